Source: an optimization exercise on an open RTL-to-GDS flow (aim: small area). Production flows keep margins and buffers that such runs may drop.
RTL that was checked went through simulation tests only; none was proved equivalent to the original.
Runs are listed by start time; runs that overlapped did not see each other's results, and the first one shown may already differ from the original design.
The series may have gaps, and a smaller design here may also do less where the tests do not look.
The RTL of runs 2, 5 to 8, 11 to 14, 16 to 20, 22, 23, 26, 27, 30, 31 and 33 was laid out without a check of its function.
In runs 24 to 36 the design's own scripts or RTL, not TritonCTS, make the clock network.
No driver is modelled on the clock port, so clock power and skew are understated where the tree is cut down; a real chip needs a root buffer or a tree.
Power figures rest on the tool's default switching activity, not on a simulated workload.

==> flow/design.v <==
`timescale 1ns / 1ps
module alu32_top(
    input  wire        clk,
    input  wire [31:0] a,
    input  wire [31:0] b,
    input  wire [2:0]  op_code,
    output reg  [32:0] result,
    output reg         zero_flag,
    output reg         control_flag
    );
    reg  [31:0] a_q, b_q;
    reg  [2:0]  op_q;
    wire [32:0] alu_result;
    wire        alu_zero, alu_control;
    always @(posedge clk) begin
        a_q  <= a;
        b_q  <= b;
        op_q <= op_code;
        result       <= alu_result;
        zero_flag    <= alu_zero;
        control_flag <= alu_control;
    end
    ALU_8_Bit #(.WIDTH(32)) u_alu (
        .A(a_q),
        .B(b_q),
        .op_code(op_q),
        .result(alu_result),
        .zero_flag(alu_zero),
        .control_flag(alu_control)
    );
endmodule

`timescale 1ns / 1ps
module ALU_8_Bit #(parameter WIDTH = 8) (
    A,
    B,
    op_code,
    result,
    zero_flag,
    control_flag
    );
    input [WIDTH-1:0] A, B;
    input [2:0] op_code;
    output reg  zero_flag,  
                control_flag;  
    output reg [WIDTH:0] result;
    parameter [2:0] Add = 3'b000,
                    Sub = 3'b001,
                    Greater = 3'b010,
                    Equal = 3'b011,
                    Less = 3'b100,
                    And = 3'b101,
                    Or = 3'b110,
                    Xor = 3'b111;
    always @ (A or B or op_code)
    begin 
    case (op_code)
    Add: 
        begin
        result = A + B;
        control_flag = result[WIDTH];
        zero_flag = (result == 16'b0);
        end
    Sub:
        begin
        result = A-B;
        control_flag = result[WIDTH];
        zero_flag = (result == 16'b0);
        end
    Greater:
        begin
        result = (A>B);
        zero_flag = (result == 16'b0);
        control_flag = 1'b0;
        end
    Equal:
        begin
        result = (A==B);
        zero_flag = (result == 16'b0); 
        control_flag = 1'b0;
        end
    Less:
        begin
        result = (A<B);
        zero_flag = (result == 16'b0);
        control_flag = 1'b0;
        end
    And:
        begin
        result = (A & B);
        zero_flag = (result == 16'b0);
        control_flag = 1'b0;
        end
    Or:
        begin
        result = (A | B);
        zero_flag = (result == 16'b0);
        control_flag = 1'b0;
        end
    Xor:
        begin
        result = A ^ B;
        zero_flag = (result == 16'b0);
        control_flag = 1'b0;
        end
    default:
        begin
        result = 16'b0;
        control_flag = 1'b0;
        zero_flag = 1'b0;
        end
    endcase 
    end
endmodule
==> flow/run.sh <==
#!/bin/bash
# synth_recipe.tcl (not shown) runs the flow's synth.tcl, then flattens the netlist and writes it again
# the make line also repeats each setting of config.mk as NAME=value (left out here)
make -C /OpenROAD-flow-scripts/flow DESIGN_CONFIG=/design/flow/config.mk WORK_HOME=/design/flow/orfs CLKGATE_MAP_FILE= SYNTH_SCRIPT=/design/flow/synth_recipe.tcl finish
==> flow/config.mk <==
export PLATFORM = sky130hd
export DESIGN_NAME = alu32_top
export DESIGN_NICKNAME = alu32_top
export VERILOG_FILES = /design/flow/design.v
export SDC_FILE = /design/flow/constraint.sdc
export NUM_CORES = 4
export LEC_CHECK = 0
export CAP_MARGIN = 20
export CORE_MARGIN = 2
export CORE_UTILIZATION = 40
export SLEW_MARGIN = 20
==> flow/constraint.sdc <==
create_clock -name core_clock -period 5.0 [get_ports {clk}]
set_input_delay 1.0000 -clock core_clock [delete_from_list [all_inputs] [get_ports {clk}]]
set_output_delay 1.0000 -clock core_clock [all_outputs]
set_load 0.01 [all_outputs]
==> results list, run 1 <==
* Worst hold path type: reg2reg
* EDFF count, synth: 0
- The library cells used most frequently in the layout, excluding fill and tap cells, are sky130_fd_sc_hd__clkdlybuf4s50_1, sky130_fd_sc_hd__dfxtp_1, sky130_fd_sc_hd__ha_1.
- Crit path top cell by count: sky130_fd_sc_hd__nand2_1
* Fraction of final layout cells with drive strength greater than 1: 5.15%
- The slowest stage of the critical path is the sky130_fd_sc_hd__o311ai_0 cell.
- Leading cell type in the layout, fill and taps excluded: sky130_fd_sc_hd__clkdlybuf4s50_1
* Vias: 8795
- Result of the run: no timing/DRC/antenna violations
- Critical path data required time: 5.32 ns
- Top flip-flop cell by instance count after synthesis: sky130_fd_sc_hd__dfxtp_1
- Final non-filler cell total: 1441
* Number of gates resized after cts: 0
- The max-slew violation count is 0.
- In this run the cell area of the synthesized design comes to 0.00855 mm².
- Diode insertion count for antenna repair: 0
* Setup-failing EPs final: 0
- The number of nets handed over by synthesis was 1261.
- Across the run, the number of max-cap violations was 0.
* Overall power consumption: 2.71 mW
- Number of distinct standard cells referenced by the synthesized netlist: 81
- The H-tree was split into 3 levels.
- Final WL: 31600 µm
- Remaining antenna violation count after routing: 0
- Min cycle time layout: 3.97 ns
- Ratio of routed vias to standard cells: 6.10
* Count of standard-cell rows: 53
- Area of the die: 0.0226 mm²
- DR iter-0 viols: 1142
- DRT Pass-1 Iters: 7
- # nets final: 1328
- Number of cells after detailed placement: 1426
* Cell count after synthesis: 1095
- Areal power density over the cells: 269 mW/mm²
- Of all nets on the critical path, the largest fanout is 15.
- Initial Utilization: 40.7%
* Synthesized flop and latch total: 102
- During placement, the flow inserted port buffers numbering 102.
* Worst vdd ir: 0.126 mV
- The clock reaches the later pin of the worst-skew pair after 0.37 ns.
- Maximum number of pins on one net before global-route repair: 47
- Dividing the detail-routed wire length by the instance count gives 21.9 µm.
- Of the synthesized area, sequential elements account for 23.9%.
- The number of antenna violations at the first check in global routing came to 0.
- Critical path capture point type: flip-flop
- Number of buffers inserted during clock tree synthesis: 9
* Via count of the first global-routing pass: 7928
- After clock tree synthesis, the flow added hold-fix buffers numbering 0.
- Buffers added to address setup during post-CTS repair amount to 0.
* Category of the critical setup timing path: reg2reg
* Leakage power figure: 4.28 nW
- On the worst path, the slowest cell contributes a delay of 0.61 ns.
- GRT Overall Usage: 28.0%
* Worst-path cell chain: inv_1 -> ha_1 -> nor2_1 -> a221oi_2 -> nand2_1 -> a21o_1 -> or2_1 -> o311ai_0 -> nand3b_1 -> nor4_1 -> a31oi_1 -> nand2_1
* Worst-case clock buffer depth: 2
- The floorplan step defined a core boundary enclosing 0.0210 mm².
* I/O pins: 103
- Post-synthesis area per instance: 7.81 µm²
- At the pin with the least slew margin, the transition time is 0.807 ns.
* Root buffer cell: sky130_fd_sc_hd__clkbuf_16
- After clock tree synthesis, the clock-pin slew on the worst setup and hold paths is 0.08 ns.
- TritonCTS built the clock tree.
- RSZ-0062 raised after global routing: no
- Final weighted congestion in routability-driven placement: 0.979
* Number of sinks driven by the clock tree: 102
- Final clock skew: 0.0110 ns
- Post-synthesis async set-or-reset flop share: 0%
- Synthesis-to-finish area growth: 17.8%
* Peak clock frequency supported by timing: 252 MHz
* Number of remaining DRC errors: 0
- Die X: 150 µm
* Period utilization: 79.4%
- Final Hold Viols: 0
- Sum of negative setup slack: 0 ns
- DIE HEIGHT: 150 µm
* Wire length of the first global-routing pass: 47900 µm
- Summed over all layers, the global routing overflow is 0.
- Data on the critical path arrives at its endpoint at 4.29 ns.
- Crit path launch type: flip-flop
* Max_slew headroom: 45.7%
- After legalization and detailed placement, the total HPWL measured 24000 µm.
- Warning count from the yosys run: 2
## registers in the layout (all words and copies together), names as in the netlist
name,flops
op_q,3
result,33
a_q,32
control_flag,1
zero_flag,1
b_q,32
## worst max-delay path: cells and delay by family, from the launching register on
family,cells,cell delay [ns]
DFF,1,0.37
and+or+nand+nor,6,1.51
AOI/OAI and AO/OA,4,1.43
buffers and inverters,1,0.06
adders and majority gates,1,0.56
## per-layer routing
metal  global-route usage (%)  up-vias  wire, µm
met1                     40.5     4171     14500
met2                     42.4      497     13600
li1                         -     4075         -
met5                        0        -         0
met3                     5.09       52      2870
met4                     7.55        0       675
## final timing paths
path / startpoint / endpoint / slack (ns) / depth (start not counted)
setup / recovery: a_q[3]$_DFF_P_ / zero_flag$_DFF_P_ / 1.03 / 12
hold / removal: b_q[7]$_DFF_P_ / result[7]$_DFF_P_ / 0.79 / 5
setup reg to reg: a_q[3]$_DFF_P_ / zero_flag$_DFF_P_ / 1.03 / 12
hold reg to reg: b_q[7]$_DFF_P_ / result[7]$_DFF_P_ / 0.79 / 5
## final cells by class
type	count	area, µm²
Fill cell	2095	11000
Multi-Input combinational cell	833	5880
Sequential cell	102	2040
Timing Repair Buffer	117	1130
Inverter	99	372
Tap cell	275	344
Clock buffer	11	243
Clock inverter	4	56.3
## cell usage after synthesis, types with 7 or more instances
| cell type | count | area share, % |
|---|---|---|
| sky130_fd_sc_hd__o22ai_1 | 37 | 2.7 |
| sky130_fd_sc_hd__a31oi_1 | 10 | 0.73 |
| sky130_fd_sc_hd__buf_2 | 15 | 0.88 |
| sky130_fd_sc_hd__a211oi_1 | 11 | 0.97 |
| sky130_fd_sc_hd__o31ai_1 | 14 | 1.2 |
| sky130_fd_sc_hd__clkbuf_1 | 36 | 1.6 |
| sky130_fd_sc_hd__o21bai_1 | 10 | 0.88 |
| sky130_fd_sc_hd__nand4_1 | 23 | 1.7 |
| sky130_fd_sc_hd__nand2_1 | 79 | 3.5 |
| sky130_fd_sc_hd__inv_1 | 93 | 4.1 |
| sky130_fd_sc_hd__dfxtp_1 | 102 | 24 |
| sky130_fd_sc_hd__or2_2 | 9 | 0.66 |
| sky130_fd_sc_hd__buf_1 | 7 | 0.31 |
| sky130_fd_sc_hd__nor2b_1 | 12 | 0.88 |
| sky130_fd_sc_hd__a21o_1 | 12 | 1.1 |
| sky130_fd_sc_hd__xnor2_1 | 40 | 4.1 |
| sky130_fd_sc_hd__a21oi_1 | 80 | 4.7 |
| sky130_fd_sc_hd__nor2_1 | 76 | 3.3 |
| sky130_fd_sc_hd__o211ai_1 | 15 | 1.3 |
| sky130_fd_sc_hd__nor3_1 | 33 | 1.9 |
| sky130_fd_sc_hd__o21ai_0 | 60 | 3.5 |
| sky130_fd_sc_hd__mux2i_1 | 46 | 5.4 |
| sky130_fd_sc_hd__or3_1 | 8 | 0.59 |
| sky130_fd_sc_hd__nand3_1 | 16 | 0.94 |
| sky130_fd_sc_hd__nand2b_1 | 8 | 0.59 |
| sky130_fd_sc_hd__ha_1 | 96 | 14 |
| sky130_fd_sc_hd__a22o_1 | 9 | 0.92 |
| sky130_fd_sc_hd__nor4_1 | 20 | 1.5 |
## logic make-up after synthesis
kind of cell    synth area share [%]
flops                           23.9
simple gates                    18.5
xor+xnor                        4.71
buf+inv                         7.37
fa+ha+maj                       14.5
mux                             5.78
compound gates                  25.3
## report_power, final
| part | leakage [nW] | internal, mW | switching (mW) | total, mW |
|---|---|---|---|---|
| combinational | 3.28 | 0.425 | 0.642 | 1.07 |
| clock | 0.146 | 0.404 | 0.337 | 0.741 |
| sequential | 0.858 | 0.877 | 0.0284 | 0.905 |
## per-stage QoR
stage | util [%] | area (µm²) | hold slack (ns) | setup slack (ns)
floorplan | - | 8550 | 0.702 | 1.96
global placement | 46.5 | 9770 | 0.766 | 1.12
detailed placement | 46.5 | 9770 | 0.777 | 1.18
CTS | 47.9 | 10100 | 0.789 | 1.16
global route | 47.9 | 10100 | 0.837 | 0.814
finish | 47.9 | 10100 | 0.786 | 1.03
==> run 2, diff against run 1 <==
==> flow/design.v (replaced) <==
`timescale 1ns / 1ps
module alu32_top(
    input  wire        clk,
    input  wire [31:0] a,
    input  wire [31:0] b,
    input  wire [2:0]  op_code,
    output reg  [32:0] result,
    output reg         zero_flag,
    output reg         control_flag
    );
    reg  [31:0] a_q, b_q;
    reg  [2:0]  op_q;
    wire [32:0] alu_result;
    wire        alu_zero, alu_control;
    always @(posedge clk) begin
        a_q  <= a;
        b_q  <= b;
        op_q <= op_code;
        result       <= alu_result;
        zero_flag    <= alu_zero;
        control_flag <= alu_control;
    end
    ALU_8_Bit #(.WIDTH(32)) u_alu (
        .A(a_q),
        .B(b_q),
        .op_code(op_q),
        .result(alu_result),
        .zero_flag(alu_zero),
        .control_flag(alu_control)
    );
endmodule

module ALU_8_Bit #(parameter WIDTH = 8) (A, B, op_code, result, zero_flag, control_flag);
    input  [WIDTH-1:0] A, B;
    input  [2:0] op_code;
    output reg zero_flag, control_flag;
    output reg [WIDTH:0] result;
    wire sub = (op_code != 3'b000);
    wire [WIDTH-1:0] bx = B ^ {WIDTH{sub}};
    wire [WIDTH-1:0] p = A ^ bx;
    wire [WIDTH:0] c;
    assign c[0] = sub;
    genvar i;
    generate for (i = 0; i < WIDTH; i = i + 1) begin : g_c
        assign c[i+1] = p[i] ? c[i] : A[i];
    end endgenerate
    wire [WIDTH-1:0] s = p ^ c[WIDTH-1:0];
    wire z = ~|s;
    wire co = c[WIDTH];
    always @* begin
        case (op_code)
        3'b000: begin result = {co, s};  control_flag = co; end
        3'b001: begin result = {~co, s}; control_flag = ~co; end
        3'b010: begin result = {{WIDTH{1'b0}}, co & ~z}; control_flag = 1'b0; end
        3'b011: begin result = {{WIDTH{1'b0}}, z};  control_flag = 1'b0; end
        3'b100: begin result = {{WIDTH{1'b0}}, ~co}; control_flag = 1'b0; end
        3'b101: begin result = {1'b0, A & B}; control_flag = 1'b0; end
        3'b110: begin result = {1'b0, A | B}; control_flag = 1'b0; end
        default: begin result = {1'b0, p}; control_flag = 1'b0; end
        endcase
        zero_flag = ~|result;
    end
endmodule
--- a/flow/config.mk
+++ b/flow/config.mk
@@ -5,6 +5,7 @@
 export SDC_FILE = /design/flow/constraint.sdc
 export NUM_CORES = 4
 export LEC_CHECK = 0
+export ABC_AREA = 1
 export CAP_MARGIN = 20
 export CORE_MARGIN = 2
 export CORE_UTILIZATION = 40
==> results list, run 2 <==
- Number of antenna violations at the first check in global routing: 0 (unchanged)
- Final Max Slew Viols: 0 (unchanged)
- The standard-cell row count was 40 (-25%).
* Top cells by count, synth: sky130_fd_sc_hd__nand2_1, sky130_fd_sc_hd__dfxtp_1, sky130_fd_sc_hd__inv_1
- The maximum clock frequency is 214 MHz (-15%).
- Worst hold path type: reg2reg
- The data required time at the worst endpoint came to 5.25 ns (-0.07 ns).
- Register clock-pin slew on the reported worst setup and hold paths: 0.07 ns (about the same)
- The share of the synthesized area in the top cell type is 41.4% (+17 points).
- Clock tree synthesis selected as its root buffer the cell sky130_fd_sc_hd__clkbuf_16.
* Post-synthesis area per instance: 7.83 µm² (+0.32%)
- The power per standard cell area is 335 mW/mm² (+24%).
* Most frequent cells in the layout: sky130_fd_sc_hd__nand2_1, sky130_fd_sc_hd__clkdlybuf4s50_1, sky130_fd_sc_hd__dfxtp_1
- Final WL: 12900 µm (-59%)
- The library cell used most frequently in the layout, excluding fill and tap cells, is sky130_fd_sc_hd__nand2_1.
- CP max stage delay: 0.37 ns (-0.24 ns)
- The worst setup path is of the reg2reg kind.
- Max capacitance violation total: 0 (unchanged)
- The pre-CTS worst setup slack came to 0.00282 ns (-1.18 ns).
- Detail Placement HPWL: 9320 µm (-61%)
- Synthesized flop and latch total: 102 (unchanged)
* Insertion delay of the later-clocked pin in the worst-skew pair: 0.36 ns (about the same)
- The iteration count of the initial detailed-routing pass came to 5 (-2).
- Launch point of the worst hold path: b_q[10]$_DFF_P_
- The violation count after the first detailed-route iteration was 231 (-80%).
- The first-pass GRT wire length was 19700 µm (-59%).
- The routed via count divided by cell count came to 4.96 (-19%).
* Fraction of final layout cells with drive strength greater than 1: 14.5% (+9.3 points)
- The count of buffers from port buffering was 102 (unchanged).
* Most instantiated library cell after synthesis: sky130_fd_sc_hd__nand2_1
- CTS Hold Buffers Added: 0 (unchanged)
- Number of distinct standard cells referenced by the synthesized netlist: 40 (-51%)
- Maximum number of pins on one net before global-route repair: 26 (-45%)
* Slack of the worst reg-to-reg path: 0.33 ns (-0.70 ns)
- Cell area after synthesis: 0.00494 mm² (-42%)
* Vias: 4492 (-49%)
- Hold EP: result[10]$_DFF_P_
- The number of buffers added by the clock tree synthesis step is 9 (unchanged).
* WHS Path Cells: 2 (-3)
* Remaining antenna violation count after routing: 0 (unchanged)
- Period utilization: 93.4% (+14 points)
- Seq/Total Area, Yosys: 41.4% (+17 points)
- Reg-to-reg critical path startpoint: op_q[1]$_DFF_P_
* Die X: 115 µm (-23%)
* EDFF count, synth: 0 (unchanged)
- Worst vdd ir: 0.242 mV (+93%)
* GRT Overall Usage: 19.2% (-8.8 points)
- Worst R2R Path Depth: 47 (+35)
* Crit path top cell by count: sky130_fd_sc_hd__nand3_2
- The clock period minus final worst setup slack is 4.67 ns (+0.697 ns).
- Clock tree from TritonCTS: yes
- Post-synthesis async set-or-reset flop share: 0% (unchanged)
- The endpoint identified for the worst register-to-register timing path is result[0]$_DFF_P_.
* Final weighted congestion in routability-driven placement: 0.847 (-13%)
- The total inserted antenna cells came to 0 (unchanged).
- Area of the die: 0.0132 mm² (-41%)
- The count of buffer and inverter cells on the critical path came to 2 (+1).
* Final cell utilization of the core: 56.6% (+8.7 points)
* Number of remaining DRC errors: 0 (unchanged)
* Synth area leader: sky130_fd_sc_hd__dfxtp_1
* Number of sinks driven by the clock tree: 102 (unchanged)
- The setup-violating endpoint count in the final report is 0 (unchanged).
* Data arrival time of the critical path: 4.91 ns (+0.62 ns)
- The worst setup path is captured at a flip-flop.
- The via count of the first global-routing pass is 4231 (-47%).
* Final Hold Viols: 0 (unchanged)
- The slew at the pin with the worst max-slew slack was 0.652 ns (-0.156 ns).
- The buffer levels on the longest clock path was 2 (unchanged).
- Sorting the synthesized cells by area gives the leading types as sky130_fd_sc_hd__dfxtp_1, sky130_fd_sc_hd__nand2_1, sky130_fd_sc_hd__xnor2_1.
- The total congestion overflow is 0 (unchanged).
- Cell count after synthesis: 630 (-42%)
* Crit path launch type: flip-flop
- Leakage power figure: 3.05 nW (-29%)
- The register with the most flip-flops in the final layout is result.
- # nets final: 825 (-38%)
- Among all flip-flop cells after synthesis, the most frequent one is sky130_fd_sc_hd__dfxtp_1.
- The boundary pin count was 103 (unchanged).
- The effective utilization at floorplan is 41.1% (+0.41 points).
* DIE HEIGHT: 115 µm (-23%)
* Net Count, Synth: 700 (-44%)
- Core outline area: 0.0120 mm² (-43%)
* Warning count from the yosys run: 2 (unchanged)
* Maximum level of the CTS H-tree: 3 (unchanged)
- Final clock skew: 0.0111 ns (+0.000164 ns)
- The largest individual stage delay along the critical path comes from the cell sky130_fd_sc_hd__dfxtp_4.
- Max_slew headroom: 56.4% (+11 points)
- The area growth from synthesis to layout is 37.7%.
- The flow ran to the end and the layout has no timing, DRC or antenna violations.
- Registers with the most flip-flops: result x33, a_q x32, b_q x32
- Biggest fanout along the worst timing path: 5 (-10)
- The average routed wire per standard cell was 14.2 µm (-35%).
- Largest register FFs: 33 (unchanged)
- Family with the most delay on the worst path: simple AND/OR/NAND/NOR gates
- Least setup slack across all paths after layout: 0.332 ns (-0.697 ns)
- The final standard cell area without fillers is 0.00680 mm² (-33%).
- Area post-placement: 0.00617 mm² (-37%)
## run 2: logic make-up after synthesis
logic type / synth area share (%)
and+or+nand+nor: 29.1
xor gates and xnor gates: 12.0
DFF: 41.4
buffers and inverters: 7.45
adders and majority gates: 0.507
AOI/OAI and AO/OA: 9.56
## run 2: layout make-up
cell class / instances / area, µm²
fillers: 1119 / 5220
multi-input cells: 432 / 2730
flip-flops and latches: 102 / 2050
repair buffers: 126 / 1210
inverters: 84 / 318
clock buffers: 11 / 253
well taps: 147 / 184
clock inverters: 4 / 53.8
## run 2: how the worst max path moves through the flow
stage	startpoint	endpoint	cells past startpoint	slack (ns)
2_1_floorplan	op_q[0]$_DFF_P_	result[0]$_DFF_P_	44	0.98
3_3_place_gp	op_q[0]$_DFF_P_	zero_flag$_DFF_P_	33	0.16
3_5_place_dp	op_q[0]$_DFF_P_	zero_flag$_DFF_P_	34	0.003
4_1_cts	op_q[0]$_DFF_P_	zero_flag$_DFF_P_	36	0.05
5_1_grt	op_q[1]$_DFF_P_	zero_flag$_DFF_P_	44	-0.03
6_report	op_q[1]$_DFF_P_	result[0]$_DFF_P_	47	0.33
## run 2: metal layers
layer	vias up	track usage (%)	part of all wire [%]
met5	-	0	0
met4	0	8.11	2.1
met3	18	4.48	4.5
met2	125	32.3	48
met1	2054	23.5	45
li1	2295	-	-
## run 2: stage by stage
stage                     hold WS, ns  TNS, ns  std cells  power [mW]
after floorplan                 0.533        0        630        1.29
after global placement          0.590        0        876        1.51
after detailed placement        0.591        0        876        1.52
after CTS                       0.603        0        891        2.23
after global routing            0.645  -0.0543        906        2.39
final                           0.593        0        906        2.27
## run 2: what timing repair did
action	in CTS	in global routing
buffers inserted	0	14
resized for setup	3	41
pin swaps	0	15
gates cloned	0	1
setup endpoints to repair	1	6
## run 2: worst reg2reg max path: cells and delay by family (launching register included)
kind / cells / cell delay (ns)
flops: 1 / 0.37
buf+inv: 2 / 0.17
simple gates: 45 / 4.03
## run 2: power breakdown
part / leakage [nW] / total [mW] / internal [mW] / switching (mW)
Clock: 0.144 / 0.706 / 0.414 / 0.293
Sequential: 0.858 / 0.926 / 0.886 / 0.0409
Combinational: 2.05 / 0.641 / 0.299 / 0.342
Total: 3.05 / 2.27 / 1.60 / 0.676
==> run 3, diff against run 2 <==
==> flow/design.v (replaced) <==
`timescale 1ns / 1ps
module alu32_top(
    input  wire        clk,
    input  wire [31:0] a,
    input  wire [31:0] b,
    input  wire [2:0]  op_code,
    output reg  [32:0] result,
    output reg         zero_flag,
    output reg         control_flag
    );
    reg  [31:0] a_q, b_q;
    reg  [2:0]  op_q;
    wire [32:0] alu_result;
    wire        alu_zero, alu_control;
    always @(posedge clk) begin
        a_q  <= a;
        b_q  <= b;
        op_q <= op_code;
        result       <= alu_result;
        zero_flag    <= alu_zero;
        control_flag <= alu_control;
    end
    ALU_8_Bit #(.WIDTH(32)) u_alu (
        .A(a_q),
        .B(b_q),
        .op_code(op_q),
        .result(alu_result),
        .zero_flag(alu_zero),
        .control_flag(alu_control)
    );
endmodule

`timescale 1ns / 1ps
module ALU_8_Bit #(parameter WIDTH = 8) (A, B, op_code, result, zero_flag, control_flag);
    input  [WIDTH-1:0] A, B;
    input  [2:0] op_code;
    output zero_flag, control_flag;
    output [WIDTH:0] result;
    wire inv, nar, kp, kg, op_add, op_sub, op_gt, op_eq, op_lt;
    alu_decode u_dec (.op(op_code), .inv(inv), .nar(nar), .kp(kp), .kg(kg), .op_add(op_add),
        .op_sub(op_sub), .op_gt(op_gt), .op_eq(op_eq), .op_lt(op_lt));
    wire [31:0] bx, p, g, ns, nl, r;
    wire [32:0] cc;    
    alu_xor2 u_bx0 (.a(B[0]), .b(inv), .y(bx[0]));
    alu_ha u_ha0 (.a(A[0]), .b(bx[0]), .s(p[0]), .c(g[0]));
    alu_xor2 u_bx1 (.a(B[1]), .b(inv), .y(bx[1]));
    alu_ha u_ha1 (.a(A[1]), .b(bx[1]), .s(p[1]), .c(g[1]));
    alu_xor2 u_bx2 (.a(B[2]), .b(inv), .y(bx[2]));
    alu_ha u_ha2 (.a(A[2]), .b(bx[2]), .s(p[2]), .c(g[2]));
    alu_xor2 u_bx3 (.a(B[3]), .b(inv), .y(bx[3]));
    alu_ha u_ha3 (.a(A[3]), .b(bx[3]), .s(p[3]), .c(g[3]));
    alu_xor2 u_bx4 (.a(B[4]), .b(inv), .y(bx[4]));
    alu_ha u_ha4 (.a(A[4]), .b(bx[4]), .s(p[4]), .c(g[4]));
    alu_xor2 u_bx5 (.a(B[5]), .b(inv), .y(bx[5]));
    alu_ha u_ha5 (.a(A[5]), .b(bx[5]), .s(p[5]), .c(g[5]));
    alu_xor2 u_bx6 (.a(B[6]), .b(inv), .y(bx[6]));
    alu_ha u_ha6 (.a(A[6]), .b(bx[6]), .s(p[6]), .c(g[6]));
    alu_xor2 u_bx7 (.a(B[7]), .b(inv), .y(bx[7]));
    alu_ha u_ha7 (.a(A[7]), .b(bx[7]), .s(p[7]), .c(g[7]));
    alu_xor2 u_bx8 (.a(B[8]), .b(inv), .y(bx[8]));
    alu_ha u_ha8 (.a(A[8]), .b(bx[8]), .s(p[8]), .c(g[8]));
    alu_xor2 u_bx9 (.a(B[9]), .b(inv), .y(bx[9]));
    alu_ha u_ha9 (.a(A[9]), .b(bx[9]), .s(p[9]), .c(g[9]));
    alu_xor2 u_bx10 (.a(B[10]), .b(inv), .y(bx[10]));
    alu_ha u_ha10 (.a(A[10]), .b(bx[10]), .s(p[10]), .c(g[10]));
    alu_xor2 u_bx11 (.a(B[11]), .b(inv), .y(bx[11]));
    alu_ha u_ha11 (.a(A[11]), .b(bx[11]), .s(p[11]), .c(g[11]));
    alu_xor2 u_bx12 (.a(B[12]), .b(inv), .y(bx[12]));
    alu_ha u_ha12 (.a(A[12]), .b(bx[12]), .s(p[12]), .c(g[12]));
    alu_xor2 u_bx13 (.a(B[13]), .b(inv), .y(bx[13]));
    alu_ha u_ha13 (.a(A[13]), .b(bx[13]), .s(p[13]), .c(g[13]));
    alu_xor2 u_bx14 (.a(B[14]), .b(inv), .y(bx[14]));
    alu_ha u_ha14 (.a(A[14]), .b(bx[14]), .s(p[14]), .c(g[14]));
    alu_xor2 u_bx15 (.a(B[15]), .b(inv), .y(bx[15]));
    alu_ha u_ha15 (.a(A[15]), .b(bx[15]), .s(p[15]), .c(g[15]));
    alu_xor2 u_bx16 (.a(B[16]), .b(inv), .y(bx[16]));
    alu_ha u_ha16 (.a(A[16]), .b(bx[16]), .s(p[16]), .c(g[16]));
    alu_xor2 u_bx17 (.a(B[17]), .b(inv), .y(bx[17]));
    alu_ha u_ha17 (.a(A[17]), .b(bx[17]), .s(p[17]), .c(g[17]));
    alu_xor2 u_bx18 (.a(B[18]), .b(inv), .y(bx[18]));
    alu_ha u_ha18 (.a(A[18]), .b(bx[18]), .s(p[18]), .c(g[18]));
    alu_xor2 u_bx19 (.a(B[19]), .b(inv), .y(bx[19]));
    alu_ha u_ha19 (.a(A[19]), .b(bx[19]), .s(p[19]), .c(g[19]));
    alu_xor2 u_bx20 (.a(B[20]), .b(inv), .y(bx[20]));
    alu_ha u_ha20 (.a(A[20]), .b(bx[20]), .s(p[20]), .c(g[20]));
    alu_xor2 u_bx21 (.a(B[21]), .b(inv), .y(bx[21]));
    alu_ha u_ha21 (.a(A[21]), .b(bx[21]), .s(p[21]), .c(g[21]));
    alu_xor2 u_bx22 (.a(B[22]), .b(inv), .y(bx[22]));
    alu_ha u_ha22 (.a(A[22]), .b(bx[22]), .s(p[22]), .c(g[22]));
    alu_xor2 u_bx23 (.a(B[23]), .b(inv), .y(bx[23]));
    alu_ha u_ha23 (.a(A[23]), .b(bx[23]), .s(p[23]), .c(g[23]));
    alu_xor2 u_bx24 (.a(B[24]), .b(inv), .y(bx[24]));
    alu_ha u_ha24 (.a(A[24]), .b(bx[24]), .s(p[24]), .c(g[24]));
    alu_xor2 u_bx25 (.a(B[25]), .b(inv), .y(bx[25]));
    alu_ha u_ha25 (.a(A[25]), .b(bx[25]), .s(p[25]), .c(g[25]));
    alu_xor2 u_bx26 (.a(B[26]), .b(inv), .y(bx[26]));
    alu_ha u_ha26 (.a(A[26]), .b(bx[26]), .s(p[26]), .c(g[26]));
    alu_xor2 u_bx27 (.a(B[27]), .b(inv), .y(bx[27]));
    alu_ha u_ha27 (.a(A[27]), .b(bx[27]), .s(p[27]), .c(g[27]));
    alu_xor2 u_bx28 (.a(B[28]), .b(inv), .y(bx[28]));
    alu_ha u_ha28 (.a(A[28]), .b(bx[28]), .s(p[28]), .c(g[28]));
    alu_xor2 u_bx29 (.a(B[29]), .b(inv), .y(bx[29]));
    alu_ha u_ha29 (.a(A[29]), .b(bx[29]), .s(p[29]), .c(g[29]));
    alu_xor2 u_bx30 (.a(B[30]), .b(inv), .y(bx[30]));
    alu_ha u_ha30 (.a(A[30]), .b(bx[30]), .s(p[30]), .c(g[30]));
    alu_xor2 u_bx31 (.a(B[31]), .b(inv), .y(bx[31]));
    alu_ha u_ha31 (.a(A[31]), .b(bx[31]), .s(p[31]), .c(g[31]));
    assign cc[0] = inv;
    alu_a21oi u_c0 (.a1(p[0]), .a2(cc[0]), .b1(g[0]), .y(cc[1]));
    wire k1;
    alu_nor2 u_k1 (.a(p[1]), .b(g[1]), .y(k1));
    alu_a21oi u_c1 (.a1(p[1]), .a2(cc[1]), .b1(k1), .y(cc[2]));
    alu_a21oi u_c2 (.a1(p[2]), .a2(cc[2]), .b1(g[2]), .y(cc[3]));
    wire k3;
    alu_nor2 u_k3 (.a(p[3]), .b(g[3]), .y(k3));
    alu_a21oi u_c3 (.a1(p[3]), .a2(cc[3]), .b1(k3), .y(cc[4]));
    alu_a21oi u_c4 (.a1(p[4]), .a2(cc[4]), .b1(g[4]), .y(cc[5]));
    wire k5;
    alu_nor2 u_k5 (.a(p[5]), .b(g[5]), .y(k5));
    alu_a21oi u_c5 (.a1(p[5]), .a2(cc[5]), .b1(k5), .y(cc[6]));
    alu_a21oi u_c6 (.a1(p[6]), .a2(cc[6]), .b1(g[6]), .y(cc[7]));
    wire k7;
    alu_nor2 u_k7 (.a(p[7]), .b(g[7]), .y(k7));
    alu_a21oi u_c7 (.a1(p[7]), .a2(cc[7]), .b1(k7), .y(cc[8]));
    wire P8, G8;
    alu_gp #(.N(4)) u_gp8 (.p(p[11:8]), .g(g[11:8]), .P(P8), .G(G8));
    alu_a21oi u_c8 (.a1(p[8]), .a2(cc[8]), .b1(g[8]), .y(cc[9]));
    wire k9;
    alu_nor2 u_k9 (.a(p[9]), .b(g[9]), .y(k9));
    alu_a21oi u_c9 (.a1(p[9]), .a2(cc[9]), .b1(k9), .y(cc[10]));
    alu_a21oi u_c10 (.a1(p[10]), .a2(cc[10]), .b1(g[10]), .y(cc[11]));
    alu_a21oi u_bc8 (.a1(P8), .a2(cc[8]), .b1(G8), .y(cc[12]));
    wire P12, G12;
    alu_gp #(.N(4)) u_gp12 (.p(p[15:12]), .g(g[15:12]), .P(P12), .G(G12));
    wire k12;
    alu_nor2 u_k12 (.a(p[12]), .b(g[12]), .y(k12));
    alu_a21oi u_c12 (.a1(p[12]), .a2(cc[12]), .b1(k12), .y(cc[13]));
    alu_a21oi u_c13 (.a1(p[13]), .a2(cc[13]), .b1(g[13]), .y(cc[14]));
    wire k14;
    alu_nor2 u_k14 (.a(p[14]), .b(g[14]), .y(k14));
    alu_a21oi u_c14 (.a1(p[14]), .a2(cc[14]), .b1(k14), .y(cc[15]));
    wire K12;
    alu_nor2 u_K12 (.a(P12), .b(G12), .y(K12));
    alu_a21oi u_bc12 (.a1(P12), .a2(cc[12]), .b1(K12), .y(cc[16]));
    wire P16, G16;
    alu_gp #(.N(4)) u_gp16 (.p(p[19:16]), .g(g[19:16]), .P(P16), .G(G16));
    alu_a21oi u_c16 (.a1(p[16]), .a2(cc[16]), .b1(g[16]), .y(cc[17]));
    wire k17;
    alu_nor2 u_k17 (.a(p[17]), .b(g[17]), .y(k17));
    alu_a21oi u_c17 (.a1(p[17]), .a2(cc[17]), .b1(k17), .y(cc[18]));
    alu_a21oi u_c18 (.a1(p[18]), .a2(cc[18]), .b1(g[18]), .y(cc[19]));
    alu_a21oi u_bc16 (.a1(P16), .a2(cc[16]), .b1(G16), .y(cc[20]));
    wire P20, G20;
    alu_gp #(.N(4)) u_gp20 (.p(p[23:20]), .g(g[23:20]), .P(P20), .G(G20));
    wire k20;
    alu_nor2 u_k20 (.a(p[20]), .b(g[20]), .y(k20));
    alu_a21oi u_c20 (.a1(p[20]), .a2(cc[20]), .b1(k20), .y(cc[21]));
    alu_a21oi u_c21 (.a1(p[21]), .a2(cc[21]), .b1(g[21]), .y(cc[22]));
    wire k22;
    alu_nor2 u_k22 (.a(p[22]), .b(g[22]), .y(k22));
    alu_a21oi u_c22 (.a1(p[22]), .a2(cc[22]), .b1(k22), .y(cc[23]));
    wire K20;
    alu_nor2 u_K20 (.a(P20), .b(G20), .y(K20));
    alu_a21oi u_bc20 (.a1(P20), .a2(cc[20]), .b1(K20), .y(cc[24]));
    wire P24, G24;
    alu_gp #(.N(4)) u_gp24 (.p(p[27:24]), .g(g[27:24]), .P(P24), .G(G24));
    alu_a21oi u_c24 (.a1(p[24]), .a2(cc[24]), .b1(g[24]), .y(cc[25]));
    wire k25;
    alu_nor2 u_k25 (.a(p[25]), .b(g[25]), .y(k25));
    alu_a21oi u_c25 (.a1(p[25]), .a2(cc[25]), .b1(k25), .y(cc[26]));
    alu_a21oi u_c26 (.a1(p[26]), .a2(cc[26]), .b1(g[26]), .y(cc[27]));
    alu_a21oi u_bc24 (.a1(P24), .a2(cc[24]), .b1(G24), .y(cc[28]));
    wire P28, G28;
    alu_gp #(.N(4)) u_gp28 (.p(p[31:28]), .g(g[31:28]), .P(P28), .G(G28));
    wire k28;
    alu_nor2 u_k28 (.a(p[28]), .b(g[28]), .y(k28));
    alu_a21oi u_c28 (.a1(p[28]), .a2(cc[28]), .b1(k28), .y(cc[29]));
    alu_a21oi u_c29 (.a1(p[29]), .a2(cc[29]), .b1(g[29]), .y(cc[30]));
    wire k30;
    alu_nor2 u_k30 (.a(p[30]), .b(g[30]), .y(k30));
    alu_a21oi u_c30 (.a1(p[30]), .a2(cc[30]), .b1(k30), .y(cc[31]));
    wire K28;
    alu_nor2 u_K28 (.a(P28), .b(G28), .y(K28));
    alu_a21oi u_bc28 (.a1(P28), .a2(cc[28]), .b1(K28), .y(cc[32]));
    alu_xnor2 u_s0 (.a(p[0]), .b(cc[0]), .y(ns[0]));
    alu_xor2 u_s1 (.a(p[1]), .b(cc[1]), .y(ns[1]));
    alu_xnor2 u_s2 (.a(p[2]), .b(cc[2]), .y(ns[2]));
    alu_xor2 u_s3 (.a(p[3]), .b(cc[3]), .y(ns[3]));
    alu_xnor2 u_s4 (.a(p[4]), .b(cc[4]), .y(ns[4]));
    alu_xor2 u_s5 (.a(p[5]), .b(cc[5]), .y(ns[5]));
    alu_xnor2 u_s6 (.a(p[6]), .b(cc[6]), .y(ns[6]));
    alu_xor2 u_s7 (.a(p[7]), .b(cc[7]), .y(ns[7]));
    alu_xnor2 u_s8 (.a(p[8]), .b(cc[8]), .y(ns[8]));
    alu_xor2 u_s9 (.a(p[9]), .b(cc[9]), .y(ns[9]));
    alu_xnor2 u_s10 (.a(p[10]), .b(cc[10]), .y(ns[10]));
    alu_xor2 u_s11 (.a(p[11]), .b(cc[11]), .y(ns[11]));
    alu_xor2 u_s12 (.a(p[12]), .b(cc[12]), .y(ns[12]));
    alu_xnor2 u_s13 (.a(p[13]), .b(cc[13]), .y(ns[13]));
    alu_xor2 u_s14 (.a(p[14]), .b(cc[14]), .y(ns[14]));
    alu_xnor2 u_s15 (.a(p[15]), .b(cc[15]), .y(ns[15]));
    alu_xnor2 u_s16 (.a(p[16]), .b(cc[16]), .y(ns[16]));
    alu_xor2 u_s17 (.a(p[17]), .b(cc[17]), .y(ns[17]));
    alu_xnor2 u_s18 (.a(p[18]), .b(cc[18]), .y(ns[18]));
    alu_xor2 u_s19 (.a(p[19]), .b(cc[19]), .y(ns[19]));
    alu_xor2 u_s20 (.a(p[20]), .b(cc[20]), .y(ns[20]));
    alu_xnor2 u_s21 (.a(p[21]), .b(cc[21]), .y(ns[21]));
    alu_xor2 u_s22 (.a(p[22]), .b(cc[22]), .y(ns[22]));
    alu_xnor2 u_s23 (.a(p[23]), .b(cc[23]), .y(ns[23]));
    alu_xnor2 u_s24 (.a(p[24]), .b(cc[24]), .y(ns[24]));
    alu_xor2 u_s25 (.a(p[25]), .b(cc[25]), .y(ns[25]));
    alu_xnor2 u_s26 (.a(p[26]), .b(cc[26]), .y(ns[26]));
    alu_xor2 u_s27 (.a(p[27]), .b(cc[27]), .y(ns[27]));
    alu_xor2 u_s28 (.a(p[28]), .b(cc[28]), .y(ns[28]));
    alu_xnor2 u_s29 (.a(p[29]), .b(cc[29]), .y(ns[29]));
    alu_xor2 u_s30 (.a(p[30]), .b(cc[30]), .y(ns[30]));
    alu_xnor2 u_s31 (.a(p[31]), .b(cc[31]), .y(ns[31]));
    wire co = cc[32];
    wire eq;
    alu_and_tree #(.N(14)) u_eq (.a({P8, P12, P16, P20, P24, P28, p[0], p[1], p[2], p[3], p[4], p[5], p[6], p[7]}), .y(eq));
    wire hi, cmpbit;
    alu_flags u_fl (.co(co), .eq(eq), .op_add(op_add), .op_sub(op_sub), .op_gt(op_gt),
        .op_eq(op_eq), .op_lt(op_lt), .hi(hi), .cmpbit(cmpbit));
    wire ncmp;
    alu_inv u_ncmp (.a(cmpbit), .y(ncmp));
    alu_a22oi u_l0 (.a1(p[0]), .a2(kp), .b1(g[0]), .b2(kg), .y(nl[0]));
    alu_a22oi u_l1 (.a1(p[1]), .a2(kp), .b1(g[1]), .b2(kg), .y(nl[1]));
    alu_a22oi u_l2 (.a1(p[2]), .a2(kp), .b1(g[2]), .b2(kg), .y(nl[2]));
    alu_a22oi u_l3 (.a1(p[3]), .a2(kp), .b1(g[3]), .b2(kg), .y(nl[3]));
    alu_a22oi u_l4 (.a1(p[4]), .a2(kp), .b1(g[4]), .b2(kg), .y(nl[4]));
    alu_a22oi u_l5 (.a1(p[5]), .a2(kp), .b1(g[5]), .b2(kg), .y(nl[5]));
    alu_a22oi u_l6 (.a1(p[6]), .a2(kp), .b1(g[6]), .b2(kg), .y(nl[6]));
    alu_a22oi u_l7 (.a1(p[7]), .a2(kp), .b1(g[7]), .b2(kg), .y(nl[7]));
    alu_a22oi u_l8 (.a1(p[8]), .a2(kp), .b1(g[8]), .b2(kg), .y(nl[8]));
    alu_a22oi u_l9 (.a1(p[9]), .a2(kp), .b1(g[9]), .b2(kg), .y(nl[9]));
    alu_a22oi u_l10 (.a1(p[10]), .a2(kp), .b1(g[10]), .b2(kg), .y(nl[10]));
    alu_a22oi u_l11 (.a1(p[11]), .a2(kp), .b1(g[11]), .b2(kg), .y(nl[11]));
    alu_a22oi u_l12 (.a1(p[12]), .a2(kp), .b1(g[12]), .b2(kg), .y(nl[12]));
    alu_a22oi u_l13 (.a1(p[13]), .a2(kp), .b1(g[13]), .b2(kg), .y(nl[13]));
    alu_a22oi u_l14 (.a1(p[14]), .a2(kp), .b1(g[14]), .b2(kg), .y(nl[14]));
    alu_a22oi u_l15 (.a1(p[15]), .a2(kp), .b1(g[15]), .b2(kg), .y(nl[15]));
    alu_a22oi u_l16 (.a1(p[16]), .a2(kp), .b1(g[16]), .b2(kg), .y(nl[16]));
    alu_a22oi u_l17 (.a1(p[17]), .a2(kp), .b1(g[17]), .b2(kg), .y(nl[17]));
    alu_a22oi u_l18 (.a1(p[18]), .a2(kp), .b1(g[18]), .b2(kg), .y(nl[18]));
    alu_a22oi u_l19 (.a1(p[19]), .a2(kp), .b1(g[19]), .b2(kg), .y(nl[19]));
    alu_a22oi u_l20 (.a1(p[20]), .a2(kp), .b1(g[20]), .b2(kg), .y(nl[20]));
    alu_a22oi u_l21 (.a1(p[21]), .a2(kp), .b1(g[21]), .b2(kg), .y(nl[21]));
    alu_a22oi u_l22 (.a1(p[22]), .a2(kp), .b1(g[22]), .b2(kg), .y(nl[22]));
    alu_a22oi u_l23 (.a1(p[23]), .a2(kp), .b1(g[23]), .b2(kg), .y(nl[23]));
    alu_a22oi u_l24 (.a1(p[24]), .a2(kp), .b1(g[24]), .b2(kg), .y(nl[24]));
    alu_a22oi u_l25 (.a1(p[25]), .a2(kp), .b1(g[25]), .b2(kg), .y(nl[25]));
    alu_a22oi u_l26 (.a1(p[26]), .a2(kp), .b1(g[26]), .b2(kg), .y(nl[26]));
    alu_a22oi u_l27 (.a1(p[27]), .a2(kp), .b1(g[27]), .b2(kg), .y(nl[27]));
    alu_a22oi u_l28 (.a1(p[28]), .a2(kp), .b1(g[28]), .b2(kg), .y(nl[28]));
    alu_a22oi u_l29 (.a1(p[29]), .a2(kp), .b1(g[29]), .b2(kg), .y(nl[29]));
    alu_a22oi u_l30 (.a1(p[30]), .a2(kp), .b1(g[30]), .b2(kg), .y(nl[30]));
    alu_a22oi u_l31 (.a1(p[31]), .a2(kp), .b1(g[31]), .b2(kg), .y(nl[31]));
    alu_o211ai u_r0 (.a1(ns[0]), .a2(nar), .b1(nl[0]), .c1(ncmp), .y(r[0]));
    alu_o21ai u_r1 (.a1(ns[1]), .a2(nar), .b1(nl[1]), .y(r[1]));
    alu_o21ai u_r2 (.a1(ns[2]), .a2(nar), .b1(nl[2]), .y(r[2]));
    alu_o21ai u_r3 (.a1(ns[3]), .a2(nar), .b1(nl[3]), .y(r[3]));
    alu_o21ai u_r4 (.a1(ns[4]), .a2(nar), .b1(nl[4]), .y(r[4]));
    alu_o21ai u_r5 (.a1(ns[5]), .a2(nar), .b1(nl[5]), .y(r[5]));
    alu_o21ai u_r6 (.a1(ns[6]), .a2(nar), .b1(nl[6]), .y(r[6]));
    alu_o21ai u_r7 (.a1(ns[7]), .a2(nar), .b1(nl[7]), .y(r[7]));
    alu_o21ai u_r8 (.a1(ns[8]), .a2(nar), .b1(nl[8]), .y(r[8]));
    alu_o21ai u_r9 (.a1(ns[9]), .a2(nar), .b1(nl[9]), .y(r[9]));
    alu_o21ai u_r10 (.a1(ns[10]), .a2(nar), .b1(nl[10]), .y(r[10]));
    alu_o21ai u_r11 (.a1(ns[11]), .a2(nar), .b1(nl[11]), .y(r[11]));
    alu_o21ai u_r12 (.a1(ns[12]), .a2(nar), .b1(nl[12]), .y(r[12]));
    alu_o21ai u_r13 (.a1(ns[13]), .a2(nar), .b1(nl[13]), .y(r[13]));
    alu_o21ai u_r14 (.a1(ns[14]), .a2(nar), .b1(nl[14]), .y(r[14]));
    alu_o21ai u_r15 (.a1(ns[15]), .a2(nar), .b1(nl[15]), .y(r[15]));
    alu_o21ai u_r16 (.a1(ns[16]), .a2(nar), .b1(nl[16]), .y(r[16]));
    alu_o21ai u_r17 (.a1(ns[17]), .a2(nar), .b1(nl[17]), .y(r[17]));
    alu_o21ai u_r18 (.a1(ns[18]), .a2(nar), .b1(nl[18]), .y(r[18]));
    alu_o21ai u_r19 (.a1(ns[19]), .a2(nar), .b1(nl[19]), .y(r[19]));
    alu_o21ai u_r20 (.a1(ns[20]), .a2(nar), .b1(nl[20]), .y(r[20]));
    alu_o21ai u_r21 (.a1(ns[21]), .a2(nar), .b1(nl[21]), .y(r[21]));
    alu_o21ai u_r22 (.a1(ns[22]), .a2(nar), .b1(nl[22]), .y(r[22]));
    alu_o21ai u_r23 (.a1(ns[23]), .a2(nar), .b1(nl[23]), .y(r[23]));
    alu_o21ai u_r24 (.a1(ns[24]), .a2(nar), .b1(nl[24]), .y(r[24]));
    alu_o21ai u_r25 (.a1(ns[25]), .a2(nar), .b1(nl[25]), .y(r[25]));
    alu_o21ai u_r26 (.a1(ns[26]), .a2(nar), .b1(nl[26]), .y(r[26]));
    alu_o21ai u_r27 (.a1(ns[27]), .a2(nar), .b1(nl[27]), .y(r[27]));
    alu_o21ai u_r28 (.a1(ns[28]), .a2(nar), .b1(nl[28]), .y(r[28]));
    alu_o21ai u_r29 (.a1(ns[29]), .a2(nar), .b1(nl[29]), .y(r[29]));
    alu_o21ai u_r30 (.a1(ns[30]), .a2(nar), .b1(nl[30]), .y(r[30]));
    alu_o21ai u_r31 (.a1(ns[31]), .a2(nar), .b1(nl[31]), .y(r[31]));
    assign result = {hi, r};
    assign control_flag = hi;
    wire zlo;
    alu_or #(.N(24)) u_zlo (.a(r[23:0]), .y(zlo));
    alu_nor #(.N(10)) u_z (.a({hi, r[31:24], zlo}), .y(zero_flag));
endmodule
module alu_xor2 (input a, input b, output y);
    assign y = a ^ b;
endmodule
module alu_xnor2 (input a, input b, output y);
    assign y = ~(a ^ b);
endmodule
module alu_ha (input a, input b, output s, output c);
    assign s = a ^ b;
    assign c = a & b;
endmodule
module alu_nor2 (input a, input b, output y);
    assign y = ~(a | b);
endmodule
module alu_a21oi (input a1, input a2, input b1, output y);
    assign y = ~((a1 & a2) | b1);
endmodule
module alu_a22oi (input a1, input a2, input b1, input b2, output y);
    assign y = ~((a1 & a2) | (b1 & b2));
endmodule
module alu_o21ai (input a1, input a2, input b1, output y);
    assign y = ~((a1 | a2) & b1);
endmodule
module alu_o211ai (input a1, input a2, input b1, input c1, output y);
    assign y = ~((a1 | a2) & b1 & c1);
endmodule
module alu_inv (input a, output y);
    assign y = ~a;
endmodule
module alu_gp #(parameter N = 4) (input [N-1:0] p, input [N-1:0] g, output P, output G);
    integer k;
    reg gg;
    always @* begin
        gg = g[0];
        for (k = 1; k < N; k = k + 1) gg = g[k] | (p[k] & gg);
    end
    assign G = gg;
    assign P = &p;
endmodule
module alu_and_tree #(parameter N = 8) (input [N-1:0] a, output y);
    assign y = &a;
endmodule
module alu_or #(parameter N = 8) (input [N-1:0] a, output y);
    assign y = |a;
endmodule
module alu_nor #(parameter N = 8) (input [N-1:0] a, output y);
    assign y = ~|a;
endmodule
module alu_decode (input [2:0] op, output inv, output nar, output kp, output kg,
                   output op_add, output op_sub, output op_gt, output op_eq, output op_lt);
    assign op_add = (op == 3'b000);
    assign op_sub = (op == 3'b001);
    assign op_gt  = (op == 3'b010);
    assign op_eq  = (op == 3'b011);
    assign op_lt  = (op == 3'b100);
    assign inv = op_sub | op_gt | op_eq | op_lt;
    assign nar = ~(op_add | op_sub);
    assign kp  = (op == 3'b110) | (op == 3'b111);
    assign kg  = (op == 3'b101) | (op == 3'b110);
endmodule
module alu_flags (input co, input eq, input op_add, input op_sub, input op_gt, input op_eq,
                  input op_lt, output hi, output cmpbit);
    assign hi = (op_add & co) | (op_sub & ~co);
    assign cmpbit = (op_gt & co & ~eq) | (op_eq & eq) | (op_lt & ~co);
endmodule
==> flow/flow/run.sh (new file) <==
#!/bin/bash
# Standard ORFS layout, with the port buffers made from the smallest buffer cell and
# power recovery (downsizing of non-critical cells) after global routing.
set -euo pipefail
bash standard.sh BUFFER_PORTS_ARGS="-buffer_cell sky130_fd_sc_hd__buf_1" RECOVER_POWER=100 finish > make_finish.log 2>&1
==> flow/standard.sh (new file) <==
#!/bin/bash
# synth_recipe.tcl (not shown) runs the flow's synth.tcl, then flattens the netlist and writes it again
# the make line also repeats each setting of config.mk as NAME=value (left out here)
make -C /OpenROAD-flow-scripts/flow DESIGN_CONFIG=/design/flow/config.mk WORK_HOME=/design/flow/orfs CLKGATE_MAP_FILE= SYNTH_SCRIPT=/design/flow/synth_recipe.tcl "${@:-finish}"
--- a/flow/config.mk
+++ b/flow/config.mk
@@ -5,8 +5,9 @@
 export SDC_FILE = /design/flow/constraint.sdc
 export NUM_CORES = 4
 export LEC_CHECK = 0
-export ABC_AREA = 1
 export CAP_MARGIN = 20
 export CORE_MARGIN = 2
 export CORE_UTILIZATION = 40
 export SLEW_MARGIN = 20
+export SYNTH_HIERARCHICAL = 1
+export SYNTH_MINIMUM_KEEP_SIZE = 0
removed: flow/run.sh
==> results list, run 3 <==
- Vias: 3199 (-29%)
- Data arrival time of the critical path: 5.00 ns (+0.09 ns)
- The count of buffers from port buffering came to 102 (unchanged).
- The number of buffers added by the clock tree synthesis step was 9 (unchanged).
- Crit path launch type: flip-flop
- Number of antenna violations at the first check in global routing: 0 (unchanged)
- The Yosys warning count is 8 (+6).
* Proportion of netlist area held by the largest area contributor: 47.3% (+6.0 points)
* CTS Hold Buffers Added: 0 (unchanged)
* Max capacitance violation total: 0 (unchanged)
- The worst setup path is captured at a flip-flop.
- The most numerous cell type found on the critical path is sky130_fd_sc_hd__a21oi_2.
- The number of instances on the worst hold path was 3 (+1).
* Top cells by count, synth: sky130_fd_sc_hd__dfxtp_1, sky130_fd_sc_hd__xor2_1, sky130_fd_sc_hd__o21ai_1
- The peak ir drop on the vdd network was 0.197 mV (-18%).
- Final Instance Area: 0.00524 mm² (-23%)
* Leakage power figure: 1.96 nW (-36%)
* Seq/Total Area, Yosys: 47.3% (+6.0 points)
- Critical path data required time: 5.29 ns (+0.04 ns)
- The fraction of the cycle the final worst path needs is 94.1% (+0.75 points).
- The number of distinct library cell variants in the gate-level netlist after synthesis was 27 (-33%).
- The buffer levels on the longest clock path is 2 (unchanged).
- The boundary pin count was 103 (unchanged).
* Worst R2R Path Depth: 25 (-47%)
- Net Count, Synth: 475 (-32%)
* Cell area after synthesis: 0.00431 mm² (-13%)
* Peak clock frequency supported by timing: 213 MHz (-0.80%)
- Worst slew pin tran: 1.01 ns (+0.355 ns)
* Detail Placement HPWL: 7280 µm (-22%)
* Final Max Slew Viols: 0 (unchanged)
- The async set-or-reset flop fraction in the synthesized netlist is 0% (unchanged).
- The final sum of negative setup slack is 0 ns (unchanged).
* Root buffer cell: sky130_fd_sc_hd__clkbuf_8
* Die X: 108 µm (-6.3%)
- result holds more flip-flops than any other register.
- The worst register-to-register path ends at zero_flag$_DFF_P_.
- Crit path max-delay cell type: sky130_fd_sc_hd__or4_1
- Synth area leader: sky130_fd_sc_hd__dfxtp_1
- The power per standard cell area was 395 mW/mm² (+18%).
* DIE HEIGHT: 108 µm (-6.3%)
* Final cell utilization of the core: 50.3% (-6.3 points)
- The number of cells in the finished layout apart from fillers came to 646 (-29%).
* GRT Overall Usage: 17.8% (-1.4 points)
- The effective utilization at floorplan is 41.4% (+0.31 points).
* Most instantiated library cell after synthesis: sky130_fd_sc_hd__dfxtp_1
- The cell count after synthesis came to 375 (-40%).
- Registers with the most flip-flops: result x33, a_q x32, b_q x32
* Diode insertion count for antenna repair: 0 (unchanged)
* Residual overflow from global routing: 0 (unchanged)
* Insertion delay of the later-clocked pin in the worst-skew pair: 0.38 ns (+0.02 ns)
- Count of standard-cell rows: 37 (-7.5%)
- Remaining antenna violation count after routing: 0 (unchanged)
- The total number of H-tree levels was 3 (unchanged).
* Final Hold Viols: 0 (unchanged)
- The total core area is 0.0104 mm² (-13%).
- The weighted congestion at the end of routability-driven global placement came to 0.886 (+4.6%).
- Synthesized flop and latch total: 102 (unchanged)
- Area of the multi-input gates: 0.00232 mm² (-15%)
- The run finished with no timing, DRC or antenna violations.
* Via count of the first global-routing pass: 3136 (-26%)
- Min cycle time layout: 4.71 ns (+0.0376 ns)
* Category of the critical setup timing path: reg2reg
* Synthesis-to-finish area growth: 21.4%
- Ranked by total cell area, the synthesized netlist is headed by sky130_fd_sc_hd__dfxtp_1, sky130_fd_sc_hd__xor2_1, sky130_fd_sc_hd__a22oi_2.
- The remaining max-slew budget at the tightest pin was 32.9% (-24 points).
* Number of sinks driven by the clock tree: 102 (unchanged)
* Worst hold path type: reg2reg
- In this run the critical register-to-register path is launched from op_q[2]$_DFF_P_.
- Area of the die: 0.0116 mm² (-12%)
- The startpoint identified for the worst hold timing path is a_q[31]$_DFF_P_.
- # fillers: 996 (-11%)
- The routed via count divided by cell count is 4.95 (-0.12%).
- CP max stage delay: 0.42 ns (+0.05 ns)
- Number of remaining DRC errors: 0 (unchanged)
- The final routed wirelength across all metal layers is 9880 µm (-23%).
- Largest register FFs: 33 (unchanged)
- Setup-failing EPs final: 0 (unchanged)
- TritonCTS built the clock tree.
* Final clock skew: 0.0109 ns (-0.000191 ns)
* DR iter-0 viols: 124 (-46%)
- The register clock-pin slew on the reported worst setup and hold paths was 0.09 ns (+0.02 ns).
- Slack of the worst reg-to-reg path: 0.29 ns (-0.04 ns)
* # nets final: 606 (-27%)
- Most frequent cells in the layout: sky130_fd_sc_hd__buf_1, sky130_fd_sc_hd__dfxtp_1, sky130_fd_sc_hd__xor2_1
* Fraction of final layout cells with drive strength greater than 1: 21.2% (+6.7 points)
* Top flip-flop cell by instance count after synthesis: sky130_fd_sc_hd__dfxtp_1
- Number of cells after detailed placement: 624 (-29%)
- The worst hold path terminates at result[31]$_DFF_P_.
* Wire length of the first global-routing pass: 15600 µm (-21%)
- Area post-placement: 0.00496 mm² (-20%)
- The pin count of the biggest net entering global routing was 33 (+27%).
- Leading cell type in the layout, fill and taps excluded: sky130_fd_sc_hd__buf_1
- The largest fanout of any net on the critical path was 7 (+2).
* Average wire per standard cell: 15.3 µm (+7.6%)
- EDFF count, synth: 0 (unchanged)
* DRT Pass-1 Iters: 4 (-1)
- The mean cell area of the mapped netlist was 11.5 µm² (+47%).
* Flip-flop and latch area: 0.00204 mm² (-0.18%)
[run 3: worst max-delay path by stage]
| stage | depth (start not counted) | to | from | slack [ns] |
|---|---|---|---|---|
| after global placement | 24 | zero_flag$_DFF_P_ | op_q[2]$_DFF_P_ | 0.13 |
| after floorplan | 27 | zero_flag$_DFF_P_ | op_q[0]$_DFF_P_ | -0.28 |
| after global routing | 28 | zero_flag$_DFF_P_ | op_q[2]$_DFF_P_ | -0.04 |
| after CTS | 28 | zero_flag$_DFF_P_ | op_q[2]$_DFF_P_ | 0.03 |
| final | 25 | zero_flag$_DFF_P_ | op_q[2]$_DFF_P_ | 0.29 |
| after detailed placement | 24 | zero_flag$_DFF_P_ | op_q[2]$_DFF_P_ | -0.05 |
[run 3: kinds of logic after synthesis]
| logic type | synth area share [%] |
|---|---|
| simple gates | 7.54 |
| flops | 47.3 |
| buf+inv | 0.348 |
| mux | 0.348 |
| xor+xnor | 13.2 |
| fa+ha+maj | 9.28 |
| compound gates | 21.9 |
[run 3: routing by layer]
layer	global-route usage, %	vias up	part of all wire (%)
met3	5.33	18	5.1
met5	0	-	0
met1	22.7	1464	46
met2	28.4	94	47
met4	6.32	0	1.8
li1	-	1623	-
[run 3: critical path: cells and delay by family, from the launching register on]
kind                     cells  cell delay [ns]
flip-flops                   1             0.34
AO/OA/AOI/OAI               15             2.08
XOR/XNOR                     2             0.31
AND/OR/NAND/NOR              6             1.44
buffers and inverters        1             0.15
adder cells (fa/ha/maj)      1             0.28
[run 3: repair_timing]
action,4_1_cts,5_1_grt
setup buffers,0,7
pin swaps,0,10
endpoints found under the setup margin,1,1
resized for setup,2,6
[run 3: cell type report]
type	instances	area share, %
Clock buffer	14	3.11
Multi-Input combinational cell	270	44.3
Clock inverter	1	0.0956
Timing Repair Buffer	121	10.0
Tap cell	136	3.25
Inverter	2	0.143
Sequential cell	102	39.1
[run 3: stage by stage]
step / total power [mW] / hold slack (ns) / setup WS, ns
floorplan: 1.41 / 0.618 / -0.276
global placement: 1.58 / 0.663 / 0.127
detailed placement: 1.59 / 0.677 / -0.0542
CTS: 2.06 / 0.686 / 0.0322
global route: 2.20 / 0.678 / -0.0370
finish: 2.07 / 0.686 / 0.295
[run 3: Yosys stat by module, one instance, submodules excluded, a selection]
module      area (µm²)  flip-flops and latches  cells inside  times used
alu_a22oi         12.5                       0             1          32
alu_o21ai         5.00                       0             1          31
alu_nor2          3.75                       0             1          16
alu_xnor2         8.76                       0             1          16
alu_decode        73.8                       0            12           1
alu_a21oi         8.76                       0             1          32
alu32_top         2040                     102           102           1
alu_inv           3.75                       0             1           1
alu_o211ai        12.5                       0             1           1
alu_ha            12.5                       0             1          32
[run 3: where the power goes]
group | internal [mW] | switching [mW]
Sequential | 0.897 | 0.0296
Combinational | 0.287 | 0.394
Clock | 0.206 | 0.257
==> run 4, diff against run 3 <==
--- a/flow/design.v
+++ b/flow/design.v
@@ -288,9 +288,27 @@
     alu_o21ai u_r31 (.a1(ns[31]), .a2(nar), .b1(nl[31]), .y(r[31]));
     assign result = {hi, r};
     assign control_flag = hi;
-    wire zlo;
-    alu_or #(.N(24)) u_zlo (.a(r[23:0]), .y(zlo));
-    alu_nor #(.N(10)) u_z (.a({hi, r[31:24], zlo}), .y(zero_flag));
+    wire ze;
+    alu_nor #(.N(20)) u_zlo (.a(r[19:0]), .y(ze));
+    wire zp0;
+    alu_nor2 u_zp0 (.a(r[20]), .b(r[21]), .y(zp0));
+    wire zp1;
+    alu_nor2 u_zp1 (.a(r[22]), .b(r[23]), .y(zp1));
+    wire zp2;
+    alu_nor2 u_zp2 (.a(r[24]), .b(r[25]), .y(zp2));
+    wire zp3;
+    alu_nor2 u_zp3 (.a(r[26]), .b(r[27]), .y(zp3));
+    wire zp4;
+    alu_nor2 u_zp4 (.a(r[28]), .b(r[29]), .y(zp4));
+    wire zp5;
+    alu_nor2 u_zp5 (.a(r[30]), .b(r[31]), .y(zp5));
+    wire zp6;
+    alu_inv u_zp6 (.a(hi), .y(zp6));
+    wire zn0;
+    alu_nand #(.N(4)) u_zn0 (.a({ze, zp0, zp1, zp2}), .y(zn0));
+    wire zn1;
+    alu_nand #(.N(4)) u_zn1 (.a({zp3, zp4, zp5, zp6}), .y(zn1));
+    alu_nor #(.N(2)) u_z (.a({zn0, zn1}), .y(zero_flag));
 endmodule
 module alu_xor2 (input a, input b, output y);
     assign y = a ^ b;
@@ -339,6 +357,9 @@
 module alu_nor #(parameter N = 8) (input [N-1:0] a, output y);
     assign y = ~|a;
 endmodule
+module alu_nand #(parameter N = 4) (input [N-1:0] a, output y);
+    assign y = ~&a;
+endmodule
 module alu_decode (input [2:0] op, output inv, output nar, output kp, output kg,
                    output op_add, output op_sub, output op_gt, output op_eq, output op_lt);
     assign op_add = (op == 3'b000);
==> flow/flow/run.sh (replaced) <==
#!/bin/bash
# Standard ORFS layout with three changes: the port buffers use the smallest buffer cell,
# every combinational cell is put at its smallest drive strength after floorplanning (the
# repair steps then size up only what timing needs), and power recovery downsizes
# non-critical cells after global routing.
set -euo pipefail
W=$(pwd)
bash standard.sh BUFFER_PORTS_ARGS="-buffer_cell sky130_fd_sc_hd__buf_1" \
  POST_FLOORPLAN_TCL="$W/flow/downsize.tcl" RECOVER_POWER=100 finish > make_finish.log 2>&1
==> flow/flow/downsize.tcl (new file) <==
# POST_FLOORPLAN hook: put every combinational cell at the smallest drive strength of its
# family; the later repair steps size up what timing needs.
set n 0
foreach inst [[ord::get_db_block] getInsts] {
  set m [$inst getMaster]
  set name [$m getName]
  if {![regexp {^(sky130_fd_sc_hd__[a-z0-9]+)_([0-9]+)$} $name -> base sz]} { continue }
  if {[string match {*df*} $base] || [string match {*clk*} $base] || [string match {*tap*} $base]
      || [string match {*conb*} $base] || [string match {*dl*} $base]} { continue }
  set best ""
  set best_a 1e9
  foreach lc [get_lib_cells ${base}_*] {
    set ln [get_name $lc]
    if {![regexp "^${base}_\[0-9\]+\$" $ln]} { continue }
    if {[get_property $lc dont_use]} { continue }
    set a [get_property $lc area]
    if {$a < $best_a} { set best_a $a; set best $ln }
  }
  if {$best ne "" && $best ne $name} {
    $inst swapMaster [[ord::get_db] findMaster $best]
    incr n
  }
}
puts "downsize: replaced $n cells"
==> results list, run 4 <==
- Diode insertion count for antenna repair: 0 (unchanged)
- Among all stages on the critical path, the largest delay is contributed by sky130_fd_sc_hd__dfxtp_1.
* Flip-flop and latch area: 0.00204 mm² (-0.12%)
* Buffers added on ports: 102 (unchanged)
- The peak ir drop on the vdd network is 0.176 mV (-11%).
- Detail Placement HPWL: 6550 µm (-9.9%)
- The largest fanout of any net on the critical path came to 7 (unchanged).
* Final weighted congestion in routability-driven placement: 0.843 (-4.9%)
* Final Instance Area: 0.00491 mm² (-6.2%)
* # nets final: 602 (-0.66%)
- Root buffer cell: sky130_fd_sc_hd__clkbuf_8
- The tightest min-delay check is of the reg2reg type.
- Number of antenna violations at the first check in global routing: 0 (unchanged)
- The global routing usage summed across all routing layers is 16.1% (-1.7 points).
* Ratio of routed vias to standard cells: 4.94 (-0.16%)
- Largest register FFs: 33 (unchanged)
- Proportion of netlist area held by the largest area contributor: 47.3% (-0.082 points)
- Adder-cell area share of the yosys netlist: 9.27% (-0.016 points)
* Register containing the most flip-flops in the final layout: result
- Critical path capture point type: flip-flop
* Register clock-pin slew on the reported worst setup and hold paths: 0.09 ns (about the same)
- The number of clock sinks is 102 (unchanged).
* Areal power density over the cells: 407 mW/mm² (+3.0%)
* Fraction of final layout cells with drive strength greater than 1: 8.09% (-13 points)
* Number of distinct standard cells referenced by the synthesized netlist: 26 (-3.7%)
- Final cell utilization of the core: 47.1% (-3.1 points)
- Critical path data required time: 5.32 ns (+0.03 ns)
* Insertion delay of the later-clocked pin in the worst-skew pair: 0.37 ns (about the same)
- The count of antenna-violating nets left after detailed routing was 0 (unchanged).
* Top cells by count, synth: sky130_fd_sc_hd__dfxtp_1, sky130_fd_sc_hd__xor2_1, sky130_fd_sc_hd__o21ai_1
* Cell count after synthesis: 382 (+1.9%)
- Count of standard-cell rows: 37 (unchanged)
- The pin count of the biggest net entering global routing was 34 (+3.0%).
- The post-synthesis compound-gate area fraction came to 21.9% (-0.038 points).
* Final Hold Viols: 0 (unchanged)
- Data arrival time of the critical path: 4.87 ns (-0.13 ns)
- The largest total area in the synthesized netlist belongs to sky130_fd_sc_hd__dfxtp_1.
* Leakage power figure: 1.90 nW (-2.9%)
* Worst slew pin tran: 0.703 ns (-0.304 ns)
* WHS Path Cells: 3 (unchanged)
- The violation count after the first detailed-route iteration came to 124 (unchanged).
- The sequential share of the synthesized area came to 47.3% (-0.082 points).
* Number of remaining DRC errors: 0 (unchanged)
- Reg2Reg Capture Point: zero_flag$_DFF_P_
* Worst R2R Path Depth: 28 (+12%)
* Period utilization: 91.0% (-3.1 points)
- Maximum level of the CTS H-tree: 3 (unchanged)
- Share of cell area taken by muxes after synthesis: 0.348% (-0.00060 points)
* Area of the multi-input gates: 0.00204 mm² (-12%)
* Max_slew headroom: 53.1% (+20 points)
- Peak clock frequency supported by timing: 220 MHz (+3.4%)
* Synthesis-to-finish area growth: 13.6%
* Crit path top cell by count: sky130_fd_sc_hd__a21oi_2
- Setup-failing EPs final: 0 (unchanged)
- Post-synthesis area per instance: 11.3 µm² (-1.7%)
- The synthesized-area fraction occupied by and/or/nand/nor cells came to 7.62% (+0.074 points).
* Average wire per standard cell: 14.0 µm (-8.3%)
* Final Max Slew Viols: 0 (unchanged)
- The critical path starts at op_q[2]$_DFF_P_.
- Max capacitance violation total: 0 (unchanged)
- Highest Signal Layer: met4
* Min cycle time layout: 4.55 ns (-0.154 ns)
- Number of buffers inserted during clock tree synthesis: 9 (unchanged)
- Met1 layer wirelength in the final routing: 4080 µm (-11%)
- Synthesized flop and latch total: 102 (unchanged)
- The flow ran to the end and the layout has no timing, DRC or antenna violations.
- TritonCTS built the clock tree.
- The number of enable-type register cells in the synthesized netlist is 0 (unchanged).
- The maximum clock skew at final layout came to 0.00693 ns (-0.00400 ns).
- # fillers: 1022 (+2.6%)
- The worst register-to-register path begins at op_q[2]$_DFF_P_.
- In the final layout, the registers with the most flip-flops are result x33, a_q x32, b_q x32.
- The worst hold path terminates at result[31]$_DFF_P_.
- After synthesis, the largest family of logic cells by area is compound AO/OA/AOI/OAI gates.
- The boundary pin count came to 103 (unchanged).
- Initial Utilization: 41.5% (+0.072 points)
* Wire length of the first global-routing pass: 14300 µm (-8.3%)
- Final WL: 9020 µm (-8.7%)
- Sorting the synthesized cells by area gives the leading types as sky130_fd_sc_hd__dfxtp_1, sky130_fd_sc_hd__xor2_1, sky130_fd_sc_hd__a22oi_2.
- Met2 wire len: 4120 µm (-11%)
* Most frequent cells in the layout: sky130_fd_sc_hd__dfxtp_1, sky130_fd_sc_hd__buf_1, sky130_fd_sc_hd__xor2_1
* DRT Pass-1 Iters: 6 (+2)
- Vias: 3179 (-0.63%)
* Core outline area: 0.0104 mm² (unchanged)
- Launch point of the worst hold path: a_q[31]$_DFF_P_
- Area post-placement: 0.00463 mm² (-6.6%)
* Area of the die: 0.0116 mm² (+0.17%)
- Worst-case clock buffer depth: 2 (unchanged)
* Top flip-flop cell by instance count after synthesis: sky130_fd_sc_hd__dfxtp_1
- Met3 wire len: 562 µm (+11%)
* DIE HEIGHT: 108 µm (about the same)
* Cell area after synthesis: 0.00432 mm² (+0.17%)
- Crit path launch type: flip-flop
* Most instantiated library cell after synthesis: sky130_fd_sc_hd__dfxtp_1
- Worst hold slack: 0.687 ns (+0.00134 ns)
* Warning count from the yosys run: 8 (unchanged)
- Post-synthesis async set-or-reset flop share: 0% (unchanged)
- Category of the critical setup timing path: reg2reg
- CP max stage delay: 0.38 ns (-0.04 ns)
* Residual overflow from global routing: 0 (unchanged)
* XOR/XNOR share of the synthesized area: 13.2% (-0.023 points)
* Via count of the first global-routing pass: 3068 (-2.2%)
* Net Count, Synth: 482 (+1.5%)
- The width of the die came to 108 µm (about the same).
- Slack of the worst reg-to-reg path: 0.45 ns (+0.15 ns)
run 4: worst max-delay path, delay by kind of cell (launching register included):
family | cells | cell delay [ns]
compound gates | 16 | 2.40
simple gates | 8 | 0.98
flops | 1 | 0.38
fa+ha+maj | 1 | 0.36
buf+inv | 2 | 0.21
xor+xnor | 1 | 0.17
run 4: logic make-up (layout without fill, tap and decap cells):
kind of cell | after synthesis | after routing
flops | 102 | 102
compound gates | 115 | 115
xor+xnor | 65 | 65
mux | 1 | 1
simple gates | 63 | 63
fa+ha+maj | 32 | 32
buf+inv | 4 | 129
run 4: worst max path at each step:
stage | endpoint
finish | zero_flag$_DFF_P_
global route | zero_flag$_DFF_P_
CTS | zero_flag$_DFF_P_
detailed placement | zero_flag$_DFF_P_
global placement | zero_flag$_DFF_P_
floorplan | zero_flag$_DFF_P_
run 4: layer usage:
layer | global-route usage [%] | up-vias
met1 | 19.5 | 1448
met3 | 4.12 | 18
li1 | - | 1613
met4 | 8.52 | 0
met2 | 26.1 | 100
met5 | 0 | -
run 4: repair_timing:
action	4_1_cts	5_1_grt
endpoints found under the setup margin	1	3
hold buffers	0	0
resized for setup	5	12
gates cloned	0	0
pin swaps	0	1
setup buffers	0	1
run 4: cell type report:
class	instances	area share (%)
flip-flops and latches	102	41.6
repair buffers	110	9.10
clock inverters	4	0.918
well taps	136	3.47
clock buffers	12	3.16
inverters	3	0.229
multi-input cells	276	41.5
run 4: power breakdown:
| group | switching [mW] | total (mW) | leakage [nW] | internal, mW |
|---|---|---|---|---|
| logic | 0.327 | 0.557 | 0.937 | 0.230 |
| registers | 0.0283 | 0.925 | 0.857 | 0.896 |
| clock network | 0.262 | 0.519 | 0.106 | 0.256 |
run 4: modules after synthesis (local to each module, per instance), excerpt:
module,flip-flops and latches,cells,area [µm²],times used
alu32_top,102,102,2040,1
alu_a21oi,0,1,8.76,32
alu_a22oi,0,1,12.5,32
alu_decode,0,12,73.8,1
alu_flags,0,5,37.5,1
alu_o211ai,0,1,12.5,1
alu_xnor2,0,1,8.76,16
run 4: stage by stage:
stage	total power [mW]	setup WS, ns	setup TNS [ns]	cells
detailed placement	1.47	-0.298	-0.298	626
floorplan	1.41	0.199	0	382
global placement	1.47	-0.0369	-0.0369	626
global route	2.12	-0.0285	-0.0285	643
CTS	2.00	0.0190	0	642
finish	2.00	0.448	0	643
==> run 5, diff against run 4 <==
--- a/flow/design.v
+++ b/flow/design.v
@@ -122,66 +122,62 @@
     wire k7;
     alu_nor2 u_k7 (.a(p[7]), .b(g[7]), .y(k7));
     alu_a21oi u_c7 (.a1(p[7]), .a2(cc[7]), .b1(k7), .y(cc[8]));
-    wire P8, G8;
-    alu_gp #(.N(4)) u_gp8 (.p(p[11:8]), .g(g[11:8]), .P(P8), .G(G8));
     alu_a21oi u_c8 (.a1(p[8]), .a2(cc[8]), .b1(g[8]), .y(cc[9]));
     wire k9;
     alu_nor2 u_k9 (.a(p[9]), .b(g[9]), .y(k9));
     alu_a21oi u_c9 (.a1(p[9]), .a2(cc[9]), .b1(k9), .y(cc[10]));
     alu_a21oi u_c10 (.a1(p[10]), .a2(cc[10]), .b1(g[10]), .y(cc[11]));
-    alu_a21oi u_bc8 (.a1(P8), .a2(cc[8]), .b1(G8), .y(cc[12]));
+    wire k11;
+    alu_nor2 u_k11 (.a(p[11]), .b(g[11]), .y(k11));
+    alu_a21oi u_c11 (.a1(p[11]), .a2(cc[11]), .b1(k11), .y(cc[12]));
     wire P12, G12;
     alu_gp #(.N(4)) u_gp12 (.p(p[15:12]), .g(g[15:12]), .P(P12), .G(G12));
-    wire k12;
-    alu_nor2 u_k12 (.a(p[12]), .b(g[12]), .y(k12));
-    alu_a21oi u_c12 (.a1(p[12]), .a2(cc[12]), .b1(k12), .y(cc[13]));
-    alu_a21oi u_c13 (.a1(p[13]), .a2(cc[13]), .b1(g[13]), .y(cc[14]));
-    wire k14;
-    alu_nor2 u_k14 (.a(p[14]), .b(g[14]), .y(k14));
-    alu_a21oi u_c14 (.a1(p[14]), .a2(cc[14]), .b1(k14), .y(cc[15]));
-    wire K12;
-    alu_nor2 u_K12 (.a(P12), .b(G12), .y(K12));
-    alu_a21oi u_bc12 (.a1(P12), .a2(cc[12]), .b1(K12), .y(cc[16]));
+    alu_a21oi u_c12 (.a1(p[12]), .a2(cc[12]), .b1(g[12]), .y(cc[13]));
+    wire k13;
+    alu_nor2 u_k13 (.a(p[13]), .b(g[13]), .y(k13));
+    alu_a21oi u_c13 (.a1(p[13]), .a2(cc[13]), .b1(k13), .y(cc[14]));
+    alu_a21oi u_c14 (.a1(p[14]), .a2(cc[14]), .b1(g[14]), .y(cc[15]));
+    alu_a21oi u_bc12 (.a1(P12), .a2(cc[12]), .b1(G12), .y(cc[16]));
     wire P16, G16;
     alu_gp #(.N(4)) u_gp16 (.p(p[19:16]), .g(g[19:16]), .P(P16), .G(G16));
-    alu_a21oi u_c16 (.a1(p[16]), .a2(cc[16]), .b1(g[16]), .y(cc[17]));
-    wire k17;
-    alu_nor2 u_k17 (.a(p[17]), .b(g[17]), .y(k17));
-    alu_a21oi u_c17 (.a1(p[17]), .a2(cc[17]), .b1(k17), .y(cc[18]));
-    alu_a21oi u_c18 (.a1(p[18]), .a2(cc[18]), .b1(g[18]), .y(cc[19]));
-    alu_a21oi u_bc16 (.a1(P16), .a2(cc[16]), .b1(G16), .y(cc[20]));
+    wire k16;
+    alu_nor2 u_k16 (.a(p[16]), .b(g[16]), .y(k16));
+    alu_a21oi u_c16 (.a1(p[16]), .a2(cc[16]), .b1(k16), .y(cc[17]));
+    alu_a21oi u_c17 (.a1(p[17]), .a2(cc[17]), .b1(g[17]), .y(cc[18]));
+    wire k18;
+    alu_nor2 u_k18 (.a(p[18]), .b(g[18]), .y(k18));
+    alu_a21oi u_c18 (.a1(p[18]), .a2(cc[18]), .b1(k18), .y(cc[19]));
+    wire K16;
+    alu_nor2 u_K16 (.a(P16), .b(G16), .y(K16));
+    alu_a21oi u_bc16 (.a1(P16), .a2(cc[16]), .b1(K16), .y(cc[20]));
     wire P20, G20;
     alu_gp #(.N(4)) u_gp20 (.p(p[23:20]), .g(g[23:20]), .P(P20), .G(G20));
-    wire k20;
-    alu_nor2 u_k20 (.a(p[20]), .b(g[20]), .y(k20));
-    alu_a21oi u_c20 (.a1(p[20]), .a2(cc[20]), .b1(k20), .y(cc[21]));
-    alu_a21oi u_c21 (.a1(p[21]), .a2(cc[21]), .b1(g[21]), .y(cc[22]));
-    wire k22;
-    alu_nor2 u_k22 (.a(p[22]), .b(g[22]), .y(k22));
-    alu_a21oi u_c22 (.a1(p[22]), .a2(cc[22]), .b1(k22), .y(cc[23]));
-    wire K20;
-    alu_nor2 u_K20 (.a(P20), .b(G20), .y(K20));
-    alu_a21oi u_bc20 (.a1(P20), .a2(cc[20]), .b1(K20), .y(cc[24]));
+    alu_a21oi u_c20 (.a1(p[20]), .a2(cc[20]), .b1(g[20]), .y(cc[21]));
+    wire k21;
+    alu_nor2 u_k21 (.a(p[21]), .b(g[21]), .y(k21));
+    alu_a21oi u_c21 (.a1(p[21]), .a2(cc[21]), .b1(k21), .y(cc[22]));
+    alu_a21oi u_c22 (.a1(p[22]), .a2(cc[22]), .b1(g[22]), .y(cc[23]));
+    alu_a21oi u_bc20 (.a1(P20), .a2(cc[20]), .b1(G20), .y(cc[24]));
     wire P24, G24;
     alu_gp #(.N(4)) u_gp24 (.p(p[27:24]), .g(g[27:24]), .P(P24), .G(G24));
-    alu_a21oi u_c24 (.a1(p[24]), .a2(cc[24]), .b1(g[24]), .y(cc[25]));
-    wire k25;
-    alu_nor2 u_k25 (.a(p[25]), .b(g[25]), .y(k25));
-    alu_a21oi u_c25 (.a1(p[25]), .a2(cc[25]), .b1(k25), .y(cc[26]));
-    alu_a21oi u_c26 (.a1(p[26]), .a2(cc[26]), .b1(g[26]), .y(cc[27]));
-    alu_a21oi u_bc24 (.a1(P24), .a2(cc[24]), .b1(G24), .y(cc[28]));
+    wire k24;
+    alu_nor2 u_k24 (.a(p[24]), .b(g[24]), .y(k24));
+    alu_a21oi u_c24 (.a1(p[24]), .a2(cc[24]), .b1(k24), .y(cc[25]));
+    alu_a21oi u_c25 (.a1(p[25]), .a2(cc[25]), .b1(g[25]), .y(cc[26]));
+    wire k26;
+    alu_nor2 u_k26 (.a(p[26]), .b(g[26]), .y(k26));
+    alu_a21oi u_c26 (.a1(p[26]), .a2(cc[26]), .b1(k26), .y(cc[27]));
+    wire K24;
+    alu_nor2 u_K24 (.a(P24), .b(G24), .y(K24));
+    alu_a21oi u_bc24 (.a1(P24), .a2(cc[24]), .b1(K24), .y(cc[28]));
     wire P28, G28;
     alu_gp #(.N(4)) u_gp28 (.p(p[31:28]), .g(g[31:28]), .P(P28), .G(G28));
-    wire k28;
-    alu_nor2 u_k28 (.a(p[28]), .b(g[28]), .y(k28));
-    alu_a21oi u_c28 (.a1(p[28]), .a2(cc[28]), .b1(k28), .y(cc[29]));
-    alu_a21oi u_c29 (.a1(p[29]), .a2(cc[29]), .b1(g[29]), .y(cc[30]));
-    wire k30;
-    alu_nor2 u_k30 (.a(p[30]), .b(g[30]), .y(k30));
-    alu_a21oi u_c30 (.a1(p[30]), .a2(cc[30]), .b1(k30), .y(cc[31]));
-    wire K28;
-    alu_nor2 u_K28 (.a(P28), .b(G28), .y(K28));
-    alu_a21oi u_bc28 (.a1(P28), .a2(cc[28]), .b1(K28), .y(cc[32]));
+    alu_a21oi u_c28 (.a1(p[28]), .a2(cc[28]), .b1(g[28]), .y(cc[29]));
+    wire k29;
+    alu_nor2 u_k29 (.a(p[29]), .b(g[29]), .y(k29));
+    alu_a21oi u_c29 (.a1(p[29]), .a2(cc[29]), .b1(k29), .y(cc[30]));
+    alu_a21oi u_c30 (.a1(p[30]), .a2(cc[30]), .b1(g[30]), .y(cc[31]));
+    alu_a21oi u_bc28 (.a1(P28), .a2(cc[28]), .b1(G28), .y(cc[32]));
     alu_xnor2 u_s0 (.a(p[0]), .b(cc[0]), .y(ns[0]));
     alu_xor2 u_s1 (.a(p[1]), .b(cc[1]), .y(ns[1]));
     alu_xnor2 u_s2 (.a(p[2]), .b(cc[2]), .y(ns[2]));
@@ -194,34 +190,32 @@
     alu_xor2 u_s9 (.a(p[9]), .b(cc[9]), .y(ns[9]));
     alu_xnor2 u_s10 (.a(p[10]), .b(cc[10]), .y(ns[10]));
     alu_xor2 u_s11 (.a(p[11]), .b(cc[11]), .y(ns[11]));
-    alu_xor2 u_s12 (.a(p[12]), .b(cc[12]), .y(ns[12]));
-    alu_xnor2 u_s13 (.a(p[13]), .b(cc[13]), .y(ns[13]));
-    alu_xor2 u_s14 (.a(p[14]), .b(cc[14]), .y(ns[14]));
-    alu_xnor2 u_s15 (.a(p[15]), .b(cc[15]), .y(ns[15]));
-    alu_xnor2 u_s16 (.a(p[16]), .b(cc[16]), .y(ns[16]));
-    alu_xor2 u_s17 (.a(p[17]), .b(cc[17]), .y(ns[17]));
-    alu_xnor2 u_s18 (.a(p[18]), .b(cc[18]), .y(ns[18]));
-    alu_xor2 u_s19 (.a(p[19]), .b(cc[19]), .y(ns[19]));
-    alu_xor2 u_s20 (.a(p[20]), .b(cc[20]), .y(ns[20]));
-    alu_xnor2 u_s21 (.a(p[21]), .b(cc[21]), .y(ns[21]));
-    alu_xor2 u_s22 (.a(p[22]), .b(cc[22]), .y(ns[22]));
-    alu_xnor2 u_s23 (.a(p[23]), .b(cc[23]), .y(ns[23]));
-    alu_xnor2 u_s24 (.a(p[24]), .b(cc[24]), .y(ns[24]));
-    alu_xor2 u_s25 (.a(p[25]), .b(cc[25]), .y(ns[25]));
-    alu_xnor2 u_s26 (.a(p[26]), .b(cc[26]), .y(ns[26]));
-    alu_xor2 u_s27 (.a(p[27]), .b(cc[27]), .y(ns[27]));
-    alu_xor2 u_s28 (.a(p[28]), .b(cc[28]), .y(ns[28]));
-    alu_xnor2 u_s29 (.a(p[29]), .b(cc[29]), .y(ns[29]));
-    alu_xor2 u_s30 (.a(p[30]), .b(cc[30]), .y(ns[30]));
-    alu_xnor2 u_s31 (.a(p[31]), .b(cc[31]), .y(ns[31]));
-    wire co = cc[32];
+    alu_xnor2 u_s12 (.a(p[12]), .b(cc[12]), .y(ns[12]));
+    alu_xor2 u_s13 (.a(p[13]), .b(cc[13]), .y(ns[13]));
+    alu_xnor2 u_s14 (.a(p[14]), .b(cc[14]), .y(ns[14]));
+    alu_xor2 u_s15 (.a(p[15]), .b(cc[15]), .y(ns[15]));
+    alu_xor2 u_s16 (.a(p[16]), .b(cc[16]), .y(ns[16]));
+    alu_xnor2 u_s17 (.a(p[17]), .b(cc[17]), .y(ns[17]));
+    alu_xor2 u_s18 (.a(p[18]), .b(cc[18]), .y(ns[18]));
+    alu_xnor2 u_s19 (.a(p[19]), .b(cc[19]), .y(ns[19]));
+    alu_xnor2 u_s20 (.a(p[20]), .b(cc[20]), .y(ns[20]));
+    alu_xor2 u_s21 (.a(p[21]), .b(cc[21]), .y(ns[21]));
+    alu_xnor2 u_s22 (.a(p[22]), .b(cc[22]), .y(ns[22]));
+    alu_xor2 u_s23 (.a(p[23]), .b(cc[23]), .y(ns[23]));
+    alu_xor2 u_s24 (.a(p[24]), .b(cc[24]), .y(ns[24]));
+    alu_xnor2 u_s25 (.a(p[25]), .b(cc[25]), .y(ns[25]));
+    alu_xor2 u_s26 (.a(p[26]), .b(cc[26]), .y(ns[26]));
+    alu_xnor2 u_s27 (.a(p[27]), .b(cc[27]), .y(ns[27]));
+    alu_xnor2 u_s28 (.a(p[28]), .b(cc[28]), .y(ns[28]));
+    alu_xor2 u_s29 (.a(p[29]), .b(cc[29]), .y(ns[29]));
+    alu_xnor2 u_s30 (.a(p[30]), .b(cc[30]), .y(ns[30]));
+    alu_xor2 u_s31 (.a(p[31]), .b(cc[31]), .y(ns[31]));
+    wire co = ~cc[32];
     wire eq;
-    alu_and_tree #(.N(14)) u_eq (.a({P8, P12, P16, P20, P24, P28, p[0], p[1], p[2], p[3], p[4], p[5], p[6], p[7]}), .y(eq));
-    wire hi, cmpbit;
+    alu_and_tree #(.N(17)) u_eq (.a({P12, P16, P20, P24, P28, p[0], p[1], p[2], p[3], p[4], p[5], p[6], p[7], p[8], p[9], p[10], p[11]}), .y(eq));
+    wire hi, ncmp;
     alu_flags u_fl (.co(co), .eq(eq), .op_add(op_add), .op_sub(op_sub), .op_gt(op_gt),
-        .op_eq(op_eq), .op_lt(op_lt), .hi(hi), .cmpbit(cmpbit));
-    wire ncmp;
-    alu_inv u_ncmp (.a(cmpbit), .y(ncmp));
+        .op_eq(op_eq), .op_lt(op_lt), .hi(hi), .ncmp(ncmp));
     alu_a22oi u_l0 (.a1(p[0]), .a2(kp), .b1(g[0]), .b2(kg), .y(nl[0]));
     alu_a22oi u_l1 (.a1(p[1]), .a2(kp), .b1(g[1]), .b2(kg), .y(nl[1]));
     alu_a22oi u_l2 (.a1(p[2]), .a2(kp), .b1(g[2]), .b2(kg), .y(nl[2]));
@@ -289,7 +283,7 @@
     assign result = {hi, r};
     assign control_flag = hi;
     wire ze;
-    alu_nor #(.N(20)) u_zlo (.a(r[19:0]), .y(ze));
+    alu_nor #(.N(19)) u_zlo (.a(r[19:1]), .y(ze));
     wire zp0;
     alu_nor2 u_zp0 (.a(r[20]), .b(r[21]), .y(zp0));
     wire zp1;
@@ -303,7 +297,7 @@
     wire zp5;
     alu_nor2 u_zp5 (.a(r[30]), .b(r[31]), .y(zp5));
     wire zp6;
-    alu_inv u_zp6 (.a(hi), .y(zp6));
+    alu_nor2 u_zp6 (.a(hi), .b(r[0]), .y(zp6));
     wire zn0;
     alu_nand #(.N(4)) u_zn0 (.a({ze, zp0, zp1, zp2}), .y(zn0));
     wire zn1;
@@ -373,7 +367,7 @@
     assign kg  = (op == 3'b101) | (op == 3'b110);
 endmodule
 module alu_flags (input co, input eq, input op_add, input op_sub, input op_gt, input op_eq,
-                  input op_lt, output hi, output cmpbit);
+                  input op_lt, output hi, output ncmp);
     assign hi = (op_add & co) | (op_sub & ~co);
-    assign cmpbit = (op_gt & co & ~eq) | (op_eq & eq) | (op_lt & ~co);
+    assign ncmp = ~((op_gt & co & ~eq) | (op_eq & eq) | (op_lt & ~co));
 endmodule
==> results list, run 5 <==
* Result of the run: no timing/DRC/antenna violations
* Maximum number of pins on one net before global-route repair: 33 (-2.9%)
* Leakage power figure: 2.06 nW (+8.4%)
- Buffering stage count on the worst path with inverters included: 3 (+1)
- The final standard cell area without fillers came to 0.00522 mm² (+6.3%).
- Ratio of routed vias to standard cells: 4.87 (-1.6%)
* Final non-filler cell total: 670 (+4.2%)
- The sequential share of the synthesized area is 47.4% (+0.16 points).
- Family with the most delay on the worst path: compound AO/OA/AOI/OAI gates
* Synthesis-to-finish area growth: 21.2%
- The area enclosed by the die boundary was 0.0116 mm² (-0.33%).
* Top cells by count, synth: sky130_fd_sc_hd__dfxtp_1, sky130_fd_sc_hd__xor2_1, sky130_fd_sc_hd__o21ai_1
- Net Count, Synth: 474 (-1.7%)
- The width of the die was 108 µm (-0.17%).
- The delay of the slowest cell on the worst path was 0.35 ns (-0.03 ns).
- The number of nets in the layout is 630 (+4.7%).
- In the final layout, the registers with the most flip-flops are result x33, a_q x32, b_q x32.
* Depth of the critical timing path with buffers and inverters included: 30 (+7.1%)
- Crit path max-delay cell type: sky130_fd_sc_hd__dfxtp_2
- The setup-violating endpoint count in the final report is 0 (unchanged).
- The number of clock sinks was 102 (unchanged).
- The count of hold buffers inserted by post-cts repair is 0 (unchanged).
- The max-slew violation count is 0 (unchanged).
- The clock period minus final worst setup slack came to 4.66 ns (+0.111 ns).
* Final clock skew: 0.00614 ns (-0.000794 ns)
* Crit path launch type: flip-flop
- Max capacitance violation total: 0 (unchanged)
* Crit path top cell by count: sky130_fd_sc_hd__a21oi_2
- The number of cells on the worst reg-to-reg path came to 30 (+7.1%).
- The buffer levels on the longest clock path came to 2 (unchanged).
* Vias: 3260 (+2.5%)
- Remaining antenna violation count after routing: 0 (unchanged)
- CTS placed an instance of sky130_fd_sc_hd__clkbuf_8 at the clock tree root.
* Number of remaining DRC errors: 0 (unchanged)
- The power per standard cell area was 394 mW/mm² (-3.2%).
* Worst slew pin tran: 0.816 ns (+0.113 ns)
- Number of cells after detailed placement: 647 (+3.4%)
- The area of the mapped netlist was 0.00431 mm² (-0.35%).
- Category of the critical setup timing path: reg2reg
- The iteration count of the initial detailed-routing pass came to 4 (-2).
- By instance count, the leading cell after synthesis is sky130_fd_sc_hd__dfxtp_1.
- The number of flip-flops in the largest register was 33 (unchanged).
* Worst hold path type: reg2reg
- Among all flip-flop cells after synthesis, the most frequent one is sky130_fd_sc_hd__dfxtp_1.
* Post-synthesis area per instance: 11.5 µm² (+1.8%)
- The final routed wirelength across all metal layers is 9380 µm (+4.0%).
- Diode insertion count for antenna repair: 0 (unchanged)
* Register containing the most flip-flops in the final layout: result
- The effective utilization at floorplan was 41.5% (about the same).
- The later-pin clock latency in the skew report is 0.37 ns (about the same).
- Clock tree from TritonCTS: yes
- Via count of the first global-routing pass: 3110 (+1.4%)
- Biggest area contributors in the synthesized netlist: sky130_fd_sc_hd__dfxtp_1, sky130_fd_sc_hd__xor2_1, sky130_fd_sc_hd__a22oi_2
* Critical path data required time: 5.31 ns (about the same)
- The total number of H-tree levels was 3 (unchanged).
- The post-detailed-placement cell area came to 0.00483 mm² (+4.3%).
- Worst vdd ir: 0.133 mV (-24%)
- Number of distinct standard cells referenced by the synthesized netlist: 26 (unchanged)
- Post-synthesis async set-or-reset flop share: 0% (unchanged)
- The synthesized design spends more area on one cell type than any other, namely sky130_fd_sc_hd__dfxtp_1.
- GRT Overall Usage: 16.5% (+0.41 points)
- The average routed wire per standard cell was 14.0 µm (-0.17%).
* Worst setup endpoint: zero_flag$_DFF_P_
- The number of enable-type register cells in the synthesized netlist is 0 (unchanged).
* Reg2Reg Capture Point: zero_flag$_DFF_P_
- Slack of the worst reg-to-reg path: 0.34 ns (-0.11 ns)
* Overall power consumption: 2.06 mW (+2.9%)
- Core outline area: 0.0104 mm² (-0.44%)
- The first-pass GRT wire length was 14800 µm (+3.6%).
- The flop and latch count out of synthesis was 102 (unchanged).
* Cell count after synthesis: 374 (-2.1%)
- DIE HEIGHT: 108 µm (-0.17%)
- The violation count after the first detailed-route iteration came to 110 (-11%).
- Leading cell type in the layout, fill and taps excluded: sky130_fd_sc_hd__buf_1
* Detail Placement HPWL: 6920 µm (+5.6%)
- Final weighted congestion in routability-driven placement: 0.814 (-3.5%)
* Launching instance or port of the critical path: op_q[1]$_DFF_P_
- The Yosys warning count is 8 (unchanged).
- The remaining max-slew budget at the tightest pin is 45.6% (-7.5 points).
- Peak clock frequency supported by timing: 214 MHz (-2.4%)
- The arrival time at the worst endpoint was 4.97 ns (+0.10 ns).
* Biggest fanout along the worst timing path: 4 (-3)
* Final Hold Viols: 0 (unchanged)
- Register clock-pin slew on the reported worst setup and hold paths: 0.09 ns (about the same)
- Buffers added on ports: 102 (unchanged)
- Residual overflow from global routing: 0 (unchanged)
- The number of antenna violations at the first check in global routing came to 0 (unchanged).
- The share of the synthesized area in the top cell type came to 47.4% (+0.16 points).
- The number of buffers added by the clock tree synthesis step is 9 (unchanged).
- The standard-cell row count was 37 (unchanged).
* Critical path capture point type: flip-flop
- I/O pins: 103 (unchanged)
- Fraction of final layout cells with drive strength greater than 1: 18.0% (+9.9 points)
* Period utilization: 93.3% (+2.2 points)
- In the layout the commonest cells are sky130_fd_sc_hd__buf_1, sky130_fd_sc_hd__dfxtp_1, sky130_fd_sc_hd__xor2_1.
- Reg-to-reg critical path startpoint: op_q[1]$_DFF_P_
[run 5: changes by cell type in the layout (fill, tap and decap cells not counted), moves of 3 or more]
cell	delta
sky130_fd_sc_hd__o21ai_0	-4
sky130_fd_sc_hd__a21oi_2	+11
sky130_fd_sc_hd__clkinvlp_4	+3
sky130_fd_sc_hd__buf_4	+34
sky130_fd_sc_hd__a21oi_1	-13
sky130_fd_sc_hd__nand2_1	-4
sky130_fd_sc_hd__o21ai_1	+3
[run 5: how the worst min path moves through the flow]
stage	end	from	cells after the start
6_report	result[27]$_DFF_P_	a_q[27]$_DFF_P_	3
3_5_place_dp	result[27]$_DFF_P_	a_q[27]$_DFF_P_	3
5_1_grt	b_q[31]$_DFF_P_	b[31]	1
3_3_place_gp	result[27]$_DFF_P_	a_q[27]$_DFF_P_	3
2_1_floorplan	result[5]$_DFF_P_	a_q[5]$_DFF_P_	3
4_1_cts	result[2]$_DFF_P_	a_q[2]$_DFF_P_	3
[run 5: cell families after synthesis]
logic type	after synthesis	share of synthesized area, %
flops	102	47.4
compound gates	113	22.0
buf+inv	4	0.436
fa+ha+maj	32	9.30
simple gates	57	7.38
xor+xnor	65	13.2
mux	1	0.262
[run 5: metal layers]
layer	vias up	track usage (%)	part of all wire, %
li1	1672	-	-
met1	1487	21.0	43
met2	88	27.4	50
met3	13	3.57	4.8
met4	0	5.59	1.7
met5	-	0	0
[run 5: what timing repair did]
item | in CTS | in global routing
pin swaps | 0 | 26
buffers inserted | 0 | 8
setup endpoints to repair | 2 | 5
gates resized for setup | 6 | 33
[run 5: worst reg2reg max path: cells and delay by family, from the launching register on]
family / cells / cell delay (ns)
adders and majority gates: 1 / 0.30
and+or+nand+nor: 6 / 0.69
xor gates and xnor gates: 2 / 0.28
DFF: 1 / 0.35
buffers and inverters: 3 / 0.41
AOI/OAI and AO/OA: 18 / 2.58
[run 5: final cells by class]
type,instances,area [µm²]
fillers,1014,5150
clock buffers,10,138
repair buffers,146,733
multi-input cells,268,2080
flip-flops and latches,102,2040
well taps,136,170
inverters,3,11.3
clock inverters,5,36.3
[run 5: per-stage QoR]
stage	utilization, %	setup TNS [ns]	hold slack (ns)	setup slack, ns
5_1_grt	50.3	-0.0934	0.698	-0.0934
4_1_cts	48.5	0	0.691	0.00607
2_1_floorplan	-	0	0.630	0.0494
3_3_place_gp	46.6	0	0.667	0.00608
6_report	50.3	0	0.687	0.337
3_5_place_dp	46.6	-0.184	0.668	-0.184
[run 5: power by group]
group | switching [mW] | leakage (nW) | total, mW | internal [mW]
clock network | 0.274 | 0.0804 | 0.466 | 0.192
registers | 0.0302 | 0.857 | 0.927 | 0.897
logic | 0.356 | 1.12 | 0.665 | 0.309
total | 0.660 | 2.06 | 2.06 | 1.40
[run 5: modules after synthesis (local to each module, per instance), excerpt]
module | times used | cells inside
alu32_top | 1 | 102
alu_o211ai | 1 | 1
alu_o21ai | 31 | 1
alu_ha | 32 | 1
alu_decode | 1 | 12
alu_xor2 | 48 | 1
alu_a22oi | 32 | 1
alu_flags | 1 | 4
alu_xnor2 | 16 | 1
alu_a21oi | 32 | 1
alu_nor2 | 22 | 1
==> run 6, diff against run 5 <==
==> flow/flow/run.sh (replaced) <==
#!/bin/bash
# Standard ORFS layout with these changes: the port buffers use the smallest buffer cell;
# every combinational cell is put at its smallest drive strength after floorplanning (the
# repair steps then size up only what timing needs); clock tree synthesis adds no dummy
# loads; power recovery downsizes non-critical cells after global routing.
set -euo pipefail
W=$(pwd)
bash standard.sh BUFFER_PORTS_ARGS="-buffer_cell sky130_fd_sc_hd__buf_1" \
  POST_FLOORPLAN_TCL="$W/flow/downsize.tcl" \
  CTS_ARGS="-sink_clustering_enable -repair_clock_nets -dont_use_dummy_load" \
  RECOVER_POWER=100 finish > make_finish.log 2>&1
--- a/flow/config.mk
+++ b/flow/config.mk
@@ -8,6 +8,7 @@
 export CAP_MARGIN = 20
 export CORE_MARGIN = 2
 export CORE_UTILIZATION = 40
+export GPL_TIMING_DRIVEN = 0
 export SLEW_MARGIN = 20
 export SYNTH_HIERARCHICAL = 1
 export SYNTH_MINIMUM_KEEP_SIZE = 0
==> results list, run 6 <==
- Result of the run: no timing/DRC/antenna violations
* Proportion of netlist area held by the largest area contributor: 47.4% (unchanged)
* Detail Placement HPWL: 6460 µm (-6.8%)
* Biggest fanout along the worst timing path: 6 (+2)
* Most frequent cells in the layout: sky130_fd_sc_hd__buf_1, sky130_fd_sc_hd__dfxtp_1, sky130_fd_sc_hd__xor2_1
- Following the worst setup path forward leads to its endpoint at zero_flag$_DFF_P_.
* Reg2Reg Capture Point: zero_flag$_DFF_P_
- The via count of the first global-routing pass came to 3063 (-1.5%).
- Register containing the most flip-flops in the final layout: result
- Register clock-pin slew on the reported worst setup and hold paths: 0.09 ns (about the same)
- Launching instance or port of the critical path: op_q[0]$_DFF_P_
- The slew at the pin with the worst max-slew slack was 0.738 ns (-0.0785 ns).
* Top flip-flop cell by instance count after synthesis: sky130_fd_sc_hd__dfxtp_1
- Post-synthesis area per instance: 11.5 µm² (unchanged)
* Largest register FFs: 33 (unchanged)
- Maximum level of the CTS H-tree: 3 (unchanged)
- EDFF count, synth: 0 (unchanged)
- The setup-violating endpoint count in the final report was 0 (unchanged).
- The standard-cell row count was 37 (unchanged).
- Synthesized flop and latch total: 102 (unchanged)
* Leakage power figure: 2.02 nW (-2.1%)
- Area of the die: 0.0116 mm² (unchanged)
* Number of remaining DRC errors: 0 (unchanged)
- Root buffer cell: sky130_fd_sc_hd__clkbuf_8
- Number of antenna violations at the first check in global routing: 0 (unchanged)
* Remaining antenna violation count after routing: 0 (unchanged)
- The fraction of the cycle the final worst path needs was 97.1% (+3.9 points).
- The buffer levels on the longest clock path was 2 (unchanged).
* Registers with the most flip-flops: result x33, a_q x32, b_q x32
- Depth of the critical timing path with buffers and inverters included: 30 (unchanged)
- The iteration count of the initial detailed-routing pass came to 4 (unchanged).
* Final WL: 9300 µm (-0.81%)
- Max capacitance violation total: 0 (unchanged)
* Overall power consumption: 1.99 mW (-3.2%)
* Number of buffers inserted during clock tree synthesis: 9 (unchanged)
- Synthesis-to-finish area growth: 19.9%
* Most instantiated library cell after synthesis: sky130_fd_sc_hd__dfxtp_1
- The area of the mapped netlist is 0.00431 mm² (unchanged).
- The number of filler cells placed in the layout came to 996 (-1.8%).
- Vias: 3235 (-0.77%)
- Buffering stage count on the worst path with inverters included: 3 (unchanged)
- The Yosys warning count was 8 (unchanged).
* Diode insertion count for antenna repair: 0 (unchanged)
* Biggest area contributors in the synthesized netlist: sky130_fd_sc_hd__dfxtp_1, sky130_fd_sc_hd__xor2_1, sky130_fd_sc_hd__a22oi_2
* Core outline area: 0.0104 mm² (unchanged)
- Number of sinks driven by the clock tree: 102 (unchanged)
- Family with the most delay on the worst path: compound AO/OA/AOI/OAI gates
* GRT Overall Usage: 16.1% (-0.34 points)
- The power per standard cell area was 386 mW/mm² (-2.2%).
- Ratio of routed vias to standard cells: 4.95 (+1.7%)
- The boundary pin count came to 103 (unchanged).
- Crit path top cell by count: sky130_fd_sc_hd__a21oi_2
- Maximum number of pins on one net before global-route repair: 33 (unchanged)
- Max_slew headroom: 50.8% (+5.2 points)
* Net Count, Synth: 474 (unchanged)
- # nets final: 620 (-1.6%)
- The sequential share of the synthesized area was 47.4% (unchanged).
- Peak clock frequency supported by timing: 206 MHz (-4.0%)
* Top cells by count, synth: sky130_fd_sc_hd__dfxtp_1, sky130_fd_sc_hd__xor2_1, sky130_fd_sc_hd__o21ai_1
- Setup repair after global routing could not meet its margin everywhere.
- The average routed wire per standard cell was 14.2 µm (+1.6%).
- The arrival time at the worst endpoint is 5.17 ns (+0.20 ns).
- CP max stage delay: 0.38 ns (+0.03 ns)
- The later-pin clock latency in the skew report is 0.38 ns (about the same).
- Clock tree from TritonCTS: yes
* Final Max Slew Viols: 0 (unchanged)
- The number of cells on the worst reg-to-reg path is 30 (unchanged).
- Worst hold path type: reg2reg
- Crit path launch type: flip-flop
- The number of distinct library cell variants in the gate-level netlist after synthesis is 26 (unchanged).
- Final clock skew: 0.0143 ns (+0.00816 ns)
- Category of the critical setup timing path: reg2reg
- The final standard cell utilization of the core came to 49.8% (-0.54 points).
- The data required time at the worst endpoint was 5.32 ns (about the same).
* WHS Path Cells: 3 (unchanged)
- The cell count after synthesis came to 374 (unchanged).
- The library cell used most frequently in the layout, excluding fill and tap cells, is sky130_fd_sc_hd__buf_1.
- The width of the die came to 108 µm (unchanged).
- DIE HEIGHT: 108 µm (unchanged)
- The count of buffers from port buffering came to 102 (unchanged).
- The share of final-layout standard cells stronger than drive strength 1 is 15.6% (-2.3 points).
- Critical path capture point type: flip-flop
- The slowest stage of the critical path belongs to the cell sky130_fd_sc_hd__dfxtp_4.
- The violation count after the first detailed-route iteration came to 77 (-30%).
* Post-synthesis async set-or-reset flop share: 0% (unchanged)
* Final weighted congestion in routability-driven placement: 0.799 (-1.8%)
- Worst vdd ir: 0.185 mV (+39%)
- Min cycle time layout: 4.86 ns (+0.194 ns)
* Slack of the worst reg-to-reg path: 0.14 ns (-0.19 ns)
* Synth area leader: sky130_fd_sc_hd__dfxtp_1
* Wire length of the first global-routing pass: 14100 µm (-5.3%)
- The total congestion overflow came to 0 (unchanged).
- Reg-to-reg critical path startpoint: op_q[0]$_DFF_P_
- The effective utilization at floorplan came to 41.5% (unchanged).
* Final Hold Viols: 0 (unchanged)
## run 6: cell counts after synthesis
Identical to the previous run, type by type.
## run 6: logic make-up after synthesis
group / after synthesis / share of synthesized area (%)
adder cells (fa/ha/maj): 32 / 9.30
multiplexers: 1 / 0.262
XOR/XNOR: 65 / 13.2
flip-flops: 102 / 47.4
buffers and inverters: 4 / 0.436
AND/OR/NAND/NOR: 57 / 7.38
AO/OA/AOI/OAI: 113 / 22.0
## run 6: cell type report
cell class / count / area (µm²) / share of cell area [%]
repair buffers: 135 / 688 / 13.3
well taps: 136 / 170 / 3.30
multi-input cells: 268 / 2110 / 40.9
plain buffers: 1 / 3.75 / 0.0727
clock buffers: 9 / 124 / 2.40
inverters: 3 / 11.3 / 0.218
flip-flops and latches: 102 / 2050 / 39.7
## run 6: worst min-delay path by stage
stage / end / start
floorplan: result[5]$_DFF_P_ / a_q[5]$_DFF_P_
global placement: result[2]$_DFF_P_ / a_q[2]$_DFF_P_
detailed placement: result[2]$_DFF_P_ / a_q[2]$_DFF_P_
CTS: a_q[22]$_DFF_P_ / a[22]
global route: a_q[22]$_DFF_P_ / a[22]
finish: result[21]$_DFF_P_ / a_q[21]$_DFF_P_
## run 6: worst register-to-register path, delay by kind of cell, from the launching register on
kind | cells | cell delay, ns
compound gates | 19 | 2.68
flops | 1 | 0.38
buf+inv | 3 | 0.45
fa+ha+maj | 1 | 0.32
simple gates | 5 | 0.70
xor+xnor | 2 | 0.28
## run 6: through the flow
step | setup TNS [ns] | hold WS (ns) | cells | area, µm² | worst slack, ns
floorplan | 0 | 0.630 | 374 | 4310 | 0.0494
global placement | -76.47 | 0.641 | 612 | 4540 | -3.74
detailed placement | -10.25 | 0.655 | 615 | 4620 | -1.26
CTS | 0 | 0.677 | 635 | 4970 | 0.00250
global route | -0.146 | 0.680 | 654 | 5160 | -0.146
finish | 0 | 0.693 | 654 | 5160 | 0.143
## run 6: modules after synthesis, one instance, submodules excluded, a selection
module	cells inside	copies in the design	cell area, µm²	flip-flops and latches
alu_a21oi	1	32	8.76	0
alu_a22oi	1	32	12.5	0
alu_decode	12	1	73.8	0
alu_flags	4	1	38.8	0
alu_ha	1	32	12.5	0
alu_nor2	1	22	3.75	0
alu_o211ai	1	1	12.5	0
alu_o21ai	1	31	5.00	0
alu_xnor2	1	16	8.76	0
alu_xor2	1	48	8.76	0
## run 6: routing by layer
| layer | vias up | global-route usage [%] | wire length (µm) |
|---|---|---|---|
| met1 | 1501 | 18.5 | 4060 |
| met3 | 16 | 4.00 | 440 |
| met2 | 80 | 27.3 | 4550 |
| met4 | 0 | 9.16 | 245 |
| li1 | 1638 | - | - |
| met5 | - | 0 | 0 |
## run 6: timing repair
action	4_1_cts	5_1_grt
setup endpoints to repair	19	4
hold buffers	0	0
resized for setup	34	17
pin swaps	16	33
setup buffers	11	19
## run 6: where the power goes
group	switching, mW	internal [mW]	total [mW]	leakage [nW]
Clock	0.241	0.162	0.403	0.0647
Sequential	0.0287	0.896	0.925	0.858
Combinational	0.362	0.301	0.663	1.10
Total	0.632	1.36	1.99	2.02
==> run 7, diff against run 6 <==
--- a/flow/design.v
+++ b/flow/design.v
@@ -130,54 +130,54 @@
     wire k11;
     alu_nor2 u_k11 (.a(p[11]), .b(g[11]), .y(k11));
     alu_a21oi u_c11 (.a1(p[11]), .a2(cc[11]), .b1(k11), .y(cc[12]));
-    wire P12, G12;
-    alu_gp #(.N(4)) u_gp12 (.p(p[15:12]), .g(g[15:12]), .P(P12), .G(G12));
     alu_a21oi u_c12 (.a1(p[12]), .a2(cc[12]), .b1(g[12]), .y(cc[13]));
     wire k13;
     alu_nor2 u_k13 (.a(p[13]), .b(g[13]), .y(k13));
     alu_a21oi u_c13 (.a1(p[13]), .a2(cc[13]), .b1(k13), .y(cc[14]));
     alu_a21oi u_c14 (.a1(p[14]), .a2(cc[14]), .b1(g[14]), .y(cc[15]));
-    alu_a21oi u_bc12 (.a1(P12), .a2(cc[12]), .b1(G12), .y(cc[16]));
+    wire k15;
+    alu_nor2 u_k15 (.a(p[15]), .b(g[15]), .y(k15));
+    alu_a21oi u_c15 (.a1(p[15]), .a2(cc[15]), .b1(k15), .y(cc[16]));
     wire P16, G16;
     alu_gp #(.N(4)) u_gp16 (.p(p[19:16]), .g(g[19:16]), .P(P16), .G(G16));
-    wire k16;
-    alu_nor2 u_k16 (.a(p[16]), .b(g[16]), .y(k16));
-    alu_a21oi u_c16 (.a1(p[16]), .a2(cc[16]), .b1(k16), .y(cc[17]));
-    alu_a21oi u_c17 (.a1(p[17]), .a2(cc[17]), .b1(g[17]), .y(cc[18]));
-    wire k18;
-    alu_nor2 u_k18 (.a(p[18]), .b(g[18]), .y(k18));
-    alu_a21oi u_c18 (.a1(p[18]), .a2(cc[18]), .b1(k18), .y(cc[19]));
-    wire K16;
-    alu_nor2 u_K16 (.a(P16), .b(G16), .y(K16));
-    alu_a21oi u_bc16 (.a1(P16), .a2(cc[16]), .b1(K16), .y(cc[20]));
+    alu_a21oi u_c16 (.a1(p[16]), .a2(cc[16]), .b1(g[16]), .y(cc[17]));
+    wire k17;
+    alu_nor2 u_k17 (.a(p[17]), .b(g[17]), .y(k17));
+    alu_a21oi u_c17 (.a1(p[17]), .a2(cc[17]), .b1(k17), .y(cc[18]));
+    alu_a21oi u_c18 (.a1(p[18]), .a2(cc[18]), .b1(g[18]), .y(cc[19]));
+    alu_a21oi u_bc16 (.a1(P16), .a2(cc[16]), .b1(G16), .y(cc[20]));
     wire P20, G20;
     alu_gp #(.N(4)) u_gp20 (.p(p[23:20]), .g(g[23:20]), .P(P20), .G(G20));
-    alu_a21oi u_c20 (.a1(p[20]), .a2(cc[20]), .b1(g[20]), .y(cc[21]));
-    wire k21;
-    alu_nor2 u_k21 (.a(p[21]), .b(g[21]), .y(k21));
-    alu_a21oi u_c21 (.a1(p[21]), .a2(cc[21]), .b1(k21), .y(cc[22]));
-    alu_a21oi u_c22 (.a1(p[22]), .a2(cc[22]), .b1(g[22]), .y(cc[23]));
-    alu_a21oi u_bc20 (.a1(P20), .a2(cc[20]), .b1(G20), .y(cc[24]));
+    wire k20;
+    alu_nor2 u_k20 (.a(p[20]), .b(g[20]), .y(k20));
+    alu_a21oi u_c20 (.a1(p[20]), .a2(cc[20]), .b1(k20), .y(cc[21]));
+    alu_a21oi u_c21 (.a1(p[21]), .a2(cc[21]), .b1(g[21]), .y(cc[22]));
+    wire k22;
+    alu_nor2 u_k22 (.a(p[22]), .b(g[22]), .y(k22));
+    alu_a21oi u_c22 (.a1(p[22]), .a2(cc[22]), .b1(k22), .y(cc[23]));
+    wire K20;
+    alu_nor2 u_K20 (.a(P20), .b(G20), .y(K20));
+    alu_a21oi u_bc20 (.a1(P20), .a2(cc[20]), .b1(K20), .y(cc[24]));
     wire P24, G24;
     alu_gp #(.N(4)) u_gp24 (.p(p[27:24]), .g(g[27:24]), .P(P24), .G(G24));
-    wire k24;
-    alu_nor2 u_k24 (.a(p[24]), .b(g[24]), .y(k24));
-    alu_a21oi u_c24 (.a1(p[24]), .a2(cc[24]), .b1(k24), .y(cc[25]));
-    alu_a21oi u_c25 (.a1(p[25]), .a2(cc[25]), .b1(g[25]), .y(cc[26]));
-    wire k26;
-    alu_nor2 u_k26 (.a(p[26]), .b(g[26]), .y(k26));
-    alu_a21oi u_c26 (.a1(p[26]), .a2(cc[26]), .b1(k26), .y(cc[27]));
-    wire K24;
-    alu_nor2 u_K24 (.a(P24), .b(G24), .y(K24));
-    alu_a21oi u_bc24 (.a1(P24), .a2(cc[24]), .b1(K24), .y(cc[28]));
+    alu_a21oi u_c24 (.a1(p[24]), .a2(cc[24]), .b1(g[24]), .y(cc[25]));
+    wire k25;
+    alu_nor2 u_k25 (.a(p[25]), .b(g[25]), .y(k25));
+    alu_a21oi u_c25 (.a1(p[25]), .a2(cc[25]), .b1(k25), .y(cc[26]));
+    alu_a21oi u_c26 (.a1(p[26]), .a2(cc[26]), .b1(g[26]), .y(cc[27]));
+    alu_a21oi u_bc24 (.a1(P24), .a2(cc[24]), .b1(G24), .y(cc[28]));
     wire P28, G28;
     alu_gp #(.N(4)) u_gp28 (.p(p[31:28]), .g(g[31:28]), .P(P28), .G(G28));
-    alu_a21oi u_c28 (.a1(p[28]), .a2(cc[28]), .b1(g[28]), .y(cc[29]));
-    wire k29;
-    alu_nor2 u_k29 (.a(p[29]), .b(g[29]), .y(k29));
-    alu_a21oi u_c29 (.a1(p[29]), .a2(cc[29]), .b1(k29), .y(cc[30]));
-    alu_a21oi u_c30 (.a1(p[30]), .a2(cc[30]), .b1(g[30]), .y(cc[31]));
-    alu_a21oi u_bc28 (.a1(P28), .a2(cc[28]), .b1(G28), .y(cc[32]));
+    wire k28;
+    alu_nor2 u_k28 (.a(p[28]), .b(g[28]), .y(k28));
+    alu_a21oi u_c28 (.a1(p[28]), .a2(cc[28]), .b1(k28), .y(cc[29]));
+    alu_a21oi u_c29 (.a1(p[29]), .a2(cc[29]), .b1(g[29]), .y(cc[30]));
+    wire k30;
+    alu_nor2 u_k30 (.a(p[30]), .b(g[30]), .y(k30));
+    alu_a21oi u_c30 (.a1(p[30]), .a2(cc[30]), .b1(k30), .y(cc[31]));
+    wire K28;
+    alu_nor2 u_K28 (.a(P28), .b(G28), .y(K28));
+    alu_a21oi u_bc28 (.a1(P28), .a2(cc[28]), .b1(K28), .y(cc[32]));
     alu_xnor2 u_s0 (.a(p[0]), .b(cc[0]), .y(ns[0]));
     alu_xor2 u_s1 (.a(p[1]), .b(cc[1]), .y(ns[1]));
     alu_xnor2 u_s2 (.a(p[2]), .b(cc[2]), .y(ns[2]));
@@ -194,25 +194,25 @@
     alu_xor2 u_s13 (.a(p[13]), .b(cc[13]), .y(ns[13]));
     alu_xnor2 u_s14 (.a(p[14]), .b(cc[14]), .y(ns[14]));
     alu_xor2 u_s15 (.a(p[15]), .b(cc[15]), .y(ns[15]));
-    alu_xor2 u_s16 (.a(p[16]), .b(cc[16]), .y(ns[16]));
-    alu_xnor2 u_s17 (.a(p[17]), .b(cc[17]), .y(ns[17]));
-    alu_xor2 u_s18 (.a(p[18]), .b(cc[18]), .y(ns[18]));
-    alu_xnor2 u_s19 (.a(p[19]), .b(cc[19]), .y(ns[19]));
-    alu_xnor2 u_s20 (.a(p[20]), .b(cc[20]), .y(ns[20]));
-    alu_xor2 u_s21 (.a(p[21]), .b(cc[21]), .y(ns[21]));
-    alu_xnor2 u_s22 (.a(p[22]), .b(cc[22]), .y(ns[22]));
-    alu_xor2 u_s23 (.a(p[23]), .b(cc[23]), .y(ns[23]));
-    alu_xor2 u_s24 (.a(p[24]), .b(cc[24]), .y(ns[24]));
-    alu_xnor2 u_s25 (.a(p[25]), .b(cc[25]), .y(ns[25]));
-    alu_xor2 u_s26 (.a(p[26]), .b(cc[26]), .y(ns[26]));
-    alu_xnor2 u_s27 (.a(p[27]), .b(cc[27]), .y(ns[27]));
-    alu_xnor2 u_s28 (.a(p[28]), .b(cc[28]), .y(ns[28]));
-    alu_xor2 u_s29 (.a(p[29]), .b(cc[29]), .y(ns[29]));
-    alu_xnor2 u_s30 (.a(p[30]), .b(cc[30]), .y(ns[30]));
-    alu_xor2 u_s31 (.a(p[31]), .b(cc[31]), .y(ns[31]));
-    wire co = ~cc[32];
+    alu_xnor2 u_s16 (.a(p[16]), .b(cc[16]), .y(ns[16]));
+    alu_xor2 u_s17 (.a(p[17]), .b(cc[17]), .y(ns[17]));
+    alu_xnor2 u_s18 (.a(p[18]), .b(cc[18]), .y(ns[18]));
+    alu_xor2 u_s19 (.a(p[19]), .b(cc[19]), .y(ns[19]));
+    alu_xor2 u_s20 (.a(p[20]), .b(cc[20]), .y(ns[20]));
+    alu_xnor2 u_s21 (.a(p[21]), .b(cc[21]), .y(ns[21]));
+    alu_xor2 u_s22 (.a(p[22]), .b(cc[22]), .y(ns[22]));
+    alu_xnor2 u_s23 (.a(p[23]), .b(cc[23]), .y(ns[23]));
+    alu_xnor2 u_s24 (.a(p[24]), .b(cc[24]), .y(ns[24]));
+    alu_xor2 u_s25 (.a(p[25]), .b(cc[25]), .y(ns[25]));
+    alu_xnor2 u_s26 (.a(p[26]), .b(cc[26]), .y(ns[26]));
+    alu_xor2 u_s27 (.a(p[27]), .b(cc[27]), .y(ns[27]));
+    alu_xor2 u_s28 (.a(p[28]), .b(cc[28]), .y(ns[28]));
+    alu_xnor2 u_s29 (.a(p[29]), .b(cc[29]), .y(ns[29]));
+    alu_xor2 u_s30 (.a(p[30]), .b(cc[30]), .y(ns[30]));
+    alu_xnor2 u_s31 (.a(p[31]), .b(cc[31]), .y(ns[31]));
+    wire co = cc[32];
     wire eq;
-    alu_and_tree #(.N(17)) u_eq (.a({P12, P16, P20, P24, P28, p[0], p[1], p[2], p[3], p[4], p[5], p[6], p[7], p[8], p[9], p[10], p[11]}), .y(eq));
+    alu_and_tree #(.N(20)) u_eq (.a({P16, P20, P24, P28, p[0], p[1], p[2], p[3], p[4], p[5], p[6], p[7], p[8], p[9], p[10], p[11], p[12], p[13], p[14], p[15]}), .y(eq));
     wire hi, ncmp;
     alu_flags u_fl (.co(co), .eq(eq), .op_add(op_add), .op_sub(op_sub), .op_gt(op_gt),
         .op_eq(op_eq), .op_lt(op_lt), .hi(hi), .ncmp(ncmp));
==> results list, run 7 <==
- The flow ran to the end, but the layout failed its checks.
- The run did not pass the layout checks because of negative setup slack.
* Critical path capture point type: flip-flop
* Number of buffers inserted during clock tree synthesis: 9 (unchanged)
- Post-synthesis async set-or-reset flop share: 0% (unchanged)
* Insertion delay of the later-clocked pin in the worst-skew pair: 0.37 ns (about the same)
* Category of the critical setup timing path: reg2reg
- By instance count, the cell type seen most on the critical path is sky130_fd_sc_hd__a21oi_2.
- The register clock-pin slew on the reported worst setup and hold paths was 0.09 ns (about the same).
* Worst hold slack: 0.681 ns (-0.0112 ns)
- The setup-violating endpoint count in the final report came to 1 (+1).
- # fillers: 1006 (+1.0%)
* Area of the die: 0.0115 mm² (-0.53%)
- The routed via count divided by cell count was 4.91 (-0.67%).
* Number of antenna violations at the first check in global routing: 0 (unchanged)
- Leading cell type in the layout, fill and taps excluded: sky130_fd_sc_hd__buf_1
- CTS Hold Buffers Added: 0 (unchanged)
* Peak clock frequency supported by timing: 199 MHz (-3.5%)
- The width of the die was 107 µm (-0.26%).
- The largest fanout of any net on the critical path came to 4 (-2).
* Reg2Reg Capture Point: zero_flag$_DFF_P_
- Leaving out fill and tap cells, the most frequent cells in the layout are sky130_fd_sc_hd__buf_1, sky130_fd_sc_hd__dfxtp_1, sky130_fd_sc_hd__xor2_1.
- Sequential group share of total power: 46.2% (-0.2 points)
- Top flip-flop cell by instance count after synthesis: sky130_fd_sc_hd__dfxtp_1
- Register containing the most flip-flops in the final layout: result
- The global routing usage summed across all routing layers is 16.3% (+0.17 points).
- The number of clock sinks is 102 (unchanged).
* Maximum level of the CTS H-tree: 3 (unchanged)
- In this run the most critical hold path is launched from a_q[22]$_DFF_P_.
- Synth area leader: sky130_fd_sc_hd__dfxtp_1
- Min cycle time layout: 5.03 ns (+0.174 ns)
* Proportion of netlist area held by the largest area contributor: 47.7% (+0.26 points)
- The boundary pin count is 103 (unchanged).
- Final weighted congestion in routability-driven placement: 0.806 (+0.81%)
- The worst hold path terminates at result[22]$_DFF_P_.
- The total via count after detailed routing was 3238 (+0.093%).
- The total core area is 0.0104 mm² (unchanged).
- The maximum clock skew at final layout is 0.0261 ns (+0.0118 ns).
* Leakage power figure: 2.04 nW (+0.88%)
- The total inserted antenna cells is 0 (unchanged).
- The fraction of the cycle the final worst path needs came to 101% (+3.5 points).
* Least setup slack across all paths after layout: -0.0313 ns (-0.174 ns)
- Areal power density over the cells: 387 mW/mm² (+0.30%)
* Reg-to-reg critical path startpoint: op_q[0]$_DFF_P_
- The relative contribution of the clock network to total power came to 20.2% (about the same).
- Final WL: 9360 µm (+0.62%)
* Fraction of power spent switching nets: 31.6% (-0.17 points)
- The first-pass GRT wire length is 14400 µm (+2.4%).
- Top cells by count, synth: sky130_fd_sc_hd__dfxtp_1, sky130_fd_sc_hd__xor2_1, sky130_fd_sc_hd__o21ai_1
* Cell area after synthesis: 0.00428 mm² (-0.55%)
* Data arrival time of the critical path: 5.33 ns (+0.16 ns)
- DR iter-0 viols: 85 (+10%)
- The number of enable-type register cells in the synthesized netlist was 0 (unchanged).
* Initial Utilization: 41.3% (-0.23 points)
* Cell count after synthesis: 370 (-1.1%)
- The data required time at the worst endpoint was 5.30 ns (-0.02 ns).
* Final Max Slew Viols: 0 (unchanged)
- Seq/Total Area, Yosys: 47.7% (+0.26 points)
- Synthesis-to-finish area growth: 21.0%
- Detail Placement HPWL: 6440 µm (-0.27%)
- Area post-placement: 0.00458 mm² (-1.1%)
* Internal power: 1.37 mW (+0.97%)
* WHS Path Cells: 3 (unchanged)
- Number of distinct standard cells referenced by the synthesized netlist: 27 (+3.8%)
- Residual overflow from global routing: 0 (unchanged)
- The pin count of the biggest net entering global routing is 33 (unchanged).
- Final Hold Viols: 0 (unchanged)
- The part of the total power dissipated in combinational logic is 33.6% (+0.3 points).
- Via count of the first global-routing pass: 3091 (+0.91%)
- By area the synthesized netlist is led by sky130_fd_sc_hd__dfxtp_1, sky130_fd_sc_hd__xor2_1, sky130_fd_sc_hd__a22oi_2.
* Worst hold path type: reg2reg
- Switching power: 0.633 mW (+0.17%)
- The remaining design rule violation count came to 0 (unchanged).
- The buffer levels on the longest clock path is 2 (unchanged).
* Root buffer cell: sky130_fd_sc_hd__clkbuf_8
- Average wire per standard cell: 14.2 µm (-0.14%)
- The standard-cell row count is 37 (unchanged).
- Yosys instantiated no cell more often than sky130_fd_sc_hd__dfxtp_1.
- The mean cell area of the mapped netlist came to 11.6 µm² (+0.52%).
- The flop and latch count out of synthesis was 102 (unchanged).
- Max_slew headroom: 50.7% (-0.16 points)
- Setup repair after global routing could not meet its margin everywhere.
- Max capacitance violation total: 0 (unchanged)
- # nets final: 625 (+0.81%)
* Clock tree from TritonCTS: yes
- Worst vdd ir: 0.141 mV (-24%)
- The delay of the slowest cell on the worst path is 0.37 ns (about the same).
- The final standard cell area without fillers was 0.00518 mm² (+0.41%).
- DIE HEIGHT: 107 µm (-0.26%)
- The largest registers in the layout are result x33, a_q x32, b_q x32.
* Remaining antenna violation count after routing: 0 (unchanged)
- The total area of multi-input combinational cells came to 0.00210 mm² (-0.83%).
- DRT Pass-1 Iters: 5 (+1)
* Flip-flop and latch area: 0.00205 mm² (unchanged)
- Crit path max-delay cell type: sky130_fd_sc_hd__dfxtp_4
* Fraction of final layout cells with drive strength greater than 1: 17.2% (+1.6 points)
- The number of nets produced by synthesis is 470 (-0.84%).
- STA classifies the critical path startpoint as a flip-flop.
* Largest register FFs: 33 (unchanged)
- The Yosys warning count was 8 (unchanged).
- The count of buffers from port buffering came to 102 (unchanged).
- The slew at the pin with the worst max-slew slack is 0.740 ns (+0.00247 ns).
- Slack of the worst reg-to-reg path: -0.03 ns (-0.17 ns)
- Worst R2R Path Depth: 32 (+6.7%)
## run 7: logic make-up after synthesis
group | count (synthesis) | share of synthesized area, %
and+or+nand+nor | 57 | 7.31
AOI/OAI and AO/OA | 110 | 21.7
xor gates and xnor gates | 65 | 13.3
buffers and inverters | 3 | 0.351
DFF | 102 | 47.7
adders and majority gates | 32 | 9.35
muxes | 1 | 0.263
## run 7: per-module statistics from Yosys, one instance, submodules excluded, a selection
| module | times used | flops+latches | cell area [µm²] | cells |
|---|---|---|---|---|
| alu_o21ai | 31 | 0 | 5.00 | 1 |
| alu_xor2 | 48 | 0 | 8.76 | 1 |
| alu_decode | 1 | 0 | 73.8 | 12 |
| alu32_top | 1 | 102 | 2040 | 102 |
| alu_ha | 32 | 0 | 12.5 | 1 |
| alu_a22oi | 32 | 0 | 12.5 | 1 |
| alu_flags | 1 | 0 | 38.8 | 4 |
| alu_o211ai | 1 | 0 | 12.5 | 1 |
| alu_xnor2 | 16 | 0 | 8.76 | 1 |
| alu_nor2 | 23 | 0 | 3.75 | 1 |
## run 7: power by group through the flow
| stage | Clock (mW) | Sequential [mW] | Combinational (mW) |
|---|---|---|---|
| detailed placement | 0 | 0.947 | 0.516 |
| floorplan | 0 | 0.969 | 0.439 |
| finish | 0.405 | 0.927 | 0.674 |
| global placement | 0 | 0.946 | 0.497 |
| CTS | 0.423 | 0.928 | 0.631 |
| global route | 0.458 | 0.934 | 0.738 |
## run 7: cell type report
cell class / count / share of cell area, %
Clock buffer: 9 / 2.39
Buffer: 1 / 0.0724
Sequential cell: 102 / 39.6
Timing Repair Buffer: 144 / 14.1
Inverter: 2 / 0.145
Multi-Input combinational cell: 265 / 40.4
Tap cell: 136 / 3.28
## run 7: timing repair
| item | CTS | global route |
|---|---|---|
| setup endpoints to repair | 22 | 14 |
| pin swaps | 35 | 36 |
| setup buffers | 31 | 11 |
| resized for setup | 37 | 12 |
## run 7: through the flow
stage | util [%] | setup WS [ns] | total power, mW | setup TNS (ns) | std cells
2_1_floorplan | - | -0.252 | 1.41 | -0.477 | 370
3_3_place_gp | 43.6 | -4.06 | 1.44 | -81.94 | 608
3_5_place_dp | 44.1 | -2.05 | 1.46 | -25.28 | 610
4_1_cts | 48.9 | -0.263 | 1.98 | -0.302 | 649
5_1_grt | 50.0 | -0.394 | 2.13 | -0.676 | 659
6_report | 50.0 | -0.0313 | 2.01 | -0.0313 | 659
## run 7: worst max-delay path by stage
stage,from,to,slack (ns),depth (start not counted)
floorplan,op_q[1]$_DFF_P_,zero_flag$_DFF_P_,-0.25,30
global placement,op_q[0]$_DFF_P_,zero_flag$_DFF_P_,-4.06,31
detailed placement,op_q[0]$_DFF_P_,zero_flag$_DFF_P_,-2.05,32
CTS,op_q[0]$_DFF_P_,zero_flag$_DFF_P_,-0.26,30
global route,op_q[0]$_DFF_P_,zero_flag$_DFF_P_,-0.39,32
finish,op_q[0]$_DFF_P_,zero_flag$_DFF_P_,-0.03,32
## run 7: critical path, delay by kind of cell (launching register included)
kind	cells	cell delay, ns
compound gates	22	3.06
simple gates	5	0.69
flops	1	0.37
fa+ha+maj	1	0.30
buf+inv	2	0.28
xor+xnor	2	0.25
## run 7: routing by layer
layer	up-vias	GRT usage (%)	part of all wire [%]
met5	-	0	0
met3	20	3.03	4.3
met2	86	26.6	49
li1	1645	-	-
met4	0	9.71	3.0
met1	1487	20.0	43
--- run 8: outline of the changes from run 7 ---
flow/design.v: 373 -> 383 lines; modules unchanged: 12
  ALU_8_Bit: edited, 273 -> 265 lines, shown in part
  alu_nand2: new, 3 lines
  alu_a21o: new, 3 lines
  alu_o22ai: new, 3 lines
  alu_a211o: new, 3 lines
  alu_gp: edited, 10 -> 13 lines, not shown
  alu_and: new, 3 lines, not shown
  alu_decode: edited, 12 -> 16 lines, not shown
  alu_flags: edited, 5 -> 7 lines, not shown
  removed: alu_and_tree, alu_or
==> module ALU_8_Bit, changes in run 8, first 10 of 454 lines <==
@@ -3,250 +3,242 @@
     input  [2:0] op_code;
     output zero_flag, control_flag;
     output [WIDTH:0] result;
-    wire inv, nar, kp, kg, op_add, op_sub, op_gt, op_eq, op_lt;
-    alu_decode u_dec (.op(op_code), .inv(inv), .nar(nar), .kp(kp), .kg(kg), .op_add(op_add),
-        .op_sub(op_sub), .op_gt(op_gt), .op_eq(op_eq), .op_lt(op_lt));
-    wire [31:0] bx, p, g, ns, nl, r;
-    wire [32:0] cc;    
+    wire inv, ar, nar, kp, kg, nkp, nkg, op_add, op_sub, op_gt, op_eq, op_lt;
==> module alu_nand2 as of run 8 <==
module alu_nand2 (input a, input b, output y);
    assign y = ~(a & b);
endmodule
==> module alu_a21o as of run 8 <==
module alu_a21o (input a1, input a2, input b1, output y);
    assign y = (a1 & a2) | b1;
endmodule
==> module alu_o22ai as of run 8 <==
module alu_o22ai (input a1, input a2, input b1, input b2, output y);
    assign y = ~((a1 | a2) & (b1 | b2));
endmodule
==> module alu_a211o as of run 8 <==
module alu_a211o (input a1, input a2, input b1, input c1, output y);
    assign y = (a1 & a2) | b1 | c1;
endmodule
--- a/flow/config.mk
+++ b/flow/config.mk
@@ -8,7 +8,6 @@
 export CAP_MARGIN = 20
 export CORE_MARGIN = 2
 export CORE_UTILIZATION = 40
-export GPL_TIMING_DRIVEN = 0
 export SLEW_MARGIN = 20
 export SYNTH_HIERARCHICAL = 1
 export SYNTH_MINIMUM_KEEP_SIZE = 0
==> results list, run 8 <==
- Areal power density over the cells: 383 mW/mm² (-1.1%)
- The Yosys warning count came to 9 (+1).
- The leakage power of the design is 2.02 nW (-0.59%).
- Number of antenna violations at the first check in global routing: 0 (unchanged)
- Clock tree from TritonCTS: yes
* Part of the total power dissipated in the clock network: 21.5% (+1.3 points)
* Cell area after synthesis: 0.00426 mm² (-0.56%)
- In the final layout, the registers with the most flip-flops are result x33, a_q x32, b_q x32.
- Compared with the post-synthesis result, the final layout area differs by 16.2%.
* Worst-case clock buffer depth: 2 (unchanged)
- Final Max Slew Viols: 0 (unchanged)
- Net Count, Synth: 478 (+1.7%)
- The number of clock sinks was 102 (unchanged).
- Buffers added on ports: 102 (unchanged)
* Category of the critical setup timing path: reg2reg
* Post-synthesis area per instance: 10.8 µm² (-6.6%)
- The remaining max-slew budget at the tightest pin came to 29.6% (-21 points).
- Peak clock frequency supported by timing: 217 MHz (+9.1%)
- Remaining antenna violation count after routing: 0 (unchanged)
- Register containing the most flip-flops in the final layout: result
- The arrival time at the worst endpoint came to 4.92 ns (-0.41 ns).
- GRT Overall Usage: 17.0% (+0.75 points)
- Launching instance or port of the critical path: op_q[2]$_DFF_P_
- Maximum level of the CTS H-tree: 3 (unchanged)
- Result of the run: no timing/DRC/antenna violations
- Maximum number of pins on one net before global-route repair: 18 (-45%)
* Sum of negative setup slack: 0 ns (+0.0313 ns)
- The largest fanout of any net on the critical path was 8 (+4).
- The via count of the first global-routing pass was 3108 (+0.55%).
* Period utilization: 92.3% (-8.4 points)
* Worst hold slack: 0.668 ns (-0.0135 ns)
- DIE HEIGHT: 107 µm (-0.27%)
- The part of the total power dissipated in combinational logic came to 29.8% (-3.8 points).
* Final WL: 9700 µm (+3.6%)
- The maximum clock skew at final layout came to 0.0136 ns (-0.0125 ns).
* # fillers: 1016 (+0.99%)
- Reg2Reg Capture Point: zero_flag$_DFF_P_
- The weighted congestion at the end of routability-driven global placement is 0.885 (+9.8%).
- The standard-cell row count came to 37 (unchanged).
- Detail Placement HPWL: 7120 µm (+11%)
- Worst slew pin tran: 1.06 ns (+0.316 ns)
- In this run the critical register-to-register path is launched from op_q[2]$_DFF_P_.
- The total congestion overflow came to 0 (unchanged).
- In the layout the commonest cells are sky130_fd_sc_hd__dfxtp_1, sky130_fd_sc_hd__buf_1, sky130_fd_sc_hd__xor2_1.
- STA classifies the critical path endpoint as a flip-flop.
- Critical path data required time: 5.31 ns (about the same)
- Vias: 3221 (-0.53%)
- STA classifies the critical path startpoint as a flip-flop.
* # nets final: 607 (-2.9%)
- In this run the worst setup path terminates at zero_flag$_DFF_P_.
* Root buffer cell: sky130_fd_sc_hd__clkbuf_8
- The post-detailed-placement cell area was 0.00474 mm² (+3.6%).
- The remaining design rule violation count was 0 (unchanged).
- The sequential share of power was 48.7% (+2.5 points).
- Insertion delay of the later-clocked pin in the worst-skew pair: 0.38 ns (about the same)
- The routed via count divided by cell count was 4.90 (-0.22%).
- I/O pins: 103 (unchanged)
- The path class of the tightest hold or removal check is reg2reg.
- The setup-violating endpoint count in the final report came to 0 (-1).
- Slack of the worst reg-to-reg path: 0.39 ns (+0.42 ns)
- The final standard cell area without fillers was 0.00495 mm² (-4.6%).
* Diode insertion count for antenna repair: 0 (unchanged)
- Area of the die: 0.0115 mm² (-0.54%)
* Worst vdd ir: 0.130 mV (-7.9%)
* Final cell utilization of the core: 47.9% (-2.1 points)
* Wire length of the first global-routing pass: 15000 µm (+3.9%)
- Worst setup slack after placement: -0.362 ns (+1.69 ns)
- Worst R2R Path Depth: 25 (-22%)
- The iteration count of the initial detailed-routing pass is 4 (-1).
- Internal power: 1.30 mW (-5.6%)
- The register clock-pin slew on the reported worst setup and hold paths was 0.08 ns (about the same).
- The width of the die came to 107 µm (-0.27%).
- Max capacitance violation total: 0 (unchanged)
- The total core area is 0.0103 mm² (-0.45%).
* Number of buffers inserted during clock tree synthesis: 9 (unchanged)
- Least setup slack across all paths after layout: 0.387 ns (+0.419 ns)
- Final Hold Viols: 0 (unchanged)
- The share of final-layout standard cells stronger than drive strength 1 was 8.06% (-9.1 points).
* Min cycle time layout: 4.61 ns (-0.419 ns)
- The cell count after synthesis is 394 (+6.5%).
* Largest register FFs: 33 (unchanged)
- The average routed wire per standard cell came to 14.8 µm (+3.9%).
- The switching share of total power came to 31.6% (about the same).
- The effective utilization at floorplan came to 41.2% (-0.045 points).
- The violation count after the first detailed-route iteration is 106 (+25%).
- Switching power: 0.597 mW (-5.7%)
[run 8: power by group through the flow]
stage / clock network (mW) / logic [mW] / registers (mW)
2_1_floorplan: 0 / 0.399 / 0.966
3_3_place_gp: 0 / 0.523 / 0.942
3_5_place_dp: 0 / 0.530 / 0.942
4_1_cts: 0.422 / 0.539 / 0.924
5_1_grt: 0.448 / 0.622 / 0.931
6_report: 0.406 / 0.564 / 0.923
[run 8: final cells by class]
class / instances / area, µm² / share of cell area, %
tap: 136 / 170 / 3.44
inverter: 21 / 78.8 / 1.59
timing repair buffer: 120 / 510 / 10.3
multi-input combinational: 269 / 2020 / 40.9
sequential: 102 / 2040 / 41.3
clock buffer: 9 / 124 / 2.50
[run 8: metal layers]
metal | vias up | GRT usage (%) | share of wire, %
li1 | 1644 | - | -
met1 | 1477 | 21.7 | 46
met2 | 88 | 27.4 | 47
met3 | 12 | 3.16 | 4.5
met4 | 0 | 8.91 | 2.2
met5 | - | 0 | 0
[run 8: repair_timing]
item | in CTS | in global routing
pin swaps | 0 | 9
endpoints found under the setup margin | 3 | 7
hold buffers | 0 | 0
endpoints found under the hold margin | 0 | 0
gates cloned | 0 | 0
setup buffers | 0 | 3
gates resized for setup | 7 | 19
[run 8: critical path: stages (launching register included)]
cell	delay (ns)
sky130_fd_sc_hd__dfxtp_1	0.36
sky130_fd_sc_hd__buf_4	0.15
sky130_fd_sc_hd__o21a_1	0.16
sky130_fd_sc_hd__nor2_4	0.06
sky130_fd_sc_hd__xor2_1	0.16
sky130_fd_sc_hd__ha_1	0.30
sky130_fd_sc_hd__a21oi_2	0.18
sky130_fd_sc_hd__o21ai_2	0.10
sky130_fd_sc_hd__a21oi_2	0.18
sky130_fd_sc_hd__o21ai_1	0.12
sky130_fd_sc_hd__a21oi_2	0.21
sky130_fd_sc_hd__o21ai_2	0.10
sky130_fd_sc_hd__a21oi_2	0.21
sky130_fd_sc_hd__o21ai_2	0.10
sky130_fd_sc_hd__a21oi_2	0.23
sky130_fd_sc_hd__o21ai_2	0.11
sky130_fd_sc_hd__buf_4	0.15
sky130_fd_sc_hd__a21oi_2	0.16
sky130_fd_sc_hd__o21ai_1	0.13
sky130_fd_sc_hd__xnor2_1	0.16
sky130_fd_sc_hd__o21ai_1	0.11
sky130_fd_sc_hd__nor4_2	0.27
sky130_fd_sc_hd__nand4_1	0.21
sky130_fd_sc_hd__nor4_2	0.32
sky130_fd_sc_hd__nand4_1	0.17
sky130_fd_sc_hd__nor2_1	0.12
[run 8: stage by stage]
stage / power (mW) / instances
floorplan: 1.37 / 394
global placement: 1.46 / 645
detailed placement: 1.47 / 645
CTS: 1.88 / 654
global route: 2.00 / 657
finish: 1.89 / 657
[run 8: worst min path at each step]
stage | startpoint | to | cells after the start
6_report | a_q[11]$_DFF_P_ | result[11]$_DFF_P_ | 3
5_1_grt | b[16] | b_q[16]$_DFF_P_ | 1
4_1_cts | a_q[11]$_DFF_P_ | result[11]$_DFF_P_ | 3
3_5_place_dp | a_q[27]$_DFF_P_ | result[27]$_DFF_P_ | 3
3_3_place_gp | a_q[11]$_DFF_P_ | result[11]$_DFF_P_ | 3
2_1_floorplan | a_q[27]$_DFF_P_ | result[27]$_DFF_P_ | 3
## Run 9: large edit since run 8, in outline
flow/design.v: 383 -> 385 lines; modules unchanged: 20
  ALU_8_Bit: edited, 265 -> 267 lines, not shown
==> results list, run 9 <==
* RSZ-0062 raised after global routing: no
- The data required time at the worst endpoint was 5.28 ns (-0.03 ns).
* Largest register FFs: 33 (unchanged)
- Switching power: 0.582 mW (-2.6%)
- Part of the total power dissipated in the clock network: 21.6% (about the same)
* Synthesis-to-finish area growth: 12.9%
- Core outline area: 0.0104 mm² (+0.45%)
- The total inserted antenna cells was 0 (unchanged).
- Data arrival time of the critical path: 4.83 ns (-0.09 ns)
- Slack of the worst reg-to-reg path: 0.45 ns (+0.06 ns)
* Sum of negative setup slack: 0 ns (unchanged)
* Remaining antenna violation count after routing: 0 (unchanged)
- The weighted congestion at the end of routability-driven global placement was 0.865 (-2.2%).
- The buffer levels on the longest clock path came to 2 (unchanged).
- Final clock skew: 0.0254 ns (+0.0118 ns)
- The largest fanout of any net on the critical path was 9 (+1).
- The final routed wirelength across all metal layers came to 9540 µm (-1.6%).
- The later-pin clock latency in the skew report came to 0.36 ns (-0.02 ns).
- Root buffer cell: sky130_fd_sc_hd__clkbuf_8
- The number of buffers added by the clock tree synthesis step was 9 (unchanged).
- GRT Overall Usage: 16.9% (-0.12 points)
- The area of the mapped netlist came to 0.00429 mm² (+0.85%).
- The internal power contribution came to 1.28 mW (-1.5%).
- Hold EP: result[23]$_DFF_P_
* Cell count after synthesis: 398 (+1.0%)
- The Yosys warning count was 9 (unchanged).
* Registers with the most flip-flops: result x33, a_q x32, b_q x32
- The number of nets in the layout is 600 (-1.2%).
- The total area of multi-input combinational cells came to 0.00199 mm² (-1.4%).
- The total via count after detailed routing was 3258 (+1.1%).
* Register clock-pin slew on the reported worst setup and hold paths: 0.08 ns (about the same)
- Reg2Reg Capture Point: zero_flag$_DFF_P_
- Post-synthesis area per instance: 10.8 µm² (-0.16%)
- The share of final-layout standard cells stronger than drive strength 1 came to 3.70% (-4.4 points).
- The maximum clock frequency came to 220 MHz (+1.3%).
- Share of power burned in combinational logic: 28.6% (-1.2 points)
* Worst vdd ir: 0.188 mV (+45%)
- Critical path capture point type: flip-flop
- Wire length of the first global-routing pass: 15200 µm (+1.5%)
* Crit path launch type: flip-flop
- Sequential group share of total power: 49.8% (+1.1 points)
* Final Max Slew Viols: 0 (unchanged)
- The count of final hold-check violations came to 0 (unchanged).
- The pin count of the biggest net entering global routing is 20 (+2).
* Register containing the most flip-flops in the final layout: result
- The power per standard cell area is 383 mW/mm² (+0.15%).
- Area post-placement: 0.00471 mm² (-0.69%)
- Most frequent cells in the layout: sky130_fd_sc_hd__dfxtp_1, sky130_fd_sc_hd__buf_1, sky130_fd_sc_hd__xor2_1
- Residual overflow from global routing: 0 (unchanged)
- The iteration count of the initial detailed-routing pass came to 5 (+1).
* Fraction of power spent switching nets: 31.3% (-0.25 points)
* Setup-failing EPs final: 0 (unchanged)
* # fillers: 1025 (+0.89%)
- Ratio of routed vias to standard cells: 5.01 (+2.2%)
- Min cycle time layout: 4.55 ns (-0.0603 ns)
- Max_slew headroom: 27.1% (-2.5 points)
- Buffers added on ports: 102 (unchanged)
- The number of cells on the worst reg-to-reg path came to 22 (-12%).
- The fraction of the cycle the final worst path needs came to 91.0% (-1.2 points).
- The average routed wire per standard cell was 14.7 µm (-0.51%).
- Result of the run: no timing/DRC/antenna violations
- DIE HEIGHT: 108 µm (+0.41%)
- Number of sinks driven by the clock tree: 102 (unchanged)
* Maximum level of the CTS H-tree: 3 (unchanged)
* Launch point of the worst hold path: a_q[23]$_DFF_P_
- Number of remaining DRC errors: 0 (unchanged)
- The width of the die is 108 µm (+0.41%).
* WHS Path Cells: 3 (unchanged)
- The worst setup path is of the reg2reg kind.
* Final Instance Area: 0.00485 mm² (-2.0%)
- Net Count, Synth: 482 (+0.84%)
- Detail Placement HPWL: 6950 µm (-2.3%)
- Number of antenna violations at the first check in global routing: 0 (unchanged)
* Max capacitance violation total: 0 (unchanged)
* Count of standard-cell rows: 37 (unchanged)
* Via count of the first global-routing pass: 3134 (+0.84%)
- The violation count after the first detailed-route iteration was 132 (+25%).
- The tightest min-delay check is of the reg2reg type.
- Initial Utilization: 41.4% (+0.17 points)
- The slew at the pin with the worst max-slew slack came to 1.09 ns (+0.0374 ns).
- I/O pins: 103 (unchanged)
* Leakage power figure: 1.98 nW (-2.0%)
* Reg-to-reg critical path startpoint: op_q[2]$_DFF_P_
* Clock tree from TritonCTS: yes
- The area enclosed by the die boundary is 0.0116 mm² (+0.82%).
- The register area came to 0.00204 mm² (unchanged).
run 9: cell types whose count changed in the layout (fill, tap and decap cells not counted), moves of 2 or more:
cell	previous run	this run
sky130_fd_sc_hd__o21ai_2	5	1
sky130_fd_sc_hd__o21ai_0	27	36
sky130_fd_sc_hd__buf_4	16	3
sky130_fd_sc_hd__inv_1	21	23
sky130_fd_sc_hd__a21oi_2	8	1
sky130_fd_sc_hd__a21oi_1	14	22
sky130_fd_sc_hd__o21ai_1	5	1
run 9: worst max-delay path, cell delays in order, from the launching register on:
cell and delay [ns]:
sky130_fd_sc_hd__dfxtp_1 0.40, sky130_fd_sc_hd__nor3_2 0.32, sky130_fd_sc_hd__nor2_4 0.09, sky130_fd_sc_hd__xor2_1 0.17, sky130_fd_sc_hd__ha_1 0.33, sky130_fd_sc_hd__a21oi_1 0.25, sky130_fd_sc_hd__o21ai_1 0.15, sky130_fd_sc_hd__a21oi_1 0.21
sky130_fd_sc_hd__o21ai_0 0.14, sky130_fd_sc_hd__a21oi_1 0.26, sky130_fd_sc_hd__o21ai_0 0.16, sky130_fd_sc_hd__a21oi_1 0.26, sky130_fd_sc_hd__o21ai_0 0.21, sky130_fd_sc_hd__a21oi_2 0.26, sky130_fd_sc_hd__o21ai_2 0.12, sky130_fd_sc_hd__a21oi_1 0.21
sky130_fd_sc_hd__o21ai_0 0.17, sky130_fd_sc_hd__a21oi_1 0.19, sky130_fd_sc_hd__xor2_1 0.09, sky130_fd_sc_hd__a21o_1 0.22, sky130_fd_sc_hd__nor2_1 0.10, sky130_fd_sc_hd__nand4_1 0.09, sky130_fd_sc_hd__nor2_1 0.09
run 9: through the flow:
| stage | std cells | setup WS, ns | power, mW | hold slack, ns | utilization (%) |
|---|---|---|---|---|---|
| after detailed placement | 641 | 0.117 | 1.47 | 0.669 | 45.4 |
| after floorplan | 398 | 0.200 | 1.37 | 0.614 | - |
| after global routing | 650 | 0.0254 | 1.97 | 0.709 | 46.7 |
| final | 650 | 0.448 | 1.86 | 0.673 | 46.7 |
| after global placement | 641 | 0.306 | 1.46 | 0.654 | 45.4 |
| after CTS | 650 | 0.0419 | 1.87 | 0.688 | 46.6 |
run 9: worst max-delay path by stage:
stage | startpoint | to | slack [ns] | depth (start not counted)
global placement | op_q[1]$_DFF_P_ | zero_flag$_DFF_P_ | 0.31 | 22
detailed placement | op_q[2]$_DFF_P_ | zero_flag$_DFF_P_ | 0.12 | 22
CTS | op_q[2]$_DFF_P_ | zero_flag$_DFF_P_ | 0.04 | 22
global route | op_q[2]$_DFF_P_ | zero_flag$_DFF_P_ | 0.03 | 21
floorplan | op_q[1]$_DFF_P_ | zero_flag$_DFF_P_ | 0.20 | 23
finish | op_q[2]$_DFF_P_ | zero_flag$_DFF_P_ | 0.45 | 22
run 9: power groups by stage:
stage	clock network, mW	logic [mW]	registers [mW]
final	0.402	0.531	0.925
after global routing	0.447	0.588	0.934
after CTS	0.415	0.527	0.926
after detailed placement	0	0.522	0.944
after global placement	0	0.519	0.942
after floorplan	0	0.403	0.967
run 9: metal layers:
layer	vias up	wire length [µm]	global-route usage [%]
li1	1629	-	-
met1	1504	4330	22.3
met2	115	4460	27.8
met3	10	611	3.33
met4	0	137	5.49
met5	-	0	0
run 9: area by class of cell:
class | count | share of cell area (%)
Sequential cell | 102 | 42.1
Tap cell | 136 | 3.51
Inverter | 23 | 1.78
Clock buffer | 9 | 2.56
Timing Repair Buffer | 109 | 8.91
Multi-Input combinational cell | 271 | 41.1
run 9: repair_timing:
| action | CTS | global route |
|---|---|---|
| hold buffers | 0 | 0 |
| endpoints found under the setup margin | 0 | 4 |
| setup buffers | 0 | 0 |
| gates resized for setup | 0 | 7 |
==> run 10, diff against run 9 <==
==> flow/flow/run.sh (replaced) <==
#!/bin/bash
set -euo pipefail
W=$(pwd)
bash standard.sh BUFFER_PORTS_ARGS="-buffer_cell sky130_fd_sc_hd__buf_1" \
  POST_FLOORPLAN_TCL="$W/flow/downsize.tcl" \
  CTS_ARGS="-sink_clustering_enable -repair_clock_nets -dont_use_dummy_load -sink_clustering_size 20 -sink_clustering_max_diameter 60 -buf_list sky130_fd_sc_hd__clkbuf_8" \
  RECOVER_POWER=100 finish > make_finish.log 2>&1
==> results list, run 10 <==
- The flow ran to the end and the layout has no timing, DRC or antenna violations.
* Maximum number of pins on one net before global-route repair: 20 (unchanged)
* Overall power consumption: 1.86 mW (unchanged)
- Routing layer with the top usage in global route: met2
- Clock tree from TritonCTS: yes
* Net Count, Synth: 482 (unchanged)
- The number of flip-flops in the largest register was 33 (unchanged).
- Buffers added on ports: 102 (unchanged)
- Following the worst setup path forward leads to its endpoint at zero_flag$_DFF_P_.
- CP max stage delay: 0.40 ns (about the same)
- Areal power density over the cells: 383 mW/mm² (unchanged)
- Critical path data required time: 5.28 ns (about the same)
- Area post-placement: 0.00471 mm² (unchanged)
- Biggest fanout along the worst timing path: 9 (unchanged)
* RSZ-0062 raised after global routing: no
* Met3 GRT Util: 3.33% (unchanged)
* Leakage power figure: 1.98 nW (unchanged)
- Final cell utilization of the core: 46.7% (unchanged)
- The critical path goes through nor3_2 -> nor2_4 -> xor2_1 -> ha_1 -> a21oi_1 -> o21ai_1 -> a21oi_1 -> o21ai_0 -> a21oi_1 -> o21ai_0 -> a21oi_1 -> o21ai_0 -> a21oi_2 -> o21ai_2 -> a21oi_1 -> o21ai_0 -> a21oi_1 -> xor2_1 -> a21o_1 -> nor2_1 -> nand4_1 -> nor2_1.
- The number of instances on the worst hold path is 3 (unchanged).
- The endpoint identified for the worst register-to-register timing path is zero_flag$_DFF_P_.
- The later-pin clock latency in the skew report was 0.36 ns (about the same).
* Average wire per standard cell: 14.7 µm (unchanged)
- The register clock-pin slew on the reported worst setup and hold paths was 0.08 ns (about the same).
- Number of buffers inserted during clock tree synthesis: 9 (unchanged)
* DIE HEIGHT: 108 µm (unchanged)
- The share of final-layout standard cells stronger than drive strength 1 is 3.70% (unchanged).
* # nets final: 600 (unchanged)
- Final weighted congestion in routability-driven placement: 0.865 (unchanged)
- Cell count after synthesis: 398 (unchanged)
- The violation count after the first detailed-route iteration is 132 (unchanged).
- Launching instance or port of the critical path: op_q[2]$_DFF_P_
- Crit path top cell by count: sky130_fd_sc_hd__a21oi_1
- Ranked by flip-flop count, first place goes to result.
- Ratio of routed vias to standard cells: 5.01 (unchanged)
* Worst-case clock buffer depth: 2 (unchanged)
* Number of sinks driven by the clock tree: 102 (unchanged)
- The area of the mapped netlist came to 0.00429 mm² (unchanged).
- The area enclosed by the die boundary came to 0.0116 mm² (unchanged).
* Max capacitance violation total: 0 (unchanged)
- The arrival time at the worst endpoint is 4.83 ns (about the same).
* Final WL: 9540 µm (unchanged)
* Reg-to-reg critical path startpoint: op_q[2]$_DFF_P_
* Met2 Resource Use GR: 27.8% (unchanged)
- The maximum clock skew at final layout is 0.0254 ns (unchanged).
- The count of antenna-violating nets left after detailed routing came to 0 (unchanged).
- The total inserted antenna cells is 0 (unchanged).
* Buffering stage count on the worst path with inverters included: 0 (unchanged)
- Worst hold path type: reg2reg
- Wire length of the first global-routing pass: 15200 µm (unchanged)
- The via count of the first global-routing pass came to 3134 (unchanged).
- # fillers: 1025 (unchanged)
- The count of final hold-check violations was 0 (unchanged).
- Worst R2R Path Depth: 22 (unchanged)
- The worst setup path is of the reg2reg kind.
- The boundary pin count is 103 (unchanged).
- The mean cell area of the mapped netlist is 10.8 µm² (unchanged).
- Critical path capture point type: flip-flop
* Setup-failing EPs final: 0 (unchanged)
* Final Max Slew Viols: 0 (unchanged)
* DRT Pass-1 Iters: 5 (unchanged)
* M1 GR Usage: 22.3% (unchanged)
- The width of the die is 108 µm (unchanged).
* Final Instance Area: 0.00485 mm² (unchanged)
- Slack of the worst reg-to-reg path: 0.45 ns (about the same)
- Detail Placement HPWL: 6950 µm (unchanged)
* Warning count from the yosys run: 9 (unchanged)
- Residual overflow from global routing: 0 (unchanged)
- Among cell families on the critical path, the largest total delay comes from compound AO/OA/AOI/OAI gates.
- The slew at the pin with the worst max-slew slack came to 1.09 ns (unchanged).
- The total number of H-tree levels is 3 (unchanged).
- Sum of negative setup slack: 0 ns (unchanged)
- The global routing usage summed across all routing layers was 16.9% (unchanged).
- Peak clock frequency supported by timing: 220 MHz (unchanged)
- Clock tree synthesis selected as its root buffer the cell sky130_fd_sc_hd__clkbuf_8.
- Worst vdd ir: 0.188 mV (unchanged)
* Period utilization: 91.0% (unchanged)
- Core outline area: 0.0104 mm² (unchanged)
- Most frequent cells in the layout: sky130_fd_sc_hd__dfxtp_1, sky130_fd_sc_hd__buf_1, sky130_fd_sc_hd__xor2_1
- Synthesis-to-finish area growth: 12.9% (unchanged)
- Max_slew headroom: 27.1% (unchanged)
- Depth of the critical timing path with buffers and inverters included: 22 (unchanged)
- The standard-cell row count came to 37 (unchanged).
- Vias: 3258 (unchanged)
- Min cycle time layout: 4.55 ns (unchanged)
- The slowest stage of the critical path is the sky130_fd_sc_hd__dfxtp_1 cell.
- The total setup buffers inserted after CTS was 0 (unchanged).
- Crit path launch type: flip-flop
- Number of remaining DRC errors: 0 (unchanged)
* Number of antenna violations at the first check in global routing: 0 (unchanged)
- The effective utilization at floorplan came to 41.4% (unchanged).
* Registers with the most flip-flops: result x33, a_q x32, b_q x32
==> run 10: cell counts in the layout (fill, tap and decap cells not counted) <==
Identical to the previous run, type by type.
==> run 10: metal layers <==
layer / part of all wire [%] / vias up
met4: 1.4 / 0
li1: - / 1629
met5: 0 / -
met1: 45 / 1504
met3: 6.4 / 10
met2: 47 / 115
==> run 10: through the flow <==
step	instances	setup slack [ns]	hold slack [ns]
floorplan	398	0.200	0.614
global placement	641	0.306	0.654
detailed placement	641	0.117	0.669
CTS	650	0.0419	0.688
global route	650	0.0254	0.709
finish	650	0.448	0.673
==> run 10: report_power, final <==
group / internal (mW) / switching (mW)
registers: 0.894 / 0.0306
clock network: 0.162 / 0.240
logic: 0.220 / 0.312
total: 1.28 / 0.582
==> run 10: how the worst min path moves through the flow <==
stage,end,slack [ns],startpoint
after global placement,result[15]$_DFF_P_,0.65,a_q[15]$_DFF_P_
final,result[23]$_DFF_P_,0.67,a_q[23]$_DFF_P_
after detailed placement,result[15]$_DFF_P_,0.67,a_q[15]$_DFF_P_
after global routing,b_q[15]$_DFF_P_,0.71,b[15]
after floorplan,result[23]$_DFF_P_,0.61,a_q[23]$_DFF_P_
after CTS,result[23]$_DFF_P_,0.69,a_q[23]$_DFF_P_
==> run 10: cell type report <==
type	count	area (µm²)	share of cell area [%]
flip-flops and latches	102	2040	42.1
clock buffers	9	124	2.56
repair buffers	109	432	8.91
inverters	23	86.3	1.78
multi-input cells	271	1990	41.1
well taps	136	170	3.51
==> run 10: worst min-delay path: stages, from the launching register on <==
cell and delay [ns]:
sky130_fd_sc_hd__dfxtp_1 0.33, sky130_fd_sc_hd__nand2_1 0.08, sky130_fd_sc_hd__o22ai_1 0.06, sky130_fd_sc_hd__a21o_1 0.17
==> run 10: repair_timing <==
item                       in CTS  in global routing
gates resized for setup         0                  7
hold buffers                    0                  0
setup endpoints to repair       0                  4
==> run 11, diff against run 10 <==
--- a/flow/design.v
+++ b/flow/design.v
@@ -72,8 +72,13 @@
     alu_xor2 u_bx7 (.a(B[7]), .b(inv), .y(bx[7]));
     alu_xnor2 u_np7 (.a(A[7]), .b(bx[7]), .y(pp[7]));
     alu_nand2 u_ng7 (.a(A[7]), .b(bx[7]), .y(gg[7]));
-    wire P4, G4;
-    alu_gp #(.N(4), .INV(4'b1010), .OINV(0)) u_gp4 (.pi(pp[7:4]), .gi(gg[7:4]), .P(P4), .G(G4));
+    wire P4, G4, x4a, x4b, x4c, q4;
+    alu_inv u_x4a (.a(gg[4]), .y(x4a));
+    alu_o21ai u_x4b (.a1(pp[5]), .a2(x4a), .b1(gg[5]), .y(x4b));
+    alu_a21oi u_x4c (.a1(pp[6]), .a2(x4b), .b1(gg[6]), .y(x4c));
+    alu_o21ai u_G4 (.a1(pp[7]), .a2(x4c), .b1(gg[7]), .y(G4));
+    alu_nand2 u_q4 (.a(pp[4]), .b(pp[6]), .y(q4));
+    alu_nor3 u_P4 (.a(q4), .b(pp[5]), .c(pp[7]), .y(P4));
     alu_a21oi u_c4 (.a1(pp[4]), .a2(cc[4]), .b1(gg[4]), .y(cc[5]));
     alu_o21ai u_c5 (.a1(pp[5]), .a2(cc[5]), .b1(gg[5]), .y(cc[6]));
     alu_a21oi u_c6 (.a1(pp[6]), .a2(cc[6]), .b1(gg[6]), .y(cc[7]));
@@ -88,8 +93,13 @@
     alu_nand2 u_ng10 (.a(A[10]), .b(bx[10]), .y(gg[10]));
     alu_xor2 u_bx11 (.a(B[11]), .b(inv), .y(bx[11]));
     alu_ha u_ha11 (.a(A[11]), .b(bx[11]), .s(pp[11]), .c(gg[11]));
-    wire P8, G8;
-    alu_gp #(.N(4), .INV(4'b0101), .OINV(1)) u_gp8 (.pi(pp[11:8]), .gi(gg[11:8]), .P(P8), .G(G8));
+    wire P8, G8, x8a, x8b, x8c, q8;
+    alu_inv u_x8a (.a(gg[8]), .y(x8a));
+    alu_a21oi u_x8b (.a1(pp[9]), .a2(x8a), .b1(gg[9]), .y(x8b));
+    alu_o21ai u_x8c (.a1(pp[10]), .a2(x8b), .b1(gg[10]), .y(x8c));
+    alu_a21oi u_G8 (.a1(pp[11]), .a2(x8c), .b1(gg[11]), .y(G8));
+    alu_nor2 u_q8 (.a(pp[8]), .b(pp[10]), .y(q8));
+    alu_nand3 u_P8 (.a(q8), .b(pp[9]), .c(pp[11]), .y(P8));
     alu_o21ai u_c8 (.a1(pp[8]), .a2(cc[8]), .b1(gg[8]), .y(cc[9]));
     alu_a21oi u_c9 (.a1(pp[9]), .a2(cc[9]), .b1(gg[9]), .y(cc[10]));
     alu_o21ai u_c10 (.a1(pp[10]), .a2(cc[10]), .b1(gg[10]), .y(cc[11]));
@@ -104,8 +114,13 @@
     alu_xor2 u_bx15 (.a(B[15]), .b(inv), .y(bx[15]));
     alu_xnor2 u_np15 (.a(A[15]), .b(bx[15]), .y(pp[15]));
     alu_nand2 u_ng15 (.a(A[15]), .b(bx[15]), .y(gg[15]));
-    wire P12, G12;
-    alu_gp #(.N(4), .INV(4'b1010), .OINV(0)) u_gp12 (.pi(pp[15:12]), .gi(gg[15:12]), .P(P12), .G(G12));
+    wire P12, G12, x12a, x12b, x12c, q12;
+    alu_inv u_x12a (.a(gg[12]), .y(x12a));
+    alu_o21ai u_x12b (.a1(pp[13]), .a2(x12a), .b1(gg[13]), .y(x12b));
+    alu_a21oi u_x12c (.a1(pp[14]), .a2(x12b), .b1(gg[14]), .y(x12c));
+    alu_o21ai u_G12 (.a1(pp[15]), .a2(x12c), .b1(gg[15]), .y(G12));
+    alu_nand2 u_q12 (.a(pp[12]), .b(pp[14]), .y(q12));
+    alu_nor3 u_P12 (.a(q12), .b(pp[13]), .c(pp[15]), .y(P12));
     alu_a21oi u_c12 (.a1(pp[12]), .a2(cc[12]), .b1(gg[12]), .y(cc[13]));
     alu_o21ai u_c13 (.a1(pp[13]), .a2(cc[13]), .b1(gg[13]), .y(cc[14]));
     alu_a21oi u_c14 (.a1(pp[14]), .a2(cc[14]), .b1(gg[14]), .y(cc[15]));
@@ -120,8 +135,13 @@
     alu_nand2 u_ng18 (.a(A[18]), .b(bx[18]), .y(gg[18]));
     alu_xor2 u_bx19 (.a(B[19]), .b(inv), .y(bx[19]));
     alu_ha u_ha19 (.a(A[19]), .b(bx[19]), .s(pp[19]), .c(gg[19]));
-    wire P16, G16;
-    alu_gp #(.N(4), .INV(4'b0101), .OINV(1)) u_gp16 (.pi(pp[19:16]), .gi(gg[19:16]), .P(P16), .G(G16));
+    wire P16, G16, x16a, x16b, x16c, q16;
+    alu_inv u_x16a (.a(gg[16]), .y(x16a));
+    alu_a21oi u_x16b (.a1(pp[17]), .a2(x16a), .b1(gg[17]), .y(x16b));
+    alu_o21ai u_x16c (.a1(pp[18]), .a2(x16b), .b1(gg[18]), .y(x16c));
+    alu_a21oi u_G16 (.a1(pp[19]), .a2(x16c), .b1(gg[19]), .y(G16));
+    alu_nor2 u_q16 (.a(pp[16]), .b(pp[18]), .y(q16));
+    alu_nand3 u_P16 (.a(q16), .b(pp[17]), .c(pp[19]), .y(P16));
     alu_o21ai u_c16 (.a1(pp[16]), .a2(cc[16]), .b1(gg[16]), .y(cc[17]));
     alu_a21oi u_c17 (.a1(pp[17]), .a2(cc[17]), .b1(gg[17]), .y(cc[18]));
     alu_o21ai u_c18 (.a1(pp[18]), .a2(cc[18]), .b1(gg[18]), .y(cc[19]));
@@ -136,8 +156,13 @@
     alu_xor2 u_bx23 (.a(B[23]), .b(inv), .y(bx[23]));
     alu_xnor2 u_np23 (.a(A[23]), .b(bx[23]), .y(pp[23]));
     alu_nand2 u_ng23 (.a(A[23]), .b(bx[23]), .y(gg[23]));
-    wire P20, G20;
-    alu_gp #(.N(4), .INV(4'b1010), .OINV(0)) u_gp20 (.pi(pp[23:20]), .gi(gg[23:20]), .P(P20), .G(G20));
+    wire P20, G20, x20a, x20b, x20c, q20;
+    alu_inv u_x20a (.a(gg[20]), .y(x20a));
+    alu_o21ai u_x20b (.a1(pp[21]), .a2(x20a), .b1(gg[21]), .y(x20b));
+    alu_a21oi u_x20c (.a1(pp[22]), .a2(x20b), .b1(gg[22]), .y(x20c));
+    alu_o21ai u_G20 (.a1(pp[23]), .a2(x20c), .b1(gg[23]), .y(G20));
+    alu_nand2 u_q20 (.a(pp[20]), .b(pp[22]), .y(q20));
+    alu_nor3 u_P20 (.a(q20), .b(pp[21]), .c(pp[23]), .y(P20));
     alu_a21oi u_c20 (.a1(pp[20]), .a2(cc[20]), .b1(gg[20]), .y(cc[21]));
     alu_o21ai u_c21 (.a1(pp[21]), .a2(cc[21]), .b1(gg[21]), .y(cc[22]));
     alu_a21oi u_c22 (.a1(pp[22]), .a2(cc[22]), .b1(gg[22]), .y(cc[23]));
@@ -152,8 +177,13 @@
     alu_nand2 u_ng26 (.a(A[26]), .b(bx[26]), .y(gg[26]));
     alu_xor2 u_bx27 (.a(B[27]), .b(inv), .y(bx[27]));
     alu_ha u_ha27 (.a(A[27]), .b(bx[27]), .s(pp[27]), .c(gg[27]));
-    wire P24, G24;
-    alu_gp #(.N(4), .INV(4'b0101), .OINV(1)) u_gp24 (.pi(pp[27:24]), .gi(gg[27:24]), .P(P24), .G(G24));
+    wire P24, G24, x24a, x24b, x24c, q24;
+    alu_inv u_x24a (.a(gg[24]), .y(x24a));
+    alu_a21oi u_x24b (.a1(pp[25]), .a2(x24a), .b1(gg[25]), .y(x24b));
+    alu_o21ai u_x24c (.a1(pp[26]), .a2(x24b), .b1(gg[26]), .y(x24c));
+    alu_a21oi u_G24 (.a1(pp[27]), .a2(x24c), .b1(gg[27]), .y(G24));
+    alu_nor2 u_q24 (.a(pp[24]), .b(pp[26]), .y(q24));
+    alu_nand3 u_P24 (.a(q24), .b(pp[25]), .c(pp[27]), .y(P24));
     alu_o21ai u_c24 (.a1(pp[24]), .a2(cc[24]), .b1(gg[24]), .y(cc[25]));
     alu_a21oi u_c25 (.a1(pp[25]), .a2(cc[25]), .b1(gg[25]), .y(cc[26]));
     alu_o21ai u_c26 (.a1(pp[26]), .a2(cc[26]), .b1(gg[26]), .y(cc[27]));
@@ -168,8 +198,13 @@
     alu_xor2 u_bx31 (.a(B[31]), .b(inv), .y(bx[31]));
     alu_xnor2 u_np31 (.a(A[31]), .b(bx[31]), .y(pp[31]));
     alu_nand2 u_ng31 (.a(A[31]), .b(bx[31]), .y(gg[31]));
-    wire P28, G28;
-    alu_gp #(.N(4), .INV(4'b1010), .OINV(0)) u_gp28 (.pi(pp[31:28]), .gi(gg[31:28]), .P(P28), .G(G28));
+    wire P28, G28, x28a, x28b, x28c, q28;
+    alu_inv u_x28a (.a(gg[28]), .y(x28a));
+    alu_o21ai u_x28b (.a1(pp[29]), .a2(x28a), .b1(gg[29]), .y(x28b));
+    alu_a21oi u_x28c (.a1(pp[30]), .a2(x28b), .b1(gg[30]), .y(x28c));
+    alu_o21ai u_G28 (.a1(pp[31]), .a2(x28c), .b1(gg[31]), .y(G28));
+    alu_nand2 u_q28 (.a(pp[28]), .b(pp[30]), .y(q28));
+    alu_nor3 u_P28 (.a(q28), .b(pp[29]), .c(pp[31]), .y(P28));
     alu_a21oi u_c28 (.a1(pp[28]), .a2(cc[28]), .b1(gg[28]), .y(cc[29]));
     alu_o21ai u_c29 (.a1(pp[29]), .a2(cc[29]), .b1(gg[29]), .y(cc[30]));
     alu_a21oi u_c30 (.a1(pp[30]), .a2(cc[30]), .b1(gg[30]), .y(cc[31]));
@@ -314,6 +349,12 @@
 module alu_nor2 (input a, input b, output y);
     assign y = ~(a | b);
 endmodule
+module alu_nor3 (input a, input b, input c, output y);
+    assign y = ~(a | b | c);
+endmodule
+module alu_nand3 (input a, input b, input c, output y);
+    assign y = ~(a & b & c);
+endmodule
 module alu_inv (input a, output y);
     assign y = ~a;
 endmodule
@@ -338,19 +379,6 @@
 module alu_a211o (input a1, input a2, input b1, input c1, output y);
     assign y = (a1 & a2) | b1 | c1;
 endmodule
-module alu_gp #(parameter N = 4, parameter [N-1:0] INV = 0, parameter OINV = 0)
-               (input [N-1:0] pi, input [N-1:0] gi, output P, output G);
-    wire [N-1:0] p = pi ^ INV;
-    wire [N-1:0] g = gi ^ INV;
-    integer k;
-    reg gg;
-    always @* begin
-        gg = g[0];
-        for (k = 1; k < N; k = k + 1) gg = g[k] | (p[k] & gg);
-    end
-    assign G = gg ^ OINV;
-    assign P = (&p) ^ OINV;
-endmodule
 module alu_and #(parameter N = 8, parameter [N-1:0] INV = 0) (input [N-1:0] a, output y);
     assign y = &(a ^ INV);
 endmodule
==> flow/flow/run.sh (replaced) <==
#!/bin/bash
# Standard ORFS layout with these changes: the port buffers use the smallest buffer cell;
# every combinational cell is put at its smallest drive strength after floorplanning (the
# repair steps then size up only what timing needs); clock tree synthesis adds no dummy
# loads; power recovery downsizes non-critical cells after global routing.
set -euo pipefail
W=$(pwd)
bash standard.sh BUFFER_PORTS_ARGS="-buffer_cell sky130_fd_sc_hd__buf_1" \
  POST_FLOORPLAN_TCL="$W/flow/downsize.tcl" \
  CTS_ARGS="-sink_clustering_enable -repair_clock_nets -dont_use_dummy_load" \
  RECOVER_POWER=100 finish > make_finish.log 2>&1
==> results list, run 11 <==
- The final routed wirelength across all metal layers was 9250 µm (-3.1%).
- The register clock-pin slew on the reported worst setup and hold paths is 0.08 ns (about the same).
* Fraction of final layout cells with drive strength greater than 1: 3.74% (+0.044 points)
- Compared with the post-synthesis result, the final layout area differs by 11.7%.
- Worst hold slack: 0.683 ns (+0.0101 ns)
- Ratio of routed vias to standard cells: 4.94 (-1.5%)
* Worst setup endpoint: zero_flag$_DFF_P_
- Number of cells after detailed placement: 635 (-0.94%)
- The count of final hold-check violations was 0 (unchanged).
* Final Instance Area: 0.00475 mm² (-2.0%)
* Vias: 3180 (-2.4%)
- The number of flip-flops in the largest register came to 33 (unchanged).
- In this run the critical register-to-register path is launched from op_q[2]$_DFF_P_.
- The number of clock sinks is 102 (unchanged).
- The later-pin clock latency in the skew report is 0.37 ns (about the same).
- The number of buffers added by the clock tree synthesis step was 9 (unchanged).
- The violation count after the first detailed-route iteration came to 118 (-11%).
- The number of cells in the finished layout apart from fillers came to 644 (-0.92%).
- The first-pass GRT wire length came to 14300 µm (-5.9%).
* Number of remaining DRC errors: 0 (unchanged)
* Initial Utilization: 41.2% (-0.24 points)
- Peak clock frequency supported by timing: 218 MHz (-0.70%)
- The peak ir drop on the vdd network is 0.265 mV (+41%).
- Diode insertion count for antenna repair: 0 (unchanged)
- Worst R2R Path Depth: 21 (-4.5%)
* Reg2Reg Capture Point: zero_flag$_DFF_P_
* Registers with the most flip-flops: result x33, a_q x32, b_q x32
- Min cycle time layout: 4.58 ns (+0.0322 ns)
- Leaving out fill and tap cells, the most frequent cells in the layout are sky130_fd_sc_hd__dfxtp_1, sky130_fd_sc_hd__buf_1, sky130_fd_sc_hd__xor2_1.
* Flip-flop and latch area: 0.00204 mm² (unchanged)
- Remaining antenna violation count after routing: 0 (unchanged)
* Worst setup slack after placement: 0.129 ns (+0.0119 ns)
- The placed wire-length estimate is 6870 µm (-1.2%).
- The number of antenna violations at the first check in global routing was 0 (unchanged).
- Max capacitance violation total: 0 (unchanged)
- Die X: 107 µm (-0.49%)
- The fraction of the cycle the final worst path needs came to 91.7% (+0.64 points).
- The area of the mapped netlist is 0.00425 mm² (-1.0%).
- The setup-violating endpoint count in the final report is 0 (unchanged).
- Final clock skew: 0.0170 ns (-0.00839 ns)
* Area of the die: 0.0115 mm² (-0.98%)
* Cell count after synthesis: 391 (-1.8%)
* Average wire per standard cell: 14.4 µm (-2.2%)
* CP max stage delay: 0.38 ns (-0.02 ns)
- The mean cell area of the mapped netlist was 10.9 µm² (+0.75%).
* Least setup slack across all paths after layout: 0.415 ns (-0.0322 ns)
- The reg2reg setup slack is 0.42 ns (-0.03 ns).
- Final Max Slew Viols: 0 (unchanged)
* I/O pins: 103 (unchanged)
- Root buffer cell: sky130_fd_sc_hd__clkbuf_8
- Area post-placement: 0.00462 mm² (-1.9%)
- The total setup buffers inserted after CTS was 0 (unchanged).
* Crit path top cell by count: sky130_fd_sc_hd__a21oi_1
* CTS Hold Buffers Added: 0 (unchanged)
* Biggest fanout along the worst timing path: 9 (unchanged)
- Clock tree from TritonCTS: yes
- In this run the worst setup path begins at op_q[2]$_DFF_P_.
* DIE HEIGHT: 107 µm (-0.49%)
- Result of the run: no timing/DRC/antenna violations
* Critical path capture point type: flip-flop
- # nets final: 594 (-1.0%)
- The slew at the pin with the worst max-slew slack came to 1.07 ns (-0.0281 ns).
- The data required time at the worst endpoint came to 5.31 ns (+0.03 ns).
- Via count of the first global-routing pass: 3025 (-3.5%)
- The worst setup path is launched from a flip-flop.
* Final weighted congestion in routability-driven placement: 0.885 (+2.4%)
* Worst-path cell chain: nor3_2 -> nor2_4 -> xor2_1 -> ha_1 -> a21oi_1 -> o21ai_0 -> a21oi_1 -> o21ai_1 -> a21oi_1 -> o21ai_0 -> clkbuf_1 -> a21oi_1 -> o21ai_0 -> a21oi_1 -> xor2_1 -> a21o_1 -> nor4_1 -> nand4_1 -> nor4_2 -> nand4_1 -> nor2_1
- The number of filler cells placed in the layout is 994 (-3.0%).
* GRT Overall Usage: 16.3% (-0.59 points)
- Number of gates resized after cts: 0 (unchanged)
- The iteration count of the initial detailed-routing pass is 4 (-1).
- Crit path max-delay cell type: sky130_fd_sc_hd__dfxtp_1
- The total number of H-tree levels is 3 (unchanged).
- The register with the most flip-flops in the final layout is result.
- The count of buffers from port buffering is 102 (unchanged).
- The number of nets produced by synthesis came to 475 (-1.5%).
* Warning count from the yosys run: 7 (-2)
* Core outline area: 0.0103 mm² (-0.45%)
- The buffer levels on the longest clock path is 2 (unchanged).
- Residual overflow from global routing: 0 (unchanged)
- The leakage power of the design came to 1.89 nW (-4.6%).
- The worst setup path is of the reg2reg kind.
- Count of standard-cell rows: 37 (unchanged)
- Areal power density over the cells: 386 mW/mm² (+0.60%)
- The arrival time at the worst endpoint came to 4.90 ns (+0.07 ns).
* Max_slew headroom: 29.0% (+1.9 points)
* Area of the multi-input gates: 0.00194 mm² (-2.4%)
- The pin count of the biggest net entering global routing is 19 (-5.0%).
- The worst hold path belongs to the class reg2reg.
* Final cell utilization of the core: 46.0% (-0.74 points)
run 11: routing by layer:
| layer | GRT usage (%) | wire, µm | share of wire (%) | up-vias |
|---|---|---|---|---|
| li1 | - | - | - | 1613 |
| met1 | 20.9 | 4240 | 46 | 1454 |
| met2 | 26.0 | 4250 | 46 | 100 |
| met3 | 4.80 | 628 | 6.8 | 13 |
| met4 | 6.03 | 138 | 1.5 | 0 |
| met5 | 0 | 0 | 0 | - |
run 11: cell type report:
type,instances,area share (%)
clock buffer,9,2.61
inverter,9,0.711
multi-input combinational,278,40.9
sequential,102,43.0
tap,136,3.58
timing repair buffer,110,9.17
run 11: worst min path at each step:
stage / startpoint / to / slack (ns) / cells after the start
after floorplan: a_q[23]$_DFF_P_ / result[23]$_DFF_P_ / 0.62 / 3
after global placement: a_q[15]$_DFF_P_ / result[15]$_DFF_P_ / 0.66 / 3
after detailed placement: a_q[26]$_DFF_P_ / result[26]$_DFF_P_ / 0.66 / 3
after CTS: a_q[31]$_DFF_P_ / result[31]$_DFF_P_ / 0.68 / 3
after global routing: b[1] / b_q[1]$_DFF_P_ / 0.69 / 1
final: a_q[31]$_DFF_P_ / result[31]$_DFF_P_ / 0.68 / 3
run 11: where the power goes:
part	switching [mW]	internal, mW
logic	0.301	0.210
registers	0.0319	0.895
clock network	0.232	0.161
total	0.565	1.27
run 11: stage by stage:
step | total power, mW | setup TNS, ns
final | 1.83 | 0
after global routing | 1.95 | -0.00508
after CTS | 1.85 | 0
after detailed placement | 1.45 | 0
after global placement | 1.45 | 0
after floorplan | 1.37 | 0
run 11: critical path: cells and delay by family, from the launching register on:
kind / cells / cell delay, ns
fa+ha+maj: 1 / 0.35
flops: 1 / 0.38
compound gates: 10 / 1.93
simple gates: 7 / 1.36
xor+xnor: 2 / 0.34
buf+inv: 1 / 0.18
==> run 12: too many edits to list; what changed since run 11 <==
flow/design.v: 413 -> 420 lines; modules unchanged: 21
  ALU_8_Bit: edited, 302 -> 309 lines, not shown
==> results list, run 12 <==
- The relative contribution of the clock network to total power is 21.6% (about the same).
- Largest register FFs: 33 (unchanged)
- Cell count after synthesis: 398 (+1.8%)
- The total number of H-tree levels was 3 (unchanged).
* Detail Placement HPWL: 6850 µm (-0.32%)
- The width of the die came to 107 µm (+0.28%).
- Remaining antenna violation count after routing: 0 (unchanged)
- The total inserted antenna cells came to 0 (unchanged).
- Max_slew headroom: 28.0% (-0.98 points)
- RSZ-0062 raised after global routing: no
- Overall power consumption: 1.84 mW (+0.57%)
- DR iter-0 viols: 145 (+23%)
* Met1 layer wirelength in the final routing: 4190 µm (-1.1%)
* Worst R2R Path Depth: 22 (+4.8%)
* GRT Overall Usage: 16.6% (+0.29 points)
- The area of the mapped netlist came to 0.00428 mm² (+0.59%).
- Register clock-pin slew on the reported worst setup and hold paths: 0.08 ns (about the same)
- The buffer levels on the longest clock path came to 2 (unchanged).
* Critical path capture point type: flip-flop
* Biggest fanout along the worst timing path: 8 (-1)
- The startpoint identified for the worst register-to-register timing path is op_q[1]$_DFF_P_.
- The most critical setup path has its endpoint at zero_flag$_DFF_P_.
* Insertion delay of the later-clocked pin in the worst-skew pair: 0.36 ns (about the same)
- The via count of the first global-routing pass is 3132 (+3.5%).
- The register with the most flip-flops in the final layout is result.
- The number of nets produced by synthesis came to 482 (+1.5%).
* Sum of negative setup slack: 0 ns (unchanged)
- Min cycle time layout: 4.62 ns (+0.0371 ns)
- Met2 wire len: 4550 µm (+7.3%)
* Areal power density over the cells: 386 mW/mm² (about the same)
* Sequential group share of total power: 50.2% (-0.4 points)
- The effective utilization at floorplan was 41.2% (+0.058 points).
- The count of final hold-check violations is 0 (unchanged).
- Result of the run: no timing/DRC/antenna violations
- Number of sinks driven by the clock tree: 102 (unchanged)
* Share of power burned in combinational logic: 28.2% (+0.3 points)
- Tracing the worst setup path back leads to its startpoint at op_q[1]$_DFF_P_.
- Setup-failing EPs final: 0 (unchanged)
* Worst setup slack after placement: 0.0710 ns (-0.0577 ns)
- Count of standard-cell rows: 37 (unchanged)
- Average wire per standard cell: 14.6 µm (+1.5%)
* Reg2Reg Capture Point: zero_flag$_DFF_P_
- Worst hold path type: reg2reg
- DRT Pass-1 Iters: 5 (+1)
- The total core area came to 0.0104 mm² (+0.45%).
* Final cell utilization of the core: 46.0% (about the same)
- Vias: 3195 (+0.47%)
* Final Max Slew Viols: 0 (unchanged)
* Crit path launch type: flip-flop
- Final WL: 9460 µm (+2.2%)
- Final clock skew: 0.0185 ns (+0.00151 ns)
- Worst hold slack: 0.688 ns (+0.00562 ns)
- The max-capacitance violation count came to 0 (unchanged).
- After detailed routing, no signal wire sits above met4.
- The pin count of the biggest net entering global routing came to 20 (+1).
- # nets final: 599 (+0.84%)
- Warning count from the yosys run: 7 (unchanged)
* Leakage power figure: 1.91 nW (+0.92%)
- Wire length of the first global-routing pass: 14600 µm (+2.6%)
- Number of buffers inserted during clock tree synthesis: 9 (unchanged)
* Worst vdd ir: 0.140 mV (-47%)
* Data arrival time of the critical path: 4.92 ns (+0.02 ns)
* Synthesis-to-finish area growth: 11.6%
- The routed via count divided by cell count was 4.92 (-0.30%).
* Most frequent cells in the layout: sky130_fd_sc_hd__dfxtp_1, sky130_fd_sc_hd__buf_1, sky130_fd_sc_hd__xor2_1
- DIE HEIGHT: 107 µm (+0.28%)
* Least setup slack across all paths after layout: 0.378 ns (-0.0371 ns)
- The critical path is of the reg2reg type.
- Buffers added on ports: 102 (unchanged)
- The internal power contribution is 1.27 mW (about the same).
- Number of remaining DRC errors: 0 (unchanged)
- Area of the die: 0.0115 mm² (+0.57%)
* Slack of the worst reg-to-reg path: 0.38 ns (-0.04 ns)
- The slew at the pin with the worst max-slew slack was 1.08 ns (+0.0146 ns).
- The mean cell area of the mapped netlist is 10.7 µm² (-1.2%).
* Residual overflow from global routing: 0 (unchanged)
- The tree is rooted in a sky130_fd_sc_hd__clkbuf_8.
- Peak clock frequency supported by timing: 216 MHz (-0.80%)
- Period utilization: 92.4% (+0.74 points)
* Met3 wire len: 536 µm (-15%)
- Fraction of final layout cells with drive strength greater than 1: 3.70% (-0.036 points)
* Registers with the most flip-flops: result x33, a_q x32, b_q x32
* I/O pins: 103 (unchanged)
- The switching power came to 0.575 mW (+1.6%).
* Number of antenna violations at the first check in global routing: 0 (unchanged)
* Fraction of power spent switching nets: 31.2% (+0.33 points)
* Clock tree from TritonCTS: yes
* Critical path data required time: 5.30 ns (about the same)
- The weighted congestion at the end of routability-driven global placement came to 0.867 (-2.1%).
## run 12: stage by stage
| stage | cells | cell area [µm²] |
|---|---|---|
| after CTS | 648 | 4750 |
| after detailed placement | 639 | 4620 |
| after global placement | 639 | 4620 |
| final | 649 | 4770 |
| after global routing | 649 | 4770 |
| after floorplan | 398 | 4280 |
## run 12: per-layer routing
metal,up-vias,global-route usage [%]
li1,1625,-
met1,1450,20.5
met2,103,27.2
met3,17,4.72
met4,0,6.87
met5,-,0
## run 12: cell type report
type	instances	area (µm²)
Sequential cell	102	2040
Timing Repair Buffer	108	424
Tap cell	136	170
Fill cell	1034	5600
Clock buffer	9	124
Inverter	11	41.3
Multi-Input combinational cell	283	1970
## run 12: critical path, stage by stage (launching register included)
cell and delay (ns):
sky130_fd_sc_hd__dfxtp_1 0.39, sky130_fd_sc_hd__o21a_1 0.25, sky130_fd_sc_hd__nor2_4 0.22, sky130_fd_sc_hd__xor2_1 0.31, sky130_fd_sc_hd__xnor2_2 0.21, sky130_fd_sc_hd__o21ai_0 0.12
sky130_fd_sc_hd__a21oi_1 0.13, sky130_fd_sc_hd__o21ai_0 0.10, sky130_fd_sc_hd__a21oi_1 0.26, sky130_fd_sc_hd__o21ai_0 0.19, sky130_fd_sc_hd__a21oi_1 0.32, sky130_fd_sc_hd__o21ai_1 0.19
sky130_fd_sc_hd__a21oi_1 0.29, sky130_fd_sc_hd__o21ai_1 0.20, sky130_fd_sc_hd__a21oi_2 0.21, sky130_fd_sc_hd__o21ai_0 0.17, sky130_fd_sc_hd__a21oi_1 0.23, sky130_fd_sc_hd__o21ai_0 0.14
sky130_fd_sc_hd__xnor2_1 0.20, sky130_fd_sc_hd__o21ai_0 0.11, sky130_fd_sc_hd__nor2_1 0.13, sky130_fd_sc_hd__nand4_1 0.09, sky130_fd_sc_hd__nor2_1 0.10
## run 12: power by group through the flow
stage	clock network (mW)	logic [mW]	registers, mW
after floorplan	0	0.413	0.966
after global placement	0	0.503	0.945
after detailed placement	0	0.511	0.944
after CTS	0.412	0.514	0.926
after global routing	0.444	0.574	0.933
final	0.397	0.520	0.925
## run 12: how the worst min path moves through the flow
stage	slack (ns)	from	cells after the start	to
after global placement	0.66	a_q[27]$_DFF_P_	3	result[27]$_DFF_P_
final	0.69	a_q[27]$_DFF_P_	3	result[27]$_DFF_P_
after CTS	0.69	a_q[27]$_DFF_P_	3	result[27]$_DFF_P_
after global routing	0.70	b[24]	1	b_q[24]$_DFF_P_
after detailed placement	0.67	a_q[17]$_DFF_P_	3	result[17]$_DFF_P_
after floorplan	0.62	a_q[27]$_DFF_P_	3	result[27]$_DFF_P_
## run 12: what timing repair did
action | in CTS | in global routing
hold buffers | 0 | 0
setup buffers | 0 | 1
setup endpoints to repair | 0 | 2
gates resized for setup | 0 | 6
==> run 13, diff against run 12 <==
--- a/flow/design.v
+++ b/flow/design.v
@@ -50,46 +50,32 @@
     assign cc[0] = inv;
     alu_xor2 u_bx0 (.a(B[0]), .b(inv), .y(bx[0]));
     alu_ha u_ha0 (.a(A[0]), .b(bx[0]), .s(pp[0]), .c(gg[0]));
+    alu_a21oi u_c0 (.a1(pp[0]), .a2(cc[0]), .b1(gg[0]), .y(cc[1]));
     alu_xor2 u_bx1 (.a(B[1]), .b(inv), .y(bx[1]));
     alu_xnor2 u_np1 (.a(A[1]), .b(bx[1]), .y(pp[1]));
     alu_nand2 u_ng1 (.a(A[1]), .b(bx[1]), .y(gg[1]));
+    alu_o21ai u_c1 (.a1(pp[1]), .a2(cc[1]), .b1(gg[1]), .y(cc[2]));
     alu_xor2 u_bx2 (.a(B[2]), .b(inv), .y(bx[2]));
     alu_ha u_ha2 (.a(A[2]), .b(bx[2]), .s(pp[2]), .c(gg[2]));
+    alu_a21oi u_c2 (.a1(pp[2]), .a2(cc[2]), .b1(gg[2]), .y(cc[3]));
     alu_xor2 u_bx3 (.a(B[3]), .b(inv), .y(bx[3]));
     alu_xnor2 u_np3 (.a(A[3]), .b(bx[3]), .y(pp[3]));
     alu_nand2 u_ng3 (.a(A[3]), .b(bx[3]), .y(gg[3]));
-    wire P0, G0, x0a, x0b, x0c, q0;
-    alu_inv u_x0a (.a(gg[0]), .y(x0a));
-    alu_o21ai u_x0b (.a1(pp[1]), .a2(x0a), .b1(gg[1]), .y(x0b));
-    alu_a21oi u_x0c (.a1(pp[2]), .a2(x0b), .b1(gg[2]), .y(x0c));
-    alu_o21ai u_G0 (.a1(pp[3]), .a2(x0c), .b1(gg[3]), .y(G0));
-    alu_nand2 u_q0 (.a(pp[0]), .b(pp[2]), .y(q0));
-    alu_nor3 u_P0 (.a(q0), .b(pp[1]), .c(pp[3]), .y(P0));
-    alu_a21oi u_c0 (.a1(pp[0]), .a2(cc[0]), .b1(gg[0]), .y(cc[1]));
-    alu_o21ai u_c1 (.a1(pp[1]), .a2(cc[1]), .b1(gg[1]), .y(cc[2]));
-    alu_a21oi u_c2 (.a1(pp[2]), .a2(cc[2]), .b1(gg[2]), .y(cc[3]));
-    alu_a21oi u_gc0 (.a1(P0), .a2(cc[0]), .b1(G0), .y(cc[4]));
+    alu_o21ai u_c3 (.a1(pp[3]), .a2(cc[3]), .b1(gg[3]), .y(cc[4]));
     alu_xor2 u_bx4 (.a(B[4]), .b(inv), .y(bx[4]));
-    alu_xnor2 u_np4 (.a(A[4]), .b(bx[4]), .y(pp[4]));
-    alu_nand2 u_ng4 (.a(A[4]), .b(bx[4]), .y(gg[4]));
+    alu_ha u_ha4 (.a(A[4]), .b(bx[4]), .s(pp[4]), .c(gg[4]));
+    alu_a21oi u_c4 (.a1(pp[4]), .a2(cc[4]), .b1(gg[4]), .y(cc[5]));
     alu_xor2 u_bx5 (.a(B[5]), .b(inv), .y(bx[5]));
-    alu_ha u_ha5 (.a(A[5]), .b(bx[5]), .s(pp[5]), .c(gg[5]));
+    alu_xnor2 u_np5 (.a(A[5]), .b(bx[5]), .y(pp[5]));
+    alu_nand2 u_ng5 (.a(A[5]), .b(bx[5]), .y(gg[5]));
+    alu_o21ai u_c5 (.a1(pp[5]), .a2(cc[5]), .b1(gg[5]), .y(cc[6]));
     alu_xor2 u_bx6 (.a(B[6]), .b(inv), .y(bx[6]));
-    alu_xnor2 u_np6 (.a(A[6]), .b(bx[6]), .y(pp[6]));
-    alu_nand2 u_ng6 (.a(A[6]), .b(bx[6]), .y(gg[6]));
+    alu_ha u_ha6 (.a(A[6]), .b(bx[6]), .s(pp[6]), .c(gg[6]));
+    alu_a21oi u_c6 (.a1(pp[6]), .a2(cc[6]), .b1(gg[6]), .y(cc[7]));
     alu_xor2 u_bx7 (.a(B[7]), .b(inv), .y(bx[7]));
-    alu_ha u_ha7 (.a(A[7]), .b(bx[7]), .s(pp[7]), .c(gg[7]));
-    wire P4, G4, x4a, x4b, x4c, q4;
-    alu_inv u_x4a (.a(gg[4]), .y(x4a));
-    alu_a21oi u_x4b (.a1(pp[5]), .a2(x4a), .b1(gg[5]), .y(x4b));
-    alu_o21ai u_x4c (.a1(pp[6]), .a2(x4b), .b1(gg[6]), .y(x4c));
-    alu_a21oi u_G4 (.a1(pp[7]), .a2(x4c), .b1(gg[7]), .y(G4));
-    alu_nor2 u_q4 (.a(pp[4]), .b(pp[6]), .y(q4));
-    alu_nand3 u_P4 (.a(q4), .b(pp[5]), .c(pp[7]), .y(P4));
-    alu_o21ai u_c4 (.a1(pp[4]), .a2(cc[4]), .b1(gg[4]), .y(cc[5]));
-    alu_a21oi u_c5 (.a1(pp[5]), .a2(cc[5]), .b1(gg[5]), .y(cc[6]));
-    alu_o21ai u_c6 (.a1(pp[6]), .a2(cc[6]), .b1(gg[6]), .y(cc[7]));
-    alu_o21ai u_gc4 (.a1(P4), .a2(cc[4]), .b1(G4), .y(cc[8]));
+    alu_xnor2 u_np7 (.a(A[7]), .b(bx[7]), .y(pp[7]));
+    alu_nand2 u_ng7 (.a(A[7]), .b(bx[7]), .y(gg[7]));
+    alu_o21ai u_c7 (.a1(pp[7]), .a2(cc[7]), .b1(gg[7]), .y(cc[8]));
     alu_xor2 u_bx8 (.a(B[8]), .b(inv), .y(bx[8]));
     alu_ha u_ha8 (.a(A[8]), .b(bx[8]), .s(pp[8]), .c(gg[8]));
     alu_xor2 u_bx9 (.a(B[9]), .b(inv), .y(bx[9]));
@@ -224,14 +210,14 @@
     alu_a22oi u_l2 (.a1(pp[2]), .a2(kp), .b1(gg[2]), .b2(kg), .y(lt[2]));
     alu_xor2 u_s3 (.a(pp[3]), .b(cc[3]), .y(sx[3]));
     alu_o22ai u_l3 (.a1(pp[3]), .a2(nkp), .b1(gg[3]), .b2(nkg), .y(lt[3]));
-    alu_xor2 u_s4 (.a(pp[4]), .b(cc[4]), .y(sx[4]));
-    alu_o22ai u_l4 (.a1(pp[4]), .a2(nkp), .b1(gg[4]), .b2(nkg), .y(lt[4]));
-    alu_xnor2 u_s5 (.a(pp[5]), .b(cc[5]), .y(sx[5]));
-    alu_a22oi u_l5 (.a1(pp[5]), .a2(kp), .b1(gg[5]), .b2(kg), .y(lt[5]));
-    alu_xor2 u_s6 (.a(pp[6]), .b(cc[6]), .y(sx[6]));
-    alu_o22ai u_l6 (.a1(pp[6]), .a2(nkp), .b1(gg[6]), .b2(nkg), .y(lt[6]));
-    alu_xnor2 u_s7 (.a(pp[7]), .b(cc[7]), .y(sx[7]));
-    alu_a22oi u_l7 (.a1(pp[7]), .a2(kp), .b1(gg[7]), .b2(kg), .y(lt[7]));
+    alu_xnor2 u_s4 (.a(pp[4]), .b(cc[4]), .y(sx[4]));
+    alu_a22oi u_l4 (.a1(pp[4]), .a2(kp), .b1(gg[4]), .b2(kg), .y(lt[4]));
+    alu_xor2 u_s5 (.a(pp[5]), .b(cc[5]), .y(sx[5]));
+    alu_o22ai u_l5 (.a1(pp[5]), .a2(nkp), .b1(gg[5]), .b2(nkg), .y(lt[5]));
+    alu_xnor2 u_s6 (.a(pp[6]), .b(cc[6]), .y(sx[6]));
+    alu_a22oi u_l6 (.a1(pp[6]), .a2(kp), .b1(gg[6]), .b2(kg), .y(lt[6]));
+    alu_xor2 u_s7 (.a(pp[7]), .b(cc[7]), .y(sx[7]));
+    alu_o22ai u_l7 (.a1(pp[7]), .a2(nkp), .b1(gg[7]), .b2(nkg), .y(lt[7]));
     alu_xnor2 u_s8 (.a(pp[8]), .b(cc[8]), .y(sx[8]));
     alu_a22oi u_l8 (.a1(pp[8]), .a2(kp), .b1(gg[8]), .b2(kg), .y(lt[8]));
     alu_xor2 u_s9 (.a(pp[9]), .b(cc[9]), .y(sx[9]));
@@ -281,17 +267,17 @@
     alu_xnor2 u_s31 (.a(pp[31]), .b(cc[31]), .y(sx[31]));
     alu_a22oi u_l31 (.a1(pp[31]), .a2(kp), .b1(gg[31]), .b2(kg), .y(lt[31]));
     wire eq, hi, cmp, ncmp;
-    alu_and #(.N(8), .INV(8'b10101010)) u_eq (.a({P28, P24, P20, P16, P12, P8, P4, P0}), .y(eq));
+    alu_and #(.N(14), .INV(14'b10101010101010)) u_eq (.a({pp[7], pp[6], pp[5], pp[4], pp[3], pp[2], pp[1], pp[0], P28, P24, P20, P16, P12, P8}), .y(eq));
     alu_flags #(.CINV(0)) u_fl (.ci(cc[32]), .eq(eq), .op_add(op_add), .op_sub(op_sub), .op_gt(op_gt),
         .op_eq(op_eq), .op_lt(op_lt), .hi(hi), .cmp(cmp), .ncmp(ncmp));
     alu_o211ai u_r0 (.a1(sx[0]), .a2(nar), .b1(lt[0]), .c1(ncmp), .y(r[0]));
     alu_a21o u_r1 (.a1(sx[1]), .a2(ar), .b1(lt[1]), .y(r[1]));
     alu_o21ai u_r2 (.a1(sx[2]), .a2(nar), .b1(lt[2]), .y(r[2]));
     alu_a21o u_r3 (.a1(sx[3]), .a2(ar), .b1(lt[3]), .y(r[3]));
-    alu_a21o u_r4 (.a1(sx[4]), .a2(ar), .b1(lt[4]), .y(r[4]));
-    alu_o21ai u_r5 (.a1(sx[5]), .a2(nar), .b1(lt[5]), .y(r[5]));
-    alu_a21o u_r6 (.a1(sx[6]), .a2(ar), .b1(lt[6]), .y(r[6]));
-    alu_o21ai u_r7 (.a1(sx[7]), .a2(nar), .b1(lt[7]), .y(r[7]));
+    alu_o21ai u_r4 (.a1(sx[4]), .a2(nar), .b1(lt[4]), .y(r[4]));
+    alu_a21o u_r5 (.a1(sx[5]), .a2(ar), .b1(lt[5]), .y(r[5]));
+    alu_o21ai u_r6 (.a1(sx[6]), .a2(nar), .b1(lt[6]), .y(r[6]));
+    alu_a21o u_r7 (.a1(sx[7]), .a2(ar), .b1(lt[7]), .y(r[7]));
     alu_o21ai u_r8 (.a1(sx[8]), .a2(nar), .b1(lt[8]), .y(r[8]));
     alu_a21o u_r9 (.a1(sx[9]), .a2(ar), .b1(lt[9]), .y(r[9]));
     alu_o21ai u_r10 (.a1(sx[10]), .a2(nar), .b1(lt[10]), .y(r[10]));
==> results list, run 13 <==
- The run finished with no timing, DRC or antenna violations.
- The global routing usage summed across all routing layers came to 16.8% (+0.19 points).
* Area of the die: 0.0114 mm² (-1.2%)
- # fillers: 1011 (-2.2%)
- The arrival time at the worst endpoint came to 4.98 ns (+0.06 ns).
* Remaining antenna violation count after routing: 0 (unchanged)
* Leading cell type in the layout, fill and taps excluded: sky130_fd_sc_hd__buf_1
- The final routed wirelength across all metal layers was 9360 µm (-0.99%).
- The register area came to 0.00204 mm² (about the same).
- The buffer levels on the longest clock path is 2 (unchanged).
- The worst setup path is captured at a flip-flop.
- Via count of the first global-routing pass: 3016 (-3.7%)
- Critical path data required time: 5.26 ns (-0.04 ns)
* Max capacitance violation total: 0 (unchanged)
* Largest register FFs: 33 (unchanged)
- Final Max Slew Viols: 0 (unchanged)
- Final Hold Viols: 0 (unchanged)
- The mean cell area of the mapped netlist came to 10.9 µm² (+1.3%).
- Worst hold path type: reg2reg
- WHS Path Cells: 3 (unchanged)
- Max_slew headroom: 35.8% (+7.9 points)
- Wire length of the first global-routing pass: 14700 µm (+0.47%)
- Clock tree from TritonCTS: yes
- Register containing the most flip-flops in the final layout: result
- Root buffer cell: sky130_fd_sc_hd__clkbuf_8
- Number of antenna violations at the first check in global routing: 0 (unchanged)
- The width of the die was 107 µm (-0.62%).
- Setup-failing EPs final: 0 (unchanged)
* Launch point of the worst hold path: a_q[11]$_DFF_P_
* Most frequent cells in the layout: sky130_fd_sc_hd__buf_1, sky130_fd_sc_hd__dfxtp_1, sky130_fd_sc_hd__xor2_1
- The pin count of the biggest net entering global routing was 23 (+15%).
* # nets final: 602 (+0.50%)
- Vias: 3137 (-1.8%)
- The largest fanout of any net on the critical path came to 4 (-4).
- Average wire per standard cell: 14.4 µm (-1.4%)
- The total area of multi-input combinational cells was 0.00196 mm² (-0.63%).
* Warning count from the yosys run: 7 (unchanged)
- The total number of H-tree levels is 3 (unchanged).
- Final weighted congestion in routability-driven placement: 0.922 (+6.4%)
* Residual overflow from global routing: 0 (unchanged)
- Areal power density over the cells: 385 mW/mm² (-0.18%)
- DR iter-0 viols: 151 (+4.1%)
- Net Count, Synth: 472 (-2.1%)
- The leakage power of the design came to 1.94 nW (+1.8%).
- The placed wire-length estimate was 6930 µm (+1.2%).
- The critical path is of the reg2reg type.
- The total inserted antenna cells came to 0 (unchanged).
- The maximum clock frequency came to 212 MHz (-2.1%).
* Cell area after synthesis: 0.00422 mm² (-1.3%)
* Launching instance or port of the critical path: op_q[2]$_DFF_P_
* Cell count after synthesis: 388 (-2.5%)
* Reg-to-reg critical path startpoint: op_q[2]$_DFF_P_
- Period utilization: 94.4% (+2.0 points)
- The floorplan die height came to 107 µm (-0.62%).
- The largest registers in the layout are result x33, a_q x32, b_q x32.
- Crit path launch type: flip-flop
- The effective utilization at floorplan was 41.1% (-0.16 points).
- The slew at the pin with the worst max-slew slack is 0.962 ns (-0.117 ns).
- Number of buffers inserted during clock tree synthesis: 9 (unchanged)
* Number of remaining DRC errors: 0 (unchanged)
- Fraction of final layout cells with drive strength greater than 1: 7.36% (+3.7 points)
- The later-pin clock latency in the skew report is 0.37 ns (about the same).
- The final sum of negative setup slack came to 0 ns (unchanged).
* Synthesis-to-finish area growth: 14.9%
* Ratio of routed vias to standard cells: 4.81 (-2.3%)
- Number of sinks driven by the clock tree: 102 (unchanged)
* Buffers added on ports: 102 (unchanged)
- The boundary pin count is 103 (unchanged).
- Register clock-pin slew on the reported worst setup and hold paths: 0.09 ns (about the same)
- Worst vdd ir: 0.123 mV (-12%)
- The total core area came to 0.0103 mm² (-0.89%).
* Final clock skew: 0.0205 ns (+0.00198 ns)
- The worst slack on hold paths was 0.677 ns (-0.0118 ns).
* DRT Pass-1 Iters: 4 (-1)
- The total power came to 1.87 mW (+1.4%).
- Min cycle time layout: 4.72 ns (+0.100 ns)
- Count of standard-cell rows: 37 (unchanged)
- Worst R2R Path Depth: 26 (+18%)
[run 13: cell types whose count changed in the layout (fill, tap and decap cells not counted), sizes merged, moves of 2 or more]
| cell | change |
|---|---|
| buf | +12 |
| nand4b | +2 |
| nand2 | -2 |
| a21oi | -3 |
| inv | -2 |
| o21ai | -3 |
[run 13: worst paths after layout]
kind                                      endpoint  slack [ns]
worst max-delay path             zero_flag$_DFF_P_        0.28
worst min-delay path            result[11]$_DFF_P_        0.68
worst max register to register   zero_flag$_DFF_P_        0.28
worst min register to register  result[11]$_DFF_P_        0.68
[run 13: layout make-up]
cell class | instances | area share (%)
multi-input cells | 275 | 40.4
inverters | 9 | 0.697
flip-flops and latches | 102 | 42.2
repair buffers | 121 | 10.7
clock buffers | 9 | 2.56
well taps | 136 | 3.51
[run 13: metal layers]
layer / GRT usage [%] / part of all wire [%]
met5: 0 / 0
met4: 7.79 / 2.5
met3: 3.71 / 4.2
met2: 26.7 / 46
met1: 21.8 / 47
[run 13: where the power goes]
group | total, mW | internal, mW | switching (mW)
Sequential | 0.925 | 0.894 | 0.0301
Combinational | 0.542 | 0.232 | 0.311
Clock | 0.401 | 0.162 | 0.239
Total | 1.87 | 1.29 | 0.580
[run 13: worst max-delay path, cell delays in order, from the launching register on]
cell and delay, ns:
sky130_fd_sc_hd__dfxtp_1 0.36, sky130_fd_sc_hd__buf_4 0.14, sky130_fd_sc_hd__o21a_1 0.15, sky130_fd_sc_hd__nor2_4 0.06, sky130_fd_sc_hd__xor2_1 0.16, sky130_fd_sc_hd__ha_1 0.29
sky130_fd_sc_hd__a21oi_1 0.24, sky130_fd_sc_hd__o21ai_0 0.16, sky130_fd_sc_hd__a21oi_1 0.23, sky130_fd_sc_hd__o21ai_1 0.14, sky130_fd_sc_hd__a21oi_2 0.20, sky130_fd_sc_hd__o21ai_1 0.14
sky130_fd_sc_hd__a21oi_2 0.20, sky130_fd_sc_hd__o21ai_0 0.16, sky130_fd_sc_hd__a21oi_2 0.27, sky130_fd_sc_hd__o21ai_2 0.13, sky130_fd_sc_hd__a21oi_2 0.20, sky130_fd_sc_hd__o21ai_2 0.11
sky130_fd_sc_hd__a21oi_1 0.22, sky130_fd_sc_hd__o21ai_1 0.14, sky130_fd_sc_hd__a21oi_1 0.22, sky130_fd_sc_hd__o21ai_0 0.14, sky130_fd_sc_hd__xnor2_1 0.14, sky130_fd_sc_hd__o21ai_0 0.21
sky130_fd_sc_hd__nor2_1 0.09, sky130_fd_sc_hd__nand4_1 0.07, sky130_fd_sc_hd__nor2_1 0.04
[run 13: what timing repair did]
action	in CTS	in global routing
gates resized for setup	5	16
endpoints found under the setup margin	5	7
hold buffers	0	0
buffers inserted	0	2
pin swaps	0	3
[run 13: stage by stage]
| stage | cells | setup slack, ns | utilization [%] | area, µm² |
|---|---|---|---|---|
| 2_1_floorplan | 388 | 0.0592 | - | 4240 |
| 3_3_place_gp | 641 | -0.0275 | 45.5 | 4670 |
| 3_5_place_dp | 641 | -0.309 | 45.5 | 4670 |
| 4_1_cts | 650 | 0.0163 | 46.8 | 4810 |
| 5_1_grt | 652 | -0.0263 | 47.2 | 4850 |
| 6_report | 652 | 0.278 | 47.2 | 4850 |
==> run 14, diff against run 13 <==
--- a/flow/design.v
+++ b/flow/design.v
@@ -305,26 +305,36 @@
     assign result = {hi, r};
     assign control_flag = hi;
     wire ze;
-    alu_nor #(.N(19)) u_zlo (.a(r[19:1]), .y(ze));
+    alu_nor #(.N(11)) u_zlo (.a(r[11:1]), .y(ze));
     wire zp0;
-    alu_nor2 u_zp0 (.a(r[20]), .b(r[21]), .y(zp0));
+    alu_nor2 u_zp0 (.a(r[12]), .b(r[13]), .y(zp0));
     wire zp1;
-    alu_nor2 u_zp1 (.a(r[22]), .b(r[23]), .y(zp1));
+    alu_nor2 u_zp1 (.a(r[14]), .b(r[15]), .y(zp1));
     wire zp2;
-    alu_nor2 u_zp2 (.a(r[24]), .b(r[25]), .y(zp2));
+    alu_nor2 u_zp2 (.a(r[16]), .b(r[17]), .y(zp2));
     wire zp3;
-    alu_nor2 u_zp3 (.a(r[26]), .b(r[27]), .y(zp3));
+    alu_nor2 u_zp3 (.a(r[18]), .b(r[19]), .y(zp3));
     wire zp4;
-    alu_nor2 u_zp4 (.a(r[28]), .b(r[29]), .y(zp4));
+    alu_nor2 u_zp4 (.a(r[20]), .b(r[21]), .y(zp4));
     wire zp5;
-    alu_nor2 u_zp5 (.a(r[30]), .b(r[31]), .y(zp5));
+    alu_nor2 u_zp5 (.a(r[22]), .b(r[23]), .y(zp5));
     wire zp6;
-    alu_nor2 u_zp6 (.a(hi), .b(r[0]), .y(zp6));
+    alu_nor2 u_zp6 (.a(r[24]), .b(r[25]), .y(zp6));
+    wire zp7;
+    alu_nor2 u_zp7 (.a(r[26]), .b(r[27]), .y(zp7));
+    wire zp8;
+    alu_nor2 u_zp8 (.a(r[28]), .b(r[29]), .y(zp8));
+    wire zp9;
+    alu_nor2 u_zp9 (.a(r[30]), .b(r[31]), .y(zp9));
+    wire zp10;
+    alu_nor2 u_zp10 (.a(hi), .b(r[0]), .y(zp10));
     wire zn0;
     alu_nand #(.N(4)) u_zn0 (.a({ze, zp0, zp1, zp2}), .y(zn0));
     wire zn1;
     alu_nand #(.N(4)) u_zn1 (.a({zp3, zp4, zp5, zp6}), .y(zn1));
-    alu_nor #(.N(2)) u_z (.a({zn0, zn1}), .y(zero_flag));
+    wire zn2;
+    alu_nand #(.N(4)) u_zn2 (.a({zp7, zp8, zp9, zp10}), .y(zn2));
+    alu_nor #(.N(3)) u_z (.a({zn0, zn1, zn2}), .y(zero_flag));
 endmodule
 module alu_xor2 (input a, input b, output y);
     assign y = a ^ b;
==> results list, run 14 <==
- Initial Utilization: 41.1% (about the same)
- Worst hold path type: reg2reg
- The total via count after detailed routing was 3276 (+4.4%).
* Root buffer cell: sky130_fd_sc_hd__clkbuf_8
- The final routed wirelength across all metal layers is 9550 µm (+2.0%).
- Broken down by cell family, the worst path's largest delay share belongs to compound AO/OA/AOI/OAI gates.
* Count of standard-cell rows: 37 (unchanged)
- Most frequent cells in the layout: sky130_fd_sc_hd__dfxtp_1, sky130_fd_sc_hd__buf_1, sky130_fd_sc_hd__xor2_1
- The clock period minus final worst setup slack came to 4.59 ns (-0.131 ns).
- The weighted congestion at the end of routability-driven global placement was 0.842 (-8.7%).
* Insertion delay of the later-clocked pin in the worst-skew pair: 0.36 ns (about the same)
* Worst setup endpoint: zero_flag$_DFF_P_
* Critical path capture point type: flip-flop
- The setup-violating endpoint count in the final report is 0 (unchanged).
- Final Hold Viols: 0 (unchanged)
- Registers with the most flip-flops: result x33, a_q x32, b_q x32
- Worst slew pin tran: 1.17 ns (+0.206 ns)
- # fillers: 1038 (+2.7%)
- The number of cells on the worst reg-to-reg path came to 26 (unchanged).
- Maximum number of pins on one net before global-route repair: 24 (+4.3%)
* Die X: 107 µm (about the same)
- Maximum level of the CTS H-tree: 3 (unchanged)
- The largest fanout of any net on the critical path was 8 (+4).
- The count of antenna-violating nets left after detailed routing was 0 (unchanged).
* Cell count after synthesis: 391 (+0.77%)
- The maximum clock frequency was 218 MHz (+2.8%).
- DIE HEIGHT: 107 µm (about the same)
- The number of placed cells counting well taps came to 643 (+0.31%).
* I/O pins: 103 (unchanged)
- The reg2reg setup slack was 0.41 ns (+0.13 ns).
- Result of the run: no timing/DRC/antenna violations
- The maximum clock skew at final layout was 0.0253 ns (+0.00483 ns).
* Critical path data required time: 5.28 ns (+0.02 ns)
* Leakage power figure: 1.95 nW (+0.22%)
- The number of nets in the layout was 606 (+0.66%).
- Max_slew headroom: 22.1% (-14 points)
- The synthesis-to-finish area growth came to 14.8% (about the same).
* Crit path max-delay cell type: sky130_fd_sc_hd__dfxtp_1
* Diode insertion count for antenna repair: 0 (unchanged)
- The number of flip-flops in the largest register came to 33 (unchanged).
- The global routing usage summed across all routing layers was 17.4% (+0.55 points).
* Residual overflow from global routing: 0 (unchanged)
- In this design, the critical path's most frequently occurring cell is sky130_fd_sc_hd__a21oi_2.
- The number of clock sinks is 102 (unchanged).
* DRT Pass-1 Iters: 5 (+1)
- The count of buffers from port buffering is 102 (unchanged).
* Launching instance or port of the critical path: op_q[2]$_DFF_P_
- The count of buffer and inverter cells on the critical path came to 2 (+1).
- M1 GR Usage: 22.6% (+0.79 points)
* Post-synthesis area per instance: 10.8 µm² (-0.74%)
- The remaining design rule violation count is 0 (unchanged).
- The via count of the first global-routing pass was 3215 (+6.6%).
* Met3 GRT Util: 5.53% (+1.8 points)
- The peak ir drop on the vdd network came to 0.185 mV (+51%).
- The max-slew violation count came to 0 (unchanged).
- The number of logic stages on the critical path including buffering is 26 (unchanged).
- Data arrival time of the critical path: 4.87 ns (-0.11 ns)
- Warning count from the yosys run: 7 (unchanged)
- More flip-flops sit in one register than any other, and that register is result.
- The power per standard cell area came to 385 mW/mm² (about the same).
* Clock tree from TritonCTS: yes
- The share of final-layout standard cells stronger than drive strength 1 was 6.54% (-0.83 points).
- The total core area came to 0.0103 mm² (unchanged).
- Cell area after synthesis: 0.00422 mm² (about the same)
- The routed via count divided by cell count is 4.99 (+3.8%).
- The number of buffers added by the clock tree synthesis step is 9 (unchanged).
- The worst setup path is launched from a flip-flop.
* Final non-filler cell total: 656 (+0.61%)
- met2 is the most crowded layer.
- Period utilization: 91.8% (-2.6 points)
- DR iter-0 viols: 150 (-0.66%)
* Detail Placement HPWL: 6850 µm (-1.2%)
- Net Count, Synth: 475 (+0.64%)
- Number of antenna violations at the first check in global routing: 0 (unchanged)
- The startpoint identified for the worst register-to-register timing path is op_q[2]$_DFF_P_.
- Max capacitance violation total: 0 (unchanged)
* Average wire per standard cell: 14.6 µm (+1.3%)
- The critical path in this run is classified as reg2reg.
- Register clock-pin slew on the reported worst setup and hold paths: 0.08 ns (about the same)
- Sum of negative setup slack: 0 ns (unchanged)
- The final standard cell utilization of the core was 47.2% (about the same).
* CP max stage delay: 0.36 ns (about the same)
- In this run the critical register-to-register path is captured at zero_flag$_DFF_P_.
* Worst-case clock buffer depth: 2 (unchanged)
- Area of the die: 0.0114 mm² (about the same)
- Met2 Resource Use GR: 27.6% (+0.86 points)
- The first-pass GRT wire length is 15200 µm (+3.4%).
[run 14: metrics by stage]
step / hold WS (ns) / instance area (µm²) / total power, mW / setup WS (ns)
2_1_floorplan: 0.616 / 4240 / 1.37 / 0.0453
3_3_place_gp: 0.659 / 4670 / 1.46 / 0.0505
3_5_place_dp: 0.675 / 4670 / 1.47 / -0.219
4_1_cts: 0.697 / 4810 / 1.87 / 0.0500
5_1_grt: 0.687 / 4850 / 1.98 / -0.0259
6_report: 0.694 / 4850 / 1.87 / 0.409
[run 14: area by class of cell]
cell class	instances	area, µm²	share of cell area (%)
Clock buffer	9	124	2.55
Tap cell	136	170	3.51
Multi-Input combinational cell	278	1960	40.5
Timing Repair Buffer	122	514	10.6
Sequential cell	102	2040	42.1
Inverter	9	33.8	0.697
[run 14: worst min-delay path by stage]
stage | start | end | slack (ns) | depth (start not counted)
global route | a[17] | a_q[17]$_DFF_P_ | 0.69 | 1
global placement | a_q[27]$_DFF_P_ | result[27]$_DFF_P_ | 0.66 | 3
floorplan | a_q[5]$_DFF_P_ | result[5]$_DFF_P_ | 0.62 | 3
CTS | a[30] | a_q[30]$_DFF_P_ | 0.70 | 1
finish | a_q[9]$_DFF_P_ | result[9]$_DFF_P_ | 0.69 | 3
detailed placement | a_q[31]$_DFF_P_ | result[31]$_DFF_P_ | 0.68 | 3
[run 14: power breakdown]
group	switching (mW)	total (mW)	internal (mW)
logic	0.319	0.551	0.231
registers	0.0293	0.924	0.894
clock network	0.230	0.392	0.162
total	0.579	1.87	1.29
[run 14: timing repair]
item | CTS | global route
hold buffers | 0 | 0
gates cloned | 0 | 0
gates resized for setup | 5 | 12
pin swaps | 0 | 8
endpoints found under the setup margin | 1 | 7
setup buffers | 0 | 4
[run 14: worst min-delay path: stages, from the launching register on]
cell	delay, ns
sky130_fd_sc_hd__dfxtp_1	0.34
sky130_fd_sc_hd__nand2_1	0.09
sky130_fd_sc_hd__o22ai_1	0.11
sky130_fd_sc_hd__a21o_1	0.12
[run 14: metal layers]
| metal | vias to the layer above | share of wire [%] |
|---|---|---|
| met5 | - | 0 |
| met4 | 0 | 1.4 |
| met3 | 13 | 7.9 |
| met2 | 160 | 45 |
| met1 | 1468 | 46 |
| li1 | 1635 | - |
==> run 15: too many edits to list; what changed since run 14 <==
flow/design.v: 416 -> 423 lines; modules unchanged: 21
  ALU_8_Bit: edited, 305 -> 312 lines, not shown
--- a/flow/config.mk
+++ b/flow/config.mk
@@ -8,6 +8,7 @@
 export CAP_MARGIN = 20
 export CORE_MARGIN = 2
 export CORE_UTILIZATION = 40
+export GPL_TIMING_DRIVEN = 0
 export SLEW_MARGIN = 20
 export SYNTH_HIERARCHICAL = 1
 export SYNTH_MINIMUM_KEEP_SIZE = 0
==> results list, run 15 <==
- The final sum of negative setup slack is 0 ns (unchanged).
- The power per standard cell area was 385 mW/mm² (+0.15%).
* Maximum level of the CTS H-tree: 3 (unchanged)
- Peak clock frequency supported by timing: 219 MHz (+0.64%)
- The area enclosed by the die boundary is 0.0115 mm² (+0.68%).
* Warning count from the yosys run: 7 (unchanged)
* Vias: 3229 (-1.4%)
* DRT Pass-1 Iters: 5 (unchanged)
- Final Max Slew Viols: 19 (+19)
- The count of buffer and inverter cells on the critical path is 2 (unchanged).
- Among cell families on the critical path, the largest total delay comes from compound AO/OA/AOI/OAI gates.
- The total power is 1.85 mW (-0.81%).
* Final Hold Viols: 0 (unchanged)
* Leading cell type in the layout, fill and taps excluded: sky130_fd_sc_hd__buf_1
- The count of buffers from port buffering came to 102 (unchanged).
* Worst vdd ir: 0.209 mV (+13%)
- # fillers: 971 (-6.5%)
- Number of sinks driven by the clock tree: 102 (unchanged)
* Register clock-pin slew on the reported worst setup and hold paths: 0.09 ns (about the same)
- The width of the die is 107 µm (+0.34%).
- Worst-case clock buffer depth: 2 (unchanged)
- The maximum clock skew at final layout was 0.0203 ns (-0.00507 ns).
- The total congestion overflow is 0 (unchanged).
- The fraction of the cycle the final worst path needs was 91.2% (-0.59 points).
- Number of buffers inserted during clock tree synthesis: 9 (unchanged)
* Average wire per standard cell: 14.4 µm (-1.1%)
- CP max stage delay: 0.37 ns (about the same)
- Registers with the most flip-flops: result x33, a_q x32, b_q x32
- Crit path max-delay cell type: sky130_fd_sc_hd__dfxtp_2
- Count of standard-cell rows: 37 (unchanged)
- The total inserted antenna cells came to 0 (unchanged).
- Worst hold path type: reg2reg
- The floorplan die height came to 107 µm (+0.34%).
* Max_slew headroom: -5.74% (-28 points)
- Worst-path cell chain: nor3_4 -> nor2_4 -> buf_4 -> buf_16 -> xor2_1 -> ha_1 -> nand2_1 -> nor3_2 -> a21oi_2 -> o21ai_2 -> a21oi_2 -> o21ai_2 -> a21oi_2 -> o21ai_1 -> a21oi_1 -> o21ai_1 -> a21oi_1 -> xor2_1 -> a21o_1 -> nor2_1 -> nand4_1 -> nor3_1
- Slack of the worst reg-to-reg path: 0.44 ns (+0.03 ns)
- Insertion delay of the later-clocked pin in the worst-skew pair: 0.37 ns (about the same)
- The critical path is of the reg2reg type.
- # nets final: 594 (-2.0%)
- The number of antenna violations at the first check in global routing came to 0 (unchanged).
* Final WL: 9260 µm (-2.9%)
* Number of remaining DRC errors: 0 (unchanged)
* Result of the run: complete, but fails checks
* Violated checks: max-capacitance violations, max-slew violations
* Worst slew pin tran: 1.58 ns (+0.412 ns)
- Wire length of the first global-routing pass: 14900 µm (-2.3%)
- The register with the most flip-flops in the final layout is result.
* Leakage power figure: 1.91 nW (-1.7%)
* RSZ-0062 raised after global routing: no
- Net Count, Synth: 478 (+0.63%)
* Ratio of routed vias to standard cells: 5.01 (+0.40%)
- Remaining antenna violation count after routing: 0 (unchanged)
- Maximum number of pins on one net before global-route repair: 19 (-21%)
- Post-synthesis area per instance: 10.8 µm² (about the same)
* I/O pins: 103 (unchanged)
- TritonCTS built the clock tree.
* DR iter-0 viols: 217 (+45%)
- The effective utilization at floorplan was 41.2% (+0.11 points).
- Fraction of final layout cells with drive strength greater than 1: 5.31% (-1.2 points)
- Crit path launch type: flip-flop
- Critical path capture point type: flip-flop
- Relative to the synthesized area, the layout overhead comes to 12.9%.
* GRT Overall Usage: 16.6% (-0.76 points)
* Biggest fanout along the worst timing path: 18 (+10)
* Detail Placement HPWL: 6530 µm (-4.7%)
- The area of the mapped netlist was 0.00425 mm² (+0.71%).
- Core outline area: 0.0103 mm² (+0.45%)
- The worst slack on hold paths is 0.668 ns (-0.0258 ns).
- In the layout the commonest cells are sky130_fd_sc_hd__buf_1, sky130_fd_sc_hd__dfxtp_1, sky130_fd_sc_hd__xor2_1.
- Max capacitance violation total: 1 (+1)
- The clock period minus final worst setup slack came to 4.56 ns (-0.0293 ns).
- Data arrival time of the critical path: 4.83 ns (-0.04 ns)
- Via count of the first global-routing pass: 3235 (+0.62%)
- The weighted congestion at the end of routability-driven global placement came to 0.863 (+2.5%).
- The setup-violating endpoint count in the final report came to 0 (unchanged).
- CTS Hold Buffers Added: 0 (unchanged)
- Crit path top cell by count: sky130_fd_sc_hd__a21oi_2
- The root buffer cell chosen for the clock tree is sky130_fd_sc_hd__clkbuf_8.
* Critical path data required time: 5.27 ns (about the same)
- Cell count after synthesis: 394 (+0.77%)
- Largest register FFs: 33 (unchanged)
[run 15: per-stage QoR]
| stage | util, % | std cells | area, µm² | worst slack, ns |
|---|---|---|---|---|
| 2_1_floorplan | - | 394 | 4260 | 0.107 |
| 3_3_place_gp | 44.2 | 632 | 4570 | -3.69 |
| 3_5_place_dp | 44.6 | 633 | 4600 | -1.33 |
| 4_1_cts | 46.1 | 644 | 4760 | 0.0585 |
| 5_1_grt | 46.5 | 644 | 4800 | 0.0496 |
| 6_report | 46.5 | 644 | 4800 | 0.438 |
[run 15: what timing repair did]
item	4_1_cts	5_1_grt
setup endpoints to repair	13	1
hold endpoints to repair	0	0
pin swaps	1	0
setup buffers	3	0
gates resized for setup	8	12
[run 15: layer usage]
layer | global-route usage [%] | wire (µm) | up-vias
li1 | - | - | 1615
met1 | 20.4 | 3930 | 1468
met2 | 27.7 | 4440 | 131
met3 | 4.56 | 752 | 15
met4 | 6.31 | 141 | 0
met5 | 0 | 0 | -
[run 15: final timing paths]
check | start | endpoint | cells after the start
min | a_q[15]$_DFF_P_ | result[15]$_DFF_P_ | 3
min reg2reg | a_q[15]$_DFF_P_ | result[15]$_DFF_P_ | 3
max reg2reg | op_q[2]$_DFF_P_ | zero_flag$_DFF_P_ | 22
max | op_q[2]$_DFF_P_ | zero_flag$_DFF_P_ | 22
[run 15: area by class of cell]
| type | instances | area [µm²] | share of cell area [%] |
|---|---|---|---|
| Sequential cell | 102 | 2050 | 42.6 |
| Multi-Input combinational cell | 281 | 1990 | 41.5 |
| Timing Repair Buffer | 106 | 433 | 9.02 |
| Tap cell | 136 | 170 | 3.54 |
| Clock buffer | 9 | 124 | 2.58 |
| Inverter | 9 | 33.8 | 0.703 |
| Buffer | 1 | 3.75 | 0.0782 |
[run 15: worst min-delay path: stages (launching register included)]
cell                      delay [ns]
sky130_fd_sc_hd__dfxtp_1        0.33
sky130_fd_sc_hd__nand2_1        0.08
sky130_fd_sc_hd__o22ai_1        0.06
sky130_fd_sc_hd__a21o_1         0.16
[run 15: power breakdown]
group | leakage, nW | internal [mW] | total [mW] | switching (mW)
clock | 0.0647 | 0.162 | 0.401 | 0.239
sequential | 0.857 | 0.895 | 0.925 | 0.0303
combinational | 0.992 | 0.215 | 0.526 | 0.310
total | 1.91 | 1.27 | 1.85 | 0.579
==> run 16, diff against run 15 <==
==> flow/design.v: back to that of run 14 <==
==> results list, run 16 <==
- The routed via count divided by cell count is 4.90 (-2.2%).
- Warning count from the yosys run: 7 (unchanged)
- Crit path top cell by count: sky130_fd_sc_hd__a21oi_2
- The total core area is 0.0103 mm² (-0.45%).
- The highest metal layer carrying signal wires in the routed design is met4.
* Met2 wire len: 4310 µm (-2.9%)
- The mean cell area of the mapped netlist came to 10.8 µm² (about the same).
* DRT Pass-1 Iters: 4 (-1)
* Root buffer cell: sky130_fd_sc_hd__clkbuf_8
* Cell count after synthesis: 391 (-0.76%)
* Met3 wire len: 668 µm (-11%)
- By startpoint and endpoint, the worst setup path is classified as reg2reg.
- The maximum clock frequency came to 209 MHz (-4.6%).
- Die X: 107 µm (-0.34%)
- Crit path launch type: flip-flop
* DIE HEIGHT: 107 µm (-0.34%)
- The max-capacitance violation count came to 0 (-1).
- Result of the run: no timing/DRC/antenna violations
* Vias: 3196 (-1.0%)
- The final sum of negative setup slack is 0 ns (unchanged).
- The weighted congestion at the end of routability-driven global placement was 0.775 (-10%).
* Final clock skew: 0.0231 ns (+0.00282 ns)
- Final Max Slew Viols: 0 (-19)
* I/O pins: 103 (unchanged)
* CP max stage delay: 0.38 ns (about the same)
- Final WL: 9330 µm (+0.69%)
* Maximum number of pins on one net before global-route repair: 19 (unchanged)
* Met1 layer wirelength in the final routing: 4250 µm (+8.1%)
- # nets final: 601 (+1.2%)
- The peak ir drop on the vdd network was 0.147 mV (-30%).
- The arrival time at the worst endpoint was 5.07 ns (+0.24 ns).
- Biggest fanout along the worst timing path: 12 (-6)
* Average wire per standard cell: 14.3 µm (-0.54%)
- The number of filler cells placed in the layout came to 1051 (+8.2%).
- Critical path data required time: 5.29 ns (+0.02 ns)
- The placed wire-length estimate is 6590 µm (+0.93%).
* Worst-case clock buffer depth: 2 (unchanged)
- The first-pass GRT wire length is 14700 µm (-1.4%).
- The area enclosed by the die boundary is 0.0114 mm² (-0.68%).
- Insertion delay of the later-clocked pin in the worst-skew pair: 0.36 ns (about the same)
* Worst hold path type: reg2reg
* Critical path capture point type: flip-flop
- Residual overflow from global routing: 0 (unchanged)
- Buffers added on ports: 102 (unchanged)
- Leading cell type in the layout, fill and taps excluded: sky130_fd_sc_hd__buf_1
- Max_slew headroom: 23.9% (+30 points)
* Setup-failing EPs final: 0 (unchanged)
- The count of hold buffers inserted by post-cts repair is 0 (unchanged).
* Largest register FFs: 33 (unchanged)
- GRT Overall Usage: 16.6% (+0.032 points)
- The share of final-layout standard cells stronger than drive strength 1 is 8.74% (+3.4 points).
- Number of antenna violations at the first check in global routing: 0 (unchanged)
* Min cycle time layout: 4.78 ns (+0.218 ns)
- For this design, the slowest cell found on the critical path is sky130_fd_sc_hd__dfxtp_4.
* Registers with the most flip-flops: result x33, a_q x32, b_q x32
* Clock tree from TritonCTS: yes
* Leakage power figure: 1.96 nW (+2.4%)
- The remaining design rule violation count is 0 (unchanged).
- Number of sinks driven by the clock tree: 102 (unchanged)
- The slew at the pin with the worst max-slew slack is 1.14 ns (-0.439 ns).
* Synthesis-to-finish area growth: 16.1%
* Final cell utilization of the core: 47.7% (+1.2 points)
- The number of buffers added by the clock tree synthesis step is 9 (unchanged).
- Register containing the most flip-flops in the final layout: result
- The effective utilization at floorplan is 41.1% (-0.11 points).
- Net Count, Synth: 475 (-0.63%)
* DR iter-0 viols: 111 (-49%)
- Period utilization: 95.6% (+4.4 points)
- Areal power density over the cells: 384 mW/mm² (-0.31%)
- Via count of the first global-routing pass: 3111 (-3.8%)
- Final Hold Viols: 0 (unchanged)
- The area of the mapped netlist is 0.00422 mm² (-0.71%).
- Most frequent cells in the layout: sky130_fd_sc_hd__buf_1, sky130_fd_sc_hd__dfxtp_1, sky130_fd_sc_hd__xor2_1
* Count of standard-cell rows: 37 (unchanged)
- Register clock-pin slew on the reported worst setup and hold paths: 0.09 ns (about the same)
* Maximum level of the CTS H-tree: 3 (unchanged)
- The count of antenna-violating nets left after detailed routing is 0 (unchanged).
==> run 16: timing repair <==
| item | in CTS | in global routing |
|---|---|---|
| hold endpoints to repair | 0 | 0 |
| endpoints found under the setup margin | 21 | 3 |
| pin swaps | 3 | 18 |
| gates resized for setup | 21 | 12 |
| buffers inserted | 2 | 10 |
==> run 16: power by group <==
part / internal [mW] / total, mW / leakage, nW / switching [mW]
logic: 0.240 / 0.561 / 1.04 / 0.321
registers: 0.894 / 0.925 / 0.858 / 0.0310
clock network: 0.162 / 0.399 / 0.0647 / 0.237
==> run 16: cell type report <==
| type | instances | area [µm²] | area share, % |
|---|---|---|---|
| flip-flops and latches | 102 | 2050 | 41.9 |
| diodes | 1 | 2.50 | 0.0510 |
| well taps | 136 | 170 | 3.47 |
| repair buffers | 116 | 515 | 10.5 |
| inverters | 9 | 33.8 | 0.689 |
| plain buffers | 1 | 3.75 | 0.0766 |
| multi-input cells | 278 | 2000 | 40.8 |
| clock buffers | 9 | 124 | 2.53 |
==> run 16: stage by stage <==
step,cells,cell area (µm²),worst slack (ns),power [mW],hold WS (ns)
floorplan,391,4240,0.0453,1.37,0.616
global placement,629,4550,-4.01,1.43,0.644
detailed placement,631,4610,-1.77,1.44,0.667
CTS,641,4790,0.00428,1.86,0.685
global route,651,4900,-0.0277,2.00,0.699
finish,652,4900,0.220,1.88,0.687
==> run 16: critical path: cells and delay by family (launching register included) <==
family | cells | cell delay [ns]
DFF | 1 | 0.38
xor gates and xnor gates | 1 | 0.16
adders and majority gates | 1 | 0.37
AOI/OAI and AO/OA | 16 | 2.68
and+or+nand+nor | 6 | 0.94
buffers and inverters | 1 | 0.16
==> run 16: final timing paths <==
kind | start | to | slack (ns) | cells after the start
setup / recovery | op_q[0]$_DFF_P_ | zero_flag$_DFF_P_ | 0.22 | 25
hold / removal | a_q[27]$_DFF_P_ | result[27]$_DFF_P_ | 0.69 | 3
setup reg to reg | op_q[0]$_DFF_P_ | zero_flag$_DFF_P_ | 0.22 | 25
hold reg to reg | a_q[27]$_DFF_P_ | result[27]$_DFF_P_ | 0.69 | 3
==> run 16: per-layer routing <==
metal,vias up,track usage [%]
li1,1629,-
met1,1438,21.4
met2,119,26.8
met3,10,4.19
met4,0,6.40
met5,-,0
==> run 17: too many edits to list; what changed since run 16 <==
flow/design.v: 416 -> 416 lines; modules unchanged: 19
  ALU_8_Bit: edited, 305 -> 311 lines, shown in part
  alu_decode: edited, 16 -> 10 lines, not shown
  alu_flags: edited, 7 -> 7 lines
==> module ALU_8_Bit, changes in run 17, first 18 of 424 lines <==
@@ -3,10 +3,9 @@
     input  [2:0] op_code;
     output zero_flag, control_flag;
     output [WIDTH:0] result;
-    wire inv, ar, nar, kp, kg, nkp, nkg, op_add, op_sub, op_gt, op_eq, op_lt;
+    wire inv, ar, nar, kp, kg, nkp, nkg;
     alu_decode u_dec (.op(op_code), .inv(inv), .ar(ar), .nar(nar), .kp(kp), .kg(kg),
-        .nkp(nkp), .nkg(nkg), .op_add(op_add), .op_sub(op_sub), .op_gt(op_gt),
-        .op_eq(op_eq), .op_lt(op_lt));
+        .nkp(nkp), .nkg(nkg));
     wire [31:0] bx;    
     wire [31:0] pp;    
     wire [31:0] gg;    
@@ -31,144 +30,151 @@
     alu_o21ai u_c3 (.a1(pp[3]), .a2(cc[3]), .b1(gg[3]), .y(cc[4]));
     alu_xor2 u_bx4 (.a(B[4]), .b(inv), .y(bx[4]));
     alu_ha u_ha4 (.a(A[4]), .b(bx[4]), .s(pp[4]), .c(gg[4]));
-    alu_a21oi u_c4 (.a1(pp[4]), .a2(cc[4]), .b1(gg[4]), .y(cc[5]));
==> module alu_flags as of run 17 <==
module alu_flags #(parameter CINV = 0) (input [2:0] op, input ci, input eq, output hi,
                                        output cmp, output ncmp);
    wire co = ci ^ CINV;
    assign hi = ~op[2] & ~op[1] & (co ^ op[0]);    
    assign cmp = ((op == 3'b010) & co & ~eq) | ((op == 3'b011) & eq) | ((op == 3'b100) & ~co);
    assign ncmp = ~cmp;
endmodule
--- a/flow/config.mk
+++ b/flow/config.mk
@@ -8,7 +8,6 @@
 export CAP_MARGIN = 20
 export CORE_MARGIN = 2
 export CORE_UTILIZATION = 40
-export GPL_TIMING_DRIVEN = 0
 export SLEW_MARGIN = 20
 export SYNTH_HIERARCHICAL = 1
 export SYNTH_MINIMUM_KEEP_SIZE = 0
==> results list, run 17 <==
- The count of buffers from port buffering came to 102 (unchanged).
- Final Instance Area: 0.00479 mm² (-2.3%)
- The part of the total power dissipated in combinational logic came to 30.9% (+1.1 points).
* Slack of the worst reg-to-reg path: 0.45 ns (+0.23 ns)
- Register containing the most flip-flops in the final layout: result
- Critical path data required time: 5.26 ns (-0.03 ns)
- In this run the most critical hold path is launched from op_q[1]$_DFF_P_.
- The total inserted antenna cells came to 0 (-1).
- The later-pin clock latency in the skew report was 0.36 ns (about the same).
- Net Count, Synth: 478 (+0.63%)
- Sequential group share of total power: 48.7% (-0.4 points)
- The total number of H-tree levels came to 3 (unchanged).
- Cell count after synthesis: 393 (+0.51%)
- Biggest fanout along the worst timing path: 5 (-7)
- Initial Utilization: 41.2% (+0.11 points)
* Hold EP: control_flag$_DFF_P_
- Crit path launch type: flip-flop
* Fraction of final layout cells with drive strength greater than 1: 5.10% (-3.6 points)
- Number of sinks driven by the clock tree: 102 (unchanged)
* Reg2Reg Capture Point: zero_flag$_DFF_P_
* Vias: 3224 (+0.88%)
- Among cell families on the critical path, the largest total delay comes from compound AO/OA/AOI/OAI gates.
- The switching power came to 0.612 mW (+4.0%).
* WHS Path Cells: 1 (-2)
* Maximum number of pins on one net before global-route repair: 18 (-1)
* I/O pins: 103 (unchanged)
- Max capacitance violation total: 0 (unchanged)
- The slowest stage of the critical path belongs to the cell sky130_fd_sc_hd__dfxtp_1.
- The flow ran to the end and the layout has no timing, DRC or antenna violations.
* Die X: 107 µm (+0.13%)
- In the layout the commonest cells are sky130_fd_sc_hd__buf_1, sky130_fd_sc_hd__dfxtp_1, sky130_fd_sc_hd__xor2_1.
- Worst hold slack: 0.529 ns (-0.158 ns)
- Critical path capture point type: flip-flop
- The total congestion overflow came to 0 (unchanged).
* DIE HEIGHT: 107 µm (+0.13%)
- Core outline area: 0.0103 mm² (unchanged)
* Leading cell type in the layout, fill and taps excluded: sky130_fd_sc_hd__buf_1
- The Yosys warning count came to 7 (unchanged).
- Sum of negative setup slack: 0 ns (unchanged)
- The placed wire-length estimate came to 6920 µm (+5.1%).
* Min cycle time layout: 4.55 ns (-0.229 ns)
* Areal power density over the cells: 400 mW/mm² (+4.2%)
- Worst vdd ir: 0.162 mV (+11%)
- DRT Pass-1 Iters: 5 (+1)
- The pre-CTS worst setup slack is -0.130 ns (+1.64 ns).
- The number of nets in the layout is 597 (-0.67%).
- The count of final hold-check violations came to 0 (unchanged).
- The weighted congestion at the end of routability-driven global placement was 0.884 (+14%).
- Leakage power figure: 1.93 nW (-1.4%)
* Worst-case clock buffer depth: 2 (unchanged)
- Max_slew headroom: 31.6% (+7.7 points)
* Internal power: 1.30 mW (+0.73%)
- Root buffer cell: sky130_fd_sc_hd__clkbuf_8
- Compared with the post-synthesis result, the final layout area differs by 13.1%.
- GRT Overall Usage: 16.8% (+0.12 points)
- Final clock skew: 0.0266 ns (+0.00353 ns)
* Count of standard-cell rows: 37 (unchanged)
* Worst-path cell chain: inv_1 -> ha_1 -> xnor2_2 -> xor2_1 -> ha_1 -> a21oi_1 -> o21ai_1 -> a21oi_1 -> o21ai_0 -> a21oi_2 -> o21ai_1 -> a21oi_2 -> o21ai_1 -> a21oi_2 -> o21ai_0 -> a21oi_1 -> o21ai_0 -> xnor2_1 -> o21ai_0 -> nor2_1 -> nand4_1 -> nor3_1
* Average wire per standard cell: 14.4 µm (+0.82%)
- The count of antenna-violating nets left after detailed routing is 0 (unchanged).
- Number of antenna violations at the first check in global routing: 0 (unchanged)
- Category of the critical setup timing path: reg2reg
* Area post-placement: 0.00462 mm² (+0.24%)
- The number of flip-flops in the largest register came to 33 (unchanged).
- The relative contribution of the clock network to total power came to 20.4% (-0.8 points).
- Worst hold path type: reg2reg
- Wire length of the first global-routing pass: 14800 µm (+0.85%)
* Post-synthesis area per instance: 10.8 µm² (-0.24%)
* Crit path top cell by count: sky130_fd_sc_hd__o21ai_0
- Final Max Slew Viols: 0 (unchanged)
- The slew at the pin with the worst max-slew slack was 1.03 ns (-0.115 ns).
* Via count of the first global-routing pass: 3188 (+2.5%)
* CP max stage delay: 0.41 ns (+0.03 ns)
* Registers with the most flip-flops: result x33, a_q x32, b_q x32
* Register clock-pin slew on the reported worst setup and hold paths: 0.07 ns (-0.02 ns)
- Reg-to-reg critical path startpoint: op_q[0]$_DFF_P_
* Worst R2R Path Depth: 22 (-12%)
* Number of buffers inserted during clock tree synthesis: 9 (unchanged)
* Setup-failing EPs final: 0 (unchanged)
* Least setup slack across all paths after layout: 0.449 ns (+0.229 ns)
- Clock tree from TritonCTS: yes
- Final WL: 9320 µm (-0.11%)
* DR iter-0 viols: 142 (+28%)
- The maximum clock frequency was 220 MHz (+5.0%).
- Final non-filler cell total: 646 (-0.92%)
- Data arrival time of the critical path: 4.81 ns (-0.26 ns)
- Overall power consumption: 1.92 mW (+1.7%)
- The remaining design rule violation count was 0 (unchanged).
* Fraction of power spent switching nets: 31.9% (+0.69 points)
- Area of the die: 0.0114 mm² (+0.26%)
* Ratio of routed vias to standard cells: 4.99 (+1.8%)
- Buffering stage count on the worst path with inverters included: 1 (unchanged)
- Cell area after synthesis: 0.00423 mm² (+0.27%)
- The fraction of the cycle the final worst path needs was 91.0% (-4.6 points).
- Final cell utilization of the core: 46.6% (-1.1 points)
- The count of hold buffers inserted by post-cts repair is 0 (unchanged).
* Number of cells after detailed placement: 637 (+0.95%)
## run 17: routing by layer
layer / track usage [%] / up-vias / share of wire, %
met5: 0 / - / 0
met4: 6.59 / 0 / 1.6
met3: 3.83 / 14 / 6.5
li1: - / 1607 / -
met1: 21.1 / 1470 / 45
met2: 27.8 / 133 / 47
## run 17: final cells by class
class | count | area (µm²)
clock buffer | 9 | 124
fill | 1038 | 5490
inverter | 9 | 33.8
multi-input combinational | 281 | 1980
sequential | 102 | 2040
tap | 136 | 170
timing repair buffer | 109 | 439
## run 17: worst max-delay path by stage
stage,start,end,depth (start not counted)
after floorplan,op_q[1]$_DFF_P_,zero_flag$_DFF_P_,23
after global placement,op_q[1]$_DFF_P_,zero_flag$_DFF_P_,23
after detailed placement,op_q[1]$_DFF_P_,zero_flag$_DFF_P_,23
after CTS,op_q[1]$_DFF_P_,zero_flag$_DFF_P_,23
after global routing,op_q[0]$_DFF_P_,zero_flag$_DFF_P_,22
final,op_q[0]$_DFF_P_,zero_flag$_DFF_P_,22
## run 17: worst register-to-register path, stage by stage (launching register included)
cell                      delay (ns)
sky130_fd_sc_hd__dfxtp_1        0.41
sky130_fd_sc_hd__inv_1          0.07
sky130_fd_sc_hd__ha_1           0.22
sky130_fd_sc_hd__xnor2_2        0.23
sky130_fd_sc_hd__xor2_1         0.17
sky130_fd_sc_hd__ha_1           0.29
sky130_fd_sc_hd__a21oi_1        0.24
sky130_fd_sc_hd__o21ai_1        0.14
sky130_fd_sc_hd__a21oi_1        0.23
sky130_fd_sc_hd__o21ai_0        0.18
sky130_fd_sc_hd__a21oi_2        0.21
sky130_fd_sc_hd__o21ai_1        0.15
sky130_fd_sc_hd__a21oi_2        0.21
sky130_fd_sc_hd__o21ai_1        0.13
sky130_fd_sc_hd__a21oi_2        0.24
sky130_fd_sc_hd__o21ai_0        0.18
sky130_fd_sc_hd__a21oi_1        0.23
sky130_fd_sc_hd__o21ai_0        0.14
sky130_fd_sc_hd__xnor2_1        0.17
sky130_fd_sc_hd__o21ai_0        0.13
sky130_fd_sc_hd__nor2_1         0.19
sky130_fd_sc_hd__nand4_1        0.11
sky130_fd_sc_hd__nor3_1         0.20
## run 17: power groups by stage
stage | clock, mW | combinational, mW | sequential [mW]
final | 0.391 | 0.593 | 0.933
after global placement | 0 | 0.564 | 0.950
after floorplan | 0 | 0.459 | 0.975
after global routing | 0.438 | 0.653 | 0.941
after detailed placement | 0 | 0.571 | 0.951
after CTS | 0.406 | 0.577 | 0.934
## run 17: repair_timing
action,in CTS,in global routing
resized for setup,2,13
hold endpoints to repair,0,0
pin swaps,0,0
setup endpoints to repair,1,3
buffers inserted,0,0
## Run 18: large edit since run 17, in outline
flow/design.v: 416 -> 409 lines; modules unchanged: 21
  ALU_8_Bit: edited, 311 -> 304 lines, not shown
==> results list, run 18 <==
* Result of the run: no timing/DRC/antenna violations
- Average wire per standard cell: 14.3 µm (-0.64%)
- Biggest fanout along the worst timing path: 3 (-2)
- Number of sinks driven by the clock tree: 102 (unchanged)
- Worst R2R Path Depth: 25 (+14%)
- GRT Overall Usage: 17.2% (+0.48 points)
- Number of antenna violations at the first check in global routing: 0 (unchanged)
- DR iter-0 viols: 144 (+1.4%)
* Net Count, Synth: 473 (-1.0%)
- Post-synthesis area per instance: 10.8 µm² (+0.66%)
- # fillers: 1017 (-2.0%)
- The peak ir drop on the vdd network was 0.147 mV (-9.6%).
- Root buffer cell: sky130_fd_sc_hd__clkbuf_8
* CTS Hold Buffers Added: 0 (unchanged)
* Ratio of routed vias to standard cells: 4.89 (-2.1%)
* Fraction of power spent switching nets: 31.7% (-0.25 points)
* Final weighted congestion in routability-driven placement: 0.839 (-5.1%)
- The arrival time at the worst endpoint was 4.82 ns (about the same).
- The total power came to 1.93 mW (+0.78%).
- The total inserted antenna cells was 0 (unchanged).
* # nets final: 602 (+0.84%)
- The area enclosed by the die boundary came to 0.0114 mm² (-0.60%).
- From synthesis to final layout, the design area changed by 15.1%.
* Leading cell type in the layout, fill and taps excluded: sky130_fd_sc_hd__buf_1
- The later-pin clock latency in the skew report is 0.36 ns (about the same).
- The power per standard cell area came to 399 mW/mm² (-0.29%).
* Share of power burned in combinational logic: 31.5% (+0.6 points)
* I/O pins: 103 (unchanged)
- The standard-cell row count came to 37 (unchanged).
* Final Max Slew Viols: 0 (unchanged)
- Most frequent cells in the layout: sky130_fd_sc_hd__buf_1, sky130_fd_sc_hd__dfxtp_1, sky130_fd_sc_hd__xor2_1
* Category of the critical setup timing path: reg2reg
* Register containing the most flip-flops in the final layout: result
- Critical path data required time: 5.26 ns (about the same)
* Crit path launch type: flip-flop
* Warning count from the yosys run: 7 (unchanged)
* Register clock-pin slew on the reported worst setup and hold paths: 0.08 ns (about the same)
- The count of antenna-violating nets left after detailed routing came to 0 (unchanged).
- Reg2Reg Capture Point: zero_flag$_DFF_P_
* Detail Placement HPWL: 6880 µm (-0.54%)
* Number of remaining DRC errors: 0 (unchanged)
* Period utilization: 91.2% (+0.18 points)
- Area post-placement: 0.00467 mm² (+1.1%)
- The number of instances on the worst hold path is 2 (+1).
* Reg-to-reg critical path startpoint: op_q[0]$_DFF_P_
- Min cycle time layout: 4.56 ns (+0.00876 ns)
* Cell area after synthesis: 0.00421 mm² (-0.62%)
- DRT Pass-1 Iters: 4 (-1)
* Final cell utilization of the core: 47.1% (+0.50 points)
- Initial Utilization: 40.9% (-0.26 points)
* Least setup slack across all paths after layout: 0.440 ns (-0.00876 ns)
- The worst setup path is captured at a flip-flop.
- DIE HEIGHT: 107 µm (-0.30%)
- Worst-case clock buffer depth: 2 (unchanged)
- The first-pass GRT wire length is 15000 µm (+1.6%).
* Final WL: 9330 µm (+0.13%)
* Buffers added on ports: 102 (unchanged)
* Via count of the first global-routing pass: 3199 (+0.35%)
- Worst slew pin tran: 1.14 ns (+0.113 ns)
* Part of the total power dissipated in the clock network: 20.4% (about the same)
- The total via count after detailed routing is 3182 (-1.3%).
- The width of the die was 107 µm (-0.30%).
- The leakage power of the design is 1.96 nW (+1.5%).
* Final Instance Area: 0.00484 mm² (+1.1%)
* Final Hold Viols: 0 (unchanged)
* Final clock skew: 0.0242 ns (-0.00241 ns)
- Peak clock frequency supported by timing: 219 MHz (-0.19%)
- Sequential group share of total power: 48.2% (-0.5 points)
* Worst hold path type: reg2reg
- Max_slew headroom: 24.0% (-7.6 points)
- Setup-failing EPs final: 0 (unchanged)
- TritonCTS built the clock tree.
- The switching power is 0.612 mW (about the same).
- Max capacitance violation total: 0 (unchanged)
* Slack of the worst reg-to-reg path: 0.44 ns (about the same)
- Cell count after synthesis: 388 (-1.3%)
- In this run the most critical hold path is launched from op_q[1]$_DFF_P_.
- The pin count of the biggest net entering global routing is 23 (+5).
- For hold timing, the worst endpoint is control_flag$_DFF_P_.
- In the final layout, the registers with the most flip-flops are result x33, a_q x32, b_q x32.
* Number of buffers inserted during clock tree synthesis: 9 (unchanged)
- Fraction of final layout cells with drive strength greater than 1: 7.57% (+2.5 points)
- The final sum of negative setup slack was 0 ns (unchanged).
- Largest register FFs: 33 (unchanged)
* Worst setup slack after placement: -0.293 ns (-0.162 ns)
- The total number of H-tree levels came to 3 (unchanged).
- Core outline area: 0.0103 mm² (unchanged)
- The total congestion overflow came to 0 (unchanged).
* Internal power: 1.32 mW (+1.1%)
==> run 18: stage by stage <==
step	std cells	hold WS [ns]
after detailed placement	641	0.581
after CTS	650	0.601
after global placement	641	0.567
after global routing	651	0.620
final	651	0.607
after floorplan	388	0.484
==> run 18: layer usage <==
layer | wire [µm] | track usage (%)
met2 | 4360 | 27.7
met3 | 557 | 5.76
met5 | 0 | 0
met4 | 100 | 5.66
met1 | 4310 | 21.8
==> run 18: power by group through the flow <==
stage               registers [mW]  clock network, mW  logic [mW]
CTS                          0.932              0.414       0.592
finish                       0.930              0.394       0.608
floorplan                    0.976                  0       0.459
global placement             0.948                  0       0.576
detailed placement           0.949                  0       0.582
global route                 0.939              0.450       0.672
==> run 18: layout make-up <==
class	instances	area [µm²]	share of cell area, %
Clock buffer	9	124	2.56
Inverter	8	30.0	0.620
Multi-Input combinational cell	277	1960	40.5
Sequential cell	102	2040	42.2
Tap cell	136	170	3.52
Timing Repair Buffer	119	510	10.5
==> run 18: how the worst max path moves through the flow <==
stage | from | to | slack (ns)
after floorplan | op_q[1]$_DFF_P_ | zero_flag$_DFF_P_ | 0.01
after global placement | op_q[0]$_DFF_P_ | zero_flag$_DFF_P_ | 0.03
after detailed placement | op_q[0]$_DFF_P_ | zero_flag$_DFF_P_ | -0.29
after CTS | op_q[0]$_DFF_P_ | zero_flag$_DFF_P_ | 0.01
after global routing | op_q[0]$_DFF_P_ | zero_flag$_DFF_P_ | -0.02
final | op_q[0]$_DFF_P_ | zero_flag$_DFF_P_ | 0.44
==> run 18: critical path: stages (launching register included) <==
cell and delay [ns]:
sky130_fd_sc_hd__dfxtp_2 0.34, sky130_fd_sc_hd__inv_1 0.05, sky130_fd_sc_hd__ha_1 0.23, sky130_fd_sc_hd__xnor2_2 0.22
sky130_fd_sc_hd__xor2_1 0.18, sky130_fd_sc_hd__ha_1 0.27, sky130_fd_sc_hd__a21oi_2 0.19, sky130_fd_sc_hd__o21ai_2 0.09
sky130_fd_sc_hd__a21oi_2 0.18, sky130_fd_sc_hd__o21ai_1 0.11, sky130_fd_sc_hd__a21oi_2 0.20, sky130_fd_sc_hd__o21ai_2 0.10
sky130_fd_sc_hd__a21oi_2 0.20, sky130_fd_sc_hd__o21ai_1 0.11, sky130_fd_sc_hd__a21oi_2 0.20, sky130_fd_sc_hd__o21ai_1 0.11
sky130_fd_sc_hd__a21oi_2 0.18, sky130_fd_sc_hd__o21ai_2 0.10, sky130_fd_sc_hd__a21oi_2 0.20, sky130_fd_sc_hd__o21ai_0 0.17
sky130_fd_sc_hd__or4b_1 0.54, sky130_fd_sc_hd__o21a_1 0.12, sky130_fd_sc_hd__o211ai_1 0.11, sky130_fd_sc_hd__nor2_1 0.08
sky130_fd_sc_hd__nand4_1 0.10, sky130_fd_sc_hd__nor3_1 0.06
==> run 18: repair_timing <==
| item | CTS | global route |
|---|---|---|
| buffers inserted | 0 | 1 |
| resized for setup | 6 | 11 |
| setup endpoints to repair | 1 | 4 |
| pin swaps | 2 | 3 |
==> run 19, diff against run 18 <==
==> flow/design.v: back to that of run 17 <==
--- a/flow/flow/run.sh
+++ b/flow/flow/run.sh
@@ -1,6 +1,6 @@
 #!/bin/bash
 # Standard ORFS layout with these changes: the port buffers use the smallest buffer cell;
-# every combinational cell is put at its smallest drive strength after floorplanning (the
+# combinational cells are put at their smallest drive strength after floorplanning (the
 # repair steps then size up only what timing needs); clock tree synthesis adds no dummy
 # loads; power recovery downsizes non-critical cells after global routing.
 set -euo pipefail
--- a/flow/flow/downsize.tcl
+++ b/flow/flow/downsize.tcl
@@ -7,6 +7,14 @@
   if {![regexp {^(sky130_fd_sc_hd__[a-z0-9]+)_([0-9]+)$} $name -> base sz]} { continue }
   if {[string match {*df*} $base] || [string match {*clk*} $base] || [string match {*tap*} $base]
       || [string match {*conb*} $base] || [string match {*dl*} $base]} { continue }
+  # leave the drivers of wide nets (the op-code decode) as synthesis sized them
+  set fo 0
+  foreach it [$inst getITerms] {
+    if {[$it isOutputSignal] && [$it getNet] ne "NULL"} {
+      set fo [expr {max($fo, [llength [[$it getNet] getITerms]] - 1)}]
+    }
+  }
+  if {$fo > 6} { continue }
   set best ""
   set best_a 1e9
   foreach lc [get_lib_cells ${base}_*] {
==> results list, run 19 <==
- Result of the run: no timing/DRC/antenna violations
- The average routed wire per standard cell was 14.5 µm (+0.89%).
- The mean cell area of the mapped netlist is 10.8 µm² (-0.66%).
- The number of flip-flops in the largest register was 33 (unchanged).
- Root buffer cell: sky130_fd_sc_hd__clkbuf_8
- STA classifies the critical path startpoint as a flip-flop.
- Final weighted congestion in routability-driven placement: 0.844 (+0.56%)
- The standard-cell row count was 37 (unchanged).
- DR iter-0 viols: 138 (-4.2%)
- In this design, the largest share of critical-path delay is due to compound AO/OA/AOI/OAI gates.
- The Yosys warning count came to 7 (unchanged).
- In this run the most critical hold path is launched from op_q[1]$_DFF_P_.
- The count of final hold-check violations was 0 (unchanged).
- Biggest fanout along the worst timing path: 21 (+18)
* DIE HEIGHT: 107 µm (+0.30%)
* Number of antenna violations at the first check in global routing: 0 (unchanged)
- The max-slew violation count came to 0 (unchanged).
* Met3 wire len: 624 µm (+12%)
- Compared with the post-synthesis result, the final layout area differs by 12.9%.
* Critical path data required time: 5.27 ns (about the same)
* Sum of negative setup slack: 0 ns (unchanged)
* Peak clock frequency supported by timing: 224 MHz (+2.2%)
- The effective utilization at floorplan was 41.2% (+0.26 points).
- Hold EP: result[32]$_DFF_P_
- Crit path top cell by count: sky130_fd_sc_hd__o21ai_1
- Critical path capture point type: flip-flop
* Remaining antenna violation count after routing: 0 (unchanged)
- Final cell utilization of the core: 46.5% (-0.61 points)
* Worst R2R Path Depth: 23 (-8.0%)
* I/O pins: 103 (unchanged)
- The clock period minus final worst setup slack came to 4.46 ns (-0.0984 ns).
* Register containing the most flip-flops in the final layout: result
- The number of placed cells counting well taps came to 636 (-0.78%).
- The later-pin clock latency in the skew report is 0.36 ns (about the same).
- The maximum clock skew at final layout came to 0.0276 ns (+0.00339 ns).
- The register clock-pin slew on the reported worst setup and hold paths came to 0.07 ns (about the same).
* Cell area after synthesis: 0.00423 mm² (+0.62%)
* Crit path max-delay cell type: sky130_fd_sc_hd__dfxtp_1
* Fraction of final layout cells with drive strength greater than 1: 4.32% (-3.3 points)
- The pin count of the biggest net entering global routing came to 22 (-4.3%).
* Worst hold path type: reg2reg
- The area enclosed by the die boundary is 0.0114 mm² (+0.60%).
- The remaining max-slew budget at the tightest pin came to 53.6% (+30 points).
* Reg-to-reg critical path startpoint: op_q[0]$_DFF_P_
- The slew at the pin with the worst max-slew slack is 0.695 ns (-0.444 ns).
- Clock tree from TritonCTS: yes
- Final non-filler cell total: 645 (-0.92%)
- The power per standard cell area is 399 mW/mm² (-0.10%).
* CTS Hold Buffers Added: 0 (unchanged)
- Least setup slack across all paths after layout: 0.538 ns (+0.0984 ns)
- In this run the critical register-to-register path is captured at zero_flag$_DFF_P_.
- The fraction of the cycle the final worst path needs was 89.2% (-2.0 points).
- The post-detailed-placement cell area was 0.00464 mm² (-0.72%).
* Detail Placement HPWL: 6940 µm (+0.75%)
* WHS Path Cells: 1 (-1)
- Met1 layer wirelength in the final routing: 4180 µm (-3.1%)
- Worst vdd ir: 0.210 mV (+43%)
- Vias: 3176 (-0.19%)
- Category of the critical setup timing path: reg2reg
* Core outline area: 0.0103 mm² (unchanged)
* Slack of the worst reg-to-reg path: 0.54 ns (+0.10 ns)
- The width of the die was 107 µm (+0.30%).
- # nets final: 596 (-1.0%)
* DRT Pass-1 Iters: 4 (unchanged)
* Number of sinks driven by the clock tree: 102 (unchanged)
- The via count of the first global-routing pass came to 3169 (-0.94%).
- The count of buffers from port buffering came to 102 (unchanged).
- Buffering stage count on the worst path with inverters included: 2 (+1)
* Highest Signal Layer: met4
- Number of buffers inserted during clock tree synthesis: 9 (unchanged)
* Diode insertion count for antenna repair: 0 (unchanged)
- The detailed-routed wire length on met2 was 4370 µm (+0.32%).
- Ratio of routed vias to standard cells: 4.92 (+0.74%)
- The buffer levels on the longest clock path is 2 (unchanged).
- The leakage power of the design came to 1.92 nW (-2.2%).
- In the layout the commonest cells are sky130_fd_sc_hd__buf_1, sky130_fd_sc_hd__dfxtp_1, sky130_fd_sc_hd__xor2_1.
- The first-pass GRT wire length was 15100 µm (+0.55%).
* Worst hold slack: 0.534 ns (-0.0734 ns)
- Leading cell type in the layout, fill and taps excluded: sky130_fd_sc_hd__buf_1
* Final Instance Area: 0.00478 mm² (-1.3%)
* Depth of the critical timing path with buffers and inverters included: 23 (-8.0%)
- Registers with the most flip-flops: result x33, a_q x32, b_q x32
- Traced cell by cell, the critical path runs through inv_1 -> ha_1 -> xnor2_4 -> buf_12 -> xor2_1 -> xnor2_1 -> o21ai_1 -> a21oi_1 -> o21ai_1 -> a21oi_2 -> o21ai_2 -> a21oi_2 -> o21ai_1 -> a21oi_2 -> o21ai_1 -> a21oi_1 -> o21ai_1 -> a21oi_1 -> xor2_1 -> a21o_1 -> nor2_1 -> nand4_1 -> nor3_1.
- The total setup buffers inserted after CTS was 0 (unchanged).
- Setup-failing EPs final: 0 (unchanged)
- Number of remaining DRC errors: 0 (unchanged)
- RSZ-0062 raised after global routing: no
- Data arrival time of the critical path: 4.73 ns (-0.09 ns)
- The cell count after synthesis is 393 (+1.3%).
- The max-capacitance violation count is 0 (unchanged).
- Net Count, Synth: 478 (+1.1%)
- Maximum level of the CTS H-tree: 3 (unchanged)
- The delay of the slowest cell on the worst path is 0.40 ns (-0.14 ns).
- GRT Overall Usage: 17.1% (-0.16 points)
* Overall power consumption: 1.90 mW (-1.4%)
* Worst setup slack after placement: -0.0976 ns (+0.195 ns)
- Final WL: 9330 µm (about the same)
* Residual overflow from global routing: 0 (unchanged)
## run 19: cell count changes in the layout (fill, tap and decap cells not counted), moves of 3 or more
cell,delta
sky130_fd_sc_hd__buf_4,-15
sky130_fd_sc_hd__a21oi_1,+5
sky130_fd_sc_hd__a21oi_2,-3
sky130_fd_sc_hd__clkbuf_1,+3
## run 19: what timing repair did
| item | in CTS | in global routing |
|---|---|---|
| resized for setup | 2 | 11 |
| endpoints found under the hold margin | 0 | 0 |
| endpoints found under the setup margin | 1 | 5 |
## run 19: worst max path at each step
stage	endpoint	slack, ns	start
finish	zero_flag$_DFF_P_	0.54	op_q[0]$_DFF_P_
global route	zero_flag$_DFF_P_	0.01	op_q[0]$_DFF_P_
CTS	zero_flag$_DFF_P_	0.05	op_q[1]$_DFF_P_
detailed placement	zero_flag$_DFF_P_	-0.1	op_q[1]$_DFF_P_
global placement	zero_flag$_DFF_P_	0.18	op_q[1]$_DFF_P_
floorplan	zero_flag$_DFF_P_	0.008	op_q[1]$_DFF_P_
## run 19: area by class of cell
| class | count | area (µm²) |
|---|---|---|
| fillers | 1035 | 5500 |
| multi-input cells | 281 | 1980 |
| clock buffers | 9 | 124 |
| repair buffers | 108 | 429 |
| well taps | 136 | 170 |
| inverters | 9 | 33.8 |
| flip-flops and latches | 102 | 2040 |
## run 19: power breakdown
group | switching (mW) | total (mW) | leakage [nW] | internal (mW)
registers | 0.0322 | 0.932 | 0.857 | 0.899
clock network | 0.227 | 0.388 | 0.0647 | 0.162
logic | 0.345 | 0.585 | 0.997 | 0.240
## run 19: worst register-to-register path: stages (launching register included)
cell                      delay [ns]
sky130_fd_sc_hd__dfxtp_1        0.40
sky130_fd_sc_hd__inv_1          0.06
sky130_fd_sc_hd__ha_1           0.26
sky130_fd_sc_hd__xnor2_4        0.23
sky130_fd_sc_hd__buf_12         0.21
sky130_fd_sc_hd__xor2_1         0.23
sky130_fd_sc_hd__xnor2_1        0.23
sky130_fd_sc_hd__o21ai_1        0.15
sky130_fd_sc_hd__a21oi_1        0.22
sky130_fd_sc_hd__o21ai_1        0.14
sky130_fd_sc_hd__a21oi_2        0.23
sky130_fd_sc_hd__o21ai_2        0.11
sky130_fd_sc_hd__a21oi_2        0.19
sky130_fd_sc_hd__o21ai_1        0.13
sky130_fd_sc_hd__a21oi_2        0.21
sky130_fd_sc_hd__o21ai_1        0.15
sky130_fd_sc_hd__a21oi_1        0.22
sky130_fd_sc_hd__o21ai_1        0.13
sky130_fd_sc_hd__a21oi_1        0.19
sky130_fd_sc_hd__xor2_1         0.09
sky130_fd_sc_hd__a21o_1         0.21
sky130_fd_sc_hd__nor2_1         0.10
sky130_fd_sc_hd__nand4_1        0.09
sky130_fd_sc_hd__nor3_1         0.19
## run 19: per-layer routing
metal,track usage (%),up-vias
li1,-,1616
met5,0,-
met1,21.5,1428
met3,4.19,14
met2,27.8,118
met4,7.51,0
==> run 20, diff against run 19 <==
--- a/flow/flow/run.sh
+++ b/flow/flow/run.sh
@@ -8,4 +8,4 @@
 bash standard.sh BUFFER_PORTS_ARGS="-buffer_cell sky130_fd_sc_hd__buf_1" \
   POST_FLOORPLAN_TCL="$W/flow/downsize.tcl" \
   CTS_ARGS="-sink_clustering_enable -repair_clock_nets -dont_use_dummy_load" \
-  RECOVER_POWER=100 finish > make_finish.log 2>&1
+  GPL_KEEP_OVERFLOW=0 RECOVER_POWER=100 finish > make_finish.log 2>&1
==> results list, run 20 <==
* Worst hold slack: 0.531 ns (-0.00267 ns)
* Registers with the most flip-flops: result x33, a_q x32, b_q x32
- Area post-placement: 0.00464 mm² (unchanged)
- The number of flip-flops in the largest register is 33 (unchanged).
- Register clock-pin slew on the reported worst setup and hold paths: 0.07 ns (about the same)
- Worst slew pin tran: 0.853 ns (+0.158 ns)
* Critical path data required time: 5.26 ns (about the same)
- Final weighted congestion in routability-driven placement: 0.825 (-2.2%)
- The arrival time at the worst endpoint is 4.81 ns (+0.08 ns).
- Setup repair after global routing left no endpoint under its margin.
- I/O pins: 103 (unchanged)
* # nets final: 597 (+0.17%)
* Cell area after synthesis: 0.00423 mm² (unchanged)
- Final cell utilization of the core: 47.1% (+0.60 points)
- The number of clock sinks came to 102 (unchanged).
- Average wire per standard cell: 14.7 µm (+1.7%)
* Die X: 107 µm (unchanged)
- CTS placed an instance of sky130_fd_sc_hd__clkbuf_8 at the clock tree root.
- The count of final hold-check violations is 0 (unchanged).
* Worst setup slack after placement: -1.24 ns (-1.14 ns)
* Area of the die: 0.0114 mm² (unchanged)
- Cell count after synthesis: 393 (unchanged)
* Final WL: 9500 µm (+1.9%)
- Ranked by flip-flop count, first place goes to result.
- The via count of the first global-routing pass was 3095 (-2.3%).
- Final clock skew: 0.0283 ns (+0.000690 ns)
* Final Instance Area: 0.00484 mm² (+1.3%)
- Period utilization: 91.1% (+1.8 points)
- Residual overflow from global routing: 0 (unchanged)
* DRT Pass-1 Iters: 4 (unchanged)
* Warning count from the yosys run: 7 (unchanged)
- Diode insertion count for antenna repair: 0 (unchanged)
- Maximum level of the CTS H-tree: 3 (unchanged)
* Worst-case clock buffer depth: 2 (unchanged)
* Maximum number of pins on one net before global-route repair: 19 (-14%)
* # fillers: 1055 (+1.9%)
- The max-slew violation count was 0 (unchanged).
- The remaining max-slew budget at the tightest pin was 43.1% (-10 points).
- Max capacitance violation total: 0 (unchanged)
* WHS Path Cells: 1 (unchanged)
* Critical path capture point type: flip-flop
* Clock tree from TritonCTS: yes
- Worst R2R Path Depth: 24 (+4.3%)
- The standard-cell row count came to 37 (unchanged).
* Areal power density over the cells: 399 mW/mm² (about the same)
- The clock period minus final worst setup slack is 4.55 ns (+0.0917 ns).
* Number of buffers inserted during clock tree synthesis: 9 (unchanged)
* Result of the run: no timing/DRC/antenna violations
- Biggest fanout along the worst timing path: 12 (-43%)
- DIE HEIGHT: 107 µm (unchanged)
- CTS Hold Buffers Added: 0 (unchanged)
- The number of nets produced by synthesis is 478 (unchanged).
- The global routing usage summed across all routing layers is 16.9% (-0.23 points).
- Setup-failing EPs final: 0 (unchanged)
* Synthesis-to-finish area growth: 14.3%
- The number of antenna violations at the first check in global routing came to 0 (unchanged).
- Most frequent cells in the layout: sky130_fd_sc_hd__buf_1, sky130_fd_sc_hd__dfxtp_1, sky130_fd_sc_hd__xor2_1
- Initial Utilization: 41.2% (unchanged)
* Ratio of routed vias to standard cells: 4.94 (+0.29%)
- The total core area came to 0.0103 mm² (unchanged).
- The maximum clock frequency came to 220 MHz (-2.0%).
* Remaining antenna violation count after routing: 0 (unchanged)
* Fraction of final layout cells with drive strength greater than 1: 6.27% (+2.0 points)
- The total via count after detailed routing came to 3190 (+0.44%).
* Worst vdd ir: 0.161 mV (-23%)
- Leading cell type in the layout, fill and taps excluded: sky130_fd_sc_hd__buf_1
* Wire length of the first global-routing pass: 15000 µm (-1.0%)
- Post-synthesis area per instance: 10.8 µm² (unchanged)
- Category of the critical setup timing path: reg2reg
* Crit path launch type: flip-flop
- Leakage power figure: 1.94 nW (+1.0%)
- The remaining design rule violation count came to 0 (unchanged).
* DR iter-0 viols: 129 (-6.5%)
- In this run the worst hold path is classified as reg2reg.
- Detail Placement HPWL: 7050 µm (+1.6%)
* Least setup slack across all paths after layout: 0.447 ns (-0.0917 ns)
* Overall power consumption: 1.93 mW (+1.4%)
* Insertion delay of the later-clocked pin in the worst-skew pair: 0.36 ns (about the same)
- Buffers added on ports: 102 (unchanged)
-- run 20: what timing repair did --
| action | in CTS | in global routing |
|---|---|---|
| setup endpoints to repair | 15 | 5 |
| gates resized for setup | 11 | 10 |
| pin swaps | 1 | 7 |
| setup buffers | 1 | 4 |
| hold endpoints to repair | 0 | 0 |
-- run 20: area by class of cell --
class | instances | area [µm²] | share of cell area [%]
multi-input cells | 281 | 2000 | 41.3
repair buffers | 109 | 468 | 9.67
clock buffers | 9 | 124 | 2.56
flip-flops and latches | 102 | 2040 | 42.3
well taps | 136 | 170 | 3.52
inverters | 9 | 33.8 | 0.698
-- run 20: worst paths after layout --
check / startpoint / endpoint / slack [ns]
setup / recovery: op_q[1]$_DFF_P_ / zero_flag$_DFF_P_ / 0.45
hold / removal: op_q[1]$_DFF_P_ / result[32]$_DFF_P_ / 0.53
setup reg to reg: op_q[1]$_DFF_P_ / zero_flag$_DFF_P_ / 0.45
hold reg to reg: op_q[1]$_DFF_P_ / result[32]$_DFF_P_ / 0.53
-- run 20: per-stage QoR --
step | setup TNS (ns) | instances
3_5_place_dp | -7.64 | 632
5_1_grt | 0 | 646
3_3_place_gp | -11.15 | 630
2_1_floorplan | 0 | 393
4_1_cts | 0 | 642
6_report | 0 | 646
-- run 20: power breakdown --
part,leakage (nW),internal (mW),switching [mW],total (mW)
sequential,0.857,0.899,0.0306,0.930
combinational,1.02,0.251,0.359,0.611
clock,0.0647,0.162,0.229,0.391
-- run 20: routing by layer --
layer / vias to the layer above / track usage, % / wire, µm
met5: - / 0 / 0
met4: 0 / 7.24 / 192
met3: 19 / 2.98 / 531
met2: 130 / 26.3 / 4320
met1: 1424 / 23.0 / 4460
li1: 1617 / - / -
-- run 20: critical path, cell delays in order (launching register included) --
cell and delay (ns):
sky130_fd_sc_hd__dfxtp_2 0.38, sky130_fd_sc_hd__inv_1 0.06, sky130_fd_sc_hd__ha_1 0.24, sky130_fd_sc_hd__xnor2_4 0.17, sky130_fd_sc_hd__buf_16 0.18, sky130_fd_sc_hd__buf_16 0.16, sky130_fd_sc_hd__xor2_1 0.16, sky130_fd_sc_hd__ha_1 0.34
sky130_fd_sc_hd__a21oi_2 0.21, sky130_fd_sc_hd__o21ai_2 0.11, sky130_fd_sc_hd__a21oi_2 0.21, sky130_fd_sc_hd__o21ai_2 0.11, sky130_fd_sc_hd__a21oi_2 0.21, sky130_fd_sc_hd__o21ai_2 0.09, sky130_fd_sc_hd__a21oi_2 0.22, sky130_fd_sc_hd__o21ai_2 0.12
sky130_fd_sc_hd__a21oi_2 0.22, sky130_fd_sc_hd__o21ai_1 0.13, sky130_fd_sc_hd__a21oi_1 0.22, sky130_fd_sc_hd__o21ai_0 0.15, sky130_fd_sc_hd__xnor2_1 0.17, sky130_fd_sc_hd__o21ai_0 0.13, sky130_fd_sc_hd__nor2_1 0.19, sky130_fd_sc_hd__nand4_1 0.11
sky130_fd_sc_hd__nor3_1 0.18
==> run 21, diff against run 20 <==
==> flow/design.v: back to that of run 15 <==
==> flow/flow/run.sh (replaced) <==
#!/bin/bash
# Standard ORFS layout with these changes: the port buffers use the smallest buffer cell;
# every combinational cell is put at its smallest drive strength after floorplanning (the
# repair steps then size up only what timing needs); clock tree synthesis adds no dummy
# loads; power recovery downsizes non-critical cells after global routing.
set -euo pipefail
W=$(pwd)
bash standard.sh BUFFER_PORTS_ARGS="-buffer_cell sky130_fd_sc_hd__buf_1" \
  POST_FLOORPLAN_TCL="$W/flow/downsize.tcl" \
  CTS_ARGS="-sink_clustering_enable -repair_clock_nets -dont_use_dummy_load" \
  RECOVER_POWER=100 finish > make_finish.log 2>&1
--- a/flow/flow/downsize.tcl
+++ b/flow/flow/downsize.tcl
@@ -7,14 +7,6 @@
   if {![regexp {^(sky130_fd_sc_hd__[a-z0-9]+)_([0-9]+)$} $name -> base sz]} { continue }
   if {[string match {*df*} $base] || [string match {*clk*} $base] || [string match {*tap*} $base]
       || [string match {*conb*} $base] || [string match {*dl*} $base]} { continue }
-  # leave the drivers of wide nets (the op-code decode) as synthesis sized them
-  set fo 0
-  foreach it [$inst getITerms] {
-    if {[$it isOutputSignal] && [$it getNet] ne "NULL"} {
-      set fo [expr {max($fo, [llength [[$it getNet] getITerms]] - 1)}]
-    }
-  }
-  if {$fo > 6} { continue }
   set best ""
   set best_a 1e9
   foreach lc [get_lib_cells ${base}_*] {
==> results list, run 21 <==
- The area enclosed by the die boundary came to 0.0115 mm² (+0.42%).
- Max_slew headroom: 28.9% (-14 points)
- Crit path launch type: flip-flop
- Result of the run: no timing/DRC/antenna violations
* Crit path max-delay cell type: sky130_fd_sc_hd__dfxtp_1
- Post-synthesis area per instance: 10.8 µm² (+0.19%)
- The total via count after detailed routing was 3219 (+0.91%).
- The placed wire-length estimate came to 6650 µm (-5.6%).
- The clock period minus final worst setup slack is 4.54 ns (-0.00943 ns).
* Number of cells after detailed placement: 636 (+0.63%)
* Number of antenna violations at the first check in global routing: 0 (unchanged)
* Diode insertion count for antenna repair: 0 (unchanged)
- The number of flip-flops in the largest register came to 33 (unchanged).
- The width of the die is 107 µm (+0.21%).
- Buffers added on ports: 102 (unchanged)
- The final routed wirelength across all metal layers came to 9160 µm (-3.6%).
* DRT Pass-1 Iters: 4 (unchanged)
* Peak clock frequency supported by timing: 220 MHz (+0.21%)
- In this run the most critical hold path is launched from a_q[23]$_DFF_P_.
* RSZ-0062 raised after global routing: no
* Residual overflow from global routing: 0 (unchanged)
- Worst vdd ir: 0.234 mV (+45%)
- The Yosys warning count came to 7 (unchanged).
- Met1 layer wirelength in the final routing: 4090 µm (-8.3%)
- Biggest fanout along the worst timing path: 31 (+19)
- The fraction of the cycle the final worst path needs was 90.9% (-0.19 points).
* Ratio of routed vias to standard cells: 4.99 (+1.1%)
* Switching power: 0.566 mW (-8.6%)
- Sequential group share of total power: 50.6% (+2.4 points)
- Fraction of final layout cells with drive strength greater than 1: 3.54% (-2.7 points)
* Register containing the most flip-flops in the final layout: result
* Worst R2R Path Depth: 21 (-13%)
- The number of cells in the finished layout apart from fillers is 645 (-0.15%).
- The global routing usage summed across all routing layers was 16.6% (-0.25 points).
* Data arrival time of the critical path: 4.82 ns (about the same)
- The later-pin clock latency in the skew report was 0.38 ns (+0.02 ns).
- The maximum clock skew at final layout is 0.0199 ns (-0.00837 ns).
* WHS Path Cells: 3 (+2)
- The internal power contribution is 1.27 mW (-3.5%).
- The buffer levels on the longest clock path came to 2 (unchanged).
- Cell area after synthesis: 0.00425 mm² (+0.44%)
- The critical path goes through nor3_2 -> nor2_4 -> buf_6 -> xor2_1 -> ha_1 -> nand2_1 -> nor3_1 -> a21oi_2 -> o21ai_1 -> a21oi_2 -> o21ai_1 -> a21oi_2 -> o21ai_2 -> a21oi_1 -> o21ai_0 -> a21oi_1 -> xor2_1 -> a21o_1 -> nor2_1 -> nand4_1 -> nor3_1.
- STA classifies the critical path endpoint as a flip-flop.
- Hold EP: result[23]$_DFF_P_
- The amount of wire on met3 after detailed routing came to 605 µm (+14%).
- The pin count of the biggest net entering global routing was 32 (+13).
- The number of filler cells placed in the layout is 1006 (-4.6%).
- Critical path data required time: 5.27 ns (about the same)
- Register clock-pin slew on the reported worst setup and hold paths: 0.08 ns (about the same)
* Maximum level of the CTS H-tree: 3 (unchanged)
- Worst slew pin tran: 1.07 ns (+0.213 ns)
- The reg2reg setup slack is 0.46 ns (about the same).
- The switching share of total power came to 30.9% (-1.2 points).
- Cell count after synthesis: 394 (+0.25%)
- Highest Signal Layer: met4
- # nets final: 595 (-0.34%)
- The average routed wire per standard cell was 14.2 µm (-3.5%).
* Setup-failing EPs final: 0 (unchanged)
- I/O pins: 103 (unchanged)
- The floorplan die height came to 107 µm (+0.21%).
* Initial Utilization: 41.2% (about the same)
- CTS placed an instance of sky130_fd_sc_hd__clkbuf_8 at the clock tree root.
* DR iter-0 viols: 139 (+7.8%)
* Count of standard-cell rows: 37 (unchanged)
- The power per standard cell area is 386 mW/mm² (-3.3%).
- The endpoint identified for the worst register-to-register timing path is zero_flag$_DFF_P_.
* Final weighted congestion in routability-driven placement: 0.832 (+0.87%)
* Clock tree from TritonCTS: yes
- The detailed-routed wire length on met2 is 4220 µm (-2.3%).
- The first-pass GRT wire length was 14600 µm (-2.7%).
* Max capacitance violation total: 0 (unchanged)
- Compared with the post-synthesis result, the final layout area differs by 11.7%.
* Number of remaining DRC errors: 0 (unchanged)
* Crit path top cell by count: sky130_fd_sc_hd__a21oi_2
- Worst hold path type: reg2reg
- Final Max Slew Viols: 0 (unchanged)
- Final Hold Viols: 0 (unchanged)
* Share of power burned in combinational logic: 28.1% (-3.5 points)
- The via count of the first global-routing pass is 3058 (-1.2%).
* Sum of negative setup slack: 0 ns (unchanged)
- The number of nets produced by synthesis is 478 (unchanged).
- The top cell types in the final layout, fill and taps aside, are sky130_fd_sc_hd__dfxtp_1, sky130_fd_sc_hd__buf_1, sky130_fd_sc_hd__xor2_1.
- Registers with the most flip-flops: result x33, a_q x32, b_q x32
- The total setup buffers inserted after CTS was 0 (-1).
- Category of the critical setup timing path: reg2reg
- The number of buffers added by the clock tree synthesis step was 9 (unchanged).
* Number of sinks driven by the clock tree: 102 (unchanged)
- Part of the total power dissipated in the clock network: 21.4% (+1.2 points)
- The delay of the slowest cell on the worst path came to 0.48 ns (+0.10 ns).
- The count of antenna-violating nets left after detailed routing was 0 (unchanged).
- The total core area is 0.0103 mm² (+0.45%).
* Leakage power figure: 1.89 nW (-2.4%)
- The startpoint identified for the worst register-to-register timing path is op_q[2]$_DFF_P_.
==> run 21: worst max path at each step <==
stage	from	endpoint	slack (ns)	cells past startpoint
CTS	op_q[2]$_DFF_P_	zero_flag$_DFF_P_	0.05	22
finish	op_q[2]$_DFF_P_	zero_flag$_DFF_P_	0.46	21
global placement	op_q[2]$_DFF_P_	zero_flag$_DFF_P_	0.19	22
detailed placement	op_q[2]$_DFF_P_	zero_flag$_DFF_P_	-0.02	22
floorplan	op_q[1]$_DFF_P_	zero_flag$_DFF_P_	0.11	23
global route	op_q[2]$_DFF_P_	zero_flag$_DFF_P_	0.06	22
==> run 21: what timing repair did <==
item | CTS | global route
gates resized for setup | 1 | 10
endpoints found under the setup margin | 1 | 5
cloned | 0 | 0
hold endpoints to repair | 0 | 0
hold buffers | 0 | 0
==> run 21: layout make-up <==
| class | count | area, µm² | share of cell area, % |
|---|---|---|---|
| Sequential cell | 102 | 2040 | 43.0 |
| Multi-Input combinational cell | 281 | 1960 | 41.2 |
| Timing Repair Buffer | 108 | 420 | 8.85 |
| Tap cell | 136 | 170 | 3.58 |
| Clock buffer | 9 | 124 | 2.61 |
| Inverter | 9 | 33.8 | 0.711 |
==> run 21: per-layer routing <==
metal  vias to the layer above  GRT usage (%)
met2                       123           25.5
li1                       1614              -
met5                         -              0
met3                        19           4.92
met1                      1463           21.0
met4                         0           8.63
==> run 21: stage by stage <==
stage | setup WS (ns) | hold slack (ns) | instance area, µm² | util (%) | power [mW]
finish | 0.456 | 0.678 | 4750 | 46.0 | 1.83
global route | 0.0608 | 0.684 | 4750 | 46.0 | 1.95
CTS | 0.0538 | 0.680 | 4740 | 45.9 | 1.85
detailed placement | -0.0207 | 0.669 | 4610 | 44.7 | 1.45
global placement | 0.186 | 0.662 | 4610 | 44.7 | 1.44
floorplan | 0.107 | 0.617 | 4260 | - | 1.37
==> run 21: critical path: cells and delay by family (launching register included) <==
kind / cells / cell delay (ns)
xor gates and xnor gates: 2 / 0.31
buffers and inverters: 1 / 0.36
AOI/OAI and AO/OA: 10 / 1.80
DFF: 1 / 0.48
and+or+nand+nor: 7 / 1.11
adders and majority gates: 1 / 0.39
==> run 21: power by group through the flow <==
stage | Sequential, mW | Clock [mW] | Combinational [mW]
floorplan | 0.966 | 0 | 0.408
global placement | 0.944 | 0 | 0.500
detailed placement | 0.945 | 0 | 0.505
CTS | 0.927 | 0.413 | 0.509
global route | 0.934 | 0.444 | 0.570
finish | 0.926 | 0.391 | 0.514
==> run 22, diff against run 21 <==
--- a/flow/design.v
+++ b/flow/design.v
@@ -36,10 +36,14 @@
     input  [2:0] op_code;
     output zero_flag, control_flag;
     output [WIDTH:0] result;
-    wire inv, ar, nar, kp, kg, nkp, nkg, op_add, op_sub, op_gt, op_eq, op_lt;
-    alu_decode u_dec (.op(op_code), .inv(inv), .ar(ar), .nar(nar), .kp(kp), .kg(kg),
-        .nkp(nkp), .nkg(nkg), .op_add(op_add), .op_sub(op_sub), .op_gt(op_gt),
-        .op_eq(op_eq), .op_lt(op_lt));
+    wire ninv01, ar, nar, kp, kg, nkp, nkg;
+    wire [3:0] invc;    
+    alu_decode u_dec (.op(op_code), .ninv01(ninv01), .ar(ar), .nar(nar), .kp(kp), .kg(kg),
+        .nkp(nkp), .nkg(nkg));
+    alu_xnor2 u_inv0 (.a(op_code[2]), .b(ninv01), .y(invc[0]));
+    alu_xnor2 u_inv1 (.a(op_code[2]), .b(ninv01), .y(invc[1]));
+    alu_xnor2 u_inv2 (.a(op_code[2]), .b(ninv01), .y(invc[2]));
+    alu_xnor2 u_inv3 (.a(op_code[2]), .b(ninv01), .y(invc[3]));
     wire [31:0] bx;    
     wire [31:0] pp;    
     wire [31:0] gg;    
@@ -47,29 +51,29 @@
     wire [31:0] lt;    
     wire [31:0] r;
     wire [32:0] cc;      
-    assign cc[0] = inv;
-    alu_xor2 u_bx0 (.a(B[0]), .b(inv), .y(bx[0]));
+    assign cc[0] = invc[0];
+    alu_xor2 u_bx0 (.a(B[0]), .b(invc[0]), .y(bx[0]));
     alu_ha u_ha0 (.a(A[0]), .b(bx[0]), .s(pp[0]), .c(gg[0]));
     alu_a21oi u_c0 (.a1(pp[0]), .a2(cc[0]), .b1(gg[0]), .y(cc[1]));
-    alu_xor2 u_bx1 (.a(B[1]), .b(inv), .y(bx[1]));
+    alu_xor2 u_bx1 (.a(B[1]), .b(invc[0]), .y(bx[1]));
     alu_xnor2 u_np1 (.a(A[1]), .b(bx[1]), .y(pp[1]));
     alu_nand2 u_ng1 (.a(A[1]), .b(bx[1]), .y(gg[1]));
     alu_o21ai u_c1 (.a1(pp[1]), .a2(cc[1]), .b1(gg[1]), .y(cc[2]));
-    alu_xor2 u_bx2 (.a(B[2]), .b(inv), .y(bx[2]));
+    alu_xor2 u_bx2 (.a(B[2]), .b(invc[0]), .y(bx[2]));
     alu_ha u_ha2 (.a(A[2]), .b(bx[2]), .s(pp[2]), .c(gg[2]));
     alu_a21oi u_c2 (.a1(pp[2]), .a2(cc[2]), .b1(gg[2]), .y(cc[3]));
-    alu_xor2 u_bx3 (.a(B[3]), .b(inv), .y(bx[3]));
+    alu_xor2 u_bx3 (.a(B[3]), .b(invc[0]), .y(bx[3]));
     alu_xnor2 u_np3 (.a(A[3]), .b(bx[3]), .y(pp[3]));
     alu_nand2 u_ng3 (.a(A[3]), .b(bx[3]), .y(gg[3]));
     alu_o21ai u_c3 (.a1(pp[3]), .a2(cc[3]), .b1(gg[3]), .y(cc[4]));
-    alu_xor2 u_bx4 (.a(B[4]), .b(inv), .y(bx[4]));
+    alu_xor2 u_bx4 (.a(B[4]), .b(invc[0]), .y(bx[4]));
     alu_ha u_ha4 (.a(A[4]), .b(bx[4]), .s(pp[4]), .c(gg[4]));
-    alu_xor2 u_bx5 (.a(B[5]), .b(inv), .y(bx[5]));
+    alu_xor2 u_bx5 (.a(B[5]), .b(invc[0]), .y(bx[5]));
     alu_xnor2 u_np5 (.a(A[5]), .b(bx[5]), .y(pp[5]));
     alu_nand2 u_ng5 (.a(A[5]), .b(bx[5]), .y(gg[5]));
-    alu_xor2 u_bx6 (.a(B[6]), .b(inv), .y(bx[6]));
+    alu_xor2 u_bx6 (.a(B[6]), .b(invc[0]), .y(bx[6]));
     alu_ha u_ha6 (.a(A[6]), .b(bx[6]), .s(pp[6]), .c(gg[6]));
-    alu_xor2 u_bx7 (.a(B[7]), .b(inv), .y(bx[7]));
+    alu_xor2 u_bx7 (.a(B[7]), .b(invc[0]), .y(bx[7]));
     alu_xnor2 u_np7 (.a(A[7]), .b(bx[7]), .y(pp[7]));
     alu_nand2 u_ng7 (.a(A[7]), .b(bx[7]), .y(gg[7]));
     wire P4, G4, x4a, x4b, x4c, q4;
@@ -83,15 +87,15 @@
     alu_o21ai u_c5 (.a1(pp[5]), .a2(cc[5]), .b1(gg[5]), .y(cc[6]));
     alu_a21oi u_c6 (.a1(pp[6]), .a2(cc[6]), .b1(gg[6]), .y(cc[7]));
     alu_a21oi u_gc4 (.a1(P4), .a2(cc[4]), .b1(G4), .y(cc[8]));
-    alu_xor2 u_bx8 (.a(B[8]), .b(inv), .y(bx[8]));
+    alu_xor2 u_bx8 (.a(B[8]), .b(invc[1]), .y(bx[8]));
     alu_xnor2 u_np8 (.a(A[8]), .b(bx[8]), .y(pp[8]));
     alu_nand2 u_ng8 (.a(A[8]), .b(bx[8]), .y(gg[8]));
-    alu_xor2 u_bx9 (.a(B[9]), .b(inv), .y(bx[9]));
+    alu_xor2 u_bx9 (.a(B[9]), .b(invc[1]), .y(bx[9]));
     alu_ha u_ha9 (.a(A[9]), .b(bx[9]), .s(pp[9]), .c(gg[9]));
-    alu_xor2 u_bx10 (.a(B[10]), .b(inv), .y(bx[10]));
+    alu_xor2 u_bx10 (.a(B[10]), .b(invc[1]), .y(bx[10]));
     alu_xnor2 u_np10 (.a(A[10]), .b(bx[10]), .y(pp[10]));
     alu_nand2 u_ng10 (.a(A[10]), .b(bx[10]), .y(gg[10]));
-    alu_xor2 u_bx11 (.a(B[11]), .b(inv), .y(bx[11]));
+    alu_xor2 u_bx11 (.a(B[11]), .b(invc[1]), .y(bx[11]));
     alu_ha u_ha11 (.a(A[11]), .b(bx[11]), .s(pp[11]), .c(gg[11]));
     wire P8, G8, x8a, x8b, x8c, q8;
     alu_inv u_x8a (.a(gg[8]), .y(x8a));
@@ -104,14 +108,14 @@
     alu_a21oi u_c9 (.a1(pp[9]), .a2(cc[9]), .b1(gg[9]), .y(cc[10]));
     alu_o21ai u_c10 (.a1(pp[10]), .a2(cc[10]), .b1(gg[10]), .y(cc[11]));
     alu_o21ai u_gc8 (.a1(P8), .a2(cc[8]), .b1(G8), .y(cc[12]));
-    alu_xor2 u_bx12 (.a(B[12]), .b(inv), .y(bx[12]));
+    alu_xor2 u_bx12 (.a(B[12]), .b(invc[1]), .y(bx[12]));
     alu_ha u_ha12 (.a(A[12]), .b(bx[12]), .s(pp[12]), .c(gg[12]));
-    alu_xor2 u_bx13 (.a(B[13]), .b(inv), .y(bx[13]));
+    alu_xor2 u_bx13 (.a(B[13]), .b(invc[1]), .y(bx[13]));
     alu_xnor2 u_np13 (.a(A[13]), .b(bx[13]), .y(pp[13]));
     alu_nand2 u_ng13 (.a(A[13]), .b(bx[13]), .y(gg[13]));
-    alu_xor2 u_bx14 (.a(B[14]), .b(inv), .y(bx[14]));
+    alu_xor2 u_bx14 (.a(B[14]), .b(invc[1]), .y(bx[14]));
     alu_ha u_ha14 (.a(A[14]), .b(bx[14]), .s(pp[14]), .c(gg[14]));
-    alu_xor2 u_bx15 (.a(B[15]), .b(inv), .y(bx[15]));
+    alu_xor2 u_bx15 (.a(B[15]), .b(invc[1]), .y(bx[15]));
     alu_xnor2 u_np15 (.a(A[15]), .b(bx[15]), .y(pp[15]));
     alu_nand2 u_ng15 (.a(A[15]), .b(bx[15]), .y(gg[15]));
     wire P12, G12, x12a, x12b, x12c, q12;
@@ -125,15 +129,15 @@
     alu_o21ai u_c13 (.a1(pp[13]), .a2(cc[13]), .b1(gg[13]), .y(cc[14]));
     alu_a21oi u_c14 (.a1(pp[14]), .a2(cc[14]), .b1(gg[14]), .y(cc[15]));
     alu_a21oi u_gc12 (.a1(P12), .a2(cc[12]), .b1(G12), .y(cc[16]));
-    alu_xor2 u_bx16 (.a(B[16]), .b(inv), .y(bx[16]));
+    alu_xor2 u_bx16 (.a(B[16]), .b(invc[2]), .y(bx[16]));
     alu_xnor2 u_np16 (.a(A[16]), .b(bx[16]), .y(pp[16]));
     alu_nand2 u_ng16 (.a(A[16]), .b(bx[16]), .y(gg[16]));
-    alu_xor2 u_bx17 (.a(B[17]), .b(inv), .y(bx[17]));
+    alu_xor2 u_bx17 (.a(B[17]), .b(invc[2]), .y(bx[17]));
     alu_ha u_ha17 (.a(A[17]), .b(bx[17]), .s(pp[17]), .c(gg[17]));
-    alu_xor2 u_bx18 (.a(B[18]), .b(inv), .y(bx[18]));
+    alu_xor2 u_bx18 (.a(B[18]), .b(invc[2]), .y(bx[18]));
     alu_xnor2 u_np18 (.a(A[18]), .b(bx[18]), .y(pp[18]));
     alu_nand2 u_ng18 (.a(A[18]), .b(bx[18]), .y(gg[18]));
-    alu_xor2 u_bx19 (.a(B[19]), .b(inv), .y(bx[19]));
+    alu_xor2 u_bx19 (.a(B[19]), .b(invc[2]), .y(bx[19]));
     alu_ha u_ha19 (.a(A[19]), .b(bx[19]), .s(pp[19]), .c(gg[19]));
     wire P16, G16, x16a, x16b, x16c, q16;
     alu_inv u_x16a (.a(gg[16]), .y(x16a));
@@ -146,14 +150,14 @@
     alu_a21oi u_c17 (.a1(pp[17]), .a2(cc[17]), .b1(gg[17]), .y(cc[18]));
     alu_o21ai u_c18 (.a1(pp[18]), .a2(cc[18]), .b1(gg[18]), .y(cc[19]));
     alu_o21ai u_gc16 (.a1(P16), .a2(cc[16]), .b1(G16), .y(cc[20]));
-    alu_xor2 u_bx20 (.a(B[20]), .b(inv), .y(bx[20]));
+    alu_xor2 u_bx20 (.a(B[20]), .b(invc[2]), .y(bx[20]));
     alu_ha u_ha20 (.a(A[20]), .b(bx[20]), .s(pp[20]), .c(gg[20]));
-    alu_xor2 u_bx21 (.a(B[21]), .b(inv), .y(bx[21]));
+    alu_xor2 u_bx21 (.a(B[21]), .b(invc[2]), .y(bx[21]));
     alu_xnor2 u_np21 (.a(A[21]), .b(bx[21]), .y(pp[21]));
     alu_nand2 u_ng21 (.a(A[21]), .b(bx[21]), .y(gg[21]));
-    alu_xor2 u_bx22 (.a(B[22]), .b(inv), .y(bx[22]));
+    alu_xor2 u_bx22 (.a(B[22]), .b(invc[2]), .y(bx[22]));
     alu_ha u_ha22 (.a(A[22]), .b(bx[22]), .s(pp[22]), .c(gg[22]));
-    alu_xor2 u_bx23 (.a(B[23]), .b(inv), .y(bx[23]));
+    alu_xor2 u_bx23 (.a(B[23]), .b(invc[2]), .y(bx[23]));
     alu_xnor2 u_np23 (.a(A[23]), .b(bx[23]), .y(pp[23]));
     alu_nand2 u_ng23 (.a(A[23]), .b(bx[23]), .y(gg[23]));
     wire P20, G20, x20a, x20b, x20c, q20;
@@ -167,15 +171,15 @@
     alu_o21ai u_c21 (.a1(pp[21]), .a2(cc[21]), .b1(gg[21]), .y(cc[22]));
     alu_a21oi u_c22 (.a1(pp[22]), .a2(cc[22]), .b1(gg[22]), .y(cc[23]));
     alu_a21oi u_gc20 (.a1(P20), .a2(cc[20]), .b1(G20), .y(cc[24]));
-    alu_xor2 u_bx24 (.a(B[24]), .b(inv), .y(bx[24]));
+    alu_xor2 u_bx24 (.a(B[24]), .b(invc[3]), .y(bx[24]));
     alu_xnor2 u_np24 (.a(A[24]), .b(bx[24]), .y(pp[24]));
     alu_nand2 u_ng24 (.a(A[24]), .b(bx[24]), .y(gg[24]));
-    alu_xor2 u_bx25 (.a(B[25]), .b(inv), .y(bx[25]));
+    alu_xor2 u_bx25 (.a(B[25]), .b(invc[3]), .y(bx[25]));
     alu_ha u_ha25 (.a(A[25]), .b(bx[25]), .s(pp[25]), .c(gg[25]));
-    alu_xor2 u_bx26 (.a(B[26]), .b(inv), .y(bx[26]));
+    alu_xor2 u_bx26 (.a(B[26]), .b(invc[3]), .y(bx[26]));
     alu_xnor2 u_np26 (.a(A[26]), .b(bx[26]), .y(pp[26]));
     alu_nand2 u_ng26 (.a(A[26]), .b(bx[26]), .y(gg[26]));
-    alu_xor2 u_bx27 (.a(B[27]), .b(inv), .y(bx[27]));
+    alu_xor2 u_bx27 (.a(B[27]), .b(invc[3]), .y(bx[27]));
     alu_ha u_ha27 (.a(A[27]), .b(bx[27]), .s(pp[27]), .c(gg[27]));
     wire P24, G24, x24a, x24b, x24c, q24;
     alu_inv u_x24a (.a(gg[24]), .y(x24a));
@@ -188,14 +192,14 @@
     alu_a21oi u_c25 (.a1(pp[25]), .a2(cc[25]), .b1(gg[25]), .y(cc[26]));
     alu_o21ai u_c26 (.a1(pp[26]), .a2(cc[26]), .b1(gg[26]), .y(cc[27]));
     alu_o21ai u_gc24 (.a1(P24), .a2(cc[24]), .b1(G24), .y(cc[28]));
-    alu_xor2 u_bx28 (.a(B[28]), .b(inv), .y(bx[28]));
+    alu_xor2 u_bx28 (.a(B[28]), .b(invc[3]), .y(bx[28]));
     alu_ha u_ha28 (.a(A[28]), .b(bx[28]), .s(pp[28]), .c(gg[28]));
-    alu_xor2 u_bx29 (.a(B[29]), .b(inv), .y(bx[29]));
+    alu_xor2 u_bx29 (.a(B[29]), .b(invc[3]), .y(bx[29]));
     alu_xnor2 u_np29 (.a(A[29]), .b(bx[29]), .y(pp[29]));
     alu_nand2 u_ng29 (.a(A[29]), .b(bx[29]), .y(gg[29]));
-    alu_xor2 u_bx30 (.a(B[30]), .b(inv), .y(bx[30]));
+    alu_xor2 u_bx30 (.a(B[30]), .b(invc[3]), .y(bx[30]));
     alu_ha u_ha30 (.a(A[30]), .b(bx[30]), .s(pp[30]), .c(gg[30]));
-    alu_xor2 u_bx31 (.a(B[31]), .b(inv), .y(bx[31]));
+    alu_xor2 u_bx31 (.a(B[31]), .b(invc[3]), .y(bx[31]));
     alu_xnor2 u_np31 (.a(A[31]), .b(bx[31]), .y(pp[31]));
     alu_nand2 u_ng31 (.a(A[31]), .b(bx[31]), .y(gg[31]));
     wire P28, G28, x28a, x28b, x28c, q28;
@@ -275,8 +279,8 @@
     alu_o22ai u_l31 (.a1(pp[31]), .a2(nkp), .b1(gg[31]), .b2(nkg), .y(lt[31]));
     wire eq, hi, cmp, ncmp;
     alu_and #(.N(11), .INV(11'b10100101010)) u_eq (.a({pp[3], pp[2], pp[1], pp[0], P28, P24, P20, P16, P12, P8, P4}), .y(eq));
-    alu_flags #(.CINV(1)) u_fl (.ci(cc[32]), .eq(eq), .op_add(op_add), .op_sub(op_sub), .op_gt(op_gt),
-        .op_eq(op_eq), .op_lt(op_lt), .hi(hi), .cmp(cmp), .ncmp(ncmp));
+    alu_flags #(.CINV(1)) u_fl (.op(op_code), .ci(cc[32]), .eq(eq),
+        .hi(hi), .cmp(cmp), .ncmp(ncmp));
     alu_o211ai u_r0 (.a1(sx[0]), .a2(nar), .b1(lt[0]), .c1(ncmp), .y(r[0]));
     alu_a21o u_r1 (.a1(sx[1]), .a2(ar), .b1(lt[1]), .y(r[1]));
     alu_o21ai u_r2 (.a1(sx[2]), .a2(nar), .b1(lt[2]), .y(r[2]));
@@ -398,26 +402,20 @@
 module alu_nand #(parameter N = 4) (input [N-1:0] a, output y);
     assign y = ~&a;
 endmodule
-module alu_decode (input [2:0] op, output inv, output ar, output nar, output kp, output kg,
-                   output nkp, output nkg, output op_add, output op_sub, output op_gt,
-                   output op_eq, output op_lt);
-    assign op_add = (op == 3'b000);
-    assign op_sub = (op == 3'b001);
-    assign op_gt  = (op == 3'b010);
-    assign op_eq  = (op == 3'b011);
-    assign op_lt  = (op == 3'b100);
-    assign inv = op_sub | op_gt | op_eq | op_lt;
-    assign ar  = op_add | op_sub;
-    assign nar = ~ar;
-    assign kp  = (op == 3'b110) | (op == 3'b111);
-    assign kg  = (op == 3'b101) | (op == 3'b110);
+module alu_decode (input [2:0] op, output ninv01, output ar, output nar, output kp, output kg,
+                   output nkp, output nkg);
+    assign ninv01 = ~(op[1] | op[0]);          
+    assign nar = op[2] | op[1];
+    assign ar  = ~nar;                         
+    assign kp  = op[2] & op[1];                
+    assign kg  = op[2] & (op[1] ^ op[0]);      
     assign nkp = ~kp;
     assign nkg = ~kg;
 endmodule
-module alu_flags #(parameter CINV = 0) (input ci, input eq, input op_add, input op_sub, input op_gt, input op_eq,
-                  input op_lt, output hi, output cmp, output ncmp);
+module alu_flags #(parameter CINV = 0) (input [2:0] op, input ci, input eq, output hi,
+                                        output cmp, output ncmp);
     wire co = ci ^ CINV;
-    assign hi = (op_add & co) | (op_sub & ~co);
-    assign cmp = (op_gt & co & ~eq) | (op_eq & eq) | (op_lt & ~co);
+    assign hi = ~op[2] & ~op[1] & (co ^ op[0]);    
+    assign cmp = ((op == 3'b010) & co & ~eq) | ((op == 3'b011) & eq) | ((op == 3'b100) & ~co);
     assign ncmp = ~cmp;
 endmodule
--- a/flow/flow/run.sh
+++ b/flow/flow/run.sh
@@ -1,6 +1,6 @@
 #!/bin/bash
 # Standard ORFS layout with these changes: the port buffers use the smallest buffer cell;
-# every combinational cell is put at its smallest drive strength after floorplanning (the
+# combinational cells are put at their smallest drive strength after floorplanning (the
 # repair steps then size up only what timing needs); clock tree synthesis adds no dummy
 # loads; power recovery downsizes non-critical cells after global routing.
 set -euo pipefail
--- a/flow/flow/downsize.tcl
+++ b/flow/flow/downsize.tcl
@@ -7,6 +7,14 @@
   if {![regexp {^(sky130_fd_sc_hd__[a-z0-9]+)_([0-9]+)$} $name -> base sz]} { continue }
   if {[string match {*df*} $base] || [string match {*clk*} $base] || [string match {*tap*} $base]
       || [string match {*conb*} $base] || [string match {*dl*} $base]} { continue }
+  # leave the drivers of wide nets (the op-code decode) as synthesis sized them
+  set fo 0
+  foreach it [$inst getITerms] {
+    if {[$it isOutputSignal] && [$it getNet] ne "NULL"} {
+      set fo [expr {max($fo, [llength [[$it getNet] getITerms]] - 1)}]
+    }
+  }
+  if {$fo > 6} { continue }
   set best ""
   set best_a 1e9
   foreach lc [get_lib_cells ${base}_*] {
==> results list, run 22 <==
- Post-synthesis area per instance: 10.8 µm² (-0.36%)
* Via count of the first global-routing pass: 3197 (+4.5%)
- Final Max Slew Viols: 0 (unchanged)
- The flow ran to the end and the layout has no timing, DRC or antenna violations.
- The number of clock sinks came to 102 (unchanged).
- Largest register FFs: 33 (unchanged)
- CTS Hold Buffers Added: 0 (unchanged)
- The boundary pin count was 103 (unchanged).
- The reg2reg setup slack came to 0.43 ns (-0.03 ns).
- Count of standard-cell rows: 37 (unchanged)
- The remaining max-slew budget at the tightest pin was 35.4% (+6.5 points).
- Number of buffers inserted by post-CTS setup repair: 0 (unchanged)
* Overall power consumption: 1.91 mW (+4.3%)
- The first-pass GRT wire length came to 14600 µm (+0.52%).
- Register containing the most flip-flops in the final layout: result
- Final weighted congestion in routability-driven placement: 0.835 (+0.32%)
- The maximum clock skew at final layout came to 0.0214 ns (+0.00152 ns).
* Fraction of final layout cells with drive strength greater than 1: 4.27% (+0.74 points)
* # nets final: 602 (+1.2%)
- Maximum number of pins on one net before global-route repair: 17 (-47%)
* Data arrival time of the critical path: 4.83 ns (about the same)
- The critical path in this run is classified as reg2reg.
- The number of placed cells counting well taps was 642 (+0.94%).
- Ratio of routed vias to standard cells: 4.95 (-0.74%)
- The setup-violating endpoint count in the final report was 0 (unchanged).
- The count of final hold-check violations was 0 (unchanged).
- The remaining design rule violation count came to 0 (unchanged).
- The leakage power of the design is 1.93 nW (+1.8%).
* DR iter-0 viols: 148 (+6.5%)
- Most frequent cells in the layout: sky130_fd_sc_hd__dfxtp_1, sky130_fd_sc_hd__buf_1, sky130_fd_sc_hd__xor2_1
- Max capacitance violation total: 0 (unchanged)
- Average wire per standard cell: 14.2 µm (+0.37%)
* Area of the die: 0.0115 mm² (+0.14%)
- The total via count after detailed routing came to 3225 (+0.19%).
- The total number of H-tree levels is 3 (unchanged).
- The number of gates given a new drive strength after cts was 3 (+2).
- Tracing the worst setup path back leads to its startpoint at op_q[0]$_DFF_P_.
- Areal power density over the cells: 399 mW/mm² (+3.4%)
- The worst-case setup margin in the final layout was 0.429 ns (-0.0273 ns).
- The area growth from synthesis to layout is 12.5%.
* Number of buffers inserted during clock tree synthesis: 9 (unchanged)
- The worst slack on hold paths is 0.607 ns (-0.0703 ns).
- Min cycle time layout: 4.57 ns (+0.0273 ns)
- The cell count after synthesis was 396 (+0.51%).
- Worst R2R Path Depth: 23 (+9.5%)
* Worst slew pin tran: 0.965 ns (-0.101 ns)
- Final WL: 9280 µm (+1.3%)
- The number of cells in the finished layout apart from fillers came to 651 (+0.93%).
* Number of antenna violations at the first check in global routing: 0 (unchanged)
* Reg-to-reg critical path startpoint: op_q[0]$_DFF_P_
- Remaining antenna violation count after routing: 0 (unchanged)
- Peak clock frequency supported by timing: 219 MHz (-0.60%)
- Die X: 107 µm (about the same)
- The fraction of the cycle the final worst path needs was 91.4% (+0.55 points).
* RSZ-0062 raised after global routing: no
- TritonCTS built the clock tree.
* Warning count from the yosys run: 7 (unchanged)
- Reg2Reg Capture Point: zero_flag$_DFF_P_
* Core outline area: 0.0103 mm² (unchanged)
- Cell area after synthesis: 0.00426 mm² (+0.15%)
- Register clock-pin slew on the reported worst setup and hold paths: 0.09 ns (about the same)
- Detail Placement HPWL: 6830 µm (+2.8%)
- Buffers added on ports: 102 (unchanged)
* Initial Utilization: 41.2% (+0.061 points)
- DIE HEIGHT: 107 µm (about the same)
- Final cell utilization of the core: 46.4% (+0.42 points)
- STA classifies the critical path startpoint as a flip-flop.
- Registers with the most flip-flops: result x33, a_q x32, b_q x32
- Worst-case clock buffer depth: 2 (unchanged)
* Diode insertion count for antenna repair: 0 (unchanged)
- The data required time at the worst endpoint came to 5.26 ns (about the same).
* Critical path capture point type: flip-flop
* Worst setup slack after placement: -0.175 ns (-0.154 ns)
- The total congestion overflow was 0 (unchanged).
- The number of nets produced by synthesis came to 481 (+0.63%).
- DRT Pass-1 Iters: 5 (+1)
- Root buffer cell: sky130_fd_sc_hd__clkbuf_8
- Insertion delay of the later-clocked pin in the worst-skew pair: 0.36 ns (-0.02 ns)
- In this run the worst hold path is classified as reg2reg.
* GRT Overall Usage: 16.3% (-0.30 points)
* Worst vdd ir: 0.182 mV (-22%)
- Biggest fanout along the worst timing path: 5 (-84%)
* Worst setup endpoint: zero_flag$_DFF_P_
==> run 22: how the worst min path moves through the flow <==
stage	start	endpoint	slack [ns]	cells past startpoint
2_1_floorplan	op_q[1]$_DFF_P_	control_flag$_DFF_P_	0.52	1
4_1_cts	op_q[1]$_DFF_P_	result[32]$_DFF_P_	0.61	1
6_report	op_q[1]$_DFF_P_	result[32]$_DFF_P_	0.61	1
3_3_place_gp	op_q[1]$_DFF_P_	control_flag$_DFF_P_	0.57	1
5_1_grt	op_q[1]$_DFF_P_	result[32]$_DFF_P_	0.65	1
3_5_place_dp	op_q[1]$_DFF_P_	result[32]$_DFF_P_	0.60	1
==> run 22: worst max-delay path: stages, from the launching register on <==
cell and delay [ns]:
sky130_fd_sc_hd__dfxtp_1 0.40, sky130_fd_sc_hd__inv_1 0.07, sky130_fd_sc_hd__ha_1 0.29, sky130_fd_sc_hd__xnor2_2 0.18
sky130_fd_sc_hd__xor2_1 0.17, sky130_fd_sc_hd__ha_1 0.34, sky130_fd_sc_hd__a21oi_1 0.26, sky130_fd_sc_hd__o21ai_1 0.14
sky130_fd_sc_hd__a21oi_1 0.23, sky130_fd_sc_hd__o21ai_1 0.14, sky130_fd_sc_hd__a21oi_2 0.21, sky130_fd_sc_hd__o21ai_1 0.12
sky130_fd_sc_hd__a21oi_2 0.19, sky130_fd_sc_hd__o21ai_1 0.13, sky130_fd_sc_hd__a21oi_2 0.22, sky130_fd_sc_hd__o21ai_2 0.12
sky130_fd_sc_hd__a21oi_1 0.21, sky130_fd_sc_hd__o21ai_1 0.14, sky130_fd_sc_hd__a21oi_1 0.18, sky130_fd_sc_hd__xor2_1 0.09
sky130_fd_sc_hd__a21o_1 0.22, sky130_fd_sc_hd__nor2_1 0.11, sky130_fd_sc_hd__nand4_1 0.08, sky130_fd_sc_hd__nor3_1 0.21
==> run 22: where the power goes <==
| group | leakage, nW | switching, mW | internal (mW) |
|---|---|---|---|
| Combinational | 1.00 | 0.348 | 0.240 |
| Sequential | 0.857 | 0.0314 | 0.899 |
| Clock | 0.0647 | 0.231 | 0.162 |
==> run 22: cell type report <==
class | count | area [µm²]
fillers | 1027 | 5530
flip-flops and latches | 102 | 2040
multi-input cells | 284 | 1980
repair buffers | 111 | 439
well taps | 136 | 170
clock buffers | 9 | 124
inverters | 9 | 33.8
==> run 22: through the flow <==
step,setup TNS (ns),area (µm²)
after detailed placement,-0.175,4660
after global routing,0,4790
after CTS,0,4790
final,0,4790
after global placement,0,4660
after floorplan,0,4270
==> run 22: metal layers <==
| layer | GRT usage, % | share of wire, % | vias up |
|---|---|---|---|
| met1 | 19.4 | 44 | 1452 |
| met2 | 27.6 | 48 | 125 |
| met4 | 7.14 | 2.0 | 0 |
| met3 | 4.19 | 6.4 | 19 |
| met5 | 0 | 0 | - |
| li1 | - | - | 1629 |
==> run 23, diff against run 22 <==
--- a/flow/config.mk
+++ b/flow/config.mk
@@ -8,6 +8,8 @@
 export CAP_MARGIN = 20
 export CORE_MARGIN = 2
 export CORE_UTILIZATION = 40
+export GPL_TIMING_DRIVEN = 0
+export SETUP_SLACK_MARGIN = -0.4
 export SLEW_MARGIN = 20
 export SYNTH_HIERARCHICAL = 1
 export SYNTH_MINIMUM_KEEP_SIZE = 0
==> results list, run 23 <==
* Remaining antenna violation count after routing: 0 (unchanged)
- The iteration count of the initial detailed-routing pass is 4 (-1).
- The critical path in this run is classified as reg2reg.
- The number of nets produced by synthesis was 481 (unchanged).
- The routed via count divided by cell count was 4.89 (-1.2%).
- Peak clock frequency supported by timing: 198 MHz (-9.4%)
- The worst-case setup margin in the final layout was -0.0448 ns (-0.474 ns).
- The arrival time at the worst endpoint was 5.34 ns (+0.51 ns).
- Critical path data required time: 5.29 ns (+0.03 ns)
* Warning count from the yosys run: 7 (unchanged)
- The pin count of the biggest net entering global routing is 17 (unchanged).
- The boundary pin count was 103 (unchanged).
* DR iter-0 viols: 154 (+4.1%)
* Crit path launch type: flip-flop
- Post-synthesis area per instance: 10.8 µm² (unchanged)
* Most frequent cells in the layout: sky130_fd_sc_hd__buf_1, sky130_fd_sc_hd__dfxtp_1, sky130_fd_sc_hd__xor2_1
- The peak ir drop on the vdd network came to 0.184 mV (+1.3%).
- The total inserted antenna cells was 0 (unchanged).
- Final WL: 9050 µm (-2.5%)
- Via count of the first global-routing pass: 3082 (-3.6%)
* GRT Overall Usage: 16.3% (about the same)
* Areal power density over the cells: 399 mW/mm² (about the same)
- Initial Utilization: 41.2% (unchanged)
- Area post-placement: 0.00460 mm² (-1.3%)
- The worst slack on hold paths came to 0.641 ns (+0.0333 ns).
- The final sum of negative setup slack came to -0.0448 ns (-0.0448 ns).
* Count of standard-cell rows: 37 (unchanged)
- STA classifies the critical path endpoint as a flip-flop.
- The min-delay analysis places its worst path in the category reg2reg.
- The number of cells on the worst reg-to-reg path is 23 (unchanged).
- The buffer levels on the longest clock path came to 2 (unchanged).
- Root buffer cell: sky130_fd_sc_hd__clkbuf_8
- The average routed wire per standard cell came to 14.0 µm (-1.6%).
- Residual overflow from global routing: 0 (unchanged)
* Register clock-pin slew on the reported worst setup and hold paths: 0.08 ns (about the same)
- The area of the mapped netlist came to 0.00426 mm² (unchanged).
* Number of antenna violations at the first check in global routing: 0 (unchanged)
- Registers with the most flip-flops: result x33, a_q x32, b_q x32
* Period utilization: 101% (+9.5 points)
- The share of final-layout standard cells stronger than drive strength 1 came to 3.93% (-0.34 points).
- Crit path top cell by count: sky130_fd_sc_hd__a21oi_1
- Final Max Slew Viols: 0 (unchanged)
- The cell count after synthesis came to 396 (unchanged).
- Broken down by cell family, the worst path's largest delay share belongs to compound AO/OA/AOI/OAI gates.
- Area of the die: 0.0115 mm² (unchanged)
- Number of remaining DRC errors: 0 (unchanged)
- The total number of H-tree levels was 3 (unchanged).
- The first-pass GRT wire length came to 14300 µm (-2.3%).
- The count of final hold-check violations came to 0 (unchanged).
* WHS Path Cells: 1 (unchanged)
- Number of sinks driven by the clock tree: 102 (unchanged)
- Final weighted congestion in routability-driven placement: 0.824 (-1.3%)
- The pre-CTS worst setup slack is -1.27 ns (-1.09 ns).
- CTS Hold Buffers Added: 0 (unchanged)
- Depth of the critical timing path with buffers and inverters included: 23 (unchanged)
- Worst slew pin tran: 1.05 ns (+0.0872 ns)
- The floorplan die height is 107 µm (unchanged).
* Biggest fanout along the worst timing path: 8 (+3)
- The setup-violating endpoint count in the final report is 1 (+1).
- The number of filler cells placed in the layout was 1026 (-0.097%).
* Clock tree from TritonCTS: yes
* Number of buffers inserted during clock tree synthesis: 9 (unchanged)
- The signal on the critical path passes through inv_1 -> ha_1 -> xnor2_4 -> xor2_1 -> ha_1 -> a21oi_1 -> o21ai_0 -> a21oi_1 -> o21ai_1 -> a21oi_1 -> o21ai_2 -> a21oi_2 -> o21ai_2 -> a21oi_2 -> o21ai_1 -> a21oi_1 -> o21ai_1 -> a21oi_1 -> xor2_1 -> a21o_1 -> nor2_1 -> nand4_1 -> nor3_1.
- Max_slew headroom: 29.4% (-6.1 points)
- The flow ran to the end, but the layout failed its checks.
* Buffering stage count on the worst path with inverters included: 1 (unchanged)
- Relative to the synthesized area, the layout overhead comes to 12.3%.
* Die X: 107 µm (unchanged)
- Overall power consumption: 1.91 mW (-0.25%)
- The number of nets in the layout was 596 (-1.0%).
- The placed wire-length estimate came to 6540 µm (-4.4%).
- Leading cell type in the layout, fill and taps excluded: sky130_fd_sc_hd__buf_1
- Leakage power figure: 1.92 nW (-0.50%)
- Core outline area: 0.0103 mm² (unchanged)
- On the critical path, the stage with the largest delay is an instance of sky130_fd_sc_hd__dfxtp_1.
* Register containing the most flip-flops in the final layout: result
* Largest register FFs: 33 (unchanged)
- The clock period minus final worst setup slack came to 5.04 ns (+0.474 ns).
* Final Instance Area: 0.00478 mm² (-0.26%)
* Buffers added on ports: 102 (unchanged)
- Max capacitance violation total: 0 (unchanged)
* Vias: 3156 (-2.1%)
- The delay of the slowest cell on the worst path came to 0.44 ns (+0.04 ns).
* Insertion delay of the later-clocked pin in the worst-skew pair: 0.37 ns (about the same)
- Violated checks: negative setup slack
- The maximum clock skew at final layout was 0.0212 ns (-0.000261 ns).
## run 23: per-layer routing
metal  vias up  GRT usage [%]  part of all wire, %
met5         -              0                    0
met1      1429           20.6                   45
met3        13           4.01                  5.8
li1       1611              -                    -
met4         0           7.24                  2.0
met2       103           26.3                   47
## run 23: timing repair
action                     in CTS  in global routing
pin swaps                       1                  0
buffers inserted                2                  0
setup endpoints to repair       9                  1
gates cloned                    0                  0
resized for setup               5                  6
## run 23: path summary, 6_finish.rpt
check / start / to / slack [ns]
min reg2reg: op_q[1]$_DFF_P_ / control_flag$_DFF_P_ / 0.64
max: op_q[1]$_DFF_P_ / zero_flag$_DFF_P_ / -0.04
max reg2reg: op_q[1]$_DFF_P_ / zero_flag$_DFF_P_ / -0.04
min: op_q[1]$_DFF_P_ / control_flag$_DFF_P_ / 0.64
## run 23: cell type report
| cell class | instances | area [µm²] | share of cell area, % |
|---|---|---|---|
| flip-flops and latches | 102 | 2040 | 42.7 |
| inverters | 9 | 33.8 | 0.707 |
| well taps | 136 | 170 | 3.56 |
| plain buffers | 1 | 3.75 | 0.0785 |
| multi-input cells | 284 | 2010 | 42.0 |
| repair buffers | 104 | 398 | 8.32 |
| clock buffers | 9 | 124 | 2.59 |
## run 23: stage by stage
step / utilization (%) / instances
floorplan: - / 396
global placement: 44.5 / 634
detailed placement: 44.6 / 634
CTS: 46.0 / 645
global route: 46.3 / 645
finish: 46.3 / 645
## run 23: power by group
part	internal [mW]	switching (mW)	total (mW)
clock network	0.162	0.236	0.397
registers	0.899	0.0326	0.932
logic	0.235	0.342	0.577
==> run 24, diff against run 23 <==
==> flow/design.v: back to that of run 15 <==
==> flow/flow/run.sh (replaced) <==
#!/bin/bash
# Standard ORFS layout with these changes: the port buffers use the smallest buffer cell;
# every combinational cell is put at its smallest drive strength after floorplanning (the
# repair steps then size up only what timing needs); after clock tree synthesis its tree is
# replaced by four clkbuf_16 cells fed straight from the clock port (flow/mycts.tcl); power
# recovery downsizes non-critical cells after global routing.
set -euo pipefail
W=$(pwd)
bash standard.sh BUFFER_PORTS_ARGS="-buffer_cell sky130_fd_sc_hd__buf_1" \
  POST_FLOORPLAN_TCL="$W/flow/downsize.tcl" POST_CTS_TCL="$W/flow/mycts.tcl" \
  CTS_ARGS="-sink_clustering_enable -repair_clock_nets -dont_use_dummy_load" \
  RECOVER_POWER=100 finish > make_finish.log 2>&1
--- a/flow/flow/downsize.tcl
+++ b/flow/flow/downsize.tcl
@@ -7,14 +7,6 @@
   if {![regexp {^(sky130_fd_sc_hd__[a-z0-9]+)_([0-9]+)$} $name -> base sz]} { continue }
   if {[string match {*df*} $base] || [string match {*clk*} $base] || [string match {*tap*} $base]
       || [string match {*conb*} $base] || [string match {*dl*} $base]} { continue }
-  # leave the drivers of wide nets (the op-code decode) as synthesis sized them
-  set fo 0
-  foreach it [$inst getITerms] {
-    if {[$it isOutputSignal] && [$it getNet] ne "NULL"} {
-      set fo [expr {max($fo, [llength [[$it getNet] getITerms]] - 1)}]
-    }
-  }
-  if {$fo > 6} { continue }
   set best ""
   set best_a 1e9
   foreach lc [get_lib_cells ${base}_*] {
==> flow/flow/mycts.tcl (new file) <==
if {![info exists ::env(MYCTS_NB)]} { set NB 4 } else { set NB $::env(MYCTS_NB) }
set block [ord::get_db_block]
set clknet [$block findNet clk]

# walk the clock network from the port: flip-flop clock pins are the sinks, every other cell
# on it is a clock buffer or inverter that clock_tree_synthesis inserted
set sinks {}
set kill_insts {}
set kill_nets {}
set todo [list $clknet]
while {[llength $todo]} {
  set net [lindex $todo 0]
  set todo [lrange $todo 1 end]
  foreach it [$net getITerms] {
    if {[$it isOutputSignal]} { continue }
    set inst [$it getInst]
    set mname [[$inst getMaster] getName]
    if {[string match {*df*} $mname]} {
      lappend sinks $it
    } else {
      lappend kill_insts $inst
      foreach ot [$inst getITerms] {
        if {[$ot isOutputSignal] && [$ot getNet] ne "NULL"} {
          lappend kill_nets [$ot getNet]
          lappend todo [$ot getNet]
        }
      }
    }
  }
}
puts "mycts: [llength $sinks] clock sinks, removing [llength $kill_insts] clock tree cells"
foreach it $sinks { $it disconnect }
foreach inst $kill_insts { odb::dbInst_destroy $inst }
foreach net $kill_nets { odb::dbNet_destroy $net }

set master [[ord::get_db] findMaster sky130_fd_sc_hd__clkbuf_16]
set order {}
foreach it $sinks {
  lappend order [list [lindex [[$it getInst] getLocation] 0] $it]
}
set order [lsort -integer -index 0 $order]
set n [llength $order]
for {set k 0} {$k < $NB} {incr k} {
  set lo [expr {$k * $n / $NB}]
  set hi [expr {($k + 1) * $n / $NB - 1}]
  set net [odb::dbNet_create $block "clknet_leaf_$k"]
  $net setSigType CLOCK
  set buf [odb::dbInst_create $block $master "clkbuf_leaf_$k"]
  set sx 0
  set sy 0
  set m 0
  foreach s [lrange $order $lo $hi] {
    set it [lindex $s 1]
    $it connect $net
    set loc [[$it getInst] getLocation]
    set sx [expr {$sx + [lindex $loc 0]}]
    set sy [expr {$sy + [lindex $loc 1]}]
    incr m
  }
  [$buf findITerm A] connect $clknet
  [$buf findITerm X] connect $net
  $buf setLocation [expr {$sx / $m}] [expr {$sy / $m}]
  $buf setPlacementStatus PLACED
  puts "mycts: leaf $k drives $m flip-flops"
}
detailed_placement
check_placement -verbose
estimate_parasitics -placement
report_clock_skew
--- a/flow/config.mk
+++ b/flow/config.mk
@@ -8,8 +8,6 @@
 export CAP_MARGIN = 20
 export CORE_MARGIN = 2
 export CORE_UTILIZATION = 40
-export GPL_TIMING_DRIVEN = 0
-export SETUP_SLACK_MARGIN = -0.4
 export SLEW_MARGIN = 20
 export SYNTH_HIERARCHICAL = 1
 export SYNTH_MINIMUM_KEEP_SIZE = 0
==> results list, run 24 <==
- The max-slew violation count was 0 (unchanged).
* Initial Utilization: 41.2% (-0.061 points)
* Post-synthesis area per instance: 10.8 µm² (+0.36%)
- Number of sinks driven by the clock tree: 102 (unchanged)
- Crit path launch type: flip-flop
- Residual overflow from global routing: 0 (unchanged)
- The fraction of the cycle the final worst path needs is 90.8% (-10 points).
- The remaining max-slew budget at the tightest pin is 28.5% (-0.82 points).
* Final Hold Viols: 0 (unchanged)
- Areal power density over the cells: 376 mW/mm² (-5.7%)
- Max capacitance violation total: 0 (unchanged)
- In this run the worst hold path is classified as reg2reg.
- The first-pass GRT wire length was 14400 µm (+0.48%).
* Die X: 107 µm (about the same)
* Final cell utilization of the core: 45.8% (-0.53 points)
- Count of standard-cell rows: 37 (unchanged)
* Net Count, Synth: 478 (-0.62%)
- The largest fanout of any net on the critical path came to 31 (+23).
- The area of the mapped netlist is 0.00425 mm² (-0.15%).
* Min cycle time layout: 4.54 ns (-0.505 ns)
- Flip-flop and latch area: 0.00204 mm² (unchanged)
- Synthesis-to-finish area growth: 11.1%
- The leakage power of the design came to 1.88 nW (-2.0%).
- The peak ir drop on the vdd network came to 0.407 mV (+120%).
- The area enclosed by the die boundary was 0.0115 mm² (-0.14%).
- The number of cells in the finished layout apart from fillers was 640 (-0.78%).
- Core outline area: 0.0103 mm² (unchanged)
- Final weighted congestion in routability-driven placement: 0.832 (+1.0%)
- The number of antenna violations at the first check in global routing was 0 (unchanged).
* DRT Pass-1 Iters: 4 (unchanged)
* Warning count from the yosys run: 7 (unchanged)
* Detail Placement HPWL: 6650 µm (+1.7%)
- The count of buffers from port buffering is 102 (unchanged).
* Result of the run: no timing/DRC/antenna violations
- The violation count after the first detailed-route iteration is 125 (-19%).
- Data arrival time of the critical path: 4.61 ns (-0.73 ns)
- Peak clock frequency supported by timing: 220 MHz (+11%)
- The cell count after synthesis came to 394 (-0.51%).
- The largest registers in the layout are result x33, a_q x32, b_q x32.
* # fillers: 999 (-2.6%)
- The via count of the first global-routing pass came to 3050 (-1.0%).
- The remaining design rule violation count is 0 (unchanged).
- Setup-failing EPs final: 0 (-1)
* DIE HEIGHT: 107 µm (about the same)
* Most frequent cells in the layout: sky130_fd_sc_hd__dfxtp_1, sky130_fd_sc_hd__buf_1, sky130_fd_sc_hd__xor2_1
- Maximum number of pins on one net before global-route repair: 32 (+15)
- Insertion delay of the later-clocked pin in the worst-skew pair: 0.16 ns (-0.21 ns)
* Diode insertion count for antenna repair: 0 (unchanged)
- The boundary pin count was 103 (unchanged).
* Vias: 3178 (+0.70%)
* Final WL: 9060 µm (+0.17%)
- The global routing usage summed across all routing layers was 15.6% (-0.69 points).
- Largest register FFs: 33 (unchanged)
* Sum of negative setup slack: 0 ns (+0.0448 ns)
* Ratio of routed vias to standard cells: 4.97 (+1.5%)
* Area of the multi-input gates: 0.00196 mm² (-2.5%)
- The register clock-pin slew on the reported worst setup and hold paths is 0.10 ns (+0.02 ns).
- The maximum clock skew at final layout is 0.0176 ns (-0.00359 ns).
- The critical path is of the reg2reg type.
* Register containing the most flip-flops in the final layout: result
* Worst slew pin tran: 1.07 ns (+0.0193 ns)
- Critical path data required time: 5.07 ns (-0.22 ns)
* Worst hold slack: 0.677 ns (+0.0366 ns)
- Average wire per standard cell: 14.2 µm (+0.95%)
* RSZ-0062 raised after global routing: no
* Critical path capture point type: flip-flop
- The number of nets in the layout is 590 (-1.0%).
- The share of final-layout standard cells stronger than drive strength 1 was 2.58% (-1.3 points).
- Remaining antenna violation count after routing: 0 (unchanged)
* Number of cells after detailed placement: 636 (+0.32%)
-- run 24: routing by layer --
metal,up-vias,GRT usage [%],share of wire (%)
met2,123,26.0,47
met1,1435,20.8,45
met4,0,4.55,1.8
met3,12,2.55,5.8
met5,-,0,0
li1,1608,-,-
-- run 24: power by group --
part	internal [mW]	leakage (nW)	switching, mW	total (mW)
registers	0.894	0.857	0.0319	0.926
clock network	0.147	0.0493	0.190	0.337
logic	0.210	0.971	0.304	0.514
total	1.25	1.88	0.526	1.78
-- run 24: layout make-up --
class                   instances  share of cell area, %
flip-flops and latches        102                   43.2
multi-input cells             281                   41.4
repair buffers                108                   8.90
well taps                     136                   3.60
plain buffers                   4                   2.12
inverters                       9                  0.715
-- run 24: critical path, stage by stage, from the launching register on --
cell                      delay [ns]
sky130_fd_sc_hd__dfxtp_1        0.49
sky130_fd_sc_hd__nor3_2         0.12
sky130_fd_sc_hd__nor2_4         0.18
sky130_fd_sc_hd__buf_6          0.35
sky130_fd_sc_hd__xor2_1         0.13
sky130_fd_sc_hd__ha_1           0.38
sky130_fd_sc_hd__nand2_1        0.07
sky130_fd_sc_hd__nor3_1         0.36
sky130_fd_sc_hd__a21oi_2        0.14
sky130_fd_sc_hd__o21ai_1        0.22
sky130_fd_sc_hd__a21oi_2        0.11
sky130_fd_sc_hd__o21ai_1        0.22
sky130_fd_sc_hd__a21oi_2        0.11
sky130_fd_sc_hd__o21ai_2        0.24
sky130_fd_sc_hd__a21oi_1        0.12
sky130_fd_sc_hd__o21ai_0        0.28
sky130_fd_sc_hd__a21oi_1        0.13
sky130_fd_sc_hd__xor2_1         0.18
sky130_fd_sc_hd__a21o_1         0.22
sky130_fd_sc_hd__nor2_1         0.10
sky130_fd_sc_hd__nand4_1        0.08
sky130_fd_sc_hd__nor3_1         0.20
-- run 24: final timing paths --
check,startpoint,to,slack (ns),cells after the start
worst max-delay path,op_q[2]$_DFF_P_,zero_flag$_DFF_P_,0.46,21
worst min-delay path,a_q[15]$_DFF_P_,result[15]$_DFF_P_,0.68,3
worst max register to register,op_q[2]$_DFF_P_,zero_flag$_DFF_P_,0.46,21
worst min register to register,a_q[15]$_DFF_P_,result[15]$_DFF_P_,0.68,3
-- run 24: per-stage QoR --
step	area, µm²	setup slack, ns	power, mW
after floorplan	4260	0.107	1.37
after detailed placement	4610	-0.0207	1.45
final	4720	0.460	1.78
after global placement	4610	0.186	1.44
after global routing	4720	0.0654	1.88
==> run 25, diff against run 24 <==
--- a/flow/flow/run.sh
+++ b/flow/flow/run.sh
@@ -2,7 +2,7 @@
 # Standard ORFS layout with these changes: the port buffers use the smallest buffer cell;
 # every combinational cell is put at its smallest drive strength after floorplanning (the
 # repair steps then size up only what timing needs); after clock tree synthesis its tree is
-# replaced by four clkbuf_16 cells fed straight from the clock port (flow/mycts.tcl); power
+# replaced by three clkbuf_16 cells fed straight from the clock port (flow/mycts.tcl); power
 # recovery downsizes non-critical cells after global routing.
 set -euo pipefail
 W=$(pwd)
--- a/flow/flow/mycts.tcl
+++ b/flow/flow/mycts.tcl
@@ -1,4 +1,4 @@
-if {![info exists ::env(MYCTS_NB)]} { set NB 4 } else { set NB $::env(MYCTS_NB) }
+if {![info exists ::env(MYCTS_NB)]} { set NB 3 } else { set NB $::env(MYCTS_NB) }
 set block [ord::get_db_block]
 set clknet [$block findNet clk]
 
@@ -34,32 +34,56 @@
 foreach net $kill_nets { odb::dbNet_destroy $net }
 
 set master [[ord::get_db] findMaster sky130_fd_sc_hd__clkbuf_16]
-set order {}
+# group the flip-flops by k-means on their locations, starting from vertical strips
+set pts {}
 foreach it $sinks {
-  lappend order [list [lindex [[$it getInst] getLocation] 0] $it]
+  set loc [[$it getInst] getLocation]
+  lappend pts [list [lindex $loc 0] [lindex $loc 1] $it]
 }
-set order [lsort -integer -index 0 $order]
-set n [llength $order]
+set pts [lsort -integer -index 0 $pts]
+set n [llength $pts]
+set cx {}
+set cy {}
 for {set k 0} {$k < $NB} {incr k} {
-  set lo [expr {$k * $n / $NB}]
-  set hi [expr {($k + 1) * $n / $NB - 1}]
+  set p [lindex $pts [expr {(2 * $k + 1) * $n / (2 * $NB)}]]
+  lappend cx [lindex $p 0]
+  lappend cy [lindex $p 1]
+}
+for {set iter 0} {$iter < 30} {incr iter} {
+  set asg {}
+  foreach p $pts {
+    set best 0
+    set bd 1e30
+    for {set k 0} {$k < $NB} {incr k} {
+      set d [expr {abs([lindex $p 0] - [lindex $cx $k]) + abs([lindex $p 1] - [lindex $cy $k])}]
+      if {$d < $bd} { set bd $d; set best $k }
+    }
+    lappend asg $best
+  }
+  set sx [lrepeat $NB 0]; set sy [lrepeat $NB 0]; set cnt [lrepeat $NB 0]
+  foreach p $pts a $asg {
+    lset sx $a [expr {[lindex $sx $a] + [lindex $p 0]}]
+    lset sy $a [expr {[lindex $sy $a] + [lindex $p 1]}]
+    lset cnt $a [expr {[lindex $cnt $a] + 1}]
+  }
+  for {set k 0} {$k < $NB} {incr k} {
+    if {[lindex $cnt $k] > 0} {
+      lset cx $k [expr {[lindex $sx $k] / [lindex $cnt $k]}]
+      lset cy $k [expr {[lindex $sy $k] / [lindex $cnt $k]}]
+    }
+  }
+}
+for {set k 0} {$k < $NB} {incr k} {
   set net [odb::dbNet_create $block "clknet_leaf_$k"]
   $net setSigType CLOCK
   set buf [odb::dbInst_create $block $master "clkbuf_leaf_$k"]
-  set sx 0
-  set sy 0
   set m 0
-  foreach s [lrange $order $lo $hi] {
-    set it [lindex $s 1]
-    $it connect $net
-    set loc [[$it getInst] getLocation]
-    set sx [expr {$sx + [lindex $loc 0]}]
-    set sy [expr {$sy + [lindex $loc 1]}]
-    incr m
+  foreach p $pts a $asg {
+    if {$a == $k} { [lindex $p 2] connect $net; incr m }
   }
   [$buf findITerm A] connect $clknet
   [$buf findITerm X] connect $net
-  $buf setLocation [expr {$sx / $m}] [expr {$sy / $m}]
+  $buf setLocation [lindex $cx $k] [lindex $cy $k]
   $buf setPlacementStatus PLACED
   puts "mycts: leaf $k drives $m flip-flops"
 }
==> results list, run 25 <==
- The flow ran to the end and the layout has no timing, DRC or antenna violations.
* Fraction of final layout cells with drive strength greater than 1: 2.39% (-0.19 points)
- The later-pin clock latency in the skew report came to 0.18 ns (+0.02 ns).
- Warning count from the yosys run: 7 (unchanged)
- Slack of the worst reg-to-reg path: 0.49 ns (+0.03 ns)
- Via count of the first global-routing pass: 3023 (-0.89%)
* Max capacitance violation total: 0 (unchanged)
- Buffers added on ports: 102 (unchanged)
- The register with the most flip-flops in the final layout is result.
- # fillers: 1007 (+0.80%)
* Count of standard-cell rows: 37 (unchanged)
- The number of nets produced by synthesis came to 478 (unchanged).
- Min cycle time layout: 4.51 ns (-0.0337 ns)
* Worst setup slack after placement: -0.0207 ns (unchanged)
* Setup-failing EPs final: 0 (unchanged)
- Peak clock frequency supported by timing: 222 MHz (+0.75%)
- In this run the worst setup path terminates at zero_flag$_DFF_P_.
* Worst hold path type: reg2reg
* Register clock-pin slew on the reported worst setup and hold paths: 0.12 ns (+0.02 ns)
* Final Max Slew Viols: 0 (unchanged)
* CP max stage delay: 0.49 ns (about the same)
- Critical path data required time: 5.10 ns (+0.03 ns)
- DIE HEIGHT: 107 µm (unchanged)
- The cell count after synthesis is 394 (unchanged).
- Worst vdd ir: 0.316 mV (-22%)
* Final clock skew: 0.0300 ns (+0.0124 ns)
- The global routing usage summed across all routing layers is 15.7% (+0.094 points).
- Family with the most delay on the worst path: compound AO/OA/AOI/OAI gates
- Number of remaining DRC errors: 0 (unchanged)
* Diode insertion count for antenna repair: 0 (unchanged)
* Reg-to-reg critical path startpoint: op_q[2]$_DFF_P_
* RSZ-0062 raised after global routing: no
- Launching instance or port of the critical path: op_q[2]$_DFF_P_
- Wire length of the first global-routing pass: 14400 µm (about the same)
- The routed via count divided by cell count came to 4.96 (about the same).
* Biggest fanout along the worst timing path: 31 (unchanged)
- Overall power consumption: 1.74 mW (-2.1%)
- Among all stages on the critical path, the largest delay is contributed by sky130_fd_sc_hd__dfxtp_1.
- Detail Placement HPWL: 6650 µm (unchanged)
- The number of logic stages on the critical path including buffering came to 21 (unchanged).
- The mean cell area of the mapped netlist is 10.8 µm² (unchanged).
- Final Hold Viols: 0 (unchanged)
- The area enclosed by the die boundary was 0.0115 mm² (unchanged).
- Core outline area: 0.0103 mm² (unchanged)
- The remaining max-slew budget at the tightest pin came to 29.8% (+1.3 points).
- Final WL: 9020 µm (-0.46%)
- The number of cells on the worst reg-to-reg path was 21 (unchanged).
- Data arrival time of the critical path: 4.61 ns (about the same)
* Worst hold slack: 0.667 ns (-0.0101 ns)
* Number of antenna violations at the first check in global routing: 0 (unchanged)
* Number of sinks driven by the clock tree: 102 (unchanged)
* Least setup slack across all paths after layout: 0.493 ns (+0.0337 ns)
- DR iter-0 viols: 135 (+8.0%)
- Leaving out fill and tap cells, the most frequent cells in the layout are sky130_fd_sc_hd__dfxtp_1, sky130_fd_sc_hd__buf_1, sky130_fd_sc_hd__xor2_1.
- The leakage power of the design came to 1.87 nW (-0.66%).
- The total congestion overflow was 0 (unchanged).
- Average wire per standard cell: 14.1 µm (-0.31%)
- Crit path top cell by count: sky130_fd_sc_hd__a21oi_2
- Areal power density over the cells: 370 mW/mm² (-1.6%)
* I/O pins: 103 (unchanged)
* Final weighted congestion in routability-driven placement: 0.832 (unchanged)
* Crit path launch type: flip-flop
- Worst-path cell chain: nor3_2 -> nor2_4 -> buf_6 -> xor2_1 -> ha_1 -> nand2_1 -> nor3_1 -> a21oi_2 -> o21ai_1 -> a21oi_2 -> o21ai_1 -> a21oi_2 -> o21ai_2 -> a21oi_1 -> o21ai_0 -> a21oi_1 -> xor2_1 -> a21o_1 -> nor2_1 -> nand4_1 -> nor3_1
* Registers with the most flip-flops: result x33, a_q x32, b_q x32
* # nets final: 589 (-0.17%)
- The area of the mapped netlist was 0.00425 mm² (unchanged).
- The pin count of the biggest net entering global routing came to 40 (+25%).
- The final standard cell utilization of the core was 45.5% (-0.24 points).
- Largest register FFs: 33 (unchanged)
- The count of antenna-violating nets left after detailed routing came to 0 (unchanged).
- DRT Pass-1 Iters: 4 (unchanged)
- The total via count after detailed routing came to 3171 (-0.22%).
* Synthesis-to-finish area growth: 10.5%
* Period utilization: 90.1% (-0.67 points)
- The width of the die is 107 µm (unchanged).
- The endpoint identified for the worst register-to-register timing path is zero_flag$_DFF_P_.
* Sum of negative setup slack: 0 ns (unchanged)
- Worst slew pin tran: 1.05 ns (-0.0194 ns)
* Initial Utilization: 41.2% (unchanged)
- The count of buffer and inverter cells on the critical path was 1 (unchanged).
- The worst setup path is captured at a flip-flop.
- Category of the critical setup timing path: reg2reg
==> run 25: worst min-delay path by stage <==
| stage | depth (start not counted) | end | slack (ns) | startpoint |
|---|---|---|---|---|
| finish | 3 | result[31]$_DFF_P_ | 0.67 | a_q[31]$_DFF_P_ |
| floorplan | 3 | result[15]$_DFF_P_ | 0.62 | a_q[15]$_DFF_P_ |
| global route | 3 | result[31]$_DFF_P_ | 0.71 | a_q[31]$_DFF_P_ |
| detailed placement | 3 | result[15]$_DFF_P_ | 0.67 | a_q[15]$_DFF_P_ |
| global placement | 3 | result[15]$_DFF_P_ | 0.66 | a_q[15]$_DFF_P_ |
==> run 25: stage by stage <==
stage | std cells | area (µm²)
2_1_floorplan | 394 | 4260
3_3_place_gp | 636 | 4610
3_5_place_dp | 636 | 4610
5_1_grt | 639 | 4700
6_report | 639 | 4700
==> run 25: worst register-to-register path, cell delays in order (launching register included) <==
cell,delay (ns)
sky130_fd_sc_hd__dfxtp_1,0.49
sky130_fd_sc_hd__nor3_2,0.12
sky130_fd_sc_hd__nor2_4,0.18
sky130_fd_sc_hd__buf_6,0.36
sky130_fd_sc_hd__xor2_1,0.14
sky130_fd_sc_hd__ha_1,0.39
sky130_fd_sc_hd__nand2_1,0.07
sky130_fd_sc_hd__nor3_1,0.35
sky130_fd_sc_hd__a21oi_2,0.14
sky130_fd_sc_hd__o21ai_1,0.22
sky130_fd_sc_hd__a21oi_2,0.11
sky130_fd_sc_hd__o21ai_1,0.23
sky130_fd_sc_hd__a21oi_2,0.11
sky130_fd_sc_hd__o21ai_2,0.24
sky130_fd_sc_hd__a21oi_1,0.13
sky130_fd_sc_hd__o21ai_0,0.28
sky130_fd_sc_hd__a21oi_1,0.13
sky130_fd_sc_hd__xor2_1,0.18
sky130_fd_sc_hd__a21o_1,0.22
sky130_fd_sc_hd__nor2_1,0.10
sky130_fd_sc_hd__nand4_1,0.08
sky130_fd_sc_hd__nor3_1,0.21
==> run 25: area by class of cell <==
class                           count  area, µm²  share of cell area, %
Sequential cell                   102       2040                   43.5
Multi-Input combinational cell    281       1960                   41.7
Timing Repair Buffer              108        420                   8.95
Tap cell                          136        170                   3.62
Buffer                              3       75.1                   1.60
Inverter                            9       33.8                  0.719
==> run 25: power breakdown <==
part	total (mW)	switching (mW)	internal, mW
sequential	0.926	0.0319	0.895
combinational	0.514	0.304	0.210
clock	0.299	0.187	0.112
total	1.74	0.524	1.22
==> run 25: metal layers <==
| metal | routed length [µm] | vias up | share of wire (%) | global-route usage (%) |
|---|---|---|---|---|
| li1 | - | 1608 | - | - |
| met1 | 4230 | 1458 | 47 | 21.1 |
| met2 | 4180 | 97 | 46 | 25.5 |
| met3 | 453 | 8 | 5.0 | 2.31 |
| met4 | 165 | 0 | 1.8 | 5.94 |
| met5 | 0 | - | 0 | 0 |
==> run 26, diff against run 25 <==
--- a/flow/design.v
+++ b/flow/design.v
@@ -36,10 +36,9 @@
     input  [2:0] op_code;
     output zero_flag, control_flag;
     output [WIDTH:0] result;
-    wire inv, ar, nar, kp, kg, nkp, nkg, op_add, op_sub, op_gt, op_eq, op_lt;
+    wire inv, ar, nar, kp, kg, nkp, nkg;
     alu_decode u_dec (.op(op_code), .inv(inv), .ar(ar), .nar(nar), .kp(kp), .kg(kg),
-        .nkp(nkp), .nkg(nkg), .op_add(op_add), .op_sub(op_sub), .op_gt(op_gt),
-        .op_eq(op_eq), .op_lt(op_lt));
+        .nkp(nkp), .nkg(nkg));
     wire [31:0] bx;    
     wire [31:0] pp;    
     wire [31:0] gg;    
@@ -212,103 +211,103 @@
     alu_xnor2 u_s0 (.a(pp[0]), .b(cc[0]), .y(sx[0]));
     alu_a22oi u_l0 (.a1(pp[0]), .a2(kp), .b1(gg[0]), .b2(kg), .y(lt[0]));
     alu_xor2 u_s1 (.a(pp[1]), .b(cc[1]), .y(sx[1]));
-    alu_o22ai u_l1 (.a1(pp[1]), .a2(nkp), .b1(gg[1]), .b2(nkg), .y(lt[1]));
+    alu_nand2 u_l1 (.a(sx[1]), .b(ar), .y(lt[1]));
     alu_xnor2 u_s2 (.a(pp[2]), .b(cc[2]), .y(sx[2]));
     alu_a22oi u_l2 (.a1(pp[2]), .a2(kp), .b1(gg[2]), .b2(kg), .y(lt[2]));
     alu_xor2 u_s3 (.a(pp[3]), .b(cc[3]), .y(sx[3]));
-    alu_o22ai u_l3 (.a1(pp[3]), .a2(nkp), .b1(gg[3]), .b2(nkg), .y(lt[3]));
+    alu_nand2 u_l3 (.a(sx[3]), .b(ar), .y(lt[3]));
     alu_xnor2 u_s4 (.a(pp[4]), .b(cc[4]), .y(sx[4]));
     alu_a22oi u_l4 (.a1(pp[4]), .a2(kp), .b1(gg[4]), .b2(kg), .y(lt[4]));
     alu_xor2 u_s5 (.a(pp[5]), .b(cc[5]), .y(sx[5]));
-    alu_o22ai u_l5 (.a1(pp[5]), .a2(nkp), .b1(gg[5]), .b2(nkg), .y(lt[5]));
+    alu_nand2 u_l5 (.a(sx[5]), .b(ar), .y(lt[5]));
     alu_xnor2 u_s6 (.a(pp[6]), .b(cc[6]), .y(sx[6]));
     alu_a22oi u_l6 (.a1(pp[6]), .a2(kp), .b1(gg[6]), .b2(kg), .y(lt[6]));
     alu_xor2 u_s7 (.a(pp[7]), .b(cc[7]), .y(sx[7]));
-    alu_o22ai u_l7 (.a1(pp[7]), .a2(nkp), .b1(gg[7]), .b2(nkg), .y(lt[7]));
+    alu_nand2 u_l7 (.a(sx[7]), .b(ar), .y(lt[7]));
     alu_xor2 u_s8 (.a(pp[8]), .b(cc[8]), .y(sx[8]));
-    alu_o22ai u_l8 (.a1(pp[8]), .a2(nkp), .b1(gg[8]), .b2(nkg), .y(lt[8]));
+    alu_nand2 u_l8 (.a(sx[8]), .b(ar), .y(lt[8]));
     alu_xnor2 u_s9 (.a(pp[9]), .b(cc[9]), .y(sx[9]));
     alu_a22oi u_l9 (.a1(pp[9]), .a2(kp), .b1(gg[9]), .b2(kg), .y(lt[9]));
     alu_xor2 u_s10 (.a(pp[10]), .b(cc[10]), .y(sx[10]));
-    alu_o22ai u_l10 (.a1(pp[10]), .a2(nkp), .b1(gg[10]), .b2(nkg), .y(lt[10]));
+    alu_nand2 u_l10 (.a(sx[10]), .b(ar), .y(lt[10]));
     alu_xnor2 u_s11 (.a(pp[11]), .b(cc[11]), .y(sx[11]));
     alu_a22oi u_l11 (.a1(pp[11]), .a2(kp), .b1(gg[11]), .b2(kg), .y(lt[11]));
     alu_xnor2 u_s12 (.a(pp[12]), .b(cc[12]), .y(sx[12]));
     alu_a22oi u_l12 (.a1(pp[12]), .a2(kp), .b1(gg[12]), .b2(kg), .y(lt[12]));
     alu_xor2 u_s13 (.a(pp[13]), .b(cc[13]), .y(sx[13]));
-    alu_o22ai u_l13 (.a1(pp[13]), .a2(nkp), .b1(gg[13]), .b2(nkg), .y(lt[13]));
+    alu_nand2 u_l13 (.a(sx[13]), .b(ar), .y(lt[13]));
     alu_xnor2 u_s14 (.a(pp[14]), .b(cc[14]), .y(sx[14]));
     alu_a22oi u_l14 (.a1(pp[14]), .a2(kp), .b1(gg[14]), .b2(kg), .y(lt[14]));
     alu_xor2 u_s15 (.a(pp[15]), .b(cc[15]), .y(sx[15]));
-    alu_o22ai u_l15 (.a1(pp[15]), .a2(nkp), .b1(gg[15]), .b2(nkg), .y(lt[15]));
+    alu_nand2 u_l15 (.a(sx[15]), .b(ar), .y(lt[15]));
     alu_xor2 u_s16 (.a(pp[16]), .b(cc[16]), .y(sx[16]));
-    alu_o22ai u_l16 (.a1(pp[16]), .a2(nkp), .b1(gg[16]), .b2(nkg), .y(lt[16]));
+    alu_nand2 u_l16 (.a(sx[16]), .b(ar), .y(lt[16]));
     alu_xnor2 u_s17 (.a(pp[17]), .b(cc[17]), .y(sx[17]));
     alu_a22oi u_l17 (.a1(pp[17]), .a2(kp), .b1(gg[17]), .b2(kg), .y(lt[17]));
     alu_xor2 u_s18 (.a(pp[18]), .b(cc[18]), .y(sx[18]));
-    alu_o22ai u_l18 (.a1(pp[18]), .a2(nkp), .b1(gg[18]), .b2(nkg), .y(lt[18]));
+    alu_nand2 u_l18 (.a(sx[18]), .b(ar), .y(lt[18]));
     alu_xnor2 u_s19 (.a(pp[19]), .b(cc[19]), .y(sx[19]));
     alu_a22oi u_l19 (.a1(pp[19]), .a2(kp), .b1(gg[19]), .b2(kg), .y(lt[19]));
     alu_xnor2 u_s20 (.a(pp[20]), .b(cc[20]), .y(sx[20]));
     alu_a22oi u_l20 (.a1(pp[20]), .a2(kp), .b1(gg[20]), .b2(kg), .y(lt[20]));
     alu_xor2 u_s21 (.a(pp[21]), .b(cc[21]), .y(sx[21]));
-    alu_o22ai u_l21 (.a1(pp[21]), .a2(nkp), .b1(gg[21]), .b2(nkg), .y(lt[21]));
+    alu_nand2 u_l21 (.a(sx[21]), .b(ar), .y(lt[21]));
     alu_xnor2 u_s22 (.a(pp[22]), .b(cc[22]), .y(sx[22]));
     alu_a22oi u_l22 (.a1(pp[22]), .a2(kp), .b1(gg[22]), .b2(kg), .y(lt[22]));
     alu_xor2 u_s23 (.a(pp[23]), .b(cc[23]), .y(sx[23]));
-    alu_o22ai u_l23 (.a1(pp[23]), .a2(nkp), .b1(gg[23]), .b2(nkg), .y(lt[23]));
+    alu_nand2 u_l23 (.a(sx[23]), .b(ar), .y(lt[23]));
     alu_xor2 u_s24 (.a(pp[24]), .b(cc[24]), .y(sx[24]));
-    alu_o22ai u_l24 (.a1(pp[24]), .a2(nkp), .b1(gg[24]), .b2(nkg), .y(lt[24]));
+    alu_nand2 u_l24 (.a(sx[24]), .b(ar), .y(lt[24]));
     alu_xnor2 u_s25 (.a(pp[25]), .b(cc[25]), .y(sx[25]));
     alu_a22oi u_l25 (.a1(pp[25]), .a2(kp), .b1(gg[25]), .b2(kg), .y(lt[25]));
     alu_xor2 u_s26 (.a(pp[26]), .b(cc[26]), .y(sx[26]));
-    alu_o22ai u_l26 (.a1(pp[26]), .a2(nkp), .b1(gg[26]), .b2(nkg), .y(lt[26]));
+    alu_nand2 u_l26 (.a(sx[26]), .b(ar), .y(lt[26]));
     alu_xnor2 u_s27 (.a(pp[27]), .b(cc[27]), .y(sx[27]));
     alu_a22oi u_l27 (.a1(pp[27]), .a2(kp), .b1(gg[27]), .b2(kg), .y(lt[27]));
     alu_xnor2 u_s28 (.a(pp[28]), .b(cc[28]), .y(sx[28]));
     alu_a22oi u_l28 (.a1(pp[28]), .a2(kp), .b1(gg[28]), .b2(kg), .y(lt[28]));
     alu_xor2 u_s29 (.a(pp[29]), .b(cc[29]), .y(sx[29]));
-    alu_o22ai u_l29 (.a1(pp[29]), .a2(nkp), .b1(gg[29]), .b2(nkg), .y(lt[29]));
+    alu_nand2 u_l29 (.a(sx[29]), .b(ar), .y(lt[29]));
     alu_xnor2 u_s30 (.a(pp[30]), .b(cc[30]), .y(sx[30]));
     alu_a22oi u_l30 (.a1(pp[30]), .a2(kp), .b1(gg[30]), .b2(kg), .y(lt[30]));
     alu_xor2 u_s31 (.a(pp[31]), .b(cc[31]), .y(sx[31]));
-    alu_o22ai u_l31 (.a1(pp[31]), .a2(nkp), .b1(gg[31]), .b2(nkg), .y(lt[31]));
+    alu_nand2 u_l31 (.a(sx[31]), .b(ar), .y(lt[31]));
     wire eq, hi, cmp, ncmp;
     alu_and #(.N(11), .INV(11'b10100101010)) u_eq (.a({pp[3], pp[2], pp[1], pp[0], P28, P24, P20, P16, P12, P8, P4}), .y(eq));
-    alu_flags #(.CINV(1)) u_fl (.ci(cc[32]), .eq(eq), .op_add(op_add), .op_sub(op_sub), .op_gt(op_gt),
-        .op_eq(op_eq), .op_lt(op_lt), .hi(hi), .cmp(cmp), .ncmp(ncmp));
+    alu_flags #(.CINV(1)) u_fl (.op(op_code), .ci(cc[32]), .eq(eq),
+        .hi(hi), .cmp(cmp), .ncmp(ncmp));
     alu_o211ai u_r0 (.a1(sx[0]), .a2(nar), .b1(lt[0]), .c1(ncmp), .y(r[0]));
-    alu_a21o u_r1 (.a1(sx[1]), .a2(ar), .b1(lt[1]), .y(r[1]));
+    alu_o221ai u_r1 (.a1(pp[1]), .a2(nkp), .b1(gg[1]), .b2(nkg), .c1(lt[1]), .y(r[1]));
     alu_o21ai u_r2 (.a1(sx[2]), .a2(nar), .b1(lt[2]), .y(r[2]));
-    alu_a21o u_r3 (.a1(sx[3]), .a2(ar), .b1(lt[3]), .y(r[3]));
+    alu_o221ai u_r3 (.a1(pp[3]), .a2(nkp), .b1(gg[3]), .b2(nkg), .c1(lt[3]), .y(r[3]));
     alu_o21ai u_r4 (.a1(sx[4]), .a2(nar), .b1(lt[4]), .y(r[4]));
-    alu_a21o u_r5 (.a1(sx[5]), .a2(ar), .b1(lt[5]), .y(r[5]));
+    alu_o221ai u_r5 (.a1(pp[5]), .a2(nkp), .b1(gg[5]), .b2(nkg), .c1(lt[5]), .y(r[5]));
     alu_o21ai u_r6 (.a1(sx[6]), .a2(nar), .b1(lt[6]), .y(r[6]));
-    alu_a21o u_r7 (.a1(sx[7]), .a2(ar), .b1(lt[7]), .y(r[7]));
-    alu_a21o u_r8 (.a1(sx[8]), .a2(ar), .b1(lt[8]), .y(r[8]));
+    alu_o221ai u_r7 (.a1(pp[7]), .a2(nkp), .b1(gg[7]), .b2(nkg), .c1(lt[7]), .y(r[7]));
+    alu_o221ai u_r8 (.a1(pp[8]), .a2(nkp), .b1(gg[8]), .b2(nkg), .c1(lt[8]), .y(r[8]));
     alu_o21ai u_r9 (.a1(sx[9]), .a2(nar), .b1(lt[9]), .y(r[9]));
-    alu_a21o u_r10 (.a1(sx[10]), .a2(ar), .b1(lt[10]), .y(r[10]));
+    alu_o221ai u_r10 (.a1(pp[10]), .a2(nkp), .b1(gg[10]), .b2(nkg), .c1(lt[10]), .y(r[10]));
     alu_o21ai u_r11 (.a1(sx[11]), .a2(nar), .b1(lt[11]), .y(r[11]));
     alu_o21ai u_r12 (.a1(sx[12]), .a2(nar), .b1(lt[12]), .y(r[12]));
-    alu_a21o u_r13 (.a1(sx[13]), .a2(ar), .b1(lt[13]), .y(r[13]));
+    alu_o221ai u_r13 (.a1(pp[13]), .a2(nkp), .b1(gg[13]), .b2(nkg), .c1(lt[13]), .y(r[13]));
     alu_o21ai u_r14 (.a1(sx[14]), .a2(nar), .b1(lt[14]), .y(r[14]));
-    alu_a21o u_r15 (.a1(sx[15]), .a2(ar), .b1(lt[15]), .y(r[15]));
-    alu_a21o u_r16 (.a1(sx[16]), .a2(ar), .b1(lt[16]), .y(r[16]));
+    alu_o221ai u_r15 (.a1(pp[15]), .a2(nkp), .b1(gg[15]), .b2(nkg), .c1(lt[15]), .y(r[15]));
+    alu_o221ai u_r16 (.a1(pp[16]), .a2(nkp), .b1(gg[16]), .b2(nkg), .c1(lt[16]), .y(r[16]));
     alu_o21ai u_r17 (.a1(sx[17]), .a2(nar), .b1(lt[17]), .y(r[17]));
-    alu_a21o u_r18 (.a1(sx[18]), .a2(ar), .b1(lt[18]), .y(r[18]));
+    alu_o221ai u_r18 (.a1(pp[18]), .a2(nkp), .b1(gg[18]), .b2(nkg), .c1(lt[18]), .y(r[18]));
     alu_o21ai u_r19 (.a1(sx[19]), .a2(nar), .b1(lt[19]), .y(r[19]));
     alu_o21ai u_r20 (.a1(sx[20]), .a2(nar), .b1(lt[20]), .y(r[20]));
-    alu_a21o u_r21 (.a1(sx[21]), .a2(ar), .b1(lt[21]), .y(r[21]));
+    alu_o221ai u_r21 (.a1(pp[21]), .a2(nkp), .b1(gg[21]), .b2(nkg), .c1(lt[21]), .y(r[21]));
     alu_o21ai u_r22 (.a1(sx[22]), .a2(nar), .b1(lt[22]), .y(r[22]));
-    alu_a21o u_r23 (.a1(sx[23]), .a2(ar), .b1(lt[23]), .y(r[23]));
-    alu_a21o u_r24 (.a1(sx[24]), .a2(ar), .b1(lt[24]), .y(r[24]));
+    alu_o221ai u_r23 (.a1(pp[23]), .a2(nkp), .b1(gg[23]), .b2(nkg), .c1(lt[23]), .y(r[23]));
+    alu_o221ai u_r24 (.a1(pp[24]), .a2(nkp), .b1(gg[24]), .b2(nkg), .c1(lt[24]), .y(r[24]));
     alu_o21ai u_r25 (.a1(sx[25]), .a2(nar), .b1(lt[25]), .y(r[25]));
-    alu_a21o u_r26 (.a1(sx[26]), .a2(ar), .b1(lt[26]), .y(r[26]));
+    alu_o221ai u_r26 (.a1(pp[26]), .a2(nkp), .b1(gg[26]), .b2(nkg), .c1(lt[26]), .y(r[26]));
     alu_o21ai u_r27 (.a1(sx[27]), .a2(nar), .b1(lt[27]), .y(r[27]));
     alu_o21ai u_r28 (.a1(sx[28]), .a2(nar), .b1(lt[28]), .y(r[28]));
-    alu_a21o u_r29 (.a1(sx[29]), .a2(ar), .b1(lt[29]), .y(r[29]));
+    alu_o221ai u_r29 (.a1(pp[29]), .a2(nkp), .b1(gg[29]), .b2(nkg), .c1(lt[29]), .y(r[29]));
     alu_o21ai u_r30 (.a1(sx[30]), .a2(nar), .b1(lt[30]), .y(r[30]));
-    alu_a21o u_r31 (.a1(sx[31]), .a2(ar), .b1(lt[31]), .y(r[31]));
+    alu_o221ai u_r31 (.a1(pp[31]), .a2(nkp), .b1(gg[31]), .b2(nkg), .c1(lt[31]), .y(r[31]));
     assign result = {hi, r};
     assign control_flag = hi;
     wire ze;
@@ -386,6 +385,9 @@
 module alu_o211ai (input a1, input a2, input b1, input c1, output y);
     assign y = ~((a1 | a2) & b1 & c1);
 endmodule
+module alu_o221ai (input a1, input a2, input b1, input b2, input c1, output y);
+    assign y = ~((a1 | a2) & (b1 | b2) & c1);
+endmodule
 module alu_a211o (input a1, input a2, input b1, input c1, output y);
     assign y = (a1 & a2) | b1 | c1;
 endmodule
@@ -399,25 +401,19 @@
     assign y = ~&a;
 endmodule
 module alu_decode (input [2:0] op, output inv, output ar, output nar, output kp, output kg,
-                   output nkp, output nkg, output op_add, output op_sub, output op_gt,
-                   output op_eq, output op_lt);
-    assign op_add = (op == 3'b000);
-    assign op_sub = (op == 3'b001);
-    assign op_gt  = (op == 3'b010);
-    assign op_eq  = (op == 3'b011);
-    assign op_lt  = (op == 3'b100);
-    assign inv = op_sub | op_gt | op_eq | op_lt;
-    assign ar  = op_add | op_sub;
-    assign nar = ~ar;
-    assign kp  = (op == 3'b110) | (op == 3'b111);
-    assign kg  = (op == 3'b101) | (op == 3'b110);
+                   output nkp, output nkg);
+    assign inv = op[2] ^ (op[1] | op[0]);      
+    assign nar = op[2] | op[1];
+    assign ar  = ~nar;                         
+    assign kp  = op[2] & op[1];                
+    assign kg  = op[2] & (op[1] ^ op[0]);      
     assign nkp = ~kp;
     assign nkg = ~kg;
 endmodule
-module alu_flags #(parameter CINV = 0) (input ci, input eq, input op_add, input op_sub, input op_gt, input op_eq,
-                  input op_lt, output hi, output cmp, output ncmp);
+module alu_flags #(parameter CINV = 0) (input [2:0] op, input ci, input eq, output hi,
+                                        output cmp, output ncmp);
     wire co = ci ^ CINV;
-    assign hi = (op_add & co) | (op_sub & ~co);
-    assign cmp = (op_gt & co & ~eq) | (op_eq & eq) | (op_lt & ~co);
+    assign hi = ~op[2] & ~op[1] & (co ^ op[0]);    
+    assign cmp = ((op == 3'b010) & co & ~eq) | ((op == 3'b011) & eq) | ((op == 3'b100) & ~co);
     assign ncmp = ~cmp;
 endmodule
--- a/flow/flow/run.sh
+++ b/flow/flow/run.sh
@@ -2,7 +2,7 @@
 # Standard ORFS layout with these changes: the port buffers use the smallest buffer cell;
 # every combinational cell is put at its smallest drive strength after floorplanning (the
 # repair steps then size up only what timing needs); after clock tree synthesis its tree is
-# replaced by three clkbuf_16 cells fed straight from the clock port (flow/mycts.tcl); power
+# replaced by four clkbuf_16 cells fed straight from the clock port (flow/mycts.tcl); power
 # recovery downsizes non-critical cells after global routing.
 set -euo pipefail
 W=$(pwd)
==> flow/flow/mycts.tcl (replaced) <==
if {![info exists ::env(MYCTS_NB)]} { set NB 4 } else { set NB $::env(MYCTS_NB) }
set block [ord::get_db_block]
set clknet [$block findNet clk]

# walk the clock network from the port: flip-flop clock pins are the sinks, every other cell
# on it is a clock buffer or inverter that clock_tree_synthesis inserted
set sinks {}
set kill_insts {}
set kill_nets {}
set todo [list $clknet]
while {[llength $todo]} {
  set net [lindex $todo 0]
  set todo [lrange $todo 1 end]
  foreach it [$net getITerms] {
    if {[$it isOutputSignal]} { continue }
    set inst [$it getInst]
    set mname [[$inst getMaster] getName]
    if {[string match {*df*} $mname]} {
      lappend sinks $it
    } else {
      lappend kill_insts $inst
      foreach ot [$inst getITerms] {
        if {[$ot isOutputSignal] && [$ot getNet] ne "NULL"} {
          lappend kill_nets [$ot getNet]
          lappend todo [$ot getNet]
        }
      }
    }
  }
}
puts "mycts: [llength $sinks] clock sinks, removing [llength $kill_insts] clock tree cells"
foreach it $sinks { $it disconnect }
foreach inst $kill_insts { odb::dbInst_destroy $inst }
foreach net $kill_nets { odb::dbNet_destroy $net }

set master [[ord::get_db] findMaster sky130_fd_sc_hd__clkbuf_16]
set order {}
foreach it $sinks {
  lappend order [list [lindex [[$it getInst] getLocation] 0] $it]
}
set order [lsort -integer -index 0 $order]
set n [llength $order]
for {set k 0} {$k < $NB} {incr k} {
  set lo [expr {$k * $n / $NB}]
  set hi [expr {($k + 1) * $n / $NB - 1}]
  set net [odb::dbNet_create $block "clknet_leaf_$k"]
  $net setSigType CLOCK
  set buf [odb::dbInst_create $block $master "clkbuf_leaf_$k"]
  set sx 0
  set sy 0
  set m 0
  foreach s [lrange $order $lo $hi] {
    set it [lindex $s 1]
    $it connect $net
    set loc [[$it getInst] getLocation]
    set sx [expr {$sx + [lindex $loc 0]}]
    set sy [expr {$sy + [lindex $loc 1]}]
    incr m
  }
  [$buf findITerm A] connect $clknet
  [$buf findITerm X] connect $net
  $buf setLocation [expr {$sx / $m}] [expr {$sy / $m}]
  $buf setPlacementStatus PLACED
  puts "mycts: leaf $k drives $m flip-flops"
}
detailed_placement
check_placement -verbose
estimate_parasitics -placement
report_clock_skew
==> results list, run 26 <==
* Result of the run: no timing/DRC/antenna violations
- Setup-failing EPs final: 0 (unchanged)
- Register containing the most flip-flops in the final layout: result
- The cell count after synthesis came to 393 (-0.25%).
* DRT Pass-1 Iters: 4 (unchanged)
- The width of the die came to 108 µm (+0.69%).
- The total core area was 0.0104 mm² (+0.90%).
- Setup repair after global routing left no endpoint under its margin.
- Initial Utilization: 41.4% (+0.22 points)
* Critical path data required time: 5.08 ns (-0.02 ns)
- The total via count after detailed routing is 3136 (-1.1%).
- # nets final: 593 (+0.68%)
- The final sum of negative setup slack is 0 ns (unchanged).
- The average routed wire per standard cell was 14.1 µm (-0.32%).
- Ratio of routed vias to standard cells: 4.88 (-1.6%)
- Part of the total power dissipated in the clock network: 18.3% (+1.1 points)
- Most frequent cells in the layout: sky130_fd_sc_hd__dfxtp_1, sky130_fd_sc_hd__buf_1, sky130_fd_sc_hd__xor2_1
- The later-pin clock latency in the skew report is 0.16 ns (-0.02 ns).
* DIE HEIGHT: 108 µm (+0.69%)
* Sequential group share of total power: 50.5% (-2.7 points)
* Category of the critical setup timing path: reg2reg
- The number of clock sinks is 102 (unchanged).
* Final clock skew: 0.0137 ns (-0.0163 ns)
- Number of antenna violations at the first check in global routing: 0 (unchanged)
- Worst vdd ir: 0.370 mV (+17%)
- Slack of the worst reg-to-reg path: 0.50 ns (about the same)
* Register clock-pin slew on the reported worst setup and hold paths: 0.09 ns (-0.03 ns)
- The global routing usage summed across all routing layers came to 15.7% (about the same).
- The violation count after the first detailed-route iteration was 141 (+4.4%).
- The number of instances on the worst hold path came to 2 (-1).
- The area enclosed by the die boundary came to 0.0116 mm² (+1.4%).
- The post-detailed-placement cell area was 0.00462 mm² (+0.14%).
- The count of buffers from port buffering was 102 (unchanged).
- The boundary pin count is 103 (unchanged).
- The via count of the first global-routing pass came to 3029 (+0.20%).
* Fraction of final layout cells with drive strength greater than 1: 3.36% (+0.97 points)
- The tightest min-delay check is of the reg2reg type.
- The total congestion overflow is 0 (unchanged).
- Final WL: 9030 µm (+0.14%)
- The first-pass GRT wire length is 14400 µm (+0.62%).
- The Yosys warning count was 7 (unchanged).
- Data arrival time of the critical path: 4.58 ns (-0.03 ns)
- Final Hold Viols: 0 (unchanged)
* Registers with the most flip-flops: result x33, a_q x32, b_q x32
- Net Count, Synth: 478 (unchanged)
- The weighted congestion at the end of routability-driven global placement came to 0.833 (+0.13%).
- # fillers: 1046 (+3.9%)
* Number of remaining DRC errors: 0 (unchanged)
- Count of standard-cell rows: 37 (unchanged)
- Critical path capture point type: flip-flop
- Crit path launch type: flip-flop
- The fraction of the cycle the final worst path needs is 89.9% (-0.21 points).
* Min cycle time layout: 4.50 ns (-0.0107 ns)
* Internal power: 1.28 mW (+5.1%)
* Largest register FFs: 33 (unchanged)
* Post-synthesis area per instance: 11.0 µm² (+1.7%)
- The switching share of total power came to 30.6% (+0.51 points).
- The largest fanout of any net on the critical path came to 5 (-84%).
* Leakage power figure: 1.80 nW (-3.3%)
- Cell area after synthesis: 0.00431 mm² (+1.4%)
- The final standard cell area without fillers is 0.00474 mm² (+0.88%).
* Switching power: 0.564 mW (+7.7%)
- Max capacitance violation total: 0 (unchanged)
- The placed wire-length estimate came to 6840 µm (+2.8%).
- Synthesis-to-finish area growth: 9.92%
- Areal power density over the cells: 389 mW/mm² (+5.0%)
- Maximum number of pins on one net before global-route repair: 27 (-33%)
- The max-slew violation count was 0 (unchanged).
- Share of power burned in combinational logic: 31.3% (+1.7 points)
- Worst slew pin tran: 1.13 ns (+0.0746 ns)
- The maximum clock frequency was 222 MHz (+0.24%).
- The total inserted antenna cells is 0 (unchanged).
* Max_slew headroom: 24.9% (-5.0 points)
- The count of antenna-violating nets left after detailed routing was 0 (unchanged).
* Worst R2R Path Depth: 24 (+14%)
[run 26: path summary, 6_finish.rpt]
path / from / to
worst max-delay path: op_q[0]$_DFF_P_ / zero_flag$_DFF_P_
worst min-delay path: a_q[23]$_DFF_P_ / result[23]$_DFF_P_
worst max register to register: op_q[0]$_DFF_P_ / zero_flag$_DFF_P_
worst min register to register: a_q[23]$_DFF_P_ / result[23]$_DFF_P_
[run 26: cell type report]
cell class / count / area (µm²) / share of cell area (%)
Sequential cell: 102 / 2040 / 43.1
Multi-Input combinational cell: 281 / 1950 / 41.1
Timing Repair Buffer: 110 / 448 / 9.45
Tap cell: 136 / 170 / 3.59
Buffer: 4 / 100 / 2.11
Inverter: 9 / 33.8 / 0.713
[run 26: power groups by stage]
| stage | sequential (mW) | combinational [mW] | clock (mW) |
|---|---|---|---|
| floorplan | 0.975 | 0.475 | 0 |
| global placement | 0.948 | 0.562 | 0 |
| detailed placement | 0.949 | 0.565 | 0 |
| global route | 0.939 | 0.640 | 0.380 |
| finish | 0.930 | 0.576 | 0.337 |
[run 26: layer usage]
metal	share of wire [%]	up-vias	global-route usage (%)	wire, µm
met2	47	116	26.3	4230
li1	-	1602	-	-
met1	45	1405	21.1	4100
met5	0	-	0	0
met3	6.3	13	2.72	569
met4	1.5	0	3.57	136
[run 26: stage by stage]
| stage | worst slack (ns) | std cells | util (%) | hold WS, ns | power [mW] |
|---|---|---|---|---|---|
| after global routing | 0.0502 | 642 | 45.5 | 0.604 | 1.96 |
| after floorplan | 0.0634 | 393 | - | 0.521 | 1.45 |
| after global placement | 0.0929 | 638 | 44.3 | 0.569 | 1.51 |
| final | 0.504 | 642 | 45.5 | 0.587 | 1.84 |
| after detailed placement | -0.176 | 638 | 44.3 | 0.573 | 1.51 |
[run 26: critical path: stages (launching register included)]
cell,delay (ns)
sky130_fd_sc_hd__dfxtp_1,0.40
sky130_fd_sc_hd__inv_1,0.07
sky130_fd_sc_hd__ha_1,0.23
sky130_fd_sc_hd__xnor2_2,0.26
sky130_fd_sc_hd__xor2_1,0.18
sky130_fd_sc_hd__ha_1,0.29
sky130_fd_sc_hd__a21oi_1,0.25
sky130_fd_sc_hd__o21ai_1,0.15
sky130_fd_sc_hd__a21oi_1,0.22
sky130_fd_sc_hd__o21ai_1,0.14
sky130_fd_sc_hd__a21oi_2,0.21
sky130_fd_sc_hd__o21ai_2,0.11
sky130_fd_sc_hd__a21oi_2,0.19
sky130_fd_sc_hd__o21ai_1,0.13
sky130_fd_sc_hd__a21oi_2,0.22
sky130_fd_sc_hd__o21ai_1,0.15
sky130_fd_sc_hd__a21oi_1,0.22
sky130_fd_sc_hd__o21ai_1,0.14
sky130_fd_sc_hd__a21oi_1,0.18
sky130_fd_sc_hd__xor2_1,0.08
sky130_fd_sc_hd__nand2_1,0.09
sky130_fd_sc_hd__o221ai_1,0.12
sky130_fd_sc_hd__nor2_1,0.13
sky130_fd_sc_hd__nand4_1,0.09
sky130_fd_sc_hd__nor3_1,0.18
==> run 27, diff against run 26 <==
==> flow/flow/run.sh (replaced) <==
#!/bin/bash
# Standard ORFS layout with these changes: the port buffers use the smallest buffer cell;
# every combinational cell is put at its smallest drive strength after floorplanning (the
# repair steps then size up only what timing needs); after clock tree synthesis its tree is
# replaced by a smaller two-level one (flow/mycts.tcl: the clock port drives one inv_8, which
# drives two clkinv_16, each clocking half the flip-flops); power recovery downsizes
# non-critical cells after global routing.
set -euo pipefail
W=$(pwd)
bash standard.sh BUFFER_PORTS_ARGS="-buffer_cell sky130_fd_sc_hd__buf_1" \
  POST_FLOORPLAN_TCL="$W/flow/downsize.tcl" POST_CTS_TCL="$W/flow/mycts.tcl" \
  CTS_ARGS="-sink_clustering_enable -repair_clock_nets -dont_use_dummy_load" \
  RECOVER_POWER=100 finish > make_finish.log 2>&1
--- a/flow/flow/mycts.tcl
+++ b/flow/flow/mycts.tcl
@@ -1,4 +1,14 @@
-if {![info exists ::env(MYCTS_NB)]} { set NB 4 } else { set NB $::env(MYCTS_NB) }
+# POST_CTS hook: replace the clock tree that clock_tree_synthesis built with a smaller one.
+# The clock port drives one ROOT inverter, which drives NB LEAF inverters; each leaf drives
+# the clock pins of one cluster of flip-flops (balanced k-means on their locations) and sits at
+# the cluster's centre. Every flip-flop's clock goes through the same two inversions. With ROOT
+# empty, the port drives the leaves (buffers then) directly.
+set NB 2
+set LEAF sky130_fd_sc_hd__clkinv_16
+set ROOT sky130_fd_sc_hd__inv_8
+if {[info exists ::env(MYCTS_NB)]} { set NB $::env(MYCTS_NB) }
+if {[info exists ::env(MYCTS_LEAF)]} { set LEAF $::env(MYCTS_LEAF) }
+if {[info exists ::env(MYCTS_ROOT)]} { set ROOT $::env(MYCTS_ROOT) }
 set block [ord::get_db_block]
 set clknet [$block findNet clk]
 
@@ -33,35 +43,84 @@
 foreach inst $kill_insts { odb::dbInst_destroy $inst }
 foreach net $kill_nets { odb::dbNet_destroy $net }
 
-set master [[ord::get_db] findMaster sky130_fd_sc_hd__clkbuf_16]
-set order {}
+set master [[ord::get_db] findMaster $LEAF]
+# with a root cell (an inverter), the port drives it and it drives the leaves (inverters too)
+set leafin $clknet
+if {$ROOT ne ""} {
+  set leafin [odb::dbNet_create $block "clknet_root"]
+  $leafin setSigType CLOCK
+  set rbuf [odb::dbInst_create $block [[ord::get_db] findMaster $ROOT] "clkbuf_root"]
+}
+# group the flip-flops by k-means on their locations, starting from vertical strips
+set pts {}
 foreach it $sinks {
-  lappend order [list [lindex [[$it getInst] getLocation] 0] $it]
+  set loc [[$it getInst] getLocation]
+  lappend pts [list [lindex $loc 0] [lindex $loc 1] $it]
 }
-set order [lsort -integer -index 0 $order]
-set n [llength $order]
+set pts [lsort -integer -index 0 $pts]
+set n [llength $pts]
+set cx {}
+set cy {}
 for {set k 0} {$k < $NB} {incr k} {
-  set lo [expr {$k * $n / $NB}]
-  set hi [expr {($k + 1) * $n / $NB - 1}]
+  set p [lindex $pts [expr {(2 * $k + 1) * $n / (2 * $NB)}]]
+  lappend cx [lindex $p 0]
+  lappend cy [lindex $p 1]
+}
+# balanced k-means: each cluster takes at most ceil(n / NB) flip-flops
+set cap [expr {($n + $NB - 1) / $NB}]
+for {set iter 0} {$iter < 20} {incr iter} {
+  set pairs {}
+  set i 0
+  foreach p $pts {
+    for {set k 0} {$k < $NB} {incr k} {
+      set d [expr {abs([lindex $p 0] - [lindex $cx $k]) + abs([lindex $p 1] - [lindex $cy $k])}]
+      lappend pairs [list $d $i $k]
+    }
+    incr i
+  }
+  set pairs [lsort -real -index 0 $pairs]
+  set asg [lrepeat $n -1]
+  set cnt [lrepeat $NB 0]
+  foreach pr $pairs {
+    lassign $pr d i k
+    if {[lindex $asg $i] >= 0 || [lindex $cnt $k] >= $cap} { continue }
+    lset asg $i $k
+    lset cnt $k [expr {[lindex $cnt $k] + 1}]
+  }
+  set sx [lrepeat $NB 0]; set sy [lrepeat $NB 0]
+  foreach p $pts a $asg {
+    lset sx $a [expr {[lindex $sx $a] + [lindex $p 0]}]
+    lset sy $a [expr {[lindex $sy $a] + [lindex $p 1]}]
+  }
+  for {set k 0} {$k < $NB} {incr k} {
+    if {[lindex $cnt $k] > 0} {
+      lset cx $k [expr {[lindex $sx $k] / [lindex $cnt $k]}]
+      lset cy $k [expr {[lindex $sy $k] / [lindex $cnt $k]}]
+    }
+  }
+}
+for {set k 0} {$k < $NB} {incr k} {
   set net [odb::dbNet_create $block "clknet_leaf_$k"]
   $net setSigType CLOCK
   set buf [odb::dbInst_create $block $master "clkbuf_leaf_$k"]
-  set sx 0
-  set sy 0
   set m 0
-  foreach s [lrange $order $lo $hi] {
-    set it [lindex $s 1]
-    $it connect $net
-    set loc [[$it getInst] getLocation]
-    set sx [expr {$sx + [lindex $loc 0]}]
-    set sy [expr {$sy + [lindex $loc 1]}]
-    incr m
+  foreach p $pts a $asg {
+    if {$a == $k} { [lindex $p 2] connect $net; incr m }
   }
-  [$buf findITerm A] connect $clknet
-  [$buf findITerm X] connect $net
-  $buf setLocation [expr {$sx / $m}] [expr {$sy / $m}]
+  [$buf findITerm A] connect $leafin
+  foreach ot [$buf getITerms] { if {[$ot isOutputSignal]} { $ot connect $net } }
+  $buf setLocation [lindex $cx $k] [lindex $cy $k]
   $buf setPlacementStatus PLACED
   puts "mycts: leaf $k drives $m flip-flops"
+}
+if {$ROOT ne ""} {
+  [$rbuf findITerm A] connect $clknet
+  foreach ot [$rbuf getITerms] { if {[$ot isOutputSignal]} { $ot connect $leafin } }
+  set rx 0
+  set ry 0
+  foreach x $cx y $cy { set rx [expr {$rx + $x}]; set ry [expr {$ry + $y}] }
+  $rbuf setLocation [expr {$rx / $NB}] [expr {$ry / $NB}]
+  $rbuf setPlacementStatus PLACED
 }
 detailed_placement
 check_placement -verbose
==> results list, run 27 <==
- The maximum clock skew at final layout came to 0.0139 ns (+0.000159 ns).
- The slew at the pin with the worst max-slew slack came to 1.13 ns (+0.00412 ns).
* Final Hold Viols: 0 (unchanged)
- The routed via count divided by cell count was 4.90 (+0.22%).
- The max-capacitance violation count came to 0 (unchanged).
* Registers with the most flip-flops: result x33, a_q x32, b_q x32
* Detail Placement HPWL: 6840 µm (unchanged)
- The total congestion overflow is 0 (unchanged).
* Setup-failing EPs final: 0 (unchanged)
* Vias: 3138 (+0.064%)
* Biggest fanout along the worst timing path: 5 (unchanged)
- Diode insertion count for antenna repair: 0 (unchanged)
* Initial Utilization: 41.4% (unchanged)
* Wire length of the first global-routing pass: 14500 µm (+0.15%)
- The reg2reg setup slack came to 0.49 ns (-0.02 ns).
- STA classifies the critical path endpoint as a flip-flop.
- Traced cell by cell, the critical path runs through inv_1 -> ha_1 -> xnor2_2 -> xor2_1 -> ha_1 -> a21oi_1 -> o21ai_1 -> a21oi_1 -> o21ai_1 -> a21oi_2 -> o21ai_2 -> a21oi_2 -> o21ai_1 -> a21oi_2 -> o21ai_1 -> a21oi_1 -> o21ai_1 -> a21oi_1 -> xor2_1 -> nand2_1 -> o221ai_1 -> nor2_1 -> nand4_1 -> nor3_1.
* Max_slew headroom: 24.6% (-0.28 points)
- The post-detailed-placement cell area was 0.00462 mm² (unchanged).
- Final Instance Area: 0.00471 mm² (-0.61%)
- The flow ran to the end and the layout has no timing, DRC or antenna violations.
- Ranked by flip-flop count, first place goes to result.
* Post-synthesis area per instance: 11.0 µm² (unchanged)
- The Yosys warning count is 7 (unchanged).
* Final weighted congestion in routability-driven placement: 0.833 (unchanged)
- Die X: 108 µm (unchanged)
- The final standard cell utilization of the core was 45.2% (-0.28 points).
- The worst setup path is launched from a flip-flop.
- The average routed wire per standard cell was 14.0 µm (-0.40%).
- The worst hold path belongs to the class reg2reg.
* Final WL: 8980 µm (-0.55%)
- Cell area after synthesis: 0.00431 mm² (unchanged)
* Data arrival time of the critical path: 4.59 ns (about the same)
* Maximum number of pins on one net before global-route repair: 52 (+93%)
- Synthesis-to-finish area growth: 9.25%
* Number of antenna violations at the first check in global routing: 0 (unchanged)
* Most frequent cells in the layout: sky130_fd_sc_hd__dfxtp_1, sky130_fd_sc_hd__buf_1, sky130_fd_sc_hd__xor2_1
- The total area of multi-input combinational cells is 0.00195 mm² (unchanged).
* Min cycle time layout: 4.51 ns (+0.0170 ns)
* Insertion delay of the later-clocked pin in the worst-skew pair: 0.16 ns (about the same)
- The number of clock sinks was 102 (unchanged).
- Buffers added on ports: 102 (unchanged)
* Net Count, Synth: 478 (unchanged)
* Count of standard-cell rows: 37 (unchanged)
- Cell count after synthesis: 393 (unchanged)
* # fillers: 1046 (unchanged)
- Crit path max-delay cell type: sky130_fd_sc_hd__dfxtp_1
- CP max stage delay: 0.41 ns (about the same)
- Critical path data required time: 5.08 ns (about the same)
* Register clock-pin slew on the reported worst setup and hold paths: 0.11 ns (+0.02 ns)
- Worst vdd ir: 0.297 mV (-20%)
* Number of remaining DRC errors: 0 (unchanged)
- Via count of the first global-routing pass: 3052 (+0.76%)
- Area of the die: 0.0116 mm² (unchanged)
- The floorplan die height was 108 µm (unchanged).
* GRT Overall Usage: 15.6% (-0.15 points)
- The power per standard cell area came to 380 mW/mm² (-2.1%).
- The iteration count of the initial detailed-routing pass is 4 (unchanged).
- The number of nets in the layout was 592 (-0.17%).
- Period utilization: 90.3% (+0.34 points)
* Final Max Slew Viols: 0 (unchanged)
- The total core area is 0.0104 mm² (unchanged).
- The count of antenna-violating nets left after detailed routing was 0 (unchanged).
- Flip-flop and latch area: 0.00204 mm² (unchanged)
- Leakage power figure: 1.78 nW (-1.1%)
- The maximum clock frequency came to 222 MHz (-0.38%).
- I/O pins: 103 (unchanged)
- The worst setup path is of the reg2reg kind.
* Largest register FFs: 33 (unchanged)
- Crit path top cell by count: sky130_fd_sc_hd__o21ai_1
- Fraction of final layout cells with drive strength greater than 1: 3.17% (-0.19 points)
- The violation count after the first detailed-route iteration was 134 (-5.0%).
- RSZ-0062 raised after global routing: no
## run 27: report_power, final
group / switching, mW / internal [mW] / leakage, nW
registers: 0.0306 / 0.900 / 0.857
logic: 0.343 / 0.233 / 0.897
clock network: 0.245 / 0.0415 / 0.0289
## run 27: final timing paths
kind | start | endpoint | depth (start not counted)
min reg2reg | a_q[23]$_DFF_P_ | result[23]$_DFF_P_ | 2
max | op_q[0]$_DFF_P_ | zero_flag$_DFF_P_ | 24
max reg2reg | op_q[0]$_DFF_P_ | zero_flag$_DFF_P_ | 24
min | a_q[23]$_DFF_P_ | result[23]$_DFF_P_ | 2
## run 27: worst max-delay path, delay by kind of cell, from the launching register on
kind                       cells  cell delay [ns]
AOI/OAI and AO/OA             14             2.44
buffers and inverters          1             0.07
xor gates and xnor gates       3             0.52
adders and majority gates      2             0.51
DFF                            1             0.41
and+or+nand+nor                4             0.49
## run 27: per-layer routing
layer  vias up  wire length, µm  GRT usage, %
li1       1599                -             -
met1      1417             4110          21.3
met2       112             4190          26.0
met3        10              552          2.12
met4         0              131          3.57
met5         -                0             0
## run 27: layout make-up
cell class,instances,share of cell area (%)
multi-input cells,281,41.3
repair buffers,110,9.51
well taps,136,3.61
flip-flops and latches,102,43.3
inverters,12,2.23
## run 27: metrics by stage
stage	setup TNS, ns	instances	setup WS, ns	hold WS, ns	total power [mW]
finish	0	641	0.487	0.593	1.79
detailed placement	-0.176	638	-0.176	0.573	1.51
floorplan	0	393	0.0634	0.521	1.45
global placement	0	638	0.0929	0.569	1.51
global route	0	641	0.0441	0.625	1.91
==> run 28, diff against run 27 <==
==> flow/design.v: back to that of run 15 <==
==> results list, run 28 <==
- Result of the run: no timing/DRC/antenna violations
- Crit path launch type: flip-flop
- The count of buffers from port buffering came to 102 (unchanged).
* Data arrival time of the critical path: 4.64 ns (+0.05 ns)
- Number of antenna violations at the first check in global routing: 0 (unchanged)
- Register clock-pin slew on the reported worst setup and hold paths: 0.10 ns (about the same)
* Residual overflow from global routing: 0 (unchanged)
- Core outline area: 0.0103 mm² (-0.89%)
- The area of the mapped netlist is 0.00425 mm² (-1.4%).
- Grouping stages by cell kind, the critical path spends the most delay in compound AO/OA/AOI/OAI gates.
- Worst hold path type: reg2reg
* Crit path top cell by count: sky130_fd_sc_hd__a21oi_2
- The total area of multi-input combinational cells came to 0.00196 mm² (+0.58%).
* Final Instance Area: 0.00470 mm² (-0.35%)
- The delay of the slowest cell on the worst path came to 0.50 ns (+0.09 ns).
* I/O pins: 103 (unchanged)
- Wire length of the first global-routing pass: 14300 µm (-1.2%)
- Vias: 3167 (+0.92%)
- The critical path is of the reg2reg type.
* Warning count from the yosys run: 7 (unchanged)
- Final Max Slew Viols: 0 (unchanged)
- Biggest fanout along the worst timing path: 31 (+26)
- The clock period minus final worst setup slack is 4.56 ns (+0.0519 ns).
- Final Hold Viols: 0 (unchanged)
* Period utilization: 91.3% (+1.0 points)
- In the final layout, the registers with the most flip-flops are result x33, a_q x32, b_q x32.
- On the critical path, the stage with the largest delay is an instance of sky130_fd_sc_hd__dfxtp_1.
* Synthesis-to-finish area growth: 10.4%
- The number of nets produced by synthesis came to 478 (unchanged).
- Max_slew headroom: 29.2% (+4.6 points)
* Final cell utilization of the core: 45.5% (+0.25 points)
- The floorplan die height is 107 µm (-0.69%).
- The placed wire-length estimate is 6650 µm (-2.7%).
- The leakage power of the design came to 1.86 nW (+4.1%).
- # fillers: 1006 (-3.8%)
- In this run the most critical hold path is launched from a_q[15]$_DFF_P_.
- Cell count after synthesis: 394 (+0.25%)
- Buffering stage count on the worst path with inverters included: 1 (unchanged)
* Max capacitance violation total: 0 (unchanged)
- The width of the die came to 107 µm (-0.69%).
- Worst vdd ir: 0.288 mV (-2.9%)
- The mean cell area of the mapped netlist came to 10.8 µm² (-1.7%).
- Flip-flop and latch area: 0.00204 mm² (unchanged)
* Worst-path cell chain: nor3_2 -> nor2_4 -> buf_6 -> xor2_1 -> ha_1 -> nand2_1 -> nor3_1 -> a21oi_2 -> o21ai_1 -> a21oi_2 -> o21ai_1 -> a21oi_2 -> o21ai_2 -> a21oi_1 -> o21ai_0 -> a21oi_1 -> xor2_1 -> a21o_1 -> nor2_1 -> nand4_1 -> nor3_1
* Number of sinks driven by the clock tree: 102 (unchanged)
* Area of the die: 0.0115 mm² (-1.4%)
- Diode insertion count for antenna repair: 0 (unchanged)
* Via count of the first global-routing pass: 3027 (-0.82%)
- The worst register-to-register path begins at op_q[2]$_DFF_P_.
- # nets final: 589 (-0.51%)
- Counting flops per register, the top entry is result.
* Critical path capture point type: flip-flop
* Final WL: 9000 µm (+0.16%)
* Average wire per standard cell: 14.1 µm (+0.47%)
- The post-detailed-placement cell area came to 0.00461 mm² (-0.14%).
- Insertion delay of the later-clocked pin in the worst-skew pair: 0.16 ns (about the same)
* Number of remaining DRC errors: 0 (unchanged)
- The slew at the pin with the worst max-slew slack is 1.06 ns (-0.0694 ns).
* Peak clock frequency supported by timing: 219 MHz (-1.1%)
* Final weighted congestion in routability-driven placement: 0.832 (-0.13%)
- Ratio of routed vias to standard cells: 4.96 (+1.2%)
* GRT Overall Usage: 15.3% (-0.21 points)
* Launching instance or port of the critical path: op_q[2]$_DFF_P_
- Maximum number of pins on one net before global-route repair: 52 (unchanged)
- The setup-violating endpoint count in the final report was 0 (unchanged).
- Largest register FFs: 33 (unchanged)
- Critical path data required time: 5.07 ns (about the same)
- The share of final-layout standard cells stronger than drive strength 1 is 2.39% (-0.78 points).
- The power per standard cell area came to 368 mW/mm² (-3.3%).
- Initial Utilization: 41.2% (-0.22 points)
- Remaining antenna violation count after routing: 0 (unchanged)
- DR iter-0 viols: 133 (-0.75%)
* RSZ-0062 raised after global routing: no
* Final clock skew: 0.0105 ns (-0.00335 ns)
* Most frequent cells in the layout: sky130_fd_sc_hd__dfxtp_1, sky130_fd_sc_hd__buf_1, sky130_fd_sc_hd__xor2_1
- DRT Pass-1 Iters: 4 (unchanged)
* Count of standard-cell rows: 37 (unchanged)
-- run 28: final cells by class --
class | instances | share of cell area [%]
inverter | 12 | 2.24
multi-input combinational | 281 | 41.7
sequential | 102 | 43.5
tap | 136 | 3.62
timing repair buffer | 108 | 8.95
-- run 28: final timing paths --
check,slack (ns),cells after the start,endpoint
worst max-delay path,0.44,21,zero_flag$_DFF_P_
worst min-delay path,0.68,3,result[15]$_DFF_P_
worst min register to register,0.68,3,result[15]$_DFF_P_
worst max register to register,0.44,21,zero_flag$_DFF_P_
-- run 28: worst reg2reg max path: cells and delay by family (launching register included) --
kind	cells	cell delay (ns)
AOI/OAI and AO/OA	10	1.81
buffers and inverters	1	0.36
DFF	1	0.50
and+or+nand+nor	7	1.12
xor gates and xnor gates	2	0.32
adders and majority gates	1	0.39
-- run 28: report_power, final --
part	switching, mW	leakage (nW)	internal (mW)
clock network	0.244	0.0289	0.0414
registers	0.0318	0.857	0.895
logic	0.304	0.971	0.210
total	0.581	1.86	1.15
-- run 28: metrics by stage --
step / power, mW / TNS (ns) / hold slack [ns] / setup slack, ns / std cells
5_1_grt: 1.83 / 0 / 0.721 / 0.0634 / 639
3_5_place_dp: 1.45 / -0.0207 / 0.669 / -0.0207 / 636
6_report: 1.73 / 0 / 0.679 / 0.435 / 639
2_1_floorplan: 1.37 / 0 / 0.617 / 0.107 / 394
3_3_place_gp: 1.44 / 0 / 0.662 / 0.186 / 636
-- run 28: layer usage --
layer  routed length [µm]  vias to the layer above  GRT usage, %
met4                  145                        0          4.45
met2                 4160                      111          25.2
met5                    0                        -             0
met1                 4190                     1446          21.0
met3                  505                        9          2.19
li1                     -                     1601             -
==> run 29, diff against run 28 <==
--- a/flow/design.v
+++ b/flow/design.v
@@ -36,10 +36,11 @@
     input  [2:0] op_code;
     output zero_flag, control_flag;
     output [WIDTH:0] result;
-    wire inv, ar, nar, kp, kg, nkp, nkg, op_add, op_sub, op_gt, op_eq, op_lt;
-    alu_decode u_dec (.op(op_code), .inv(inv), .ar(ar), .nar(nar), .kp(kp), .kg(kg),
-        .nkp(nkp), .nkg(nkg), .op_add(op_add), .op_sub(op_sub), .op_gt(op_gt),
-        .op_eq(op_eq), .op_lt(op_lt));
+    wire inv, ar, nar, kp, kg, nkp, nkg;
+    alu_dinv u_dinv (.op(op_code), .inv(inv));
+    alu_dar u_dar (.op(op_code), .ar(ar), .nar(nar));
+    alu_dkp u_dkp (.op(op_code), .kp(kp), .nkp(nkp));
+    alu_dkg u_dkg (.op(op_code), .kg(kg), .nkg(nkg));
     wire [31:0] bx;    
     wire [31:0] pp;    
     wire [31:0] gg;    
@@ -212,103 +213,103 @@
     alu_xnor2 u_s0 (.a(pp[0]), .b(cc[0]), .y(sx[0]));
     alu_a22oi u_l0 (.a1(pp[0]), .a2(kp), .b1(gg[0]), .b2(kg), .y(lt[0]));
     alu_xor2 u_s1 (.a(pp[1]), .b(cc[1]), .y(sx[1]));
-    alu_o22ai u_l1 (.a1(pp[1]), .a2(nkp), .b1(gg[1]), .b2(nkg), .y(lt[1]));
+    alu_nand2 u_l1 (.a(sx[1]), .b(ar), .y(lt[1]));
     alu_xnor2 u_s2 (.a(pp[2]), .b(cc[2]), .y(sx[2]));
     alu_a22oi u_l2 (.a1(pp[2]), .a2(kp), .b1(gg[2]), .b2(kg), .y(lt[2]));
     alu_xor2 u_s3 (.a(pp[3]), .b(cc[3]), .y(sx[3]));
-    alu_o22ai u_l3 (.a1(pp[3]), .a2(nkp), .b1(gg[3]), .b2(nkg), .y(lt[3]));
+    alu_nand2 u_l3 (.a(sx[3]), .b(ar), .y(lt[3]));
     alu_xnor2 u_s4 (.a(pp[4]), .b(cc[4]), .y(sx[4]));
     alu_a22oi u_l4 (.a1(pp[4]), .a2(kp), .b1(gg[4]), .b2(kg), .y(lt[4]));
     alu_xor2 u_s5 (.a(pp[5]), .b(cc[5]), .y(sx[5]));
-    alu_o22ai u_l5 (.a1(pp[5]), .a2(nkp), .b1(gg[5]), .b2(nkg), .y(lt[5]));
+    alu_nand2 u_l5 (.a(sx[5]), .b(ar), .y(lt[5]));
     alu_xnor2 u_s6 (.a(pp[6]), .b(cc[6]), .y(sx[6]));
     alu_a22oi u_l6 (.a1(pp[6]), .a2(kp), .b1(gg[6]), .b2(kg), .y(lt[6]));
     alu_xor2 u_s7 (.a(pp[7]), .b(cc[7]), .y(sx[7]));
-    alu_o22ai u_l7 (.a1(pp[7]), .a2(nkp), .b1(gg[7]), .b2(nkg), .y(lt[7]));
+    alu_nand2 u_l7 (.a(sx[7]), .b(ar), .y(lt[7]));
     alu_xor2 u_s8 (.a(pp[8]), .b(cc[8]), .y(sx[8]));
-    alu_o22ai u_l8 (.a1(pp[8]), .a2(nkp), .b1(gg[8]), .b2(nkg), .y(lt[8]));
+    alu_nand2 u_l8 (.a(sx[8]), .b(ar), .y(lt[8]));
     alu_xnor2 u_s9 (.a(pp[9]), .b(cc[9]), .y(sx[9]));
     alu_a22oi u_l9 (.a1(pp[9]), .a2(kp), .b1(gg[9]), .b2(kg), .y(lt[9]));
     alu_xor2 u_s10 (.a(pp[10]), .b(cc[10]), .y(sx[10]));
-    alu_o22ai u_l10 (.a1(pp[10]), .a2(nkp), .b1(gg[10]), .b2(nkg), .y(lt[10]));
+    alu_nand2 u_l10 (.a(sx[10]), .b(ar), .y(lt[10]));
     alu_xnor2 u_s11 (.a(pp[11]), .b(cc[11]), .y(sx[11]));
     alu_a22oi u_l11 (.a1(pp[11]), .a2(kp), .b1(gg[11]), .b2(kg), .y(lt[11]));
     alu_xnor2 u_s12 (.a(pp[12]), .b(cc[12]), .y(sx[12]));
     alu_a22oi u_l12 (.a1(pp[12]), .a2(kp), .b1(gg[12]), .b2(kg), .y(lt[12]));
     alu_xor2 u_s13 (.a(pp[13]), .b(cc[13]), .y(sx[13]));
-    alu_o22ai u_l13 (.a1(pp[13]), .a2(nkp), .b1(gg[13]), .b2(nkg), .y(lt[13]));
+    alu_nand2 u_l13 (.a(sx[13]), .b(ar), .y(lt[13]));
     alu_xnor2 u_s14 (.a(pp[14]), .b(cc[14]), .y(sx[14]));
     alu_a22oi u_l14 (.a1(pp[14]), .a2(kp), .b1(gg[14]), .b2(kg), .y(lt[14]));
     alu_xor2 u_s15 (.a(pp[15]), .b(cc[15]), .y(sx[15]));
-    alu_o22ai u_l15 (.a1(pp[15]), .a2(nkp), .b1(gg[15]), .b2(nkg), .y(lt[15]));
+    alu_nand2 u_l15 (.a(sx[15]), .b(ar), .y(lt[15]));
     alu_xor2 u_s16 (.a(pp[16]), .b(cc[16]), .y(sx[16]));
-    alu_o22ai u_l16 (.a1(pp[16]), .a2(nkp), .b1(gg[16]), .b2(nkg), .y(lt[16]));
+    alu_nand2 u_l16 (.a(sx[16]), .b(ar), .y(lt[16]));
     alu_xnor2 u_s17 (.a(pp[17]), .b(cc[17]), .y(sx[17]));
     alu_a22oi u_l17 (.a1(pp[17]), .a2(kp), .b1(gg[17]), .b2(kg), .y(lt[17]));
     alu_xor2 u_s18 (.a(pp[18]), .b(cc[18]), .y(sx[18]));
-    alu_o22ai u_l18 (.a1(pp[18]), .a2(nkp), .b1(gg[18]), .b2(nkg), .y(lt[18]));
+    alu_nand2 u_l18 (.a(sx[18]), .b(ar), .y(lt[18]));
     alu_xnor2 u_s19 (.a(pp[19]), .b(cc[19]), .y(sx[19]));
     alu_a22oi u_l19 (.a1(pp[19]), .a2(kp), .b1(gg[19]), .b2(kg), .y(lt[19]));
     alu_xnor2 u_s20 (.a(pp[20]), .b(cc[20]), .y(sx[20]));
     alu_a22oi u_l20 (.a1(pp[20]), .a2(kp), .b1(gg[20]), .b2(kg), .y(lt[20]));
     alu_xor2 u_s21 (.a(pp[21]), .b(cc[21]), .y(sx[21]));
-    alu_o22ai u_l21 (.a1(pp[21]), .a2(nkp), .b1(gg[21]), .b2(nkg), .y(lt[21]));
+    alu_nand2 u_l21 (.a(sx[21]), .b(ar), .y(lt[21]));
     alu_xnor2 u_s22 (.a(pp[22]), .b(cc[22]), .y(sx[22]));
     alu_a22oi u_l22 (.a1(pp[22]), .a2(kp), .b1(gg[22]), .b2(kg), .y(lt[22]));
     alu_xor2 u_s23 (.a(pp[23]), .b(cc[23]), .y(sx[23]));
-    alu_o22ai u_l23 (.a1(pp[23]), .a2(nkp), .b1(gg[23]), .b2(nkg), .y(lt[23]));
+    alu_nand2 u_l23 (.a(sx[23]), .b(ar), .y(lt[23]));
     alu_xor2 u_s24 (.a(pp[24]), .b(cc[24]), .y(sx[24]));
-    alu_o22ai u_l24 (.a1(pp[24]), .a2(nkp), .b1(gg[24]), .b2(nkg), .y(lt[24]));
+    alu_nand2 u_l24 (.a(sx[24]), .b(ar), .y(lt[24]));
     alu_xnor2 u_s25 (.a(pp[25]), .b(cc[25]), .y(sx[25]));
     alu_a22oi u_l25 (.a1(pp[25]), .a2(kp), .b1(gg[25]), .b2(kg), .y(lt[25]));
     alu_xor2 u_s26 (.a(pp[26]), .b(cc[26]), .y(sx[26]));
-    alu_o22ai u_l26 (.a1(pp[26]), .a2(nkp), .b1(gg[26]), .b2(nkg), .y(lt[26]));
+    alu_nand2 u_l26 (.a(sx[26]), .b(ar), .y(lt[26]));
     alu_xnor2 u_s27 (.a(pp[27]), .b(cc[27]), .y(sx[27]));
     alu_a22oi u_l27 (.a1(pp[27]), .a2(kp), .b1(gg[27]), .b2(kg), .y(lt[27]));
     alu_xnor2 u_s28 (.a(pp[28]), .b(cc[28]), .y(sx[28]));
     alu_a22oi u_l28 (.a1(pp[28]), .a2(kp), .b1(gg[28]), .b2(kg), .y(lt[28]));
     alu_xor2 u_s29 (.a(pp[29]), .b(cc[29]), .y(sx[29]));
-    alu_o22ai u_l29 (.a1(pp[29]), .a2(nkp), .b1(gg[29]), .b2(nkg), .y(lt[29]));
+    alu_nand2 u_l29 (.a(sx[29]), .b(ar), .y(lt[29]));
     alu_xnor2 u_s30 (.a(pp[30]), .b(cc[30]), .y(sx[30]));
     alu_a22oi u_l30 (.a1(pp[30]), .a2(kp), .b1(gg[30]), .b2(kg), .y(lt[30]));
     alu_xor2 u_s31 (.a(pp[31]), .b(cc[31]), .y(sx[31]));
-    alu_o22ai u_l31 (.a1(pp[31]), .a2(nkp), .b1(gg[31]), .b2(nkg), .y(lt[31]));
+    alu_nand2 u_l31 (.a(sx[31]), .b(ar), .y(lt[31]));
     wire eq, hi, cmp, ncmp;
     alu_and #(.N(11), .INV(11'b10100101010)) u_eq (.a({pp[3], pp[2], pp[1], pp[0], P28, P24, P20, P16, P12, P8, P4}), .y(eq));
-    alu_flags #(.CINV(1)) u_fl (.ci(cc[32]), .eq(eq), .op_add(op_add), .op_sub(op_sub), .op_gt(op_gt),
-        .op_eq(op_eq), .op_lt(op_lt), .hi(hi), .cmp(cmp), .ncmp(ncmp));
+    alu_flags #(.CINV(1)) u_fl (.op(op_code), .ci(cc[32]), .eq(eq),
+        .hi(hi), .cmp(cmp), .ncmp(ncmp));
     alu_o211ai u_r0 (.a1(sx[0]), .a2(nar), .b1(lt[0]), .c1(ncmp), .y(r[0]));
-    alu_a21o u_r1 (.a1(sx[1]), .a2(ar), .b1(lt[1]), .y(r[1]));
+    alu_o221ai u_r1 (.a1(pp[1]), .a2(nkp), .b1(gg[1]), .b2(nkg), .c1(lt[1]), .y(r[1]));
     alu_o21ai u_r2 (.a1(sx[2]), .a2(nar), .b1(lt[2]), .y(r[2]));
-    alu_a21o u_r3 (.a1(sx[3]), .a2(ar), .b1(lt[3]), .y(r[3]));
+    alu_o221ai u_r3 (.a1(pp[3]), .a2(nkp), .b1(gg[3]), .b2(nkg), .c1(lt[3]), .y(r[3]));
     alu_o21ai u_r4 (.a1(sx[4]), .a2(nar), .b1(lt[4]), .y(r[4]));
-    alu_a21o u_r5 (.a1(sx[5]), .a2(ar), .b1(lt[5]), .y(r[5]));
+    alu_o221ai u_r5 (.a1(pp[5]), .a2(nkp), .b1(gg[5]), .b2(nkg), .c1(lt[5]), .y(r[5]));
     alu_o21ai u_r6 (.a1(sx[6]), .a2(nar), .b1(lt[6]), .y(r[6]));
-    alu_a21o u_r7 (.a1(sx[7]), .a2(ar), .b1(lt[7]), .y(r[7]));
-    alu_a21o u_r8 (.a1(sx[8]), .a2(ar), .b1(lt[8]), .y(r[8]));
+    alu_o221ai u_r7 (.a1(pp[7]), .a2(nkp), .b1(gg[7]), .b2(nkg), .c1(lt[7]), .y(r[7]));
+    alu_o221ai u_r8 (.a1(pp[8]), .a2(nkp), .b1(gg[8]), .b2(nkg), .c1(lt[8]), .y(r[8]));
     alu_o21ai u_r9 (.a1(sx[9]), .a2(nar), .b1(lt[9]), .y(r[9]));
-    alu_a21o u_r10 (.a1(sx[10]), .a2(ar), .b1(lt[10]), .y(r[10]));
+    alu_o221ai u_r10 (.a1(pp[10]), .a2(nkp), .b1(gg[10]), .b2(nkg), .c1(lt[10]), .y(r[10]));
     alu_o21ai u_r11 (.a1(sx[11]), .a2(nar), .b1(lt[11]), .y(r[11]));
     alu_o21ai u_r12 (.a1(sx[12]), .a2(nar), .b1(lt[12]), .y(r[12]));
-    alu_a21o u_r13 (.a1(sx[13]), .a2(ar), .b1(lt[13]), .y(r[13]));
+    alu_o221ai u_r13 (.a1(pp[13]), .a2(nkp), .b1(gg[13]), .b2(nkg), .c1(lt[13]), .y(r[13]));
     alu_o21ai u_r14 (.a1(sx[14]), .a2(nar), .b1(lt[14]), .y(r[14]));
-    alu_a21o u_r15 (.a1(sx[15]), .a2(ar), .b1(lt[15]), .y(r[15]));
-    alu_a21o u_r16 (.a1(sx[16]), .a2(ar), .b1(lt[16]), .y(r[16]));
+    alu_o221ai u_r15 (.a1(pp[15]), .a2(nkp), .b1(gg[15]), .b2(nkg), .c1(lt[15]), .y(r[15]));
+    alu_o221ai u_r16 (.a1(pp[16]), .a2(nkp), .b1(gg[16]), .b2(nkg), .c1(lt[16]), .y(r[16]));
     alu_o21ai u_r17 (.a1(sx[17]), .a2(nar), .b1(lt[17]), .y(r[17]));
-    alu_a21o u_r18 (.a1(sx[18]), .a2(ar), .b1(lt[18]), .y(r[18]));
+    alu_o221ai u_r18 (.a1(pp[18]), .a2(nkp), .b1(gg[18]), .b2(nkg), .c1(lt[18]), .y(r[18]));
     alu_o21ai u_r19 (.a1(sx[19]), .a2(nar), .b1(lt[19]), .y(r[19]));
     alu_o21ai u_r20 (.a1(sx[20]), .a2(nar), .b1(lt[20]), .y(r[20]));
-    alu_a21o u_r21 (.a1(sx[21]), .a2(ar), .b1(lt[21]), .y(r[21]));
+    alu_o221ai u_r21 (.a1(pp[21]), .a2(nkp), .b1(gg[21]), .b2(nkg), .c1(lt[21]), .y(r[21]));
     alu_o21ai u_r22 (.a1(sx[22]), .a2(nar), .b1(lt[22]), .y(r[22]));
-    alu_a21o u_r23 (.a1(sx[23]), .a2(ar), .b1(lt[23]), .y(r[23]));
-    alu_a21o u_r24 (.a1(sx[24]), .a2(ar), .b1(lt[24]), .y(r[24]));
+    alu_o221ai u_r23 (.a1(pp[23]), .a2(nkp), .b1(gg[23]), .b2(nkg), .c1(lt[23]), .y(r[23]));
+    alu_o221ai u_r24 (.a1(pp[24]), .a2(nkp), .b1(gg[24]), .b2(nkg), .c1(lt[24]), .y(r[24]));
     alu_o21ai u_r25 (.a1(sx[25]), .a2(nar), .b1(lt[25]), .y(r[25]));
-    alu_a21o u_r26 (.a1(sx[26]), .a2(ar), .b1(lt[26]), .y(r[26]));
+    alu_o221ai u_r26 (.a1(pp[26]), .a2(nkp), .b1(gg[26]), .b2(nkg), .c1(lt[26]), .y(r[26]));
     alu_o21ai u_r27 (.a1(sx[27]), .a2(nar), .b1(lt[27]), .y(r[27]));
     alu_o21ai u_r28 (.a1(sx[28]), .a2(nar), .b1(lt[28]), .y(r[28]));
-    alu_a21o u_r29 (.a1(sx[29]), .a2(ar), .b1(lt[29]), .y(r[29]));
+    alu_o221ai u_r29 (.a1(pp[29]), .a2(nkp), .b1(gg[29]), .b2(nkg), .c1(lt[29]), .y(r[29]));
     alu_o21ai u_r30 (.a1(sx[30]), .a2(nar), .b1(lt[30]), .y(r[30]));
-    alu_a21o u_r31 (.a1(sx[31]), .a2(ar), .b1(lt[31]), .y(r[31]));
+    alu_o221ai u_r31 (.a1(pp[31]), .a2(nkp), .b1(gg[31]), .b2(nkg), .c1(lt[31]), .y(r[31]));
     assign result = {hi, r};
     assign control_flag = hi;
     wire ze;
@@ -386,6 +387,9 @@
 module alu_o211ai (input a1, input a2, input b1, input c1, output y);
     assign y = ~((a1 | a2) & b1 & c1);
 endmodule
+module alu_o221ai (input a1, input a2, input b1, input b2, input c1, output y);
+    assign y = ~((a1 | a2) & (b1 | b2) & c1);
+endmodule
 module alu_a211o (input a1, input a2, input b1, input c1, output y);
     assign y = (a1 & a2) | b1 | c1;
 endmodule
@@ -398,26 +402,25 @@
 module alu_nand #(parameter N = 4) (input [N-1:0] a, output y);
     assign y = ~&a;
 endmodule
-module alu_decode (input [2:0] op, output inv, output ar, output nar, output kp, output kg,
-                   output nkp, output nkg, output op_add, output op_sub, output op_gt,
-                   output op_eq, output op_lt);
-    assign op_add = (op == 3'b000);
-    assign op_sub = (op == 3'b001);
-    assign op_gt  = (op == 3'b010);
-    assign op_eq  = (op == 3'b011);
-    assign op_lt  = (op == 3'b100);
-    assign inv = op_sub | op_gt | op_eq | op_lt;
-    assign ar  = op_add | op_sub;
-    assign nar = ~ar;
-    assign kp  = (op == 3'b110) | (op == 3'b111);
-    assign kg  = (op == 3'b101) | (op == 3'b110);
+module alu_dinv (input [2:0] op, output inv);
+    assign inv = op[2] ^ (op[1] | op[0]);      
+endmodule
+module alu_dar (input [2:0] op, output ar, output nar);
+    assign nar = op[2] | op[1];
+    assign ar  = ~nar;                         
+endmodule
+module alu_dkp (input [2:0] op, output kp, output nkp);
+    assign kp  = op[2] & op[1];                
     assign nkp = ~kp;
+endmodule
+module alu_dkg (input [2:0] op, output kg, output nkg);
+    assign kg  = op[2] & (op[1] ^ op[0]);      
     assign nkg = ~kg;
 endmodule
-module alu_flags #(parameter CINV = 0) (input ci, input eq, input op_add, input op_sub, input op_gt, input op_eq,
-                  input op_lt, output hi, output cmp, output ncmp);
+module alu_flags #(parameter CINV = 0) (input [2:0] op, input ci, input eq, output hi,
+                                        output cmp, output ncmp);
     wire co = ci ^ CINV;
-    assign hi = (op_add & co) | (op_sub & ~co);
-    assign cmp = (op_gt & co & ~eq) | (op_eq & eq) | (op_lt & ~co);
+    assign hi = ~op[2] & ~op[1] & (co ^ op[0]);    
+    assign cmp = ((op == 3'b010) & co & ~eq) | ((op == 3'b011) & eq) | ((op == 3'b100) & ~co);
     assign ncmp = ~cmp;
 endmodule
==> results list, run 29 <==
* Result of the run: no timing/DRC/antenna violations
* Worst-path cell chain: xnor2_2 -> xor2_1 -> ha_1 -> a21oi_1 -> o21ai_1 -> a21oi_1 -> o21ai_1 -> a21oi_1 -> o21ai_1 -> a21oi_2 -> o21ai_1 -> a21oi_2 -> o21ai_1 -> a21oi_1 -> o21ai_0 -> a21oi_1 -> xor2_1 -> nand2_1 -> o221ai_1 -> nor2_1 -> nand4_1 -> nor3_1
* Worst slew pin tran: 1.15 ns (+0.0922 ns)
- Count of standard-cell rows: 37 (unchanged)
* Number of sinks driven by the clock tree: 102 (unchanged)
- Peak clock frequency supported by timing: 221 MHz (+0.75%)
* Ratio of routed vias to standard cells: 5.01 (+1.1%)
- Insertion delay of the later-clocked pin in the worst-skew pair: 0.17 ns (about the same)
* Synthesis-to-finish area growth: 8.17%
- The number of cells in the finished layout apart from fillers was 638 (-0.16%).
- Setup-failing EPs final: 0 (unchanged)
- Family with the most delay on the worst path: compound AO/OA/AOI/OAI gates
- Registers with the most flip-flops: result x33, a_q x32, b_q x32
- I/O pins: 103 (unchanged)
- The area of the mapped netlist was 0.00431 mm² (+1.3%).
* Worst setup slack after placement: -0.0128 ns (+0.00792 ns)
- Via count of the first global-routing pass: 3133 (+3.5%)
- The cell count after synthesis is 392 (-0.51%).
* GRT Overall Usage: 15.4% (+0.10 points)
* Fraction of final layout cells with drive strength greater than 1: 2.19% (-0.19 points)
- The delay of the slowest cell on the worst path is 0.55 ns (+0.05 ns).
- The total core area is 0.0104 mm² (+0.45%).
- The floorplan die height is 108 µm (+0.61%).
- Depth of the critical timing path with buffers and inverters included: 22 (+4.8%)
* Max capacitance violation total: 0 (unchanged)
- Final WL: 9300 µm (+3.4%)
- RSZ-0062 raised after global routing: no
- In this run the critical register-to-register path is launched from op_q[2]$_DFF_P_.
* # fillers: 1079 (+7.3%)
* Maximum number of pins on one net before global-route repair: 52 (unchanged)
* Number of antenna violations at the first check in global routing: 0 (unchanged)
- Worst vdd ir: 0.274 mV (-5.2%)
- Critical path capture point type: flip-flop
* Die X: 108 µm (+0.61%)
* Average wire per standard cell: 14.6 µm (+3.5%)
- In this run the most critical hold path is launched from op_q[1]$_DFF_P_.
- The count of buffer and inverter cells on the critical path was 0 (-1).
* Final Instance Area: 0.00466 mm² (-0.83%)
- Warning count from the yosys run: 7 (unchanged)
* Crit path launch type: flip-flop
- Category of the critical setup timing path: reg2reg
* Biggest fanout along the worst timing path: 10 (-68%)
- The worst register-to-register path ends at zero_flag$_DFF_P_.
* Least setup slack across all paths after layout: 0.469 ns (+0.0341 ns)
- The count of final hold-check violations is 0 (unchanged).
- The count of buffers from port buffering was 102 (unchanged).
- The fraction of the cycle the final worst path needs was 90.6% (-0.68 points).
- Data arrival time of the critical path: 4.60 ns (-0.04 ns)
* Leading cell type in the layout, fill and taps excluded: sky130_fd_sc_hd__buf_1
- Final clock skew: 0.0272 ns (+0.0166 ns)
* Area post-placement: 0.00458 mm² (-0.62%)
* Area of the die: 0.0116 mm² (+1.2%)
- Post-synthesis area per instance: 11.0 µm² (+1.8%)
- The power per standard cell area is 385 mW/mm² (+4.7%).
- Critical path data required time: 5.07 ns (about the same)
* Detail Placement HPWL: 6890 µm (+3.6%)
- Crit path max-delay cell type: sky130_fd_sc_hd__dfxtp_1
- Number of remaining DRC errors: 0 (unchanged)
- The number of flip-flops in the largest register is 33 (unchanged).
- Worst setup endpoint: zero_flag$_DFF_P_
* Worst hold path type: reg2reg
* Residual overflow from global routing: 0 (unchanged)
* Max_slew headroom: 23.1% (-6.1 points)
* # nets final: 588 (-0.17%)
- The count of antenna-violating nets left after detailed routing came to 0 (unchanged).
* Register clock-pin slew on the reported worst setup and hold paths: 0.11 ns (about the same)
- More flip-flops sit in one register than any other, and that register is result.
- The critical path starts at op_q[2]$_DFF_P_.
* DR iter-0 viols: 148 (+11%)
- Wire length of the first global-routing pass: 14500 µm (+1.3%)
- Slack of the worst reg-to-reg path: 0.47 ns (+0.03 ns)
* Net Count, Synth: 476 (-0.42%)
* Initial Utilization: 41.5% (+0.33 points)
- The library cells used most frequently in the layout, excluding fill and tap cells, are sky130_fd_sc_hd__buf_1, sky130_fd_sc_hd__dfxtp_1, sky130_fd_sc_hd__xor2_1.
* Vias: 3198 (+0.98%)
- DRT Pass-1 Iters: 4 (unchanged)
- The weighted congestion at the end of routability-driven global placement is 0.825 (-0.84%).
- Diode insertion count for antenna repair: 0 (unchanged)
- Worst R2R Path Depth: 22 (+4.8%)
- WHS Path Cells: 1 (-2)
- The number of placed cells counting well taps came to 635 (-0.16%).
- Leakage power figure: 1.75 nW (-6.0%)
* Final Max Slew Viols: 0 (unchanged)
* Min cycle time layout: 4.53 ns (-0.0341 ns)
run 29: layout make-up:
cell class	count	area (µm²)	share of cell area [%]
Timing Repair Buffer	108	420	9.03
Inverter	10	97.6	2.10
Tap cell	136	170	3.65
Sequential cell	102	2040	43.9
Multi-Input combinational cell	282	1920	41.3
run 29: per-layer routing:
layer / share of wire [%] / track usage, % / routed length (µm) / vias up
li1: - / - / - / 1598
met1: 47 / 20.6 / 4370 / 1492
met2: 47 / 26.8 / 4380 / 100
met3: 4.6 / 1.88 / 430 / 8
met4: 1.3 / 3.21 / 121 / 0
met5: 0 / 0 / 0 / -
run 29: where the power goes:
part | switching (mW) | internal (mW)
Clock | 0.250 | 0.0417
Combinational | 0.345 | 0.227
Sequential | 0.0314 | 0.900
run 29: worst min path at each step:
stage,end,slack [ns]
floorplan,result[3]$_DFF_P_,0.53
global placement,result[31]$_DFF_P_,0.59
detailed placement,result[31]$_DFF_P_,0.59
global route,control_flag$_DFF_P_,0.62
finish,result[32]$_DFF_P_,0.56
run 29: through the flow:
stage	hold slack (ns)	TNS, ns	power, mW	util [%]
after floorplan	0.531	0	1.45	-
after global placement	0.585	0	1.50	44.2
after detailed placement	0.593	-0.0128	1.51	44.2
after global routing	0.619	0	1.91	44.9
final	0.558	0	1.79	44.9
## Run 30: large edit since run 29, in outline
flow/design.v: 426 -> 419 lines; modules unchanged: 25
  ALU_8_Bit: edited, 313 -> 306 lines, not shown
==> results list, run 30 <==
- Result of the run: no timing/DRC/antenna violations
- The area of the mapped netlist came to 0.00428 mm² (-0.61%).
- Maximum number of pins on one net before global-route repair: 52 (unchanged)
- Final Hold Viols: 0 (unchanged)
* Register clock-pin slew on the reported worst setup and hold paths: 0.10 ns (about the same)
- The total via count after detailed routing is 3141 (-1.8%).
- Leading cell type in the layout, fill and taps excluded: sky130_fd_sc_hd__buf_1
* Final Max Slew Viols: 0 (unchanged)
- The area enclosed by the die boundary is 0.0115 mm² (-0.58%).
- The arrival time at the worst endpoint was 4.77 ns (+0.17 ns).
* Remaining antenna violation count after routing: 0 (unchanged)
- Max_slew headroom: 26.5% (+3.5 points)
* Final weighted congestion in routability-driven placement: 0.836 (+1.4%)
- Reg2Reg Capture Point: zero_flag$_DFF_P_
- Ratio of routed vias to standard cells: 4.87 (-2.8%)
* DRT Pass-1 Iters: 5 (+1)
- Areal power density over the cells: 383 mW/mm² (-0.53%)
- The violation count after the first detailed-route iteration is 152 (+2.7%).
- Sum of negative setup slack: 0 ns (unchanged)
- Worst hold slack: 0.599 ns (+0.0408 ns)
* WHS Path Cells: 2 (+1)
- The slowest stage of the critical path is the sky130_fd_sc_hd__dfxtp_1 cell.
- The total core area was 0.0104 mm² (unchanged).
- The count of buffers from port buffering was 102 (unchanged).
* Net Count, Synth: 471 (-1.1%)
* Final WL: 9230 µm (-0.73%)
- The number of cells on the worst reg-to-reg path is 25 (+14%).
* Synthesis-to-finish area growth: 11.1%
* # nets final: 595 (+1.2%)
- The data required time at the worst endpoint came to 5.08 ns (about the same).
* Number of remaining DRC errors: 0 (unchanged)
- The standard-cell row count came to 37 (unchanged).
- The delay of the slowest cell on the worst path is 0.34 ns (-0.21 ns).
* DIE HEIGHT: 107 µm (-0.29%)
* Largest register FFs: 33 (unchanged)
- Biggest fanout along the worst timing path: 8 (-2)
- The average routed wire per standard cell is 14.3 µm (-1.8%).
* Worst slew pin tran: 1.10 ns (-0.0521 ns)
* Insertion delay of the later-clocked pin in the worst-skew pair: 0.16 ns (about the same)
- Wire length of the first global-routing pass: 14600 µm (+0.91%)
* Initial Utilization: 41.3% (-0.25 points)
- Setup-failing EPs final: 0 (unchanged)
- The tightest min-delay check is of the reg2reg type.
* Most frequent cells in the layout: sky130_fd_sc_hd__buf_1, sky130_fd_sc_hd__dfxtp_1, sky130_fd_sc_hd__xor2_1
- Period utilization: 93.7% (+3.1 points)
* Reg-to-reg critical path startpoint: op_q[0]$_DFF_P_
* Min cycle time layout: 4.69 ns (+0.156 ns)
- Final Instance Area: 0.00475 mm² (+2.1%)
* Register containing the most flip-flops in the final layout: result
* Worst vdd ir: 0.186 mV (-32%)
- The register area is 0.00204 mm² (about the same).
- Via count of the first global-routing pass: 3119 (-0.45%)
- Crit path launch type: flip-flop
* Number of cells after detailed placement: 638 (+0.47%)
- Number of antenna violations at the first check in global routing: 0 (unchanged)
* Cell count after synthesis: 387 (-1.3%)
* Detail Placement HPWL: 6860 µm (-0.46%)
* Diode insertion count for antenna repair: 0 (unchanged)
- Warning count from the yosys run: 7 (unchanged)
- Category of the critical setup timing path: reg2reg
- Final non-filler cell total: 645 (+1.1%)
- # fillers: 1026 (-4.9%)
- The total congestion overflow is 0 (unchanged).
- The share of final-layout standard cells stronger than drive strength 1 was 5.89% (+3.7 points).
* Critical path capture point type: flip-flop
- For hold timing, the worst endpoint is result[27]$_DFF_P_.
* Slack of the worst reg-to-reg path: 0.31 ns (-0.16 ns)
- The mean cell area of the mapped netlist came to 11.1 µm² (+0.67%).
- The global routing usage summed across all routing layers came to 15.8% (+0.37 points).
- The total area of multi-input combinational cells was 0.00193 mm² (+0.39%).
- Area post-placement: 0.00463 mm² (+0.96%)
* I/O pins: 103 (unchanged)
- Final clock skew: 0.00968 ns (-0.0175 ns)
- The number of clock sinks is 102 (unchanged).
- Leakage power figure: 1.80 nW (+3.3%)
- Peak clock frequency supported by timing: 213 MHz (-3.3%)
- Launch point of the worst hold path: a_q[27]$_DFF_P_
- Registers with the most flip-flops: result x33, a_q x32, b_q x32
* Die X: 107 µm (-0.29%)
- The max-capacitance violation count was 0 (unchanged).
-- run 30: where the power goes --
part	internal (mW)	switching (mW)
Combinational	0.251	0.351
Sequential	0.900	0.0304
Clock	0.0417	0.248
Total	1.19	0.629
-- run 30: cell type report --
class | instances | share of cell area, %
sequential | 102 | 43.0
multi-input combinational | 278 | 40.6
timing repair buffer | 120 | 10.8
tap | 136 | 3.58
inverter | 9 | 1.97
-- run 30: worst max-delay path: cells and delay by family, from the launching register on --
family / cells / cell delay, ns
XOR/XNOR: 3 / 0.51
flip-flops: 1 / 0.34
adder cells (fa/ha/maj): 1 / 0.32
buffers and inverters: 2 / 0.34
AO/OA/AOI/OAI: 15 / 2.46
AND/OR/NAND/NOR: 4 / 0.62
-- run 30: how the worst max path moves through the flow --
stage                    startpoint                end  slack, ns  cells past startpoint
detailed placement  op_q[0]$_DFF_P_  zero_flag$_DFF_P_      -0.27                     25
global route        op_q[0]$_DFF_P_  zero_flag$_DFF_P_      -0.04                     25
floorplan           op_q[0]$_DFF_P_  zero_flag$_DFF_P_      0.004                     24
finish              op_q[0]$_DFF_P_  zero_flag$_DFF_P_       0.31                     25
global placement    op_q[0]$_DFF_P_  zero_flag$_DFF_P_       0.19                     25
-- run 30: through the flow --
| stage | setup slack (ns) | util (%) | power, mW |
|---|---|---|---|
| floorplan | 0.00398 | - | 1.44 |
| global placement | 0.188 | 44.6 | 1.51 |
| detailed placement | -0.270 | 44.6 | 1.52 |
| global route | -0.0377 | 45.8 | 1.94 |
| finish | 0.314 | 45.8 | 1.82 |
-- run 30: routing by layer --
metal  vias up  share of wire (%)  track usage, %
li1       1602                  -               -
met1      1405                 45            21.7
met2       124                 47            26.7
met3        10                6.5            1.88
met4         0                1.2            3.57
met5         -                  0               0
==> run 31, diff against run 30 <==
--- a/flow/design.v
+++ b/flow/design.v
@@ -51,32 +51,46 @@
     assign cc[0] = inv;
     alu_xor2 u_bx0 (.a(B[0]), .b(inv), .y(bx[0]));
     alu_ha u_ha0 (.a(A[0]), .b(bx[0]), .s(pp[0]), .c(gg[0]));
-    alu_a21oi u_c0 (.a1(pp[0]), .a2(cc[0]), .b1(gg[0]), .y(cc[1]));
     alu_xor2 u_bx1 (.a(B[1]), .b(inv), .y(bx[1]));
     alu_xnor2 u_np1 (.a(A[1]), .b(bx[1]), .y(pp[1]));
     alu_nand2 u_ng1 (.a(A[1]), .b(bx[1]), .y(gg[1]));
-    alu_o21ai u_c1 (.a1(pp[1]), .a2(cc[1]), .b1(gg[1]), .y(cc[2]));
     alu_xor2 u_bx2 (.a(B[2]), .b(inv), .y(bx[2]));
     alu_ha u_ha2 (.a(A[2]), .b(bx[2]), .s(pp[2]), .c(gg[2]));
-    alu_a21oi u_c2 (.a1(pp[2]), .a2(cc[2]), .b1(gg[2]), .y(cc[3]));
     alu_xor2 u_bx3 (.a(B[3]), .b(inv), .y(bx[3]));
     alu_xnor2 u_np3 (.a(A[3]), .b(bx[3]), .y(pp[3]));
     alu_nand2 u_ng3 (.a(A[3]), .b(bx[3]), .y(gg[3]));
-    alu_o21ai u_c3 (.a1(pp[3]), .a2(cc[3]), .b1(gg[3]), .y(cc[4]));
+    wire P0, G0, x0a, x0b, x0c, q0;
+    alu_inv u_x0a (.a(gg[0]), .y(x0a));
+    alu_o21ai u_x0b (.a1(pp[1]), .a2(x0a), .b1(gg[1]), .y(x0b));
+    alu_a21oi u_x0c (.a1(pp[2]), .a2(x0b), .b1(gg[2]), .y(x0c));
+    alu_o21ai u_G0 (.a1(pp[3]), .a2(x0c), .b1(gg[3]), .y(G0));
+    alu_nand2 u_q0 (.a(pp[0]), .b(pp[2]), .y(q0));
+    alu_nor3 u_P0 (.a(q0), .b(pp[1]), .c(pp[3]), .y(P0));
+    alu_a21oi u_c0 (.a1(pp[0]), .a2(cc[0]), .b1(gg[0]), .y(cc[1]));
+    alu_o21ai u_c1 (.a1(pp[1]), .a2(cc[1]), .b1(gg[1]), .y(cc[2]));
+    alu_a21oi u_c2 (.a1(pp[2]), .a2(cc[2]), .b1(gg[2]), .y(cc[3]));
+    alu_a21oi u_gc0 (.a1(P0), .a2(cc[0]), .b1(G0), .y(cc[4]));
     alu_xor2 u_bx4 (.a(B[4]), .b(inv), .y(bx[4]));
-    alu_ha u_ha4 (.a(A[4]), .b(bx[4]), .s(pp[4]), .c(gg[4]));
-    alu_a21oi u_c4 (.a1(pp[4]), .a2(cc[4]), .b1(gg[4]), .y(cc[5]));
+    alu_xnor2 u_np4 (.a(A[4]), .b(bx[4]), .y(pp[4]));
+    alu_nand2 u_ng4 (.a(A[4]), .b(bx[4]), .y(gg[4]));
     alu_xor2 u_bx5 (.a(B[5]), .b(inv), .y(bx[5]));
-    alu_xnor2 u_np5 (.a(A[5]), .b(bx[5]), .y(pp[5]));
-    alu_nand2 u_ng5 (.a(A[5]), .b(bx[5]), .y(gg[5]));
-    alu_o21ai u_c5 (.a1(pp[5]), .a2(cc[5]), .b1(gg[5]), .y(cc[6]));
+    alu_ha u_ha5 (.a(A[5]), .b(bx[5]), .s(pp[5]), .c(gg[5]));
     alu_xor2 u_bx6 (.a(B[6]), .b(inv), .y(bx[6]));
-    alu_ha u_ha6 (.a(A[6]), .b(bx[6]), .s(pp[6]), .c(gg[6]));
-    alu_a21oi u_c6 (.a1(pp[6]), .a2(cc[6]), .b1(gg[6]), .y(cc[7]));
+    alu_xnor2 u_np6 (.a(A[6]), .b(bx[6]), .y(pp[6]));
+    alu_nand2 u_ng6 (.a(A[6]), .b(bx[6]), .y(gg[6]));
     alu_xor2 u_bx7 (.a(B[7]), .b(inv), .y(bx[7]));
-    alu_xnor2 u_np7 (.a(A[7]), .b(bx[7]), .y(pp[7]));
-    alu_nand2 u_ng7 (.a(A[7]), .b(bx[7]), .y(gg[7]));
-    alu_o21ai u_c7 (.a1(pp[7]), .a2(cc[7]), .b1(gg[7]), .y(cc[8]));
+    alu_ha u_ha7 (.a(A[7]), .b(bx[7]), .s(pp[7]), .c(gg[7]));
+    wire P4, G4, x4a, x4b, x4c, q4;
+    alu_inv u_x4a (.a(gg[4]), .y(x4a));
+    alu_a21oi u_x4b (.a1(pp[5]), .a2(x4a), .b1(gg[5]), .y(x4b));
+    alu_o21ai u_x4c (.a1(pp[6]), .a2(x4b), .b1(gg[6]), .y(x4c));
+    alu_a21oi u_G4 (.a1(pp[7]), .a2(x4c), .b1(gg[7]), .y(G4));
+    alu_nor2 u_q4 (.a(pp[4]), .b(pp[6]), .y(q4));
+    alu_nand3 u_P4 (.a(q4), .b(pp[5]), .c(pp[7]), .y(P4));
+    alu_o21ai u_c4 (.a1(pp[4]), .a2(cc[4]), .b1(gg[4]), .y(cc[5]));
+    alu_a21oi u_c5 (.a1(pp[5]), .a2(cc[5]), .b1(gg[5]), .y(cc[6]));
+    alu_o21ai u_c6 (.a1(pp[6]), .a2(cc[6]), .b1(gg[6]), .y(cc[7]));
+    alu_o21ai u_gc4 (.a1(P4), .a2(cc[4]), .b1(G4), .y(cc[8]));
     alu_xor2 u_bx8 (.a(B[8]), .b(inv), .y(bx[8]));
     alu_ha u_ha8 (.a(A[8]), .b(bx[8]), .s(pp[8]), .c(gg[8]));
     alu_xor2 u_bx9 (.a(B[9]), .b(inv), .y(bx[9]));
@@ -211,14 +225,14 @@
     alu_a22oi u_l2 (.a1(pp[2]), .a2(kp), .b1(gg[2]), .b2(kg), .y(lt[2]));
     alu_xor2 u_s3 (.a(pp[3]), .b(cc[3]), .y(sx[3]));
     alu_nand2 u_l3 (.a(sx[3]), .b(ar), .y(lt[3]));
-    alu_xnor2 u_s4 (.a(pp[4]), .b(cc[4]), .y(sx[4]));
-    alu_a22oi u_l4 (.a1(pp[4]), .a2(kp), .b1(gg[4]), .b2(kg), .y(lt[4]));
-    alu_xor2 u_s5 (.a(pp[5]), .b(cc[5]), .y(sx[5]));
-    alu_nand2 u_l5 (.a(sx[5]), .b(ar), .y(lt[5]));
-    alu_xnor2 u_s6 (.a(pp[6]), .b(cc[6]), .y(sx[6]));
-    alu_a22oi u_l6 (.a1(pp[6]), .a2(kp), .b1(gg[6]), .b2(kg), .y(lt[6]));
-    alu_xor2 u_s7 (.a(pp[7]), .b(cc[7]), .y(sx[7]));
-    alu_nand2 u_l7 (.a(sx[7]), .b(ar), .y(lt[7]));
+    alu_xor2 u_s4 (.a(pp[4]), .b(cc[4]), .y(sx[4]));
+    alu_nand2 u_l4 (.a(sx[4]), .b(ar), .y(lt[4]));
+    alu_xnor2 u_s5 (.a(pp[5]), .b(cc[5]), .y(sx[5]));
+    alu_a22oi u_l5 (.a1(pp[5]), .a2(kp), .b1(gg[5]), .b2(kg), .y(lt[5]));
+    alu_xor2 u_s6 (.a(pp[6]), .b(cc[6]), .y(sx[6]));
+    alu_nand2 u_l6 (.a(sx[6]), .b(ar), .y(lt[6]));
+    alu_xnor2 u_s7 (.a(pp[7]), .b(cc[7]), .y(sx[7]));
+    alu_a22oi u_l7 (.a1(pp[7]), .a2(kp), .b1(gg[7]), .b2(kg), .y(lt[7]));
     alu_xnor2 u_s8 (.a(pp[8]), .b(cc[8]), .y(sx[8]));
     alu_a22oi u_l8 (.a1(pp[8]), .a2(kp), .b1(gg[8]), .b2(kg), .y(lt[8]));
     alu_xor2 u_s9 (.a(pp[9]), .b(cc[9]), .y(sx[9]));
@@ -268,17 +282,17 @@
     alu_xnor2 u_s31 (.a(pp[31]), .b(cc[31]), .y(sx[31]));
     alu_a22oi u_l31 (.a1(pp[31]), .a2(kp), .b1(gg[31]), .b2(kg), .y(lt[31]));
     wire eq, hi, cmp, ncmp;
-    alu_and #(.N(14), .INV(14'b10101010101010)) u_eq (.a({pp[7], pp[6], pp[5], pp[4], pp[3], pp[2], pp[1], pp[0], P28, P24, P20, P16, P12, P8}), .y(eq));
+    alu_and #(.N(8), .INV(8'b10101010)) u_eq (.a({P28, P24, P20, P16, P12, P8, P4, P0}), .y(eq));
     alu_flags #(.CINV(0)) u_fl (.op(op_code), .ci(cc[32]), .eq(eq),
         .hi(hi), .cmp(cmp), .ncmp(ncmp));
     alu_o211ai u_r0 (.a1(sx[0]), .a2(nar), .b1(lt[0]), .c1(ncmp), .y(r[0]));
     alu_o221ai u_r1 (.a1(pp[1]), .a2(nkp), .b1(gg[1]), .b2(nkg), .c1(lt[1]), .y(r[1]));
     alu_o21ai u_r2 (.a1(sx[2]), .a2(nar), .b1(lt[2]), .y(r[2]));
     alu_o221ai u_r3 (.a1(pp[3]), .a2(nkp), .b1(gg[3]), .b2(nkg), .c1(lt[3]), .y(r[3]));
-    alu_o21ai u_r4 (.a1(sx[4]), .a2(nar), .b1(lt[4]), .y(r[4]));
-    alu_o221ai u_r5 (.a1(pp[5]), .a2(nkp), .b1(gg[5]), .b2(nkg), .c1(lt[5]), .y(r[5]));
-    alu_o21ai u_r6 (.a1(sx[6]), .a2(nar), .b1(lt[6]), .y(r[6]));
-    alu_o221ai u_r7 (.a1(pp[7]), .a2(nkp), .b1(gg[7]), .b2(nkg), .c1(lt[7]), .y(r[7]));
+    alu_o221ai u_r4 (.a1(pp[4]), .a2(nkp), .b1(gg[4]), .b2(nkg), .c1(lt[4]), .y(r[4]));
+    alu_o21ai u_r5 (.a1(sx[5]), .a2(nar), .b1(lt[5]), .y(r[5]));
+    alu_o221ai u_r6 (.a1(pp[6]), .a2(nkp), .b1(gg[6]), .b2(nkg), .c1(lt[6]), .y(r[6]));
+    alu_o21ai u_r7 (.a1(sx[7]), .a2(nar), .b1(lt[7]), .y(r[7]));
     alu_o21ai u_r8 (.a1(sx[8]), .a2(nar), .b1(lt[8]), .y(r[8]));
     alu_o221ai u_r9 (.a1(pp[9]), .a2(nkp), .b1(gg[9]), .b2(nkg), .c1(lt[9]), .y(r[9]));
     alu_o21ai u_r10 (.a1(sx[10]), .a2(nar), .b1(lt[10]), .y(r[10]));
==> results list, run 31 <==
* DRT Pass-1 Iters: 5 (unchanged)
- The number of cells in the finished layout apart from fillers was 648 (+0.47%).
* Count of standard-cell rows: 38 (+2.7%)
* Cell count after synthesis: 397 (+2.6%)
* Final WL: 8990 µm (-2.6%)
- # nets final: 594 (-0.17%)
* DR iter-0 viols: 138 (-9.2%)
* Number of remaining DRC errors: 0 (unchanged)
- Net Count, Synth: 481 (+2.1%)
- The pre-CTS worst setup slack came to -0.0273 ns (+0.242 ns).
* Max capacitance violation total: 0 (unchanged)
- Diode insertion count for antenna repair: 0 (unchanged)
- The count of buffers from port buffering is 102 (unchanged).
- The number of placed cells counting well taps came to 644 (+0.94%).
* Areal power density over the cells: 380 mW/mm² (-0.75%)
- The largest fanout of any net on the critical path is 6 (-2).
- Fraction of final layout cells with drive strength greater than 1: 3.35% (-2.5 points)
* RSZ-0062 raised after global routing: no
- Least setup slack across all paths after layout: 0.440 ns (+0.126 ns)
- The clock period minus final worst setup slack is 4.56 ns (-0.126 ns).
- Average wire per standard cell: 13.9 µm (-3.1%)
- Leakage power figure: 1.79 nW (-0.85%)
- The max-slew violation count is 0 (unchanged).
* Core outline area: 0.0107 mm² (+3.2%)
- The area enclosed by the die boundary came to 0.0117 mm² (+1.2%).
- Post-synthesis area per instance: 10.9 µm² (-1.3%)
- The placed wire-length estimate is 6950 µm (+1.4%).
* Insertion delay of the later-clocked pin in the worst-skew pair: 0.16 ns (about the same)
* Crit path launch type: flip-flop
- CP max stage delay: 0.45 ns (+0.11 ns)
- The count of final hold-check violations is 0 (unchanged).
* Initial Utilization: 40.5% (-0.75 points)
- Among all stages on the critical path, the largest delay is contributed by sky130_fd_sc_hd__dfxtp_1.
- Register clock-pin slew on the reported worst setup and hold paths: 0.10 ns (about the same)
- Worst-path cell chain: nor2_1 -> xnor2_2 -> buf_4 -> xor2_1 -> xnor2_2 -> o21ai_0 -> a21oi_1 -> o21ai_0 -> a21oi_1 -> o21ai_1 -> a21oi_2 -> o21ai_1 -> a21oi_2 -> o21ai_2 -> a21oi_2 -> o21ai_0 -> a21oi_1 -> o21ai_0 -> xnor2_1 -> o21ai_0 -> nor2_1 -> nand4_1 -> nor3_1
* Cell area after synthesis: 0.00433 mm² (+1.3%)
- Setup-failing EPs final: 0 (unchanged)
- The routed via count divided by cell count was 4.90 (+0.55%).
* Critical path capture point type: flip-flop
* Largest register FFs: 33 (unchanged)
- The number of antenna violations at the first check in global routing is 0 (unchanged).
* Register containing the most flip-flops in the final layout: result
* Buffering stage count on the worst path with inverters included: 1 (-1)
- The total via count after detailed routing is 3173 (+1.0%).
- The width of the die is 108 µm (+0.62%).
* I/O pins: 103 (unchanged)
* Wire length of the first global-routing pass: 14500 µm (-0.52%)
- The count of antenna-violating nets left after detailed routing was 0 (unchanged).
- Warning count from the yosys run: 7 (unchanged)
- Via count of the first global-routing pass: 2982 (-4.4%)
* Final weighted congestion in routability-driven placement: 0.845 (+1.0%)
* Residual overflow from global routing: 0 (unchanged)
* DIE HEIGHT: 108 µm (+0.62%)
* Category of the critical setup timing path: reg2reg
- Leaving out fill and tap cells, the most frequent cells in the layout are sky130_fd_sc_hd__dfxtp_1, sky130_fd_sc_hd__buf_1, sky130_fd_sc_hd__xor2_1.
* Critical path data required time: 5.07 ns (about the same)
* GRT Overall Usage: 15.3% (-0.50 points)
- Number of sinks driven by the clock tree: 102 (unchanged)
- Worst vdd ir: 0.369 mV (+98%)
- Crit path top cell by count: sky130_fd_sc_hd__o21ai_0
- Compared with the post-synthesis result, the final layout area differs by 8.86%.
* Family with the most delay on the worst path: compound AO/OA/AOI/OAI gates
- Data arrival time of the critical path: 4.63 ns (-0.14 ns)
- The maximum clock frequency is 219 MHz (+2.8%).
- Max_slew headroom: 29.9% (+3.4 points)
- In the final layout, the registers with the most flip-flops are result x33, a_q x32, b_q x32.
* Worst hold path type: reg2reg
* Final clock skew: 0.0144 ns (+0.00474 ns)
- The slew at the pin with the worst max-slew slack was 1.05 ns (-0.0512 ns).
* Period utilization: 91.2% (-2.5 points)
- Result of the run: no timing/DRC/antenna violations
- The pin count of the biggest net entering global routing was 52 (unchanged).
[run 31: tightest hold or removal path, stage by stage (launching register included)]
cell and delay [ns]:
sky130_fd_sc_hd__dfxtp_1 0.33, sky130_fd_sc_hd__nand2_1 0.10, sky130_fd_sc_hd__o221ai_1 0.12
[run 31: through the flow]
| step | util [%] | instance area [µm²] | power, mW | TNS [ns] | hold WS, ns |
|---|---|---|---|---|---|
| 6_report | 44.1 | 4720 | 1.79 | 0 | 0.611 |
| 5_1_grt | 44.1 | 4720 | 1.92 | 0 | 0.649 |
| 3_5_place_dp | 43.1 | 4610 | 1.51 | -0.0273 | 0.603 |
| 3_3_place_gp | 43.1 | 4610 | 1.51 | 0 | 0.588 |
| 2_1_floorplan | - | 4350 | 1.45 | 0 | 0.531 |
[run 31: layout make-up]
| cell class | instances | area, µm² |
|---|---|---|
| Fill cell | 1048 | 5980 |
| Sequential cell | 102 | 2040 |
| Multi-Input combinational cell | 286 | 1960 |
| Timing Repair Buffer | 109 | 435 |
| Tap cell | 140 | 175 |
| Inverter | 11 | 101 |
[run 31: layer usage]
layer	global-route usage, %	vias to the layer above	wire [µm]	share of wire [%]
met5	0	-	0	0
met4	3.21	0	142	1.6
met3	1.87	10	534	5.9
met2	25.5	108	4200	47
met1	21.4	1443	4110	46
li1	-	1612	-	-
[run 31: final timing paths]
| check | start | slack, ns | end | cells past startpoint |
|---|---|---|---|---|
| setup / recovery | op_q[0]$_DFF_P_ | 0.44 | zero_flag$_DFF_P_ | 23 |
| hold / removal | a_q[22]$_DFF_P_ | 0.61 | result[22]$_DFF_P_ | 2 |
| setup reg to reg | op_q[0]$_DFF_P_ | 0.44 | zero_flag$_DFF_P_ | 23 |
| hold reg to reg | a_q[22]$_DFF_P_ | 0.61 | result[22]$_DFF_P_ | 2 |
[run 31: report_power, final]
group	internal, mW	switching (mW)
combinational	0.234	0.344
clock	0.0416	0.244
sequential	0.900	0.0306
total	1.18	0.619
--- run 32: outline of the changes from run 31 ---
flow/design.v: 433 -> 442 lines; modules unchanged: 25
  ALU_8_Bit: edited, 320 -> 329 lines, not shown
==> results list, run 32 <==
* Leading cell type in the layout, fill and taps excluded: sky130_fd_sc_hd__buf_1
- Final Hold Viols: 0 (unchanged)
- Worst hold path type: reg2reg
- Ratio of routed vias to standard cells: 5.01 (+2.4%)
* Register clock-pin slew on the reported worst setup and hold paths: 0.11 ns (about the same)
- RSZ-0062 raised after global routing: no
* Crit path launch type: flip-flop
* Buffering stage count on the worst path with inverters included: 0 (-1)
- The count of buffers from port buffering came to 102 (unchanged).
* Setup-failing EPs final: 0 (unchanged)
- Synthesis-to-finish area growth: 8.17%
* Via count of the first global-routing pass: 3133 (+5.1%)
* Least setup slack across all paths after layout: 0.469 ns (+0.0295 ns)
* Diode insertion count for antenna repair: 0 (unchanged)
- The cell family contributing the most delay on the critical path is compound AO/OA/AOI/OAI gates.
- The number of cells in the finished layout apart from fillers is 638 (-1.5%).
* Cell count after synthesis: 392 (-1.3%)
- In the final layout, the registers with the most flip-flops are result x33, a_q x32, b_q x32.
- Detail Placement HPWL: 6890 µm (-0.96%)
- The share of final-layout standard cells stronger than drive strength 1 came to 2.19% (-1.2 points).
- CP max stage delay: 0.55 ns (+0.10 ns)
- Number of remaining DRC errors: 0 (unchanged)
* Biggest fanout along the worst timing path: 10 (+4)
- Period utilization: 90.6% (-0.59 points)
- The maximum clock skew at final layout was 0.0272 ns (+0.0128 ns).
- Count of standard-cell rows: 37 (-2.6%)
- The peak ir drop on the vdd network is 0.274 mV (-26%).
* Max capacitance violation total: 0 (unchanged)
- Max_slew headroom: 23.1% (-6.9 points)
* Die X: 108 µm (-0.32%)
* Cell area after synthesis: 0.00431 mm² (-0.66%)
- The Yosys warning count came to 7 (unchanged).
- The data required time at the worst endpoint came to 5.07 ns (about the same).
- GRT Overall Usage: 15.4% (+0.14 points)
* Critical path capture point type: flip-flop
- Most frequent cells in the layout: sky130_fd_sc_hd__buf_1, sky130_fd_sc_hd__dfxtp_1, sky130_fd_sc_hd__xor2_1
- The number of clock sinks was 102 (unchanged).
* Net Count, Synth: 476 (-1.0%)
- The maximum clock frequency came to 221 MHz (+0.65%).
* Final WL: 9300 µm (+3.4%)
- The later-pin clock latency in the skew report is 0.17 ns (about the same).
- # fillers: 1079 (+3.0%)
- Register containing the most flip-flops in the final layout: result
- The slew at the pin with the worst max-slew slack is 1.15 ns (+0.103 ns).
- Final cell utilization of the core: 44.9% (+0.80 points)
- Crit path max-delay cell type: sky130_fd_sc_hd__dfxtp_1
- DRT Pass-1 Iters: 4 (-1)
- Number of antenna violations at the first check in global routing: 0 (unchanged)
* DIE HEIGHT: 108 µm (-0.32%)
- The arrival time at the worst endpoint came to 4.60 ns (-0.03 ns).
- I/O pins: 103 (unchanged)
- Final weighted congestion in routability-driven placement: 0.825 (-2.3%)
- Largest register FFs: 33 (unchanged)
* Remaining antenna violation count after routing: 0 (unchanged)
- The pin count of the biggest net entering global routing is 52 (unchanged).
* # nets final: 588 (-1.0%)
- Areal power density over the cells: 385 mW/mm² (+1.3%)
- Post-synthesis area per instance: 11.0 µm² (+0.60%)
* Vias: 3198 (+0.79%)
- Worst setup slack after placement: -0.0128 ns (+0.0146 ns)
* Worst-path cell chain: xnor2_2 -> xor2_1 -> ha_1 -> a21oi_1 -> o21ai_1 -> a21oi_1 -> o21ai_1 -> a21oi_1 -> o21ai_1 -> a21oi_2 -> o21ai_1 -> a21oi_2 -> o21ai_1 -> a21oi_1 -> o21ai_0 -> a21oi_1 -> xor2_1 -> nand2_1 -> o221ai_1 -> nor2_1 -> nand4_1 -> nor3_1
- Residual overflow from global routing: 0 (unchanged)
- DR iter-0 viols: 148 (+7.2%)
- The effective utilization at floorplan is 41.5% (+1.0 points).
* Number of cells after detailed placement: 635 (-1.4%)
* Final Max Slew Viols: 0 (unchanged)
- Min cycle time layout: 4.53 ns (-0.0295 ns)
- Category of the critical setup timing path: reg2reg
- Average wire per standard cell: 14.6 µm (+5.1%)
- Leakage power figure: 1.75 nW (-2.3%)
* Result of the run: no timing/DRC/antenna violations
* Area of the die: 0.0116 mm² (-0.65%)
- Core outline area: 0.0104 mm² (-3.1%)
- Wire length of the first global-routing pass: 14500 µm (-0.38%)
run 32: stage by stage:
step / hold WS [ns] / power, mW / setup TNS (ns) / instance area (µm²)
detailed placement: 0.593 / 1.51 / -0.0128 / 4580
finish: 0.558 / 1.79 / 0 / 4660
floorplan: 0.531 / 1.45 / 0 / 4320
global placement: 0.585 / 1.50 / 0 / 4580
global route: 0.619 / 1.91 / 0 / 4660
run 32: path summary, 6_finish.rpt:
path,from,endpoint,slack (ns),cells after the start
worst max-delay path,op_q[2]$_DFF_P_,zero_flag$_DFF_P_,0.47,22
worst min-delay path,op_q[1]$_DFF_P_,result[32]$_DFF_P_,0.56,1
worst max register to register,op_q[2]$_DFF_P_,zero_flag$_DFF_P_,0.47,22
worst min register to register,op_q[1]$_DFF_P_,result[32]$_DFF_P_,0.56,1
run 32: worst reg2reg max path: cells and delay by family, from the launching register on:
family | cells | cell delay, ns
compound gates | 14 | 2.61
flops | 1 | 0.55
simple gates | 4 | 0.49
xor+xnor | 3 | 0.46
fa+ha+maj | 1 | 0.34
run 32: cell type report:
type,count,area (µm²),area share (%)
timing repair buffer,108,420,9.03
sequential,102,2040,43.9
multi-input combinational,282,1920,41.3
tap,136,170,3.65
inverter,10,97.6,2.10
run 32: layer usage:
| layer | routed length [µm] | vias up | share of wire (%) | GRT usage [%] |
|---|---|---|---|---|
| met5 | 0 | - | 0 | 0 |
| met4 | 121 | 0 | 1.3 | 3.21 |
| met3 | 430 | 8 | 4.6 | 1.88 |
| met2 | 4380 | 100 | 47 | 26.8 |
| met1 | 4370 | 1492 | 47 | 20.6 |
| li1 | - | 1598 | - | - |
run 32: power by group:
group / switching [mW] / internal, mW / total, mW / leakage, nW
combinational: 0.345 / 0.227 / 0.571 / 0.860
sequential: 0.0314 / 0.900 / 0.931 / 0.857
clock: 0.250 / 0.0417 / 0.292 / 0.0289
==> run 33, diff against run 32 <==
--- a/flow/design.v
+++ b/flow/design.v
@@ -275,10 +275,10 @@
     alu_a22oi u_l30 (.a1(pp[30]), .a2(kp), .b1(gg[30]), .b2(kg), .y(lt[30]));
     alu_xor2 u_s31 (.a(pp[31]), .b(cc[31]), .y(sx[31]));
     alu_nand2 u_l31 (.a(sx[31]), .b(ar), .y(lt[31]));
-    wire eq, hi, cmp, ncmp;
+    wire eq, hi, ncmp;
     alu_and #(.N(11), .INV(11'b10100101010)) u_eq (.a({pp[3], pp[2], pp[1], pp[0], P28, P24, P20, P16, P12, P8, P4}), .y(eq));
-    alu_flags #(.CINV(1)) u_fl (.op(op_code), .ci(cc[32]), .eq(eq),
-        .hi(hi), .cmp(cmp), .ncmp(ncmp));
+    alu_hi #(.CINV(1)) u_hi (.ci(cc[32]), .op0(op_code[0]), .ar(ar), .hi(hi));
+    alu_ncmp #(.CINV(1)) u_ncmp (.op(op_code), .ci(cc[32]), .eq(eq), .ncmp(ncmp));
     alu_o211ai u_r0 (.a1(sx[0]), .a2(nar), .b1(lt[0]), .c1(ncmp), .y(r[0]));
     alu_o221ai u_r1 (.a1(pp[1]), .a2(nkp), .b1(gg[1]), .b2(nkg), .c1(lt[1]), .y(r[1]));
     alu_o21ai u_r2 (.a1(sx[2]), .a2(nar), .b1(lt[2]), .y(r[2]));
@@ -433,10 +433,10 @@
     assign kg  = op[2] & (op[1] ^ op[0]);      
     assign nkg = ~kg;
 endmodule
-module alu_flags #(parameter CINV = 0) (input [2:0] op, input ci, input eq, output hi,
-                                        output cmp, output ncmp);
+module alu_hi #(parameter CINV = 0) (input ci, input op0, input ar, output hi);
+    assign hi = ar & (ci ^ CINV ^ op0);
+endmodule
+module alu_ncmp #(parameter CINV = 0) (input [2:0] op, input ci, input eq, output ncmp);
     wire co = ci ^ CINV;
-    assign hi = ~op[2] & ~op[1] & (co ^ op[0]);    
-    assign cmp = ((op == 3'b010) & co & ~eq) | ((op == 3'b011) & eq) | ((op == 3'b100) & ~co);
-    assign ncmp = ~cmp;
+    assign ncmp = ~(((op == 3'b010) & co & ~eq) | ((op == 3'b011) & eq) | ((op == 3'b100) & ~co));
 endmodule
==> results list, run 33 <==
* Warning count from the yosys run: 7 (unchanged)
- The count of antenna-violating nets left after detailed routing is 0 (unchanged).
- The total via count after detailed routing was 3122 (-2.4%).
- Among the stages of the critical path, the cell type that occurs most often is sky130_fd_sc_hd__a21oi_1.
- Via count of the first global-routing pass: 2983 (-4.8%)
- Synthesized flop and latch total: 102
- Residual overflow from global routing: 0 (unchanged)
* Final Max Slew Viols: 0 (unchanged)
- The total core area is 0.0104 mm² (unchanged).
- Number of cells after detailed placement: 636 (+0.16%)
- Final weighted congestion in routability-driven placement: 0.829 (+0.48%)
- Summing the sequential cell areas from Yosys gives 47.4% of the chip area.
- Summed over its instances, the top area cell type makes up 47.4% of the synthesized netlist area.
- The run finished with no timing, DRC or antenna violations.
* Synth area leader: sky130_fd_sc_hd__dfxtp_1
- The count of final hold-check violations was 0 (unchanged).
- Critical path capture point type: flip-flop
* Most instantiated library cell after synthesis: sky130_fd_sc_hd__dfxtp_1
* Die X: 108 µm (unchanged)
- The iteration count of the initial detailed-routing pass came to 5 (+1).
* Crit path max-delay cell type: sky130_fd_sc_hd__or4b_1
- Flip-flop and latch area: 0.00204 mm² (about the same)
- Buffering stage count on the worst path with inverters included: 0 (unchanged)
- The share of final-layout standard cells stronger than drive strength 1 came to 2.58% (+0.39 points).
- The path class of the tightest hold or removal check is reg2reg.
* Most frequent cells in the layout: sky130_fd_sc_hd__buf_1, sky130_fd_sc_hd__dfxtp_1, sky130_fd_sc_hd__xor2_1
- In the synthesized netlist the dominant register cell turns out to be sky130_fd_sc_hd__dfxtp_1.
- Biggest fanout along the worst timing path: 5 (-5)
* Diode insertion count for antenna repair: 0 (unchanged)
- Net Count, Synth: 476 (unchanged)
* Setup-failing EPs final: 0 (unchanged)
- The maximum clock skew at final layout is 0.00950 ns (-0.0177 ns).
* Worst hold slack: 0.603 ns (+0.0446 ns)
* Final non-filler cell total: 639 (+0.16%)
- Ranked by instance count, the synthesized netlist is headed by sky130_fd_sc_hd__dfxtp_1, sky130_fd_sc_hd__xor2_1, sky130_fd_sc_hd__o21ai_1.
* Ratio of routed vias to standard cells: 4.89 (-2.5%)
- The worst-case setup margin in the final layout came to 0.430 ns (-0.0398 ns).
* Area post-placement: 0.00459 mm² (+0.16%)
- The pin count of the biggest net entering global routing is 52 (unchanged).
- Biggest area contributors in the synthesized netlist: sky130_fd_sc_hd__dfxtp_1, sky130_fd_sc_hd__xor2_1, sky130_fd_sc_hd__xnor2_1
* Number of distinct standard cells referenced by the synthesized netlist: 28
- The maximum clock frequency came to 219 MHz (-0.87%).
- Worst setup slack after placement: -0.0186 ns (-0.00589 ns)
* Overall power consumption: 1.79 mW (-0.42%)
* Leading cell type in the layout, fill and taps excluded: sky130_fd_sc_hd__buf_1
- I/O pins: 103 (unchanged)
- Worst-path cell chain: nor2_1 -> xnor2_2 -> xor2_1 -> ha_1 -> a21oi_1 -> o21ai_0 -> a21oi_1 -> o21ai_0 -> a21oi_1 -> o21ai_1 -> a21oi_2 -> o21ai_1 -> a21oi_2 -> o21ai_1 -> a21oi_1 -> or4b_1 -> a21oi_1 -> a41oi_1 -> o211ai_1 -> nor2_1 -> nand4_1 -> nor3_1
* Sum of negative setup slack: 0 ns (unchanged)
* Register containing the most flip-flops in the final layout: result
- Period utilization: 91.4% (+0.80 points)
- The clock period minus final worst setup slack was 4.57 ns (+0.0398 ns).
* Areal power density over the cells: 382 mW/mm² (-0.71%)
- Max_slew headroom: 30.8% (+7.7 points)
- Family with the most delay on the worst path: compound AO/OA/AOI/OAI gates
* Worst slew pin tran: 1.04 ns (-0.115 ns)
- RSZ-0062 raised after global routing: no
* Number of sinks driven by the clock tree: 102 (unchanged)
* Synthesis-to-finish area growth: 8.49%
* Category of the critical setup timing path: reg2reg
* Area of the die: 0.0116 mm² (unchanged)
* Critical path data required time: 5.06 ns (about the same)
* Average wire per standard cell: 14.0 µm (-3.7%)
* EDFF count, synth: 0
* Registers with the most flip-flops: result x33, a_q x32, b_q x32
- Slack of the worst reg-to-reg path: 0.43 ns (-0.04 ns)
* Wire length of the first global-routing pass: 14100 µm (-2.6%)
* Detail Placement HPWL: 6840 µm (-0.71%)
- # nets final: 589 (+0.17%)
* Max capacitance violation total: 0 (unchanged)
- The floorplan die height is 108 µm (unchanged).
- The later-pin clock latency in the skew report was 0.16 ns (about the same).
- Cell count after synthesis: 392 (unchanged)
- The final standard cell area without fillers came to 0.00467 mm² (+0.30%).
- The delay of the slowest cell on the worst path was 0.54 ns (about the same).
- Count of standard-cell rows: 37 (unchanged)
- Final cell utilization of the core: 45.0% (+0.13 points)
* GRT Overall Usage: 15.1% (-0.39 points)
* Data arrival time of the critical path: 4.63 ns (+0.03 ns)
- The peak ir drop on the vdd network was 0.273 mV (about the same).
- Initial Utilization: 41.5% (unchanged)
* Buffers added on ports: 102 (unchanged)
- Crit path launch type: flip-flop
- Register clock-pin slew on the reported worst setup and hold paths: 0.10 ns (about the same)
* Number of antenna violations at the first check in global routing: 0 (unchanged)
- The area of the mapped netlist was 0.00431 mm² (unchanged).
- Leakage power figure: 1.76 nW (+0.80%)
- The mean cell area of the mapped netlist was 11.0 µm² (unchanged).
- Final WL: 8970 µm (-3.6%)
* Post-synthesis async set-or-reset flop share: 0%
- # fillers: 1041 (-3.5%)
* Area of the multi-input gates: 0.00192 mm² (-0.20%)
- The remaining design rule violation count came to 0 (unchanged).
- The violation count after the first detailed-route iteration is 107 (-28%).
* Largest register FFs: 33 (unchanged)
## run 33: power breakdown
group,internal (mW),switching [mW],total [mW]
Combinational,0.230,0.338,0.568
Clock,0.0415,0.245,0.287
Sequential,0.900,0.0314,0.931
## run 33: final cells by class
type	count	share of cell area, %
tap	136	3.64
timing repair buffer	109	9.32
multi-input combinational	281	41.1
inverter	11	2.17
sequential	102	43.7
## run 33: worst paths after layout
path / startpoint / endpoint / cells after the start
min reg2reg: a_q[31]$_DFF_P_ / result[31]$_DFF_P_ / 2
min: a_q[31]$_DFF_P_ / result[31]$_DFF_P_ / 2
max: op_q[0]$_DFF_P_ / zero_flag$_DFF_P_ / 22
max reg2reg: op_q[0]$_DFF_P_ / zero_flag$_DFF_P_ / 22
## run 33: logic make-up (layout without fill, tap and decap cells)
group | Yosys count | after routing | synth area share (%)
compound gates | 103 | 103 | 21.1
flops | 102 | 102 | 47.4
xor+xnor | 83 | 83 | 16.9
simple gates | 79 | 79 | 9.07
fa+ha+maj | 16 | 16 | 4.65
buf+inv | 9 | 120 | 0.872
## run 33: modules after synthesis, one instance, submodules excluded, excerpt
| module | area [µm²] | times used | cells inside |
|---|---|---|---|
| alu32_top | 2040 | 1 | 102 |
| alu_o221ai | 15.0 | 16 | 1 |
| alu_a22oi | 12.5 | 16 | 1 |
| alu_nand3 | 5.00 | 3 | 1 |
| alu_dar | 10.0 | 1 | 2 |
| alu_o211ai | 12.5 | 1 | 1 |
## run 33: worst min-delay path: cells and delay by family (launching register included)
family | cells | cell delay [ns]
flops | 1 | 0.33
compound gates | 1 | 0.13
simple gates | 1 | 0.08
## run 33: per-layer routing
layer	global-route usage (%)	wire length, µm	up-vias
met1	20.2	4160	1430
met2	26.1	4270	88
li1	-	-	1596
met5	0	0	-
met3	2.12	471	8
met4	2.47	67	0
==> run 34, diff against run 33 <==
--- a/flow/design.v
+++ b/flow/design.v
@@ -275,10 +275,10 @@
     alu_a22oi u_l30 (.a1(pp[30]), .a2(kp), .b1(gg[30]), .b2(kg), .y(lt[30]));
     alu_xor2 u_s31 (.a(pp[31]), .b(cc[31]), .y(sx[31]));
     alu_nand2 u_l31 (.a(sx[31]), .b(ar), .y(lt[31]));
-    wire eq, hi, ncmp;
+    wire eq, hi, cmp, ncmp;
     alu_and #(.N(11), .INV(11'b10100101010)) u_eq (.a({pp[3], pp[2], pp[1], pp[0], P28, P24, P20, P16, P12, P8, P4}), .y(eq));
-    alu_hi #(.CINV(1)) u_hi (.ci(cc[32]), .op0(op_code[0]), .ar(ar), .hi(hi));
-    alu_ncmp #(.CINV(1)) u_ncmp (.op(op_code), .ci(cc[32]), .eq(eq), .ncmp(ncmp));
+    alu_flags #(.CINV(1)) u_fl (.op(op_code), .ci(cc[32]), .eq(eq),
+        .hi(hi), .cmp(cmp), .ncmp(ncmp));
     alu_o211ai u_r0 (.a1(sx[0]), .a2(nar), .b1(lt[0]), .c1(ncmp), .y(r[0]));
     alu_o221ai u_r1 (.a1(pp[1]), .a2(nkp), .b1(gg[1]), .b2(nkg), .c1(lt[1]), .y(r[1]));
     alu_o21ai u_r2 (.a1(sx[2]), .a2(nar), .b1(lt[2]), .y(r[2]));
@@ -433,10 +433,10 @@
     assign kg  = op[2] & (op[1] ^ op[0]);      
     assign nkg = ~kg;
 endmodule
-module alu_hi #(parameter CINV = 0) (input ci, input op0, input ar, output hi);
-    assign hi = ar & (ci ^ CINV ^ op0);
-endmodule
-module alu_ncmp #(parameter CINV = 0) (input [2:0] op, input ci, input eq, output ncmp);
+module alu_flags #(parameter CINV = 0) (input [2:0] op, input ci, input eq, output hi,
+                                        output cmp, output ncmp);
     wire co = ci ^ CINV;
-    assign ncmp = ~(((op == 3'b010) & co & ~eq) | ((op == 3'b011) & eq) | ((op == 3'b100) & ~co));
+    assign hi = ~op[2] & ~op[1] & (co ^ op[0]);    
+    assign cmp = ((op == 3'b010) & co & ~eq) | ((op == 3'b011) & eq) | ((op == 3'b100) & ~co);
+    assign ncmp = ~cmp;
 endmodule
--- a/flow/config.mk
+++ b/flow/config.mk
@@ -7,7 +7,7 @@
 export LEC_CHECK = 0
 export CAP_MARGIN = 20
 export CORE_MARGIN = 2
-export CORE_UTILIZATION = 40
+export CORE_UTILIZATION = 55
 export SLEW_MARGIN = 20
 export SYNTH_HIERARCHICAL = 1
 export SYNTH_MINIMUM_KEEP_SIZE = 0
==> results list, run 34 <==
* Final clock skew: 0.00767 ns (-0.00183 ns)
- Met2 wire len: 4490 µm (+5.2%)
* Largest register FFs: 33 (unchanged)
- The count of final hold-check violations was 0 (unchanged).
- Leading cell type in the layout, fill and taps excluded: sky130_fd_sc_hd__buf_1
- Fraction of final layout cells with drive strength greater than 1: 2.59% (+0.0051 points)
- Number of antenna violations at the first check in global routing: 0 (unchanged)
- Final Max Slew Viols: 0 (unchanged)
- RSZ-0062 raised after global routing: no
- Peak clock frequency supported by timing: 223 MHz (+1.8%)
* Buffers added on ports: 102 (unchanged)
- DRT Pass-1 Iters: 4 (-1)
- The total via count after detailed routing came to 3184 (+2.0%).
- Worst slew pin tran: 1.09 ns (+0.0561 ns)
* # fillers: 702 (-33%)
- The fraction of the cycle the final worst path needs came to 89.8% (-1.6 points).
- Core outline area: 0.00765 mm² (-26%)
* Area post-placement: 0.00454 mm² (-1.1%)
- The amount of wire on met3 after detailed routing was 522 µm (+11%).
* Cell area after synthesis: 0.00431 mm² (unchanged)
* Data arrival time of the critical path: 4.57 ns (-0.06 ns)
* Final weighted congestion in routability-driven placement: 0.906 (+9.3%)
- Residual overflow from global routing: 0 (unchanged)
- Final cell utilization of the core: 60.4% (+15 points)
- The peak ir drop on the vdd network was 0.320 mV (+17%).
* Warning count from the yosys run: 7 (unchanged)
- Areal power density over the cells: 387 mW/mm² (+1.3%)
- Cell count after synthesis: 392 (unchanged)
- The switching share of total power came to 34.7% (+0.23 points).
* Most frequent cells in the layout: sky130_fd_sc_hd__buf_1, sky130_fd_sc_hd__dfxtp_1, sky130_fd_sc_hd__xor2_1
- Final non-filler cell total: 604 (-5.5%)
- Area of the die: 0.00855 mm² (-26%)
- The pin count of the biggest net entering global routing was 52 (unchanged).
- Final WL: 8920 µm (-0.46%)
* Detail Placement HPWL: 6690 µm (-2.1%)
- The largest fanout of any net on the critical path is 17 (+12).
- The routed via count divided by cell count came to 5.27 (+7.9%).
* Synthesis-to-finish area growth: 7.35%
- Leakage power figure: 1.75 nW (-0.59%)
- The internal power contribution came to 1.17 mW (-0.15%).
- The final sum of negative setup slack was 0 ns (unchanged).
* Setup-failing EPs final: 0 (unchanged)
- The standard-cell row count is 32 (-14%).
- Max_slew headroom: 27.0% (-3.8 points)
* Remaining antenna violation count after routing: 0 (unchanged)
- The number of nets produced by synthesis is 476 (unchanged).
- The boundary pin count was 103 (unchanged).
- The sequential share of power came to 51.9% (-0.2 points).
* Worst hold path type: reg2reg
* Final Instance Area: 0.00462 mm² (-1.0%)
- Result of the run: no timing/DRC/antenna violations
* Insertion delay of the later-clocked pin in the worst-skew pair: 0.16 ns (about the same)
- Number of remaining DRC errors: 0 (unchanged)
- Registers with the most flip-flops: result x33, a_q x32, b_q x32
- Number of cells after detailed placement: 601 (-5.5%)
- The worst setup path is launched from a flip-flop.
* Average wire per standard cell: 14.8 µm (+5.3%)
- The effective utilization at floorplan was 56.3% (+15 points).
- Highest Signal Layer: met4
- STA classifies the critical path endpoint as a flip-flop.
* Worst-path cell chain: nor2_1 -> xnor2_2 -> buf_6 -> xor2_1 -> ha_1 -> nand2_1 -> nor3_1 -> a21oi_2 -> o21ai_1 -> a21oi_2 -> o21ai_1 -> a21oi_2 -> o21ai_1 -> a21oi_1 -> o21ai_0 -> a21oi_1 -> xor2_1 -> nand2_1 -> o221ai_1 -> nor2_1 -> nand4_1 -> nor3_1
* Wire length of the first global-routing pass: 14500 µm (+3.2%)
- The delay of the slowest cell on the worst path is 0.41 ns (-0.13 ns).
- # nets final: 588 (-0.17%)
- DIE HEIGHT: 92.5 µm (-14%)
* Max capacitance violation total: 0 (unchanged)
- The mean cell area of the mapped netlist is 11.0 µm² (unchanged).
* Via count of the first global-routing pass: 3145 (+5.4%)
- More flip-flops sit in one register than any other, and that register is result.
* Diode insertion count for antenna repair: 0 (unchanged)
- The wire length on met1 is 3730 µm (-10%).
- The data required time at the worst endpoint came to 5.08 ns (+0.02 ns).
* Min cycle time layout: 4.49 ns (-0.0792 ns)
- Register clock-pin slew on the reported worst setup and hold paths: 0.10 ns (about the same)
- Die X: 92.5 µm (-14%)
- Number of sinks driven by the clock tree: 102 (unchanged)
- The violation count after the first detailed-route iteration came to 103 (-3.7%).
* Worst hold slack: 0.571 ns (-0.0320 ns)
- GRT Overall Usage: 21.2% (+6.2 points)
- The relative contribution of the clock network to total power was 16.2% (about the same).
- The part of the total power dissipated in combinational logic is 31.9% (about the same).
- The setup path with the least slack is of type reg2reg.
* Crit path max-delay cell type: sky130_fd_sc_hd__dfxtp_2
- The switching power came to 0.621 mW (+0.87%).
## run 34: worst paths after layout
| check | slack (ns) | from | end | cells after the start |
|---|---|---|---|---|
| setup / recovery | 0.51 | op_q[1]$_DFF_P_ | zero_flag$_DFF_P_ | 22 |
| hold / removal | 0.57 | op_q[1]$_DFF_P_ | control_flag$_DFF_P_ | 1 |
| setup reg to reg | 0.51 | op_q[1]$_DFF_P_ | zero_flag$_DFF_P_ | 22 |
| hold reg to reg | 0.57 | op_q[1]$_DFF_P_ | control_flag$_DFF_P_ | 1 |
## run 34: layer usage
layer	global-route usage (%)	up-vias
li1	-	1592
met1	26.8	1474
met2	37.8	102
met3	2.28	16
met4	6.97	0
met5	0	-
## run 34: through the flow
step	power [mW]	setup slack, ns
6_report	1.79	0.509
3_5_place_dp	1.51	0.0336
3_3_place_gp	1.50	0.294
2_1_floorplan	1.45	0.0242
5_1_grt	1.91	0.0379
## run 34: area by class of cell
cell class	instances	area, µm²	share of cell area, %
Sequential cell	102	2040	44.2
Multi-Input combinational cell	282	1930	41.7
Timing Repair Buffer	108	424	9.18
Tap cell	102	128	2.76
Inverter	10	97.6	2.11
## run 34: power by group through the flow
| stage | Clock (mW) | Sequential, mW | Combinational [mW] |
|---|---|---|---|
| after floorplan | 0 | 0.976 | 0.470 |
| after global placement | 0 | 0.947 | 0.557 |
| after detailed placement | 0 | 0.949 | 0.562 |
| after global routing | 0.333 | 0.939 | 0.637 |
| final | 0.290 | 0.929 | 0.571 |
## run 34: critical path: cells and delay by family, from the launching register on
kind            cells  cell delay (ns)
fa+ha+maj           1             0.38
simple gates        7             1.01
xor+xnor            3             0.53
buf+inv             1             0.27
flops               1             0.41
compound gates     10             1.80
==> run 35, diff against run 34 <==
--- a/flow/flow/downsize.tcl
+++ b/flow/flow/downsize.tcl
@@ -7,6 +7,14 @@
   if {![regexp {^(sky130_fd_sc_hd__[a-z0-9]+)_([0-9]+)$} $name -> base sz]} { continue }
   if {[string match {*df*} $base] || [string match {*clk*} $base] || [string match {*tap*} $base]
       || [string match {*conb*} $base] || [string match {*dl*} $base]} { continue }
+  # leave the drivers of wide nets (the op-code decode) as synthesis sized them
+  set fo 0
+  foreach it [$inst getITerms] {
+    if {[$it isOutputSignal] && [$it getNet] ne "NULL"} {
+      set fo [expr {max($fo, [llength [[$it getNet] getITerms]] - 1)}]
+    }
+  }
+  if {$fo > 6} { continue }
   set best ""
   set best_a 1e9
   foreach lc [get_lib_cells ${base}_*] {
--- a/flow/config.mk
+++ b/flow/config.mk
@@ -7,7 +7,8 @@
 export LEC_CHECK = 0
 export CAP_MARGIN = 20
 export CORE_MARGIN = 2
-export CORE_UTILIZATION = 55
+export CORE_UTILIZATION = 40
+export GPL_TIMING_DRIVEN = 0
 export SLEW_MARGIN = 20
 export SYNTH_HIERARCHICAL = 1
 export SYNTH_MINIMUM_KEEP_SIZE = 0
==> results list, run 35 <==
- The final routed wirelength across all metal layers came to 9120 µm (+2.2%).
* Share of power burned in combinational logic: 32.8% (+0.9 points)
* WHS Path Cells: 1 (unchanged)
- Final Instance Area: 0.00475 mm² (+2.9%)
- Ratio of routed vias to standard cells: 4.92 (-6.7%)
- The number of cells on the worst reg-to-reg path was 25 (+14%).
* Final clock skew: 0.0103 ns (+0.00264 ns)
- Met3 wire len: 637 µm (+22%)
* Fraction of final layout cells with drive strength greater than 1: 4.20% (+1.6 points)
- The peak ir drop on the vdd network was 0.266 mV (-17%).
- The max-slew violation count is 0 (unchanged).
- The most critical setup path has its endpoint at zero_flag$_DFF_P_.
- The register with the most flip-flops in the final layout is result.
- Count of standard-cell rows: 37 (+16%)
* Cell area after synthesis: 0.00431 mm² (unchanged)
- Final non-filler cell total: 636 (+5.3%)
* Least setup slack across all paths after layout: 0.285 ns (-0.224 ns)
- The total via count after detailed routing was 3128 (-1.8%).
- Most frequent cells in the layout: sky130_fd_sc_hd__buf_1, sky130_fd_sc_hd__dfxtp_1, sky130_fd_sc_hd__xor2_1
- The internal power contribution was 1.18 mW (+0.93%).
* Max capacitance violation total: 0 (unchanged)
- Detail Placement HPWL: 6710 µm (+0.22%)
* Category of the critical setup timing path: reg2reg
- Sum of negative setup slack: 0 ns (unchanged)
* DIE HEIGHT: 108 µm (+17%)
* DR iter-0 viols: 154 (+50%)
- The endpoint identified for the worst register-to-register timing path is zero_flag$_DFF_P_.
- The weighted congestion at the end of routability-driven global placement came to 0.854 (-5.6%).
- Switching power: 0.636 mW (+2.5%)
- Average wire per standard cell: 14.3 µm (-3.0%)
* Final cell utilization of the core: 45.8% (-15 points)
- The relative contribution of the clock network to total power is 15.9% (-0.3 points).
- Remaining antenna violation count after routing: 0 (unchanged)
- Area post-placement: 0.00460 mm² (+1.3%)
- The number of nets in the layout was 586 (-0.34%).
- The total congestion overflow is 0 (unchanged).
- Data arrival time of the critical path: 4.79 ns (+0.22 ns)
* Number of sinks driven by the clock tree: 102 (unchanged)
- The highest metal layer carrying signal wires in the routed design is met4.
- The sequential share of power is 51.3% (-0.6 points).
* Synthesis-to-finish area growth: 10.4%
- Final Hold Viols: 0 (unchanged)
- Launching instance or port of the critical path: op_q[0]$_DFF_P_
- By instance count, the cell type seen most on the critical path is sky130_fd_sc_hd__a21oi_4.
* Crit path max-delay cell type: sky130_fd_sc_hd__dfxtp_2
- Core outline area: 0.0104 mm² (+36%)
- The slew at the pin with the worst max-slew slack is 0.848 ns (-0.246 ns).
- The total power is 1.82 mW (+1.5%).
* Warning count from the yosys run: 7 (unchanged)
- Number of cells after detailed placement: 632 (+5.2%)
* Area of the die: 0.0116 mm² (+36%)
* Period utilization: 94.3% (+4.5 points)
- The number of antenna violations at the first check in global routing came to 0 (unchanged).
- Min cycle time layout: 4.72 ns (+0.224 ns)
- Via count of the first global-routing pass: 3070 (-2.4%)
- Fraction of power spent switching nets: 35.0% (+0.36 points)
- Wire length of the first global-routing pass: 14300 µm (-1.5%)
- GRT Overall Usage: 15.4% (-5.8 points)
- The detailed-routed wire length on met2 is 4190 µm (-6.7%).
- Maximum number of pins on one net before global-route repair: 52 (unchanged)
- Leaving out fill and tap cells, the most frequent cell in the layout is sky130_fd_sc_hd__buf_1.
- The mean cell area of the mapped netlist was 11.0 µm² (unchanged).
* Registers with the most flip-flops: result x33, a_q x32, b_q x32
* Max_slew headroom: 43.4% (+16 points)
- RSZ-0062 raised after global routing: no
- The worst slack on hold paths came to 0.588 ns (+0.0168 ns).
- The maximum clock frequency was 212 MHz (-4.8%).
- I/O pins: 103 (unchanged)
* CP max stage delay: 0.37 ns (-0.04 ns)
- The count of buffers from port buffering is 102 (unchanged).
- The worst setup path is captured at a flip-flop.
- The width of the die was 108 µm (+17%).
- The reg2reg setup slack is 0.28 ns (-0.22 ns).
- Leakage power figure: 1.77 nW (+1.1%)
* Areal power density over the cells: 382 mW/mm² (-1.3%)
* Critical path data required time: 5.08 ns (about the same)
- The iteration count of the initial detailed-routing pass came to 5 (+1).
- Initial Utilization: 41.5% (-15 points)
- The largest fanout of any net on the critical path is 17 (unchanged).
- The setup-violating endpoint count in the final report is 0 (unchanged).
- Number of remaining DRC errors: 0 (unchanged)
- Worst setup slack after placement: -1.34 ns (-1.37 ns)
- The min-delay analysis places its worst path in the category reg2reg.
- Diode insertion count for antenna repair: 0 (unchanged)
- The number of nets produced by synthesis is 476 (unchanged).
- Crit path launch type: flip-flop
* Met1 layer wirelength in the final routing: 4180 µm (+12%)
- The number of flip-flops in the largest register is 33 (unchanged).
- The startpoint identified for the worst register-to-register timing path is op_q[0]$_DFF_P_.
- Cell count after synthesis: 392 (unchanged)
- The register clock-pin slew on the reported worst setup and hold paths is 0.11 ns (about the same).
- Result of the run: no timing/DRC/antenna violations
- Insertion delay of the later-clocked pin in the worst-skew pair: 0.16 ns (about the same)
[run 35: layout make-up]
class	count	area (µm²)
multi-input cells	282	2000
inverters	10	97.6
flip-flops and latches	102	2050
plain buffers	1	3.75
well taps	136	170
fillers	1017	5620
repair buffers	105	433
[run 35: layer usage]
layer  up-vias  track usage [%]
met1      1403             20.4
met3         8             2.78
met2       125             25.6
li1       1592                -
met5         -                0
met4         0             4.58
[run 35: how the worst min path moves through the flow]
stage | slack [ns] | to | start
6_report | 0.59 | control_flag$_DFF_P_ | op_q[1]$_DFF_P_
5_1_grt | 0.62 | control_flag$_DFF_P_ | op_q[1]$_DFF_P_
3_5_place_dp | 0.58 | result[15]$_DFF_P_ | a_q[15]$_DFF_P_
3_3_place_gp | 0.58 | result[1]$_DFF_P_ | a_q[1]$_DFF_P_
2_1_floorplan | 0.53 | result[3]$_DFF_P_ | a_q[3]$_DFF_P_
[run 35: power by group through the flow]
stage          Sequential, mW  Combinational (mW)  Clock, mW
2_1_floorplan           0.976               0.470          0
3_3_place_gp            0.950               0.541          0
3_5_place_dp            0.951               0.560          0
5_1_grt                 0.941               0.660      0.343
6_report                0.932               0.597      0.288
[run 35: critical path, delay by kind of cell, from the launching register on]
family | cells | cell delay [ns]
AO/OA/AOI/OAI | 14 | 2.35
AND/OR/NAND/NOR | 5 | 0.75
XOR/XNOR | 3 | 0.45
flip-flops | 1 | 0.37
adder cells (fa/ha/maj) | 1 | 0.37
buffers and inverters | 2 | 0.33
==> run 36, diff against run 35 <==
--- a/flow/flow/downsize.tcl
+++ b/flow/flow/downsize.tcl
@@ -7,14 +7,6 @@
   if {![regexp {^(sky130_fd_sc_hd__[a-z0-9]+)_([0-9]+)$} $name -> base sz]} { continue }
   if {[string match {*df*} $base] || [string match {*clk*} $base] || [string match {*tap*} $base]
       || [string match {*conb*} $base] || [string match {*dl*} $base]} { continue }
-  # leave the drivers of wide nets (the op-code decode) as synthesis sized them
-  set fo 0
-  foreach it [$inst getITerms] {
-    if {[$it isOutputSignal] && [$it getNet] ne "NULL"} {
-      set fo [expr {max($fo, [llength [[$it getNet] getITerms]] - 1)}]
-    }
-  }
-  if {$fo > 6} { continue }
   set best ""
   set best_a 1e9
   foreach lc [get_lib_cells ${base}_*] {
==> results list, run 36 <==
* Result of the run: no timing/DRC/antenna violations
- Area of the die: 0.0116 mm² (unchanged)
- Net Count, Synth: 476 (unchanged)
- The number of cells in the finished layout apart from fillers is 637 (+0.16%).
- The later-pin clock latency in the skew report is 0.16 ns (about the same).
* Registers with the most flip-flops: result x33, a_q x32, b_q x32
* Worst setup endpoint: zero_flag$_DFF_P_
- Core outline area: 0.0104 mm² (unchanged)
- The number of placed cells counting well taps came to 633 (+0.16%).
* Vias: 3105 (-0.74%)
* Worst R2R Path Depth: 23 (-8.0%)
- Max capacitance violation total: 0 (unchanged)
* Areal power density over the cells: 382 mW/mm² (-0.13%)
- Reg-to-reg critical path startpoint: op_q[0]$_DFF_P_
* Peak clock frequency supported by timing: 220 MHz (+3.8%)
* I/O pins: 103 (unchanged)
- Maximum number of pins on one net before global-route repair: 52 (unchanged)
- The floorplan die height is 108 µm (unchanged).
- Die X: 108 µm (unchanged)
- # nets final: 587 (+0.17%)
* Number of remaining DRC errors: 0 (unchanged)
- The mean cell area of the mapped netlist came to 11.0 µm² (unchanged).
- Launching instance or port of the critical path: op_q[0]$_DFF_P_
* Cell count after synthesis: 392 (unchanged)
* Warning count from the yosys run: 7 (unchanged)
* Count of standard-cell rows: 37 (unchanged)
- Reg2Reg Capture Point: zero_flag$_DFF_P_
* Synthesis-to-finish area growth: 9.59%
- Part of the total power dissipated in the clock network: 16.0% (about the same)
- Final weighted congestion in routability-driven placement: 0.860 (+0.69%)
- The data required time at the worst endpoint is 5.08 ns (about the same).
* Max_slew headroom: 26.1% (-17 points)
- Biggest fanout along the worst timing path: 10 (-7)
- GRT Overall Usage: 15.6% (+0.15 points)
- The number of filler cells placed in the layout is 1027 (+0.98%).
* Buffers added on ports: 102 (unchanged)
- The part of the total power dissipated in combinational logic was 32.3% (-0.5 points).
* Cell area after synthesis: 0.00431 mm² (unchanged)
- The total congestion overflow was 0 (unchanged).
- Most frequent cells in the layout: sky130_fd_sc_hd__buf_1, sky130_fd_sc_hd__dfxtp_1, sky130_fd_sc_hd__xor2_1
* Worst slew pin tran: 1.11 ns (+0.260 ns)
- Setup-failing EPs final: 0 (unchanged)
- Fraction of power spent switching nets: 34.8% (-0.27 points)
- Final WL: 9100 µm (-0.23%)
- The internal power contribution came to 1.17 mW (-0.48%).
- Final Hold Viols: 0 (unchanged)
- Switching power: 0.626 mW (-1.6%)
- The number of antenna violations at the first check in global routing came to 0 (unchanged).
* DRT Pass-1 Iters: 5 (unchanged)
* Number of sinks driven by the clock tree: 102 (unchanged)
- The register clock-pin slew on the reported worst setup and hold paths was 0.10 ns (about the same).
- Worst hold path type: reg2reg
- Leakage power figure: 1.76 nW (-0.44%)
- Final Instance Area: 0.00472 mm² (-0.76%)
- Register containing the most flip-flops in the final layout: result
- The effective utilization at floorplan is 41.5% (unchanged).
* Leading cell type in the layout, fill and taps excluded: sky130_fd_sc_hd__buf_1
* Area post-placement: 0.00458 mm² (-0.35%)
- Category of the critical setup timing path: reg2reg
- The number of flip-flops in the largest register is 33 (unchanged).
* Critical path capture point type: flip-flop
- The placed wire-length estimate was 6730 µm (+0.28%).
- The reg2reg setup slack came to 0.46 ns (+0.17 ns).
- Diode insertion count for antenna repair: 0 (unchanged)
- Crit path launch type: flip-flop
- Data arrival time of the critical path: 4.62 ns (-0.17 ns)
- The first-pass GRT wire length is 14300 µm (about the same).
- The maximum clock skew at final layout came to 0.0258 ns (+0.0155 ns).
* Remaining antenna violation count after routing: 0 (unchanged)
- The sequential share of power is 51.7% (+0.4 points).
- The average routed wire per standard cell is 14.3 µm (-0.39%).
- Worst vdd ir: 0.278 mV (+4.5%)
- The violation count after the first detailed-route iteration is 171 (+11%).
- Setup repair after global routing left no endpoint under its margin.
* Min cycle time layout: 4.54 ns (-0.172 ns)
- The share of final-layout standard cells stronger than drive strength 1 is 3.79% (-0.41 points).
* Via count of the first global-routing pass: 3018 (-1.7%)
- Final Max Slew Viols: 0 (unchanged)
- Period utilization: 90.9% (-3.4 points)
- The routed via count divided by cell count came to 4.87 (-0.89%).
-- run 36: worst max-delay path, stage by stage (launching register included) --
cell and delay, ns:
sky130_fd_sc_hd__dfxtp_1 0.47, sky130_fd_sc_hd__nor2_2 0.11, sky130_fd_sc_hd__xnor2_4 0.16, sky130_fd_sc_hd__buf_4 0.18, sky130_fd_sc_hd__buf_6 0.16, sky130_fd_sc_hd__xor2_1 0.16, sky130_fd_sc_hd__ha_1 0.37, sky130_fd_sc_hd__nand2_1 0.07
sky130_fd_sc_hd__nor3_1 0.35, sky130_fd_sc_hd__a21oi_2 0.16, sky130_fd_sc_hd__o21ai_2 0.27, sky130_fd_sc_hd__a21oi_2 0.14, sky130_fd_sc_hd__o21ai_4 0.23, sky130_fd_sc_hd__a21oi_4 0.11, sky130_fd_sc_hd__o21ai_2 0.23, sky130_fd_sc_hd__a21oi_1 0.12
sky130_fd_sc_hd__o21ai_1 0.23, sky130_fd_sc_hd__a21oi_1 0.12, sky130_fd_sc_hd__xor2_1 0.17, sky130_fd_sc_hd__nand2_1 0.08, sky130_fd_sc_hd__o221ai_1 0.13, sky130_fd_sc_hd__nor2_1 0.14, sky130_fd_sc_hd__nand4_1 0.11, sky130_fd_sc_hd__nor3_1 0.20
-- run 36: metrics by stage --
stage / total power [mW] / utilization [%] / hold slack, ns / setup WS, ns / TNS (ns)
floorplan: 1.45 / - / 0.531 / 0.0242 / 0
global placement: 1.49 / 43.7 / 0.583 / -4.35 / -92.48
detailed placement: 1.51 / 44.2 / 0.583 / -1.15 / -4.92
global route: 1.93 / 45.5 / 0.620 / 0.0127 / 0
finish: 1.80 / 45.5 / 0.599 / 0.457 / 0
-- run 36: area by class of cell --
type                            count  area, µm²  area share (%)
Buffer                              1       3.75          0.0796
Inverter                           10       97.6            2.07
Multi-Input combinational cell    282       1970            41.8
Sequential cell                   102       2040            43.3
Tap cell                          136        170            3.61
Timing Repair Buffer              106        428            9.07
-- run 36: layer usage --
| layer | track usage [%] | vias to the layer above | part of all wire [%] |
|---|---|---|---|
| li1 | - | 1596 | - |
| met1 | 21.1 | 1395 | 46 |
| met2 | 25.7 | 102 | 46 |
| met3 | 2.30 | 12 | 6.7 |
| met4 | 4.30 | 0 | 1.3 |
| met5 | 0 | - | 0 |
-- run 36: power groups by stage --
stage / Clock, mW / Sequential, mW / Combinational, mW
6_report: 0.289 / 0.931 / 0.581
5_1_grt: 0.343 / 0.940 / 0.649
3_5_place_dp: 0 / 0.949 / 0.559
3_3_place_gp: 0 / 0.948 / 0.543
2_1_floorplan: 0 / 0.976 / 0.470
-- run 36: how the worst min path moves through the flow --
stage                               start                   end  slack, ns  cells past startpoint
after floorplan            a_q[3]$_DFF_P_     result[3]$_DFF_P_       0.53                      2
after global placement     a_q[1]$_DFF_P_     result[1]$_DFF_P_       0.58                      2
after detailed placement   a_q[1]$_DFF_P_     result[1]$_DFF_P_       0.58                      2
after global routing      op_q[1]$_DFF_P_  control_flag$_DFF_P_       0.62                      1
final                     op_q[1]$_DFF_P_  control_flag$_DFF_P_       0.60                      1

[static timing again, ports no longer ideal]
How much do the figures lean on ideal ports? The routed layouts below were timed once more, with nothing changed but the port constraints.
Step 1 assumes that a clkbuf_16 drives the clock port and a buf_2 every other input.
Step 2 also shifts input and output timing later by t, the mid clock arrival at the registers, as if the neighbouring blocks saw the same clock.
a / b / c = no drivers / after step 1 / after step 2; a / b = the first two.
| run | shift t [ns] | slack for setup (ns) | latest minus earliest clock arrival (ns) | cell pins on the clock port's net |
|---|---|---|---|---|
| run 1 | 0.408 | 1.029 / 1.029 / 1.029 | 0.011 / 0.011 | 1 |
| run 2 | 0.390 | 0.332 / 0.332 / 0.332 | 0.011 / 0.011 | 1 |
| run 3 | 0.405 | 0.295 / 0.295 / 0.295 | 0.012 / 0.011 | 1 |
| run 4 | 0.403 | 0.448 / 0.448 / 0.448 | 0.007 / 0.007 | 1 |
| run 5 | 0.395 | 0.337 / 0.337 / 0.337 | 0.006 / 0.006 | 1 |
| run 6 | 0.402 | 0.143 / 0.143 / 0.143 | 0.015 / 0.015 | 1 |
| run 7 | 0.386 | -0.031 / -0.031 / -0.031 | 0.026 / 0.027 | 1 |
| run 8 | 0.408 | 0.387 / 0.387 / 0.387 | 0.014 / 0.014 | 1 |
| run 9 | 0.378 | 0.448 / 0.448 / 0.448 | 0.025 / 0.025 | 1 |
| run 10 | 0.378 | 0.448 / 0.448 / 0.448 | 0.025 / 0.025 | 1 |
| run 11 | 0.392 | 0.415 / 0.415 / 0.415 | 0.017 / 0.017 | 1 |
| run 12 | 0.386 | 0.378 / 0.378 / 0.378 | 0.018 / 0.019 | 1 |
| run 13 | 0.387 | 0.278 / 0.278 / 0.278 | 0.020 / 0.021 | 1 |
| run 14 | 0.383 | 0.409 / 0.409 / 0.409 | 0.026 / 0.026 | 1 |
| run 15 | 0.390 | 0.438 / 0.438 / 0.438 | 0.021 / 0.021 | 1 |
| run 16 | 0.378 | 0.220 / 0.220 / 0.220 | 0.023 / 0.023 | 1 |
| run 17 | 0.385 | 0.449 / 0.449 / 0.449 | 0.027 / 0.026 | 1 |
| run 18 | 0.383 | 0.440 / 0.440 / 0.440 | 0.025 / 0.024 | 1 |
| run 19 | 0.381 | 0.538 / 0.538 / 0.538 | 0.028 / 0.028 | 1 |
| run 20 | 0.381 | 0.447 / 0.447 / 0.447 | 0.028 / 0.029 | 1 |
| run 21 | 0.398 | 0.456 / 0.456 / 0.456 | 0.020 / 0.020 | 1 |
| run 22 | 0.384 | 0.429 / 0.429 / 0.429 | 0.022 / 0.022 | 1 |
| run 23 | 0.390 | -0.045 / -0.045 / -0.045 | 0.021 / 0.021 | 1 |
| run 24 | 0.223 | 0.460 / 0.460 / 0.460 | 0.018 / 0.017 | 4 |
| run 25 | 0.236 | 0.493 / 0.493 / 0.493 | 0.031 / 0.030 | 3 |
| run 26 | 0.225 | 0.504 / 0.504 / 0.504 | 0.014 / 0.014 | 4 |
| run 27 | 0.203 | 0.487 / 0.487 / 0.487 | 0.014 / 0.014 | 1 |
| run 28 | 0.203 | 0.435 / 0.435 / 0.435 | 0.010 / 0.010 | 1 |
| run 29 | 0.203 | 0.469 / 0.469 / 0.469 | 0.027 / 0.027 | 1 |
| run 30 | 0.202 | 0.314 / 0.314 / 0.314 | 0.010 / 0.009 | 1 |
| run 31 | 0.201 | 0.440 / 0.440 / 0.440 | 0.015 / 0.015 | 1 |
| run 32 | 0.203 | 0.469 / 0.469 / 0.469 | 0.027 / 0.027 | 1 |
| run 33 | 0.204 | 0.430 / 0.430 / 0.430 | 0.010 / 0.011 | 1 |
| run 34 | 0.206 | 0.509 / 0.509 / 0.509 | 0.008 / 0.008 | 1 |
| run 35 | 0.202 | 0.285 / 0.285 / 0.285 | 0.012 / 0.012 | 1 |
| run 36 | 0.200 | 0.457 / 0.457 / 0.457 | 0.026 / 0.027 | 1 |
